This is an optimization exercise on Yosys and OpenROAD, whose aim is small area, not a production implementation. At most, simulation tests tie the RTL to the original design; equivalence was not proved. The runs stand in the order in which they began. Some may have run side by side, so a run need not build on the results above it, and the first need not be the original design. Not every run is shown, and edits may drop behaviour that the tests do not exercise. Only the layout flow was run in runs 13, 15 to 21, 32 to 35, 37 and 38; the RTL was not checked for function there.

### flow/constraint.sdc
create_clock -name core_clock -period 3.2 [get_ports {clk}]
set_input_delay 0.6400 -clock core_clock [delete_from_list [all_inputs] [get_ports {clk}]]
set_output_delay 0.6400 -clock core_clock [all_outputs]
set_load 0.01 [all_outputs]
### flow/config.mk
export PLATFORM = sky130hd
export DESIGN_NAME = Cordic
export DESIGN_NICKNAME = Cordic
export VERILOG_FILES = /design/flow/design.v
export SDC_FILE = /design/flow/constraint.sdc
export NUM_CORES = 4
export LEC_CHECK = 0
export CAP_MARGIN = 20
export CORE_MARGIN = 2
export CORE_UTILIZATION = 40
export SLEW_MARGIN = 20
### flow/run.sh
#!/bin/bash
# synth_recipe.tcl (not shown) runs the flow's synth.tcl, then flattens the netlist and writes it again
# the make line also repeats each setting of config.mk as NAME=value (left out here)
make -C /OpenROAD-flow-scripts/flow DESIGN_CONFIG=/design/flow/config.mk WORK_HOME=/design/flow/orfs CLKGATE_MAP_FILE= SYNTH_SCRIPT=/design/flow/synth_recipe.tcl finish
### flow/design.v
`timescale 1ns / 1ps
module CordicMachine(
	input clk,
	input [12:0] x_0,
	input [12:0] y_0,
	input [12:0] z_0,
	input [31:0] stage,
	output reg [12:0] x_N,
	output reg [12:0] y_N,
	output reg [12:0] z_N
);
	reg [12:0] arctan [12:0];
	initial begin
	arctan[0] = 13'b0101101000000;
	arctan[1] = 13'b0011010100100;
	arctan[2] = 13'b0001110000010;
	arctan[3] = 13'b0000111001000;
	arctan[4] = 13'b0000011100100;
	arctan[5] = 13'b0000001110010;
	arctan[6] = 13'b0000000111001;
	arctan[7] = 13'b0000000011100;
	arctan[8] = 13'b0000000001110;
	arctan[9] = 13'b0000000000111;
	arctan[10] = 13'b0000000000011;
	arctan[11] = 13'b0000000000001;
	arctan[12] = 13'b0000000000000;
	end
	wire signed [12:0] x_s = x_0;
	wire signed [12:0] y_s = y_0;
	wire [12:0] x_sh = x_s >>> stage;
	wire [12:0] y_sh = y_s >>> stage;
	always @(posedge clk) begin
		if (stage != 10) begin
			x_N <= z_0[12] ? x_0 + y_sh : x_0 - y_sh;
			y_N <= z_0[12] ? y_0 - x_sh : y_0 + x_sh;
			z_N <= z_0[12] ? z_0 + arctan[stage] : z_0 - arctan[stage];
		end
	end
endmodule
`timescale 1ns / 1ps
module Cordic(
	input clk, 
	input [12:0] x_0,
	input [12:0] y_0,
	input [12:0] z_0,
	output [12:0] x_N,
	output [12:0] y_N,
	output [12:0] z_N
);
	wire [12:0] x0, y0, z0;
	wire [12:0] x1, y1, z1;
	wire [12:0] x2, y2, z2;
	wire [12:0] x3, y3, z3;
	wire [12:0] x4, y4, z4;
	wire [12:0] x5, y5, z5;
	wire [12:0] x6, y6, z6;
	wire [12:0] x7, y7, z7;
	wire [12:0] x8, y8, z8;
	wire [12:0] x9, y9, z9;
	CordicMachine C1 (.clk(clk), .x_0(x_0), .y_0(y_0), .z_0(z_0), .stage(0), .x_N(x0), .y_N(y0), .z_N(z0));
	CordicMachine C2 (.clk(clk), .x_0(x0), .y_0(y0), .z_0(z0), .stage(1), .x_N(x1), .y_N(y1), .z_N(z1));
	CordicMachine C3 (.clk(clk), .x_0(x1), .y_0(y1), .z_0(z1), .stage(2), .x_N(x2), .y_N(y2), .z_N(z2));
	CordicMachine C4 (.clk(clk), .x_0(x2), .y_0(y2), .z_0(z2), .stage(3), .x_N(x3), .y_N(y3), .z_N(z3));
	CordicMachine C5 (.clk(clk), .x_0(x3), .y_0(y3), .z_0(z3), .stage(4), .x_N(x4), .y_N(y4), .z_N(z4));
	CordicMachine C6 (.clk(clk), .x_0(x4), .y_0(y4), .z_0(z4), .stage(5), .x_N(x5), .y_N(y5), .z_N(z5));
	CordicMachine C7 (.clk(clk), .x_0(x5), .y_0(y5), .z_0(z5), .stage(6), .x_N(x6), .y_N(y6), .z_N(z6));
	CordicMachine C8 (.clk(clk), .x_0(x6), .y_0(y6), .z_0(z6), .stage(7), .x_N(x7), .y_N(y7), .z_N(z7));
	CordicMachine C9 (.clk(clk), .x_0(x7), .y_0(y7), .z_0(z7), .stage(8), .x_N(x8), .y_N(y8), .z_N(z8));
	CordicMachine C10 (.clk(clk), .x_0(x8), .y_0(y8), .z_0(z8), .stage(9), .x_N(x9), .y_N(y9), .z_N(z9));
	assign x_N = x9;
	assign y_N = y9;
	assign z_N = z9;
endmodule
==> impl_metrics.py, run 1 <==
metrics = {
    "status": {
        "run_status": "no timing/DRC/antenna violations",
    },
    "floorplan": {
        "fp-row-count": 93,
        "core-area_sq_um": 64200,
        "io_pins": 79,
        "start_util_pct": 40.3,
        "dieHeight_microns": 258,
        "dieWidth_microns": 258,
        "die_area_sq_um": 66700,
    },
    "timing": {
        "period_needed_ps": 3100,
        "timing.final.ws_setup_ps": 100,
        "tightestPinTransition_ps": 597,
        "slew_headroom_pct": 60.2,
        "slew_violations": 0,
        "setup_viol": 0,
        "finalHoldViolations": 0,
        "fin_skew_ps": 16.6,
        "rsz0062_at_grt": "no",
        "hold_slack_ps": 326,
        "max_clock_freq_ghz": 0.323,
        "post-route-period-util_pct": 96.9,
    },
    "layout": {
        "num-nets-final": 3467,
        "diodes": 0,
        "synthToLayoutAreaGrowth_pct": 14.4,
        "stdcell_count": 3911,
        "drive_gt1_share_pct": 7.17,
        "nFillCells": 6132,
        "utilization_pct": 46.1,
    },
    "detailed_routing": {
        "drt-met1-wl_microns": 24100,
        "wl_per_cell_microns": 14.6,
        "drc": 0,
        "drt_iter0_markers": 875,
        "drtAntennaViolNets": 0,
        "top_signal_layer_used": "met4",
        "wl_met2_microns": 29400,
        "wirelength_microns": 56900,
        "met3_length_microns": 1780,
        "vias": 20300,
        "via_per_inst": 5.20,
        "drt_pre_antenna_iters": 5,
    },
    "yosys": {
        "yosys_warnings": 1,
        "yosys.area.top_type": "dfxtp_1",
        "synth_top_area_share_pct": 30.1,
        "syn_avg_cell_area_sq_um": 9.00,
        "syn_area_sq_um": 25900,
        "synth-edff-count": 0,
        "synthesis.nets": 3322,
        "yosys-top-cells-area": "dfxtp_1 30%, ha_1 18%, xnor2_1 9.3%",
        "synth_most_common_cell": "dfxtp_1",
        "synthDistinctLibCells": 79,
        "synth_top_flop_cell": "dfxtp_1",
        "synth-async-reset-ratio_pct": 0,
        "yosys-top-cells-count": "389 x dfxtp_1, 376 x ha_1, 274 x xnor2_1",
        "netlist_instances": 2875,
        "seq_area_frac_synth_pct": 30.1,
        "synth-seq-cells": 389,
    },
    "worst_setup_path": {
        "required_ps": 3680,
        "critPathMaxFanout": 11,
        "arrival_ps": 3580,
        "crit_end": "C6.x_N[11]$_DFF_P_",
        "r2r_end": "C6.x_N[11]$_DFF_P_",
        "rrSetupSlack_ps": 100,
        "crit_path_start_kind": "register",
        "critical_path_class": "register to register",
        "crit_path_end_kind": "register",
        "startpoint": "C5.z_N[12]$_DFF_P_",
        "r2r_start": "C5.z_N[12]$_DFF_P_",
        "ff2ff_path_depth": 9,
    },
    "global_route": {
        "grt_pass1_vias": 20500,
        "grt-ovfl-total": 0,
        "antenna_found_initial": 0,
        "grt_usage_pct": 16.9,
        "grt_start_max_net_pins": 33,
        "grt_pass1_wl_microns": 95300,
    },
    "place": {
        "hpwlAfterDp_microns": 45800,
        "preCtsSetupSlack_ps": -63.4,
        "dp_cells": 3827,
        "finalWeightedCongestion": 0.865,
        "io_buffers": 78,
    },
    "cts": {
        "clk_pin_slew_worst_paths_ps": 60,
        "htreeDepth": 2,
        "numCtsBuffers": 46,
        "cts_setup_buffers": 0,
        "worstSkewPairLatency_ps": 600,
        "cts_root_buffer": "clkbuf_16",
        "clock_tree.buffer_depth": 3,
        "cts_hold_buf": 0,
        "cts_sinks": 389,
        "tritoncts": "built",
    },
    "min_path": {
        "hold_class": "register to register",
    },
    "run": {
        "maxCapViolations": 0,
    },
}
## layout by cell type, fill, tap and decap left out, types with 13 or more instances in the layout
cell             instances
a21o_1                  64
a21oi_1                267
a21oi_2                 19
a31oi_1                 19
and3_1                  18
buf_4                   60
clkbuf_16               46
clkdlybuf4s50_1         78
dfxtp_1                387
fa_1                    31
ha_1                   375
inv_1                  219
mux2_2                  15
mux2i_1                 24
nand2_1                134
nand2b_1                25
nand3_1                 19
nor2_1                 233
nor2b_1                 36
nor3_1                 106
nor4_1                  23
o211ai_1                24
o21a_1                  41
o21ai_0                 87
o21ai_1                 16
o21bai_1                37
or2_2                   13
or3_1                   25
xnor2_1                274
xor2_1                 122
## metrics by stage
step | TNS, ps | instance area (sq um)
floorplan | 0 | 25900
global placement | -151 | 28000
detailed placement | -223 | 28000
CTS | 0 | 29600
global route | 0 | 29600
finish | 0 | 29600
## layer usage
metal  track usage [%]  vias up
met4              6.29        0
met2              32.7      351
met3              2.16      115
met5                 0        -
met1              18.7     9465
li1                  -    10400
## layout make-up
cell class                 instances  area [sq um]  area share [%]
sequential                       389          7790            26.3
tap                              855          1070            3.62
timing repair buffer             138          1230            4.16
clock buffer                      65          1310            4.44
inverter                         220           826            2.79
multi-input combinational       2225         17100            57.9
clock inverter                    19           229           0.774
## how the worst min path moves through the flow
stage	slack (ps)	cells past startpoint	endpoint	startpoint
final	330	0	C4.z_N[0]$_DFF_P_	C3.z_N[0]$_DFF_P_
after global routing	330	0	C4.z_N[0]$_DFF_P_	C3.z_N[0]$_DFF_P_
after CTS	330	0	C4.z_N[0]$_DFF_P_	C3.z_N[0]$_DFF_P_
after detailed placement	310	0	C4.z_N[0]$_DFF_P_	C3.z_N[0]$_DFF_P_
after global placement	310	0	C6.z_N[0]$_DFF_P_	C5.z_N[0]$_DFF_P_
after floorplan	310	0	C2.z_N[0]$_DFF_P_	C1.z_N[0]$_DFF_P_
## repair_timing
action                     in CTS  in global routing
pin swaps                       0                  0
gates resized for setup         2                  7
setup endpoints to repair       2                  6
## logic make-up after synthesis
logic type / Yosys count / synth area share [%]
mux: 40 / 1.62
buf+inv: 261 / 3.86
flops: 389 / 30.1
fa+ha+maj: 407 / 20.6
compound gates: 706 / 17.9
simple gates: 676 / 12.5
xor+xnor: 396 / 13.4
## critical path, cell delays in order (launching register included)
cell      delay [ps]
dfxtp_1          700
mux2_2           440
ha_1             280
a21oi_1          240
o211ai_1         150
a41oi_2          340
nor2b_1          110
o21a_1           210
o41a_1           350
xor2_1           150
Power of run 1 is left out: the tool's default activity adds up to more than one toggle a clock period on the data nets, which glitch-free logic cannot reach.
==> run 2: changes to the inputs <==
==> flow/design.v (replaced) <==
module CordicMachine #(parameter SH = 0) (
	input [12:0] a,
	input [12:0] b,
	input inv,
	output [12:0] s
);
	wire signed [12:0] bs = b;
	wire [12:0] bsh = bs >>> SH;
	wire [12:0] bx = bsh ^ {13{inv}};
	assign s = a + bx + inv;
endmodule
module Cordic(
	input clk,
	input [12:0] x_0,
	input [12:0] y_0,
	input [12:0] z_0,
	output [12:0] x_N,
	output [12:0] y_N,
	output [12:0] z_N
);
	wire [12:0] xs0 = x_0, ys0 = y_0;
	wire [12:0] zs0 = z_0;
	wire d0 = zs0[12];   
	wire [12:0] xn0, yn0;
	wire [12:0] zf0;
	CordicMachine #(.SH(0)) ax0 (.a(xs0), .b(ys0), .inv(~d0), .s(xn0));
	CordicMachine #(.SH(0)) ay0 (.a(ys0), .b(xs0), .inv(d0), .s(yn0));
	assign zf0 = d0 ? zs0 + 13'd2880 : zs0 - 13'd2880;
	reg [12:0] xr1; reg [12:1] yr1; reg [12:0] zr1;
	always @(posedge clk) begin xr1 <= xn0; yr1 <= yn0[12:1]; zr1 <= zf0[12:0]; end
	wire [12:0] xs1 = xr1, ys1 = {yr1, xr1[0]};   
	wire [12:0] zs1 = zr1;
	wire d1 = zs1[12];   
	wire [12:0] xn1, yn1;
	wire [12:0] zf1;
	CordicMachine #(.SH(1)) ax1 (.a(xs1), .b(ys1), .inv(~d1), .s(xn1));
	CordicMachine #(.SH(1)) ay1 (.a(ys1), .b(xs1), .inv(d1), .s(yn1));
	assign zf1 = d1 ? zs1 + 13'd1700 : zs1 - 13'd1700;
	reg [12:0] xr2, yr2; reg [11:0] zr2;
	always @(posedge clk) begin xr2 <= xn1; yr2 <= yn1; zr2 <= zf1[11:0]; end
	wire [12:0] xs2 = xr2, ys2 = yr2;
	wire [11:0] zs2 = zr2;
	wire d2 = zs2[11];   
	wire [12:0] xn2, yn2;
	wire [11:0] zf2;
	CordicMachine #(.SH(2)) ax2 (.a(xs2), .b(ys2), .inv(~d2), .s(xn2));
	CordicMachine #(.SH(2)) ay2 (.a(ys2), .b(xs2), .inv(d2), .s(yn2));
	assign zf2 = d2 ? zs2 + 12'd898 : zs2 - 12'd898;
	reg [12:0] xr3, yr3; reg [10:0] zr3;
	always @(posedge clk) begin xr3 <= xn2; yr3 <= yn2; zr3 <= zf2[10:0]; end
	wire [12:0] xs3 = xr3, ys3 = yr3;
	wire [10:0] zs3 = zr3;
	wire d3 = zs3[10];   
	wire [12:0] xn3, yn3;
	wire [10:0] zf3;
	CordicMachine #(.SH(3)) ax3 (.a(xs3), .b(ys3), .inv(~d3), .s(xn3));
	CordicMachine #(.SH(3)) ay3 (.a(ys3), .b(xs3), .inv(d3), .s(yn3));
	assign zf3 = d3 ? zs3 + 11'd456 : zs3 - 11'd456;
	reg [12:0] xr4, yr4; reg [9:0] zr4;
	always @(posedge clk) begin xr4 <= xn3; yr4 <= yn3; zr4 <= zf3[9:0]; end
	wire [12:0] xs4 = xr4, ys4 = yr4;
	wire [9:0] zs4 = zr4;
	wire d4 = zs4[9];   
	wire [12:0] xn4, yn4;
	wire [9:0] zf4;
	CordicMachine #(.SH(4)) ax4 (.a(xs4), .b(ys4), .inv(~d4), .s(xn4));
	CordicMachine #(.SH(4)) ay4 (.a(ys4), .b(xs4), .inv(d4), .s(yn4));
	assign zf4 = d4 ? zs4 + 10'd228 : zs4 - 10'd228;
	reg [12:0] xr5, yr5; reg [8:0] zr5;
	always @(posedge clk) begin xr5 <= xn4; yr5 <= yn4; zr5 <= zf4[8:0]; end
	wire [12:0] xs5 = xr5, ys5 = yr5;
	wire [8:0] zs5 = zr5;
	wire d5 = zs5[8];   
	wire [12:0] xn5, yn5;
	wire [8:0] zf5;
	CordicMachine #(.SH(5)) ax5 (.a(xs5), .b(ys5), .inv(~d5), .s(xn5));
	CordicMachine #(.SH(5)) ay5 (.a(ys5), .b(xs5), .inv(d5), .s(yn5));
	assign zf5 = d5 ? zs5 + 9'd114 : zs5 - 9'd114;
	reg [12:0] xr6, yr6; reg [7:0] zr6;
	always @(posedge clk) begin xr6 <= xn5; yr6 <= yn5; zr6 <= zf5[7:0]; end
	wire [12:0] xs6 = xr6, ys6 = yr6;
	wire [7:0] zs6 = zr6;
	wire d6 = zs6[7];   
	wire [12:0] xn6, yn6;
	wire [7:0] zf6;
	CordicMachine #(.SH(6)) ax6 (.a(xs6), .b(ys6), .inv(~d6), .s(xn6));
	CordicMachine #(.SH(6)) ay6 (.a(ys6), .b(xs6), .inv(d6), .s(yn6));
	assign zf6 = d6 ? zs6 + 8'd57 : zs6 - 8'd57;
	reg [12:0] xr7, yr7; reg [6:0] zr7;
	always @(posedge clk) begin xr7 <= xn6; yr7 <= yn6; zr7 <= zf6[6:0]; end
	wire [12:0] xs7 = xr7, ys7 = yr7;
	wire [6:0] zs7 = zr7;
	wire d7 = zs7[6];   
	wire [12:0] xn7, yn7;
	wire [6:0] zf7;
	CordicMachine #(.SH(7)) ax7 (.a(xs7), .b(ys7), .inv(~d7), .s(xn7));
	CordicMachine #(.SH(7)) ay7 (.a(ys7), .b(xs7), .inv(d7), .s(yn7));
	assign zf7 = d7 ? zs7 + 7'd28 : zs7 - 7'd28;
	reg [12:0] xr8, yr8; reg [5:0] zr8;
	always @(posedge clk) begin xr8 <= xn7; yr8 <= yn7; zr8 <= zf7[5:0]; end
	wire [12:0] xs8 = xr8, ys8 = yr8;
	wire [5:0] zs8 = zr8;
	wire d8 = zs8[5];   
	wire [12:0] xn8, yn8;
	wire [5:0] zf8;
	CordicMachine #(.SH(8)) ax8 (.a(xs8), .b(ys8), .inv(~d8), .s(xn8));
	CordicMachine #(.SH(8)) ay8 (.a(ys8), .b(xs8), .inv(d8), .s(yn8));
	assign zf8 = d8 ? zs8 + 6'd14 : zs8 - 6'd14;
	reg [12:0] xr9, yr9; reg [4:0] zr9;
	always @(posedge clk) begin xr9 <= xn8; yr9 <= yn8; zr9 <= zf8[4:0]; end
	wire [12:0] xs9 = xr9, ys9 = yr9;
	wire [4:0] zs9 = zr9;
	wire d9 = zs9[4];   
	wire [12:0] xn9, yn9;
	wire [4:0] zf9;
	CordicMachine #(.SH(9)) ax9 (.a(xs9), .b(ys9), .inv(~d9), .s(xn9));
	CordicMachine #(.SH(9)) ay9 (.a(ys9), .b(xs9), .inv(d9), .s(yn9));
	assign zf9 = d9 ? zs9 + 5'd7 : zs9 - 5'd7;
	reg [12:0] xr10, yr10; reg [3:0] zr10;
	always @(posedge clk) begin xr10 <= xn9; yr10 <= yn9; zr10 <= zf9[3:0]; end
	wire [12:0] xs10 = xr10, ys10 = yr10;
	wire [3:0] zs10 = zr10;
	assign x_N = xs10;
	assign y_N = ys10;
	assign z_N = {{9{zs10[3]}}, zs10};
endmodule
==> run 2 against run 1 <==
Net effect:
- clock-buffer cell count is 12 lower
- global-route usage fell by 1.4 points
- cell count shrank 24%
- still clean on timing, DRC and antenna
==> impl_metrics.py, run 2 <==
metrics = {
    "status": {
        "run_status": "no timing/DRC/antenna violations",
    },
    "detailed_routing": {
        "drt_pre_antenna_iters": 5,
        "vias": 14800,
        "drt_iter0_markers": 551,
        "drtAntennaViolNets": 0,
        "wl_per_cell_microns": 13.6,
        "wirelength_microns": 40400,
        "via_per_inst": 4.97,
        "drc": 0,
    },
    "floorplan": {
        "io_pins": 79,
        "die_area_sq_um": 53500,
        "start_util_pct": 40.4,
        "dieHeight_microns": 231,
        "dieWidth_microns": 231,
        "core-area_sq_um": 51200,
        "fp-row-count": 83,
    },
    "yosys": {
        "synth-async-reset-ratio_pct": 0,
        "yosys.area.top_type": "dfxtp_1",
        "synthDistinctLibCells": 55,
        "netlist_instances": 2139,
        "yosys_warnings": 1,
        "synth_top_area_share_pct": 33.3,
        "yosys-top-cells-count": "344 x dfxtp_1, 274 x xnor2_1, 267 x ha_1",
        "yosys-top-cells-area": "dfxtp_1 33%, ha_1 16%, xnor2_1 12%",
        "synth_most_common_cell": "dfxtp_1",
        "synth-edff-count": 0,
        "synth_top_flop_cell": "dfxtp_1",
        "seq_area_frac_synth_pct": 33.3,
        "synth-seq-cells": 344,
        "syn_avg_cell_area_sq_um": 9.66,
        "syn_area_sq_um": 20700,
        "synthesis.nets": 2476,
    },
    "worst_setup_path": {
        "path_buf_inv": 0,
        "arrival_ps": 3170,
        "crit_path_frequent_cell": "a21oi_1",
        "crit_path_start_kind": "register",
        "crit_slowest_cell": "dfxtp_1",
        "crit_path_end_kind": "register",
        "cp_cell_sequence": "nor2b_1, or2_2, fa_1, nand2b_1, a21oi_1, nor4_1, o31ai_1, a21oi_1, xnor2_1",
        "critPathMaxFanout": 14,
        "rrSetupSlack_ps": 460,
        "required_ps": 3630,
        "critical_path_class": "register to register",
        "path_delay_family": "simple AND/OR/NAND/NOR gates",
        "crit_path_max_incr_delay_ps": 540,
    },
    "layout": {
        "synthToLayoutAreaGrowth_pct": 14.7,
        "nFillCells": 4850,
        "num-nets-final": 2599,
        "diodes": 0,
        "drive_gt1_share_pct": 5.29,
        "final_common_cell": "dfxtp_1",
        "final_cell_area_sq_um": 23700,
        "layout_common_cells": "344 x dfxtp_1, 274 x xnor2_1, 267 x ha_1",
        "seq_area_sq_um": 6890,
        "multi_input_area_sq_um": 13000,
    },
    "cts": {
        "worstSkewPairLatency_ps": 560,
        "post_cts_resized": 0,
        "numCtsBuffers": 40,
        "tritoncts": "built",
        "clk_pin_slew_worst_paths_ps": 60,
        "htreeDepth": 2,
        "cts_root_buffer": "clkbuf_16",
        "cts_sinks": 344,
        "cts_hold_buf": 0,
        "cts_setup_buffers": 0,
        "clock_tree.buffer_depth": 3,
    },
    "timing": {
        "tightestPinTransition_ps": 727,
        "slew_violations": 0,
        "finalHoldViolations": 0,
        "period_needed_ps": 2740,
        "slew_headroom_pct": 51.4,
        "fin_skew_ps": 16.7,
        "setup_viol": 0,
        "rsz0062_at_grt": "no",
        "max_clock_freq_ghz": 0.365,
        "fin_tns_setup_ps": 0,
        "post-route-period-util_pct": 85.5,
    },
    "global_route": {
        "grt_start_max_net_pins": 15,
        "antenna_found_initial": 0,
        "grt_usage_pct": 15.5,
        "grt_pass1_vias": 15000,
        "grt_pass1_wl_microns": 69100,
        "grt-ovfl-total": 0,
    },
    "place": {
        "io_buffers": 78,
        "hpwlAfterDp_microns": 32700,
        "placed_area_sq_um": 22300,
        "finalWeightedCongestion": 0.836,
    },
    "run": {
        "maxCapViolations": 0,
    },
    "min_path": {
        "hold_class": "register to register",
    },
}
run 2: final cells by class:
cell class,instances,area share [%]
Clock buffer,53,4.64
Clock inverter,16,1.12
Inverter,149,2.36
Multi-Input combinational cell,1616,54.9
Sequential cell,344,29.0
Tap cell,680,3.59
Timing Repair Buffer,111,4.34
run 2: path summary, 6_finish.rpt:
kind                                startpoint               to  cells past startpoint
worst min register to register  zr7[1]$_DFF_P_   zr8[1]$_DFF_P_                      0
worst max register to register  zr4[9]$_DFF_P_  xr5[12]$_DFF_P_                      9
worst min-delay path            zr7[1]$_DFF_P_   zr8[1]$_DFF_P_                      0
worst max-delay path            zr4[9]$_DFF_P_  xr5[12]$_DFF_P_                      9
run 2: routing by layer:
metal	global-route usage, %	vias up	routed length [microns]
met3	2.39	87	1060
met4	6.35	0	1550
met2	30.7	199	21800
met5	0	-	0
met1	16.0	6790	16000
li1	-	7683	-
run 2: kinds of logic after synthesis:
group	after synthesis	share of synthesized area (%)
buf+inv	179	3.67
fa+ha+maj	297	19.1
compound gates	546	17.3
simple gates	314	7.03
xor+xnor	449	19.0
flops	344	33.3
mux	10	0.612
run 2: metrics by stage:
| stage | hold slack (ps) | utilization [%] | worst slack (ps) | instances |
|---|---|---|---|---|
| 3_3_place_gp | 310 | 43.6 | 101 | 2900 |
| 2_1_floorplan | 310 | - | 540 | 2139 |
| 3_5_place_dp | 313 | 43.6 | 34.6 | 2900 |
| 4_1_cts | 327 | 46.3 | 452 | 2969 |
| 5_1_grt | 329 | 46.3 | 212 | 2969 |
| 6_report | 324 | 46.3 | 462 | 2969 |
Power of run 2 is left out for the same reason.
==> run 3: changes to the inputs <==
==> flow/design.v (replaced) <==
module CordicMachine #(parameter N = 4, parameter FIRST = 0) (
	input [N-1:0] a,
	input [N-1:0] b,
	input ci,
	output [N-1:0] s,
	output co
);
	wire [N:0] c;
	wire [N-1:0] ls;
	assign c[0] = FIRST ? ci : 1'b0;
	genvar j;
	generate for (j = 0; j < N; j = j + 1) begin : bit_
		assign ls[j] = a[j] ^ b[j] ^ c[j];
		assign c[j+1] = (a[j] & b[j]) | (c[j] & (a[j] ^ b[j]));
	end endgenerate
	generate if (FIRST) begin : rip
		assign s = ls;
		assign co = c[N];
	end else begin : inc
		wire [N:0] p;   
		assign p[0] = 1'b1;
		for (j = 0; j < N; j = j + 1) begin : pre
			assign p[j+1] = p[j] & ls[j];
			assign s[j] = ls[j] ^ (ci & p[j]);
		end
		assign co = c[N] | (ci & p[N]);
	end endgenerate
endmodule
module Cordic(
	input clk,
	input [12:0] x_0,
	input [12:0] y_0,
	input [12:0] z_0,
	output [12:0] x_N,
	output [12:0] y_N,
	output [12:0] z_N
);
	wire [12:0] xs0 = x_0, ys0 = y_0;
	wire [12:0] zs0 = z_0;
	wire d0 = zs0[12];   
	wire signed [12:0] xss0 = xs0, yss0 = ys0;
	wire [12:0] xsh0 = xss0 >>> 0, ysh0 = yss0 >>> 0;
	wire [12:0] bx0 = ysh0 ^ {13{~d0}}, by0 = xsh0 ^ {13{d0}};
	wire [12:0] xn0, yn0;
	wire cx0_3;
	CordicMachine #(.N(3), .FIRST(1)) ax0_0 (.a(xs0[2:0]), .b(bx0[2:0]), .ci(~d0), .s(xn0[2:0]), .co(cx0_3));
	wire cx0_6;
	CordicMachine #(.N(3), .FIRST(0)) ax0_1 (.a(xs0[5:3]), .b(bx0[5:3]), .ci(cx0_3), .s(xn0[5:3]), .co(cx0_6));
	wire cx0_9;
	CordicMachine #(.N(3), .FIRST(0)) ax0_2 (.a(xs0[8:6]), .b(bx0[8:6]), .ci(cx0_6), .s(xn0[8:6]), .co(cx0_9));
	wire cx0_13;
	CordicMachine #(.N(4), .FIRST(0)) ax0_3 (.a(xs0[12:9]), .b(bx0[12:9]), .ci(cx0_9), .s(xn0[12:9]), .co(cx0_13));
	wire cy0_3;
	CordicMachine #(.N(3), .FIRST(1)) ay0_0 (.a(ys0[2:0]), .b(by0[2:0]), .ci(d0), .s(yn0[2:0]), .co(cy0_3));
	wire cy0_6;
	CordicMachine #(.N(3), .FIRST(0)) ay0_1 (.a(ys0[5:3]), .b(by0[5:3]), .ci(cy0_3), .s(yn0[5:3]), .co(cy0_6));
	wire cy0_9;
	CordicMachine #(.N(3), .FIRST(0)) ay0_2 (.a(ys0[8:6]), .b(by0[8:6]), .ci(cy0_6), .s(yn0[8:6]), .co(cy0_9));
	wire cy0_13;
	CordicMachine #(.N(4), .FIRST(0)) ay0_3 (.a(ys0[12:9]), .b(by0[12:9]), .ci(cy0_9), .s(yn0[12:9]), .co(cy0_13));
	wire [12:0] zf0 = d0 ? zs0 + 13'd2880 : zs0 - 13'd2880;
	reg [12:0] xr1; reg [12:1] yr1; reg [12:0] zr1;
	always @(posedge clk) begin xr1 <= xn0; yr1 <= yn0[12:1]; zr1 <= zf0[12:0]; end
	wire [12:0] xs1 = xr1, ys1 = {yr1, xr1[0]};   
	wire [12:0] zs1 = zr1;
	wire d1 = zs1[12];   
	wire signed [12:0] xss1 = xs1, yss1 = ys1;
	wire [12:0] xsh1 = xss1 >>> 1, ysh1 = yss1 >>> 1;
	wire [12:0] bx1 = ysh1 ^ {13{~d1}}, by1 = xsh1 ^ {13{d1}};
	wire [12:0] xn1, yn1;
	wire cx1_3;
	CordicMachine #(.N(3), .FIRST(1)) ax1_0 (.a(xs1[2:0]), .b(bx1[2:0]), .ci(~d1), .s(xn1[2:0]), .co(cx1_3));
	wire cx1_6;
	CordicMachine #(.N(3), .FIRST(0)) ax1_1 (.a(xs1[5:3]), .b(bx1[5:3]), .ci(cx1_3), .s(xn1[5:3]), .co(cx1_6));
	wire cx1_9;
	CordicMachine #(.N(3), .FIRST(0)) ax1_2 (.a(xs1[8:6]), .b(bx1[8:6]), .ci(cx1_6), .s(xn1[8:6]), .co(cx1_9));
	wire cx1_13;
	CordicMachine #(.N(4), .FIRST(0)) ax1_3 (.a(xs1[12:9]), .b(bx1[12:9]), .ci(cx1_9), .s(xn1[12:9]), .co(cx1_13));
	wire cy1_3;
	CordicMachine #(.N(3), .FIRST(1)) ay1_0 (.a(ys1[2:0]), .b(by1[2:0]), .ci(d1), .s(yn1[2:0]), .co(cy1_3));
	wire cy1_6;
	CordicMachine #(.N(3), .FIRST(0)) ay1_1 (.a(ys1[5:3]), .b(by1[5:3]), .ci(cy1_3), .s(yn1[5:3]), .co(cy1_6));
	wire cy1_9;
	CordicMachine #(.N(3), .FIRST(0)) ay1_2 (.a(ys1[8:6]), .b(by1[8:6]), .ci(cy1_6), .s(yn1[8:6]), .co(cy1_9));
	wire cy1_13;
	CordicMachine #(.N(4), .FIRST(0)) ay1_3 (.a(ys1[12:9]), .b(by1[12:9]), .ci(cy1_9), .s(yn1[12:9]), .co(cy1_13));
	wire [12:0] zf1 = d1 ? zs1 + 13'd1700 : zs1 - 13'd1700;
	reg [12:0] xr2, yr2; reg [11:0] zr2;
	always @(posedge clk) begin xr2 <= xn1; yr2 <= yn1; zr2 <= zf1[11:0]; end
	wire [12:0] xs2 = xr2, ys2 = yr2;
	wire [11:0] zs2 = zr2;
	wire d2 = zs2[11];   
	wire signed [12:0] xss2 = xs2, yss2 = ys2;
	wire [12:0] xsh2 = xss2 >>> 2, ysh2 = yss2 >>> 2;
	wire [12:0] bx2 = ysh2 ^ {13{~d2}}, by2 = xsh2 ^ {13{d2}};
	wire [12:0] xn2, yn2;
	wire cx2_3;
	CordicMachine #(.N(3), .FIRST(1)) ax2_0 (.a(xs2[2:0]), .b(bx2[2:0]), .ci(~d2), .s(xn2[2:0]), .co(cx2_3));
	wire cx2_6;
	CordicMachine #(.N(3), .FIRST(0)) ax2_1 (.a(xs2[5:3]), .b(bx2[5:3]), .ci(cx2_3), .s(xn2[5:3]), .co(cx2_6));
	wire cx2_9;
	CordicMachine #(.N(3), .FIRST(0)) ax2_2 (.a(xs2[8:6]), .b(bx2[8:6]), .ci(cx2_6), .s(xn2[8:6]), .co(cx2_9));
	wire cx2_13;
	CordicMachine #(.N(4), .FIRST(0)) ax2_3 (.a(xs2[12:9]), .b(bx2[12:9]), .ci(cx2_9), .s(xn2[12:9]), .co(cx2_13));
	wire cy2_3;
	CordicMachine #(.N(3), .FIRST(1)) ay2_0 (.a(ys2[2:0]), .b(by2[2:0]), .ci(d2), .s(yn2[2:0]), .co(cy2_3));
	wire cy2_6;
	CordicMachine #(.N(3), .FIRST(0)) ay2_1 (.a(ys2[5:3]), .b(by2[5:3]), .ci(cy2_3), .s(yn2[5:3]), .co(cy2_6));
	wire cy2_9;
	CordicMachine #(.N(3), .FIRST(0)) ay2_2 (.a(ys2[8:6]), .b(by2[8:6]), .ci(cy2_6), .s(yn2[8:6]), .co(cy2_9));
	wire cy2_13;
	CordicMachine #(.N(4), .FIRST(0)) ay2_3 (.a(ys2[12:9]), .b(by2[12:9]), .ci(cy2_9), .s(yn2[12:9]), .co(cy2_13));
	wire [11:0] zf2 = d2 ? zs2 + 12'd898 : zs2 - 12'd898;
	reg [12:0] xr3, yr3; reg [10:0] zr3;
	always @(posedge clk) begin xr3 <= xn2; yr3 <= yn2; zr3 <= zf2[10:0]; end
	wire [12:0] xs3 = xr3, ys3 = yr3;
	wire [10:0] zs3 = zr3;
	wire d3 = zs3[10];   
	wire signed [12:0] xss3 = xs3, yss3 = ys3;
	wire [12:0] xsh3 = xss3 >>> 3, ysh3 = yss3 >>> 3;
	wire [12:0] bx3 = ysh3 ^ {13{~d3}}, by3 = xsh3 ^ {13{d3}};
	wire [12:0] xn3, yn3;
	wire cx3_3;
	CordicMachine #(.N(3), .FIRST(1)) ax3_0 (.a(xs3[2:0]), .b(bx3[2:0]), .ci(~d3), .s(xn3[2:0]), .co(cx3_3));
	wire cx3_6;
	CordicMachine #(.N(3), .FIRST(0)) ax3_1 (.a(xs3[5:3]), .b(bx3[5:3]), .ci(cx3_3), .s(xn3[5:3]), .co(cx3_6));
	wire cx3_9;
	CordicMachine #(.N(3), .FIRST(0)) ax3_2 (.a(xs3[8:6]), .b(bx3[8:6]), .ci(cx3_6), .s(xn3[8:6]), .co(cx3_9));
	wire cx3_13;
	CordicMachine #(.N(4), .FIRST(0)) ax3_3 (.a(xs3[12:9]), .b(bx3[12:9]), .ci(cx3_9), .s(xn3[12:9]), .co(cx3_13));
	wire cy3_3;
	CordicMachine #(.N(3), .FIRST(1)) ay3_0 (.a(ys3[2:0]), .b(by3[2:0]), .ci(d3), .s(yn3[2:0]), .co(cy3_3));
	wire cy3_6;
	CordicMachine #(.N(3), .FIRST(0)) ay3_1 (.a(ys3[5:3]), .b(by3[5:3]), .ci(cy3_3), .s(yn3[5:3]), .co(cy3_6));
	wire cy3_9;
	CordicMachine #(.N(3), .FIRST(0)) ay3_2 (.a(ys3[8:6]), .b(by3[8:6]), .ci(cy3_6), .s(yn3[8:6]), .co(cy3_9));
	wire cy3_13;
	CordicMachine #(.N(4), .FIRST(0)) ay3_3 (.a(ys3[12:9]), .b(by3[12:9]), .ci(cy3_9), .s(yn3[12:9]), .co(cy3_13));
	wire [10:0] zf3 = d3 ? zs3 + 11'd456 : zs3 - 11'd456;
	reg [12:0] xr4, yr4; reg [9:0] zr4;
	always @(posedge clk) begin xr4 <= xn3; yr4 <= yn3; zr4 <= zf3[9:0]; end
	wire [12:0] xs4 = xr4, ys4 = yr4;
	wire [9:0] zs4 = zr4;
	wire d4 = zs4[9];   
	wire signed [12:0] xss4 = xs4, yss4 = ys4;
	wire [12:0] xsh4 = xss4 >>> 4, ysh4 = yss4 >>> 4;
	wire [12:0] bx4 = ysh4 ^ {13{~d4}}, by4 = xsh4 ^ {13{d4}};
	wire [12:0] xn4, yn4;
	wire cx4_3;
	CordicMachine #(.N(3), .FIRST(1)) ax4_0 (.a(xs4[2:0]), .b(bx4[2:0]), .ci(~d4), .s(xn4[2:0]), .co(cx4_3));
	wire cx4_6;
	CordicMachine #(.N(3), .FIRST(0)) ax4_1 (.a(xs4[5:3]), .b(bx4[5:3]), .ci(cx4_3), .s(xn4[5:3]), .co(cx4_6));
	wire cx4_9;
	CordicMachine #(.N(3), .FIRST(0)) ax4_2 (.a(xs4[8:6]), .b(bx4[8:6]), .ci(cx4_6), .s(xn4[8:6]), .co(cx4_9));
	wire cx4_13;
	CordicMachine #(.N(4), .FIRST(0)) ax4_3 (.a(xs4[12:9]), .b(bx4[12:9]), .ci(cx4_9), .s(xn4[12:9]), .co(cx4_13));
	wire cy4_3;
	CordicMachine #(.N(3), .FIRST(1)) ay4_0 (.a(ys4[2:0]), .b(by4[2:0]), .ci(d4), .s(yn4[2:0]), .co(cy4_3));
	wire cy4_6;
	CordicMachine #(.N(3), .FIRST(0)) ay4_1 (.a(ys4[5:3]), .b(by4[5:3]), .ci(cy4_3), .s(yn4[5:3]), .co(cy4_6));
	wire cy4_9;
	CordicMachine #(.N(3), .FIRST(0)) ay4_2 (.a(ys4[8:6]), .b(by4[8:6]), .ci(cy4_6), .s(yn4[8:6]), .co(cy4_9));
	wire cy4_13;
	CordicMachine #(.N(4), .FIRST(0)) ay4_3 (.a(ys4[12:9]), .b(by4[12:9]), .ci(cy4_9), .s(yn4[12:9]), .co(cy4_13));
	wire [9:0] zf4 = d4 ? zs4 + 10'd228 : zs4 - 10'd228;
	reg [12:0] xr5, yr5; reg [8:0] zr5;
	always @(posedge clk) begin xr5 <= xn4; yr5 <= yn4; zr5 <= zf4[8:0]; end
	wire [12:0] xs5 = xr5, ys5 = yr5;
	wire [8:0] zs5 = zr5;
	wire d5 = zs5[8];   
	wire signed [12:0] xss5 = xs5, yss5 = ys5;
	wire [12:0] xsh5 = xss5 >>> 5, ysh5 = yss5 >>> 5;
	wire [12:0] bx5 = ysh5 ^ {13{~d5}}, by5 = xsh5 ^ {13{d5}};
	wire [12:0] xn5, yn5;
	wire cx5_3;
	CordicMachine #(.N(3), .FIRST(1)) ax5_0 (.a(xs5[2:0]), .b(bx5[2:0]), .ci(~d5), .s(xn5[2:0]), .co(cx5_3));
	wire cx5_6;
	CordicMachine #(.N(3), .FIRST(0)) ax5_1 (.a(xs5[5:3]), .b(bx5[5:3]), .ci(cx5_3), .s(xn5[5:3]), .co(cx5_6));
	wire cx5_9;
	CordicMachine #(.N(3), .FIRST(0)) ax5_2 (.a(xs5[8:6]), .b(bx5[8:6]), .ci(cx5_6), .s(xn5[8:6]), .co(cx5_9));
	wire cx5_13;
	CordicMachine #(.N(4), .FIRST(0)) ax5_3 (.a(xs5[12:9]), .b(bx5[12:9]), .ci(cx5_9), .s(xn5[12:9]), .co(cx5_13));
	wire cy5_3;
	CordicMachine #(.N(3), .FIRST(1)) ay5_0 (.a(ys5[2:0]), .b(by5[2:0]), .ci(d5), .s(yn5[2:0]), .co(cy5_3));
	wire cy5_6;
	CordicMachine #(.N(3), .FIRST(0)) ay5_1 (.a(ys5[5:3]), .b(by5[5:3]), .ci(cy5_3), .s(yn5[5:3]), .co(cy5_6));
	wire cy5_9;
	CordicMachine #(.N(3), .FIRST(0)) ay5_2 (.a(ys5[8:6]), .b(by5[8:6]), .ci(cy5_6), .s(yn5[8:6]), .co(cy5_9));
	wire cy5_13;
	CordicMachine #(.N(4), .FIRST(0)) ay5_3 (.a(ys5[12:9]), .b(by5[12:9]), .ci(cy5_9), .s(yn5[12:9]), .co(cy5_13));
	wire [8:0] zf5 = d5 ? zs5 + 9'd114 : zs5 - 9'd114;
	reg [12:0] xr6, yr6; reg [7:0] zr6;
	always @(posedge clk) begin xr6 <= xn5; yr6 <= yn5; zr6 <= zf5[7:0]; end
	wire [12:0] xs6 = xr6, ys6 = yr6;
	wire [7:0] zs6 = zr6;
	wire d6 = zs6[7];   
	wire signed [12:0] xss6 = xs6, yss6 = ys6;
	wire [12:0] xsh6 = xss6 >>> 6, ysh6 = yss6 >>> 6;
	wire [12:0] bx6 = ysh6 ^ {13{~d6}}, by6 = xsh6 ^ {13{d6}};
	wire [12:0] xn6, yn6;
	wire cx6_3;
	CordicMachine #(.N(3), .FIRST(1)) ax6_0 (.a(xs6[2:0]), .b(bx6[2:0]), .ci(~d6), .s(xn6[2:0]), .co(cx6_3));
	wire cx6_6;
	CordicMachine #(.N(3), .FIRST(0)) ax6_1 (.a(xs6[5:3]), .b(bx6[5:3]), .ci(cx6_3), .s(xn6[5:3]), .co(cx6_6));
	wire cx6_9;
	CordicMachine #(.N(3), .FIRST(0)) ax6_2 (.a(xs6[8:6]), .b(bx6[8:6]), .ci(cx6_6), .s(xn6[8:6]), .co(cx6_9));
	wire cx6_13;
	CordicMachine #(.N(4), .FIRST(0)) ax6_3 (.a(xs6[12:9]), .b(bx6[12:9]), .ci(cx6_9), .s(xn6[12:9]), .co(cx6_13));
	wire cy6_3;
	CordicMachine #(.N(3), .FIRST(1)) ay6_0 (.a(ys6[2:0]), .b(by6[2:0]), .ci(d6), .s(yn6[2:0]), .co(cy6_3));
	wire cy6_6;
	CordicMachine #(.N(3), .FIRST(0)) ay6_1 (.a(ys6[5:3]), .b(by6[5:3]), .ci(cy6_3), .s(yn6[5:3]), .co(cy6_6));
	wire cy6_9;
	CordicMachine #(.N(3), .FIRST(0)) ay6_2 (.a(ys6[8:6]), .b(by6[8:6]), .ci(cy6_6), .s(yn6[8:6]), .co(cy6_9));
	wire cy6_13;
	CordicMachine #(.N(4), .FIRST(0)) ay6_3 (.a(ys6[12:9]), .b(by6[12:9]), .ci(cy6_9), .s(yn6[12:9]), .co(cy6_13));
	wire [7:0] zf6 = d6 ? zs6 + 8'd57 : zs6 - 8'd57;
	reg [12:0] xr7, yr7; reg [6:0] zr7;
	always @(posedge clk) begin xr7 <= xn6; yr7 <= yn6; zr7 <= zf6[6:0]; end
	wire [12:0] xs7 = xr7, ys7 = yr7;
	wire [6:0] zs7 = zr7;
	wire d7 = zs7[6];   
	wire signed [12:0] xss7 = xs7, yss7 = ys7;
	wire [12:0] xsh7 = xss7 >>> 7, ysh7 = yss7 >>> 7;
	wire [12:0] bx7 = ysh7 ^ {13{~d7}}, by7 = xsh7 ^ {13{d7}};
	wire [12:0] xn7, yn7;
	wire cx7_3;
	CordicMachine #(.N(3), .FIRST(1)) ax7_0 (.a(xs7[2:0]), .b(bx7[2:0]), .ci(~d7), .s(xn7[2:0]), .co(cx7_3));
	wire cx7_6;
	CordicMachine #(.N(3), .FIRST(0)) ax7_1 (.a(xs7[5:3]), .b(bx7[5:3]), .ci(cx7_3), .s(xn7[5:3]), .co(cx7_6));
	wire cx7_9;
	CordicMachine #(.N(3), .FIRST(0)) ax7_2 (.a(xs7[8:6]), .b(bx7[8:6]), .ci(cx7_6), .s(xn7[8:6]), .co(cx7_9));
	wire cx7_13;
	CordicMachine #(.N(4), .FIRST(0)) ax7_3 (.a(xs7[12:9]), .b(bx7[12:9]), .ci(cx7_9), .s(xn7[12:9]), .co(cx7_13));
	wire cy7_3;
	CordicMachine #(.N(3), .FIRST(1)) ay7_0 (.a(ys7[2:0]), .b(by7[2:0]), .ci(d7), .s(yn7[2:0]), .co(cy7_3));
	wire cy7_6;
	CordicMachine #(.N(3), .FIRST(0)) ay7_1 (.a(ys7[5:3]), .b(by7[5:3]), .ci(cy7_3), .s(yn7[5:3]), .co(cy7_6));
	wire cy7_9;
	CordicMachine #(.N(3), .FIRST(0)) ay7_2 (.a(ys7[8:6]), .b(by7[8:6]), .ci(cy7_6), .s(yn7[8:6]), .co(cy7_9));
	wire cy7_13;
	CordicMachine #(.N(4), .FIRST(0)) ay7_3 (.a(ys7[12:9]), .b(by7[12:9]), .ci(cy7_9), .s(yn7[12:9]), .co(cy7_13));
	wire [6:0] zf7 = d7 ? zs7 + 7'd28 : zs7 - 7'd28;
	reg [12:0] xr8, yr8; reg [5:0] zr8;
	always @(posedge clk) begin xr8 <= xn7; yr8 <= yn7; zr8 <= zf7[5:0]; end
	wire [12:0] xs8 = xr8, ys8 = yr8;
	wire [5:0] zs8 = zr8;
	wire d8 = zs8[5];   
	wire signed [12:0] xss8 = xs8, yss8 = ys8;
	wire [12:0] xsh8 = xss8 >>> 8, ysh8 = yss8 >>> 8;
	wire [12:0] bx8 = ysh8 ^ {13{~d8}}, by8 = xsh8 ^ {13{d8}};
	wire [12:0] xn8, yn8;
	wire cx8_3;
	CordicMachine #(.N(3), .FIRST(1)) ax8_0 (.a(xs8[2:0]), .b(bx8[2:0]), .ci(~d8), .s(xn8[2:0]), .co(cx8_3));
	wire cx8_6;
	CordicMachine #(.N(3), .FIRST(0)) ax8_1 (.a(xs8[5:3]), .b(bx8[5:3]), .ci(cx8_3), .s(xn8[5:3]), .co(cx8_6));
	wire cx8_9;
	CordicMachine #(.N(3), .FIRST(0)) ax8_2 (.a(xs8[8:6]), .b(bx8[8:6]), .ci(cx8_6), .s(xn8[8:6]), .co(cx8_9));
	wire cx8_13;
	CordicMachine #(.N(4), .FIRST(0)) ax8_3 (.a(xs8[12:9]), .b(bx8[12:9]), .ci(cx8_9), .s(xn8[12:9]), .co(cx8_13));
	wire cy8_3;
	CordicMachine #(.N(3), .FIRST(1)) ay8_0 (.a(ys8[2:0]), .b(by8[2:0]), .ci(d8), .s(yn8[2:0]), .co(cy8_3));
	wire cy8_6;
	CordicMachine #(.N(3), .FIRST(0)) ay8_1 (.a(ys8[5:3]), .b(by8[5:3]), .ci(cy8_3), .s(yn8[5:3]), .co(cy8_6));
	wire cy8_9;
	CordicMachine #(.N(3), .FIRST(0)) ay8_2 (.a(ys8[8:6]), .b(by8[8:6]), .ci(cy8_6), .s(yn8[8:6]), .co(cy8_9));
	wire cy8_13;
	CordicMachine #(.N(4), .FIRST(0)) ay8_3 (.a(ys8[12:9]), .b(by8[12:9]), .ci(cy8_9), .s(yn8[12:9]), .co(cy8_13));
	wire [5:0] zf8 = d8 ? zs8 + 6'd14 : zs8 - 6'd14;
	reg [12:0] xr9, yr9; reg [4:0] zr9;
	always @(posedge clk) begin xr9 <= xn8; yr9 <= yn8; zr9 <= zf8[4:0]; end
	wire [12:0] xs9 = xr9, ys9 = yr9;
	wire [4:0] zs9 = zr9;
	wire d9 = zs9[4];   
	wire signed [12:0] xss9 = xs9, yss9 = ys9;
	wire [12:0] xsh9 = xss9 >>> 9, ysh9 = yss9 >>> 9;
	wire [12:0] bx9 = ysh9 ^ {13{~d9}}, by9 = xsh9 ^ {13{d9}};
	wire [12:0] xn9, yn9;
	wire cx9_3;
	CordicMachine #(.N(3), .FIRST(1)) ax9_0 (.a(xs9[2:0]), .b(bx9[2:0]), .ci(~d9), .s(xn9[2:0]), .co(cx9_3));
	wire cx9_6;
	CordicMachine #(.N(3), .FIRST(0)) ax9_1 (.a(xs9[5:3]), .b(bx9[5:3]), .ci(cx9_3), .s(xn9[5:3]), .co(cx9_6));
	wire cx9_9;
	CordicMachine #(.N(3), .FIRST(0)) ax9_2 (.a(xs9[8:6]), .b(bx9[8:6]), .ci(cx9_6), .s(xn9[8:6]), .co(cx9_9));
	wire cx9_13;
	CordicMachine #(.N(4), .FIRST(0)) ax9_3 (.a(xs9[12:9]), .b(bx9[12:9]), .ci(cx9_9), .s(xn9[12:9]), .co(cx9_13));
	wire cy9_3;
	CordicMachine #(.N(3), .FIRST(1)) ay9_0 (.a(ys9[2:0]), .b(by9[2:0]), .ci(d9), .s(yn9[2:0]), .co(cy9_3));
	wire cy9_6;
	CordicMachine #(.N(3), .FIRST(0)) ay9_1 (.a(ys9[5:3]), .b(by9[5:3]), .ci(cy9_3), .s(yn9[5:3]), .co(cy9_6));
	wire cy9_9;
	CordicMachine #(.N(3), .FIRST(0)) ay9_2 (.a(ys9[8:6]), .b(by9[8:6]), .ci(cy9_6), .s(yn9[8:6]), .co(cy9_9));
	wire cy9_13;
	CordicMachine #(.N(4), .FIRST(0)) ay9_3 (.a(ys9[12:9]), .b(by9[12:9]), .ci(cy9_9), .s(yn9[12:9]), .co(cy9_13));
	wire [4:0] zf9 = d9 ? zs9 + 5'd7 : zs9 - 5'd7;
	reg [12:0] xr10, yr10; reg [3:0] zr10;
	always @(posedge clk) begin xr10 <= xn9; yr10 <= yn9; zr10 <= zf9[3:0]; end
	wire [12:0] xs10 = xr10, ys10 = yr10;
	wire [3:0] zs10 = zr10;
	assign x_N = xs10;
	assign y_N = ys10;
	assign z_N = {{9{zs10[3]}}, zs10};
endmodule
--- a/flow/config.mk
+++ b/flow/config.mk
@@ -9,3 +9,4 @@
 export CORE_MARGIN = 2
 export CORE_UTILIZATION = 40
+export CTS_BUF_LIST = sky130_fd_sc_hd__clkbuf_4
 export SLEW_MARGIN = 20
==> run 3 against run 2 <==
Net effect:
- clock skew up 74 ps
- via count down 24%
- routed wire length down 25%
- register-to-register slack worse by 290 ps
- synthesized area down 8.6%
- setup slack worse by 290 ps
- global-route usage down 2.6 points
- non-clock buffer count up 32
- critical path type unchanged
- critical endpoint is now xr9[10]$_DFF_P_
==> impl_metrics.py, run 3 <==
metrics = {
    "floorplan": {
        "die_area_sq_um": 49000,
        "io_pins": 79,
        "core-area_sq_um": 46600,
        "fp-row-count": 79,
        "start_util_pct": 40.6,
        "dieHeight_microns": 221,
        "dieWidth_microns": 221,
    },
    "detailed_routing": {
        "vias": 11300,
        "wl_met2_microns": 17500,
        "wl_per_cell_microns": 12.2,
        "met3_length_microns": 1170,
        "wirelength_microns": 30300,
        "drc": 0,
        "drtAntennaViolNets": 0,
        "top_signal_layer_used": "met4",
        "drt-met1-wl_microns": 10600,
        "drt_pre_antenna_iters": 4,
        "via_per_inst": 4.56,
        "drt_iter0_markers": 241,
    },
    "yosys": {
        "syn_avg_cell_area_sq_um": 11.9,
        "yosys_warnings": 1,
        "netlist_instances": 1582,
        "synth-async-reset-ratio_pct": 0,
        "yosys.area.top_type": "dfxtp_1",
        "synth_most_common_cell": "dfxtp_1",
        "synth-edff-count": 0,
        "synth_top_flop_cell": "dfxtp_1",
        "synth-seq-cells": 344,
        "syn_area_sq_um": 18900,
        "synth_top_area_share_pct": 36.5,
        "seq_area_frac_synth_pct": 36.5,
        "synthesis.nets": 1959,
        "yosys-top-cells-count": "344 x dfxtp_1, 189 x xnor2_1, 175 x xor2_1",
        "synthDistinctLibCells": 43,
        "yosys-top-cells-area": "dfxtp_1 36%, fa_1 18%, ha_1 11%",
    },
    "global_route": {
        "antenna_found_initial": 1,
        "grt_usage_pct": 12.9,
        "grt_start_max_net_pins": 18,
        "grt-ovfl-total": 0,
        "grt_pass1_vias": 12100,
        "grt_pass1_wl_microns": 52300,
    },
    "layout": {
        "synthToLayoutAreaGrowth_pct": 16.2,
        "layout_common_cells": "343 x dfxtp_1, 189 x xnor2_1, 174 x xor2_1",
        "nFillCells": 4325,
        "drive_gt1_share_pct": 12.9,
        "final_common_cell": "dfxtp_1",
        "num-nets-final": 2167,
    },
    "worst_setup_path": {
        "crit_path_start_kind": "register",
        "crit_path_end_kind": "register",
        "arrival_ps": 3730,
        "required_ps": 3900,
        "critical_path_class": "register to register",
        "critPathMaxFanout": 10,
    },
    "cts": {
        "cts_sinks": 344,
        "cts_root_buffer": "clkbuf_4",
        "post_cts_resized": 0,
        "tritoncts": "built",
        "cts_hold_buf": 0,
        "clock_tree.buffer_depth": 3,
        "worstSkewPairLatency_ps": 830,
        "htreeDepth": 3,
        "numCtsBuffers": 94,
        "cts_setup_buffers": 0,
        "clk_pin_slew_worst_paths_ps": 60,
    },
    "place": {
        "io_buffers": 78,
        "hpwlAfterDp_microns": 24600,
        "finalWeightedCongestion": 0.783,
    },
    "timing": {
        "finalHoldViolations": 0,
        "slew_violations": 0,
        "setup_viol": 0,
        "fin_skew_ps": 90.6,
        "hold_slack_ps": 281,
        "tightestPinTransition_ps": 579,
        "max_clock_freq_ghz": 0.330,
        "period_needed_ps": 3030,
        "rsz0062_at_grt": "no",
        "post-route-period-util_pct": 94.6,
        "slew_headroom_pct": 61.4,
    },
    "min_path": {
        "hold_class": "input pin to register",
    },
    "status": {
        "run_status": "no timing/DRC/antenna violations",
    },
    "run": {
        "maxCapViolations": 0,
    },
}
## run 3: worst paths after layout
| kind | from | to | slack, ps | cells past startpoint |
|---|---|---|---|---|
| worst min-delay path | z_0[5] | zr1[5]$_DFF_P_ | 280 | 1 |
| worst max-delay path | zr8[5]$_DFF_P_ | xr9[10]$_DFF_P_ | 170 | 9 |
| worst min register to register | zr3[0]$_DFF_P_ | zr4[0]$_DFF_P_ | 300 | 0 |
| worst max register to register | zr8[5]$_DFF_P_ | xr9[10]$_DFF_P_ | 170 | 9 |
## run 3: critical path, cell delays in order (launching register included)
cell and delay (ps):
dfxtp_1 690, xnor2_2 180, ha_1 240, fa_1 430, fa_1 520, a41oi_1 230, o21ai_0 140, buf_4 160
ha_1 190, xor2_1 130
## run 3: stage by stage
| step | std cells | cell area [sq um] | util, % | setup slack [ps] | setup TNS [ps] |
|---|---|---|---|---|---|
| after floorplan | 1582 | 18900 | - | 38.2 | 0 |
| after global placement | 2301 | 20700 | 44.5 | -374 | -3520 |
| after detailed placement | 2301 | 20700 | 44.5 | -380 | -3980 |
| after CTS | 2475 | 22000 | 47.1 | 68.2 | 0 |
| after global routing | 2476 | 22000 | 47.2 | 1.66 | 0 |
| final | 2476 | 22000 | 47.2 | 173 | 0 |
## run 3: cells by family (layout without fill, tap and decap cells)
family | Yosys count | after routing | synth area share (%)
xor gates and xnor gates | 383 | 383 | 18.9
DFF | 344 | 344 | 36.5
adders and majority gates | 337 | 337 | 29.1
and+or+nand+nor | 189 | 189 | 5.56
buffers and inverters | 177 | 463 | 4.10
AOI/OAI and AO/OA | 142 | 142 | 5.34
muxes | 10 | 10 | 0.530
other | 0 | 1 | 0
## run 3: per-layer routing
layer | vias up | global-route usage, %
li1 | 5758 | -
met5 | - | 0
met1 | 5282 | 11.6
met2 | 174 | 26.0
met3 | 76 | 3.15
met4 | 0 | 6.73
## run 3: layout make-up
| cell class | instances | area [sq um] | area share (%) |
|---|---|---|---|
| multi-input combinational | 1061 | 11200 | 51.2 |
| sequential | 344 | 6890 | 31.4 |
| timing repair buffer | 143 | 1280 | 5.84 |
| tap | 607 | 759 | 3.46 |
| clock buffer | 143 | 1070 | 4.89 |
| clock inverter | 31 | 168 | 0.764 |
| inverter | 146 | 548 | 2.50 |
| antenna | 1 | 2.50 | 0.0114 |
Power of run 3 is left out for the same reason.
==> run 4: changes to the inputs <==
--- a/flow/config.mk
+++ b/flow/config.mk
@@ -9,4 +9,3 @@
 export CORE_MARGIN = 2
 export CORE_UTILIZATION = 40
-export CTS_BUF_LIST = sky130_fd_sc_hd__clkbuf_4
 export SLEW_MARGIN = 20
==> run 4 against run 3 <==
Net effect:
- non-clock buffer count unchanged
- setup slack worse by 8.6 ps
- first-iteration DRC count fell by 3.7%
- synthesized cell count unchanged
- synthesized area is the same
==> impl_metrics.py, run 4 <==
metrics = {
    "cts": {
        "cts_root_buffer": "clkbuf_16",
        "clock_tree.buffer_depth": 3,
        "tritoncts": "built",
        "cts_setup_buffers": 0,
        "cts_hold_buf": 0,
        "post_cts_resized": 0,
        "worstSkewPairLatency_ps": 560,
        "cts_sinks": 344,
        "clk_pin_slew_worst_paths_ps": 60,
        "htreeDepth": 2,
        "numCtsBuffers": 40,
    },
    "run": {
        "maxCapViolations": 0,
    },
    "worst_setup_path": {
        "r2r_end": "xr9[10]$_DFF_P_",
        "rrSetupSlack_ps": 160,
        "startpoint": "zr8[5]$_DFF_P_",
        "r2r_start": "zr8[5]$_DFF_P_",
        "crit_path_max_incr_delay_ps": 670,
        "crit_slowest_cell": "dfxtp_1",
        "critPathMaxFanout": 10,
        "crit_path_end_kind": "register",
        "required_ps": 3630,
        "critical_path_class": "register to register",
        "arrival_ps": 3470,
        "cp_cell_sequence": "xnor2_2, ha_1, fa_1, fa_1, a41oi_1, o21ai_0, buf_4, ha_1, xor2_1",
        "crit_path_start_kind": "register",
        "ff2ff_path_depth": 9,
    },
    "status": {
        "run_status": "no timing/DRC/antenna violations",
    },
    "place": {
        "hpwlAfterDp_microns": 24600,
        "finalWeightedCongestion": 0.783,
        "io_buffers": 78,
    },
    "layout": {
        "num-nets-final": 2113,
        "synthToLayoutAreaGrowth_pct": 17.2,
        "final_common_cell": "dfxtp_1",
        "drive_gt1_share_pct": 8.71,
        "utilization_pct": 47.5,
        "nFillCells": 4215,
        "diodes": 0,
        "layout_common_cells": "343 x dfxtp_1, 189 x xnor2_1, 174 x xor2_1",
    },
    "yosys": {
        "seq_area_frac_synth_pct": 36.5,
        "yosys.area.top_type": "dfxtp_1",
        "syn_area_sq_um": 18900,
        "synth_top_flop_cell": "dfxtp_1",
        "synthesis.nets": 1959,
        "synth-seq-cells": 344,
        "synthDistinctLibCells": 43,
        "yosys_warnings": 1,
        "syn_avg_cell_area_sq_um": 11.9,
        "yosys-top-cells-area": "dfxtp_1 36%, fa_1 18%, ha_1 11%",
        "synth_top_area_share_pct": 36.5,
        "yosys-top-cells-count": "344 x dfxtp_1, 189 x xnor2_1, 175 x xor2_1",
        "synth_most_common_cell": "dfxtp_1",
        "netlist_instances": 1582,
        "synth-edff-count": 0,
        "synth-async-reset-ratio_pct": 0,
    },
    "timing": {
        "post-route-period-util_pct": 94.9,
        "fin_skew_ps": 19.9,
        "setup_viol": 0,
        "slew_headroom_pct": 62.3,
        "tightestPinTransition_ps": 564,
        "max_clock_freq_ghz": 0.329,
        "rsz0062_at_grt": "no",
        "period_needed_ps": 3040,
        "finalHoldViolations": 0,
        "slew_violations": 0,
    },
    "detailed_routing": {
        "wirelength_microns": 30000,
        "drt_pre_antenna_iters": 4,
        "wl_per_cell_microns": 12.6,
        "vias": 10900,
        "drt_iter0_markers": 232,
        "via_per_inst": 4.59,
        "drtAntennaViolNets": 0,
        "drc": 0,
    },
    "floorplan": {
        "start_util_pct": 40.6,
        "fp-row-count": 79,
        "dieWidth_microns": 221,
        "core-area_sq_um": 46600,
        "die_area_sq_um": 49000,
        "dieHeight_microns": 221,
        "io_pins": 79,
    },
    "min_path": {
        "hold_class": "register to register",
        "holdCritStartpoint": "zr3[0]$_DFF_P_",
        "hold_depth": 0,
        "hold_end": "zr4[0]$_DFF_P_",
    },
    "global_route": {
        "antenna_found_initial": 0,
        "grt_start_max_net_pins": 18,
        "grt_usage_pct": 12.7,
        "grt-ovfl-total": 0,
        "grt_pass1_vias": 11600,
        "grt_pass1_wl_microns": 51700,
    },
}
==> run 4: final cells by class <==
cell class              instances  area (sq um)  share of cell area [%]
multi-input cells            1061         11200                    50.8
flip-flops and latches        344          6890                    31.1
repair buffers                143          1280                    5.79
clock buffers                  58          1180                    5.33
well taps                     607           759                    3.43
inverters                     146           548                    2.48
clock inverters                16           243                    1.10
==> run 4: how the worst max path moves through the flow <==
stage	endpoint	slack (ps)	cells past startpoint
after floorplan	yr8[10]$_DFF_P_	40	10
after global placement	yr1[12]$_DFF_P_	-370	12
after global routing	yr9[10]$_DFF_P_	50	9
after detailed placement	yr1[12]$_DFF_P_	-380	12
after CTS	yr8[10]$_DFF_P_	80	10
final	xr9[10]$_DFF_P_	160	9
==> run 4: critical path: cells and delay by family (launching register included) <==
kind	cells	cell delay (ps)
XOR/XNOR	2	310
buffers and inverters	1	160
flip-flops	1	670
AO/OA/AOI/OAI	2	370
adder cells (fa/ha/maj)	4	1390
==> run 4: stage by stage <==
stage	instance area, sq um	TNS [ps]	hold slack [ps]	instances	setup WS, ps
3_5_place_dp	20700	-3980	312	2301	-380
2_1_floorplan	18900	0	310	1582	38.2
6_report	22100	0	306	2375	164
3_3_place_gp	20700	-3520	311	2301	-374
4_1_cts	22100	0	307	2375	81.7
5_1_grt	22100	0	314	2375	47.0
==> run 4: cell families after synthesis <==
family	synth area share [%]
multiplexers	0.530
XOR/XNOR	18.9
AO/OA/AOI/OAI	5.34
adder cells (fa/ha/maj)	29.1
buffers and inverters	4.10
flip-flops	36.5
AND/OR/NAND/NOR	5.56
==> run 4: layer usage <==
metal | global-route usage (%) | up-vias | part of all wire (%) | wire length (microns)
li1 | - | 5578 | - | -
met1 | 12.0 | 5157 | 36 | 10800
met2 | 26.2 | 120 | 58 | 17500
met3 | 2.85 | 55 | 3.7 | 1120
met4 | 4.24 | 0 | 2.3 | 688
met5 | 0 | - | 0 | 0
Power of run 4 is left out for the same reason.
==> run 5: changes to the inputs <==
--- a/flow/config.mk
+++ b/flow/config.mk
@@ -9,3 +9,6 @@
 export CORE_MARGIN = 2
 export CORE_UTILIZATION = 40
+export CTS_BUF_LIST = sky130_fd_sc_hd__clkbuf_8
+export CTS_CLUSTER_DIAMETER = 60
+export CTS_CLUSTER_SIZE = 16
 export SLEW_MARGIN = 20
==> run 5 against run 4 <==
Net effect:
- clock-buffer cell count down 25
- synthesized area did not move
- via count decreased by 0.84%
- core utilization shrank 1.8 points
==> impl_metrics.py, run 5 <==
metrics = {
    "yosys": {
        "yosys-top-cells-count": "344 x dfxtp_1, 189 x xnor2_1, 175 x xor2_1",
        "synth-edff-count": 0,
        "yosys-top-cells-area": "dfxtp_1 36%, fa_1 18%, ha_1 11%",
        "yosys.area.top_type": "dfxtp_1",
        "synthDistinctLibCells": 43,
        "synth_top_area_share_pct": 36.5,
        "syn_area_sq_um": 18900,
        "synthesis.nets": 1959,
        "netlist_instances": 1582,
        "synth-async-reset-ratio_pct": 0,
        "synth-seq-cells": 344,
        "seq_area_frac_synth_pct": 36.5,
        "synth_most_common_cell": "dfxtp_1",
        "synth_top_flop_cell": "dfxtp_1",
        "yosys_warnings": 1,
        "syn_avg_cell_area_sq_um": 11.9,
    },
    "place": {
        "preCtsSetupSlack_ps": -380,
        "dp_cells": 2301,
        "hpwlAfterDp_microns": 24600,
        "io_buffers": 78,
        "finalWeightedCongestion": 0.783,
    },
    "cts": {
        "cts_sinks": 344,
        "htreeDepth": 1,
        "cts_setup_buffers": 0,
        "clock_tree.buffer_depth": 3,
        "cts_hold_buf": 0,
        "cts_root_buffer": "clkbuf_8",
        "worstSkewPairLatency_ps": 620,
        "tritoncts": "built",
        "numCtsBuffers": 30,
        "clk_pin_slew_worst_paths_ps": 90,
    },
    "timing": {
        "setup_viol": 0,
        "fin_tns_setup_ps": 0,
        "rsz0062_at_grt": "no",
        "fin_skew_ps": 38.6,
        "timing.final.ws_setup_ps": 178,
        "max_clock_freq_ghz": 0.331,
        "finalHoldViolations": 0,
        "post-route-period-util_pct": 94.4,
        "slew_headroom_pct": 62.6,
        "tightestPinTransition_ps": 560,
        "period_needed_ps": 3020,
        "slew_violations": 0,
    },
    "status": {
        "run_status": "no timing/DRC/antenna violations",
    },
    "detailed_routing": {
        "via_per_inst": 4.60,
        "wirelength_microns": 29300,
        "drc": 0,
        "wl_per_cell_microns": 12.5,
        "drt_pre_antenna_iters": 4,
        "drt_iter0_markers": 248,
        "vias": 10800,
        "drtAntennaViolNets": 0,
    },
    "layout": {
        "diodes": 0,
        "drive_gt1_share_pct": 7.63,
        "seq_area_sq_um": 6890,
        "num-nets-final": 2103,
        "final_common_cell": "dfxtp_1",
        "nFillCells": 4305,
        "utilization_pct": 45.7,
        "layout_common_cells": "343 x dfxtp_1, 189 x xnor2_1, 174 x xor2_1",
        "multi_input_area_sq_um": 11200,
        "synthToLayoutAreaGrowth_pct": 12.7,
        "stdcell_count": 2351,
    },
    "floorplan": {
        "start_util_pct": 40.6,
        "fp-row-count": 79,
        "core-area_sq_um": 46600,
        "dieHeight_microns": 221,
        "dieWidth_microns": 221,
        "die_area_sq_um": 49000,
        "io_pins": 79,
    },
    "worst_setup_path": {
        "critical_path_class": "register to register",
        "required_ps": 3700,
        "rrSetupSlack_ps": 180,
        "crit_path_end_kind": "register",
        "arrival_ps": 3520,
        "crit_path_start_kind": "register",
        "critPathMaxFanout": 10,
    },
    "global_route": {
        "grt_pass1_vias": 11400,
        "grt-ovfl-total": 0,
        "antenna_found_initial": 0,
        "grt_start_max_net_pins": 18,
        "grt_pass1_wl_microns": 50400,
        "grt_usage_pct": 12.2,
    },
    "run": {
        "maxCapViolations": 0,
    },
    "min_path": {
        "hold_class": "register to register",
    },
}
-- run 5: path summary, 6_finish.rpt --
check,from,to,depth (start not counted)
worst max-delay path,zr8[5]$_DFF_P_,xr9[10]$_DFF_P_,9
worst min-delay path,zr4[1]$_DFF_P_,zr5[1]$_DFF_P_,0
worst max register to register,zr8[5]$_DFF_P_,xr9[10]$_DFF_P_,9
worst min register to register,zr4[1]$_DFF_P_,zr5[1]$_DFF_P_,0
-- run 5: final cells by class --
type	instances	area share [%]
sequential	344	32.3
timing repair buffer	143	6.02
clock buffer	33	2.13
inverter	146	2.57
tap	607	3.57
clock inverter	17	0.594
multi-input combinational	1061	52.8
-- run 5: layer usage --
| metal | GRT usage [%] | vias to the layer above | share of wire [%] |
|---|---|---|---|
| met5 | 0 | - | 0 |
| met4 | 3.66 | 0 | 2.5 |
| met3 | 1.69 | 51 | 2.8 |
| met2 | 25.7 | 104 | 58 |
| met1 | 11.9 | 5125 | 36 |
| li1 | - | 5538 | - |
-- run 5: metrics by stage --
stage                     hold slack, ps  cell area, sq um
after floorplan                      310             18900
after global placement               311             20700
after detailed placement             312             20700
after CTS                            333             21300
after global routing                 344             21300
final                                332             21300
-- run 5: cells by family (layout without fill, tap and decap cells) --
kind of cell,count (synthesis),after routing,synth area share (%)
adder cells (fa/ha/maj),337,337,29.1
multiplexers,10,10,0.530
flip-flops,344,344,36.5
AO/OA/AOI/OAI,142,142,5.34
XOR/XNOR,383,383,18.9
buffers and inverters,177,339,4.10
AND/OR/NAND/NOR,189,189,5.56
-- run 5: worst max-delay path, cell delays in order, from the launching register on --
cell,delay [ps]
dfxtp_1,680
xnor2_2,170
ha_1,230
fa_1,430
fa_1,520
a41oi_1,230
o21ai_0,130
buf_4,160
ha_1,190
xor2_1,130
-- run 5: repair_timing --
action | in CTS | in global routing
setup endpoints to repair | 0 | 5
gates resized for setup | 0 | 1
endpoints found under the hold margin | 0 | 0
Power of run 5 is left out for the same reason.
==> run 6: changes to the inputs <==
--- a/flow/config.mk
+++ b/flow/config.mk
@@ -9,6 +9,6 @@
 export CORE_MARGIN = 2
 export CORE_UTILIZATION = 40
-export CTS_BUF_LIST = sky130_fd_sc_hd__clkbuf_8
-export CTS_CLUSTER_DIAMETER = 60
-export CTS_CLUSTER_SIZE = 16
+export CTS_BUF_LIST = sky130_fd_sc_hd__clkbuf_16
+export CTS_CLUSTER_DIAMETER = 100
+export CTS_CLUSTER_SIZE = 24
 export SLEW_MARGIN = 20
==> run 6 against run 5 <==
Net effect:
- first-iteration DRC count is 7.3% higher
- flip-flop and latch count stayed put
- design area is 0.24% lower
==> impl_metrics.py, run 6 <==
metrics = {
    "detailed_routing": {
        "drt_iter0_markers": 266,
        "via_per_inst": 4.62,
        "drc": 0,
        "drt_pre_antenna_iters": 5,
        "wirelength_microns": 29400,
        "vias": 10700,
        "wl_per_cell_microns": 12.7,
        "drtAntennaViolNets": 0,
    },
    "yosys": {
        "netlist_instances": 1582,
        "synth_top_flop_cell": "dfxtp_1",
        "synthesis.nets": 1959,
        "synth-edff-count": 0,
        "yosys_warnings": 1,
        "yosys-top-cells-count": "344 x dfxtp_1, 189 x xnor2_1, 175 x xor2_1",
        "synth_top_area_share_pct": 36.5,
        "syn_area_sq_um": 18900,
        "synthDistinctLibCells": 43,
        "synth_most_common_cell": "dfxtp_1",
        "synth-seq-cells": 344,
        "yosys-top-cells-area": "dfxtp_1 36%, fa_1 18%, ha_1 11%",
        "seq_area_frac_synth_pct": 36.5,
        "yosys.area.top_type": "dfxtp_1",
        "synth-async-reset-ratio_pct": 0,
        "syn_avg_cell_area_sq_um": 11.9,
    },
    "worst_setup_path": {
        "arrival_ps": 3430,
        "crit_path_end_kind": "register",
        "critical_path_class": "register to register",
        "cp_cell_sequence": "xnor2_2, ha_1, fa_1, fa_1, a41oi_1, o21ai_0, buf_4, ha_1, xor2_1",
        "critPathMaxFanout": 10,
        "crit_slowest_cell": "dfxtp_1",
        "crit_path_max_incr_delay_ps": 680,
        "crit_path_start_kind": "register",
        "required_ps": 3620,
    },
    "run": {
        "maxCapViolations": 0,
    },
    "cts": {
        "clk_pin_slew_worst_paths_ps": 90,
        "tritoncts": "built",
        "numCtsBuffers": 19,
        "cts_setup_buffers": 0,
        "cts_hold_buf": 0,
        "clock_tree.buffer_depth": 3,
        "htreeDepth": 1,
        "post_cts_resized": 0,
        "cts_sinks": 344,
        "worstSkewPairLatency_ps": 530,
        "cts_root_buffer": "clkbuf_16",
    },
    "timing": {
        "tightestPinTransition_ps": 557,
        "period_needed_ps": 3010,
        "fin_skew_ps": 24.9,
        "slew_headroom_pct": 62.8,
        "max_clock_freq_ghz": 0.332,
        "post-route-period-util_pct": 94.0,
        "rsz0062_at_grt": "no",
        "setup_viol": 0,
        "finalHoldViolations": 0,
        "slew_violations": 0,
    },
    "global_route": {
        "antenna_found_initial": 0,
        "grt_pass1_wl_microns": 50500,
        "grt_start_max_net_pins": 25,
        "grt_usage_pct": 12.2,
        "grt_pass1_vias": 11300,
        "met2_usage_pct": 25.8,
        "busiest_layer": "met2",
        "grtUsageMet1_pct": 11.9,
        "use_met3_pct": 1.65,
        "grt-ovfl-total": 0,
    },
    "layout": {
        "num-nets-final": 2092,
        "diodes": 0,
        "layout_common_cells": "343 x dfxtp_1, 189 x xnor2_1, 174 x xor2_1",
        "drive_gt1_share_pct": 6.29,
        "synthToLayoutAreaGrowth_pct": 12.5,
        "stdcell_count": 2323,
        "final_common_cell": "dfxtp_1",
    },
    "floorplan": {
        "start_util_pct": 40.6,
        "fp-row-count": 79,
        "io_pins": 79,
        "core-area_sq_um": 46600,
        "die_area_sq_um": 49000,
        "dieHeight_microns": 221,
        "dieWidth_microns": 221,
    },
    "place": {
        "dp_cells": 2301,
        "finalWeightedCongestion": 0.783,
        "hpwlAfterDp_microns": 24600,
        "io_buffers": 78,
    },
    "min_path": {
        "hold_class": "register to register",
    },
    "status": {
        "run_status": "no timing/DRC/antenna violations",
    },
}
-- run 6: cell counts after synthesis --
No cell type changed its count.
-- run 6: path summary, 6_finish.rpt --
kind / endpoint / depth (start not counted) / from / slack (ps)
min reg2reg: zr5[1]$_DFF_P_ / 0 / zr4[1]$_DFF_P_ / 320
max reg2reg: xr9[10]$_DFF_P_ / 9 / zr8[5]$_DFF_P_ / 190
max: xr9[10]$_DFF_P_ / 9 / zr8[5]$_DFF_P_ / 190
min: zr5[1]$_DFF_P_ / 0 / zr4[1]$_DFF_P_ / 320
-- run 6: area by class of cell --
class / instances / area, sq um
Clock buffer: 19 / 475
Clock inverter: 3 / 53.8
Fill cell: 4302 / 25300
Inverter: 146 / 548
Multi-Input combinational cell: 1061 / 11200
Sequential cell: 344 / 6890
Tap cell: 607 / 759
Timing Repair Buffer: 143 / 1280
-- run 6: metrics by stage --
step           utilization (%)  area, sq um  TNS (ps)  setup slack, ps  hold slack [ps]
6_report                  45.6        21200         0              192              318
5_1_grt                   45.6        21200         0             21.3              328
4_1_cts                   45.6        21200         0             71.3              319
3_5_place_dp              44.5        20700     -3980             -380              312
3_3_place_gp              44.5        20700     -3520             -374              311
2_1_floorplan                -        18900         0             38.2              310
-- run 6: critical path: cells and delay by family, from the launching register on --
kind	cells	cell delay, ps
adders and majority gates	4	1380
AOI/OAI and AO/OA	2	370
xor gates and xnor gates	2	300
DFF	1	680
buffers and inverters	1	160
-- run 6: per-layer routing --
layer	share of wire (%)	routed length, microns
met1	37	10700
met2	58	17100
met3	2.8	824
met4	2.4	713
met5	0	0
-- run 6: kinds of logic after synthesis --
group	synth area share, %
compound gates	5.34
xor+xnor	18.9
fa+ha+maj	29.1
buf+inv	4.10
flops	36.5
mux	0.530
simple gates	5.56
Power of run 6 is left out for the same reason.
==> run 7: changes to the inputs <==
--- a/flow/config.mk
+++ b/flow/config.mk
@@ -11,4 +11,4 @@
 export CTS_BUF_LIST = sky130_fd_sc_hd__clkbuf_16
 export CTS_CLUSTER_DIAMETER = 100
-export CTS_CLUSTER_SIZE = 24
+export CTS_CLUSTER_SIZE = 32
 export SLEW_MARGIN = 20
==> run 7 against run 6 <==
Net effect:
- still clean
- hold slack got worse by 17 ps
- flip-flop and latch count is the same
- routed wire length shrank 0.74%
- design area about the same
- global-route usage fell by 0.060 points
==> impl_metrics.py, run 7 <==
metrics = {
    "cts": {
        "htreeDepth": 1,
        "clk_pin_slew_worst_paths_ps": 110,
        "cts_hold_buf": 0,
        "cts_root_buffer": "clkbuf_16",
        "numCtsBuffers": 16,
        "post_cts_resized": 0,
        "clock_tree.buffer_depth": 3,
        "tritoncts": "built",
        "cts_setup_buffers": 0,
        "worstSkewPairLatency_ps": 540,
        "cts_sinks": 344,
    },
    "detailed_routing": {
        "drc": 0,
        "wl_per_cell_microns": 12.6,
        "vias": 10700,
        "drt_iter0_markers": 259,
        "drtAntennaViolNets": 0,
        "wirelength_microns": 29200,
        "via_per_inst": 4.61,
        "drt_pre_antenna_iters": 4,
    },
    "yosys": {
        "synth_xor_area_share_pct": 18.9,
        "seq_area_frac_synth_pct": 36.5,
        "synth_top_area_share_pct": 36.5,
        "synth_adder_area_share_pct": 29.1,
        "synth_most_common_cell": "dfxtp_1",
        "synth_compound_area_share_pct": 5.34,
        "synthSimpleGateAreaFrac_pct": 5.56,
        "yosys-top-cells-count": "344 x dfxtp_1, 189 x xnor2_1, 175 x xor2_1",
        "synth-seq-cells": 344,
        "yosys_warnings": 1,
        "synth_top_family_by_area": "adder cells",
        "synthDistinctLibCells": 43,
        "yosys-top-cells-area": "dfxtp_1 36%, fa_1 18%, ha_1 11%",
        "yosys.area.top_type": "dfxtp_1",
        "synth-edff-count": 0,
        "syn_area_sq_um": 18900,
        "synthesis.nets": 1959,
        "synthMuxAreaShare_pct": 0.530,
        "syn_avg_cell_area_sq_um": 11.9,
        "synth_top_flop_cell": "dfxtp_1",
        "synth-async-reset-ratio_pct": 0,
        "netlist_instances": 1582,
    },
    "worst_setup_path": {
        "crit_path_end_kind": "register",
        "crit_path_max_incr_delay_ps": 690,
        "critical_path_class": "register to register",
        "crit_end": "xr9[10]$_DFF_P_",
        "rrSetupSlack_ps": 170,
        "arrival_ps": 3460,
        "critPathMaxFanout": 10,
        "crit_path_start_kind": "register",
        "ff2ff_path_depth": 9,
        "path_depth": 9,
        "required_ps": 3630,
        "r2r_start": "zr8[5]$_DFF_P_",
        "r2r_end": "xr9[10]$_DFF_P_",
        "path_buf_inv": 1,
        "crit_slowest_cell": "dfxtp_1",
        "cp_cell_sequence": "xnor2_2, ha_1, fa_1, fa_1, a41oi_1, o21ai_0, buf_4, ha_1, xor2_1",
        "path_delay_family": "adder cells",
        "startpoint": "zr8[5]$_DFF_P_",
    },
    "timing": {
        "rsz0062_at_grt": "no",
        "timing.final.ws_setup_ps": 172,
        "slew_headroom_pct": 62.7,
        "post-route-period-util_pct": 94.6,
        "max_clock_freq_ghz": 0.330,
        "period_needed_ps": 3030,
        "finalHoldViolations": 0,
        "tightestPinTransition_ps": 559,
        "fin_skew_ps": 28.0,
        "setup_viol": 0,
        "slew_violations": 0,
    },
    "layout": {
        "synthToLayoutAreaGrowth_pct": 12.4,
        "drive_gt1_share_pct": 6.34,
        "layout_common_cells": "343 x dfxtp_1, 189 x xnor2_1, 174 x xor2_1",
        "utilization_pct": 45.6,
        "nFillCells": 4303,
        "num-nets-final": 2089,
        "diodes": 0,
        "final_common_cell": "dfxtp_1",
    },
    "floorplan": {
        "core-area_sq_um": 46600,
        "io_pins": 79,
        "dieHeight_microns": 221,
        "dieWidth_microns": 221,
        "start_util_pct": 40.6,
        "die_area_sq_um": 49000,
        "fp-row-count": 79,
    },
    "global_route": {
        "grt_pass1_wl_microns": 50300,
        "grt_pass1_vias": 11200,
        "grt_start_max_net_pins": 33,
        "antenna_found_initial": 0,
        "grt-ovfl-total": 0,
        "grt_usage_pct": 12.2,
    },
    "place": {
        "preCtsSetupSlack_ps": -380,
        "hpwlAfterDp_microns": 24600,
        "io_buffers": 78,
        "finalWeightedCongestion": 0.783,
    },
    "status": {
        "run_status": "no timing/DRC/antenna violations",
    },
    "run": {
        "maxCapViolations": 0,
    },
    "min_path": {
        "hold_class": "register to register",
    },
}
run 7: cell counts after synthesis:
No cell type changed its count.
run 7: cell families (layout without fill, tap and decap cells):
| group | Yosys count | after routing |
|---|---|---|
| xor gates and xnor gates | 383 | 383 |
| DFF | 344 | 344 |
| adders and majority gates | 337 | 337 |
| and+or+nand+nor | 189 | 189 |
| buffers and inverters | 177 | 313 |
| AOI/OAI and AO/OA | 142 | 142 |
| muxes | 10 | 10 |
run 7: layer usage:
metal  vias to the layer above  routed length, microns  share of wire (%)  track usage (%)
met5                         -                       0                  0                0
met4                         0                     580                2.0             3.29
met3                        37                     756                2.6             1.58
met2                        91                   17200                 59             26.0
met1                      5089                   10600                 36             11.8
li1                       5491                       -                  -                -
run 7: how the worst min path moves through the flow:
stage                        start  slack, ps  cells past startpoint             end
floorplan           zr1[0]$_DFF_P_        310                      0  zr2[0]$_DFF_P_
global placement    zr1[0]$_DFF_P_        310                      0  zr2[0]$_DFF_P_
detailed placement  zr4[1]$_DFF_P_        310                      0  zr5[1]$_DFF_P_
CTS                 zr4[1]$_DFF_P_        300                      0  zr5[1]$_DFF_P_
global route        zr4[1]$_DFF_P_        310                      0  zr5[1]$_DFF_P_
finish              zr4[1]$_DFF_P_        300                      0  zr5[1]$_DFF_P_
run 7: area by class of cell:
type	instances	area (sq um)	share of cell area (%)
Clock buffer	17	425	2.00
Timing Repair Buffer	143	1280	6.03
Sequential cell	344	6890	32.4
Tap cell	607	759	3.58
Clock inverter	7	93.8	0.442
Inverter	146	548	2.58
Multi-Input combinational cell	1061	11200	52.9
run 7: through the flow:
| stage | setup TNS [ps] | cells | area, sq um | hold slack, ps |
|---|---|---|---|---|
| 3_3_place_gp | -3520 | 2301 | 20700 | 311 |
| 4_1_cts | 0 | 2325 | 21200 | 303 |
| 3_5_place_dp | -3980 | 2301 | 20700 | 312 |
| 2_1_floorplan | 0 | 1582 | 18900 | 310 |
| 6_report | 0 | 2325 | 21200 | 301 |
| 5_1_grt | 0 | 2325 | 21200 | 309 |
Power of run 7 is left out for the same reason.
==> run 8: changes to the inputs <==
--- a/flow/config.mk
+++ b/flow/config.mk
@@ -9,6 +9,6 @@
 export CORE_MARGIN = 2
 export CORE_UTILIZATION = 40
-export CTS_BUF_LIST = sky130_fd_sc_hd__clkbuf_16
+export CTS_BUF_LIST = sky130_fd_sc_hd__clkbuf_8
 export CTS_CLUSTER_DIAMETER = 100
-export CTS_CLUSTER_SIZE = 32
+export CTS_CLUSTER_SIZE = 18
 export SLEW_MARGIN = 20
==> run 8 against run 7 <==
Net effect:
- design area is 0.81% lower
- critical path depth stayed put
- still clean on timing, DRC and antenna
- clock skew hardly changed
- via count is 0.40% higher
- register-to-register slack hardly changed
- highest routed layer unchanged
- synthesized area stayed put
==> impl_metrics.py, run 8 <==
metrics = {
    "yosys": {
        "synth-seq-cells": 344,
        "synth_top_flop_cell": "dfxtp_1",
        "yosys-top-cells-count": "344 x dfxtp_1, 189 x xnor2_1, 175 x xor2_1",
        "syn_area_sq_um": 18900,
        "netlist_instances": 1582,
        "synth_compound_area_share_pct": 5.34,
        "yosys.area.top_type": "dfxtp_1",
        "yosys-top-cells-area": "dfxtp_1 36%, fa_1 18%, ha_1 11%",
        "synth_most_common_cell": "dfxtp_1",
        "synth_top_family_by_area": "adder cells",
        "seq_area_frac_synth_pct": 36.5,
        "synthesis.nets": 1959,
        "synth_adder_area_share_pct": 29.1,
        "yosys_warnings": 1,
        "synth-async-reset-ratio_pct": 0,
        "synth_xor_area_share_pct": 18.9,
        "synth-edff-count": 0,
        "synthSimpleGateAreaFrac_pct": 5.56,
        "synthMuxAreaShare_pct": 0.530,
        "syn_avg_cell_area_sq_um": 11.9,
        "synth_top_area_share_pct": 36.5,
        "synthDistinctLibCells": 43,
    },
    "layout": {
        "synthToLayoutAreaGrowth_pct": 11.5,
        "utilization_pct": 45.2,
        "num-nets-final": 2096,
        "layout_common_cells": "343 x dfxtp_1, 189 x xnor2_1, 174 x xor2_1",
        "nFillCells": 4325,
        "drive_gt1_share_pct": 6.57,
        "final_common_cell": "dfxtp_1",
    },
    "cts": {
        "worstSkewPairLatency_ps": 600,
        "clock_tree.buffer_depth": 3,
        "tritoncts": "built",
        "cts_sinks": 344,
        "htreeDepth": 1,
        "cts_root_buffer": "clkbuf_8",
        "cts_setup_buffers": 0,
        "numCtsBuffers": 23,
        "clk_pin_slew_worst_paths_ps": 110,
    },
    "floorplan": {
        "dieWidth_microns": 221,
        "die_area_sq_um": 49000,
        "fp-row-count": 79,
        "io_pins": 79,
        "start_util_pct": 40.6,
        "dieHeight_microns": 221,
        "core-area_sq_um": 46600,
    },
    "status": {
        "run_status": "no timing/DRC/antenna violations",
    },
    "run": {
        "maxCapViolations": 0,
    },
    "detailed_routing": {
        "drt_pre_antenna_iters": 5,
        "drc": 0,
        "drtAntennaViolNets": 0,
        "wirelength_microns": 29400,
        "wl_per_cell_microns": 12.6,
        "vias": 10800,
        "drt_iter0_markers": 210,
        "via_per_inst": 4.62,
    },
    "global_route": {
        "antenna_found_initial": 1,
        "grt_start_max_net_pins": 19,
        "grt_pass1_wl_microns": 50700,
        "grt_usage_pct": 12.3,
        "grt_pass1_vias": 11300,
        "grt-ovfl-total": 0,
    },
    "worst_setup_path": {
        "r2r_end": "xr9[10]$_DFF_P_",
        "r2r_start": "zr8[5]$_DFF_P_",
        "crit_path_start_kind": "register",
        "critPathMaxFanout": 10,
        "arrival_ps": 3510,
        "rrSetupSlack_ps": 180,
        "crit_path_end_kind": "register",
        "ff2ff_path_depth": 9,
        "critical_path_class": "register to register",
        "required_ps": 3690,
    },
    "timing": {
        "hold_slack_ps": 332,
        "rsz0062_at_grt": "no",
        "period_needed_ps": 3020,
        "finalHoldViolations": 0,
        "fin_tns_setup_ps": 0,
        "slew_headroom_pct": 62.6,
        "setup_viol": 0,
        "tightestPinTransition_ps": 560,
        "timing.final.ws_setup_ps": 176,
        "fin_skew_ps": 28.0,
        "slew_violations": 0,
        "post-route-period-util_pct": 94.5,
        "max_clock_freq_ghz": 0.331,
    },
    "min_path": {
        "hold_end": "zr8[0]$_DFF_P_",
        "hold_depth": 0,
        "holdCritStartpoint": "zr7[0]$_DFF_P_",
        "hold_class": "register to register",
    },
    "place": {
        "preCtsSetupSlack_ps": -380,
        "finalWeightedCongestion": 0.783,
        "io_buffers": 78,
        "hpwlAfterDp_microns": 24600,
    },
}
-- run 8: kinds of logic (layout without fill, tap and decap cells) --
kind of cell	count (synthesis)	count (layout)
AOI/OAI and AO/OA	142	142
xor gates and xnor gates	383	383
adders and majority gates	337	337
buffers and inverters	177	316
DFF	344	344
muxes	10	10
other	0	1
and+or+nand+nor	189	189
-- run 8: cell type report --
class,count,area (sq um),area share (%)
antenna,1,2.50,0.0119
clock buffer,23,317,1.50
clock inverter,4,28.8,0.137
inverter,146,548,2.60
multi-input combinational,1061,11200,53.3
sequential,344,6890,32.7
tap,607,759,3.61
timing repair buffer,143,1280,6.08
-- run 8: how the worst max path moves through the flow --
stage / startpoint / to / cells past startpoint / slack (ps)
CTS: zr7[6]$_DFF_P_ / yr8[10]$_DFF_P_ / 10 / 60
detailed placement: z_0[12] / yr1[12]$_DFF_P_ / 12 / -380
global route: zr4[9]$_DFF_P_ / yr5[10]$_DFF_P_ / 8 / 30
floorplan: zr7[6]$_DFF_P_ / yr8[10]$_DFF_P_ / 10 / 40
global placement: z_0[12] / yr1[12]$_DFF_P_ / 12 / -370
finish: zr8[5]$_DFF_P_ / xr9[10]$_DFF_P_ / 9 / 180
-- run 8: worst max-delay path, stage by stage (launching register included) --
cell     delay, ps
dfxtp_1        690
xnor2_2        180
ha_1           230
fa_1           430
fa_1           520
a41oi_1        230
o21ai_0        140
buf_4          160
ha_1           190
xor2_1         130
-- run 8: timing repair --
| item | in CTS | in global routing |
|---|---|---|
| gates resized for setup | 0 | 1 |
| hold buffers | 0 | 0 |
| setup endpoints to repair | 0 | 5 |
-- run 8: through the flow --
step / cell area, sq um / cells
after floorplan: 18900 / 1582
after global placement: 20700 / 2301
after detailed placement: 20700 / 2301
after CTS: 21100 / 2328
after global routing: 21100 / 2329
final: 21100 / 2329
-- run 8: layer usage --
| metal | global-route usage, % | vias to the layer above | part of all wire, % |
|---|---|---|---|
| met2 | 25.9 | 110 | 58 |
| met3 | 1.73 | 44 | 2.9 |
| li1 | - | 5502 | - |
| met4 | 3.62 | 0 | 2.2 |
| met5 | 0 | - | 0 |
| met1 | 12.1 | 5095 | 37 |
Power of run 8 is left out for the same reason.
==> run 9: changes to the inputs <==
--- a/flow/config.mk
+++ b/flow/config.mk
@@ -9,6 +9,6 @@
 export CORE_MARGIN = 2
 export CORE_UTILIZATION = 40
-export CTS_BUF_LIST = sky130_fd_sc_hd__clkbuf_8
+export CTS_BUF_LIST = sky130_fd_sc_hd__clkbuf_8 sky130_fd_sc_hd__clkbuf_16
 export CTS_CLUSTER_DIAMETER = 100
-export CTS_CLUSTER_SIZE = 18
+export CTS_CLUSTER_SIZE = 24
 export SLEW_MARGIN = 20
==> run 9 against run 8 <==
Net effect:
- still clean on timing, DRC and antenna
- setup slack improved by 16 ps
- synthesized area did not move
- routed wire length barely moved
- first-iteration DRC count is 27% higher
- cell count is 0.26% lower
- clock-buffer cell count down 4
- largest cell class unchanged
==> impl_metrics.py, run 9 <==
metrics = {
    "status": {
        "run_status": "no timing/DRC/antenna violations",
    },
    "yosys": {
        "synth_top_flop_cell": "dfxtp_1",
        "seq_area_frac_synth_pct": 36.5,
        "synth-edff-count": 0,
        "yosys.area.top_type": "dfxtp_1",
        "synth-seq-cells": 344,
        "synth_top_area_share_pct": 36.5,
        "synthDistinctLibCells": 43,
        "synthesis.nets": 1959,
        "synth-async-reset-ratio_pct": 0,
        "yosys_warnings": 1,
        "syn_area_sq_um": 18900,
        "synth_most_common_cell": "dfxtp_1",
        "yosys-top-cells-area": "dfxtp_1 36%, fa_1 18%, ha_1 11%",
        "syn_avg_cell_area_sq_um": 11.9,
        "yosys-top-cells-count": "344 x dfxtp_1, 189 x xnor2_1, 175 x xor2_1",
        "netlist_instances": 1582,
    },
    "detailed_routing": {
        "vias": 10700,
        "drt_pre_antenna_iters": 5,
        "drtAntennaViolNets": 0,
        "wirelength_microns": 29400,
        "drt_iter0_markers": 266,
        "drc": 0,
        "via_per_inst": 4.62,
        "wl_per_cell_microns": 12.7,
    },
    "global_route": {
        "antenna_found_initial": 0,
        "grt_pass1_vias": 11300,
        "grt_pass1_wl_microns": 50500,
        "grt_start_max_net_pins": 25,
        "grt-ovfl-total": 0,
        "grt_usage_pct": 12.2,
    },
    "floorplan": {
        "dieHeight_microns": 221,
        "core-area_sq_um": 46600,
        "fp-row-count": 79,
        "start_util_pct": 40.6,
        "dieWidth_microns": 221,
        "die_area_sq_um": 49000,
        "io_pins": 79,
    },
    "cts": {
        "cts_root_buffer": "clkbuf_16",
        "clk_pin_slew_worst_paths_ps": 90,
        "htreeDepth": 1,
        "numCtsBuffers": 19,
        "tritoncts": "built",
        "cts_sinks": 344,
        "clock_tree.buffer_depth": 3,
        "worstSkewPairLatency_ps": 530,
    },
    "timing": {
        "rsz0062_at_grt": "no",
        "tightestPinTransition_ps": 557,
        "post-route-period-util_pct": 94.0,
        "max_clock_freq_ghz": 0.332,
        "hold_slack_ps": 318,
        "setup_viol": 0,
        "slew_violations": 0,
        "finalHoldViolations": 0,
        "fin_tns_setup_ps": 0,
        "period_needed_ps": 3010,
        "slew_headroom_pct": 62.8,
        "fin_skew_ps": 24.9,
    },
    "layout": {
        "diodes": 0,
        "nFillCells": 4302,
        "final_common_cell": "dfxtp_1",
        "seq_area_sq_um": 6890,
        "synthToLayoutAreaGrowth_pct": 12.5,
        "multi_input_area_sq_um": 11200,
        "drive_gt1_share_pct": 6.29,
        "layout_common_cells": "343 x dfxtp_1, 189 x xnor2_1, 174 x xor2_1",
        "utilization_pct": 45.6,
        "num-nets-final": 2092,
    },
    "worst_setup_path": {
        "crit_path_end_kind": "register",
        "r2r_start": "zr8[5]$_DFF_P_",
        "critPathMaxFanout": 10,
        "arrival_ps": 3430,
        "crit_path_start_kind": "register",
        "required_ps": 3620,
        "critical_path_class": "register to register",
        "startpoint": "zr8[5]$_DFF_P_",
    },
    "run": {
        "maxCapViolations": 0,
    },
    "min_path": {
        "holdCritStartpoint": "zr4[1]$_DFF_P_",
        "hold_class": "register to register",
    },
    "place": {
        "finalWeightedCongestion": 0.783,
        "io_buffers": 78,
        "hpwlAfterDp_microns": 24600,
    },
}
## run 9: area by class of cell
| cell class | instances | share of cell area, % |
|---|---|---|
| multi-input cells | 1061 | 52.9 |
| flip-flops and latches | 344 | 32.4 |
| repair buffers | 143 | 6.03 |
| well taps | 607 | 3.58 |
| inverters | 146 | 2.58 |
| clock buffers | 19 | 2.24 |
| clock inverters | 3 | 0.253 |
## run 9: path summary, 6_finish.rpt
check	to	slack [ps]	cells past startpoint
worst max-delay path	xr9[10]$_DFF_P_	190	9
worst max register to register	xr9[10]$_DFF_P_	190	9
worst min register to register	zr5[1]$_DFF_P_	320	0
worst min-delay path	zr5[1]$_DFF_P_	320	0
## run 9: cell families (layout without fill, tap and decap cells)
logic type               Yosys count  count (layout)  share of synthesized area, %
AO/OA/AOI/OAI                    142             142                          5.34
adder cells (fa/ha/maj)          337             337                          29.1
multiplexers                      10              10                         0.530
XOR/XNOR                         383             383                          18.9
buffers and inverters            177             311                          4.10
flip-flops                       344             344                          36.5
AND/OR/NAND/NOR                  189             189                          5.56
## run 9: metrics by stage
step / worst slack, ps / instance area (sq um) / cells
final: 192 / 21200 / 2323
after global routing: 21.3 / 21200 / 2323
after CTS: 71.3 / 21200 / 2323
after detailed placement: -380 / 20700 / 2301
after global placement: -374 / 20700 / 2301
after floorplan: 38.2 / 18900 / 1582
## run 9: layer usage
layer	routed length, microns	global-route usage (%)
met4	713	3.62
met1	10700	11.9
met2	17100	25.8
met3	824	1.65
met5	0	0
## run 9: worst max-delay path, cell delays in order (launching register included)
cell     delay (ps)
dfxtp_1         680
xnor2_2         170
ha_1            230
fa_1            430
fa_1            530
a41oi_1         230
o21ai_0         140
buf_4           160
ha_1            190
xor2_1          130
## run 9: timing repair
action / 4_1_cts / 5_1_grt
buffers inserted: 0 / 0
resized for setup: 0 / 1
setup endpoints to repair: 0 / 5
hold buffers: 0 / 0
Power of run 9 is left out for the same reason.
==> run 10: changes to the inputs <==
--- a/flow/config.mk
+++ b/flow/config.mk
@@ -9,6 +9,7 @@
 export CORE_MARGIN = 2
 export CORE_UTILIZATION = 40
-export CTS_BUF_LIST = sky130_fd_sc_hd__clkbuf_8 sky130_fd_sc_hd__clkbuf_16
+export CTS_BUF_LIST = sky130_fd_sc_hd__clkbuf_16
 export CTS_CLUSTER_DIAMETER = 100
 export CTS_CLUSTER_SIZE = 24
+export GPL_TIMING_DRIVEN = 0
 export SLEW_MARGIN = 20
==> run 10 against run 9 <==
Net effect:
- via count down 1.3%
- critical path depth up 1
- first-iteration DRC count up 1.1%
- flip-flop and latch count unchanged
- highest routed layer unchanged
==> impl_metrics.py, run 10 <==
metrics = {
    "status": {
        "run_status": "no timing/DRC/antenna violations",
    },
    "detailed_routing": {
        "drt_pre_antenna_iters": 5,
        "wl_per_cell_microns": 12.6,
        "wirelength_microns": 28900,
        "drt_iter0_markers": 269,
        "via_per_inst": 4.64,
        "drc": 0,
        "drtAntennaViolNets": 0,
        "vias": 10600,
    },
    "cts": {
        "numCtsBuffers": 18,
        "htreeDepth": 1,
        "clk_pin_slew_worst_paths_ps": 90,
        "cts_sinks": 344,
        "cts_root_buffer": "clkbuf_16",
        "clock_tree.buffer_depth": 3,
        "worstSkewPairLatency_ps": 520,
        "tritoncts": "built",
    },
    "layout": {
        "num-nets-final": 2054,
        "layout_common_cells": "342 x dfxtp_1, 189 x xnor2_1, 171 x xor2_1",
        "final_common_cell": "dfxtp_1",
        "synthToLayoutAreaGrowth_pct": 11.4,
        "nFillCells": 4355,
        "diodes": 0,
        "drive_gt1_share_pct": 5.07,
    },
    "yosys": {
        "syn_avg_cell_area_sq_um": 11.9,
        "synth_top_flop_cell": "dfxtp_1",
        "synth_most_common_cell": "dfxtp_1",
        "synthesis.nets": 1959,
        "synth-edff-count": 0,
        "synth-async-reset-ratio_pct": 0,
        "netlist_instances": 1582,
        "seq_area_frac_synth_pct": 36.5,
        "synthDistinctLibCells": 43,
        "yosys_warnings": 1,
        "syn_area_sq_um": 18900,
        "yosys.area.top_type": "dfxtp_1",
        "synth_top_area_share_pct": 36.5,
        "yosys-top-cells-count": "344 x dfxtp_1, 189 x xnor2_1, 175 x xor2_1",
        "synth-seq-cells": 344,
        "yosys-top-cells-area": "dfxtp_1 36%, fa_1 18%, ha_1 11%",
    },
    "run": {
        "maxCapViolations": 0,
    },
    "place": {
        "finalWeightedCongestion": 0.802,
        "preCtsSetupSlack_ps": -857,
        "hpwlAfterDp_microns": 24300,
        "io_buffers": 78,
    },
    "worst_setup_path": {
        "crit_path_end_kind": "register",
        "arrival_ps": 3430,
        "critPathMaxFanout": 10,
        "r2r_start": "zr1[12]$_DFF_P_",
        "crit_path_start_kind": "register",
        "rrSetupSlack_ps": 190,
        "critical_path_class": "register to register",
        "r2r_end": "xr2[10]$_DFF_P_",
        "required_ps": 3620,
        "startpoint": "zr1[12]$_DFF_P_",
        "crit_end": "xr2[10]$_DFF_P_",
        "ff2ff_path_depth": 10,
    },
    "min_path": {
        "hold_class": "register to register",
    },
    "floorplan": {
        "dieWidth_microns": 221,
        "dieHeight_microns": 221,
        "core-area_sq_um": 46600,
        "start_util_pct": 40.6,
        "fp-row-count": 79,
        "io_pins": 79,
        "die_area_sq_um": 49000,
    },
    "timing": {
        "post-route-period-util_pct": 93.9,
        "max_clock_freq_ghz": 0.333,
        "finalHoldViolations": 0,
        "slew_violations": 0,
        "slew_headroom_pct": 48.9,
        "tightestPinTransition_ps": 763,
        "fin_skew_ps": 17.1,
        "timing.final.ws_setup_ps": 194,
        "setup_viol": 0,
        "period_needed_ps": 3010,
        "rsz0062_at_grt": "no",
        "fin_tns_setup_ps": 0,
    },
    "global_route": {
        "grt_pass1_wl_microns": 49500,
        "grt_pass1_vias": 11200,
        "grt_start_max_net_pins": 25,
        "antenna_found_initial": 0,
        "grt-ovfl-total": 0,
        "grt_usage_pct": 12.0,
    },
}
run 10: final cells by class:
| cell class | instances | area (sq um) | share of cell area, % |
|---|---|---|---|
| Multi-Input combinational cell | 1061 | 11300 | 53.8 |
| Sequential cell | 344 | 6890 | 32.7 |
| Timing Repair Buffer | 78 | 783 | 3.72 |
| Tap cell | 607 | 759 | 3.61 |
| Inverter | 146 | 548 | 2.61 |
| Clock buffer | 19 | 475 | 2.26 |
| Buffer | 28 | 241 | 1.15 |
| Clock inverter | 2 | 20.0 | 0.0952 |
run 10: cells by family after synthesis:
logic type                 Yosys count  synth area share, %
muxes                               10                0.530
adders and majority gates          337                 29.1
AOI/OAI and AO/OA                  142                 5.34
and+or+nand+nor                    189                 5.56
DFF                                344                 36.5
xor gates and xnor gates           383                 18.9
buffers and inverters              177                 4.10
run 10: through the flow:
stage	cell area, sq um	utilization [%]	instances	hold WS [ps]
final	21000	45.2	2285	330
after global placement	20400	43.9	2267	312
after detailed placement	20400	43.9	2267	312
after CTS	21000	45.1	2286	336
after global routing	21000	45.2	2285	336
after floorplan	18900	-	1582	310
run 10: how the worst min path moves through the flow:
stage                     endpoint  depth (start not counted)  slack (ps)            from
floorplan           zr2[0]$_DFF_P_                          0         310  zr1[0]$_DFF_P_
global placement    zr3[0]$_DFF_P_                          0         310  zr2[0]$_DFF_P_
CTS                 zr2[1]$_DFF_P_                          0         340  zr1[1]$_DFF_P_
finish              zr2[1]$_DFF_P_                          0         330  zr1[1]$_DFF_P_
detailed placement  zr8[1]$_DFF_P_                          0         310  zr7[1]$_DFF_P_
global route        zr8[1]$_DFF_P_                          0         340  zr7[1]$_DFF_P_
run 10: repair_timing:
| action | in CTS | in global routing |
|---|---|---|
| hold buffers | 0 | 0 |
| pin swaps | 0 | 1 |
| resized for setup | 23 | 21 |
| setup buffers | 0 | 0 |
| endpoints found under the setup margin | 55 | 61 |
run 10: metal layers:
layer | vias up | wire length, microns | GRT usage (%)
met5 | - | 0 | 0
met4 | 0 | 753 | 3.49
met3 | 43 | 644 | 1.61
met2 | 110 | 17100 | 26.3
met1 | 5028 | 10400 | 11.0
li1 | 5424 | - | -
run 10: worst max-delay path: stages (launching register included):
cell and delay, ps:
dfxtp_2 420, buf_6 180, clkbuf_4 250, xnor2_1 100, ha_1 200, fa_1 430
fa_1 540, a41oi_1 280, o21ai_2 140, ha_1 220, xor2_1 130
Power of run 10 is left out for the same reason.
==> run 11: changes to the inputs <==
--- a/flow/config.mk
+++ b/flow/config.mk
@@ -9,7 +9,7 @@
 export CORE_MARGIN = 2
 export CORE_UTILIZATION = 40
-export CTS_BUF_LIST = sky130_fd_sc_hd__clkbuf_16
+export CTS_BUF_LIST = sky130_fd_sc_hd__clkbuf_8
 export CTS_CLUSTER_DIAMETER = 100
-export CTS_CLUSTER_SIZE = 24
+export CTS_CLUSTER_SIZE = 18
 export GPL_TIMING_DRIVEN = 0
 export SLEW_MARGIN = 20
==> run 11 against run 10 <==
Net effect:
- highest routed layer unchanged
- core utilization fell by 0.33 points
- non-clock buffer count rose by 1
- cell count rose by 0.31%
- global-route usage barely moved
- design area fell by 0.74%
- sequential share of layout area rose by 0.24 points
- synthesized cell count did not move
- routed wire length rose by 0.40%
- hold slack got worse by 7.7 ps
- largest cell class unchanged
- critical path depth rose by 1
- register-to-register slack barely moved
- setup slack got worse by 92 ps
==> impl_metrics.py, run 11 <==
metrics = {
    "worst_setup_path": {
        "r2r_end": "xr2[10]$_DFF_P_",
        "cp_cell_sequence": "clkdlybuf4s50_1, buf_4, buf_4, xnor2_1, ha_1, fa_1, fa_1, nand4_1, o21ai_2, ha_1, xor2_1",
        "crit_path_end_kind": "register",
        "critPathMaxFanout": 10,
        "rrSetupSlack_ps": 190,
        "crit_path_max_incr_delay_ps": 600,
        "path_buf_inv": 3,
        "required_ps": 3730,
        "ff2ff_path_depth": 10,
        "r2r_start": "zr1[12]$_DFF_P_",
        "critical_path_class": "input pin to register",
        "crit_path_start_kind": "input pin",
        "arrival_ps": 3630,
        "crit_slowest_cell": "fa_1",
        "path_delay_family": "adder cells",
    },
    "floorplan": {
        "fp-row-count": 79,
        "dieHeight_microns": 221,
        "die_area_sq_um": 49000,
        "start_util_pct": 40.6,
        "core-area_sq_um": 46600,
        "io_pins": 79,
        "dieWidth_microns": 221,
    },
    "cts": {
        "cts_sinks": 344,
        "clk_pin_slew_worst_paths_ps": 110,
        "numCtsBuffers": 23,
        "tritoncts": "built",
        "htreeDepth": 1,
        "worstSkewPairLatency_ps": 600,
        "clock_tree.buffer_depth": 3,
        "cts_root_buffer": "clkbuf_8",
    },
    "timing": {
        "finalHoldViolations": 0,
        "post-route-period-util_pct": 96.8,
        "period_needed_ps": 3100,
        "setup_viol": 0,
        "rsz0062_at_grt": "yes",
        "slew_headroom_pct": 48.3,
        "tightestPinTransition_ps": 772,
        "fin_skew_ps": 17.8,
        "max_clock_freq_ghz": 0.323,
        "slew_violations": 0,
    },
    "min_path": {
        "hold_class": "register to register",
        "hold_depth": 0,
        "hold_end": "zr5[1]$_DFF_P_",
        "holdCritStartpoint": "zr4[1]$_DFF_P_",
    },
    "yosys": {
        "synth-async-reset-ratio_pct": 0,
        "synth_top_family_by_area": "adder cells",
        "yosys.area.top_type": "dfxtp_1",
        "netlist_instances": 1582,
        "synth_xor_area_share_pct": 18.9,
        "yosys-top-cells-count": "344 x dfxtp_1, 189 x xnor2_1, 175 x xor2_1",
        "synthesis.nets": 1959,
        "synth_adder_area_share_pct": 29.1,
        "synthSimpleGateAreaFrac_pct": 5.56,
        "synth_top_flop_cell": "dfxtp_1",
        "synth-seq-cells": 344,
        "synthMuxAreaShare_pct": 0.530,
        "seq_area_frac_synth_pct": 36.5,
        "syn_avg_cell_area_sq_um": 11.9,
        "synth_compound_area_share_pct": 5.34,
        "yosys_warnings": 1,
        "synth_top_area_share_pct": 36.5,
        "synth-edff-count": 0,
        "synthDistinctLibCells": 43,
        "syn_area_sq_um": 18900,
        "synth_most_common_cell": "dfxtp_1",
        "yosys-top-cells-area": "dfxtp_1 36%, fa_1 18%, ha_1 11%",
    },
    "global_route": {
        "grt-ovfl-total": 0,
        "grt_pass1_wl_microns": 49700,
        "grt_pass1_vias": 11200,
        "grt_usage_pct": 12.1,
        "grt_start_max_net_pins": 20,
        "antenna_found_initial": 0,
    },
    "layout": {
        "synthToLayoutAreaGrowth_pct": 10.6,
        "nFillCells": 4391,
        "diodes": 0,
        "utilization_pct": 44.9,
        "final_common_cell": "dfxtp_1",
        "num-nets-final": 2060,
        "layout_common_cells": "342 x dfxtp_1, 189 x xnor2_1, 171 x xor2_1",
        "drive_gt1_share_pct": 5.40,
    },
    "detailed_routing": {
        "drt_iter0_markers": 265,
        "vias": 10600,
        "wl_per_cell_microns": 12.7,
        "via_per_inst": 4.64,
        "drc": 0,
        "drt_pre_antenna_iters": 6,
        "wirelength_microns": 29000,
        "drtAntennaViolNets": 0,
    },
    "place": {
        "hpwlAfterDp_microns": 24300,
        "io_buffers": 78,
        "finalWeightedCongestion": 0.802,
    },
    "run": {
        "maxCapViolations": 0,
    },
    "status": {
        "run_status": "no timing/DRC/antenna violations",
    },
}
run 11: final cells by class:
cell class                 count  area [sq um]  area share [%]
multi-input combinational   1061         11300            54.1
sequential                   344          6890            33.0
timing repair buffer          78           781            3.74
tap                          607           759            3.64
inverter                     146           548            2.62
clock buffer                  24           330            1.58
buffer                        29           241            1.16
clock inverter                 3          26.3           0.126
run 11: layer usage:
layer	global-route usage, %	wire, microns	up-vias
met5	0	0	-
met4	3.81	803	0
met3	1.69	725	52
met2	26.4	17200	106
met1	10.9	10300	5048
li1	-	-	5434
run 11: worst max-delay path by stage:
stage	from	endpoint	depth (start not counted)
global placement	z_0[12]	xr1[12]$_DFF_P_	11
detailed placement	z_0[12]	xr1[12]$_DFF_P_	11
finish	z_0[12]	xr1[10]$_DFF_P_	11
global route	z_0[12]	xr1[10]$_DFF_P_	11
CTS	z_0[12]	xr1[10]$_DFF_P_	11
floorplan	zr7[6]$_DFF_P_	yr8[10]$_DFF_P_	10
run 11: timing repair:
action / CTS / global route
hold endpoints to repair: 0 / 0
hold buffers: 0 / 0
setup endpoints to repair: 52 / 53
buffers inserted: 0 / 0
resized for setup: 21 / 21
run 11: metrics by stage:
stage                     hold slack, ps  TNS, ps  area [sq um]  worst slack, ps  std cells
after floorplan                      310        0         18900             38.2       1582
after global placement               312   -13620         20400             -831       2267
after detailed placement             312   -15290         20400             -857       2267
after CTS                            324        0         20800             7.37       2292
after global routing                 324    -36.0         20900            -26.0       2292
final                                322        0         20900              102       2292
run 11: worst reg2reg max path, cell delays in order (launching register included):
cell	delay, ps
dfxtp_2	420
buf_6	180
clkbuf_4	260
xnor2_1	100
ha_1	200
fa_1	440
fa_1	540
a41oi_1	280
o21ai_2	130
ha_1	220
xor2_1	140
run 11: cells by family after synthesis:
group                      after synthesis
AOI/OAI and AO/OA                      142
muxes                                   10
DFF                                    344
and+or+nand+nor                        189
xor gates and xnor gates               383
adders and majority gates              337
buffers and inverters                  177
Power of run 11 is left out for the same reason.
==> run 12: changes to the inputs <==
--- a/flow/config.mk
+++ b/flow/config.mk
@@ -8,8 +8,9 @@
 export CAP_MARGIN = 20
 export CORE_MARGIN = 2
-export CORE_UTILIZATION = 40
+export CORE_UTILIZATION = 60
 export CTS_BUF_LIST = sky130_fd_sc_hd__clkbuf_8
 export CTS_CLUSTER_DIAMETER = 100
 export CTS_CLUSTER_SIZE = 18
 export GPL_TIMING_DRIVEN = 0
+export PLACE_DENSITY = 0.75
 export SLEW_MARGIN = 20
==> run 12 against run 11 <==
Net effect:
- critical path type is now register to register
- synthesized cell count stayed put
- critical path depth is 1 lower
- hold slack better by 13 ps
- flip-flop and latch count stayed put
- setup slack better by 66 ps
- via count is 1.4% higher
- sequential share of layout area is 0.46 points higher
- largest cell class unchanged
- core utilization is 22 points higher
- register-to-register slack worse by 20 ps
==> impl_metrics.py, run 12 <==
metrics = {
    "worst_setup_path": {
        "r2r_start": "zr1[12]$_DFF_P_",
        "ff2ff_path_depth": 10,
        "critical_path_class": "register to register",
        "arrival_ps": 3540,
        "rrSetupSlack_ps": 170,
        "crit_path_start_kind": "register",
        "critPathMaxFanout": 10,
        "crit_path_end_kind": "register",
        "r2r_end": "yr2[12]$_DFF_P_",
        "required_ps": 3710,
    },
    "cts": {
        "cts_root_buffer": "clkbuf_8",
        "htreeDepth": 1,
        "clock_tree.buffer_depth": 3,
        "tritoncts": "built",
        "cts_sinks": 344,
        "cts_setup_buffers": 0,
        "worstSkewPairLatency_ps": 590,
        "clk_pin_slew_worst_paths_ps": 100,
        "cts_hold_buf": 0,
        "numCtsBuffers": 23,
    },
    "detailed_routing": {
        "drt_pre_antenna_iters": 7,
        "vias": 10800,
        "via_per_inst": 5.20,
        "drc": 0,
        "wl_per_cell_microns": 13.8,
        "drt_iter0_markers": 261,
        "wirelength_microns": 28700,
        "drtAntennaViolNets": 0,
    },
    "layout": {
        "final_cell_area_sq_um": 20600,
        "final_common_cell": "dfxtp_1",
        "num-nets-final": 2058,
        "drive_gt1_share_pct": 5.06,
        "synthToLayoutAreaGrowth_pct": 9.04,
        "diodes": 0,
        "layout_common_cells": "342 x dfxtp_1, 189 x xnor2_1, 171 x xor2_1",
    },
    "yosys": {
        "synthDistinctLibCells": 43,
        "yosys_warnings": 1,
        "synth_top_family_by_area": "adder cells",
        "synth_compound_area_share_pct": 5.34,
        "yosys-top-cells-count": "344 x dfxtp_1, 189 x xnor2_1, 175 x xor2_1",
        "synth_top_area_share_pct": 36.5,
        "synth-edff-count": 0,
        "netlist_instances": 1582,
        "seq_area_frac_synth_pct": 36.5,
        "yosys.area.top_type": "dfxtp_1",
        "synth-async-reset-ratio_pct": 0,
        "synthesis.nets": 1959,
        "synthSimpleGateAreaFrac_pct": 5.56,
        "syn_avg_cell_area_sq_um": 11.9,
        "synth_top_flop_cell": "dfxtp_1",
        "synth_adder_area_share_pct": 29.1,
        "syn_area_sq_um": 18900,
        "synthMuxAreaShare_pct": 0.530,
        "synth_most_common_cell": "dfxtp_1",
        "synth-seq-cells": 344,
        "yosys-top-cells-area": "dfxtp_1 36%, fa_1 18%, ha_1 11%",
        "synth_xor_area_share_pct": 18.9,
    },
    "timing": {
        "max_clock_freq_ghz": 0.330,
        "tightestPinTransition_ps": 745,
        "rsz0062_at_grt": "no",
        "finalHoldViolations": 0,
        "setup_viol": 0,
        "period_needed_ps": 3030,
        "post-route-period-util_pct": 94.8,
        "fin_skew_ps": 27.8,
        "slew_violations": 0,
        "slew_headroom_pct": 50.2,
    },
    "status": {
        "run_status": "no timing/DRC/antenna violations",
    },
    "run": {
        "maxCapViolations": 0,
    },
    "floorplan": {
        "io_pins": 79,
        "start_util_pct": 61.3,
        "core-area_sq_um": 30800,
        "dieHeight_microns": 181,
        "die_area_sq_um": 32900,
        "fp-row-count": 64,
        "dieWidth_microns": 181,
    },
    "global_route": {
        "grt_start_max_net_pins": 20,
        "grt-ovfl-total": 0,
        "grt_pass1_vias": 11500,
        "grt_usage_pct": 18.3,
        "grt_pass1_wl_microns": 49800,
        "antenna_found_initial": 0,
    },
    "place": {
        "placed_area_sq_um": 20200,
        "hpwlAfterDp_microns": 24100,
        "io_buffers": 78,
        "finalWeightedCongestion": 0.808,
    },
    "min_path": {
        "holdCritStartpoint": "zr3[0]$_DFF_P_",
        "hold_end": "zr4[0]$_DFF_P_",
        "hold_depth": 0,
        "hold_class": "register to register",
    },
}
[run 12: changes by cell type in the layout (fill, tap and decap cells not counted), sizes merged]
cell,before,now
dlymetal6s2s,0,1
clkinvlp,2,0
clkbuf,28,25
clkdlybuf4s50,78,77
[run 12: worst max path at each step]
stage | from | to | slack, ps | cells after the start
global placement | z_0[12] | yr1[12]$_DFF_P_ | -930 | 11
finish | zr1[12]$_DFF_P_ | yr2[12]$_DFF_P_ | 170 | 10
floorplan | zr7[6]$_DFF_P_ | yr8[10]$_DFF_P_ | 40 | 10
CTS | z_0[12] | xr1[10]$_DFF_P_ | 1 | 11
global route | zr7[6]$_DFF_P_ | yr8[10]$_DFF_P_ | 10 | 9
detailed placement | z_0[12] | yr1[12]$_DFF_P_ | -950 | 11
[run 12: repair_timing]
action	in CTS	in global routing
pin swaps	0	1
gates resized for setup	21	22
setup endpoints to repair	43	51
[run 12: cell type report]
type / count / area [sq um]
sequential: 344 / 6890
timing repair buffer: 78 / 783
multi-input combinational: 1061 / 11300
fill: 2345 / 10200
inverter: 146 / 548
buffer: 27 / 231
clock buffer: 23 / 317
clock inverter: 1 / 16.3
tap: 396 / 495
[run 12: per-layer routing]
| metal | vias up | track usage (%) | wire length [microns] |
|---|---|---|---|
| met5 | - | 0 | 0 |
| met4 | 0 | 6.76 | 1110 |
| met3 | 68 | 2.21 | 694 |
| met2 | 142 | 40.5 | 17400 |
| met1 | 5143 | 16.2 | 9550 |
| li1 | 5437 | - | - |
[run 12: cells by family (layout without fill, tap and decap cells)]
group | count (synthesis) | count (layout)
AOI/OAI and AO/OA | 142 | 142
buffers and inverters | 177 | 275
adders and majority gates | 337 | 337
and+or+nand+nor | 189 | 189
xor gates and xnor gates | 383 | 383
DFF | 344 | 344
muxes | 10 | 10
[run 12: critical path, stage by stage, from the launching register on]
cell     delay [ps]
dfxtp_2         430
buf_6           180
buf_4           220
xor2_1          110
ha_1            220
fa_1            420
fa_1            590
nand4_1         130
o21ai_1         300
nand4_1         160
xnor2_1         200
[run 12: per-stage QoR]
| step | setup TNS [ps] | cells | hold WS, ps | util (%) | setup WS (ps) |
|---|---|---|---|---|---|
| 6_report | 0 | 2076 | 336 | 66.8 | 168 |
| 5_1_grt | 0 | 2076 | 345 | 66.8 | 13.1 |
| 4_1_cts | 0 | 2078 | 337 | 66.6 | 1.37 |
| 3_5_place_dp | -16210 | 2056 | 312 | 65.5 | -949 |
| 3_3_place_gp | -14380 | 2056 | 310 | 65.4 | -927 |
| 2_1_floorplan | 0 | 1582 | 310 | - | 38.2 |
Power of run 12 is left out for the same reason.
==> run 13: changes to the inputs <==
==> flow/design.v (replaced) <==
module CordicMachine #(parameter N = 4, parameter FIRST = 0) (
	input [N-1:0] a,
	input [N-1:0] b,
	input ci,
	output [N-1:0] s,
	output co
);
	wire [N:0] c;
	wire [N-1:0] ls;
	assign c[0] = FIRST ? ci : 1'b0;
	genvar j;
	generate for (j = 0; j < N; j = j + 1) begin : bit_
		assign ls[j] = a[j] ^ b[j] ^ c[j];
		assign c[j+1] = (a[j] & b[j]) | (c[j] & (a[j] ^ b[j]));
	end endgenerate
	generate if (FIRST) begin : rip
		assign s = ls;
		assign co = c[N];
	end else begin : inc
		wire [N:0] p;   
		assign p[0] = 1'b1;
		for (j = 0; j < N; j = j + 1) begin : pre
			assign p[j+1] = p[j] & ls[j];
			assign s[j] = ls[j] ^ (ci & p[j]);
		end
		assign co = c[N] | (ci & p[N]);
	end endgenerate
endmodule
module Cordic(
	input clk,
	input [12:0] x_0,
	input [12:0] y_0,
	input [12:0] z_0,
	output [12:0] x_N,
	output [12:0] y_N,
	output [12:0] z_N
);
	wire [12:0] xs0 = x_0, ys0 = y_0;
	wire [12:0] zs0 = z_0;
	wire d0 = zs0[12];   
	wire signed [12:0] xss0 = xs0, yss0 = ys0;
	wire [12:0] xsh0 = xss0 >>> 0, ysh0 = yss0 >>> 0;
	wire [12:0] bx0 = ysh0 ^ {13{~d0}}, by0 = xsh0 ^ {13{d0}};
	wire [12:0] xn0, yn0;
	wire cx0_3;
	CordicMachine #(.N(3), .FIRST(1)) ax0_0 (.a(xs0[2:0]), .b(bx0[2:0]), .ci(~d0), .s(xn0[2:0]), .co(cx0_3));
	wire cx0_6;
	CordicMachine #(.N(3), .FIRST(0)) ax0_1 (.a(xs0[5:3]), .b(bx0[5:3]), .ci(cx0_3), .s(xn0[5:3]), .co(cx0_6));
	wire cx0_9;
	CordicMachine #(.N(3), .FIRST(0)) ax0_2 (.a(xs0[8:6]), .b(bx0[8:6]), .ci(cx0_6), .s(xn0[8:6]), .co(cx0_9));
	wire cx0_13;
	CordicMachine #(.N(4), .FIRST(0)) ax0_3 (.a(xs0[12:9]), .b(bx0[12:9]), .ci(cx0_9), .s(xn0[12:9]), .co(cx0_13));
	wire cy0_3;
	CordicMachine #(.N(3), .FIRST(1)) ay0_0 (.a(ys0[2:0]), .b(by0[2:0]), .ci(d0), .s(yn0[2:0]), .co(cy0_3));
	wire cy0_6;
	CordicMachine #(.N(3), .FIRST(0)) ay0_1 (.a(ys0[5:3]), .b(by0[5:3]), .ci(cy0_3), .s(yn0[5:3]), .co(cy0_6));
	wire cy0_9;
	CordicMachine #(.N(3), .FIRST(0)) ay0_2 (.a(ys0[8:6]), .b(by0[8:6]), .ci(cy0_6), .s(yn0[8:6]), .co(cy0_9));
	wire cy0_13;
	CordicMachine #(.N(4), .FIRST(0)) ay0_3 (.a(ys0[12:9]), .b(by0[12:9]), .ci(cy0_9), .s(yn0[12:9]), .co(cy0_13));
	wire [12:0] zf0 = d0 ? zs0 + 13'd2880 : zs0 - 13'd2880;
	reg [12:0] xr1; reg [12:1] yr1; reg [12:0] zr1;
	always @(posedge clk) begin xr1 <= xn0; yr1 <= yn0[12:1]; zr1 <= zf0[12:0]; end
	wire [12:0] xs1 = xr1, ys1 = {yr1, xr1[0]};   
	wire [12:0] zs1 = zr1;
	wire d1 = zs1[12];   
	wire signed [12:0] xss1 = xs1, yss1 = ys1;
	wire [12:0] xsh1 = xss1 >>> 1, ysh1 = yss1 >>> 1;
	wire [12:0] bx1 = ysh1 ^ {13{~d1}}, by1 = xsh1 ^ {13{d1}};
	wire [12:0] xn1, yn1;
	wire cx1_4;
	CordicMachine #(.N(4), .FIRST(1)) ax1_0 (.a(xs1[3:0]), .b(bx1[3:0]), .ci(~d1), .s(xn1[3:0]), .co(cx1_4));
	wire cx1_8;
	CordicMachine #(.N(4), .FIRST(0)) ax1_1 (.a(xs1[7:4]), .b(bx1[7:4]), .ci(cx1_4), .s(xn1[7:4]), .co(cx1_8));
	wire cx1_13;
	CordicMachine #(.N(5), .FIRST(0)) ax1_2 (.a(xs1[12:8]), .b(bx1[12:8]), .ci(cx1_8), .s(xn1[12:8]), .co(cx1_13));
	wire cy1_4;
	CordicMachine #(.N(4), .FIRST(1)) ay1_0 (.a(ys1[3:0]), .b(by1[3:0]), .ci(d1), .s(yn1[3:0]), .co(cy1_4));
	wire cy1_8;
	CordicMachine #(.N(4), .FIRST(0)) ay1_1 (.a(ys1[7:4]), .b(by1[7:4]), .ci(cy1_4), .s(yn1[7:4]), .co(cy1_8));
	wire cy1_13;
	CordicMachine #(.N(5), .FIRST(0)) ay1_2 (.a(ys1[12:8]), .b(by1[12:8]), .ci(cy1_8), .s(yn1[12:8]), .co(cy1_13));
	wire [12:0] zf1 = d1 ? zs1 + 13'd1700 : zs1 - 13'd1700;
	reg [12:0] xr2, yr2; reg [11:0] zr2;
	always @(posedge clk) begin xr2 <= xn1; yr2 <= yn1; zr2 <= zf1[11:0]; end
	wire [12:0] xs2 = xr2, ys2 = yr2;
	wire [11:0] zs2 = zr2;
	wire d2 = zs2[11];   
	wire signed [12:0] xss2 = xs2, yss2 = ys2;
	wire [12:0] xsh2 = xss2 >>> 2, ysh2 = yss2 >>> 2;
	wire [12:0] bx2 = ysh2 ^ {13{~d2}}, by2 = xsh2 ^ {13{d2}};
	wire [12:0] xn2, yn2;
	wire cx2_4;
	CordicMachine #(.N(4), .FIRST(1)) ax2_0 (.a(xs2[3:0]), .b(bx2[3:0]), .ci(~d2), .s(xn2[3:0]), .co(cx2_4));
	wire cx2_8;
	CordicMachine #(.N(4), .FIRST(0)) ax2_1 (.a(xs2[7:4]), .b(bx2[7:4]), .ci(cx2_4), .s(xn2[7:4]), .co(cx2_8));
	wire cx2_13;
	CordicMachine #(.N(5), .FIRST(0)) ax2_2 (.a(xs2[12:8]), .b(bx2[12:8]), .ci(cx2_8), .s(xn2[12:8]), .co(cx2_13));
	wire cy2_4;
	CordicMachine #(.N(4), .FIRST(1)) ay2_0 (.a(ys2[3:0]), .b(by2[3:0]), .ci(d2), .s(yn2[3:0]), .co(cy2_4));
	wire cy2_8;
	CordicMachine #(.N(4), .FIRST(0)) ay2_1 (.a(ys2[7:4]), .b(by2[7:4]), .ci(cy2_4), .s(yn2[7:4]), .co(cy2_8));
	wire cy2_13;
	CordicMachine #(.N(5), .FIRST(0)) ay2_2 (.a(ys2[12:8]), .b(by2[12:8]), .ci(cy2_8), .s(yn2[12:8]), .co(cy2_13));
	wire [11:0] zf2 = d2 ? zs2 + 12'd898 : zs2 - 12'd898;
	reg [12:0] xr3, yr3; reg [10:0] zr3;
	always @(posedge clk) begin xr3 <= xn2; yr3 <= yn2; zr3 <= zf2[10:0]; end
	wire [12:0] xs3 = xr3, ys3 = yr3;
	wire [10:0] zs3 = zr3;
	wire d3 = zs3[10];   
	wire signed [12:0] xss3 = xs3, yss3 = ys3;
	wire [12:0] xsh3 = xss3 >>> 3, ysh3 = yss3 >>> 3;
	wire [12:0] bx3 = ysh3 ^ {13{~d3}}, by3 = xsh3 ^ {13{d3}};
	wire [12:0] xn3, yn3;
	wire cx3_4;
	CordicMachine #(.N(4), .FIRST(1)) ax3_0 (.a(xs3[3:0]), .b(bx3[3:0]), .ci(~d3), .s(xn3[3:0]), .co(cx3_4));
	wire cx3_8;
	CordicMachine #(.N(4), .FIRST(0)) ax3_1 (.a(xs3[7:4]), .b(bx3[7:4]), .ci(cx3_4), .s(xn3[7:4]), .co(cx3_8));
	wire cx3_13;
	CordicMachine #(.N(5), .FIRST(0)) ax3_2 (.a(xs3[12:8]), .b(bx3[12:8]), .ci(cx3_8), .s(xn3[12:8]), .co(cx3_13));
	wire cy3_4;
	CordicMachine #(.N(4), .FIRST(1)) ay3_0 (.a(ys3[3:0]), .b(by3[3:0]), .ci(d3), .s(yn3[3:0]), .co(cy3_4));
	wire cy3_8;
	CordicMachine #(.N(4), .FIRST(0)) ay3_1 (.a(ys3[7:4]), .b(by3[7:4]), .ci(cy3_4), .s(yn3[7:4]), .co(cy3_8));
	wire cy3_13;
	CordicMachine #(.N(5), .FIRST(0)) ay3_2 (.a(ys3[12:8]), .b(by3[12:8]), .ci(cy3_8), .s(yn3[12:8]), .co(cy3_13));
	wire [10:0] zf3 = d3 ? zs3 + 11'd456 : zs3 - 11'd456;
	reg [12:0] xr4, yr4; reg [9:0] zr4;
	always @(posedge clk) begin xr4 <= xn3; yr4 <= yn3; zr4 <= zf3[9:0]; end
	wire [12:0] xs4 = xr4, ys4 = yr4;
	wire [9:0] zs4 = zr4;
	wire d4 = zs4[9];   
	wire signed [12:0] xss4 = xs4, yss4 = ys4;
	wire [12:0] xsh4 = xss4 >>> 4, ysh4 = yss4 >>> 4;
	wire [12:0] bx4 = ysh4 ^ {13{~d4}}, by4 = xsh4 ^ {13{d4}};
	wire [12:0] xn4, yn4;
	wire cx4_4;
	CordicMachine #(.N(4), .FIRST(1)) ax4_0 (.a(xs4[3:0]), .b(bx4[3:0]), .ci(~d4), .s(xn4[3:0]), .co(cx4_4));
	wire cx4_8;
	CordicMachine #(.N(4), .FIRST(0)) ax4_1 (.a(xs4[7:4]), .b(bx4[7:4]), .ci(cx4_4), .s(xn4[7:4]), .co(cx4_8));
	wire cx4_13;
	CordicMachine #(.N(5), .FIRST(0)) ax4_2 (.a(xs4[12:8]), .b(bx4[12:8]), .ci(cx4_8), .s(xn4[12:8]), .co(cx4_13));
	wire cy4_4;
	CordicMachine #(.N(4), .FIRST(1)) ay4_0 (.a(ys4[3:0]), .b(by4[3:0]), .ci(d4), .s(yn4[3:0]), .co(cy4_4));
	wire cy4_8;
	CordicMachine #(.N(4), .FIRST(0)) ay4_1 (.a(ys4[7:4]), .b(by4[7:4]), .ci(cy4_4), .s(yn4[7:4]), .co(cy4_8));
	wire cy4_13;
	CordicMachine #(.N(5), .FIRST(0)) ay4_2 (.a(ys4[12:8]), .b(by4[12:8]), .ci(cy4_8), .s(yn4[12:8]), .co(cy4_13));
	wire [9:0] zf4 = d4 ? zs4 + 10'd228 : zs4 - 10'd228;
	reg [12:0] xr5, yr5; reg [8:0] zr5;
	always @(posedge clk) begin xr5 <= xn4; yr5 <= yn4; zr5 <= zf4[8:0]; end
	wire [12:0] xs5 = xr5, ys5 = yr5;
	wire [8:0] zs5 = zr5;
	wire d5 = zs5[8];   
	wire signed [12:0] xss5 = xs5, yss5 = ys5;
	wire [12:0] xsh5 = xss5 >>> 5, ysh5 = yss5 >>> 5;
	wire [12:0] bx5 = ysh5 ^ {13{~d5}}, by5 = xsh5 ^ {13{d5}};
	wire [12:0] xn5, yn5;
	wire cx5_4;
	CordicMachine #(.N(4), .FIRST(1)) ax5_0 (.a(xs5[3:0]), .b(bx5[3:0]), .ci(~d5), .s(xn5[3:0]), .co(cx5_4));
	wire cx5_8;
	CordicMachine #(.N(4), .FIRST(0)) ax5_1 (.a(xs5[7:4]), .b(bx5[7:4]), .ci(cx5_4), .s(xn5[7:4]), .co(cx5_8));
	wire cx5_13;
	CordicMachine #(.N(5), .FIRST(0)) ax5_2 (.a(xs5[12:8]), .b(bx5[12:8]), .ci(cx5_8), .s(xn5[12:8]), .co(cx5_13));
	wire cy5_4;
	CordicMachine #(.N(4), .FIRST(1)) ay5_0 (.a(ys5[3:0]), .b(by5[3:0]), .ci(d5), .s(yn5[3:0]), .co(cy5_4));
	wire cy5_8;
	CordicMachine #(.N(4), .FIRST(0)) ay5_1 (.a(ys5[7:4]), .b(by5[7:4]), .ci(cy5_4), .s(yn5[7:4]), .co(cy5_8));
	wire cy5_13;
	CordicMachine #(.N(5), .FIRST(0)) ay5_2 (.a(ys5[12:8]), .b(by5[12:8]), .ci(cy5_8), .s(yn5[12:8]), .co(cy5_13));
	wire [8:0] zf5 = d5 ? zs5 + 9'd114 : zs5 - 9'd114;
	reg [12:0] xr6, yr6; reg [7:0] zr6;
	always @(posedge clk) begin xr6 <= xn5; yr6 <= yn5; zr6 <= zf5[7:0]; end
	wire [12:0] xs6 = xr6, ys6 = yr6;
	wire [7:0] zs6 = zr6;
	wire d6 = zs6[7];   
	wire signed [12:0] xss6 = xs6, yss6 = ys6;
	wire [12:0] xsh6 = xss6 >>> 6, ysh6 = yss6 >>> 6;
	wire [12:0] bx6 = ysh6 ^ {13{~d6}}, by6 = xsh6 ^ {13{d6}};
	wire [12:0] xn6, yn6;
	wire cx6_4;
	CordicMachine #(.N(4), .FIRST(1)) ax6_0 (.a(xs6[3:0]), .b(bx6[3:0]), .ci(~d6), .s(xn6[3:0]), .co(cx6_4));
	wire cx6_8;
	CordicMachine #(.N(4), .FIRST(0)) ax6_1 (.a(xs6[7:4]), .b(bx6[7:4]), .ci(cx6_4), .s(xn6[7:4]), .co(cx6_8));
	wire cx6_13;
	CordicMachine #(.N(5), .FIRST(0)) ax6_2 (.a(xs6[12:8]), .b(bx6[12:8]), .ci(cx6_8), .s(xn6[12:8]), .co(cx6_13));
	wire cy6_4;
	CordicMachine #(.N(4), .FIRST(1)) ay6_0 (.a(ys6[3:0]), .b(by6[3:0]), .ci(d6), .s(yn6[3:0]), .co(cy6_4));
	wire cy6_8;
	CordicMachine #(.N(4), .FIRST(0)) ay6_1 (.a(ys6[7:4]), .b(by6[7:4]), .ci(cy6_4), .s(yn6[7:4]), .co(cy6_8));
	wire cy6_13;
	CordicMachine #(.N(5), .FIRST(0)) ay6_2 (.a(ys6[12:8]), .b(by6[12:8]), .ci(cy6_8), .s(yn6[12:8]), .co(cy6_13));
	wire [7:0] zf6 = d6 ? zs6 + 8'd57 : zs6 - 8'd57;
	reg [12:0] xr7, yr7; reg [6:0] zr7;
	always @(posedge clk) begin xr7 <= xn6; yr7 <= yn6; zr7 <= zf6[6:0]; end
	wire [12:0] xs7 = xr7, ys7 = yr7;
	wire [6:0] zs7 = zr7;
	wire d7 = zs7[6];   
	wire signed [12:0] xss7 = xs7, yss7 = ys7;
	wire [12:0] xsh7 = xss7 >>> 7, ysh7 = yss7 >>> 7;
	wire [12:0] bx7 = ysh7 ^ {13{~d7}}, by7 = xsh7 ^ {13{d7}};
	wire [12:0] xn7, yn7;
	wire cx7_4;
	CordicMachine #(.N(4), .FIRST(1)) ax7_0 (.a(xs7[3:0]), .b(bx7[3:0]), .ci(~d7), .s(xn7[3:0]), .co(cx7_4));
	wire cx7_8;
	CordicMachine #(.N(4), .FIRST(0)) ax7_1 (.a(xs7[7:4]), .b(bx7[7:4]), .ci(cx7_4), .s(xn7[7:4]), .co(cx7_8));
	wire cx7_13;
	CordicMachine #(.N(5), .FIRST(0)) ax7_2 (.a(xs7[12:8]), .b(bx7[12:8]), .ci(cx7_8), .s(xn7[12:8]), .co(cx7_13));
	wire cy7_4;
	CordicMachine #(.N(4), .FIRST(1)) ay7_0 (.a(ys7[3:0]), .b(by7[3:0]), .ci(d7), .s(yn7[3:0]), .co(cy7_4));
	wire cy7_8;
	CordicMachine #(.N(4), .FIRST(0)) ay7_1 (.a(ys7[7:4]), .b(by7[7:4]), .ci(cy7_4), .s(yn7[7:4]), .co(cy7_8));
	wire cy7_13;
	CordicMachine #(.N(5), .FIRST(0)) ay7_2 (.a(ys7[12:8]), .b(by7[12:8]), .ci(cy7_8), .s(yn7[12:8]), .co(cy7_13));
	wire [6:0] zf7 = d7 ? zs7 + 7'd28 : zs7 - 7'd28;
	reg [12:0] xr8, yr8; reg [5:0] zr8;
	always @(posedge clk) begin xr8 <= xn7; yr8 <= yn7; zr8 <= zf7[5:0]; end
	wire [12:0] xs8 = xr8, ys8 = yr8;
	wire [5:0] zs8 = zr8;
	wire d8 = zs8[5];   
	wire signed [12:0] xss8 = xs8, yss8 = ys8;
	wire [12:0] xsh8 = xss8 >>> 8, ysh8 = yss8 >>> 8;
	wire [12:0] bx8 = ysh8 ^ {13{~d8}}, by8 = xsh8 ^ {13{d8}};
	wire [12:0] xn8, yn8;
	wire cx8_4;
	CordicMachine #(.N(4), .FIRST(1)) ax8_0 (.a(xs8[3:0]), .b(bx8[3:0]), .ci(~d8), .s(xn8[3:0]), .co(cx8_4));
	wire cx8_8;
	CordicMachine #(.N(4), .FIRST(0)) ax8_1 (.a(xs8[7:4]), .b(bx8[7:4]), .ci(cx8_4), .s(xn8[7:4]), .co(cx8_8));
	wire cx8_13;
	CordicMachine #(.N(5), .FIRST(0)) ax8_2 (.a(xs8[12:8]), .b(bx8[12:8]), .ci(cx8_8), .s(xn8[12:8]), .co(cx8_13));
	wire cy8_4;
	CordicMachine #(.N(4), .FIRST(1)) ay8_0 (.a(ys8[3:0]), .b(by8[3:0]), .ci(d8), .s(yn8[3:0]), .co(cy8_4));
	wire cy8_8;
	CordicMachine #(.N(4), .FIRST(0)) ay8_1 (.a(ys8[7:4]), .b(by8[7:4]), .ci(cy8_4), .s(yn8[7:4]), .co(cy8_8));
	wire cy8_13;
	CordicMachine #(.N(5), .FIRST(0)) ay8_2 (.a(ys8[12:8]), .b(by8[12:8]), .ci(cy8_8), .s(yn8[12:8]), .co(cy8_13));
	wire [5:0] zf8 = d8 ? zs8 + 6'd14 : zs8 - 6'd14;
	reg [12:0] xr9, yr9; reg [4:0] zr9;
	always @(posedge clk) begin xr9 <= xn8; yr9 <= yn8; zr9 <= zf8[4:0]; end
	wire [12:0] xs9 = xr9, ys9 = yr9;
	wire [4:0] zs9 = zr9;
	wire d9 = zs9[4];   
	wire signed [12:0] xss9 = xs9, yss9 = ys9;
	wire [12:0] xsh9 = xss9 >>> 9, ysh9 = yss9 >>> 9;
	wire [12:0] bx9 = ysh9 ^ {13{~d9}}, by9 = xsh9 ^ {13{d9}};
	wire [12:0] xn9, yn9;
	wire cx9_4;
	CordicMachine #(.N(4), .FIRST(1)) ax9_0 (.a(xs9[3:0]), .b(bx9[3:0]), .ci(~d9), .s(xn9[3:0]), .co(cx9_4));
	wire cx9_8;
	CordicMachine #(.N(4), .FIRST(0)) ax9_1 (.a(xs9[7:4]), .b(bx9[7:4]), .ci(cx9_4), .s(xn9[7:4]), .co(cx9_8));
	wire cx9_13;
	CordicMachine #(.N(5), .FIRST(0)) ax9_2 (.a(xs9[12:8]), .b(bx9[12:8]), .ci(cx9_8), .s(xn9[12:8]), .co(cx9_13));
	wire cy9_4;
	CordicMachine #(.N(4), .FIRST(1)) ay9_0 (.a(ys9[3:0]), .b(by9[3:0]), .ci(d9), .s(yn9[3:0]), .co(cy9_4));
	wire cy9_8;
	CordicMachine #(.N(4), .FIRST(0)) ay9_1 (.a(ys9[7:4]), .b(by9[7:4]), .ci(cy9_4), .s(yn9[7:4]), .co(cy9_8));
	wire cy9_13;
	CordicMachine #(.N(5), .FIRST(0)) ay9_2 (.a(ys9[12:8]), .b(by9[12:8]), .ci(cy9_8), .s(yn9[12:8]), .co(cy9_13));
	wire [4:0] zf9 = d9 ? zs9 + 5'd7 : zs9 - 5'd7;
	reg [12:0] xr10, yr10; reg [3:0] zr10;
	always @(posedge clk) begin xr10 <= xn9; yr10 <= yn9; zr10 <= zf9[3:0]; end
	wire [12:0] xs10 = xr10, ys10 = yr10;
	wire [3:0] zs10 = zr10;
	assign x_N = xs10;
	assign y_N = ys10;
	assign z_N = {{9{zs10[3]}}, zs10};
endmodule
==> run 13 against run 12 <==
Net effect:
- non-clock buffer count grew 106
- setup slack lost 93 ps
- clock-buffer cell count is the same
- die area shrank 2.1%
- critical path type unchanged
- hold slack lost 0.84 ps
- sequential share of layout area shrank 1.4 points
- fmax shrank 3.0%
- critical endpoint is now xr6[12]$_DFF_P_
- routed wire length shrank 0.75%
- design area grew 4.7%
- synthesized cell count shrank 0.44%
- via count shrank 1.9%
==> impl_metrics.py, run 13 <==
metrics = {
    "yosys": {
        "yosys_warnings": 1,
        "syn_avg_cell_area_sq_um": 11.7,
        "seq_area_frac_synth_pct": 37.3,
        "yosys.area.top_type": "dfxtp_1",
        "synth_most_common_cell": "dfxtp_1",
        "yosys-top-cells-count": "344 x dfxtp_1, 242 x inv_1, 207 x xnor2_1",
        "netlist_instances": 1575,
        "synthDistinctLibCells": 40,
        "yosys-top-cells-area": "dfxtp_1 37%, fa_1 20%, xnor2_1 9.8%",
        "synth-async-reset-ratio_pct": 0,
        "syn_area_sq_um": 18500,
        "synth_top_flop_cell": "dfxtp_1",
        "synth-edff-count": 0,
        "synth_top_area_share_pct": 37.3,
        "synth-seq-cells": 344,
        "synthesis.nets": 1934,
    },
    "timing": {
        "finalHoldViolations": 0,
        "setup_viol": 0,
        "fin_tns_setup_ps": 0,
        "post-route-period-util_pct": 97.6,
        "max_clock_freq_ghz": 0.320,
        "rsz0062_at_grt": "yes",
        "tightestPinTransition_ps": 667,
        "fin_skew_ps": 25.1,
        "slew_headroom_pct": 55.4,
        "period_needed_ps": 3120,
        "slew_violations": 0,
    },
    "status": {
        "run_status": "no timing/DRC/antenna violations",
    },
    "worst_setup_path": {
        "path_buf_inv": 3,
        "r2r_start": "zr5[8]$_DFF_P_",
        "arrival_ps": 3600,
        "crit_path_max_incr_delay_ps": 450,
        "crit_path_frequent_cell": "fa_1",
        "path_delay_family": "adder cells",
        "required_ps": 3670,
        "crit_slowest_cell": "fa_1",
        "cp_cell_sequence": "buf_8, buf_12, xnor2_1, ha_2, fa_2, fa_1, inv_1, fa_1, o21ai_2, nand4_1, or2_4, xnor2_2",
        "critical_path_class": "register to register",
        "startpoint": "zr5[8]$_DFF_P_",
        "crit_path_start_kind": "register",
        "critPathMaxFanout": 10,
        "crit_path_end_kind": "register",
    },
    "cts": {
        "clk_pin_slew_worst_paths_ps": 100,
        "cts_sinks": 344,
        "cts_hold_buf": 0,
        "cts_root_buffer": "clkbuf_8",
        "worstSkewPairLatency_ps": 570,
        "htreeDepth": 1,
        "tritoncts": "built",
        "clock_tree.buffer_depth": 3,
        "numCtsBuffers": 23,
    },
    "detailed_routing": {
        "wl_per_cell_microns": 13.1,
        "vias": 10600,
        "drt_pre_antenna_iters": 4,
        "drt_iter0_markers": 205,
        "drtAntennaViolNets": 0,
        "wirelength_microns": 28500,
        "drc": 0,
        "via_per_inst": 4.86,
    },
    "floorplan": {
        "io_pins": 79,
        "start_util_pct": 60.7,
        "dieHeight_microns": 180,
        "core-area_sq_um": 30400,
        "fp-row-count": 64,
        "dieWidth_microns": 180,
        "die_area_sq_um": 32200,
    },
    "place": {
        "io_buffers": 78,
        "finalWeightedCongestion": 0.811,
        "hpwlAfterDp_microns": 22100,
    },
    "global_route": {
        "grt-ovfl-total": 0,
        "grt_usage_pct": 17.6,
        "grt_pass1_wl_microns": 46900,
        "grt_start_max_net_pins": 19,
        "grt_pass1_vias": 11100,
        "antenna_found_initial": 0,
    },
    "min_path": {
        "holdCritStartpoint": "zr3[1]$_DFF_P_",
        "hold_class": "register to register",
    },
    "layout": {
        "layout_common_cells": "334 x dfxtp_1, 232 x inv_1, 201 x xnor2_1",
        "diodes": 0,
        "drive_gt1_share_pct": 18.2,
        "final_common_cell": "dfxtp_1",
        "synthToLayoutAreaGrowth_pct": 16.7,
        "num-nets-final": 2139,
        "utilization_pct": 70.9,
    },
    "run": {
        "maxCapViolations": 0,
    },
}
[run 13: cell types whose count changed after synthesis, sizes merged, moves of 15 or more]
cell    change
a41o       -16
nand3b     -23
a41oi      -18
nand4      -20
inv        +96
fa         +18
nor3       -15
ha         -36
nand3      -15
or2        +18
[run 13: worst reg2reg max path, cell delays in order (launching register included)]
cell and delay, ps:
dfxtp_4 360, buf_8 150, buf_12 150, xnor2_1 140, ha_2 190, fa_2 380
fa_1 390, inv_1 90, fa_1 450, o21ai_2 210, nand4_1 140, or2_4 260
xnor2_2 120
[run 13: final timing paths]
path | to | cells after the start | slack [ps]
max | xr6[12]$_DFF_P_ | 12 | 80
min | zr4[1]$_DFF_P_ | 0 | 330
max reg2reg | xr6[12]$_DFF_P_ | 12 | 80
min reg2reg | zr4[1]$_DFF_P_ | 0 | 330
[run 13: cell families (layout without fill, tap and decap cells)]
logic type	Yosys count	in the layout	share of synthesized area [%]
adder cells (fa/ha/maj)	319	319	29.2
multiplexers	10	10	0.542
AND/OR/NAND/NOR	130	130	4.11
XOR/XNOR	393	393	18.8
flip-flops	344	344	37.3
AO/OA/AOI/OAI	106	106	4.12
buffers and inverters	273	478	5.94
[run 13: routing by layer]
| layer | GRT usage, % | wire [microns] |
|---|---|---|
| met1 | 14.7 | 8990 |
| met2 | 39.9 | 17900 |
| met3 | 2.27 | 752 |
| met4 | 5.53 | 856 |
| met5 | 0 | 0 |
[run 13: per-stage QoR]
step	instances	area [sq um]	setup WS, ps	hold WS [ps]
detailed placement	2049	19900	-948	312
global placement	2049	19900	-898	310
CTS	2130	21000	3.51	339
global route	2176	21600	-56.0	347
finish	2176	21600	75.2	335
floorplan	1575	18600	-20.6	310
[run 13: timing repair]
action                                  in CTS  in global routing
pin swaps                                   59                 63
gates cloned                                 0                  1
gates resized for setup                    110                 76
endpoints found under the setup margin      67                 27
buffers inserted                            56                 48
[run 13: layout make-up]
class                   count  area (sq um)
well taps                 396           495
repair buffers            183          1600
clock buffers              23           317
fillers                  2110          8860
inverters                 242           913
multi-input cells         958         10900
flip-flops and latches    344          6920
plain buffers              28           375
clock inverters             2          23.8
Power of run 13 is left out for the same reason.
==> run 14: changes to the inputs <==
==> flow/design.v: back to that of run 3 <==
==> flow/flow/run.sh (new file) <==
#!/bin/bash
# Standard layout, but the port buffers that placement inserts use the smallest buffer cell.
set -euo pipefail
export BUFFER_PORTS_ARGS="-buffer_cell sky130_fd_sc_hd__buf_1"
bash standard.sh > standard.log 2>&1
==> flow/standard.sh (new file) <==
#!/bin/bash
# synth_recipe.tcl (not shown) runs the flow's synth.tcl, then flattens the netlist and writes it again
# the make line also repeats each setting of config.mk as NAME=value (left out here)
make -C /OpenROAD-flow-scripts/flow DESIGN_CONFIG=/design/flow/config.mk WORK_HOME=/design/flow/orfs CLKGATE_MAP_FILE= SYNTH_SCRIPT=/design/flow/synth_recipe.tcl "${@:-finish}"
--- a/flow/config.mk
+++ b/flow/config.mk
@@ -8,9 +8,8 @@
 export CAP_MARGIN = 20
 export CORE_MARGIN = 2
-export CORE_UTILIZATION = 60
+export CORE_UTILIZATION = 40
 export CTS_BUF_LIST = sky130_fd_sc_hd__clkbuf_8
 export CTS_CLUSTER_DIAMETER = 100
 export CTS_CLUSTER_SIZE = 18
 export GPL_TIMING_DRIVEN = 0
-export PLACE_DENSITY = 0.75
 export SLEW_MARGIN = 20
removed: flow/run.sh
==> run 14 against run 13 <==
Net effect:
- non-clock buffer count fell by 105
- fmax is 4.1% higher
- still clean on timing, DRC and antenna
- design area decreased by 5.6%
==> impl_metrics.py, run 14 <==
metrics = {
    "global_route": {
        "grtUsageMet1_pct": 11.5,
        "use_met3_pct": 1.66,
        "grt_pass1_wl_microns": 50100,
        "antenna_found_initial": 0,
        "grt_start_max_net_pins": 20,
        "busiest_layer": "met2",
        "grt-ovfl-total": 0,
        "met2_usage_pct": 25.3,
        "grt_pass1_vias": 11300,
        "grt_usage_pct": 12.1,
    },
    "timing": {
        "tightestPinTransition_ps": 750,
        "slew_violations": 0,
        "post-route-period-util_pct": 93.8,
        "setup_viol": 0,
        "finalHoldViolations": 0,
        "period_needed_ps": 3000,
        "max_clock_freq_ghz": 0.333,
        "rsz0062_at_grt": "no",
        "fin_skew_ps": 16.0,
        "slew_headroom_pct": 49.8,
        "hold_slack_ps": 134,
    },
    "layout": {
        "layout_common_cells": "342 x dfxtp_1, 189 x xnor2_1, 171 x xor2_1",
        "diodes": 0,
        "synthToLayoutAreaGrowth_pct": 7.82,
        "num-nets-final": 2059,
        "drive_gt1_share_pct": 4.93,
        "final_common_cell": "dfxtp_1",
        "nFillCells": 4403,
    },
    "run": {
        "maxCapViolations": 0,
    },
    "worst_setup_path": {
        "arrival_ps": 3500,
        "crit_path_end_kind": "register",
        "critPathMaxFanout": 10,
        "critical_path_class": "register to register",
        "crit_path_start_kind": "register",
        "required_ps": 3700,
    },
    "yosys": {
        "synth-async-reset-ratio_pct": 0,
        "yosys_warnings": 1,
        "syn_avg_cell_area_sq_um": 11.9,
        "synthesis.nets": 1959,
        "syn_area_sq_um": 18900,
        "yosys-top-cells-area": "dfxtp_1 36%, fa_1 18%, ha_1 11%",
        "yosys-top-cells-count": "344 x dfxtp_1, 189 x xnor2_1, 175 x xor2_1",
        "synth-seq-cells": 344,
        "synth_top_flop_cell": "dfxtp_1",
        "synth_top_area_share_pct": 36.5,
        "netlist_instances": 1582,
        "synth-edff-count": 0,
        "seq_area_frac_synth_pct": 36.5,
        "yosys.area.top_type": "dfxtp_1",
        "synth_most_common_cell": "dfxtp_1",
        "synthDistinctLibCells": 43,
    },
    "detailed_routing": {
        "drc": 0,
        "wirelength_microns": 28600,
        "via_per_inst": 4.65,
        "vias": 10600,
        "drt_iter0_markers": 301,
        "drtAntennaViolNets": 0,
        "drt_pre_antenna_iters": 4,
        "wl_per_cell_microns": 12.5,
    },
    "cts": {
        "cts_hold_buf": 0,
        "cts_root_buffer": "clkbuf_8",
        "cts_sinks": 344,
        "clock_tree.buffer_depth": 3,
        "tritoncts": "built",
        "numCtsBuffers": 23,
        "worstSkewPairLatency_ps": 600,
        "htreeDepth": 1,
        "clk_pin_slew_worst_paths_ps": 110,
    },
    "min_path": {
        "hold_class": "input pin to register",
    },
    "floorplan": {
        "start_util_pct": 40.6,
        "die_area_sq_um": 49000,
        "fp-row-count": 79,
        "dieWidth_microns": 221,
        "io_pins": 79,
        "core-area_sq_um": 46600,
        "dieHeight_microns": 221,
    },
    "status": {
        "run_status": "no timing/DRC/antenna violations",
    },
    "place": {
        "finalWeightedCongestion": 0.782,
        "hpwlAfterDp_microns": 24100,
        "io_buffers": 78,
    },
}
-- run 14: cell types whose count changed in the layout (fill, tap and decap cells not counted), sizes merged, moves of 20 or more --
cell           delta
inv              -96
clkdlybuf4s50    -77
ha               +36
buf              -29
nand3b           +23
nand4            +20
-- run 14: final cells by class --
class                   instances  area, sq um  area share [%]
repair buffers                 78          293            1.44
well taps                     607          759            3.73
inverters                     146          548            2.69
flip-flops and latches        344         6890            33.8
clock buffers                  23          317            1.55
clock inverters                 2         20.0          0.0983
plain buffers                  28          234            1.15
multi-input cells            1061        11300            55.5
-- run 14: path summary, 6_finish.rpt --
path	cells past startpoint	endpoint	slack, ps	startpoint
worst min register to register	0	zr5[1]$_DFF_P_	330	zr4[1]$_DFF_P_
worst max register to register	10	yr4[10]$_DFF_P_	200	zr3[10]$_DFF_P_
worst min-delay path	1	zr1[0]$_DFF_P_	130	z_0[0]
worst max-delay path	10	yr4[10]$_DFF_P_	200	zr3[10]$_DFF_P_
-- run 14: through the flow --
step | setup slack (ps) | util [%] | instance area [sq um] | std cells | TNS, ps
after global routing | 31.0 | 43.7 | 20400 | 2289 | 0
after detailed placement | -516 | 42.9 | 20000 | 2267 | -9870
after CTS | 17.5 | 43.6 | 20300 | 2290 | 0
final | 200 | 43.7 | 20400 | 2289 | 0
after floorplan | 38.2 | - | 18900 | 1582 | 0
after global placement | -473 | 42.8 | 19900 | 2267 | -8140
-- run 14: logic make-up after synthesis --
family	count (synthesis)	share of synthesized area, %
adders and majority gates	337	29.1
and+or+nand+nor	189	5.56
muxes	10	0.530
xor gates and xnor gates	383	18.9
buffers and inverters	177	4.10
DFF	344	36.5
AOI/OAI and AO/OA	142	5.34
-- run 14: timing repair --
item,4_1_cts,5_1_grt
endpoints found under the setup margin,43,56
buffers inserted,0,0
resized for setup,16,21
-- run 14: routing by layer --
layer / wire length, microns / part of all wire [%]
met4: 1280 / 4.5
met2: 16500 / 58
met3: 657 / 2.3
met1: 10200 / 36
met5: 0 / 0
-- run 14: worst max-delay path, cell delays in order (launching register included) --
cell and delay [ps]:
dfxtp_1 410, buf_6 150, buf_2 280, xor2_1 140, ha_1 230, fa_1 420
fa_1 520, a41oi_1 240, o21ai_1 140, ha_1 210, xor2_1 150
Power of run 14 is left out for the same reason.
==> run 15: changes to the inputs <==
--- a/flow/design.v
+++ b/flow/design.v
@@ -59,5 +59,11 @@
 	wire cy0_13;
 	CordicMachine #(.N(4), .FIRST(0)) ay0_3 (.a(ys0[12:9]), .b(by0[12:9]), .ci(cy0_9), .s(yn0[12:9]), .co(cy0_13));
-	wire [12:0] zf0 = d0 ? zs0 + 13'd2880 : zs0 - 13'd2880;
+	wire [12:0] zf0;
+	wire [12:0] za0 = {~d0, d0, ~d0, d0, d0, ~d0, 1'b1, 1'b0, 1'b0, 1'b0, 1'b0, 1'b0, 1'b0};   
+	assign zf0[5:0] = zs0[5:0];
+	wire cz0_9;
+	CordicMachine #(.N(3), .FIRST(1)) az0_0 (.a(zs0[8:6]), .b(za0[8:6]), .ci(1'b0), .s(zf0[8:6]), .co(cz0_9));
+	wire cz0_13;
+	CordicMachine #(.N(4), .FIRST(0)) az0_1 (.a(zs0[12:9]), .b(za0[12:9]), .ci(cz0_9), .s(zf0[12:9]), .co(cz0_13));
 	reg [12:0] xr1; reg [12:1] yr1; reg [12:0] zr1;
 	always @(posedge clk) begin xr1 <= xn0; yr1 <= yn0[12:1]; zr1 <= zf0[12:0]; end
@@ -85,5 +91,13 @@
 	wire cy1_13;
 	CordicMachine #(.N(4), .FIRST(0)) ay1_3 (.a(ys1[12:9]), .b(by1[12:9]), .ci(cy1_9), .s(yn1[12:9]), .co(cy1_13));
-	wire [12:0] zf1 = d1 ? zs1 + 13'd1700 : zs1 - 13'd1700;
+	wire [11:0] zf1;
+	wire [11:0] za1 = {~d1, d1, d1, ~d1, d1, ~d1, d1, ~d1, ~d1, 1'b1, 1'b0, 1'b0};   
+	assign zf1[1:0] = zs1[1:0];
+	wire cz1_5;
+	CordicMachine #(.N(3), .FIRST(1)) az1_0 (.a(zs1[4:2]), .b(za1[4:2]), .ci(1'b0), .s(zf1[4:2]), .co(cz1_5));
+	wire cz1_8;
+	CordicMachine #(.N(3), .FIRST(0)) az1_1 (.a(zs1[7:5]), .b(za1[7:5]), .ci(cz1_5), .s(zf1[7:5]), .co(cz1_8));
+	wire cz1_12;
+	CordicMachine #(.N(4), .FIRST(0)) az1_2 (.a(zs1[11:8]), .b(za1[11:8]), .ci(cz1_8), .s(zf1[11:8]), .co(cz1_12));
 	reg [12:0] xr2, yr2; reg [11:0] zr2;
 	always @(posedge clk) begin xr2 <= xn1; yr2 <= yn1; zr2 <= zf1[11:0]; end
@@ -111,5 +125,13 @@
 	wire cy2_13;
 	CordicMachine #(.N(4), .FIRST(0)) ay2_3 (.a(ys2[12:9]), .b(by2[12:9]), .ci(cy2_9), .s(yn2[12:9]), .co(cy2_13));
-	wire [11:0] zf2 = d2 ? zs2 + 12'd898 : zs2 - 12'd898;
+	wire [10:0] zf2;
+	wire [10:0] za2 = {~d2, d2, d2, d2, ~d2, ~d2, ~d2, ~d2, ~d2, 1'b1, 1'b0};   
+	assign zf2[0:0] = zs2[0:0];
+	wire cz2_4;
+	CordicMachine #(.N(3), .FIRST(1)) az2_0 (.a(zs2[3:1]), .b(za2[3:1]), .ci(1'b0), .s(zf2[3:1]), .co(cz2_4));
+	wire cz2_7;
+	CordicMachine #(.N(3), .FIRST(0)) az2_1 (.a(zs2[6:4]), .b(za2[6:4]), .ci(cz2_4), .s(zf2[6:4]), .co(cz2_7));
+	wire cz2_11;
+	CordicMachine #(.N(4), .FIRST(0)) az2_2 (.a(zs2[10:7]), .b(za2[10:7]), .ci(cz2_7), .s(zf2[10:7]), .co(cz2_11));
 	reg [12:0] xr3, yr3; reg [10:0] zr3;
 	always @(posedge clk) begin xr3 <= xn2; yr3 <= yn2; zr3 <= zf2[10:0]; end
@@ -137,5 +159,11 @@
 	wire cy3_13;
 	CordicMachine #(.N(4), .FIRST(0)) ay3_3 (.a(ys3[12:9]), .b(by3[12:9]), .ci(cy3_9), .s(yn3[12:9]), .co(cy3_13));
-	wire [10:0] zf3 = d3 ? zs3 + 11'd456 : zs3 - 11'd456;
+	wire [9:0] zf3;
+	wire [9:0] za3 = {~d3, d3, d3, d3, ~d3, ~d3, 1'b1, 1'b0, 1'b0, 1'b0};   
+	assign zf3[2:0] = zs3[2:0];
+	wire cz3_6;
+	CordicMachine #(.N(3), .FIRST(1)) az3_0 (.a(zs3[5:3]), .b(za3[5:3]), .ci(1'b0), .s(zf3[5:3]), .co(cz3_6));
+	wire cz3_10;
+	CordicMachine #(.N(4), .FIRST(0)) az3_1 (.a(zs3[9:6]), .b(za3[9:6]), .ci(cz3_6), .s(zf3[9:6]), .co(cz3_10));
 	reg [12:0] xr4, yr4; reg [9:0] zr4;
 	always @(posedge clk) begin xr4 <= xn3; yr4 <= yn3; zr4 <= zf3[9:0]; end
@@ -163,5 +191,11 @@
 	wire cy4_13;
 	CordicMachine #(.N(4), .FIRST(0)) ay4_3 (.a(ys4[12:9]), .b(by4[12:9]), .ci(cy4_9), .s(yn4[12:9]), .co(cy4_13));
-	wire [9:0] zf4 = d4 ? zs4 + 10'd228 : zs4 - 10'd228;
+	wire [8:0] zf4;
+	wire [8:0] za4 = {~d4, d4, d4, d4, ~d4, ~d4, 1'b1, 1'b0, 1'b0};   
+	assign zf4[1:0] = zs4[1:0];
+	wire cz4_5;
+	CordicMachine #(.N(3), .FIRST(1)) az4_0 (.a(zs4[4:2]), .b(za4[4:2]), .ci(1'b0), .s(zf4[4:2]), .co(cz4_5));
+	wire cz4_9;
+	CordicMachine #(.N(4), .FIRST(0)) az4_1 (.a(zs4[8:5]), .b(za4[8:5]), .ci(cz4_5), .s(zf4[8:5]), .co(cz4_9));
 	reg [12:0] xr5, yr5; reg [8:0] zr5;
 	always @(posedge clk) begin xr5 <= xn4; yr5 <= yn4; zr5 <= zf4[8:0]; end
@@ -189,5 +223,11 @@
 	wire cy5_13;
 	CordicMachine #(.N(4), .FIRST(0)) ay5_3 (.a(ys5[12:9]), .b(by5[12:9]), .ci(cy5_9), .s(yn5[12:9]), .co(cy5_13));
-	wire [8:0] zf5 = d5 ? zs5 + 9'd114 : zs5 - 9'd114;
+	wire [7:0] zf5;
+	wire [7:0] za5 = {~d5, d5, d5, d5, ~d5, ~d5, 1'b1, 1'b0};   
+	assign zf5[0:0] = zs5[0:0];
+	wire cz5_4;
+	CordicMachine #(.N(3), .FIRST(1)) az5_0 (.a(zs5[3:1]), .b(za5[3:1]), .ci(1'b0), .s(zf5[3:1]), .co(cz5_4));
+	wire cz5_8;
+	CordicMachine #(.N(4), .FIRST(0)) az5_1 (.a(zs5[7:4]), .b(za5[7:4]), .ci(cz5_4), .s(zf5[7:4]), .co(cz5_8));
 	reg [12:0] xr6, yr6; reg [7:0] zr6;
 	always @(posedge clk) begin xr6 <= xn5; yr6 <= yn5; zr6 <= zf5[7:0]; end
@@ -215,5 +255,10 @@
 	wire cy6_13;
 	CordicMachine #(.N(4), .FIRST(0)) ay6_3 (.a(ys6[12:9]), .b(by6[12:9]), .ci(cy6_9), .s(yn6[12:9]), .co(cy6_13));
-	wire [7:0] zf6 = d6 ? zs6 + 8'd57 : zs6 - 8'd57;
+	wire [6:0] zf6;
+	wire [6:0] za6 = {~d6, d6, d6, d6, ~d6, ~d6, 1'b1};   
+	wire cz6_3;
+	CordicMachine #(.N(3), .FIRST(1)) az6_0 (.a(zs6[2:0]), .b(za6[2:0]), .ci(1'b0), .s(zf6[2:0]), .co(cz6_3));
+	wire cz6_7;
+	CordicMachine #(.N(4), .FIRST(0)) az6_1 (.a(zs6[6:3]), .b(za6[6:3]), .ci(cz6_3), .s(zf6[6:3]), .co(cz6_7));
 	reg [12:0] xr7, yr7; reg [6:0] zr7;
 	always @(posedge clk) begin xr7 <= xn6; yr7 <= yn6; zr7 <= zf6[6:0]; end
@@ -241,5 +286,9 @@
 	wire cy7_13;
 	CordicMachine #(.N(4), .FIRST(0)) ay7_3 (.a(ys7[12:9]), .b(by7[12:9]), .ci(cy7_9), .s(yn7[12:9]), .co(cy7_13));
-	wire [6:0] zf7 = d7 ? zs7 + 7'd28 : zs7 - 7'd28;
+	wire [5:0] zf7;
+	wire [5:0] za7 = {~d7, d7, d7, 1'b1, 1'b0, 1'b0};   
+	assign zf7[1:0] = zs7[1:0];
+	wire cz7_6;
+	CordicMachine #(.N(4), .FIRST(1)) az7_0 (.a(zs7[5:2]), .b(za7[5:2]), .ci(1'b0), .s(zf7[5:2]), .co(cz7_6));
 	reg [12:0] xr8, yr8; reg [5:0] zr8;
 	always @(posedge clk) begin xr8 <= xn7; yr8 <= yn7; zr8 <= zf7[5:0]; end
@@ -267,5 +316,9 @@
 	wire cy8_13;
 	CordicMachine #(.N(4), .FIRST(0)) ay8_3 (.a(ys8[12:9]), .b(by8[12:9]), .ci(cy8_9), .s(yn8[12:9]), .co(cy8_13));
-	wire [5:0] zf8 = d8 ? zs8 + 6'd14 : zs8 - 6'd14;
+	wire [4:0] zf8;
+	wire [4:0] za8 = {~d8, d8, d8, 1'b1, 1'b0};   
+	assign zf8[0:0] = zs8[0:0];
+	wire cz8_5;
+	CordicMachine #(.N(4), .FIRST(1)) az8_0 (.a(zs8[4:1]), .b(za8[4:1]), .ci(1'b0), .s(zf8[4:1]), .co(cz8_5));
 	reg [12:0] xr9, yr9; reg [4:0] zr9;
 	always @(posedge clk) begin xr9 <= xn8; yr9 <= yn8; zr9 <= zf8[4:0]; end
@@ -293,5 +346,8 @@
 	wire cy9_13;
 	CordicMachine #(.N(4), .FIRST(0)) ay9_3 (.a(ys9[12:9]), .b(by9[12:9]), .ci(cy9_9), .s(yn9[12:9]), .co(cy9_13));
-	wire [4:0] zf9 = d9 ? zs9 + 5'd7 : zs9 - 5'd7;
+	wire [3:0] zf9;
+	wire [3:0] za9 = {~d9, d9, d9, 1'b1};   
+	wire cz9_4;
+	CordicMachine #(.N(4), .FIRST(1)) az9_0 (.a(zs9[3:0]), .b(za9[3:0]), .ci(1'b0), .s(zf9[3:0]), .co(cz9_4));
 	reg [12:0] xr10, yr10; reg [3:0] zr10;
 	always @(posedge clk) begin xr10 <= xn9; yr10 <= yn9; zr10 <= zf9[3:0]; end
==> run 15 against run 14 <==
Net effect:
- largest cell class unchanged
- die area is 3.3% lower
- setup slack got worse by 70 ps
- core utilization about the same
- routed wire length down 1.9%
- clock-buffer cell count stayed put
- global-route usage rose by 0.31 points
- cell count decreased by 5.6%
- register-to-register slack lost 70 ps
- highest routed layer unchanged
- synthesized area down 3.3%
==> impl_metrics.py, run 15 <==
metrics = {
    "global_route": {
        "grt_pass1_wl_microns": 47600,
        "grt-ovfl-total": 0,
        "grt_usage_pct": 12.4,
        "use_met3_pct": 1.81,
        "grt_start_max_net_pins": 19,
        "met2_usage_pct": 27.3,
        "busiest_layer": "met2",
        "grt_pass1_vias": 10600,
        "antenna_found_initial": 0,
        "grtUsageMet1_pct": 10.7,
    },
    "place": {
        "io_buffers": 78,
        "finalWeightedCongestion": 0.821,
        "preCtsSetupSlack_ps": -485,
        "hpwlAfterDp_microns": 23900,
    },
    "worst_setup_path": {
        "rrSetupSlack_ps": 130,
        "critPathMaxFanout": 10,
        "required_ps": 3720,
        "startpoint": "zr7[6]$_DFF_P_",
        "cp_cell_sequence": "buf_4, xor2_4, ha_1, fa_1, fa_1, nand4_1, o21ai_2, nand4_1, xnor2_2",
        "path_depth": 9,
        "path_delay_family": "adder cells",
        "ff2ff_path_depth": 9,
        "crit_end": "yr8[12]$_DFF_P_",
        "critical_path_class": "register to register",
        "crit_path_max_incr_delay_ps": 580,
        "arrival_ps": 3590,
        "crit_slowest_cell": "fa_1",
        "crit_path_end_kind": "register",
        "r2r_start": "zr7[6]$_DFF_P_",
        "crit_path_start_kind": "register",
        "r2r_end": "yr8[12]$_DFF_P_",
        "path_buf_inv": 1,
    },
    "yosys": {
        "yosys-top-cells-area": "dfxtp_1 38%, fa_1 22%, ha_1 9.5%",
        "synthDistinctLibCells": 26,
        "synth-seq-cells": 344,
        "netlist_instances": 1461,
        "synth_top_area_share_pct": 37.7,
        "yosys_warnings": 1,
        "synth-async-reset-ratio_pct": 0,
        "seq_area_frac_synth_pct": 37.7,
        "syn_area_sq_um": 18300,
        "syn_avg_cell_area_sq_um": 12.5,
        "yosys.area.top_type": "dfxtp_1",
        "yosys-top-cells-count": "344 x dfxtp_1, 198 x fa_1, 183 x xnor2_1",
        "synth_most_common_cell": "dfxtp_1",
        "synthesis.nets": 1837,
        "synth-edff-count": 0,
        "synth_top_flop_cell": "dfxtp_1",
    },
    "layout": {
        "seq_area_sq_um": 6890,
        "layout_common_cells": "341 x dfxtp_1, 198 x fa_1, 182 x xnor2_1",
        "synthToLayoutAreaGrowth_pct": 8.14,
        "diodes": 0,
        "final_common_cell": "dfxtp_1",
        "multi_input_area_sq_um": 10700,
        "drive_gt1_share_pct": 5.71,
        "num-nets-final": 1936,
        "nFillCells": 4220,
    },
    "cts": {
        "cts_sinks": 344,
        "htreeDepth": 1,
        "numCtsBuffers": 23,
        "clk_pin_slew_worst_paths_ps": 110,
        "worstSkewPairLatency_ps": 610,
        "clock_tree.buffer_depth": 3,
        "cts_hold_buf": 0,
        "tritoncts": "built",
        "cts_setup_buffers": 0,
        "cts_root_buffer": "clkbuf_8",
    },
    "detailed_routing": {
        "wirelength_microns": 28100,
        "drt_pre_antenna_iters": 4,
        "drtAntennaViolNets": 0,
        "drc": 0,
        "via_per_inst": 4.47,
        "wl_per_cell_microns": 13.0,
        "vias": 9665,
        "drt_iter0_markers": 183,
    },
    "min_path": {
        "hold_class": "input pin to register",
    },
    "timing": {
        "fin_skew_ps": 35.9,
        "setup_viol": 0,
        "slew_violations": 0,
        "rsz0062_at_grt": "no",
        "post-route-period-util_pct": 96.0,
        "max_clock_freq_ghz": 0.326,
        "timing.final.ws_setup_ps": 129,
        "tightestPinTransition_ps": 734,
        "finalHoldViolations": 0,
        "period_needed_ps": 3070,
        "slew_headroom_pct": 50.9,
    },
    "floorplan": {
        "core-area_sq_um": 45200,
        "dieHeight_microns": 218,
        "dieWidth_microns": 218,
        "die_area_sq_um": 47400,
        "io_pins": 79,
        "start_util_pct": 40.4,
        "fp-row-count": 78,
    },
    "run": {
        "maxCapViolations": 0,
    },
    "status": {
        "run_status": "no timing/DRC/antenna violations",
    },
}
## run 15: cell count changes in the layout (fill, tap and decap cells not counted), moves of 9 or more
| cell | before | now |
|---|---|---|
| fa_1 | 170 | 198 |
| nand3_1 | 58 | 48 |
| nor3_1 | 17 | 1 |
| a21o_1 | 16 | 0 |
| nor2_1 | 26 | 16 |
| inv_2 | 0 | 9 |
| a21oi_1 | 31 | 10 |
| o21ai_0 | 13 | 0 |
| ha_1 | 167 | 138 |
## run 15: worst reg2reg max path: stages, from the launching register on
cell and delay [ps]:
dfxtp_2 450, buf_4 270, xor2_4 180, ha_1 280
fa_1 440, fa_1 580, nand4_1 120, o21ai_2 190
nand4_1 180, xnor2_2 280
## run 15: logic make-up after synthesis
family,Yosys count,synth area share (%)
xor+xnor,380,19.3
simple gates,127,3.93
compound gates,73,3.00
mux,10,0.548
buf+inv,191,4.39
flops,344,37.7
fa+ha+maj,336,31.2
## run 15: cell type report
| cell class | count | area share, % |
|---|---|---|
| flip-flops and latches | 344 | 34.9 |
| inverters | 162 | 3.08 |
| clock buffers | 23 | 1.60 |
| multi-input cells | 926 | 54.0 |
| well taps | 600 | 3.80 |
| clock inverters | 2 | 0.120 |
| repair buffers | 78 | 1.48 |
| plain buffers | 25 | 0.988 |
## run 15: worst min path at each step
stage,cells after the start,end,from,slack (ps)
detailed placement,0,zr4[0]$_DFF_P_,zr3[0]$_DFF_P_,310
global route,1,zr1[5]$_DFF_P_,z_0[5],100
finish,1,zr1[5]$_DFF_P_,z_0[5],140
CTS,1,zr1[5]$_DFF_P_,z_0[5],90
floorplan,0,zr2[0]$_DFF_P_,zr1[0]$_DFF_P_,310
global placement,0,zr9[0]$_DFF_P_,zr8[0]$_DFF_P_,310
## run 15: metal layers
| metal | vias to the layer above | wire length, microns | share of wire [%] |
|---|---|---|---|
| met3 | 69 | 668 | 2.4 |
| met5 | - | 0 | 0 |
| met4 | 0 | 1200 | 4.3 |
| li1 | 4853 | - | - |
| met2 | 118 | 16900 | 60 |
| met1 | 4625 | 9330 | 33 |
## run 15: through the flow
step	setup TNS, ps	hold WS [ps]	cells	area [sq um]	util (%)
3_3_place_gp	-7720	311	2139	19300	42.7
4_1_cts	0	92.1	2162	19700	43.6
2_1_floorplan	0	310	1461	18300	-
5_1_grt	0	101	2160	19700	43.7
3_5_place_dp	-8970	312	2139	19300	42.7
6_report	0	143	2160	19700	43.7
## run 15: what timing repair did
action	CTS	global route
gates resized for setup	10	16
endpoints found under the setup margin	24	39
hold endpoints to repair	0	0
Power of run 15 is left out for the same reason.
==> run 16: changes to the inputs <==
--- a/flow/design.v
+++ b/flow/design.v
@@ -62,8 +62,8 @@
 	wire [12:0] za0 = {~d0, d0, ~d0, d0, d0, ~d0, 1'b1, 1'b0, 1'b0, 1'b0, 1'b0, 1'b0, 1'b0};   
 	assign zf0[5:0] = zs0[5:0];
-	wire cz0_9;
-	CordicMachine #(.N(3), .FIRST(1)) az0_0 (.a(zs0[8:6]), .b(za0[8:6]), .ci(1'b0), .s(zf0[8:6]), .co(cz0_9));
+	wire cz0_10;
+	CordicMachine #(.N(4), .FIRST(1)) az0_0 (.a(zs0[9:6]), .b(za0[9:6]), .ci(1'b0), .s(zf0[9:6]), .co(cz0_10));
 	wire cz0_13;
-	CordicMachine #(.N(4), .FIRST(0)) az0_1 (.a(zs0[12:9]), .b(za0[12:9]), .ci(cz0_9), .s(zf0[12:9]), .co(cz0_13));
+	CordicMachine #(.N(3), .FIRST(0)) az0_1 (.a(zs0[12:10]), .b(za0[12:10]), .ci(cz0_10), .s(zf0[12:10]), .co(cz0_13));
 	reg [12:0] xr1; reg [12:1] yr1; reg [12:0] zr1;
 	always @(posedge clk) begin xr1 <= xn0; yr1 <= yn0[12:1]; zr1 <= zf0[12:0]; end
@@ -94,10 +94,10 @@
 	wire [11:0] za1 = {~d1, d1, d1, ~d1, d1, ~d1, d1, ~d1, ~d1, 1'b1, 1'b0, 1'b0};   
 	assign zf1[1:0] = zs1[1:0];
-	wire cz1_5;
-	CordicMachine #(.N(3), .FIRST(1)) az1_0 (.a(zs1[4:2]), .b(za1[4:2]), .ci(1'b0), .s(zf1[4:2]), .co(cz1_5));
-	wire cz1_8;
-	CordicMachine #(.N(3), .FIRST(0)) az1_1 (.a(zs1[7:5]), .b(za1[7:5]), .ci(cz1_5), .s(zf1[7:5]), .co(cz1_8));
+	wire cz1_6;
+	CordicMachine #(.N(4), .FIRST(1)) az1_0 (.a(zs1[5:2]), .b(za1[5:2]), .ci(1'b0), .s(zf1[5:2]), .co(cz1_6));
+	wire cz1_10;
+	CordicMachine #(.N(4), .FIRST(0)) az1_1 (.a(zs1[9:6]), .b(za1[9:6]), .ci(cz1_6), .s(zf1[9:6]), .co(cz1_10));
 	wire cz1_12;
-	CordicMachine #(.N(4), .FIRST(0)) az1_2 (.a(zs1[11:8]), .b(za1[11:8]), .ci(cz1_8), .s(zf1[11:8]), .co(cz1_12));
+	CordicMachine #(.N(2), .FIRST(0)) az1_2 (.a(zs1[11:10]), .b(za1[11:10]), .ci(cz1_10), .s(zf1[11:10]), .co(cz1_12));
 	reg [12:0] xr2, yr2; reg [11:0] zr2;
 	always @(posedge clk) begin xr2 <= xn1; yr2 <= yn1; zr2 <= zf1[11:0]; end
@@ -128,10 +128,10 @@
 	wire [10:0] za2 = {~d2, d2, d2, d2, ~d2, ~d2, ~d2, ~d2, ~d2, 1'b1, 1'b0};   
 	assign zf2[0:0] = zs2[0:0];
-	wire cz2_4;
-	CordicMachine #(.N(3), .FIRST(1)) az2_0 (.a(zs2[3:1]), .b(za2[3:1]), .ci(1'b0), .s(zf2[3:1]), .co(cz2_4));
-	wire cz2_7;
-	CordicMachine #(.N(3), .FIRST(0)) az2_1 (.a(zs2[6:4]), .b(za2[6:4]), .ci(cz2_4), .s(zf2[6:4]), .co(cz2_7));
+	wire cz2_5;
+	CordicMachine #(.N(4), .FIRST(1)) az2_0 (.a(zs2[4:1]), .b(za2[4:1]), .ci(1'b0), .s(zf2[4:1]), .co(cz2_5));
+	wire cz2_9;
+	CordicMachine #(.N(4), .FIRST(0)) az2_1 (.a(zs2[8:5]), .b(za2[8:5]), .ci(cz2_5), .s(zf2[8:5]), .co(cz2_9));
 	wire cz2_11;
-	CordicMachine #(.N(4), .FIRST(0)) az2_2 (.a(zs2[10:7]), .b(za2[10:7]), .ci(cz2_7), .s(zf2[10:7]), .co(cz2_11));
+	CordicMachine #(.N(2), .FIRST(0)) az2_2 (.a(zs2[10:9]), .b(za2[10:9]), .ci(cz2_9), .s(zf2[10:9]), .co(cz2_11));
 	reg [12:0] xr3, yr3; reg [10:0] zr3;
 	always @(posedge clk) begin xr3 <= xn2; yr3 <= yn2; zr3 <= zf2[10:0]; end
@@ -162,8 +162,8 @@
 	wire [9:0] za3 = {~d3, d3, d3, d3, ~d3, ~d3, 1'b1, 1'b0, 1'b0, 1'b0};   
 	assign zf3[2:0] = zs3[2:0];
-	wire cz3_6;
-	CordicMachine #(.N(3), .FIRST(1)) az3_0 (.a(zs3[5:3]), .b(za3[5:3]), .ci(1'b0), .s(zf3[5:3]), .co(cz3_6));
+	wire cz3_7;
+	CordicMachine #(.N(4), .FIRST(1)) az3_0 (.a(zs3[6:3]), .b(za3[6:3]), .ci(1'b0), .s(zf3[6:3]), .co(cz3_7));
 	wire cz3_10;
-	CordicMachine #(.N(4), .FIRST(0)) az3_1 (.a(zs3[9:6]), .b(za3[9:6]), .ci(cz3_6), .s(zf3[9:6]), .co(cz3_10));
+	CordicMachine #(.N(3), .FIRST(0)) az3_1 (.a(zs3[9:7]), .b(za3[9:7]), .ci(cz3_7), .s(zf3[9:7]), .co(cz3_10));
 	reg [12:0] xr4, yr4; reg [9:0] zr4;
 	always @(posedge clk) begin xr4 <= xn3; yr4 <= yn3; zr4 <= zf3[9:0]; end
@@ -194,8 +194,8 @@
 	wire [8:0] za4 = {~d4, d4, d4, d4, ~d4, ~d4, 1'b1, 1'b0, 1'b0};   
 	assign zf4[1:0] = zs4[1:0];
-	wire cz4_5;
-	CordicMachine #(.N(3), .FIRST(1)) az4_0 (.a(zs4[4:2]), .b(za4[4:2]), .ci(1'b0), .s(zf4[4:2]), .co(cz4_5));
+	wire cz4_6;
+	CordicMachine #(.N(4), .FIRST(1)) az4_0 (.a(zs4[5:2]), .b(za4[5:2]), .ci(1'b0), .s(zf4[5:2]), .co(cz4_6));
 	wire cz4_9;
-	CordicMachine #(.N(4), .FIRST(0)) az4_1 (.a(zs4[8:5]), .b(za4[8:5]), .ci(cz4_5), .s(zf4[8:5]), .co(cz4_9));
+	CordicMachine #(.N(3), .FIRST(0)) az4_1 (.a(zs4[8:6]), .b(za4[8:6]), .ci(cz4_6), .s(zf4[8:6]), .co(cz4_9));
 	reg [12:0] xr5, yr5; reg [8:0] zr5;
 	always @(posedge clk) begin xr5 <= xn4; yr5 <= yn4; zr5 <= zf4[8:0]; end
@@ -226,8 +226,8 @@
 	wire [7:0] za5 = {~d5, d5, d5, d5, ~d5, ~d5, 1'b1, 1'b0};   
 	assign zf5[0:0] = zs5[0:0];
-	wire cz5_4;
-	CordicMachine #(.N(3), .FIRST(1)) az5_0 (.a(zs5[3:1]), .b(za5[3:1]), .ci(1'b0), .s(zf5[3:1]), .co(cz5_4));
+	wire cz5_5;
+	CordicMachine #(.N(4), .FIRST(1)) az5_0 (.a(zs5[4:1]), .b(za5[4:1]), .ci(1'b0), .s(zf5[4:1]), .co(cz5_5));
 	wire cz5_8;
-	CordicMachine #(.N(4), .FIRST(0)) az5_1 (.a(zs5[7:4]), .b(za5[7:4]), .ci(cz5_4), .s(zf5[7:4]), .co(cz5_8));
+	CordicMachine #(.N(3), .FIRST(0)) az5_1 (.a(zs5[7:5]), .b(za5[7:5]), .ci(cz5_5), .s(zf5[7:5]), .co(cz5_8));
 	reg [12:0] xr6, yr6; reg [7:0] zr6;
 	always @(posedge clk) begin xr6 <= xn5; yr6 <= yn5; zr6 <= zf5[7:0]; end
@@ -257,8 +257,8 @@
 	wire [6:0] zf6;
 	wire [6:0] za6 = {~d6, d6, d6, d6, ~d6, ~d6, 1'b1};   
-	wire cz6_3;
-	CordicMachine #(.N(3), .FIRST(1)) az6_0 (.a(zs6[2:0]), .b(za6[2:0]), .ci(1'b0), .s(zf6[2:0]), .co(cz6_3));
+	wire cz6_4;
+	CordicMachine #(.N(4), .FIRST(1)) az6_0 (.a(zs6[3:0]), .b(za6[3:0]), .ci(1'b0), .s(zf6[3:0]), .co(cz6_4));
 	wire cz6_7;
-	CordicMachine #(.N(4), .FIRST(0)) az6_1 (.a(zs6[6:3]), .b(za6[6:3]), .ci(cz6_3), .s(zf6[6:3]), .co(cz6_7));
+	CordicMachine #(.N(3), .FIRST(0)) az6_1 (.a(zs6[6:4]), .b(za6[6:4]), .ci(cz6_4), .s(zf6[6:4]), .co(cz6_7));
 	reg [12:0] xr7, yr7; reg [6:0] zr7;
 	always @(posedge clk) begin xr7 <= xn6; yr7 <= yn6; zr7 <= zf6[6:0]; end
==> run 16 against run 15 <==
Net effect:
- still clean on timing, DRC and antenna
- synthesized cell count down 0.55%
- synthesized area decreased by 0.47%
- via count up 0.66%
- global-route usage rose by 0.29 points
- hold slack worse by 1.5 ps
- clock-buffer cell count grew 1
==> impl_metrics.py, run 16 <==
metrics = {
    "yosys": {
        "syn_avg_cell_area_sq_um": 12.5,
        "seq_area_frac_synth_pct": 37.9,
        "syn_area_sq_um": 18200,
        "synth-seq-cells": 344,
        "yosys-top-cells-area": "dfxtp_1 38%, fa_1 22%, ha_1 9.5%",
        "yosys-top-cells-count": "344 x dfxtp_1, 198 x fa_1, 181 x xor2_1",
        "synth-async-reset-ratio_pct": 0,
        "synth_top_flop_cell": "dfxtp_1",
        "synth_most_common_cell": "dfxtp_1",
        "synth_top_area_share_pct": 37.9,
        "synthesis.nets": 1829,
        "yosys.area.top_type": "dfxtp_1",
        "yosys_warnings": 1,
        "synthDistinctLibCells": 30,
        "synth-edff-count": 0,
        "netlist_instances": 1453,
    },
    "timing": {
        "setup_viol": 0,
        "slew_headroom_pct": 51.3,
        "post-route-period-util_pct": 94.2,
        "fin_skew_ps": 14.0,
        "tightestPinTransition_ps": 728,
        "hold_slack_ps": 141,
        "timing.final.ws_setup_ps": 185,
        "max_clock_freq_ghz": 0.332,
        "slew_violations": 0,
        "period_needed_ps": 3020,
        "rsz0062_at_grt": "no",
        "finalHoldViolations": 0,
    },
    "global_route": {
        "grt_usage_pct": 12.7,
        "grt_start_max_net_pins": 20,
        "grt-ovfl-total": 0,
        "grt_pass1_vias": 10700,
        "grt_pass1_wl_microns": 49400,
        "antenna_found_initial": 1,
    },
    "worst_setup_path": {
        "crit_path_frequent_cell": "fa_1",
        "crit_path_start_kind": "register",
        "crit_slowest_cell": "fa_1",
        "critical_path_class": "register to register",
        "crit_path_max_incr_delay_ps": 450,
        "critPathMaxFanout": 10,
        "cp_cell_sequence": "buf_4, buf_6, clkinvlp_4, ha_1, fa_1, inv_1, fa_1, fa_1, o31ai_1, ha_1, xnor2_1, xnor2_1",
        "required_ps": 3710,
        "crit_path_end_kind": "register",
        "arrival_ps": 3530,
    },
    "place": {
        "preCtsSetupSlack_ps": -445,
        "dp_cells": 2131,
        "io_buffers": 78,
        "placed_area_sq_um": 19200,
        "hpwlAfterDp_microns": 23100,
        "finalWeightedCongestion": 0.788,
    },
    "layout": {
        "final_cell_area_sq_um": 19800,
        "synthToLayoutAreaGrowth_pct": 9.11,
        "layout_common_cells": "336 x dfxtp_1, 198 x fa_1, 177 x xnor2_1, 177 x xor2_1, 160 x inv_1",
        "final_common_cell": "dfxtp_1",
        "num-nets-final": 1940,
        "drive_gt1_share_pct": 6.77,
        "nFillCells": 4258,
        "stdcell_count": 2165,
        "diodes": 0,
    },
    "floorplan": {
        "fp-row-count": 78,
        "start_util_pct": 40.3,
        "core-area_sq_um": 45100,
        "dieWidth_microns": 217,
        "die_area_sq_um": 47200,
        "io_pins": 79,
        "dieHeight_microns": 217,
    },
    "cts": {
        "worstSkewPairLatency_ps": 580,
        "tritoncts": "built",
        "cts_sinks": 344,
        "numCtsBuffers": 23,
        "cts_root_buffer": "clkbuf_8",
        "htreeDepth": 1,
        "clk_pin_slew_worst_paths_ps": 110,
        "clock_tree.buffer_depth": 3,
        "cts_hold_buf": 0,
    },
    "detailed_routing": {
        "drt_iter0_markers": 199,
        "wirelength_microns": 27700,
        "via_per_inst": 4.49,
        "drtAntennaViolNets": 0,
        "drc": 0,
        "wl_per_cell_microns": 12.8,
        "drt_pre_antenna_iters": 4,
        "vias": 9729,
    },
    "status": {
        "run_status": "no timing/DRC/antenna violations",
    },
    "min_path": {
        "hold_class": "input pin to register",
    },
    "run": {
        "maxCapViolations": 0,
    },
}
## run 16: cell type report
cell class	instances	area [sq um]	area share [%]
sequential	344	6900	34.8
timing repair buffer	87	360	1.82
multi-input combinational	914	10600	53.5
tap	600	751	3.79
clock buffer	24	330	1.67
buffer	28	235	1.19
inverter	166	631	3.18
clock inverter	2	17.5	0.0883
## run 16: repair_timing
item | CTS | global route
buffers inserted | 2 | 7
endpoints found under the hold margin | 0 | 0
setup endpoints to repair | 60 | 42
resized for setup | 21 | 26
## run 16: metal layers
metal  GRT usage [%]  wire, microns  up-vias
li1                -              -     4866
met1            15.2          12100     4739
met2            23.8          14300       91
met3            1.94            863       33
met4            2.97            504        0
met5               0              0        -
## run 16: final timing paths
path | startpoint | to | slack [ps] | depth (start not counted)
worst max-delay path | zr2[11]$_DFF_P_ | zr3[10]$_DFF_P_ | 180 | 12
worst min-delay path | z_0[5] | zr1[5]$_DFF_P_ | 140 | 1
worst max register to register | zr2[11]$_DFF_P_ | zr3[10]$_DFF_P_ | 180 | 12
worst min register to register | zr3[2]$_DFF_P_ | zr4[2]$_DFF_P_ | 330 | 0
## run 16: cells by family (layout without fill, tap and decap cells)
family | Yosys count | count (layout) | share of synthesized area (%)
AO/OA/AOI/OAI | 72 | 72 | 2.96
XOR/XNOR | 374 | 374 | 19.0
adder cells (fa/ha/maj) | 336 | 336 | 31.3
buffers and inverters | 195 | 307 | 4.49
flip-flops | 344 | 344 | 37.9
multiplexers | 10 | 10 | 0.551
AND/OR/NAND/NOR | 122 | 122 | 3.85
## run 16: through the flow
step	setup TNS [ps]	utilization, %
3_5_place_dp	-11790	42.7
6_report	0	44.0
4_1_cts	-2.45	43.6
2_1_floorplan	0	-
5_1_grt	0	44.0
3_3_place_gp	-10030	42.7
## run 16: worst max-delay path: cells and delay by family, from the launching register on
| family | cells | cell delay, ps |
|---|---|---|
| xor+xnor | 2 | 260 |
| buf+inv | 4 | 620 |
| flops | 1 | 410 |
| fa+ha+maj | 5 | 1400 |
| compound gates | 1 | 250 |
Power of run 16 is left out for the same reason.
==> run 17: changes to the inputs <==
--- a/flow/design.v
+++ b/flow/design.v
@@ -62,8 +62,8 @@
 	wire [12:0] za0 = {~d0, d0, ~d0, d0, d0, ~d0, 1'b1, 1'b0, 1'b0, 1'b0, 1'b0, 1'b0, 1'b0};   
 	assign zf0[5:0] = zs0[5:0];
-	wire cz0_10;
-	CordicMachine #(.N(4), .FIRST(1)) az0_0 (.a(zs0[9:6]), .b(za0[9:6]), .ci(1'b0), .s(zf0[9:6]), .co(cz0_10));
+	wire cz0_11;
+	CordicMachine #(.N(5), .FIRST(1)) az0_0 (.a(zs0[10:6]), .b(za0[10:6]), .ci(1'b0), .s(zf0[10:6]), .co(cz0_11));
 	wire cz0_13;
-	CordicMachine #(.N(3), .FIRST(0)) az0_1 (.a(zs0[12:10]), .b(za0[12:10]), .ci(cz0_10), .s(zf0[12:10]), .co(cz0_13));
+	CordicMachine #(.N(2), .FIRST(0)) az0_1 (.a(zs0[12:11]), .b(za0[12:11]), .ci(cz0_11), .s(zf0[12:11]), .co(cz0_13));
 	reg [12:0] xr1; reg [12:1] yr1; reg [12:0] zr1;
 	always @(posedge clk) begin xr1 <= xn0; yr1 <= yn0[12:1]; zr1 <= zf0[12:0]; end
@@ -94,10 +94,8 @@
 	wire [11:0] za1 = {~d1, d1, d1, ~d1, d1, ~d1, d1, ~d1, ~d1, 1'b1, 1'b0, 1'b0};   
 	assign zf1[1:0] = zs1[1:0];
-	wire cz1_6;
-	CordicMachine #(.N(4), .FIRST(1)) az1_0 (.a(zs1[5:2]), .b(za1[5:2]), .ci(1'b0), .s(zf1[5:2]), .co(cz1_6));
-	wire cz1_10;
-	CordicMachine #(.N(4), .FIRST(0)) az1_1 (.a(zs1[9:6]), .b(za1[9:6]), .ci(cz1_6), .s(zf1[9:6]), .co(cz1_10));
+	wire cz1_7;
+	CordicMachine #(.N(5), .FIRST(1)) az1_0 (.a(zs1[6:2]), .b(za1[6:2]), .ci(1'b0), .s(zf1[6:2]), .co(cz1_7));
 	wire cz1_12;
-	CordicMachine #(.N(2), .FIRST(0)) az1_2 (.a(zs1[11:10]), .b(za1[11:10]), .ci(cz1_10), .s(zf1[11:10]), .co(cz1_12));
+	CordicMachine #(.N(5), .FIRST(0)) az1_1 (.a(zs1[11:7]), .b(za1[11:7]), .ci(cz1_7), .s(zf1[11:7]), .co(cz1_12));
 	reg [12:0] xr2, yr2; reg [11:0] zr2;
 	always @(posedge clk) begin xr2 <= xn1; yr2 <= yn1; zr2 <= zf1[11:0]; end
@@ -128,10 +126,8 @@
 	wire [10:0] za2 = {~d2, d2, d2, d2, ~d2, ~d2, ~d2, ~d2, ~d2, 1'b1, 1'b0};   
 	assign zf2[0:0] = zs2[0:0];
-	wire cz2_5;
-	CordicMachine #(.N(4), .FIRST(1)) az2_0 (.a(zs2[4:1]), .b(za2[4:1]), .ci(1'b0), .s(zf2[4:1]), .co(cz2_5));
-	wire cz2_9;
-	CordicMachine #(.N(4), .FIRST(0)) az2_1 (.a(zs2[8:5]), .b(za2[8:5]), .ci(cz2_5), .s(zf2[8:5]), .co(cz2_9));
+	wire cz2_6;
+	CordicMachine #(.N(5), .FIRST(1)) az2_0 (.a(zs2[5:1]), .b(za2[5:1]), .ci(1'b0), .s(zf2[5:1]), .co(cz2_6));
 	wire cz2_11;
-	CordicMachine #(.N(2), .FIRST(0)) az2_2 (.a(zs2[10:9]), .b(za2[10:9]), .ci(cz2_9), .s(zf2[10:9]), .co(cz2_11));
+	CordicMachine #(.N(5), .FIRST(0)) az2_1 (.a(zs2[10:6]), .b(za2[10:6]), .ci(cz2_6), .s(zf2[10:6]), .co(cz2_11));
 	reg [12:0] xr3, yr3; reg [10:0] zr3;
 	always @(posedge clk) begin xr3 <= xn2; yr3 <= yn2; zr3 <= zf2[10:0]; end
@@ -162,8 +158,8 @@
 	wire [9:0] za3 = {~d3, d3, d3, d3, ~d3, ~d3, 1'b1, 1'b0, 1'b0, 1'b0};   
 	assign zf3[2:0] = zs3[2:0];
-	wire cz3_7;
-	CordicMachine #(.N(4), .FIRST(1)) az3_0 (.a(zs3[6:3]), .b(za3[6:3]), .ci(1'b0), .s(zf3[6:3]), .co(cz3_7));
+	wire cz3_8;
+	CordicMachine #(.N(5), .FIRST(1)) az3_0 (.a(zs3[7:3]), .b(za3[7:3]), .ci(1'b0), .s(zf3[7:3]), .co(cz3_8));
 	wire cz3_10;
-	CordicMachine #(.N(3), .FIRST(0)) az3_1 (.a(zs3[9:7]), .b(za3[9:7]), .ci(cz3_7), .s(zf3[9:7]), .co(cz3_10));
+	CordicMachine #(.N(2), .FIRST(0)) az3_1 (.a(zs3[9:8]), .b(za3[9:8]), .ci(cz3_8), .s(zf3[9:8]), .co(cz3_10));
 	reg [12:0] xr4, yr4; reg [9:0] zr4;
 	always @(posedge clk) begin xr4 <= xn3; yr4 <= yn3; zr4 <= zf3[9:0]; end
@@ -194,8 +190,8 @@
 	wire [8:0] za4 = {~d4, d4, d4, d4, ~d4, ~d4, 1'b1, 1'b0, 1'b0};   
 	assign zf4[1:0] = zs4[1:0];
-	wire cz4_6;
-	CordicMachine #(.N(4), .FIRST(1)) az4_0 (.a(zs4[5:2]), .b(za4[5:2]), .ci(1'b0), .s(zf4[5:2]), .co(cz4_6));
+	wire cz4_7;
+	CordicMachine #(.N(5), .FIRST(1)) az4_0 (.a(zs4[6:2]), .b(za4[6:2]), .ci(1'b0), .s(zf4[6:2]), .co(cz4_7));
 	wire cz4_9;
-	CordicMachine #(.N(3), .FIRST(0)) az4_1 (.a(zs4[8:6]), .b(za4[8:6]), .ci(cz4_6), .s(zf4[8:6]), .co(cz4_9));
+	CordicMachine #(.N(2), .FIRST(0)) az4_1 (.a(zs4[8:7]), .b(za4[8:7]), .ci(cz4_7), .s(zf4[8:7]), .co(cz4_9));
 	reg [12:0] xr5, yr5; reg [8:0] zr5;
 	always @(posedge clk) begin xr5 <= xn4; yr5 <= yn4; zr5 <= zf4[8:0]; end
@@ -226,8 +222,8 @@
 	wire [7:0] za5 = {~d5, d5, d5, d5, ~d5, ~d5, 1'b1, 1'b0};   
 	assign zf5[0:0] = zs5[0:0];
-	wire cz5_5;
-	CordicMachine #(.N(4), .FIRST(1)) az5_0 (.a(zs5[4:1]), .b(za5[4:1]), .ci(1'b0), .s(zf5[4:1]), .co(cz5_5));
+	wire cz5_6;
+	CordicMachine #(.N(5), .FIRST(1)) az5_0 (.a(zs5[5:1]), .b(za5[5:1]), .ci(1'b0), .s(zf5[5:1]), .co(cz5_6));
 	wire cz5_8;
-	CordicMachine #(.N(3), .FIRST(0)) az5_1 (.a(zs5[7:5]), .b(za5[7:5]), .ci(cz5_5), .s(zf5[7:5]), .co(cz5_8));
+	CordicMachine #(.N(2), .FIRST(0)) az5_1 (.a(zs5[7:6]), .b(za5[7:6]), .ci(cz5_6), .s(zf5[7:6]), .co(cz5_8));
 	reg [12:0] xr6, yr6; reg [7:0] zr6;
 	always @(posedge clk) begin xr6 <= xn5; yr6 <= yn5; zr6 <= zf5[7:0]; end
@@ -257,8 +253,8 @@
 	wire [6:0] zf6;
 	wire [6:0] za6 = {~d6, d6, d6, d6, ~d6, ~d6, 1'b1};   
-	wire cz6_4;
-	CordicMachine #(.N(4), .FIRST(1)) az6_0 (.a(zs6[3:0]), .b(za6[3:0]), .ci(1'b0), .s(zf6[3:0]), .co(cz6_4));
+	wire cz6_5;
+	CordicMachine #(.N(5), .FIRST(1)) az6_0 (.a(zs6[4:0]), .b(za6[4:0]), .ci(1'b0), .s(zf6[4:0]), .co(cz6_5));
 	wire cz6_7;
-	CordicMachine #(.N(3), .FIRST(0)) az6_1 (.a(zs6[6:4]), .b(za6[6:4]), .ci(cz6_4), .s(zf6[6:4]), .co(cz6_7));
+	CordicMachine #(.N(2), .FIRST(0)) az6_1 (.a(zs6[6:5]), .b(za6[6:5]), .ci(cz6_5), .s(zf6[6:5]), .co(cz6_7));
 	reg [12:0] xr7, yr7; reg [6:0] zr7;
 	always @(posedge clk) begin xr7 <= xn6; yr7 <= yn6; zr7 <= zf6[6:0]; end
==> run 17 against run 16 <==
Net effect:
- still clean on timing, DRC and antenna
- global-route usage fell by 0.52 points
- synthesized area fell by 0.33%
- cell count fell by 1.1%
- synthesized cell count fell by 0.41%
- critical path depth fell by 1
- core utilization rose by 0.30 points
- critical path type is now input pin to register
- largest cell class unchanged
==> impl_metrics.py, run 17 <==
metrics = {
    "detailed_routing": {
        "via_per_inst": 4.46,
        "drt_iter0_markers": 220,
        "vias": 9562,
        "wirelength_microns": 26800,
        "wl_per_cell_microns": 12.5,
        "drc": 0,
        "drtAntennaViolNets": 0,
        "drt_pre_antenna_iters": 4,
    },
    "min_path": {
        "hold_end": "zr1[3]$_DFF_P_",
        "hold_class": "input pin to register",
        "holdCritStartpoint": "z_0[3]",
        "hold_depth": 1,
    },
    "worst_setup_path": {
        "ff2ff_path_depth": 10,
        "critPathMaxFanout": 10,
        "rrSetupSlack_ps": 210,
        "required_ps": 3690,
        "crit_path_start_kind": "input pin",
        "crit_path_max_incr_delay_ps": 580,
        "cp_cell_sequence": "buf_1, buf_6, buf_2, xnor2_1, ha_1, fa_1, fa_1, nand4_1, o21ai_1, nand4_1, xnor2_1",
        "arrival_ps": 3520,
        "path_delay_family": "adder cells",
        "r2r_end": "yr4[10]$_DFF_P_",
        "critical_path_class": "input pin to register",
        "crit_path_end_kind": "register",
        "r2r_start": "zr3[10]$_DFF_P_",
        "path_buf_inv": 3,
        "crit_slowest_cell": "fa_1",
    },
    "global_route": {
        "grt_pass1_vias": 10400,
        "grt_start_max_net_pins": 20,
        "grt_usage_pct": 12.2,
        "grt_pass1_wl_microns": 47100,
        "antenna_found_initial": 0,
        "grt-ovfl-total": 0,
    },
    "yosys": {
        "synthesis.nets": 1820,
        "synthDistinctLibCells": 32,
        "seq_area_frac_synth_pct": 38.0,
        "yosys-top-cells-count": "344 x dfxtp_1, 201 x fa_1, 184 x xnor2_1",
        "synth-seq-cells": 344,
        "yosys-top-cells-area": "dfxtp_1 38%, fa_1 22%, ha_1 9.1%",
        "synth-async-reset-ratio_pct": 0,
        "synth_top_area_share_pct": 38.0,
        "synth-edff-count": 0,
        "netlist_instances": 1447,
        "yosys_warnings": 1,
        "syn_avg_cell_area_sq_um": 12.5,
        "syn_area_sq_um": 18100,
        "synth_most_common_cell": "dfxtp_1",
        "yosys.area.top_type": "dfxtp_1",
        "synth_top_flop_cell": "dfxtp_1",
    },
    "timing": {
        "finalHoldViolations": 0,
        "period_needed_ps": 3030,
        "setup_viol": 0,
        "tightestPinTransition_ps": 724,
        "max_clock_freq_ghz": 0.330,
        "post-route-period-util_pct": 94.7,
        "slew_violations": 0,
        "rsz0062_at_grt": "no",
        "fin_skew_ps": 22.7,
        "slew_headroom_pct": 51.5,
        "timing.final.ws_setup_ps": 168,
    },
    "floorplan": {
        "io_pins": 79,
        "dieHeight_microns": 217,
        "core-area_sq_um": 44400,
        "dieWidth_microns": 217,
        "die_area_sq_um": 47000,
        "fp-row-count": 77,
        "start_util_pct": 40.8,
    },
    "place": {
        "io_buffers": 78,
        "finalWeightedCongestion": 0.786,
        "preCtsSetupSlack_ps": -623,
        "hpwlAfterDp_microns": 22700,
    },
    "layout": {
        "multi_input_area_sq_um": 10500,
        "layout_common_cells": "337 x dfxtp_1, 200 x fa_1, 184 x xnor2_1",
        "drive_gt1_share_pct": 6.00,
        "synthToLayoutAreaGrowth_pct": 8.57,
        "num-nets-final": 1923,
        "nFillCells": 4160,
        "diodes": 0,
        "seq_area_sq_um": 6900,
        "final_common_cell": "dfxtp_1",
    },
    "cts": {
        "cts_sinks": 344,
        "htreeDepth": 1,
        "clock_tree.buffer_depth": 3,
        "numCtsBuffers": 23,
        "clk_pin_slew_worst_paths_ps": 100,
        "tritoncts": "built",
        "worstSkewPairLatency_ps": 580,
        "cts_root_buffer": "clkbuf_8",
        "cts_hold_buf": 0,
    },
    "run": {
        "maxCapViolations": 0,
    },
    "status": {
        "run_status": "no timing/DRC/antenna violations",
    },
}
## run 17: kinds of logic after synthesis
logic type / synth area share (%)
xor+xnor: 18.7
buf+inv: 4.74
simple gates: 3.76
flops: 38.0
compound gates: 2.95
fa+ha+maj: 31.3
mux: 0.553
## run 17: worst max path at each step
stage | cells after the start | to | startpoint
2_1_floorplan | 9 | yr9[10]$_DFF_P_ | zr8[5]$_DFF_P_
3_3_place_gp | 11 | xr1[12]$_DFF_P_ | z_0[12]
3_5_place_dp | 11 | xr1[12]$_DFF_P_ | z_0[12]
4_1_cts | 9 | yr9[10]$_DFF_P_ | zr8[5]$_DFF_P_
5_1_grt | 11 | xr1[12]$_DFF_P_ | z_0[12]
6_report | 11 | xr1[12]$_DFF_P_ | z_0[12]
## run 17: layer usage
| layer | wire (microns) | track usage, % | vias to the layer above |
|---|---|---|---|
| met4 | 707 | 3.58 | 0 |
| li1 | - | - | 4810 |
| met5 | 0 | 0 | - |
| met1 | 10200 | 12.4 | 4611 |
| met3 | 824 | 1.90 | 35 |
| met2 | 15100 | 25.1 | 106 |
## run 17: repair_timing
item	in CTS	in global routing
setup endpoints to repair	65	55
pin swaps	0	1
gates resized for setup	29	26
setup buffers	1	2
## run 17: cell type report
class | instances | area share, %
Buffer | 27 | 1.08
Clock buffer | 24 | 1.68
Clock inverter | 1 | 0.0827
Inverter | 174 | 3.34
Multi-Input combinational cell | 899 | 53.4
Sequential cell | 344 | 35.1
Tap cell | 592 | 3.77
Timing Repair Buffer | 81 | 1.60
## run 17: stage by stage
stage	TNS (ps)	cells	hold WS (ps)	utilization, %	instance area [sq um]
final	0	2142	140	44.3	19700
after CTS	0	2140	79.0	44.0	19600
after global placement	-17600	2117	311	43.1	19100
after floorplan	0	1447	310	-	18100
after detailed placement	-19450	2117	312	43.1	19200
after global routing	0	2142	82.6	44.3	19700
Power of run 17 is left out for the same reason.
--- run 18: outline of the changes from run 17 ---
flow/design.v: 355 -> 319 lines; modules unchanged: 1
  Cordic: edited, 327 -> 291 lines, not shown
==> run 18 against run 17 <==
Net effect:
- largest cell class unchanged
- non-clock buffer count grew 11
- register-to-register slack got worse by 70 ps
- clock skew is 6.7 ps higher
- hold slack improved by 19 ps
- core utilization increased by 0.33 points
- critical path type is now register to register
- sequential share of layout area about the same
==> impl_metrics.py, run 18 <==
metrics = {
    "yosys": {
        "synthMuxAreaShare_pct": 0.559,
        "synth_most_common_cell": "dfxtp_1",
        "synth_top_family_by_area": "adder cells",
        "netlist_instances": 1495,
        "yosys_warnings": 1,
        "synth_adder_area_share_pct": 31.2,
        "synth_top_flop_cell": "dfxtp_1",
        "yosys-top-cells-count": "344 x dfxtp_1, 256 x inv_1, 219 x fa_1",
        "synth_compound_area_share_pct": 1.14,
        "syn_area_sq_um": 17900,
        "synth-async-reset-ratio_pct": 0,
        "syn_avg_cell_area_sq_um": 12.0,
        "synth_xor_area_share_pct": 18.1,
        "yosys-top-cells-area": "dfxtp_1 38%, fa_1 24%, xnor2_1 9.3%",
        "synth_top_area_share_pct": 38.4,
        "synthDistinctLibCells": 31,
        "synth-seq-cells": 344,
        "seq_area_frac_synth_pct": 38.4,
        "synthSimpleGateAreaFrac_pct": 4.17,
        "synth-edff-count": 0,
        "yosys.area.top_type": "dfxtp_1",
        "synthesis.nets": 1850,
    },
    "floorplan": {
        "io_pins": 79,
        "dieHeight_microns": 216,
        "start_util_pct": 40.5,
        "dieWidth_microns": 216,
        "core-area_sq_um": 44200,
        "fp-row-count": 77,
        "die_area_sq_um": 46500,
    },
    "worst_setup_path": {
        "ff2ff_path_depth": 10,
        "arrival_ps": 3530,
        "crit_path_start_kind": "register",
        "critical_path_class": "register to register",
        "crit_path_end_kind": "register",
        "required_ps": 3670,
        "critPathMaxFanout": 10,
        "rrSetupSlack_ps": 140,
    },
    "cts": {
        "worstSkewPairLatency_ps": 590,
        "numCtsBuffers": 23,
        "cts_sinks": 344,
        "clock_tree.buffer_depth": 3,
        "tritoncts": "built",
        "cts_hold_buf": 0,
        "cts_root_buffer": "clkbuf_8",
        "clk_pin_slew_worst_paths_ps": 100,
        "htreeDepth": 1,
    },
    "run": {
        "maxCapViolations": 0,
    },
    "layout": {
        "synthToLayoutAreaGrowth_pct": 10.1,
        "nFillCells": 4102,
        "utilization_pct": 44.6,
        "layout_common_cells": "335 x dfxtp_1, 254 x inv_1, 213 x fa_1",
        "drive_gt1_share_pct": 7.14,
        "num-nets-final": 1964,
        "final_common_cell": "dfxtp_1",
    },
    "detailed_routing": {
        "drt_pre_antenna_iters": 4,
        "vias": 9278,
        "wl_per_cell_microns": 11.4,
        "wirelength_microns": 25200,
        "drt_iter0_markers": 192,
        "via_per_inst": 4.21,
        "drc": 0,
        "drtAntennaViolNets": 0,
    },
    "place": {
        "hpwlAfterDp_microns": 21200,
        "preCtsSetupSlack_ps": -775,
        "finalWeightedCongestion": 0.787,
        "io_buffers": 78,
    },
    "global_route": {
        "grt-ovfl-total": 0,
        "grt_start_max_net_pins": 20,
        "grt_pass1_vias": 10100,
        "grt_pass1_wl_microns": 44200,
        "grt_usage_pct": 11.6,
        "antenna_found_initial": 1,
    },
    "timing": {
        "period_needed_ps": 3060,
        "fin_skew_ps": 29.4,
        "slew_headroom_pct": 47.0,
        "timing.final.ws_setup_ps": 139,
        "finalHoldViolations": 0,
        "setup_viol": 0,
        "tightestPinTransition_ps": 792,
        "max_clock_freq_ghz": 0.327,
        "post-route-period-util_pct": 95.7,
        "slew_violations": 0,
    },
    "min_path": {
        "hold_class": "input pin to register",
        "hold_depth": 1,
    },
    "status": {
        "run_status": "no timing/DRC/antenna violations",
    },
}
## run 18: cell count changes after synthesis, sizes merged, moves of 19 or more
cell,previous run,this run
nand2,2,21
ha,132,96
inv,174,256
and3,1,21
nand4,38,2
## run 18: final cells by class
class	instances	area, sq um	share of cell area, %
Multi-Input combinational cell	865	10100	51.0
Sequential cell	344	6920	35.1
Inverter	256	963	4.88
Tap cell	592	741	3.75
Timing Repair Buffer	92	399	2.02
Clock buffer	24	330	1.67
Buffer	27	290	1.47
Clock inverter	3	28.8	0.146
Antenna cell	1	2.50	0.0127
## run 18: final timing paths
kind | startpoint | endpoint
max reg2reg | zr1[12]$_DFF_P_ | xr2[8]$_DFF_P_
min reg2reg | zr4[0]$_DFF_P_ | zr5[0]$_DFF_P_
min | z_0[3] | zr1[3]$_DFF_P_
max | zr1[12]$_DFF_P_ | xr2[8]$_DFF_P_
## run 18: critical path, cell delays in order, from the launching register on
cell and delay [ps]:
dfxtp_4 370, buf_6 140, buf_4 190, nor2_1 110, a21oi_1 60, fa_1 420
fa_1 430, fa_2 390, nand4b_1 220, o21ai_2 280, ha_2 330
## run 18: kinds of logic after synthesis
family / Yosys count
flops: 344
compound gates: 36
buf+inv: 286
xor+xnor: 367
fa+ha+maj: 315
simple gates: 137
mux: 10
## run 18: stage by stage
step	hold WS, ps	setup TNS, ps	instance area [sq um]	instances
after floorplan	310	0	17900	1495
after detailed placement	312	-39850	19000	2165
after global routing	87.6	-9.78	19700	2204
final	158	0	19700	2204
after CTS	95.2	0	19500	2195
after global placement	312	-35340	19000	2165
## run 18: timing repair
action	in CTS	in global routing
gates resized for setup	58	40
setup endpoints to repair	97	84
pin swaps	6	15
buffers inserted	5	8
## run 18: metal layers
layer	routed length (microns)	global-route usage (%)
met5	0	0
met3	673	1.76
met2	15100	25.2
met1	8690	10.5
met4	774	3.75
Power of run 18 is left out for the same reason.
==> run 19: changes to the inputs <==
--- a/flow/design.v
+++ b/flow/design.v
@@ -43,20 +43,16 @@
 	wire [12:0] bx0 = ysh0 ^ {13{~d0}}, by0 = xsh0 ^ {13{d0}};
 	wire [12:0] xn0, yn0;
-	wire cx0_3;
-	CordicMachine #(.N(3), .FIRST(1)) ax0_0 (.a(xs0[2:0]), .b(bx0[2:0]), .ci(~d0), .s(xn0[2:0]), .co(cx0_3));
-	wire cx0_6;
-	CordicMachine #(.N(3), .FIRST(0)) ax0_1 (.a(xs0[5:3]), .b(bx0[5:3]), .ci(cx0_3), .s(xn0[5:3]), .co(cx0_6));
-	wire cx0_9;
-	CordicMachine #(.N(3), .FIRST(0)) ax0_2 (.a(xs0[8:6]), .b(bx0[8:6]), .ci(cx0_6), .s(xn0[8:6]), .co(cx0_9));
+	wire cx0_4;
+	CordicMachine #(.N(4), .FIRST(1)) ax0_0 (.a(xs0[3:0]), .b(bx0[3:0]), .ci(~d0), .s(xn0[3:0]), .co(cx0_4));
+	wire cx0_8;
+	CordicMachine #(.N(4), .FIRST(0)) ax0_1 (.a(xs0[7:4]), .b(bx0[7:4]), .ci(cx0_4), .s(xn0[7:4]), .co(cx0_8));
 	wire cx0_13;
-	CordicMachine #(.N(4), .FIRST(0)) ax0_3 (.a(xs0[12:9]), .b(bx0[12:9]), .ci(cx0_9), .s(xn0[12:9]), .co(cx0_13));
-	wire cy0_3;
-	CordicMachine #(.N(3), .FIRST(1)) ay0_0 (.a(ys0[2:0]), .b(by0[2:0]), .ci(d0), .s(yn0[2:0]), .co(cy0_3));
-	wire cy0_6;
-	CordicMachine #(.N(3), .FIRST(0)) ay0_1 (.a(ys0[5:3]), .b(by0[5:3]), .ci(cy0_3), .s(yn0[5:3]), .co(cy0_6));
-	wire cy0_9;
-	CordicMachine #(.N(3), .FIRST(0)) ay0_2 (.a(ys0[8:6]), .b(by0[8:6]), .ci(cy0_6), .s(yn0[8:6]), .co(cy0_9));
+	CordicMachine #(.N(5), .FIRST(0)) ax0_2 (.a(xs0[12:8]), .b(bx0[12:8]), .ci(cx0_8), .s(xn0[12:8]), .co(cx0_13));
+	wire cy0_4;
+	CordicMachine #(.N(4), .FIRST(1)) ay0_0 (.a(ys0[3:0]), .b(by0[3:0]), .ci(d0), .s(yn0[3:0]), .co(cy0_4));
+	wire cy0_8;
+	CordicMachine #(.N(4), .FIRST(0)) ay0_1 (.a(ys0[7:4]), .b(by0[7:4]), .ci(cy0_4), .s(yn0[7:4]), .co(cy0_8));
 	wire cy0_13;
-	CordicMachine #(.N(4), .FIRST(0)) ay0_3 (.a(ys0[12:9]), .b(by0[12:9]), .ci(cy0_9), .s(yn0[12:9]), .co(cy0_13));
+	CordicMachine #(.N(5), .FIRST(0)) ay0_2 (.a(ys0[12:8]), .b(by0[12:8]), .ci(cy0_8), .s(yn0[12:8]), .co(cy0_13));
 	wire [12:0] zf0;
 	wire [12:0] za0 = {~d0, d0, ~d0, d0, d0, ~d0, 1'b1, 1'b0, 1'b0, 1'b0, 1'b0, 1'b0, 1'b0};   
==> run 19 against run 18 <==
Net effect:
- still clean
- hold slack worse by 31 ps
- critical path depth up 1
- register-to-register slack about the same
- clock-buffer cell count down 1
- cell count about the same
- die area down 0.17%
- setup slack worse by 2.7 ps
- fmax about the same
- via count up 0.63%
- clock skew up 12 ps
- critical endpoint is now xr5[9]$_DFF_P_
==> impl_metrics.py, run 19 <==
metrics = {
    "worst_setup_path": {
        "crit_path_end_kind": "register",
        "critPathMaxFanout": 10,
        "required_ps": 3730,
        "critical_path_class": "register to register",
        "arrival_ps": 3600,
        "crit_path_start_kind": "register",
    },
    "timing": {
        "period_needed_ps": 3060,
        "max_clock_freq_ghz": 0.326,
        "slew_headroom_pct": 47.4,
        "rsz0062_at_grt": "yes",
        "post-route-period-util_pct": 95.7,
        "fin_skew_ps": 40.9,
        "timing.final.ws_setup_ps": 136,
        "tightestPinTransition_ps": 786,
        "setup_viol": 0,
        "fin_tns_setup_ps": 0,
        "finalHoldViolations": 0,
        "slew_violations": 0,
    },
    "global_route": {
        "antenna_found_initial": 0,
        "grt_pass1_vias": 10100,
        "grt_start_max_net_pins": 19,
        "grt_usage_pct": 11.6,
        "grt_pass1_wl_microns": 44300,
        "grt-ovfl-total": 0,
    },
    "layout": {
        "diodes": 0,
        "num-nets-final": 1967,
        "layout_common_cells": "335 x dfxtp_1, 260 x inv_1, 216 x fa_1",
        "synthToLayoutAreaGrowth_pct": 10.5,
        "final_common_cell": "dfxtp_1",
        "drive_gt1_share_pct": 7.25,
        "nFillCells": 4143,
    },
    "yosys": {
        "yosys-top-cells-area": "dfxtp_1 38%, fa_1 25%, xnor2_1 9.6%",
        "yosys-top-cells-count": "344 x dfxtp_1, 263 x inv_1, 221 x fa_1",
        "syn_avg_cell_area_sq_um": 11.9,
        "netlist_instances": 1498,
        "synth-async-reset-ratio_pct": 0,
        "synth_most_common_cell": "dfxtp_1",
        "synth_top_flop_cell": "dfxtp_1",
        "synth-seq-cells": 344,
        "synthesis.nets": 1851,
        "synth-edff-count": 0,
        "synth_top_area_share_pct": 38.5,
        "yosys_warnings": 1,
        "synthDistinctLibCells": 22,
        "seq_area_frac_synth_pct": 38.5,
        "yosys.area.top_type": "dfxtp_1",
        "syn_area_sq_um": 17900,
    },
    "cts": {
        "tritoncts": "built",
        "htreeDepth": 1,
        "cts_hold_buf": 0,
        "numCtsBuffers": 23,
        "cts_root_buffer": "clkbuf_8",
        "clk_pin_slew_worst_paths_ps": 110,
        "cts_sinks": 344,
        "clock_tree.buffer_depth": 3,
        "worstSkewPairLatency_ps": 600,
    },
    "floorplan": {
        "io_pins": 79,
        "core-area_sq_um": 44200,
        "fp-row-count": 77,
        "die_area_sq_um": 46400,
        "dieHeight_microns": 215,
        "start_util_pct": 40.5,
        "dieWidth_microns": 215,
    },
    "detailed_routing": {
        "wl_per_cell_microns": 11.4,
        "drtAntennaViolNets": 0,
        "drt_pre_antenna_iters": 4,
        "drc": 0,
        "drt-met1-wl_microns": 8610,
        "via_per_inst": 4.23,
        "vias": 9336,
        "wirelength_microns": 25200,
        "wl_met2_microns": 15100,
        "met3_length_microns": 809,
        "drt_iter0_markers": 202,
        "top_signal_layer_used": "met4",
    },
    "place": {
        "finalWeightedCongestion": 0.771,
        "io_buffers": 78,
        "preCtsSetupSlack_ps": -826,
        "hpwlAfterDp_microns": 21000,
    },
    "status": {
        "run_status": "no timing/DRC/antenna violations",
    },
    "run": {
        "maxCapViolations": 0,
    },
    "min_path": {
        "hold_class": "input pin to register",
    },
}
run 19: metrics by stage:
step / util [%] / area (sq um) / hold slack [ps] / cells
6_report: 44.7 / 19800 / 128 / 2206
5_1_grt: 44.7 / 19800 / 65.6 / 2206
4_1_cts: 44.2 / 19500 / 63.3 / 2196
2_1_floorplan: - / 17900 / 310 / 1498
3_3_place_gp: 42.9 / 19000 / 312 / 2168
3_5_place_dp: 42.9 / 19000 / 312 / 2168
run 19: layout make-up:
cell class	count	area, sq um	area share (%)
buffer	28	322	1.63
clock buffer	23	317	1.60
clock inverter	2	23.8	0.120
inverter	263	992	5.02
multi-input combinational	861	10000	50.8
sequential	344	6920	35.0
tap	592	741	3.75
timing repair buffer	93	407	2.06
run 19: final timing paths:
| check | start | to | slack [ps] | cells after the start |
|---|---|---|---|---|
| max | zr4[9]$_DFF_P_ | xr5[9]$_DFF_P_ | 140 | 11 |
| min reg2reg | zr5[0]$_DFF_P_ | zr6[0]$_DFF_P_ | 330 | 0 |
| min | z_0[4] | zr1[4]$_DFF_P_ | 130 | 1 |
| max reg2reg | zr4[9]$_DFF_P_ | xr5[9]$_DFF_P_ | 140 | 11 |
run 19: timing repair:
item                                   in CTS  in global routing
gates resized for setup                    72                 36
setup endpoints to repair                 100                 79
endpoints found under the hold margin       0                  0
buffers inserted                            3                 12
pin swaps                                   8                 18
cloned                                      0                  0
run 19: critical path: stages, from the launching register on:
cell and delay [ps]:
dfxtp_4 370, buf_8 150, buf_8 150, nor2_1 120, a21oi_1 70, fa_1 440
fa_1 430, fa_1 440, nand4b_1 250, o21ai_2 240, ha_1 190, xor2_1 130
run 19: cell families (layout without fill, tap and decap cells):
group / Yosys count / after routing / synth area share [%]
xor+xnor: 368 / 368 / 18.1
flops: 344 / 344 / 38.5
mux: 10 / 10 / 0.560
buf+inv: 293 / 409 / 6.52
compound gates: 32 / 32 / 0.930
fa+ha+maj: 313 / 313 / 31.2
simple gates: 138 / 138 / 4.19
run 19: per-layer routing:
| layer | global-route usage [%] | vias up |
|---|---|---|
| li1 | - | 4719 |
| met1 | 10.4 | 4462 |
| met2 | 25.2 | 109 |
| met3 | 1.66 | 46 |
| met4 | 4.02 | 0 |
| met5 | 0 | - |
Power of run 19 is left out for the same reason.
==> run 20: changes to the inputs <==
--- a/flow/design.v
+++ b/flow/design.v
@@ -43,16 +43,20 @@
 	wire [12:0] bx0 = ysh0 ^ {13{~d0}}, by0 = xsh0 ^ {13{d0}};
 	wire [12:0] xn0, yn0;
-	wire cx0_4;
-	CordicMachine #(.N(4), .FIRST(1)) ax0_0 (.a(xs0[3:0]), .b(bx0[3:0]), .ci(~d0), .s(xn0[3:0]), .co(cx0_4));
-	wire cx0_8;
-	CordicMachine #(.N(4), .FIRST(0)) ax0_1 (.a(xs0[7:4]), .b(bx0[7:4]), .ci(cx0_4), .s(xn0[7:4]), .co(cx0_8));
+	wire cx0_3;
+	CordicMachine #(.N(3), .FIRST(1)) ax0_0 (.a(xs0[2:0]), .b(bx0[2:0]), .ci(~d0), .s(xn0[2:0]), .co(cx0_3));
+	wire cx0_6;
+	CordicMachine #(.N(3), .FIRST(0)) ax0_1 (.a(xs0[5:3]), .b(bx0[5:3]), .ci(cx0_3), .s(xn0[5:3]), .co(cx0_6));
+	wire cx0_9;
+	CordicMachine #(.N(3), .FIRST(0)) ax0_2 (.a(xs0[8:6]), .b(bx0[8:6]), .ci(cx0_6), .s(xn0[8:6]), .co(cx0_9));
 	wire cx0_13;
-	CordicMachine #(.N(5), .FIRST(0)) ax0_2 (.a(xs0[12:8]), .b(bx0[12:8]), .ci(cx0_8), .s(xn0[12:8]), .co(cx0_13));
-	wire cy0_4;
-	CordicMachine #(.N(4), .FIRST(1)) ay0_0 (.a(ys0[3:0]), .b(by0[3:0]), .ci(d0), .s(yn0[3:0]), .co(cy0_4));
-	wire cy0_8;
-	CordicMachine #(.N(4), .FIRST(0)) ay0_1 (.a(ys0[7:4]), .b(by0[7:4]), .ci(cy0_4), .s(yn0[7:4]), .co(cy0_8));
+	CordicMachine #(.N(4), .FIRST(0)) ax0_3 (.a(xs0[12:9]), .b(bx0[12:9]), .ci(cx0_9), .s(xn0[12:9]), .co(cx0_13));
+	wire cy0_3;
+	CordicMachine #(.N(3), .FIRST(1)) ay0_0 (.a(ys0[2:0]), .b(by0[2:0]), .ci(d0), .s(yn0[2:0]), .co(cy0_3));
+	wire cy0_6;
+	CordicMachine #(.N(3), .FIRST(0)) ay0_1 (.a(ys0[5:3]), .b(by0[5:3]), .ci(cy0_3), .s(yn0[5:3]), .co(cy0_6));
+	wire cy0_9;
+	CordicMachine #(.N(3), .FIRST(0)) ay0_2 (.a(ys0[8:6]), .b(by0[8:6]), .ci(cy0_6), .s(yn0[8:6]), .co(cy0_9));
 	wire cy0_13;
-	CordicMachine #(.N(5), .FIRST(0)) ay0_2 (.a(ys0[12:8]), .b(by0[12:8]), .ci(cy0_8), .s(yn0[12:8]), .co(cy0_13));
+	CordicMachine #(.N(4), .FIRST(0)) ay0_3 (.a(ys0[12:9]), .b(by0[12:9]), .ci(cy0_9), .s(yn0[12:9]), .co(cy0_13));
 	wire [12:0] zf0;
 	wire [12:0] za0 = {~d0, d0, ~d0, d0, d0, ~d0, 1'b1, 1'b0, 1'b0, 1'b0, 1'b0, 1'b0, 1'b0};   
@@ -71,16 +75,20 @@
 	wire [12:0] bx1 = ysh1 ^ {13{~d1}}, by1 = xsh1 ^ {13{d1}};
 	wire [12:0] xn1, yn1;
-	wire cx1_4;
-	CordicMachine #(.N(4), .FIRST(1)) ax1_0 (.a(xs1[3:0]), .b(bx1[3:0]), .ci(~d1), .s(xn1[3:0]), .co(cx1_4));
-	wire cx1_8;
-	CordicMachine #(.N(4), .FIRST(0)) ax1_1 (.a(xs1[7:4]), .b(bx1[7:4]), .ci(cx1_4), .s(xn1[7:4]), .co(cx1_8));
+	wire cx1_3;
+	CordicMachine #(.N(3), .FIRST(1)) ax1_0 (.a(xs1[2:0]), .b(bx1[2:0]), .ci(~d1), .s(xn1[2:0]), .co(cx1_3));
+	wire cx1_6;
+	CordicMachine #(.N(3), .FIRST(0)) ax1_1 (.a(xs1[5:3]), .b(bx1[5:3]), .ci(cx1_3), .s(xn1[5:3]), .co(cx1_6));
+	wire cx1_9;
+	CordicMachine #(.N(3), .FIRST(0)) ax1_2 (.a(xs1[8:6]), .b(bx1[8:6]), .ci(cx1_6), .s(xn1[8:6]), .co(cx1_9));
 	wire cx1_13;
-	CordicMachine #(.N(5), .FIRST(0)) ax1_2 (.a(xs1[12:8]), .b(bx1[12:8]), .ci(cx1_8), .s(xn1[12:8]), .co(cx1_13));
-	wire cy1_4;
-	CordicMachine #(.N(4), .FIRST(1)) ay1_0 (.a(ys1[3:0]), .b(by1[3:0]), .ci(d1), .s(yn1[3:0]), .co(cy1_4));
-	wire cy1_8;
-	CordicMachine #(.N(4), .FIRST(0)) ay1_1 (.a(ys1[7:4]), .b(by1[7:4]), .ci(cy1_4), .s(yn1[7:4]), .co(cy1_8));
+	CordicMachine #(.N(4), .FIRST(0)) ax1_3 (.a(xs1[12:9]), .b(bx1[12:9]), .ci(cx1_9), .s(xn1[12:9]), .co(cx1_13));
+	wire cy1_3;
+	CordicMachine #(.N(3), .FIRST(1)) ay1_0 (.a(ys1[2:0]), .b(by1[2:0]), .ci(d1), .s(yn1[2:0]), .co(cy1_3));
+	wire cy1_6;
+	CordicMachine #(.N(3), .FIRST(0)) ay1_1 (.a(ys1[5:3]), .b(by1[5:3]), .ci(cy1_3), .s(yn1[5:3]), .co(cy1_6));
+	wire cy1_9;
+	CordicMachine #(.N(3), .FIRST(0)) ay1_2 (.a(ys1[8:6]), .b(by1[8:6]), .ci(cy1_6), .s(yn1[8:6]), .co(cy1_9));
 	wire cy1_13;
-	CordicMachine #(.N(5), .FIRST(0)) ay1_2 (.a(ys1[12:8]), .b(by1[12:8]), .ci(cy1_8), .s(yn1[12:8]), .co(cy1_13));
+	CordicMachine #(.N(4), .FIRST(0)) ay1_3 (.a(ys1[12:9]), .b(by1[12:9]), .ci(cy1_9), .s(yn1[12:9]), .co(cy1_13));
 	wire [11:0] zf1;
 	wire [11:0] za1 = {~d1, d1, d1, ~d1, d1, ~d1, d1, ~d1, ~d1, 1'b1, 1'b0, 1'b0};   
@@ -99,16 +107,20 @@
 	wire [12:0] bx2 = ysh2 ^ {13{~d2}}, by2 = xsh2 ^ {13{d2}};
 	wire [12:0] xn2, yn2;
-	wire cx2_4;
-	CordicMachine #(.N(4), .FIRST(1)) ax2_0 (.a(xs2[3:0]), .b(bx2[3:0]), .ci(~d2), .s(xn2[3:0]), .co(cx2_4));
-	wire cx2_8;
-	CordicMachine #(.N(4), .FIRST(0)) ax2_1 (.a(xs2[7:4]), .b(bx2[7:4]), .ci(cx2_4), .s(xn2[7:4]), .co(cx2_8));
+	wire cx2_3;
+	CordicMachine #(.N(3), .FIRST(1)) ax2_0 (.a(xs2[2:0]), .b(bx2[2:0]), .ci(~d2), .s(xn2[2:0]), .co(cx2_3));
+	wire cx2_6;
+	CordicMachine #(.N(3), .FIRST(0)) ax2_1 (.a(xs2[5:3]), .b(bx2[5:3]), .ci(cx2_3), .s(xn2[5:3]), .co(cx2_6));
+	wire cx2_9;
+	CordicMachine #(.N(3), .FIRST(0)) ax2_2 (.a(xs2[8:6]), .b(bx2[8:6]), .ci(cx2_6), .s(xn2[8:6]), .co(cx2_9));
 	wire cx2_13;
-	CordicMachine #(.N(5), .FIRST(0)) ax2_2 (.a(xs2[12:8]), .b(bx2[12:8]), .ci(cx2_8), .s(xn2[12:8]), .co(cx2_13));
-	wire cy2_4;
-	CordicMachine #(.N(4), .FIRST(1)) ay2_0 (.a(ys2[3:0]), .b(by2[3:0]), .ci(d2), .s(yn2[3:0]), .co(cy2_4));
-	wire cy2_8;
-	CordicMachine #(.N(4), .FIRST(0)) ay2_1 (.a(ys2[7:4]), .b(by2[7:4]), .ci(cy2_4), .s(yn2[7:4]), .co(cy2_8));
+	CordicMachine #(.N(4), .FIRST(0)) ax2_3 (.a(xs2[12:9]), .b(bx2[12:9]), .ci(cx2_9), .s(xn2[12:9]), .co(cx2_13));
+	wire cy2_3;
+	CordicMachine #(.N(3), .FIRST(1)) ay2_0 (.a(ys2[2:0]), .b(by2[2:0]), .ci(d2), .s(yn2[2:0]), .co(cy2_3));
+	wire cy2_6;
+	CordicMachine #(.N(3), .FIRST(0)) ay2_1 (.a(ys2[5:3]), .b(by2[5:3]), .ci(cy2_3), .s(yn2[5:3]), .co(cy2_6));
+	wire cy2_9;
+	CordicMachine #(.N(3), .FIRST(0)) ay2_2 (.a(ys2[8:6]), .b(by2[8:6]), .ci(cy2_6), .s(yn2[8:6]), .co(cy2_9));
 	wire cy2_13;
-	CordicMachine #(.N(5), .FIRST(0)) ay2_2 (.a(ys2[12:8]), .b(by2[12:8]), .ci(cy2_8), .s(yn2[12:8]), .co(cy2_13));
+	CordicMachine #(.N(4), .FIRST(0)) ay2_3 (.a(ys2[12:9]), .b(by2[12:9]), .ci(cy2_9), .s(yn2[12:9]), .co(cy2_13));
 	wire [10:0] zf2;
 	wire [10:0] za2 = {~d2, d2, d2, d2, ~d2, ~d2, ~d2, ~d2, ~d2, 1'b1, 1'b0};   
@@ -127,16 +139,20 @@
 	wire [12:0] bx3 = ysh3 ^ {13{~d3}}, by3 = xsh3 ^ {13{d3}};
 	wire [12:0] xn3, yn3;
-	wire cx3_4;
-	CordicMachine #(.N(4), .FIRST(1)) ax3_0 (.a(xs3[3:0]), .b(bx3[3:0]), .ci(~d3), .s(xn3[3:0]), .co(cx3_4));
-	wire cx3_8;
-	CordicMachine #(.N(4), .FIRST(0)) ax3_1 (.a(xs3[7:4]), .b(bx3[7:4]), .ci(cx3_4), .s(xn3[7:4]), .co(cx3_8));
+	wire cx3_3;
+	CordicMachine #(.N(3), .FIRST(1)) ax3_0 (.a(xs3[2:0]), .b(bx3[2:0]), .ci(~d3), .s(xn3[2:0]), .co(cx3_3));
+	wire cx3_6;
+	CordicMachine #(.N(3), .FIRST(0)) ax3_1 (.a(xs3[5:3]), .b(bx3[5:3]), .ci(cx3_3), .s(xn3[5:3]), .co(cx3_6));
+	wire cx3_9;
+	CordicMachine #(.N(3), .FIRST(0)) ax3_2 (.a(xs3[8:6]), .b(bx3[8:6]), .ci(cx3_6), .s(xn3[8:6]), .co(cx3_9));
 	wire cx3_13;
-	CordicMachine #(.N(5), .FIRST(0)) ax3_2 (.a(xs3[12:8]), .b(bx3[12:8]), .ci(cx3_8), .s(xn3[12:8]), .co(cx3_13));
-	wire cy3_4;
-	CordicMachine #(.N(4), .FIRST(1)) ay3_0 (.a(ys3[3:0]), .b(by3[3:0]), .ci(d3), .s(yn3[3:0]), .co(cy3_4));
-	wire cy3_8;
-	CordicMachine #(.N(4), .FIRST(0)) ay3_1 (.a(ys3[7:4]), .b(by3[7:4]), .ci(cy3_4), .s(yn3[7:4]), .co(cy3_8));
+	CordicMachine #(.N(4), .FIRST(0)) ax3_3 (.a(xs3[12:9]), .b(bx3[12:9]), .ci(cx3_9), .s(xn3[12:9]), .co(cx3_13));
+	wire cy3_3;
+	CordicMachine #(.N(3), .FIRST(1)) ay3_0 (.a(ys3[2:0]), .b(by3[2:0]), .ci(d3), .s(yn3[2:0]), .co(cy3_3));
+	wire cy3_6;
+	CordicMachine #(.N(3), .FIRST(0)) ay3_1 (.a(ys3[5:3]), .b(by3[5:3]), .ci(cy3_3), .s(yn3[5:3]), .co(cy3_6));
+	wire cy3_9;
+	CordicMachine #(.N(3), .FIRST(0)) ay3_2 (.a(ys3[8:6]), .b(by3[8:6]), .ci(cy3_6), .s(yn3[8:6]), .co(cy3_9));
 	wire cy3_13;
-	CordicMachine #(.N(5), .FIRST(0)) ay3_2 (.a(ys3[12:8]), .b(by3[12:8]), .ci(cy3_8), .s(yn3[12:8]), .co(cy3_13));
+	CordicMachine #(.N(4), .FIRST(0)) ay3_3 (.a(ys3[12:9]), .b(by3[12:9]), .ci(cy3_9), .s(yn3[12:9]), .co(cy3_13));
 	wire [9:0] zf3;
 	wire [9:0] za3 = {~d3, d3, d3, d3, ~d3, ~d3, 1'b1, 1'b0, 1'b0, 1'b0};   
@@ -155,16 +171,20 @@
 	wire [12:0] bx4 = ysh4 ^ {13{~d4}}, by4 = xsh4 ^ {13{d4}};
 	wire [12:0] xn4, yn4;
-	wire cx4_4;
-	CordicMachine #(.N(4), .FIRST(1)) ax4_0 (.a(xs4[3:0]), .b(bx4[3:0]), .ci(~d4), .s(xn4[3:0]), .co(cx4_4));
-	wire cx4_8;
-	CordicMachine #(.N(4), .FIRST(0)) ax4_1 (.a(xs4[7:4]), .b(bx4[7:4]), .ci(cx4_4), .s(xn4[7:4]), .co(cx4_8));
+	wire cx4_3;
+	CordicMachine #(.N(3), .FIRST(1)) ax4_0 (.a(xs4[2:0]), .b(bx4[2:0]), .ci(~d4), .s(xn4[2:0]), .co(cx4_3));
+	wire cx4_6;
+	CordicMachine #(.N(3), .FIRST(0)) ax4_1 (.a(xs4[5:3]), .b(bx4[5:3]), .ci(cx4_3), .s(xn4[5:3]), .co(cx4_6));
+	wire cx4_9;
+	CordicMachine #(.N(3), .FIRST(0)) ax4_2 (.a(xs4[8:6]), .b(bx4[8:6]), .ci(cx4_6), .s(xn4[8:6]), .co(cx4_9));
 	wire cx4_13;
-	CordicMachine #(.N(5), .FIRST(0)) ax4_2 (.a(xs4[12:8]), .b(bx4[12:8]), .ci(cx4_8), .s(xn4[12:8]), .co(cx4_13));
-	wire cy4_4;
-	CordicMachine #(.N(4), .FIRST(1)) ay4_0 (.a(ys4[3:0]), .b(by4[3:0]), .ci(d4), .s(yn4[3:0]), .co(cy4_4));
-	wire cy4_8;
-	CordicMachine #(.N(4), .FIRST(0)) ay4_1 (.a(ys4[7:4]), .b(by4[7:4]), .ci(cy4_4), .s(yn4[7:4]), .co(cy4_8));
+	CordicMachine #(.N(4), .FIRST(0)) ax4_3 (.a(xs4[12:9]), .b(bx4[12:9]), .ci(cx4_9), .s(xn4[12:9]), .co(cx4_13));
+	wire cy4_3;
+	CordicMachine #(.N(3), .FIRST(1)) ay4_0 (.a(ys4[2:0]), .b(by4[2:0]), .ci(d4), .s(yn4[2:0]), .co(cy4_3));
+	wire cy4_6;
+	CordicMachine #(.N(3), .FIRST(0)) ay4_1 (.a(ys4[5:3]), .b(by4[5:3]), .ci(cy4_3), .s(yn4[5:3]), .co(cy4_6));
+	wire cy4_9;
+	CordicMachine #(.N(3), .FIRST(0)) ay4_2 (.a(ys4[8:6]), .b(by4[8:6]), .ci(cy4_6), .s(yn4[8:6]), .co(cy4_9));
 	wire cy4_13;
-	CordicMachine #(.N(5), .FIRST(0)) ay4_2 (.a(ys4[12:8]), .b(by4[12:8]), .ci(cy4_8), .s(yn4[12:8]), .co(cy4_13));
+	CordicMachine #(.N(4), .FIRST(0)) ay4_3 (.a(ys4[12:9]), .b(by4[12:9]), .ci(cy4_9), .s(yn4[12:9]), .co(cy4_13));
 	wire [8:0] zf4;
 	wire [8:0] za4 = {~d4, d4, d4, d4, ~d4, ~d4, 1'b1, 1'b0, 1'b0};   
==> run 20 against run 19 <==
Net effect:
- core utilization barely moved
- die area increased by 1.2%
- design area up 0.41%
- setup slack got worse by 28 ps
- flip-flop and latch count stayed put
- clock-buffer cell count did not move
- fmax decreased by 0.91%
- clock skew increased by 13 ps
- routed wire length grew 7.8%
- non-clock buffer count rose by 2
- still clean
- hold slack lost 3.7 ps
==> impl_metrics.py, run 20 <==
metrics = {
    "worst_setup_path": {
        "r2r_end": "yr6[12]$_DFF_P_",
        "required_ps": 3720,
        "crit_path_end_kind": "register",
        "r2r_start": "zr5[8]$_DFF_P_",
        "crit_path_start_kind": "register",
        "arrival_ps": 3610,
        "critPathMaxFanout": 10,
        "ff2ff_path_depth": 10,
        "critical_path_class": "register to register",
        "rrSetupSlack_ps": 110,
    },
    "cts": {
        "worstSkewPairLatency_ps": 610,
        "tritoncts": "built",
        "cts_sinks": 344,
        "clk_pin_slew_worst_paths_ps": 110,
        "htreeDepth": 1,
        "clock_tree.buffer_depth": 3,
        "cts_root_buffer": "clkbuf_8",
        "cts_hold_buf": 0,
        "numCtsBuffers": 23,
    },
    "floorplan": {
        "io_pins": 79,
        "fp-row-count": 77,
        "core-area_sq_um": 44400,
        "dieHeight_microns": 217,
        "start_util_pct": 40.8,
        "die_area_sq_um": 47000,
        "dieWidth_microns": 217,
    },
    "timing": {
        "hold_slack_ps": 124,
        "period_needed_ps": 3090,
        "timing.final.ws_setup_ps": 108,
        "post-route-period-util_pct": 96.6,
        "fin_skew_ps": 53.5,
        "setup_viol": 0,
        "max_clock_freq_ghz": 0.323,
        "finalHoldViolations": 0,
        "slew_violations": 0,
        "slew_headroom_pct": 51.7,
        "tightestPinTransition_ps": 722,
    },
    "yosys": {
        "yosys-top-cells-area": "dfxtp_1 38%, fa_1 23%, xnor2_1 9.2%",
        "synth-async-reset-ratio_pct": 0,
        "synth_most_common_cell": "dfxtp_1",
        "synth-seq-cells": 344,
        "yosys-top-cells-count": "344 x dfxtp_1, 223 x inv_1, 211 x fa_1",
        "yosys.area.top_type": "dfxtp_1",
        "yosys_warnings": 1,
        "synthesis.nets": 1841,
        "synth_top_flop_cell": "dfxtp_1",
        "synthDistinctLibCells": 33,
        "seq_area_frac_synth_pct": 38.0,
        "netlist_instances": 1478,
        "syn_area_sq_um": 18100,
        "synth-edff-count": 0,
        "synth_top_area_share_pct": 38.0,
        "syn_avg_cell_area_sq_um": 12.3,
    },
    "layout": {
        "nFillCells": 4149,
        "num-nets-final": 1958,
        "stdcell_count": 2188,
        "synthToLayoutAreaGrowth_pct": 9.58,
        "layout_common_cells": "335 x dfxtp_1, 220 x inv_1, 207 x fa_1",
        "final_cell_area_sq_um": 19800,
        "drive_gt1_share_pct": 7.65,
        "final_common_cell": "dfxtp_1",
    },
    "place": {
        "finalWeightedCongestion": 0.774,
        "dp_cells": 2148,
        "io_buffers": 78,
        "hpwlAfterDp_microns": 22900,
        "preCtsSetupSlack_ps": -598,
        "placed_area_sq_um": 19200,
    },
    "global_route": {
        "grt-ovfl-total": 0,
        "grt_start_max_net_pins": 20,
        "antenna_found_initial": 1,
        "grt_pass1_vias": 10600,
        "grt_usage_pct": 12.5,
        "grt_pass1_wl_microns": 48200,
    },
    "min_path": {
        "hold_depth": 1,
        "holdCritStartpoint": "z_0[0]",
        "hold_end": "zr1[0]$_DFF_P_",
        "hold_class": "input pin to register",
    },
    "detailed_routing": {
        "vias": 9610,
        "drtAntennaViolNets": 0,
        "wl_per_cell_microns": 12.4,
        "via_per_inst": 4.39,
        "wirelength_microns": 27200,
        "drt_pre_antenna_iters": 4,
        "drt_iter0_markers": 175,
        "drc": 0,
    },
    "run": {
        "maxCapViolations": 0,
    },
    "status": {
        "run_status": "no timing/DRC/antenna violations",
    },
}
run 20: changes by cell type after synthesis, moves of 5 or more:
cell      before  now
inv_1        263  223
ha_1          92  112
nand4_1        0   19
and3_1        22   11
nand2_1       22   11
a41o_1         0   10
fa_1         221  211
nand4b_1      20   10
a41oi_1        0    9
nand3b_1       0    9
nand3_1       58   50
xnor2_1      196  191
run 20: what timing repair did:
item,CTS,global route
endpoints found under the hold margin,0,0
pin swaps,3,11
buffers inserted,3,13
setup endpoints to repair,94,85
gates resized for setup,43,33
run 20: per-stage QoR:
| step | setup TNS (ps) | util [%] |
|---|---|---|
| detailed placement | -29200 | 43.1 |
| finish | 0 | 44.7 |
| CTS | -52.8 | 44.2 |
| global placement | -26940 | 43.1 |
| global route | -36.1 | 44.7 |
| floorplan | 0 | - |
run 20: cell type report:
type | count | area [sq um] | area share (%)
diodes | 1 | 2.50 | 0.0126
plain buffers | 29 | 269 | 1.36
clock buffers | 23 | 317 | 1.60
clock inverters | 2 | 27.5 | 0.139
inverters | 223 | 848 | 4.28
multi-input cells | 880 | 10300 | 52.0
flip-flops and latches | 344 | 6910 | 34.8
well taps | 592 | 741 | 3.73
repair buffers | 94 | 414 | 2.09
run 20: worst max-delay path: stages, from the launching register on:
cell	delay (ps)
dfxtp_4	360
buf_8	150
buf_8	160
xnor2_1	150
fa_1	460
fa_1	440
fa_1	440
nand4b_1	250
o21ai_2	200
nand3_1	140
xnor2_2	240
run 20: logic make-up after synthesis:
group                      after synthesis  synth area share [%]
and+or+nand+nor                        127                  3.95
AOI/OAI and AO/OA                       51                  1.93
adders and majority gates              323                  31.1
buffers and inverters                  254                  5.78
muxes                                   10                 0.553
xor gates and xnor gates               369                  18.7
DFF                                    344                  38.0
run 20: metal layers:
metal / vias to the layer above / share of wire [%] / GRT usage, %
met5: - / 0 / 0
met4: 0 / 2.1 / 3.38
met3: 40 / 3.0 / 1.54
met2: 102 / 52 / 23.5
met1: 4678 / 43 / 14.9
li1: 4790 / - / -
run 20: worst max path at each step:
stage                          from         endpoint  cells past startpoint
finish               zr5[8]$_DFF_P_  yr6[12]$_DFF_P_                     10
global route         zr7[6]$_DFF_P_   xr8[9]$_DFF_P_                     11
CTS                  zr5[8]$_DFF_P_  yr6[12]$_DFF_P_                     10
detailed placement          z_0[12]  xr1[12]$_DFF_P_                     11
global placement     zr5[8]$_DFF_P_  yr6[12]$_DFF_P_                     10
floorplan           zr2[11]$_DFF_P_  zr3[10]$_DFF_P_                     12
Power of run 20 is left out for the same reason.
==> run 21: changes to the inputs <==
==> flow/design.v: back to that of run 17 <==
--- a/flow/flow/run.sh
+++ b/flow/flow/run.sh
@@ -3,3 +3,4 @@
 set -euo pipefail
 export BUFFER_PORTS_ARGS="-buffer_cell sky130_fd_sc_hd__buf_1"
+export RECOVER_POWER=100
 bash standard.sh > standard.log 2>&1
==> run 21 against run 20 <==
Net effect:
- setup slack improved by 60 ps
- register-to-register slack gained 100 ps
- critical path depth is 1 higher
- clock-buffer cell count is 1 higher
- critical endpoint is now xr1[12]$_DFF_P_
- fmax up 2.0%
- sequential share of layout area is 0.25 points higher
- synthesized area is essentially flat
- still clean
- synthesized cell count shrank 2.1%
- cell count decreased by 2.1%
- routed wire length shrank 1.7%
- first-iteration DRC count up 26%
- via count down 0.52%
==> impl_metrics.py, run 21 <==
metrics = {
    "detailed_routing": {
        "wl_per_cell_microns": 12.5,
        "via_per_inst": 4.46,
        "drc": 0,
        "vias": 9560,
        "drt_pre_antenna_iters": 4,
        "drt_iter0_markers": 220,
        "wirelength_microns": 26800,
        "drtAntennaViolNets": 0,
    },
    "yosys": {
        "synth_most_common_cell": "dfxtp_1",
        "synth_top_area_share_pct": 38.0,
        "synth-seq-cells": 344,
        "synth_top_flop_cell": "dfxtp_1",
        "synthDistinctLibCells": 32,
        "syn_avg_cell_area_sq_um": 12.5,
        "synth-async-reset-ratio_pct": 0,
        "syn_area_sq_um": 18100,
        "yosys-top-cells-count": "344 x dfxtp_1, 201 x fa_1, 184 x xnor2_1",
        "seq_area_frac_synth_pct": 38.0,
        "netlist_instances": 1447,
        "yosys.area.top_type": "dfxtp_1",
        "yosys_warnings": 1,
        "synth-edff-count": 0,
        "yosys-top-cells-area": "dfxtp_1 38%, fa_1 22%, ha_1 9.1%",
        "synthesis.nets": 1820,
    },
    "worst_setup_path": {
        "crit_path_end_kind": "register",
        "path_delay_family": "adder cells",
        "crit_path_start_kind": "input pin",
        "arrival_ps": 3520,
        "critPathMaxFanout": 10,
        "crit_slowest_cell": "fa_1",
        "required_ps": 3690,
        "crit_path_max_incr_delay_ps": 580,
        "path_buf_inv": 3,
        "critical_path_class": "input pin to register",
        "cp_cell_sequence": "clkbuf_1, buf_6, buf_2, xnor2_1, ha_1, fa_1, fa_1, nand4_1, o21ai_1, nand4_1, xnor2_1",
    },
    "status": {
        "run_status": "no timing/DRC/antenna violations",
    },
    "place": {
        "dp_cells": 2117,
        "io_buffers": 78,
        "hpwlAfterDp_microns": 22700,
        "placed_area_sq_um": 19200,
        "finalWeightedCongestion": 0.786,
    },
    "layout": {
        "drive_gt1_share_pct": 6.00,
        "nFillCells": 4160,
        "diodes": 0,
        "layout_common_cells": "337 x dfxtp_1, 200 x fa_1, 184 x xnor2_1",
        "num-nets-final": 1923,
        "final_common_cell": "dfxtp_1",
        "final_cell_area_sq_um": 19700,
        "stdcell_count": 2142,
        "synthToLayoutAreaGrowth_pct": 8.57,
    },
    "cts": {
        "cts_hold_buf": 0,
        "tritoncts": "built",
        "clk_pin_slew_worst_paths_ps": 100,
        "htreeDepth": 1,
        "cts_sinks": 344,
        "numCtsBuffers": 23,
        "clock_tree.buffer_depth": 3,
        "cts_root_buffer": "clkbuf_8",
        "worstSkewPairLatency_ps": 580,
    },
    "timing": {
        "fin_skew_ps": 22.7,
        "max_clock_freq_ghz": 0.330,
        "slew_headroom_pct": 51.5,
        "slew_violations": 0,
        "post-route-period-util_pct": 94.8,
        "setup_viol": 0,
        "tightestPinTransition_ps": 724,
        "fin_tns_setup_ps": 0,
        "finalHoldViolations": 0,
        "rsz0062_at_grt": "no",
        "period_needed_ps": 3030,
    },
    "global_route": {
        "grt_start_max_net_pins": 20,
        "grt_pass1_wl_microns": 47100,
        "antenna_found_initial": 0,
        "grt_usage_pct": 12.2,
        "grt-ovfl-total": 0,
        "grt_pass1_vias": 10400,
    },
    "floorplan": {
        "start_util_pct": 40.8,
        "core-area_sq_um": 44400,
        "die_area_sq_um": 47000,
        "dieHeight_microns": 217,
        "dieWidth_microns": 217,
        "io_pins": 79,
        "fp-row-count": 77,
    },
    "run": {
        "maxCapViolations": 0,
    },
    "min_path": {
        "hold_class": "input pin to register",
    },
}
[run 21: cell count changes after synthesis, moves of 11 or more]
cell and change:
ha_1 +20, inv_1 -49, nand4_1 +19, nand3_1 -11
[run 21: logic make-up (layout without fill, tap and decap cells)]
family,count (synthesis),count (layout),share of synthesized area (%)
simple gates,118,118,3.76
xor+xnor,367,367,18.7
fa+ha+maj,333,333,31.3
compound gates,71,71,2.95
mux,10,10,0.553
buf+inv,204,307,4.74
flops,344,344,38.0
[run 21: final timing paths]
path,startpoint,slack (ps),depth (start not counted),endpoint
max,z_0[12],170,11,xr1[12]$_DFF_P_
min,z_0[3],140,1,zr1[3]$_DFF_P_
max reg2reg,zr3[10]$_DFF_P_,210,10,yr4[10]$_DFF_P_
min reg2reg,zr3[2]$_DFF_P_,340,0,zr4[2]$_DFF_P_
[run 21: stage by stage]
stage,hold slack [ps],utilization [%],setup slack (ps)
3_3_place_gp,311,43.1,-603
3_5_place_dp,312,43.1,-623
2_1_floorplan,310,-,3.75
6_report,140,44.3,168
4_1_cts,79.0,44.0,19.0
5_1_grt,82.6,44.3,4.41
[run 21: worst reg2reg max path, delay by kind of cell (launching register included)]
family / cells / cell delay [ps]
DFF: 1 / 380
adders and majority gates: 4 / 1360
AOI/OAI and AO/OA: 2 / 390
buffers and inverters: 2 / 390
xor gates and xnor gates: 2 / 360
[run 21: area by class of cell]
class / count / area (sq um) / area share [%]
plain buffers: 27 / 213 / 1.08
clock buffers: 24 / 330 / 1.68
clock inverters: 1 / 16.3 / 0.0827
inverters: 174 / 657 / 3.34
multi-input cells: 899 / 10500 / 53.4
flip-flops and latches: 344 / 6900 / 35.1
well taps: 592 / 741 / 3.77
repair buffers: 81 / 315 / 1.60
[run 21: repair_timing]
item,CTS,global route
buffers inserted,1,2
pin swaps,0,1
setup endpoints to repair,65,55
cloned,0,0
resized for setup,29,26
[run 21: routing by layer]
layer	global-route usage (%)	vias to the layer above	part of all wire, %
li1	-	4810	-
met3	1.90	35	3.1
met2	25.1	106	56
met1	12.4	4609	38
met4	3.58	0	2.6
met5	0	-	0
Power of run 21 is left out for the same reason.
==> run 22: changes to the inputs <==
--- a/flow/design.v
+++ b/flow/design.v
@@ -66,8 +66,10 @@
 	wire cz0_13;
 	CordicMachine #(.N(2), .FIRST(0)) az0_1 (.a(zs0[12:11]), .b(za0[12:11]), .ci(cz0_11), .s(zf0[12:11]), .co(cz0_13));
+	localparam [12:0] IM1 = 13'd6, JM1 = 13'd6;   
+	localparam [12:0] KM1 = 13'd576;
 	reg [12:0] xr1; reg [12:1] yr1; reg [12:0] zr1;
-	always @(posedge clk) begin xr1 <= xn0; yr1 <= yn0[12:1]; zr1 <= zf0[12:0]; end
-	wire [12:0] xs1 = xr1, ys1 = {yr1, xr1[0]};   
-	wire [12:0] zs1 = zr1;
+	always @(posedge clk) begin xr1 <= xn0 ^ IM1; yr1 <= yn0[12:1] ^ JM1[12:1]; zr1 <= zf0[12:0] ^ KM1; end
+	wire [12:0] xs1 = xr1 ^ IM1, ys1 = {yr1 ^ JM1[12:1], xs1[0]};   
+	wire [12:0] zs1 = zr1 ^ KM1;
 	wire d1 = zs1[12];   
 	wire signed [12:0] xss1 = xs1, yss1 = ys1;
@@ -98,8 +100,10 @@
 	wire cz1_12;
 	CordicMachine #(.N(5), .FIRST(0)) az1_1 (.a(zs1[11:7]), .b(za1[11:7]), .ci(cz1_7), .s(zf1[11:7]), .co(cz1_12));
+	localparam [12:0] IM2 = 13'd6, JM2 = 13'd6;   
+	localparam [11:0] KM2 = 12'd20;
 	reg [12:0] xr2, yr2; reg [11:0] zr2;
-	always @(posedge clk) begin xr2 <= xn1; yr2 <= yn1; zr2 <= zf1[11:0]; end
-	wire [12:0] xs2 = xr2, ys2 = yr2;
-	wire [11:0] zs2 = zr2;
+	always @(posedge clk) begin xr2 <= xn1 ^ IM2; yr2 <= yn1 ^ JM2; zr2 <= zf1[11:0] ^ KM2; end
+	wire [12:0] xs2 = xr2 ^ IM2, ys2 = yr2 ^ JM2;
+	wire [11:0] zs2 = zr2 ^ KM2;
 	wire d2 = zs2[11];   
 	wire signed [12:0] xss2 = xs2, yss2 = ys2;
@@ -130,8 +134,10 @@
 	wire cz2_11;
 	CordicMachine #(.N(5), .FIRST(0)) az2_1 (.a(zs2[10:6]), .b(za2[10:6]), .ci(cz2_6), .s(zf2[10:6]), .co(cz2_11));
+	localparam [12:0] IM3 = 13'd6, JM3 = 13'd6;   
+	localparam [10:0] KM3 = 11'd24;
 	reg [12:0] xr3, yr3; reg [10:0] zr3;
-	always @(posedge clk) begin xr3 <= xn2; yr3 <= yn2; zr3 <= zf2[10:0]; end
-	wire [12:0] xs3 = xr3, ys3 = yr3;
-	wire [10:0] zs3 = zr3;
+	always @(posedge clk) begin xr3 <= xn2 ^ IM3; yr3 <= yn2 ^ JM3; zr3 <= zf2[10:0] ^ KM3; end
+	wire [12:0] xs3 = xr3 ^ IM3, ys3 = yr3 ^ JM3;
+	wire [10:0] zs3 = zr3 ^ KM3;
 	wire d3 = zs3[10];   
 	wire signed [12:0] xss3 = xs3, yss3 = ys3;
@@ -162,8 +168,10 @@
 	wire cz3_10;
 	CordicMachine #(.N(2), .FIRST(0)) az3_1 (.a(zs3[9:8]), .b(za3[9:8]), .ci(cz3_8), .s(zf3[9:8]), .co(cz3_10));
+	localparam [12:0] IM4 = 13'd6, JM4 = 13'd6;   
+	localparam [9:0] KM4 = 10'd16;
 	reg [12:0] xr4, yr4; reg [9:0] zr4;
-	always @(posedge clk) begin xr4 <= xn3; yr4 <= yn3; zr4 <= zf3[9:0]; end
-	wire [12:0] xs4 = xr4, ys4 = yr4;
-	wire [9:0] zs4 = zr4;
+	always @(posedge clk) begin xr4 <= xn3 ^ IM4; yr4 <= yn3 ^ JM4; zr4 <= zf3[9:0] ^ KM4; end
+	wire [12:0] xs4 = xr4 ^ IM4, ys4 = yr4 ^ JM4;
+	wire [9:0] zs4 = zr4 ^ KM4;
 	wire d4 = zs4[9];   
 	wire signed [12:0] xss4 = xs4, yss4 = ys4;
@@ -194,8 +202,10 @@
 	wire cz4_9;
 	CordicMachine #(.N(2), .FIRST(0)) az4_1 (.a(zs4[8:7]), .b(za4[8:7]), .ci(cz4_7), .s(zf4[8:7]), .co(cz4_9));
+	localparam [12:0] IM5 = 13'd6, JM5 = 13'd6;   
+	localparam [8:0] KM5 = 9'd0;
 	reg [12:0] xr5, yr5; reg [8:0] zr5;
-	always @(posedge clk) begin xr5 <= xn4; yr5 <= yn4; zr5 <= zf4[8:0]; end
-	wire [12:0] xs5 = xr5, ys5 = yr5;
-	wire [8:0] zs5 = zr5;
+	always @(posedge clk) begin xr5 <= xn4 ^ IM5; yr5 <= yn4 ^ JM5; zr5 <= zf4[8:0] ^ KM5; end
+	wire [12:0] xs5 = xr5 ^ IM5, ys5 = yr5 ^ JM5;
+	wire [8:0] zs5 = zr5 ^ KM5;
 	wire d5 = zs5[8];   
 	wire signed [12:0] xss5 = xs5, yss5 = ys5;
@@ -226,8 +236,10 @@
 	wire cz5_8;
 	CordicMachine #(.N(2), .FIRST(0)) az5_1 (.a(zs5[7:6]), .b(za5[7:6]), .ci(cz5_6), .s(zf5[7:6]), .co(cz5_8));
+	localparam [12:0] IM6 = 13'd6, JM6 = 13'd6;   
+	localparam [7:0] KM6 = 8'd0;
 	reg [12:0] xr6, yr6; reg [7:0] zr6;
-	always @(posedge clk) begin xr6 <= xn5; yr6 <= yn5; zr6 <= zf5[7:0]; end
-	wire [12:0] xs6 = xr6, ys6 = yr6;
-	wire [7:0] zs6 = zr6;
+	always @(posedge clk) begin xr6 <= xn5 ^ IM6; yr6 <= yn5 ^ JM6; zr6 <= zf5[7:0] ^ KM6; end
+	wire [12:0] xs6 = xr6 ^ IM6, ys6 = yr6 ^ JM6;
+	wire [7:0] zs6 = zr6 ^ KM6;
 	wire d6 = zs6[7];   
 	wire signed [12:0] xss6 = xs6, yss6 = ys6;
@@ -257,8 +269,10 @@
 	wire cz6_7;
 	CordicMachine #(.N(2), .FIRST(0)) az6_1 (.a(zs6[6:5]), .b(za6[6:5]), .ci(cz6_5), .s(zf6[6:5]), .co(cz6_7));
+	localparam [12:0] IM7 = 13'd6, JM7 = 13'd6;   
+	localparam [6:0] KM7 = 7'd0;
 	reg [12:0] xr7, yr7; reg [6:0] zr7;
-	always @(posedge clk) begin xr7 <= xn6; yr7 <= yn6; zr7 <= zf6[6:0]; end
-	wire [12:0] xs7 = xr7, ys7 = yr7;
-	wire [6:0] zs7 = zr7;
+	always @(posedge clk) begin xr7 <= xn6 ^ IM7; yr7 <= yn6 ^ JM7; zr7 <= zf6[6:0] ^ KM7; end
+	wire [12:0] xs7 = xr7 ^ IM7, ys7 = yr7 ^ JM7;
+	wire [6:0] zs7 = zr7 ^ KM7;
 	wire d7 = zs7[6];   
 	wire signed [12:0] xss7 = xs7, yss7 = ys7;
@@ -287,8 +301,10 @@
 	wire cz7_6;
 	CordicMachine #(.N(4), .FIRST(1)) az7_0 (.a(zs7[5:2]), .b(za7[5:2]), .ci(1'b0), .s(zf7[5:2]), .co(cz7_6));
+	localparam [12:0] IM8 = 13'd6, JM8 = 13'd6;   
+	localparam [5:0] KM8 = 6'd0;
 	reg [12:0] xr8, yr8; reg [5:0] zr8;
-	always @(posedge clk) begin xr8 <= xn7; yr8 <= yn7; zr8 <= zf7[5:0]; end
-	wire [12:0] xs8 = xr8, ys8 = yr8;
-	wire [5:0] zs8 = zr8;
+	always @(posedge clk) begin xr8 <= xn7 ^ IM8; yr8 <= yn7 ^ JM8; zr8 <= zf7[5:0] ^ KM8; end
+	wire [12:0] xs8 = xr8 ^ IM8, ys8 = yr8 ^ JM8;
+	wire [5:0] zs8 = zr8 ^ KM8;
 	wire d8 = zs8[5];   
 	wire signed [12:0] xss8 = xs8, yss8 = ys8;
@@ -317,8 +333,10 @@
 	wire cz8_5;
 	CordicMachine #(.N(4), .FIRST(1)) az8_0 (.a(zs8[4:1]), .b(za8[4:1]), .ci(1'b0), .s(zf8[4:1]), .co(cz8_5));
+	localparam [12:0] IM9 = 13'd6, JM9 = 13'd6;   
+	localparam [4:0] KM9 = 5'd2;
 	reg [12:0] xr9, yr9; reg [4:0] zr9;
-	always @(posedge clk) begin xr9 <= xn8; yr9 <= yn8; zr9 <= zf8[4:0]; end
-	wire [12:0] xs9 = xr9, ys9 = yr9;
-	wire [4:0] zs9 = zr9;
+	always @(posedge clk) begin xr9 <= xn8 ^ IM9; yr9 <= yn8 ^ JM9; zr9 <= zf8[4:0] ^ KM9; end
+	wire [12:0] xs9 = xr9 ^ IM9, ys9 = yr9 ^ JM9;
+	wire [4:0] zs9 = zr9 ^ KM9;
 	wire d9 = zs9[4];   
 	wire signed [12:0] xss9 = xs9, yss9 = ys9;
@@ -346,8 +364,10 @@
 	wire cz9_4;
 	CordicMachine #(.N(4), .FIRST(1)) az9_0 (.a(zs9[3:0]), .b(za9[3:0]), .ci(1'b0), .s(zf9[3:0]), .co(cz9_4));
+	localparam [12:0] IM10 = 13'd0, JM10 = 13'd0;   
+	localparam [3:0] KM10 = 4'd0;
 	reg [12:0] xr10, yr10; reg [3:0] zr10;
-	always @(posedge clk) begin xr10 <= xn9; yr10 <= yn9; zr10 <= zf9[3:0]; end
-	wire [12:0] xs10 = xr10, ys10 = yr10;
-	wire [3:0] zs10 = zr10;
+	always @(posedge clk) begin xr10 <= xn9 ^ IM10; yr10 <= yn9 ^ JM10; zr10 <= zf9[3:0] ^ KM10; end
+	wire [12:0] xs10 = xr10 ^ IM10, ys10 = yr10 ^ JM10;
+	wire [3:0] zs10 = zr10 ^ KM10;
 	assign x_N = xs10;
 	assign y_N = ys10;
--- a/flow/flow/run.sh
+++ b/flow/flow/run.sh
@@ -3,4 +3,3 @@
 set -euo pipefail
 export BUFFER_PORTS_ARGS="-buffer_cell sky130_fd_sc_hd__buf_1"
-export RECOVER_POWER=100
 bash standard.sh > standard.log 2>&1
==> run 22 against run 21 <==
Net effect:
- flip-flop and latch count is the same
- critical path depth shrank 1
- still clean on timing, DRC and antenna
- largest cell class unchanged
- cell count shrank 4.1%
==> impl_metrics.py, run 22 <==
metrics = {
    "layout": {
        "final_common_cell": "dfxtp_1",
        "diodes": 0,
        "num-nets-final": 1835,
        "utilization_pct": 43.9,
        "layout_common_cells": "336 x dfxtp_1, 201 x fa_1, 186 x xnor2_1",
        "synthToLayoutAreaGrowth_pct": 9.01,
        "final_cell_area_sq_um": 19300,
        "drive_gt1_share_pct": 6.77,
    },
    "yosys": {
        "netlist_instances": 1357,
        "synth-async-reset-ratio_pct": 0,
        "synth_top_area_share_pct": 38.9,
        "yosys.area.top_type": "dfxtp_1",
        "yosys-top-cells-count": "344 x dfxtp_1, 201 x fa_1, 187 x xnor2_1",
        "syn_area_sq_um": 17700,
        "yosys-top-cells-area": "dfxtp_1 39%, fa_1 23%, ha_1 9.3%",
        "synth_top_flop_cell": "dfxtp_1",
        "synth-seq-cells": 344,
        "yosys_warnings": 1,
        "syn_avg_cell_area_sq_um": 13.1,
        "synth-edff-count": 0,
        "synthesis.nets": 1730,
        "synth_most_common_cell": "dfxtp_1",
        "synthDistinctLibCells": 30,
        "seq_area_frac_synth_pct": 38.9,
    },
    "cts": {
        "htreeDepth": 1,
        "cts_hold_buf": 0,
        "numCtsBuffers": 23,
        "cts_sinks": 344,
        "worstSkewPairLatency_ps": 590,
        "clk_pin_slew_worst_paths_ps": 110,
        "clock_tree.buffer_depth": 3,
        "tritoncts": "built",
        "cts_root_buffer": "clkbuf_8",
    },
    "min_path": {
        "hold_class": "input pin to register",
        "holdCritStartpoint": "z_0[2]",
    },
    "timing": {
        "tightestPinTransition_ps": 789,
        "setup_viol": 0,
        "fin_skew_ps": 27.2,
        "post-route-period-util_pct": 95.2,
        "slew_violations": 0,
        "max_clock_freq_ghz": 0.328,
        "fin_tns_setup_ps": 0,
        "hold_slack_ps": 152,
        "slew_headroom_pct": 47.2,
        "period_needed_ps": 3050,
        "finalHoldViolations": 0,
    },
    "worst_setup_path": {
        "arrival_ps": 3540,
        "r2r_start": "zr6[7]$_DFF_P_",
        "critical_path_class": "register to register",
        "crit_path_start_kind": "register",
        "crit_path_end_kind": "register",
        "startpoint": "zr6[7]$_DFF_P_",
        "required_ps": 3700,
        "critPathMaxFanout": 10,
    },
    "global_route": {
        "grt_usage_pct": 12.3,
        "grt_start_max_net_pins": 20,
        "grt-ovfl-total": 0,
        "antenna_found_initial": 0,
        "grt_pass1_vias": 9961,
        "grt_pass1_wl_microns": 46500,
    },
    "place": {
        "placed_area_sq_um": 18800,
        "finalWeightedCongestion": 0.820,
        "io_buffers": 78,
        "hpwlAfterDp_microns": 23100,
    },
    "detailed_routing": {
        "wirelength_microns": 27400,
        "vias": 9304,
        "drtAntennaViolNets": 0,
        "drc": 0,
        "drt_iter0_markers": 215,
        "wl_per_cell_microns": 13.3,
        "drt_pre_antenna_iters": 4,
        "via_per_inst": 4.53,
    },
    "floorplan": {
        "core-area_sq_um": 43900,
        "start_util_pct": 40.3,
        "die_area_sq_um": 46000,
        "io_pins": 79,
        "dieHeight_microns": 214,
        "dieWidth_microns": 214,
        "fp-row-count": 77,
    },
    "run": {
        "maxCapViolations": 0,
    },
    "status": {
        "run_status": "no timing/DRC/antenna violations",
    },
}
run 22: cell types whose count changed after synthesis, moves of 3 or more:
cell	previous run	this run
nand3b_1	19	15
nand2b_1	1	4
o21ai_0	19	0
xnor2_1	184	187
inv_2	0	4
o21ai_1	0	22
buf_2	14	17
inv_1	174	80
nand3_1	39	49
a21oi_1	10	6
nor2_1	13	9
a41o_1	20	16
buf_6	4	0
run 22: stage by stage:
step	std cells	setup WS, ps
6_report	2055	154
3_5_place_dp	2027	-552
4_1_cts	2052	2.27
5_1_grt	2055	-6.04
2_1_floorplan	1357	0.226
3_3_place_gp	2027	-512
run 22: path summary, 6_finish.rpt:
path	endpoint	slack (ps)	depth (start not counted)
worst max-delay path	yr7[10]$_DFF_P_	150	10
worst min-delay path	zr1[2]$_DFF_P_	150	1
worst min register to register	zr3[0]$_DFF_P_	320	0
worst max register to register	yr7[10]$_DFF_P_	150	10
run 22: metal layers:
metal  up-vias  wire (microns)  part of all wire, %  global-route usage (%)
li1       4627               -                    -                       -
met1      4536            9510                   35                    11.8
met2        90           16300                   59                    26.0
met3        51             684                  2.5                    1.83
met4         0             906                  3.3                    3.96
met5         -               0                    0                       0
run 22: cell type report:
class                      instances  area (sq um)
clock inverter                     2          23.8
clock buffer                      24           330
sequential                       344          6900
fill                            4143         24600
inverter                          84           315
timing repair buffer              82           323
buffer                            27           216
multi-input combinational        900         10500
tap                              592           741
run 22: critical path: stages (launching register included):
cell and delay [ps]:
dfxtp_2 420, buf_4 240, buf_6 210, xor2_4 150, ha_1 250, fa_1 420, fa_1 530, a41oi_1 280
o21ai_2 130, ha_1 210, xor2_1 130
run 22: what timing repair did:
action                     CTS  global route
pin swaps                    0             1
cloned                       0             0
setup endpoints to repair   63            50
buffers inserted             0             4
resized for setup           25            21
run 22: cell families (layout without fill, tap and decap cells):
| kind of cell | count (synthesis) | in the layout | synth area share [%] |
|---|---|---|---|
| muxes | 11 | 11 | 0.629 |
| AOI/OAI and AO/OA | 66 | 66 | 2.77 |
| DFF | 344 | 344 | 38.9 |
| buffers and inverters | 113 | 219 | 2.77 |
| adders and majority gates | 333 | 333 | 32.0 |
| and+or+nand+nor | 123 | 123 | 3.94 |
| xor gates and xnor gates | 367 | 367 | 19.0 |
Power of run 22 is left out for the same reason.
==> run 23: changes to the inputs <==
--- a/flow/config.mk
+++ b/flow/config.mk
@@ -10,6 +10,6 @@
 export CORE_UTILIZATION = 40
 export CTS_BUF_LIST = sky130_fd_sc_hd__clkbuf_8
-export CTS_CLUSTER_DIAMETER = 100
-export CTS_CLUSTER_SIZE = 18
+export CTS_CLUSTER_DIAMETER = 60
+export CTS_CLUSTER_SIZE = 22
 export GPL_TIMING_DRIVEN = 0
 export SLEW_MARGIN = 20
==> run 23 against run 22 <==
Net effect:
- clock skew grew 8.0 ps
- cell count grew 1.2%
- core utilization grew 0.73 points
- first-iteration DRC count grew 0.93%
- global-route usage grew 0.17 points
- critical path depth is the same
- largest cell class unchanged
- fmax shrank 0.17%
- highest routed layer unchanged
- sequential share of layout area shrank 0.57 points
- non-clock buffer count shrank 4
- synthesized cell count is the same
==> impl_metrics.py, run 23 <==
metrics = {
    "status": {
        "run_status": "no timing/DRC/antenna violations",
    },
    "yosys": {
        "synth-async-reset-ratio_pct": 0,
        "synth_most_common_cell": "dfxtp_1",
        "synth-seq-cells": 344,
        "syn_avg_cell_area_sq_um": 13.1,
        "synth_top_flop_cell": "dfxtp_1",
        "synth_xor_area_share_pct": 19.0,
        "synth_compound_area_share_pct": 2.77,
        "yosys_warnings": 1,
        "synthesis.nets": 1730,
        "yosys-top-cells-count": "344 x dfxtp_1, 201 x fa_1, 187 x xnor2_1",
        "synthDistinctLibCells": 30,
        "synth_top_family_by_area": "adder cells",
        "synth_adder_area_share_pct": 32.0,
        "synthMuxAreaShare_pct": 0.629,
        "seq_area_frac_synth_pct": 38.9,
        "yosys.area.top_type": "dfxtp_1",
        "synthSimpleGateAreaFrac_pct": 3.94,
        "syn_area_sq_um": 17700,
        "netlist_instances": 1357,
        "yosys-top-cells-area": "dfxtp_1 39%, fa_1 23%, ha_1 9.3%",
        "synth_top_area_share_pct": 38.9,
        "synth-edff-count": 0,
    },
    "global_route": {
        "grt-ovfl-total": 0,
        "grt_pass1_vias": 10100,
        "grt_start_max_net_pins": 23,
        "grt_usage_pct": 12.5,
        "antenna_found_initial": 0,
        "grt_pass1_wl_microns": 47000,
    },
    "timing": {
        "rsz0062_at_grt": "no",
        "max_clock_freq_ghz": 0.328,
        "fin_tns_setup_ps": 0,
        "period_needed_ps": 3050,
        "slew_violations": 0,
        "post-route-period-util_pct": 95.4,
        "tightestPinTransition_ps": 789,
        "finalHoldViolations": 0,
        "setup_viol": 0,
        "fin_skew_ps": 35.3,
        "slew_headroom_pct": 47.2,
    },
    "worst_setup_path": {
        "arrival_ps": 3590,
        "cp_cell_sequence": "buf_6, buf_6, xor2_4, ha_1, fa_1, fa_1, a41oi_1, o21ai_2, ha_1, xor2_1",
        "crit_path_max_incr_delay_ps": 520,
        "critPathMaxFanout": 10,
        "required_ps": 3740,
        "crit_path_end_kind": "register",
        "crit_path_start_kind": "register",
        "crit_slowest_cell": "fa_1",
        "critical_path_class": "register to register",
    },
    "cts": {
        "clk_pin_slew_worst_paths_ps": 120,
        "worstSkewPairLatency_ps": 640,
        "cts_sinks": 344,
        "cts_root_buffer": "clkbuf_8",
        "cts_hold_buf": 0,
        "clock_tree.buffer_depth": 3,
        "tritoncts": "built",
        "htreeDepth": 1,
        "numCtsBuffers": 29,
    },
    "min_path": {
        "hold_class": "input pin to register",
    },
    "place": {
        "finalWeightedCongestion": 0.820,
        "io_buffers": 78,
        "hpwlAfterDp_microns": 23100,
    },
    "layout": {
        "drive_gt1_share_pct": 8.20,
        "final_common_cell": "dfxtp_1",
        "nFillCells": 4088,
        "synthToLayoutAreaGrowth_pct": 10.8,
        "num-nets-final": 1837,
        "multi_input_area_sq_um": 10500,
        "diodes": 0,
        "seq_area_sq_um": 6900,
        "layout_common_cells": "336 x dfxtp_1, 201 x fa_1, 186 x xnor2_1",
    },
    "floorplan": {
        "die_area_sq_um": 46000,
        "fp-row-count": 77,
        "core-area_sq_um": 43900,
        "dieHeight_microns": 214,
        "io_pins": 79,
        "start_util_pct": 40.3,
        "dieWidth_microns": 214,
    },
    "detailed_routing": {
        "wl_per_cell_microns": 13.3,
        "drtAntennaViolNets": 0,
        "drt_iter0_markers": 217,
        "via_per_inst": 4.51,
        "drt_pre_antenna_iters": 4,
        "wirelength_microns": 27600,
        "vias": 9379,
        "drc": 0,
    },
    "run": {
        "maxCapViolations": 0,
    },
}
run 23: cell types whose count changed in the layout (fill, tap and decap cells not counted), sizes merged:
cell and change:
buf -4, bufinv +1, clkbuf +6, clkinv +10
clkinvlp +1, inv +10
run 23: cell type report:
cell class              count  share of cell area (%)
inverters                  84                    1.61
clock inverters            24                    1.47
clock buffers              30                    2.10
well taps                 592                    3.77
flip-flops and latches    344                    35.2
multi-input cells         900                    53.3
plain buffers              27                    1.12
repair buffers             78                    1.49
run 23: path summary, 6_finish.rpt:
path	start	end	slack (ps)	cells after the start
setup / recovery	zr6[7]$_DFF_P_	yr7[10]$_DFF_P_	150	10
hold / removal	z_0[2]	zr1[2]$_DFF_P_	90	1
setup reg to reg	zr6[7]$_DFF_P_	yr7[10]$_DFF_P_	150	10
hold reg to reg	zr7[1]$_DFF_P_	zr8[1]$_DFF_P_	330	0
run 23: critical path: cells and delay by family (launching register included):
family	cells	cell delay [ps]
buffers and inverters	2	400
adder cells (fa/ha/maj)	4	1400
flip-flops	1	430
AO/OA/AOI/OAI	2	420
XOR/XNOR	2	280
run 23: routing by layer:
metal	vias up	GRT usage, %	routed length [microns]
met4	0	4.70	1050
li1	4656	-	-
met2	103	26.2	16300
met5	-	0	0
met1	4561	11.8	9500
met3	59	1.91	735
run 23: per-stage QoR:
stage	instance area [sq um]	worst slack [ps]	utilization, %	std cells	hold WS (ps)
2_1_floorplan	17700	0.226	-	1357	310
3_3_place_gp	18700	-512	42.7	2027	312
3_5_place_dp	18800	-552	42.7	2027	312
4_1_cts	19600	39.0	44.5	2079	37.3
5_1_grt	19600	12.0	44.7	2079	30.3
6_report	19600	149	44.7	2079	89.6
run 23: logic make-up (layout without fill, tap and decap cells):
group                      after synthesis  count (layout)
AOI/OAI and AO/OA                       66              66
xor gates and xnor gates               367             367
adders and majority gates              333             333
buffers and inverters                  113             243
DFF                                    344             344
muxes                                   11              11
and+or+nand+nor                        123             123
run 23: timing repair:
item                                    in CTS  in global routing
endpoints found under the setup margin      67                 37
resized for setup                           28                 18
buffers inserted                             0                  0
Power of run 23 is left out for the same reason.
==> run 24: changes to the inputs <==
--- a/flow/config.mk
+++ b/flow/config.mk
@@ -9,7 +9,7 @@
 export CORE_MARGIN = 2
 export CORE_UTILIZATION = 40
-export CTS_BUF_LIST = sky130_fd_sc_hd__clkbuf_8
-export CTS_CLUSTER_DIAMETER = 60
-export CTS_CLUSTER_SIZE = 22
+export CTS_BUF_LIST = sky130_fd_sc_hd__clkbuf_4 sky130_fd_sc_hd__clkbuf_8
+export CTS_CLUSTER_DIAMETER = 100
+export CTS_CLUSTER_SIZE = 18
 export GPL_TIMING_DRIVEN = 0
 export SLEW_MARGIN = 20
==> run 24 against run 23 <==
Net effect:
- still clean on timing, DRC and antenna
- non-clock buffer count rose by 4
- via count decreased by 0.80%
- hold slack gained 63 ps
- critical endpoint unchanged
==> impl_metrics.py, run 24 <==
metrics = {
    "timing": {
        "fin_tns_setup_ps": 0,
        "setup_viol": 0,
        "fin_skew_ps": 27.2,
        "period_needed_ps": 3050,
        "slew_headroom_pct": 47.2,
        "finalHoldViolations": 0,
        "slew_violations": 0,
        "max_clock_freq_ghz": 0.328,
        "post-route-period-util_pct": 95.2,
        "tightestPinTransition_ps": 789,
    },
    "yosys": {
        "synth-edff-count": 0,
        "synth-seq-cells": 344,
        "yosys.area.top_type": "dfxtp_1",
        "synth_most_common_cell": "dfxtp_1",
        "synth_top_flop_cell": "dfxtp_1",
        "netlist_instances": 1357,
        "syn_area_sq_um": 17700,
        "yosys-top-cells-count": "344 x dfxtp_1, 201 x fa_1, 187 x xnor2_1",
        "synthesis.nets": 1730,
        "yosys-top-cells-area": "dfxtp_1 39%, fa_1 23%, ha_1 9.3%",
        "seq_area_frac_synth_pct": 38.9,
        "synth_top_area_share_pct": 38.9,
        "synth-async-reset-ratio_pct": 0,
        "synthDistinctLibCells": 30,
        "syn_avg_cell_area_sq_um": 13.1,
        "yosys_warnings": 1,
    },
    "floorplan": {
        "dieWidth_microns": 214,
        "start_util_pct": 40.3,
        "dieHeight_microns": 214,
        "die_area_sq_um": 46000,
        "io_pins": 79,
        "core-area_sq_um": 43900,
        "fp-row-count": 77,
    },
    "layout": {
        "synthToLayoutAreaGrowth_pct": 9.01,
        "stdcell_count": 2055,
        "nFillCells": 4143,
        "final_common_cell": "dfxtp_1",
        "layout_common_cells": "336 x dfxtp_1, 201 x fa_1, 186 x xnor2_1",
        "drive_gt1_share_pct": 6.77,
        "num-nets-final": 1835,
        "final_cell_area_sq_um": 19300,
        "multi_input_area_sq_um": 10500,
        "seq_area_sq_um": 6900,
        "utilization_pct": 43.9,
        "diodes": 0,
    },
    "cts": {
        "cts_root_buffer": "clkbuf_8",
        "numCtsBuffers": 23,
        "cts_sinks": 344,
        "worstSkewPairLatency_ps": 590,
        "clock_tree.buffer_depth": 3,
        "htreeDepth": 1,
        "tritoncts": "built",
        "clk_pin_slew_worst_paths_ps": 110,
    },
    "worst_setup_path": {
        "required_ps": 3700,
        "crit_path_end_kind": "register",
        "critPathMaxFanout": 10,
        "critical_path_class": "register to register",
        "crit_path_start_kind": "register",
        "arrival_ps": 3540,
    },
    "run": {
        "maxCapViolations": 0,
    },
    "place": {
        "hpwlAfterDp_microns": 23100,
        "dp_cells": 2027,
        "placed_area_sq_um": 18800,
        "finalWeightedCongestion": 0.820,
        "io_buffers": 78,
    },
    "detailed_routing": {
        "drt_iter0_markers": 215,
        "drc": 0,
        "vias": 9304,
        "wirelength_microns": 27400,
        "via_per_inst": 4.53,
        "drt_pre_antenna_iters": 4,
        "wl_per_cell_microns": 13.3,
        "drtAntennaViolNets": 0,
    },
    "global_route": {
        "antenna_found_initial": 0,
        "grt-ovfl-total": 0,
        "grt_pass1_vias": 9961,
        "grt_pass1_wl_microns": 46500,
        "grt_start_max_net_pins": 20,
        "grt_usage_pct": 12.3,
    },
    "min_path": {
        "hold_class": "input pin to register",
    },
    "status": {
        "run_status": "no timing/DRC/antenna violations",
    },
}
run 24: cell counts after synthesis:
Identical to the previous run, type by type.
run 24: stage by stage:
step           hold WS [ps]  setup WS (ps)
2_1_floorplan           310          0.226
5_1_grt                96.3          -6.04
4_1_cts                 100           2.27
3_5_place_dp            312           -552
6_report                152            154
3_3_place_gp            312           -512
run 24: layout make-up:
| type | instances | share of cell area, % |
|---|---|---|
| tap | 592 | 3.84 |
| multi-input combinational | 900 | 54.2 |
| timing repair buffer | 82 | 1.67 |
| clock inverter | 2 | 0.123 |
| sequential | 344 | 35.7 |
| inverter | 84 | 1.63 |
| buffer | 27 | 1.12 |
| clock buffer | 24 | 1.71 |
run 24: worst paths after layout:
path | endpoint | slack (ps) | depth (start not counted) | from
setup / recovery | yr7[10]$_DFF_P_ | 150 | 10 | zr6[7]$_DFF_P_
hold / removal | zr1[2]$_DFF_P_ | 150 | 1 | z_0[2]
hold reg to reg | zr3[0]$_DFF_P_ | 320 | 0 | zr2[0]$_DFF_P_
setup reg to reg | yr7[10]$_DFF_P_ | 150 | 10 | zr6[7]$_DFF_P_
run 24: kinds of logic (layout without fill, tap and decap cells):
family | count (synthesis) | count (layout) | share of synthesized area, %
DFF | 344 | 344 | 38.9
AOI/OAI and AO/OA | 66 | 66 | 2.77
muxes | 11 | 11 | 0.629
xor gates and xnor gates | 367 | 367 | 19.0
buffers and inverters | 113 | 219 | 2.77
adders and majority gates | 333 | 333 | 32.0
and+or+nand+nor | 123 | 123 | 3.94
run 24: worst max-delay path, stage by stage (launching register included):
cell     delay [ps]
dfxtp_2         420
buf_4           240
buf_6           210
xor2_4          150
ha_1            250
fa_1            420
fa_1            530
a41oi_1         280
o21ai_2         130
ha_1            210
xor2_1          130
run 24: per-layer routing:
metal	global-route usage (%)	vias to the layer above	routed length [microns]
li1	-	4627	-
met1	11.8	4536	9510
met2	26.0	90	16300
met3	1.83	51	684
met4	3.96	0	906
met5	0	-	0
run 24: repair_timing:
| item | 4_1_cts | 5_1_grt |
|---|---|---|
| cloned | 0 | 0 |
| setup endpoints to repair | 63 | 50 |
| buffers inserted | 0 | 4 |
| pin swaps | 0 | 1 |
| hold buffers | 0 | 0 |
| resized for setup | 25 | 21 |
| hold endpoints to repair | 0 | 0 |
Power of run 24 is left out for the same reason.
## Run 25: large edit since run 24, in outline
flow/design.v: 375 -> 339 lines; modules unchanged: 1
  Cordic: edited, 347 -> 311 lines, not shown
--- a/flow/config.mk
+++ b/flow/config.mk
@@ -9,5 +9,5 @@
 export CORE_MARGIN = 2
 export CORE_UTILIZATION = 40
-export CTS_BUF_LIST = sky130_fd_sc_hd__clkbuf_4 sky130_fd_sc_hd__clkbuf_8
+export CTS_BUF_LIST = sky130_fd_sc_hd__clkbuf_8
 export CTS_CLUSTER_DIAMETER = 100
 export CTS_CLUSTER_SIZE = 18
==> run 25 against run 24 <==
Net effect:
- still clean on timing, DRC and antenna
- fmax up 0.22%
- hold slack lost 4.3 ps
- register-to-register slack hardly changed
- via count decreased by 3.8%
- die area fell by 1.1%
- non-clock buffer count is the same
- clock skew rose by 2.1 ps
- sequential share of layout area rose by 0.28 points
- routed wire length shrank 6.3%
- highest routed layer unchanged
==> impl_metrics.py, run 25 <==
metrics = {
    "global_route": {
        "antenna_found_initial": 1,
        "grt-ovfl-total": 0,
        "grt_pass1_wl_microns": 45800,
        "grt_usage_pct": 12.6,
        "grt_start_max_net_pins": 19,
        "grt_pass1_vias": 9977,
    },
    "detailed_routing": {
        "wl_met2_microns": 14300,
        "drtAntennaViolNets": 0,
        "drt_iter0_markers": 210,
        "drc": 0,
        "top_signal_layer_used": "met4",
        "drt-met1-wl_microns": 10100,
        "drt_pre_antenna_iters": 4,
        "vias": 8950,
        "met3_length_microns": 746,
        "via_per_inst": 4.33,
        "wirelength_microns": 25700,
        "wl_per_cell_microns": 12.4,
    },
    "cts": {
        "cts_sinks": 344,
        "tritoncts": "built",
        "cts_root_buffer": "clkbuf_8",
        "clock_tree.buffer_depth": 3,
        "htreeDepth": 1,
        "numCtsBuffers": 23,
        "worstSkewPairLatency_ps": 590,
        "cts_hold_buf": 0,
        "clk_pin_slew_worst_paths_ps": 100,
    },
    "yosys": {
        "synthesis.nets": 1731,
        "yosys_warnings": 1,
        "syn_area_sq_um": 17500,
        "netlist_instances": 1376,
        "yosys.area.top_type": "dfxtp_1",
        "synth_top_area_share_pct": 39.3,
        "synth-seq-cells": 344,
        "synth_top_flop_cell": "dfxtp_1",
        "synth-edff-count": 0,
        "synth-async-reset-ratio_pct": 0,
        "yosys-top-cells-area": "dfxtp_1 39%, fa_1 25%, xnor2_1 9.6%",
        "synth_most_common_cell": "dfxtp_1",
        "synthDistinctLibCells": 27,
        "seq_area_frac_synth_pct": 39.3,
        "yosys-top-cells-count": "344 x dfxtp_1, 219 x fa_1, 191 x xnor2_1",
        "syn_avg_cell_area_sq_um": 12.7,
    },
    "worst_setup_path": {
        "crit_path_end_kind": "register",
        "critical_path_class": "register to register",
        "critPathMaxFanout": 9,
        "crit_path_start_kind": "register",
        "required_ps": 3720,
        "arrival_ps": 3560,
    },
    "timing": {
        "tightestPinTransition_ps": 933,
        "fin_skew_ps": 29.3,
        "setup_viol": 0,
        "post-route-period-util_pct": 95.0,
        "slew_violations": 0,
        "finalHoldViolations": 0,
        "max_clock_freq_ghz": 0.329,
        "slew_headroom_pct": 37.6,
        "period_needed_ps": 3040,
        "fin_tns_setup_ps": 0,
    },
    "floorplan": {
        "start_util_pct": 40.6,
        "fp-row-count": 76,
        "die_area_sq_um": 45500,
        "io_pins": 79,
        "dieHeight_microns": 213,
        "core-area_sq_um": 43200,
        "dieWidth_microns": 213,
    },
    "place": {
        "dp_cells": 2039,
        "finalWeightedCongestion": 0.763,
        "hpwlAfterDp_microns": 21700,
        "io_buffers": 78,
    },
    "layout": {
        "layout_common_cells": "335 x dfxtp_1, 217 x fa_1, 191 x xnor2_1",
        "drive_gt1_share_pct": 8.10,
        "final_common_cell": "dfxtp_1",
        "stdcell_count": 2067,
        "num-nets-final": 1836,
        "synthToLayoutAreaGrowth_pct": 9.71,
    },
    "run": {
        "maxCapViolations": 0,
    },
    "min_path": {
        "hold_class": "input pin to register",
    },
    "status": {
        "run_status": "no timing/DRC/antenna violations",
    },
}
run 25: cell count changes after synthesis, moves of 6 or more:
cell | previous run | this run
ha_1 | 132 | 96
nand2_1 | 3 | 29
and3_1 | 1 | 18
o21ai_1 | 22 | 31
nand4_1 | 40 | 9
a41o_1 | 16 | 0
inv_1 | 80 | 128
mux2i_1 | 10 | 1
nand4b_1 | 0 | 14
nand3_1 | 49 | 63
nand3b_1 | 15 | 0
inv_2 | 4 | 10
a41oi_1 | 19 | 2
fa_1 | 201 | 219
run 25: cell families after synthesis:
kind of cell | synth area share (%)
buffers and inverters | 3.97
DFF | 39.3
adders and majority gates | 31.9
AOI/OAI and AO/OA | 1.06
muxes | 0.507
and+or+nand+nor | 4.28
xor gates and xnor gates | 19.0
run 25: layer usage:
layer / up-vias / global-route usage (%)
li1: 4479 / -
met1: 4367 / 13.3
met2: 72 / 25.4
met3: 32 / 1.82
met4: 0 / 3.42
met5: - / 0
run 25: final cells by class:
class	instances	area [sq um]
Multi-Input combinational cell	865	10100
Antenna cell	1	2.50
Fill cell	4047	24000
Clock inverter	2	20.0
Inverter	138	523
Timing Repair Buffer	81	315
Clock buffer	23	317
Buffer	28	283
Sequential cell	344	6920
Tap cell	585	732
run 25: worst paths after layout:
check	start	to	slack, ps	cells after the start
worst min register to register	zr3[1]$_DFF_P_	zr4[1]$_DFF_P_	340	0
worst max register to register	zr9[4]$_DFF_P_	xr10[9]$_DFF_P_	160	11
worst min-delay path	z_0[4]	zr1[4]$_DFF_P_	150	1
worst max-delay path	zr9[4]$_DFF_P_	xr10[9]$_DFF_P_	160	11
run 25: through the flow:
stage                     hold WS (ps)  setup WS (ps)  util (%)  instance area, sq um
after detailed placement           312           -475      43.0                 18600
final                              148            161      44.5                 19200
after CTS                         90.7           1.37      44.2                 19100
after global routing               102          -15.1      44.5                 19200
after floorplan                    310           6.54         -                 17500
after global placement             313           -429      43.0                 18600
run 25: critical path, cell delays in order, from the launching register on:
cell and delay (ps):
dfxtp_4 400, buf_12 160, xor2_4 200, inv_4 100, ha_1 230, fa_1 420, fa_1 410, inv_1 80
fa_1 450, o21ai_2 210, ha_1 190, xor2_1 130
run 25: what timing repair did:
action / 4_1_cts / 5_1_grt
setup endpoints to repair: 91 / 80
resized for setup: 52 / 35
setup buffers: 1 / 2
pin swaps: 2 / 14
hold endpoints to repair: 0 / 0
Power of run 25 is left out for the same reason.
==> run 26: changes to the inputs <==
==> flow/flow/run.sh (replaced) <==
#!/bin/bash
# Standard layout, except: the port buffers that placement inserts use the smallest
# buffer cell, and the buffers synthesis left in the netlist are removed before global
# placement (placement's repair then buffers only where it needs to).
set -euo pipefail
export BUFFER_PORTS_ARGS="-buffer_cell sky130_fd_sc_hd__buf_1"
export PRE_GLOBAL_PLACE_TCL="$PWD/flow/rmbuf.tcl"
bash standard.sh > standard.log 2>&1
==> flow/flow/rmbuf.tcl (new file) <==
remove_buffers
==> run 26 against run 25 <==
Net effect:
- die area stayed put
- non-clock buffer count shrank 9
- cell count shrank 0.48%
- setup slack got worse by 7.5 ps
- critical path type unchanged
- synthesized cell count is the same
- highest routed layer unchanged
- critical path depth fell by 1
- global-route usage down 0.60 points
- fmax fell by 0.25%
- core utilization fell by 0.41 points
- design area down 0.92%
- hold slack lost 2.8 ps
==> impl_metrics.py, run 26 <==
metrics = {
    "detailed_routing": {
        "drt-met1-wl_microns": 9910,
        "via_per_inst": 4.31,
        "wl_met2_microns": 13900,
        "wl_per_cell_microns": 12.2,
        "drc": 0,
        "top_signal_layer_used": "met4",
        "met3_length_microns": 730,
        "drt_pre_antenna_iters": 4,
        "drt_iter0_markers": 256,
        "wirelength_microns": 25000,
        "drtAntennaViolNets": 0,
        "vias": 8873,
    },
    "global_route": {
        "grt_usage_pct": 12.0,
        "grt-ovfl-total": 0,
        "grt_pass1_vias": 9709,
        "grt_start_max_net_pins": 27,
        "antenna_found_initial": 0,
        "grt_pass1_wl_microns": 43900,
    },
    "worst_setup_path": {
        "crit_path_end_kind": "register",
        "required_ps": 3710,
        "critical_path_class": "register to register",
        "startpoint": "zr7[6]$_DFF_P_",
        "r2r_start": "zr7[6]$_DFF_P_",
        "critPathMaxFanout": 10,
        "crit_path_start_kind": "register",
        "arrival_ps": 3550,
    },
    "yosys": {
        "synth_top_area_share_pct": 39.3,
        "synth_most_common_cell": "dfxtp_1",
        "yosys-top-cells-area": "dfxtp_1 39%, fa_1 25%, xnor2_1 9.6%",
        "netlist_instances": 1376,
        "yosys.area.top_type": "dfxtp_1",
        "synthesis.nets": 1731,
        "seq_area_frac_synth_pct": 39.3,
        "synthDistinctLibCells": 27,
        "synth-edff-count": 0,
        "synth-seq-cells": 344,
        "synth-async-reset-ratio_pct": 0,
        "yosys_warnings": 1,
        "yosys-top-cells-count": "344 x dfxtp_1, 219 x fa_1, 191 x xnor2_1",
        "synth_top_flop_cell": "dfxtp_1",
        "syn_area_sq_um": 17500,
        "syn_avg_cell_area_sq_um": 12.7,
    },
    "cts": {
        "cts_hold_buf": 0,
        "numCtsBuffers": 23,
        "clk_pin_slew_worst_paths_ps": 110,
        "htreeDepth": 1,
        "tritoncts": "built",
        "worstSkewPairLatency_ps": 590,
        "cts_root_buffer": "clkbuf_8",
        "clock_tree.buffer_depth": 3,
        "cts_sinks": 344,
    },
    "floorplan": {
        "dieHeight_microns": 213,
        "start_util_pct": 40.6,
        "io_pins": 79,
        "die_area_sq_um": 45500,
        "fp-row-count": 76,
        "dieWidth_microns": 213,
        "core-area_sq_um": 43200,
    },
    "layout": {
        "final_common_cell": "dfxtp_1",
        "num-nets-final": 1827,
        "utilization_pct": 44.1,
        "layout_common_cells": "333 x dfxtp_1, 219 x fa_1, 191 x xnor2_1",
        "diodes": 0,
        "drive_gt1_share_pct": 6.59,
        "synthToLayoutAreaGrowth_pct": 8.69,
    },
    "place": {
        "preCtsSetupSlack_ps": -815,
        "io_buffers": 78,
        "hpwlAfterDp_microns": 20400,
        "finalWeightedCongestion": 0.739,
    },
    "timing": {
        "slew_headroom_pct": 37.9,
        "period_needed_ps": 3050,
        "rsz0062_at_grt": "no",
        "finalHoldViolations": 0,
        "fin_skew_ps": 29.4,
        "setup_viol": 0,
        "post-route-period-util_pct": 95.2,
        "timing.final.ws_setup_ps": 153,
        "slew_violations": 0,
        "tightestPinTransition_ps": 928,
        "max_clock_freq_ghz": 0.328,
        "hold_slack_ps": 145,
        "fin_tns_setup_ps": 0,
    },
    "min_path": {
        "holdCritStartpoint": "z_0[1]",
        "hold_class": "input pin to register",
    },
    "run": {
        "maxCapViolations": 0,
    },
    "status": {
        "run_status": "no timing/DRC/antenna violations",
    },
}
-- run 26: cell counts after synthesis --
Identical to the previous run, type by type.
-- run 26: cell type report --
type                            instances  area (sq um)
Clock buffer                           23           317
Clock inverter                          2          20.0
Timing Repair Buffer                  100           510
Inverter                              138           520
Sequential cell                       344          6920
Tap cell                              585           732
Fill cell                            4000         24100
Multi-Input combinational cell        865         10000
-- run 26: kinds of logic after synthesis --
group | Yosys count | synth area share, %
XOR/XNOR | 367 | 19.0
flip-flops | 344 | 39.3
adder cells (fa/ha/maj) | 315 | 31.9
buffers and inverters | 167 | 3.97
AND/OR/NAND/NOR | 140 | 4.28
AO/OA/AOI/OAI | 35 | 1.06
multiplexers | 8 | 0.507
-- run 26: through the flow --
step | instances | cell area, sq um
6_report | 2057 | 19000
3_3_place_gp | 2010 | 18400
3_5_place_dp | 2012 | 18400
2_1_floorplan | 1376 | 17500
4_1_cts | 2041 | 18800
5_1_grt | 2057 | 19000
-- run 26: path summary, 6_finish.rpt --
kind	endpoint	slack, ps	cells after the start
max	yr8[9]$_DFF_P_	150	10
min	zr1[1]$_DFF_P_	150	1
max reg2reg	yr8[9]$_DFF_P_	150	10
min reg2reg	zr5[1]$_DFF_P_	340	0
-- run 26: layer usage --
layer,global-route usage (%),vias up
li1,-,4457
met1,12.7,4309
met2,24.1,74
met3,1.99,33
met4,3.07,0
met5,0,-
-- run 26: critical path, stage by stage, from the launching register on --
cell and delay, ps:
dfxtp_4 420, buf_4 170, xor2_1 190, ha_1 230
fa_1 420, fa_1 390, inv_1 80, fa_1 440
o21ai_1 300, ha_1 220, xor2_1 120
-- run 26: what timing repair did --
action,CTS,global route
buffers inserted,4,16
setup endpoints to repair,92,68
hold endpoints to repair,0,0
pin swaps,0,3
resized for setup,19,12
Power of run 26 is left out for the same reason.
==> run 27: changes to the inputs <==
--- a/flow/config.mk
+++ b/flow/config.mk
@@ -8,8 +8,9 @@
 export CAP_MARGIN = 20
 export CORE_MARGIN = 2
-export CORE_UTILIZATION = 40
+export CORE_UTILIZATION = 60
 export CTS_BUF_LIST = sky130_fd_sc_hd__clkbuf_8
 export CTS_CLUSTER_DIAMETER = 100
 export CTS_CLUSTER_SIZE = 18
 export GPL_TIMING_DRIVEN = 0
+export PLACE_DENSITY = 0.75
 export SLEW_MARGIN = 20
==> run 27 against run 26 <==
Net effect:
- still clean
- die area down 33%
- setup slack worse by 15 ps
- register-to-register slack worse by 20 ps
- fmax down 0.50%
- global-route usage up 5.7 points
- clock skew up 6.3 ps
- routed wire length down 0.35%
- non-clock buffer count down 1
- synthesized cell count unchanged
- largest cell class unchanged
==> impl_metrics.py, run 27 <==
metrics = {
    "status": {
        "run_status": "no timing/DRC/antenna violations",
    },
    "timing": {
        "finalHoldViolations": 0,
        "setup_viol": 0,
        "slew_violations": 0,
        "post-route-period-util_pct": 95.7,
        "slew_headroom_pct": 49.5,
        "rsz0062_at_grt": "yes",
        "max_clock_freq_ghz": 0.327,
        "period_needed_ps": 3060,
        "tightestPinTransition_ps": 755,
        "fin_skew_ps": 35.7,
    },
    "worst_setup_path": {
        "ff2ff_path_depth": 10,
        "crit_path_start_kind": "register",
        "critical_path_class": "register to register",
        "rrSetupSlack_ps": 140,
        "r2r_end": "yr8[12]$_DFF_P_",
        "crit_path_end_kind": "register",
        "arrival_ps": 3520,
        "startpoint": "zr7[6]$_DFF_P_",
        "required_ps": 3660,
        "r2r_start": "zr7[6]$_DFF_P_",
        "critPathMaxFanout": 9,
        "crit_end": "yr8[12]$_DFF_P_",
    },
    "layout": {
        "num-nets-final": 1826,
        "final_common_cell": "dfxtp_1",
        "diodes": 0,
        "nFillCells": 2151,
        "synthToLayoutAreaGrowth_pct": 7.52,
        "drive_gt1_share_pct": 6.73,
        "utilization_pct": 65.6,
        "layout_common_cells": "335 x dfxtp_1, 218 x fa_1, 191 x xnor2_1",
    },
    "floorplan": {
        "start_util_pct": 61.0,
        "dieHeight_microns": 175,
        "io_pins": 79,
        "core-area_sq_um": 28700,
        "dieWidth_microns": 175,
        "fp-row-count": 62,
        "die_area_sq_um": 30600,
    },
    "detailed_routing": {
        "vias": 9025,
        "via_per_inst": 4.87,
        "drtAntennaViolNets": 0,
        "wl_per_cell_microns": 13.4,
        "wirelength_microns": 24900,
        "drc": 0,
        "drt_iter0_markers": 248,
        "drt_pre_antenna_iters": 4,
    },
    "yosys": {
        "synth-edff-count": 0,
        "synth_top_flop_cell": "dfxtp_1",
        "yosys_warnings": 1,
        "syn_area_sq_um": 17500,
        "netlist_instances": 1376,
        "yosys.area.top_type": "dfxtp_1",
        "yosys-top-cells-count": "344 x dfxtp_1, 219 x fa_1, 191 x xnor2_1",
        "syn_avg_cell_area_sq_um": 12.7,
        "synth-seq-cells": 344,
        "synth_most_common_cell": "dfxtp_1",
        "seq_area_frac_synth_pct": 39.3,
        "synth_top_area_share_pct": 39.3,
        "synth-async-reset-ratio_pct": 0,
        "synthesis.nets": 1731,
        "synthDistinctLibCells": 27,
        "yosys-top-cells-area": "dfxtp_1 39%, fa_1 25%, xnor2_1 9.6%",
    },
    "cts": {
        "clk_pin_slew_worst_paths_ps": 100,
        "worstSkewPairLatency_ps": 590,
        "htreeDepth": 1,
        "cts_root_buffer": "clkbuf_8",
        "cts_sinks": 344,
        "tritoncts": "built",
        "numCtsBuffers": 23,
        "cts_hold_buf": 0,
        "clock_tree.buffer_depth": 3,
    },
    "global_route": {
        "grt_start_max_net_pins": 27,
        "grt_pass1_wl_microns": 44200,
        "grt_usage_pct": 17.7,
        "grt-ovfl-total": 0,
        "grt_pass1_vias": 10000,
        "antenna_found_initial": 0,
    },
    "place": {
        "finalWeightedCongestion": 0.802,
        "io_buffers": 78,
        "hpwlAfterDp_microns": 20300,
    },
    "min_path": {
        "hold_class": "input pin to register",
    },
    "run": {
        "maxCapViolations": 0,
    },
}
-- run 27: cell counts after synthesis --
No cell type changed its count.
-- run 27: area by class of cell --
type                    instances  area [sq um]  area share [%]
clock buffers                  23           317            1.68
clock inverters                 2          27.5           0.146
inverters                     138           526            2.79
multi-input cells             865         10000            53.3
flip-flops and latches        344          6920            36.7
well taps                     384           480            2.55
repair buffers                 99           519            2.76
-- run 27: stage by stage --
step	cells	TNS [ps]	hold slack [ps]	cell area, sq um	setup slack, ps
after floorplan	1376	0	310	17500	6.54
after global placement	1809	-70110	310	18100	-894
after detailed placement	1810	-27950	312	18100	-853
after CTS	1840	0	104	18600	5.38
after global routing	1855	-8.30	98.5	18800	-8.30
final	1855	0	146	18800	138
-- run 27: worst min path at each step --
stage | from | to | cells after the start
after CTS | z_0[3] | zr1[3]$_DFF_P_ | 1
after global placement | zr1[0]$_DFF_P_ | zr2[0]$_DFF_P_ | 0
final | z_0[3] | zr1[3]$_DFF_P_ | 1
after detailed placement | zr7[0]$_DFF_P_ | zr8[0]$_DFF_P_ | 0
after floorplan | zr1[0]$_DFF_P_ | zr2[0]$_DFF_P_ | 0
after global routing | z_0[3] | zr1[3]$_DFF_P_ | 1
-- run 27: metal layers --
metal | global-route usage [%] | vias up | routed length (microns)
li1 | - | 4464 | -
met1 | 17.6 | 4407 | 8760
met2 | 36.8 | 102 | 14500
met3 | 2.18 | 52 | 654
met4 | 6.22 | 0 | 976
met5 | 0 | - | 0
-- run 27: logic make-up after synthesis --
group / Yosys count / share of synthesized area [%]
XOR/XNOR: 367 / 19.0
flip-flops: 344 / 39.3
adder cells (fa/ha/maj): 315 / 31.9
buffers and inverters: 167 / 3.97
AND/OR/NAND/NOR: 140 / 4.28
AO/OA/AOI/OAI: 35 / 1.06
multiplexers: 8 / 0.507
-- run 27: worst max-delay path: stages, from the launching register on --
cell and delay, ps:
dfxtp_4 420, buf_4 180, xor2_1 210, ha_1 260, fa_1 410, fa_1 410
inv_1 90, fa_1 460, o21ai_2 250, nand3_1 130, xnor2_1 130
-- run 27: what timing repair did --
item	CTS	global route
hold endpoints to repair	0	0
resized for setup	21	16
endpoints found under the setup margin	94	79
buffers inserted	5	15
pin swaps	0	7
Power of run 27 is left out for the same reason.
==> run 28: changes to the inputs <==
--- a/flow/config.mk
+++ b/flow/config.mk
@@ -8,9 +8,9 @@
 export CAP_MARGIN = 20
 export CORE_MARGIN = 2
-export CORE_UTILIZATION = 60
+export CORE_UTILIZATION = 50
 export CTS_BUF_LIST = sky130_fd_sc_hd__clkbuf_8
 export CTS_CLUSTER_DIAMETER = 100
 export CTS_CLUSTER_SIZE = 18
 export GPL_TIMING_DRIVEN = 0
-export PLACE_DENSITY = 0.75
+export PLACE_DENSITY = 0.65
 export SLEW_MARGIN = 20
==> run 28 against run 27 <==
Net effect:
- setup slack improved by 39 ps
- die area up 20%
- flip-flop and latch count is the same
- non-clock buffer count increased by 2
- design area grew 0.41%
- synthesized area unchanged
- register-to-register slack improved by 40 ps
- largest cell class unchanged
==> impl_metrics.py, run 28 <==
metrics = {
    "timing": {
        "slew_headroom_pct": 48.1,
        "period_needed_ps": 3020,
        "finalHoldViolations": 0,
        "fin_skew_ps": 29.5,
        "timing.final.ws_setup_ps": 177,
        "tightestPinTransition_ps": 777,
        "rsz0062_at_grt": "yes",
        "hold_slack_ps": 136,
        "setup_viol": 0,
        "post-route-period-util_pct": 94.5,
        "slew_violations": 0,
        "max_clock_freq_ghz": 0.331,
    },
    "run": {
        "maxCapViolations": 0,
    },
    "yosys": {
        "synth-edff-count": 0,
        "synth-seq-cells": 344,
        "synth_top_area_share_pct": 39.3,
        "synth-async-reset-ratio_pct": 0,
        "syn_avg_cell_area_sq_um": 12.7,
        "synth_most_common_cell": "dfxtp_1",
        "yosys.area.top_type": "dfxtp_1",
        "yosys-top-cells-count": "344 x dfxtp_1, 219 x fa_1, 191 x xnor2_1",
        "synthDistinctLibCells": 27,
        "seq_area_frac_synth_pct": 39.3,
        "yosys_warnings": 1,
        "netlist_instances": 1376,
        "synth_top_flop_cell": "dfxtp_1",
        "yosys-top-cells-area": "dfxtp_1 39%, fa_1 25%, xnor2_1 9.6%",
        "synthesis.nets": 1731,
        "syn_area_sq_um": 17500,
    },
    "cts": {
        "cts_root_buffer": "clkbuf_8",
        "tritoncts": "built",
        "cts_hold_buf": 0,
        "htreeDepth": 1,
        "numCtsBuffers": 23,
        "clk_pin_slew_worst_paths_ps": 110,
        "clock_tree.buffer_depth": 3,
        "worstSkewPairLatency_ps": 590,
        "cts_sinks": 344,
    },
    "detailed_routing": {
        "vias": 8969,
        "via_per_inst": 4.65,
        "drt_iter0_markers": 206,
        "drc": 0,
        "drt_pre_antenna_iters": 6,
        "drtAntennaViolNets": 0,
        "wl_per_cell_microns": 13.1,
        "wirelength_microns": 25200,
    },
    "min_path": {
        "hold_class": "input pin to register",
        "holdCritStartpoint": "z_0[5]",
    },
    "worst_setup_path": {
        "cp_cell_sequence": "buf_12, xor2_4, inv_2, ha_1, fa_1, fa_1, fa_1, nand3_1, xnor2_1",
        "arrival_ps": 3500,
        "path_delay_family": "adder cells",
        "critPathMaxFanout": 15,
        "crit_path_end_kind": "register",
        "crit_slowest_cell": "fa_1",
        "crit_path_frequent_cell": "fa_1",
        "startpoint": "zr6[7]$_DFF_P_",
        "required_ps": 3670,
        "path_buf_inv": 2,
        "crit_path_start_kind": "register",
        "r2r_start": "zr6[7]$_DFF_P_",
        "crit_path_max_incr_delay_ps": 550,
        "critical_path_class": "register to register",
    },
    "place": {
        "io_buffers": 78,
        "finalWeightedCongestion": 0.788,
        "hpwlAfterDp_microns": 20400,
        "preCtsSetupSlack_ps": -881,
    },
    "floorplan": {
        "fp-row-count": 68,
        "start_util_pct": 50.7,
        "io_pins": 79,
        "die_area_sq_um": 36500,
        "dieWidth_microns": 191,
        "core-area_sq_um": 34500,
        "dieHeight_microns": 191,
    },
    "global_route": {
        "grt-ovfl-total": 0,
        "antenna_found_initial": 0,
        "grt_pass1_wl_microns": 44100,
        "grt_start_max_net_pins": 27,
        "grt_usage_pct": 14.9,
        "grt_pass1_vias": 9836,
    },
    "layout": {
        "final_common_cell": "dfxtp_1",
        "synthToLayoutAreaGrowth_pct": 7.96,
        "layout_common_cells": "334 x dfxtp_1, 219 x fa_1, 191 x xnor2_1",
        "num-nets-final": 1828,
        "diodes": 0,
        "drive_gt1_share_pct": 6.92,
    },
    "status": {
        "run_status": "no timing/DRC/antenna violations",
    },
}
## run 28: stage by stage
step           cells  cell area [sq um]  util, %  TNS [ps]
3_3_place_gp    1880              18200     52.7    -73990
2_1_floorplan   1376              17500        -         0
6_report        1928              18900     54.7         0
4_1_cts         1911              18700     54.1         0
3_5_place_dp    1881              18200     52.8    -24010
5_1_grt         1928              18900     54.7     -70.7
## run 28: kinds of logic after synthesis
group | count (synthesis) | share of synthesized area, %
compound gates | 35 | 1.06
xor+xnor | 367 | 19.0
fa+ha+maj | 315 | 31.9
buf+inv | 167 | 3.97
flops | 344 | 39.3
mux | 8 | 0.507
simple gates | 140 | 4.28
## run 28: final timing paths
check	to	slack, ps	depth (start not counted)
hold reg to reg	zr5[0]$_DFF_P_	340	0
setup reg to reg	xr7[12]$_DFF_P_	180	9
hold / removal	zr1[5]$_DFF_P_	140	1
setup / recovery	xr7[12]$_DFF_P_	180	9
## run 28: cell type report
type / count / area, sq um
Timing Repair Buffer: 101 / 528
Inverter: 138 / 520
Clock inverter: 2 / 27.5
Fill cell: 3028 / 15600
Clock buffer: 23 / 317
Sequential cell: 344 / 6920
Multi-Input combinational cell: 865 / 10000
Tap cell: 455 / 569
## run 28: repair_timing
item	in CTS	in global routing
buffers inserted	5	17
gates resized for setup	21	11
pin swaps	0	3
endpoints found under the setup margin	86	57
gates cloned	0	0
## run 28: worst reg2reg max path, stage by stage (launching register included)
cell and delay [ps]:
dfxtp_4 520, buf_12 160, xor2_4 220, inv_2 140
ha_1 240, fa_1 420, fa_1 420, fa_1 550
nand3_1 90, xnor2_1 140
## run 28: metal layers
layer,up-vias,part of all wire [%],global-route usage (%)
li1,4468,-,-
met1,4348,36,14.7
met2,95,57,30.8
met3,58,2.6,1.98
met4,0,4.0,5.77
met5,-,0,0
Power of run 28 is left out for the same reason.
==> run 29: changes to the inputs <==
--- a/flow/config.mk
+++ b/flow/config.mk
@@ -8,9 +8,8 @@
 export CAP_MARGIN = 20
 export CORE_MARGIN = 2
-export CORE_UTILIZATION = 50
+export CORE_UTILIZATION = 40
 export CTS_BUF_LIST = sky130_fd_sc_hd__clkbuf_8
-export CTS_CLUSTER_DIAMETER = 100
+export CTS_CLUSTER_DIAMETER = 150
 export CTS_CLUSTER_SIZE = 18
 export GPL_TIMING_DRIVEN = 0
-export PLACE_DENSITY = 0.65
 export SLEW_MARGIN = 20
==> run 29 against run 28 <==
Net effect:
- still clean
- setup slack worse by 27 ps
- clock skew hardly changed
- register-to-register slack got worse by 30 ps
- routed wire length shrank 0.21%
- first-iteration DRC count grew 11%
- synthesized cell count unchanged
- global-route usage decreased by 2.9 points
- clock-buffer cell count unchanged
- core utilization down 11 points
==> impl_metrics.py, run 29 <==
metrics = {
    "layout": {
        "synthToLayoutAreaGrowth_pct": 8.65,
        "num-nets-final": 1827,
        "diodes": 0,
        "drive_gt1_share_pct": 6.53,
        "layout_common_cells": "333 x dfxtp_1, 219 x fa_1, 191 x xnor2_1",
        "nFillCells": 3997,
        "final_common_cell": "dfxtp_1",
    },
    "global_route": {
        "grt_pass1_vias": 9740,
        "grt_pass1_wl_microns": 44000,
        "grt-ovfl-total": 0,
        "grt_usage_pct": 12.0,
        "grt_start_max_net_pins": 27,
        "antenna_found_initial": 0,
    },
    "floorplan": {
        "dieHeight_microns": 213,
        "fp-row-count": 76,
        "dieWidth_microns": 213,
        "start_util_pct": 40.6,
        "die_area_sq_um": 45500,
        "core-area_sq_um": 43200,
        "io_pins": 79,
    },
    "yosys": {
        "synthDistinctLibCells": 27,
        "synth_most_common_cell": "dfxtp_1",
        "synth-async-reset-ratio_pct": 0,
        "yosys-top-cells-area": "dfxtp_1 39%, fa_1 25%, xnor2_1 9.6%",
        "synth_top_flop_cell": "dfxtp_1",
        "yosys_warnings": 1,
        "syn_area_sq_um": 17500,
        "seq_area_frac_synth_pct": 39.3,
        "synth-seq-cells": 344,
        "yosys-top-cells-count": "344 x dfxtp_1, 219 x fa_1, 191 x xnor2_1",
        "netlist_instances": 1376,
        "yosys.area.top_type": "dfxtp_1",
        "synth_top_area_share_pct": 39.3,
        "synthesis.nets": 1731,
        "syn_avg_cell_area_sq_um": 12.7,
        "synth-edff-count": 0,
    },
    "place": {
        "io_buffers": 78,
        "finalWeightedCongestion": 0.739,
        "hpwlAfterDp_microns": 20400,
    },
    "worst_setup_path": {
        "critical_path_class": "register to register",
        "startpoint": "zr7[6]$_DFF_P_",
        "critPathMaxFanout": 10,
        "crit_path_end_kind": "register",
        "r2r_start": "zr7[6]$_DFF_P_",
        "arrival_ps": 3560,
        "crit_path_start_kind": "register",
        "required_ps": 3710,
    },
    "min_path": {
        "hold_class": "input pin to register",
        "holdCritStartpoint": "z_0[0]",
    },
    "cts": {
        "cts_root_buffer": "clkbuf_8",
        "tritoncts": "built",
        "cts_hold_buf": 0,
        "worstSkewPairLatency_ps": 570,
        "htreeDepth": 1,
        "clock_tree.buffer_depth": 3,
        "clk_pin_slew_worst_paths_ps": 100,
        "cts_sinks": 344,
        "numCtsBuffers": 23,
    },
    "timing": {
        "slew_violations": 0,
        "tightestPinTransition_ps": 926,
        "hold_slack_ps": 157,
        "rsz0062_at_grt": "no",
        "fin_skew_ps": 29.4,
        "slew_headroom_pct": 38.1,
        "post-route-period-util_pct": 95.3,
        "max_clock_freq_ghz": 0.328,
        "setup_viol": 0,
        "period_needed_ps": 3050,
        "finalHoldViolations": 0,
    },
    "detailed_routing": {
        "vias": 8870,
        "drc": 0,
        "via_per_inst": 4.31,
        "drt_iter0_markers": 229,
        "wl_per_cell_microns": 12.2,
        "wirelength_microns": 25200,
        "drt_pre_antenna_iters": 4,
        "drtAntennaViolNets": 0,
    },
    "status": {
        "run_status": "no timing/DRC/antenna violations",
    },
    "run": {
        "maxCapViolations": 0,
    },
}
[run 29: logic make-up (layout without fill, tap and decap cells)]
group / count (synthesis) / in the layout / share of synthesized area [%]
DFF: 344 / 344 / 39.3
and+or+nand+nor: 140 / 140 / 4.28
muxes: 8 / 8 / 0.507
xor gates and xnor gates: 367 / 367 / 19.0
buffers and inverters: 167 / 262 / 3.97
AOI/OAI and AO/OA: 35 / 35 / 1.06
adders and majority gates: 315 / 315 / 31.9
[run 29: critical path: stages (launching register included)]
cell and delay (ps):
dfxtp_4 420, buf_4 170, xor2_1 190, ha_1 230
fa_1 420, fa_1 390, inv_1 80, fa_1 440
o21ai_1 300, ha_1 220, xor2_1 120
[run 29: layout make-up]
class	count	area [sq um]	area share [%]
Clock inverter	1	16.3	0.0855
Multi-Input combinational cell	865	10000	52.6
Sequential cell	344	6920	36.4
Clock buffer	23	317	1.66
Inverter	138	520	2.74
Timing Repair Buffer	100	510	2.68
Tap cell	585	732	3.85
[run 29: worst paths after layout]
path / endpoint / slack [ps] / cells past startpoint
max: yr8[9]$_DFF_P_ / 150 / 10
min: zr1[0]$_DFF_P_ / 160 / 1
max reg2reg: yr8[9]$_DFF_P_ / 150 / 10
min reg2reg: zr4[1]$_DFF_P_ / 320 / 0
[run 29: per-layer routing]
| metal | global-route usage [%] | wire length, microns | vias up |
|---|---|---|---|
| met5 | 0 | 0 | - |
| met4 | 3.16 | 510 | 0 |
| met3 | 1.97 | 703 | 30 |
| met2 | 24.2 | 14000 | 76 |
| met1 | 12.7 | 9970 | 4306 |
| li1 | - | - | 4458 |
[run 29: timing repair]
item,in CTS,in global routing
pin swaps,0,3
resized for setup,19,11
setup endpoints to repair,90,66
buffers inserted,4,16
[run 29: metrics by stage]
| step | setup slack [ps] | setup TNS, ps | cell area, sq um | std cells | util [%] |
|---|---|---|---|---|---|
| after floorplan | 6.54 | 0 | 17500 | 1376 | - |
| after global placement | -954 | -71280 | 18400 | 2010 | 42.6 |
| after detailed placement | -815 | -26780 | 18400 | 2012 | 42.6 |
| after CTS | 29.0 | 0 | 18800 | 2040 | 43.6 |
| after global routing | 9.78 | 0 | 19000 | 2056 | 44.1 |
| final | 150 | 0 | 19000 | 2056 | 44.1 |
Power of run 29 is left out for the same reason.
==> run 30: changes to the inputs <==
--- a/flow/config.mk
+++ b/flow/config.mk
@@ -9,7 +9,7 @@
 export CORE_MARGIN = 2
 export CORE_UTILIZATION = 40
-export CTS_BUF_LIST = sky130_fd_sc_hd__clkbuf_8
-export CTS_CLUSTER_DIAMETER = 150
-export CTS_CLUSTER_SIZE = 18
+export CTS_BUF_LIST = sky130_fd_sc_hd__clkbuf_16
+export CTS_CLUSTER_DIAMETER = 80
+export CTS_CLUSTER_SIZE = 28
 export GPL_TIMING_DRIVEN = 0
 export SLEW_MARGIN = 20
==> run 30 against run 29 <==
Net effect:
- cell count rose by 0.44%
- non-clock buffer count did not move
- via count barely moved
- synthesized cell count did not move
- clock skew fell by 17 ps
- critical path depth did not move
- largest cell class unchanged
- core utilization rose by 0.69 points
- synthesized area did not move
- setup slack got worse by 34 ps
- clock-buffer cell count fell by 4
- first-iteration DRC count rose by 16%
==> impl_metrics.py, run 30 <==
metrics = {
    "yosys": {
        "syn_avg_cell_area_sq_um": 12.7,
        "synthMuxAreaShare_pct": 0.507,
        "synth_most_common_cell": "dfxtp_1",
        "synthesis.nets": 1731,
        "synth-edff-count": 0,
        "synthDistinctLibCells": 27,
        "synthSimpleGateAreaFrac_pct": 4.28,
        "syn_area_sq_um": 17500,
        "synth_compound_area_share_pct": 1.06,
        "synth_top_flop_cell": "dfxtp_1",
        "yosys.area.top_type": "dfxtp_1",
        "synth_top_family_by_area": "adder cells",
        "synth_xor_area_share_pct": 19.0,
        "synth_top_area_share_pct": 39.3,
        "synth-async-reset-ratio_pct": 0,
        "netlist_instances": 1376,
        "yosys-top-cells-area": "dfxtp_1 39%, fa_1 25%, xnor2_1 9.6%",
        "seq_area_frac_synth_pct": 39.3,
        "synth_adder_area_share_pct": 31.9,
        "yosys-top-cells-count": "344 x dfxtp_1, 219 x fa_1, 191 x xnor2_1",
        "yosys_warnings": 1,
        "synth-seq-cells": 344,
    },
    "worst_setup_path": {
        "r2r_start": "zr7[6]$_DFF_P_",
        "crit_end": "yr8[9]$_DFF_P_",
        "crit_path_end_kind": "register",
        "cp_cell_sequence": "buf_4, xor2_1, ha_1, fa_1, fa_1, inv_1, fa_1, o21ai_1, ha_1, xor2_1",
        "crit_path_frequent_cell": "fa_1",
        "required_ps": 3650,
        "crit_path_max_incr_delay_ps": 440,
        "path_buf_inv": 2,
        "rrSetupSlack_ps": 120,
        "crit_slowest_cell": "fa_1",
        "critPathMaxFanout": 10,
        "critical_path_class": "register to register",
        "arrival_ps": 3540,
        "ff2ff_path_depth": 10,
        "crit_path_start_kind": "register",
        "startpoint": "zr7[6]$_DFF_P_",
        "r2r_end": "yr8[9]$_DFF_P_",
        "path_delay_family": "adder cells",
        "path_depth": 10,
    },
    "detailed_routing": {
        "vias": 8877,
        "drt_pre_antenna_iters": 6,
        "via_per_inst": 4.30,
        "wl_per_cell_microns": 12.1,
        "wirelength_microns": 25000,
        "drt_iter0_markers": 266,
        "drtAntennaViolNets": 0,
        "drc": 0,
    },
    "place": {
        "io_buffers": 78,
        "hpwlAfterDp_microns": 20400,
        "placed_area_sq_um": 18400,
        "finalWeightedCongestion": 0.739,
    },
    "cts": {
        "cts_sinks": 344,
        "worstSkewPairLatency_ps": 520,
        "cts_root_buffer": "clkbuf_16",
        "clk_pin_slew_worst_paths_ps": 100,
        "cts_hold_buf": 0,
        "numCtsBuffers": 19,
        "tritoncts": "built",
        "clock_tree.buffer_depth": 3,
        "htreeDepth": 1,
    },
    "layout": {
        "num-nets-final": 1823,
        "nFillCells": 3981,
        "drive_gt1_share_pct": 6.96,
        "layout_common_cells": "334 x dfxtp_1, 219 x fa_1, 191 x xnor2_1",
        "final_common_cell": "dfxtp_1",
        "synthToLayoutAreaGrowth_pct": 10.4,
        "final_cell_area_sq_um": 19300,
        "diodes": 0,
        "utilization_pct": 44.8,
    },
    "timing": {
        "max_clock_freq_ghz": 0.324,
        "fin_skew_ps": 12.2,
        "finalHoldViolations": 0,
        "hold_slack_ps": 201,
        "post-route-period-util_pct": 96.4,
        "fin_tns_setup_ps": 0,
        "setup_viol": 0,
        "period_needed_ps": 3080,
        "slew_violations": 0,
        "slew_headroom_pct": 47.9,
        "tightestPinTransition_ps": 778,
    },
    "floorplan": {
        "start_util_pct": 40.6,
        "dieHeight_microns": 213,
        "fp-row-count": 76,
        "core-area_sq_um": 43200,
        "io_pins": 79,
        "die_area_sq_um": 45500,
        "dieWidth_microns": 213,
    },
    "global_route": {
        "grt_pass1_vias": 9711,
        "grt_start_max_net_pins": 29,
        "antenna_found_initial": 0,
        "grt_usage_pct": 11.8,
        "grt_pass1_wl_microns": 43700,
        "grt-ovfl-total": 0,
    },
    "run": {
        "maxCapViolations": 0,
    },
    "status": {
        "run_status": "no timing/DRC/antenna violations",
    },
    "min_path": {
        "hold_class": "input pin to register",
        "holdCritStartpoint": "z_0[1]",
    },
}
[run 30: cell counts after synthesis]
No cell type changed its count.
[run 30: per-stage QoR]
step / setup WS (ps) / std cells
2_1_floorplan: 6.54 / 1376
3_3_place_gp: -954 / 2010
3_5_place_dp: -815 / 2012
4_1_cts: 24.0 / 2049
5_1_grt: -2.52 / 2065
6_report: 116 / 2065
[run 30: cells by family after synthesis]
| family | after synthesis |
|---|---|
| buf+inv | 167 |
| flops | 344 |
| compound gates | 35 |
| xor+xnor | 367 |
| simple gates | 140 |
| fa+ha+maj | 315 |
| mux | 8 |
[run 30: layout make-up]
| cell class | instances | area, sq um | share of cell area (%) |
|---|---|---|---|
| clock buffers | 19 | 475 | 2.46 |
| well taps | 585 | 732 | 3.79 |
| clock inverters | 14 | 154 | 0.796 |
| multi-input cells | 865 | 10000 | 51.8 |
| inverters | 138 | 520 | 2.69 |
| flip-flops and latches | 344 | 6920 | 35.8 |
| repair buffers | 100 | 513 | 2.65 |
[run 30: how the worst min path moves through the flow]
stage / depth (start not counted) / slack (ps) / endpoint
2_1_floorplan: 0 / 310 / zr2[0]$_DFF_P_
3_3_place_gp: 0 / 310 / zr8[0]$_DFF_P_
3_5_place_dp: 0 / 310 / zr6[0]$_DFF_P_
4_1_cts: 1 / 170 / zr1[1]$_DFF_P_
5_1_grt: 1 / 170 / zr1[2]$_DFF_P_
6_report: 1 / 200 / zr1[1]$_DFF_P_
[run 30: worst register-to-register path, cell delays in order (launching register included)]
cell and delay, ps:
dfxtp_4 420, buf_4 180, xor2_1 200, ha_1 240, fa_1 420, fa_1 390, inv_1 80, fa_1 440
o21ai_1 300, ha_1 220, xor2_1 120
[run 30: what timing repair did]
item                                    in CTS  in global routing
pin swaps                                    0                  3
setup buffers                                4                 16
resized for setup                           19                 11
endpoints found under the setup margin      91                 69
endpoints found under the hold margin        0                  0
[run 30: metal layers]
metal,routed length [microns],global-route usage [%]
met1,9950,12.6
met2,14000,24.1
met3,578,1.66
met4,511,2.78
met5,0,0
Power of run 30 is left out for the same reason.
==> run 31: changes to the inputs <==
--- a/flow/config.mk
+++ b/flow/config.mk
@@ -9,7 +9,7 @@
 export CORE_MARGIN = 2
 export CORE_UTILIZATION = 40
-export CTS_BUF_LIST = sky130_fd_sc_hd__clkbuf_16
-export CTS_CLUSTER_DIAMETER = 80
-export CTS_CLUSTER_SIZE = 28
-export GPL_TIMING_DRIVEN = 0
+export CTS_BUF_LIST = sky130_fd_sc_hd__clkbuf_8
+export CTS_CLUSTER_DIAMETER = 100
+export CTS_CLUSTER_SIZE = 18
+export GPL_TIMING_DRIVEN = 1
 export SLEW_MARGIN = 20
==> run 31 against run 30 <==
Net effect:
- first-iteration DRC count is 29% lower
- design area is 0.61% lower
- global-route usage is 0.77 points higher
- routed wire length is 4.0% higher
- non-clock buffer count is 37 higher
- critical path type unchanged
- largest cell class unchanged
- highest routed layer unchanged
==> impl_metrics.py, run 31 <==
metrics = {
    "yosys": {
        "seq_area_frac_synth_pct": 39.3,
        "synth_xor_area_share_pct": 19.0,
        "yosys-top-cells-area": "dfxtp_1 39%, fa_1 25%, xnor2_1 9.6%",
        "synthDistinctLibCells": 27,
        "synthSimpleGateAreaFrac_pct": 4.28,
        "synth_most_common_cell": "dfxtp_1",
        "yosys.area.top_type": "dfxtp_1",
        "synth_compound_area_share_pct": 1.06,
        "synth-async-reset-ratio_pct": 0,
        "netlist_instances": 1376,
        "yosys-top-cells-count": "344 x dfxtp_1, 219 x fa_1, 191 x xnor2_1",
        "synth-seq-cells": 344,
        "synth_top_family_by_area": "adder cells",
        "synthMuxAreaShare_pct": 0.507,
        "synth_top_flop_cell": "dfxtp_1",
        "syn_area_sq_um": 17500,
        "synth_top_area_share_pct": 39.3,
        "synth-edff-count": 0,
        "yosys_warnings": 1,
        "synthesis.nets": 1731,
        "syn_avg_cell_area_sq_um": 12.7,
        "synth_adder_area_share_pct": 31.9,
    },
    "worst_setup_path": {
        "cp_cell_sequence": "buf_4, xor2_2, buf_4, fa_1, fa_1, inv_1, fa_1, o21ai_1, ha_1, xor2_1",
        "rrSetupSlack_ps": 180,
        "critical_path_class": "register to register",
        "crit_path_start_kind": "register",
        "r2r_start": "zr8[5]$_DFF_P_",
        "crit_slowest_cell": "fa_1",
        "arrival_ps": 3520,
        "path_delay_family": "adder cells",
        "critPathMaxFanout": 9,
        "crit_path_end_kind": "register",
        "ff2ff_path_depth": 10,
        "path_buf_inv": 3,
        "crit_path_max_incr_delay_ps": 450,
        "r2r_end": "yr9[9]$_DFF_P_",
        "crit_path_frequent_cell": "fa_1",
        "required_ps": 3710,
    },
    "detailed_routing": {
        "drtAntennaViolNets": 0,
        "via_per_inst": 4.31,
        "drt_pre_antenna_iters": 4,
        "top_signal_layer_used": "met4",
        "vias": 9029,
        "wirelength_microns": 26000,
        "wl_met2_microns": 14300,
        "drt_iter0_markers": 189,
        "met3_length_microns": 639,
        "wl_per_cell_microns": 12.4,
        "drt-met1-wl_microns": 10500,
        "drc": 0,
    },
    "timing": {
        "setup_viol": 0,
        "rsz0062_at_grt": "no",
        "finalHoldViolations": 0,
        "fin_tns_setup_ps": 0,
        "max_clock_freq_ghz": 0.332,
        "slew_headroom_pct": 58.2,
        "fin_skew_ps": 13.8,
        "tightestPinTransition_ps": 623,
        "post-route-period-util_pct": 94.2,
        "slew_violations": 0,
        "period_needed_ps": 3020,
    },
    "place": {
        "io_buffers": 78,
        "finalWeightedCongestion": 0.767,
        "hpwlAfterDp_microns": 22100,
        "dp_cells": 2069,
    },
    "layout": {
        "layout_common_cells": "337 x dfxtp_1, 219 x fa_1, 190 x xnor2_1",
        "diodes": 0,
        "synthToLayoutAreaGrowth_pct": 9.67,
        "utilization_pct": 44.5,
        "num-nets-final": 1864,
        "stdcell_count": 2095,
        "seq_area_sq_um": 6900,
        "drive_gt1_share_pct": 8.28,
        "multi_input_area_sq_um": 9970,
        "nFillCells": 4031,
        "final_common_cell": "dfxtp_1",
    },
    "global_route": {
        "grt_pass1_vias": 9959,
        "grt_pass1_wl_microns": 45900,
        "grt_usage_pct": 12.6,
        "grt-ovfl-total": 0,
        "antenna_found_initial": 0,
        "grt_start_max_net_pins": 19,
    },
    "cts": {
        "numCtsBuffers": 23,
        "cts_hold_buf": 0,
        "htreeDepth": 1,
        "clk_pin_slew_worst_paths_ps": 100,
        "worstSkewPairLatency_ps": 580,
        "tritoncts": "built",
        "clock_tree.buffer_depth": 3,
        "cts_root_buffer": "clkbuf_8",
        "cts_sinks": 344,
    },
    "floorplan": {
        "start_util_pct": 40.6,
        "dieHeight_microns": 213,
        "fp-row-count": 76,
        "core-area_sq_um": 43200,
        "io_pins": 79,
        "die_area_sq_um": 45500,
        "dieWidth_microns": 213,
    },
    "status": {
        "run_status": "no timing/DRC/antenna violations",
    },
    "run": {
        "maxCapViolations": 0,
    },
    "min_path": {
        "hold_depth": 1,
        "hold_class": "input pin to register",
        "hold_end": "zr1[5]$_DFF_P_",
        "holdCritStartpoint": "z_0[5]",
    },
}
==> run 31: cell counts after synthesis <==
Identical to the previous run, type by type.
==> run 31: cell families after synthesis <==
kind of cell               count (synthesis)
DFF                                      344
AOI/OAI and AO/OA                         35
muxes                                      8
adders and majority gates                315
buffers and inverters                    167
xor gates and xnor gates                 367
and+or+nand+nor                          140
==> run 31: layout make-up <==
class                      count  share of cell area, %
sequential                   344                   35.9
clock buffer                  23                   1.65
inverter                     138                   2.70
timing repair buffer         137                   3.90
tap                          585                   3.81
multi-input combinational    865                   51.9
clock inverter                 3                  0.124
==> run 31: layer usage <==
metal	vias to the layer above	global-route usage, %
li1	4534	-
met1	4393	13.7
met2	73	25.2
met3	29	1.84
met4	0	3.16
met5	-	0
==> run 31: stage by stage <==
stage | setup slack [ps] | hold WS, ps | cell area (sq um)
after floorplan | 6.54 | 310 | 17500
after global placement | 93.3 | 312 | 18800
after detailed placement | 61.6 | 312 | 18800
after CTS | 24.9 | 86.4 | 19200
after global routing | 13.3 | 92.4 | 19200
final | 184 | 141 | 19200
==> run 31: how the worst max path moves through the flow <==
stage / slack, ps / to / start / depth (start not counted)
after CTS: 20 / xr6[9]$_DFF_P_ / zr5[8]$_DFF_P_ / 9
after floorplan: 7 / yr10[9]$_DFF_P_ / zr9[4]$_DFF_P_ / 10
after global placement: 90 / xr1[12]$_DFF_P_ / z_0[12] / 9
after global routing: 10 / yr2[9]$_DFF_P_ / zr1[12]$_DFF_P_ / 9
after detailed placement: 60 / xr6[9]$_DFF_P_ / zr5[8]$_DFF_P_ / 9
final: 180 / yr9[9]$_DFF_P_ / zr8[5]$_DFF_P_ / 10
==> run 31: what timing repair did <==
| item | 4_1_cts | 5_1_grt |
|---|---|---|
| setup buffers | 0 | 0 |
| endpoints found under the setup margin | 0 | 63 |
| gates resized for setup | 0 | 13 |
Power of run 31 is left out for the same reason.
==> run 32: changes to the inputs <==
--- a/flow/design.v
+++ b/flow/design.v
@@ -201,12 +201,36 @@
 	wire cx5_8;
 	CordicMachine #(.N(4), .FIRST(0)) ax5_1 (.a(xs5[7:4]), .b(bx5[7:4]), .ci(cx5_4), .s(xn5[7:4]), .co(cx5_8));
-	wire cx5_13;
-	CordicMachine #(.N(5), .FIRST(0)) ax5_2 (.a(xs5[12:8]), .b(bx5[12:8]), .ci(cx5_8), .s(xn5[12:8]), .co(cx5_13));
+	wire [12:8] qx5 = xs5[12:8] ^ {5{bx5[12]}};
+	wire kx5 = cx5_8 ^ bx5[12];   
+	wire [13:8] px5;
+	assign px5[8] = 1'b1;
+	assign px5[9] = px5[8] & qx5[8];
+	assign xn5[8] = xs5[8] ^ (kx5 & px5[8]);
+	assign px5[10] = px5[9] & qx5[9];
+	assign xn5[9] = xs5[9] ^ (kx5 & px5[9]);
+	assign px5[11] = px5[10] & qx5[10];
+	assign xn5[10] = xs5[10] ^ (kx5 & px5[10]);
+	assign px5[12] = px5[11] & qx5[11];
+	assign xn5[11] = xs5[11] ^ (kx5 & px5[11]);
+	assign px5[13] = px5[12] & qx5[12];
+	assign xn5[12] = xs5[12] ^ (kx5 & px5[12]);
 	wire cy5_4;
 	CordicMachine #(.N(4), .FIRST(1)) ay5_0 (.a(ys5[3:0]), .b(by5[3:0]), .ci(d5), .s(yn5[3:0]), .co(cy5_4));
 	wire cy5_8;
 	CordicMachine #(.N(4), .FIRST(0)) ay5_1 (.a(ys5[7:4]), .b(by5[7:4]), .ci(cy5_4), .s(yn5[7:4]), .co(cy5_8));
-	wire cy5_13;
-	CordicMachine #(.N(5), .FIRST(0)) ay5_2 (.a(ys5[12:8]), .b(by5[12:8]), .ci(cy5_8), .s(yn5[12:8]), .co(cy5_13));
+	wire [12:8] qy5 = ys5[12:8] ^ {5{by5[12]}};
+	wire ky5 = cy5_8 ^ by5[12];   
+	wire [13:8] py5;
+	assign py5[8] = 1'b1;
+	assign py5[9] = py5[8] & qy5[8];
+	assign yn5[8] = ys5[8] ^ (ky5 & py5[8]);
+	assign py5[10] = py5[9] & qy5[9];
+	assign yn5[9] = ys5[9] ^ (ky5 & py5[9]);
+	assign py5[11] = py5[10] & qy5[10];
+	assign yn5[10] = ys5[10] ^ (ky5 & py5[10]);
+	assign py5[12] = py5[11] & qy5[11];
+	assign yn5[11] = ys5[11] ^ (ky5 & py5[11]);
+	assign py5[13] = py5[12] & qy5[12];
+	assign yn5[12] = ys5[12] ^ (ky5 & py5[12]);
 	wire [7:0] zf5;
 	wire [7:0] za5 = {~d5, d5, d5, d5, ~d5, ~d5, 1'b1, 1'b0};   
@@ -227,16 +251,44 @@
 	wire [12:0] bx6 = ysh6 ^ {13{~d6}}, by6 = xsh6 ^ {13{d6}};
 	wire [12:0] xn6, yn6;
-	wire cx6_4;
-	CordicMachine #(.N(4), .FIRST(1)) ax6_0 (.a(xs6[3:0]), .b(bx6[3:0]), .ci(~d6), .s(xn6[3:0]), .co(cx6_4));
-	wire cx6_8;
-	CordicMachine #(.N(4), .FIRST(0)) ax6_1 (.a(xs6[7:4]), .b(bx6[7:4]), .ci(cx6_4), .s(xn6[7:4]), .co(cx6_8));
-	wire cx6_13;
-	CordicMachine #(.N(5), .FIRST(0)) ax6_2 (.a(xs6[12:8]), .b(bx6[12:8]), .ci(cx6_8), .s(xn6[12:8]), .co(cx6_13));
-	wire cy6_4;
-	CordicMachine #(.N(4), .FIRST(1)) ay6_0 (.a(ys6[3:0]), .b(by6[3:0]), .ci(d6), .s(yn6[3:0]), .co(cy6_4));
-	wire cy6_8;
-	CordicMachine #(.N(4), .FIRST(0)) ay6_1 (.a(ys6[7:4]), .b(by6[7:4]), .ci(cy6_4), .s(yn6[7:4]), .co(cy6_8));
-	wire cy6_13;
-	CordicMachine #(.N(5), .FIRST(0)) ay6_2 (.a(ys6[12:8]), .b(by6[12:8]), .ci(cy6_8), .s(yn6[12:8]), .co(cy6_13));
+	wire cx6_3;
+	CordicMachine #(.N(3), .FIRST(1)) ax6_0 (.a(xs6[2:0]), .b(bx6[2:0]), .ci(~d6), .s(xn6[2:0]), .co(cx6_3));
+	wire cx6_7;
+	CordicMachine #(.N(4), .FIRST(0)) ax6_1 (.a(xs6[6:3]), .b(bx6[6:3]), .ci(cx6_3), .s(xn6[6:3]), .co(cx6_7));
+	wire [12:7] qx6 = xs6[12:7] ^ {6{bx6[12]}};
+	wire kx6 = cx6_7 ^ bx6[12];   
+	wire [13:7] px6;
+	assign px6[7] = 1'b1;
+	assign px6[8] = px6[7] & qx6[7];
+	assign xn6[7] = xs6[7] ^ (kx6 & px6[7]);
+	assign px6[9] = px6[8] & qx6[8];
+	assign xn6[8] = xs6[8] ^ (kx6 & px6[8]);
+	assign px6[10] = px6[9] & qx6[9];
+	assign xn6[9] = xs6[9] ^ (kx6 & px6[9]);
+	assign px6[11] = px6[10] & qx6[10];
+	assign xn6[10] = xs6[10] ^ (kx6 & px6[10]);
+	assign px6[12] = px6[11] & qx6[11];
+	assign xn6[11] = xs6[11] ^ (kx6 & px6[11]);
+	assign px6[13] = px6[12] & qx6[12];
+	assign xn6[12] = xs6[12] ^ (kx6 & px6[12]);
+	wire cy6_3;
+	CordicMachine #(.N(3), .FIRST(1)) ay6_0 (.a(ys6[2:0]), .b(by6[2:0]), .ci(d6), .s(yn6[2:0]), .co(cy6_3));
+	wire cy6_7;
+	CordicMachine #(.N(4), .FIRST(0)) ay6_1 (.a(ys6[6:3]), .b(by6[6:3]), .ci(cy6_3), .s(yn6[6:3]), .co(cy6_7));
+	wire [12:7] qy6 = ys6[12:7] ^ {6{by6[12]}};
+	wire ky6 = cy6_7 ^ by6[12];   
+	wire [13:7] py6;
+	assign py6[7] = 1'b1;
+	assign py6[8] = py6[7] & qy6[7];
+	assign yn6[7] = ys6[7] ^ (ky6 & py6[7]);
+	assign py6[9] = py6[8] & qy6[8];
+	assign yn6[8] = ys6[8] ^ (ky6 & py6[8]);
+	assign py6[10] = py6[9] & qy6[9];
+	assign yn6[9] = ys6[9] ^ (ky6 & py6[9]);
+	assign py6[11] = py6[10] & qy6[10];
+	assign yn6[10] = ys6[10] ^ (ky6 & py6[10]);
+	assign py6[12] = py6[11] & qy6[11];
+	assign yn6[11] = ys6[11] ^ (ky6 & py6[11]);
+	assign py6[13] = py6[12] & qy6[12];
+	assign yn6[12] = ys6[12] ^ (ky6 & py6[12]);
 	wire [6:0] zf6;
 	wire [6:0] za6 = {~d6, d6, d6, d6, ~d6, ~d6, 1'b1};   
@@ -256,16 +308,48 @@
 	wire [12:0] bx7 = ysh7 ^ {13{~d7}}, by7 = xsh7 ^ {13{d7}};
 	wire [12:0] xn7, yn7;
-	wire cx7_4;
-	CordicMachine #(.N(4), .FIRST(1)) ax7_0 (.a(xs7[3:0]), .b(bx7[3:0]), .ci(~d7), .s(xn7[3:0]), .co(cx7_4));
-	wire cx7_8;
-	CordicMachine #(.N(4), .FIRST(0)) ax7_1 (.a(xs7[7:4]), .b(bx7[7:4]), .ci(cx7_4), .s(xn7[7:4]), .co(cx7_8));
-	wire cx7_13;
-	CordicMachine #(.N(5), .FIRST(0)) ax7_2 (.a(xs7[12:8]), .b(bx7[12:8]), .ci(cx7_8), .s(xn7[12:8]), .co(cx7_13));
-	wire cy7_4;
-	CordicMachine #(.N(4), .FIRST(1)) ay7_0 (.a(ys7[3:0]), .b(by7[3:0]), .ci(d7), .s(yn7[3:0]), .co(cy7_4));
-	wire cy7_8;
-	CordicMachine #(.N(4), .FIRST(0)) ay7_1 (.a(ys7[7:4]), .b(by7[7:4]), .ci(cy7_4), .s(yn7[7:4]), .co(cy7_8));
-	wire cy7_13;
-	CordicMachine #(.N(5), .FIRST(0)) ay7_2 (.a(ys7[12:8]), .b(by7[12:8]), .ci(cy7_8), .s(yn7[12:8]), .co(cy7_13));
+	wire cx7_3;
+	CordicMachine #(.N(3), .FIRST(1)) ax7_0 (.a(xs7[2:0]), .b(bx7[2:0]), .ci(~d7), .s(xn7[2:0]), .co(cx7_3));
+	wire cx7_6;
+	CordicMachine #(.N(3), .FIRST(0)) ax7_1 (.a(xs7[5:3]), .b(bx7[5:3]), .ci(cx7_3), .s(xn7[5:3]), .co(cx7_6));
+	wire [12:6] qx7 = xs7[12:6] ^ {7{bx7[12]}};
+	wire kx7 = cx7_6 ^ bx7[12];   
+	wire [13:6] px7;
+	assign px7[6] = 1'b1;
+	assign px7[7] = px7[6] & qx7[6];
+	assign xn7[6] = xs7[6] ^ (kx7 & px7[6]);
+	assign px7[8] = px7[7] & qx7[7];
+	assign xn7[7] = xs7[7] ^ (kx7 & px7[7]);
+	assign px7[9] = px7[8] & qx7[8];
+	assign xn7[8] = xs7[8] ^ (kx7 & px7[8]);
+	assign px7[10] = px7[9] & qx7[9];
+	assign xn7[9] = xs7[9] ^ (kx7 & px7[9]);
+	assign px7[11] = px7[10] & qx7[10];
+	assign xn7[10] = xs7[10] ^ (kx7 & px7[10]);
+	assign px7[12] = px7[11] & qx7[11];
+	assign xn7[11] = xs7[11] ^ (kx7 & px7[11]);
+	assign px7[13] = px7[12] & qx7[12];
+	assign xn7[12] = xs7[12] ^ (kx7 & px7[12]);
+	wire cy7_3;
+	CordicMachine #(.N(3), .FIRST(1)) ay7_0 (.a(ys7[2:0]), .b(by7[2:0]), .ci(d7), .s(yn7[2:0]), .co(cy7_3));
+	wire cy7_6;
+	CordicMachine #(.N(3), .FIRST(0)) ay7_1 (.a(ys7[5:3]), .b(by7[5:3]), .ci(cy7_3), .s(yn7[5:3]), .co(cy7_6));
+	wire [12:6] qy7 = ys7[12:6] ^ {7{by7[12]}};
+	wire ky7 = cy7_6 ^ by7[12];   
+	wire [13:6] py7;
+	assign py7[6] = 1'b1;
+	assign py7[7] = py7[6] & qy7[6];
+	assign yn7[6] = ys7[6] ^ (ky7 & py7[6]);
+	assign py7[8] = py7[7] & qy7[7];
+	assign yn7[7] = ys7[7] ^ (ky7 & py7[7]);
+	assign py7[9] = py7[8] & qy7[8];
+	assign yn7[8] = ys7[8] ^ (ky7 & py7[8]);
+	assign py7[10] = py7[9] & qy7[9];
+	assign yn7[9] = ys7[9] ^ (ky7 & py7[9]);
+	assign py7[11] = py7[10] & qy7[10];
+	assign yn7[10] = ys7[10] ^ (ky7 & py7[10]);
+	assign py7[12] = py7[11] & qy7[11];
+	assign yn7[11] = ys7[11] ^ (ky7 & py7[11]);
+	assign py7[13] = py7[12] & qy7[12];
+	assign yn7[12] = ys7[12] ^ (ky7 & py7[12]);
 	wire [5:0] zf7;
 	wire [5:0] za7 = {~d7, d7, d7, 1'b1, 1'b0, 1'b0};   
@@ -284,16 +368,48 @@
 	wire [12:0] bx8 = ysh8 ^ {13{~d8}}, by8 = xsh8 ^ {13{d8}};
 	wire [12:0] xn8, yn8;
-	wire cx8_4;
-	CordicMachine #(.N(4), .FIRST(1)) ax8_0 (.a(xs8[3:0]), .b(bx8[3:0]), .ci(~d8), .s(xn8[3:0]), .co(cx8_4));
-	wire cx8_8;
-	CordicMachine #(.N(4), .FIRST(0)) ax8_1 (.a(xs8[7:4]), .b(bx8[7:4]), .ci(cx8_4), .s(xn8[7:4]), .co(cx8_8));
-	wire cx8_13;
-	CordicMachine #(.N(5), .FIRST(0)) ax8_2 (.a(xs8[12:8]), .b(bx8[12:8]), .ci(cx8_8), .s(xn8[12:8]), .co(cx8_13));
-	wire cy8_4;
-	CordicMachine #(.N(4), .FIRST(1)) ay8_0 (.a(ys8[3:0]), .b(by8[3:0]), .ci(d8), .s(yn8[3:0]), .co(cy8_4));
-	wire cy8_8;
-	CordicMachine #(.N(4), .FIRST(0)) ay8_1 (.a(ys8[7:4]), .b(by8[7:4]), .ci(cy8_4), .s(yn8[7:4]), .co(cy8_8));
-	wire cy8_13;
-	CordicMachine #(.N(5), .FIRST(0)) ay8_2 (.a(ys8[12:8]), .b(by8[12:8]), .ci(cy8_8), .s(yn8[12:8]), .co(cy8_13));
+	wire cx8_5;
+	CordicMachine #(.N(5), .FIRST(1)) ax8_0 (.a(xs8[4:0]), .b(bx8[4:0]), .ci(~d8), .s(xn8[4:0]), .co(cx8_5));
+	wire [12:5] qx8 = xs8[12:5] ^ {8{bx8[12]}};
+	wire kx8 = cx8_5 ^ bx8[12];   
+	wire [13:5] px8;
+	assign px8[5] = 1'b1;
+	assign px8[6] = px8[5] & qx8[5];
+	assign xn8[5] = xs8[5] ^ (kx8 & px8[5]);
+	assign px8[7] = px8[6] & qx8[6];
+	assign xn8[6] = xs8[6] ^ (kx8 & px8[6]);
+	assign px8[8] = px8[7] & qx8[7];
+	assign xn8[7] = xs8[7] ^ (kx8 & px8[7]);
+	assign px8[9] = px8[8] & qx8[8];
+	assign xn8[8] = xs8[8] ^ (kx8 & px8[8]);
+	assign px8[10] = px8[9] & qx8[9];
+	assign xn8[9] = xs8[9] ^ (kx8 & px8[9]);
+	assign px8[11] = px8[10] & qx8[10];
+	assign xn8[10] = xs8[10] ^ (kx8 & px8[10]);
+	assign px8[12] = px8[11] & qx8[11];
+	assign xn8[11] = xs8[11] ^ (kx8 & px8[11]);
+	assign px8[13] = px8[12] & qx8[12];
+	assign xn8[12] = xs8[12] ^ (kx8 & px8[12]);
+	wire cy8_5;
+	CordicMachine #(.N(5), .FIRST(1)) ay8_0 (.a(ys8[4:0]), .b(by8[4:0]), .ci(d8), .s(yn8[4:0]), .co(cy8_5));
+	wire [12:5] qy8 = ys8[12:5] ^ {8{by8[12]}};
+	wire ky8 = cy8_5 ^ by8[12];   
+	wire [13:5] py8;
+	assign py8[5] = 1'b1;
+	assign py8[6] = py8[5] & qy8[5];
+	assign yn8[5] = ys8[5] ^ (ky8 & py8[5]);
+	assign py8[7] = py8[6] & qy8[6];
+	assign yn8[6] = ys8[6] ^ (ky8 & py8[6]);
+	assign py8[8] = py8[7] & qy8[7];
+	assign yn8[7] = ys8[7] ^ (ky8 & py8[7]);
+	assign py8[9] = py8[8] & qy8[8];
+	assign yn8[8] = ys8[8] ^ (ky8 & py8[8]);
+	assign py8[10] = py8[9] & qy8[9];
+	assign yn8[9] = ys8[9] ^ (ky8 & py8[9]);
+	assign py8[11] = py8[10] & qy8[10];
+	assign yn8[10] = ys8[10] ^ (ky8 & py8[10]);
+	assign py8[12] = py8[11] & qy8[11];
+	assign yn8[11] = ys8[11] ^ (ky8 & py8[11]);
+	assign py8[13] = py8[12] & qy8[12];
+	assign yn8[12] = ys8[12] ^ (ky8 & py8[12]);
 	wire [4:0] zf8;
 	wire [4:0] za8 = {~d8, d8, d8, 1'b1, 1'b0};   
@@ -314,14 +430,50 @@
 	wire cx9_4;
 	CordicMachine #(.N(4), .FIRST(1)) ax9_0 (.a(xs9[3:0]), .b(bx9[3:0]), .ci(~d9), .s(xn9[3:0]), .co(cx9_4));
-	wire cx9_8;
-	CordicMachine #(.N(4), .FIRST(0)) ax9_1 (.a(xs9[7:4]), .b(bx9[7:4]), .ci(cx9_4), .s(xn9[7:4]), .co(cx9_8));
-	wire cx9_13;
-	CordicMachine #(.N(5), .FIRST(0)) ax9_2 (.a(xs9[12:8]), .b(bx9[12:8]), .ci(cx9_8), .s(xn9[12:8]), .co(cx9_13));
+	wire [12:4] qx9 = xs9[12:4] ^ {9{bx9[12]}};
+	wire kx9 = cx9_4 ^ bx9[12];   
+	wire [13:4] px9;
+	assign px9[4] = 1'b1;
+	assign px9[5] = px9[4] & qx9[4];
+	assign xn9[4] = xs9[4] ^ (kx9 & px9[4]);
+	assign px9[6] = px9[5] & qx9[5];
+	assign xn9[5] = xs9[5] ^ (kx9 & px9[5]);
+	assign px9[7] = px9[6] & qx9[6];
+	assign xn9[6] = xs9[6] ^ (kx9 & px9[6]);
+	assign px9[8] = px9[7] & qx9[7];
+	assign xn9[7] = xs9[7] ^ (kx9 & px9[7]);
+	assign px9[9] = px9[8] & qx9[8];
+	assign xn9[8] = xs9[8] ^ (kx9 & px9[8]);
+	assign px9[10] = px9[9] & qx9[9];
+	assign xn9[9] = xs9[9] ^ (kx9 & px9[9]);
+	assign px9[11] = px9[10] & qx9[10];
+	assign xn9[10] = xs9[10] ^ (kx9 & px9[10]);
+	assign px9[12] = px9[11] & qx9[11];
+	assign xn9[11] = xs9[11] ^ (kx9 & px9[11]);
+	assign px9[13] = px9[12] & qx9[12];
+	assign xn9[12] = xs9[12] ^ (kx9 & px9[12]);
 	wire cy9_4;
 	CordicMachine #(.N(4), .FIRST(1)) ay9_0 (.a(ys9[3:0]), .b(by9[3:0]), .ci(d9), .s(yn9[3:0]), .co(cy9_4));
-	wire cy9_8;
-	CordicMachine #(.N(4), .FIRST(0)) ay9_1 (.a(ys9[7:4]), .b(by9[7:4]), .ci(cy9_4), .s(yn9[7:4]), .co(cy9_8));
-	wire cy9_13;
-	CordicMachine #(.N(5), .FIRST(0)) ay9_2 (.a(ys9[12:8]), .b(by9[12:8]), .ci(cy9_8), .s(yn9[12:8]), .co(cy9_13));
+	wire [12:4] qy9 = ys9[12:4] ^ {9{by9[12]}};
+	wire ky9 = cy9_4 ^ by9[12];   
+	wire [13:4] py9;
+	assign py9[4] = 1'b1;
+	assign py9[5] = py9[4] & qy9[4];
+	assign yn9[4] = ys9[4] ^ (ky9 & py9[4]);
+	assign py9[6] = py9[5] & qy9[5];
+	assign yn9[5] = ys9[5] ^ (ky9 & py9[5]);
+	assign py9[7] = py9[6] & qy9[6];
+	assign yn9[6] = ys9[6] ^ (ky9 & py9[6]);
+	assign py9[8] = py9[7] & qy9[7];
+	assign yn9[7] = ys9[7] ^ (ky9 & py9[7]);
+	assign py9[9] = py9[8] & qy9[8];
+	assign yn9[8] = ys9[8] ^ (ky9 & py9[8]);
+	assign py9[10] = py9[9] & qy9[9];
+	assign yn9[9] = ys9[9] ^ (ky9 & py9[9]);
+	assign py9[11] = py9[10] & qy9[10];
+	assign yn9[10] = ys9[10] ^ (ky9 & py9[10]);
+	assign py9[12] = py9[11] & qy9[11];
+	assign yn9[11] = ys9[11] ^ (ky9 & py9[11]);
+	assign py9[13] = py9[12] & qy9[12];
+	assign yn9[12] = ys9[12] ^ (ky9 & py9[12]);
 	wire [3:0] zf9;
 	wire [3:0] za9 = {~d9, d9, d9, 1'b1};   
--- a/flow/config.mk
+++ b/flow/config.mk
@@ -12,4 +12,4 @@
 export CTS_CLUSTER_DIAMETER = 100
 export CTS_CLUSTER_SIZE = 18
-export GPL_TIMING_DRIVEN = 1
+export GPL_TIMING_DRIVEN = 0
 export SLEW_MARGIN = 20
==> run 32 against run 31 <==
Net effect:
- design area shrank 1.2%
- still clean on timing, DRC and antenna
- core utilization grew 0.54 points
- routed wire length grew 2.3%
- highest routed layer unchanged
- critical path type unchanged
- synthesized cell count grew 5.7%
- fmax shrank 2.3%
- first-iteration DRC count grew 95%
==> impl_metrics.py, run 32 <==
metrics = {
    "worst_setup_path": {
        "cp_cell_sequence": "buf_4, xnor2_1, ha_1, fa_1, fa_1, inv_1, fa_1, o21ai_2, nand4_1, or2_2, xnor2_2",
        "path_delay_family": "adder cells",
        "path_buf_inv": 2,
        "crit_slowest_cell": "fa_1",
        "crit_path_end_kind": "register",
        "arrival_ps": 3560,
        "critical_path_class": "register to register",
        "critPathMaxFanout": 5,
        "crit_path_frequent_cell": "fa_1",
        "crit_path_max_incr_delay_ps": 430,
        "required_ps": 3670,
        "rrSetupSlack_ps": 110,
        "crit_path_start_kind": "register",
    },
    "yosys": {
        "synth_compound_area_share_pct": 2.66,
        "synth_top_area_share_pct": 40.1,
        "synthMuxAreaShare_pct": 1.35,
        "synth_most_common_cell": "dfxtp_1",
        "synth_top_family_by_area": "adder cells",
        "yosys-top-cells-area": "dfxtp_1 40%, fa_1 20%, xnor2_1 11%",
        "syn_area_sq_um": 17200,
        "synth_adder_area_share_pct": 25.1,
        "synth_xor_area_share_pct": 19.5,
        "synthDistinctLibCells": 54,
        "yosys_warnings": 1,
        "synth-edff-count": 0,
        "syn_avg_cell_area_sq_um": 11.8,
        "seq_area_frac_synth_pct": 40.1,
        "synthesis.nets": 1735,
        "yosys-top-cells-count": "344 x dfxtp_1, 220 x xnor2_1, 173 x fa_1",
        "synthSimpleGateAreaFrac_pct": 6.58,
        "yosys.area.top_type": "dfxtp_1",
        "synth-seq-cells": 344,
        "synth-async-reset-ratio_pct": 0,
        "synth_top_flop_cell": "dfxtp_1",
        "netlist_instances": 1454,
    },
    "timing": {
        "tightestPinTransition_ps": 990,
        "max_clock_freq_ghz": 0.324,
        "slew_headroom_pct": 33.5,
        "setup_viol": 0,
        "slew_violations": 0,
        "finalHoldViolations": 0,
        "fin_skew_ps": 33.7,
        "rsz0062_at_grt": "yes",
        "period_needed_ps": 3090,
        "post-route-period-util_pct": 96.4,
        "hold_slack_ps": 152,
    },
    "status": {
        "run_status": "no timing/DRC/antenna violations",
    },
    "layout": {
        "num-nets-final": 1855,
        "seq_area_sq_um": 6930,
        "diodes": 0,
        "synthToLayoutAreaGrowth_pct": 10.6,
        "drive_gt1_share_pct": 10.9,
        "final_common_cell": "dfxtp_1",
        "nFillCells": 3961,
        "final_cell_area_sq_um": 19000,
        "layout_common_cells": "331 x dfxtp_1, 216 x xnor2_1, 160 x fa_1",
        "multi_input_area_sq_um": 9670,
    },
    "place": {
        "io_buffers": 78,
        "finalWeightedCongestion": 0.784,
        "hpwlAfterDp_microns": 20500,
        "placed_area_sq_um": 17900,
    },
    "cts": {
        "cts_root_buffer": "clkbuf_8",
        "cts_sinks": 344,
        "cts_hold_buf": 0,
        "worstSkewPairLatency_ps": 580,
        "clock_tree.buffer_depth": 3,
        "clk_pin_slew_worst_paths_ps": 110,
        "tritoncts": "built",
        "numCtsBuffers": 23,
        "htreeDepth": 1,
    },
    "global_route": {
        "grt_pass1_wl_microns": 46600,
        "busiest_layer": "met2",
        "grt_pass1_vias": 10200,
        "grt_usage_pct": 12.7,
        "use_met3_pct": 2.08,
        "met2_usage_pct": 24.6,
        "grt-ovfl-total": 0,
        "grt_start_max_net_pins": 27,
        "antenna_found_initial": 0,
        "grtUsageMet1_pct": 14.0,
    },
    "floorplan": {
        "core-area_sq_um": 42100,
        "fp-row-count": 75,
        "start_util_pct": 40.7,
        "dieHeight_microns": 211,
        "io_pins": 79,
        "die_area_sq_um": 44600,
        "dieWidth_microns": 211,
    },
    "run": {
        "maxCapViolations": 0,
    },
    "detailed_routing": {
        "via_per_inst": 4.50,
        "wirelength_microns": 26600,
        "wl_per_cell_microns": 12.6,
        "drtAntennaViolNets": 0,
        "vias": 9511,
        "drt_pre_antenna_iters": 4,
        "drt_iter0_markers": 369,
        "drc": 0,
    },
    "min_path": {
        "hold_class": "input pin to register",
    },
}
==> run 32: cell types whose count changed after synthesis, moves of 10 or more <==
| cell | delta |
|---|---|
| o21ai_1 | -28 |
| mux2i_1 | +12 |
| nor2_1 | +27 |
| nor3_1 | +15 |
| nand3_1 | -28 |
| xnor2_1 | +29 |
| and3_1 | -10 |
| inv_1 | +17 |
| ha_1 | -28 |
| fa_1 | -46 |
| o21ai_0 | +26 |
| clkbuf_1 | +16 |
| nand4_1 | +12 |
==> run 32: layer usage <==
metal	up-vias	part of all wire (%)
met5	-	0
met4	0	2.6
met3	43	2.9
met2	106	54
met1	4558	41
li1	4804	-
==> run 32: cell families after synthesis <==
logic type	Yosys count
XOR/XNOR	381
flip-flops	344
adder cells (fa/ha/maj)	241
AND/OR/NAND/NOR	205
buffers and inverters	193
AO/OA/AOI/OAI	68
multiplexers	22
==> run 32: repair_timing <==
action / CTS / global route
buffers inserted: 20 / 44
pin swaps: 2 / 21
resized for setup: 20 / 37
hold endpoints to repair: 0 / 0
endpoints found under the setup margin: 89 / 38
==> run 32: cell type report <==
| class | count | share of cell area [%] |
|---|---|---|
| clock buffers | 23 | 1.67 |
| clock inverters | 1 | 0.0857 |
| inverters | 146 | 2.91 |
| multi-input cells | 917 | 51.0 |
| flip-flops and latches | 344 | 36.5 |
| well taps | 539 | 3.55 |
| repair buffers | 142 | 4.31 |
==> run 32: final timing paths <==
check                                     from         endpoint  depth (start not counted)
worst max-delay path            zr4[9]$_DFF_P_  xr5[12]$_DFF_P_                         11
worst min-delay path                    z_0[2]   zr1[2]$_DFF_P_                          1
worst max register to register  zr4[9]$_DFF_P_  xr5[12]$_DFF_P_                         11
worst min register to register  zr7[1]$_DFF_P_   zr8[1]$_DFF_P_                          0
==> run 32: stage by stage <==
| step | setup TNS (ps) | util [%] | cells | worst slack (ps) |
|---|---|---|---|---|
| 6_report | 0 | 45.0 | 2112 | 114 |
| 4_1_cts | -6.59 | 43.9 | 2068 | -6.59 |
| 2_1_floorplan | -2.30 | - | 1454 | -2.30 |
| 3_3_place_gp | -39850 | 42.6 | 2024 | -1020 |
| 5_1_grt | -95.8 | 45.0 | 2112 | -20.7 |
| 3_5_place_dp | -19770 | 42.6 | 2024 | -685 |
Power of run 32 is left out for the same reason.
==> run 33: changes to the inputs <==
==> flow/flow/run.sh (replaced) <==
#!/bin/bash
# Standard layout, but the port buffers that placement inserts use the smallest buffer cell.
set -euo pipefail
export BUFFER_PORTS_ARGS="-buffer_cell sky130_fd_sc_hd__buf_1"
bash standard.sh > standard.log 2>&1
removed: flow/flow/rmbuf.tcl
==> run 33 against run 32 <==
Net effect:
- critical path depth down 1
- fmax up 0.62%
- setup slack better by 19 ps
- register-to-register slack better by 20 ps
- first-iteration DRC count down 21%
- design area up 2.8%
- hold slack worse by 12 ps
- clock-buffer cell count up 1
- sequential share of layout area down 1.0 points
- critical path type unchanged
- largest cell class unchanged
- highest routed layer unchanged
==> impl_metrics.py, run 33 <==
metrics = {
    "timing": {
        "slew_violations": 0,
        "tightestPinTransition_ps": 698,
        "finalHoldViolations": 0,
        "fin_skew_ps": 25.6,
        "max_clock_freq_ghz": 0.326,
        "slew_headroom_pct": 53.1,
        "setup_viol": 0,
        "post-route-period-util_pct": 95.8,
        "period_needed_ps": 3070,
    },
    "layout": {
        "utilization_pct": 46.3,
        "diodes": 0,
        "num-nets-final": 1899,
        "drive_gt1_share_pct": 14.3,
        "final_common_cell": "dfxtp_1",
        "synthToLayoutAreaGrowth_pct": 13.6,
        "layout_common_cells": "336 x dfxtp_1, 213 x xnor2_1, 156 x xor2_1",
    },
    "run": {
        "maxCapViolations": 0,
    },
    "cts": {
        "clock_tree.buffer_depth": 3,
        "htreeDepth": 1,
        "numCtsBuffers": 23,
        "cts_sinks": 344,
        "clk_pin_slew_worst_paths_ps": 110,
        "worstSkewPairLatency_ps": 590,
        "tritoncts": "built",
        "cts_root_buffer": "clkbuf_8",
    },
    "yosys": {
        "synthesis.nets": 1735,
        "synth_most_common_cell": "dfxtp_1",
        "synth_adder_area_share_pct": 25.1,
        "yosys-top-cells-count": "344 x dfxtp_1, 220 x xnor2_1, 173 x fa_1",
        "syn_avg_cell_area_sq_um": 11.8,
        "synth-edff-count": 0,
        "synth-seq-cells": 344,
        "synthSimpleGateAreaFrac_pct": 6.58,
        "synth_top_area_share_pct": 40.1,
        "yosys-top-cells-area": "dfxtp_1 40%, fa_1 20%, xnor2_1 11%",
        "synth_compound_area_share_pct": 2.66,
        "synth_top_family_by_area": "adder cells",
        "synth_xor_area_share_pct": 19.5,
        "netlist_instances": 1454,
        "synthDistinctLibCells": 54,
        "synth-async-reset-ratio_pct": 0,
        "synth_top_flop_cell": "dfxtp_1",
        "seq_area_frac_synth_pct": 40.1,
        "yosys.area.top_type": "dfxtp_1",
        "synthMuxAreaShare_pct": 1.35,
        "syn_area_sq_um": 17200,
        "yosys_warnings": 1,
    },
    "worst_setup_path": {
        "arrival_ps": 3590,
        "crit_path_frequent_cell": "fa_1",
        "ff2ff_path_depth": 10,
        "path_buf_inv": 3,
        "critical_path_class": "register to register",
        "cp_cell_sequence": "buf_8, clkinvlp_4, buf_4, fa_1, fa_2, fa_1, fa_1, ha_1, xnor2_1, xnor2_1",
        "path_depth": 10,
        "crit_path_end_kind": "register",
        "crit_slowest_cell": "fa_1",
        "rrSetupSlack_ps": 130,
        "critPathMaxFanout": 10,
        "crit_path_start_kind": "register",
        "crit_end": "zr5[8]$_DFF_P_",
        "r2r_end": "zr5[8]$_DFF_P_",
        "path_delay_family": "adder cells",
        "crit_path_max_incr_delay_ps": 450,
        "startpoint": "zr4[9]$_DFF_P_",
        "required_ps": 3720,
        "r2r_start": "zr4[9]$_DFF_P_",
    },
    "floorplan": {
        "fp-row-count": 75,
        "dieWidth_microns": 211,
        "die_area_sq_um": 44600,
        "dieHeight_microns": 211,
        "io_pins": 79,
        "core-area_sq_um": 42100,
        "start_util_pct": 40.7,
    },
    "detailed_routing": {
        "drc": 0,
        "drtAntennaViolNets": 0,
        "vias": 9753,
        "wirelength_microns": 27500,
        "drt_iter0_markers": 291,
        "via_per_inst": 4.52,
        "drt_pre_antenna_iters": 4,
        "wl_per_cell_microns": 12.7,
    },
    "global_route": {
        "grt-ovfl-total": 0,
        "grt_pass1_wl_microns": 47900,
        "antenna_found_initial": 0,
        "grt_start_max_net_pins": 19,
        "grt_usage_pct": 13.1,
        "grt_pass1_vias": 10400,
    },
    "min_path": {
        "hold_class": "input pin to register",
        "hold_depth": 1,
    },
    "place": {
        "finalWeightedCongestion": 0.812,
        "io_buffers": 78,
        "hpwlAfterDp_microns": 22000,
    },
    "status": {
        "run_status": "no timing/DRC/antenna violations",
    },
}
run 33: cell count changes in the layout (fill, tap and decap cells not counted), sizes merged:
| cell | delta |
|---|---|
| inv | -2 |
| clkinvlp | +3 |
| clkbuf | +12 |
| buf | +33 |
run 33: stage by stage:
step	TNS, ps	setup slack (ps)	area [sq um]	std cells	hold slack [ps]
2_1_floorplan	-2.30	-2.30	17300	1454	310
3_3_place_gp	-10160	-433	18300	2071	313
3_5_place_dp	-12460	-472	18300	2071	312
4_1_cts	0	0.766	19000	2121	84.3
5_1_grt	-37.4	-33.0	19500	2158	78.5
6_report	0	133	19500	2158	140
run 33: cells by family (layout without fill, tap and decap cells):
| kind of cell | after synthesis | in the layout |
|---|---|---|
| compound gates | 68 | 68 |
| xor+xnor | 381 | 381 |
| fa+ha+maj | 241 | 241 |
| buf+inv | 193 | 358 |
| flops | 344 | 344 |
| mux | 22 | 22 |
| simple gates | 205 | 205 |
run 33: layout make-up:
cell class                 count  area [sq um]
clock buffer                  24           330
timing repair buffer         147           811
inverter                     146           559
clock inverter                 2          23.8
multi-input combinational    917          9810
fill                        3890         22600
buffer                        39           374
tap                          539           674
sequential                   344          6920
run 33: worst min path at each step:
| stage | start | to | slack (ps) |
|---|---|---|---|
| 2_1_floorplan | zr1[0]$_DFF_P_ | zr2[0]$_DFF_P_ | 310 |
| 3_3_place_gp | zr7[0]$_DFF_P_ | zr8[0]$_DFF_P_ | 310 |
| 3_5_place_dp | zr5[0]$_DFF_P_ | zr6[0]$_DFF_P_ | 310 |
| 4_1_cts | z_0[1] | zr1[1]$_DFF_P_ | 80 |
| 5_1_grt | z_0[1] | zr1[1]$_DFF_P_ | 80 |
| 6_report | z_0[1] | zr1[1]$_DFF_P_ | 140 |
run 33: layer usage:
metal  track usage, %  share of wire, %  wire, microns  up-vias
met2             26.0                54          14800      114
li1                 -                 -              -     4907
met3             1.93               2.6            701       69
met1             13.8                39          10700     4663
met4             5.15               4.3           1190        0
met5                0                 0              0        -
run 33: what timing repair did:
action / 4_1_cts / 5_1_grt
endpoints found under the setup margin: 63 / 44
hold buffers: 0 / 0
setup buffers: 27 / 42
gates resized for setup: 59 / 55
pin swaps: 32 / 49
run 33: worst register-to-register path: cells and delay by family (launching register included):
kind	cells	cell delay, ps
flip-flops	1	370
adder cells (fa/ha/maj)	5	1920
buffers and inverters	3	430
XOR/XNOR	2	290
Power of run 33 is left out for the same reason.
==> run 34: changes to the inputs <==
--- a/flow/design.v
+++ b/flow/design.v
@@ -297,5 +297,5 @@
 	wire cz6_7;
 	CordicMachine #(.N(2), .FIRST(0)) az6_1 (.a(zs6[6:5]), .b(za6[6:5]), .ci(cz6_5), .s(zf6[6:5]), .co(cz6_7));
-	localparam [12:0] IM7 = 13'd12, JM7 = 13'd12;   
+	localparam [12:0] IM7 = 13'd4, JM7 = 13'd4;   
 	localparam [6:0] KM7 = 7'd4;
 	reg [12:0] xr7, yr7; reg [6:0] zr7;
==> flow/flow/run.sh (replaced) <==
#!/bin/bash
# Standard layout, except: the port buffers that placement inserts use the smallest
# buffer cell, and the buffers synthesis left in the netlist are removed before global
# placement (placement's repair then buffers only where it needs to).
set -euo pipefail
export BUFFER_PORTS_ARGS="-buffer_cell sky130_fd_sc_hd__buf_1"
export PRE_GLOBAL_PLACE_TCL="$PWD/flow/rmbuf.tcl"
bash standard.sh > standard.log 2>&1
==> flow/flow/rmbuf.tcl (new file) <==
remove_buffers
==> run 34 against run 33 <==
Net effect:
- critical path depth did not move
- synthesized cell count about the same
- still clean on timing, DRC and antenna
- critical endpoint is now xr7[11]$_DFF_P_
- fmax is 0.75% lower
- design area down 3.5%
- largest cell class unchanged
- via count decreased by 2.6%
- register-to-register slack got worse by 20 ps
- flip-flop and latch count unchanged
- die area is essentially flat
==> impl_metrics.py, run 34 <==
metrics = {
    "worst_setup_path": {
        "crit_path_start_kind": "register",
        "r2r_start": "zr6[7]$_DFF_P_",
        "crit_path_end_kind": "register",
        "crit_slowest_cell": "fa_2",
        "required_ps": 3680,
        "crit_path_max_incr_delay_ps": 620,
        "critPathMaxFanout": 9,
        "cp_cell_sequence": "xnor2_1, ha_1, fa_1, fa_2, fa_2, a31oi_4, buf_4, nor4bb_1, a21oi_1, xnor2_1",
        "path_buf_inv": 1,
        "critical_path_class": "register to register",
        "rrSetupSlack_ps": 110,
        "arrival_ps": 3570,
        "startpoint": "zr6[7]$_DFF_P_",
        "path_delay_family": "adder cells",
    },
    "min_path": {
        "hold_class": "input pin to register",
        "holdCritStartpoint": "z_0[5]",
    },
    "global_route": {
        "grt_pass1_vias": 10100,
        "grt_start_max_net_pins": 27,
        "grt_usage_pct": 12.5,
        "grt_pass1_wl_microns": 45700,
        "grt-ovfl-total": 0,
        "antenna_found_initial": 0,
    },
    "layout": {
        "multi_input_area_sq_um": 9640,
        "nFillCells": 3939,
        "seq_area_sq_um": 6930,
        "synthToLayoutAreaGrowth_pct": 9.59,
        "diodes": 0,
        "layout_common_cells": "329 x dfxtp_1, 218 x xnor2_1, 166 x fa_1",
        "final_common_cell": "dfxtp_1",
        "drive_gt1_share_pct": 9.38,
        "num-nets-final": 1837,
    },
    "detailed_routing": {
        "vias": 9502,
        "via_per_inst": 4.54,
        "drt_pre_antenna_iters": 4,
        "drtAntennaViolNets": 0,
        "drt_iter0_markers": 288,
        "wl_per_cell_microns": 12.5,
        "drc": 0,
        "wirelength_microns": 26300,
    },
    "cts": {
        "tritoncts": "built",
        "worstSkewPairLatency_ps": 590,
        "cts_sinks": 344,
        "numCtsBuffers": 23,
        "cts_hold_buf": 0,
        "clock_tree.buffer_depth": 3,
        "htreeDepth": 1,
        "cts_root_buffer": "clkbuf_8",
        "clk_pin_slew_worst_paths_ps": 110,
    },
    "timing": {
        "setup_viol": 0,
        "rsz0062_at_grt": "yes",
        "fin_skew_ps": 30.7,
        "finalHoldViolations": 0,
        "max_clock_freq_ghz": 0.324,
        "post-route-period-util_pct": 96.6,
        "slew_headroom_pct": 37.4,
        "timing.final.ws_setup_ps": 110,
        "period_needed_ps": 3090,
        "tightestPinTransition_ps": 937,
        "hold_slack_ps": 155,
        "slew_violations": 0,
    },
    "yosys": {
        "yosys-top-cells-count": "344 x dfxtp_1, 220 x xnor2_1, 173 x fa_1",
        "yosys-top-cells-area": "dfxtp_1 40%, fa_1 20%, xnor2_1 11%",
        "synth-edff-count": 0,
        "syn_avg_cell_area_sq_um": 11.8,
        "seq_area_frac_synth_pct": 40.1,
        "synth_top_flop_cell": "dfxtp_1",
        "syn_area_sq_um": 17200,
        "yosys.area.top_type": "dfxtp_1",
        "synth_most_common_cell": "dfxtp_1",
        "synth-async-reset-ratio_pct": 0,
        "yosys_warnings": 1,
        "synthesis.nets": 1736,
        "netlist_instances": 1455,
        "synth_top_area_share_pct": 40.1,
        "synth-seq-cells": 344,
        "synthDistinctLibCells": 60,
    },
    "status": {
        "run_status": "no timing/DRC/antenna violations",
    },
    "floorplan": {
        "die_area_sq_um": 44600,
        "core-area_sq_um": 42100,
        "fp-row-count": 75,
        "start_util_pct": 40.8,
        "io_pins": 79,
        "dieHeight_microns": 211,
        "dieWidth_microns": 211,
    },
    "place": {
        "finalWeightedCongestion": 0.792,
        "io_buffers": 78,
        "hpwlAfterDp_microns": 20300,
        "preCtsSetupSlack_ps": -520,
    },
    "run": {
        "maxCapViolations": 0,
    },
}
run 34: final cells by class:
cell class / instances / area share [%]
Clock buffer: 23 / 1.68
Clock inverter: 2 / 0.106
Inverter: 141 / 2.83
Multi-Input combinational cell: 917 / 51.2
Sequential cell: 344 / 36.8
Tap cell: 539 / 3.58
Timing Repair Buffer: 129 / 3.79
run 34: layer usage:
layer | wire, microns | global-route usage [%] | vias to the layer above
met4 | 694 | 3.89 | 0
met2 | 14400 | 25.0 | 101
li1 | - | - | 4766
met5 | 0 | 0 | -
met3 | 694 | 1.77 | 49
met1 | 10400 | 13.3 | 4586
run 34: final timing paths:
kind	endpoint	cells past startpoint
worst max register to register	xr7[11]$_DFF_P_	10
worst min-delay path	zr1[5]$_DFF_P_	1
worst max-delay path	xr7[11]$_DFF_P_	10
worst min register to register	zr5[1]$_DFF_P_	0
run 34: kinds of logic after synthesis:
logic type / Yosys count / synth area share [%]
AO/OA/AOI/OAI: 67 / 2.64
XOR/XNOR: 381 / 19.5
adder cells (fa/ha/maj): 241 / 25.1
buffers and inverters: 194 / 4.66
flip-flops: 344 / 40.1
multiplexers: 20 / 1.22
AND/OR/NAND/NOR: 208 / 6.79
run 34: worst register-to-register path, delay by kind of cell, from the launching register on:
kind,cells,cell delay [ps]
adders and majority gates,4,1650
DFF,1,410
xor gates and xnor gates,2,310
and+or+nand+nor,1,280
AOI/OAI and AO/OA,2,190
buffers and inverters,1,170
run 34: timing repair:
action	CTS	global route
buffers inserted	19	32
gates cloned	0	0
pin swaps	2	16
resized for setup	17	32
setup endpoints to repair	92	39
run 34: through the flow:
stage               setup TNS, ps  util (%)  area [sq um]  instances
detailed placement         -18630      42.5         17900       2019
finish                          0      44.7         18800       2095
global route                -9.40      44.7         18800       2095
global placement           -44800      42.5         17900       2019
CTS                             0      43.9         18500       2063
floorplan                       0         -         17300       1455
Power of run 34 is left out for the same reason.
==> run 35: changes to the inputs <==
--- a/flow/design.v
+++ b/flow/design.v
@@ -67,5 +67,5 @@
 	CordicMachine #(.N(2), .FIRST(0)) az0_1 (.a(zs0[12:11]), .b(za0[12:11]), .ci(cz0_11), .s(zf0[12:11]), .co(cz0_13));
 	localparam [12:0] IM1 = 13'd4, JM1 = 13'd4;   
-	localparam [12:0] KM1 = 13'd1600;
+	localparam [12:0] KM1 = 13'd1856;
 	reg [12:0] xr1; reg [12:1] yr1; reg [12:0] zr1;
 	always @(posedge clk) begin xr1 <= xn0 ^ IM1; yr1 <= yn0[12:1] ^ JM1[12:1]; zr1 <= zf0[12:0] ^ KM1; end
@@ -126,5 +126,5 @@
 	wire cz2_11;
 	CordicMachine #(.N(5), .FIRST(0)) az2_1 (.a(zs2[10:6]), .b(za2[10:6]), .ci(cz2_6), .s(zf2[10:6]), .co(cz2_11));
-	localparam [12:0] IM3 = 13'd12, JM3 = 13'd12;   
+	localparam [12:0] IM3 = 13'd4, JM3 = 13'd4;   
 	localparam [10:0] KM3 = 11'd56;
 	reg [12:0] xr3, yr3; reg [10:0] zr3;
@@ -137,16 +137,36 @@
 	wire [12:0] bx3 = ysh3 ^ {13{~d3}}, by3 = xsh3 ^ {13{d3}};
 	wire [12:0] xn3, yn3;
-	wire cx3_4;
-	CordicMachine #(.N(4), .FIRST(1)) ax3_0 (.a(xs3[3:0]), .b(bx3[3:0]), .ci(~d3), .s(xn3[3:0]), .co(cx3_4));
-	wire cx3_8;
-	CordicMachine #(.N(4), .FIRST(0)) ax3_1 (.a(xs3[7:4]), .b(bx3[7:4]), .ci(cx3_4), .s(xn3[7:4]), .co(cx3_8));
-	wire cx3_13;
-	CordicMachine #(.N(5), .FIRST(0)) ax3_2 (.a(xs3[12:8]), .b(bx3[12:8]), .ci(cx3_8), .s(xn3[12:8]), .co(cx3_13));
-	wire cy3_4;
-	CordicMachine #(.N(4), .FIRST(1)) ay3_0 (.a(ys3[3:0]), .b(by3[3:0]), .ci(d3), .s(yn3[3:0]), .co(cy3_4));
-	wire cy3_8;
-	CordicMachine #(.N(4), .FIRST(0)) ay3_1 (.a(ys3[7:4]), .b(by3[7:4]), .ci(cy3_4), .s(yn3[7:4]), .co(cy3_8));
-	wire cy3_13;
-	CordicMachine #(.N(5), .FIRST(0)) ay3_2 (.a(ys3[12:8]), .b(by3[12:8]), .ci(cy3_8), .s(yn3[12:8]), .co(cy3_13));
+	wire cx3_3;
+	CordicMachine #(.N(3), .FIRST(1)) ax3_0 (.a(xs3[2:0]), .b(bx3[2:0]), .ci(~d3), .s(xn3[2:0]), .co(cx3_3));
+	wire cx3_6;
+	CordicMachine #(.N(3), .FIRST(0)) ax3_1 (.a(xs3[5:3]), .b(bx3[5:3]), .ci(cx3_3), .s(xn3[5:3]), .co(cx3_6));
+	wire cx3_10;
+	CordicMachine #(.N(4), .FIRST(0)) ax3_2 (.a(xs3[9:6]), .b(bx3[9:6]), .ci(cx3_6), .s(xn3[9:6]), .co(cx3_10));
+	wire [12:10] qx3 = xs3[12:10] ^ {3{bx3[12]}};
+	wire kx3 = cx3_10 ^ bx3[12];   
+	wire [13:10] px3;
+	assign px3[10] = 1'b1;
+	assign px3[11] = px3[10] & qx3[10];
+	assign xn3[10] = xs3[10] ^ (kx3 & px3[10]);
+	assign px3[12] = px3[11] & qx3[11];
+	assign xn3[11] = xs3[11] ^ (kx3 & px3[11]);
+	assign px3[13] = px3[12] & qx3[12];
+	assign xn3[12] = xs3[12] ^ (kx3 & px3[12]);
+	wire cy3_3;
+	CordicMachine #(.N(3), .FIRST(1)) ay3_0 (.a(ys3[2:0]), .b(by3[2:0]), .ci(d3), .s(yn3[2:0]), .co(cy3_3));
+	wire cy3_6;
+	CordicMachine #(.N(3), .FIRST(0)) ay3_1 (.a(ys3[5:3]), .b(by3[5:3]), .ci(cy3_3), .s(yn3[5:3]), .co(cy3_6));
+	wire cy3_10;
+	CordicMachine #(.N(4), .FIRST(0)) ay3_2 (.a(ys3[9:6]), .b(by3[9:6]), .ci(cy3_6), .s(yn3[9:6]), .co(cy3_10));
+	wire [12:10] qy3 = ys3[12:10] ^ {3{by3[12]}};
+	wire ky3 = cy3_10 ^ by3[12];   
+	wire [13:10] py3;
+	assign py3[10] = 1'b1;
+	assign py3[11] = py3[10] & qy3[10];
+	assign yn3[10] = ys3[10] ^ (ky3 & py3[10]);
+	assign py3[12] = py3[11] & qy3[11];
+	assign yn3[11] = ys3[11] ^ (ky3 & py3[11]);
+	assign py3[13] = py3[12] & qy3[12];
+	assign yn3[12] = ys3[12] ^ (ky3 & py3[12]);
 	wire [9:0] zf3;
 	wire [9:0] za3 = {~d3, d3, d3, d3, ~d3, ~d3, 1'b1, 1'b0, 1'b0, 1'b0};   
@@ -156,5 +176,5 @@
 	wire cz3_10;
 	CordicMachine #(.N(2), .FIRST(0)) az3_1 (.a(zs3[9:8]), .b(za3[9:8]), .ci(cz3_8), .s(zf3[9:8]), .co(cz3_10));
-	localparam [12:0] IM4 = 13'd12, JM4 = 13'd12;   
+	localparam [12:0] IM4 = 13'd4, JM4 = 13'd4;   
 	localparam [9:0] KM4 = 10'd16;
 	reg [12:0] xr4, yr4; reg [9:0] zr4;
@@ -169,14 +189,34 @@
 	wire cx4_4;
 	CordicMachine #(.N(4), .FIRST(1)) ax4_0 (.a(xs4[3:0]), .b(bx4[3:0]), .ci(~d4), .s(xn4[3:0]), .co(cx4_4));
-	wire cx4_8;
-	CordicMachine #(.N(4), .FIRST(0)) ax4_1 (.a(xs4[7:4]), .b(bx4[7:4]), .ci(cx4_4), .s(xn4[7:4]), .co(cx4_8));
-	wire cx4_13;
-	CordicMachine #(.N(5), .FIRST(0)) ax4_2 (.a(xs4[12:8]), .b(bx4[12:8]), .ci(cx4_8), .s(xn4[12:8]), .co(cx4_13));
+	wire cx4_9;
+	CordicMachine #(.N(5), .FIRST(0)) ax4_1 (.a(xs4[8:4]), .b(bx4[8:4]), .ci(cx4_4), .s(xn4[8:4]), .co(cx4_9));
+	wire [12:9] qx4 = xs4[12:9] ^ {4{bx4[12]}};
+	wire kx4 = cx4_9 ^ bx4[12];   
+	wire [13:9] px4;
+	assign px4[9] = 1'b1;
+	assign px4[10] = px4[9] & qx4[9];
+	assign xn4[9] = xs4[9] ^ (kx4 & px4[9]);
+	assign px4[11] = px4[10] & qx4[10];
+	assign xn4[10] = xs4[10] ^ (kx4 & px4[10]);
+	assign px4[12] = px4[11] & qx4[11];
+	assign xn4[11] = xs4[11] ^ (kx4 & px4[11]);
+	assign px4[13] = px4[12] & qx4[12];
+	assign xn4[12] = xs4[12] ^ (kx4 & px4[12]);
 	wire cy4_4;
 	CordicMachine #(.N(4), .FIRST(1)) ay4_0 (.a(ys4[3:0]), .b(by4[3:0]), .ci(d4), .s(yn4[3:0]), .co(cy4_4));
-	wire cy4_8;
-	CordicMachine #(.N(4), .FIRST(0)) ay4_1 (.a(ys4[7:4]), .b(by4[7:4]), .ci(cy4_4), .s(yn4[7:4]), .co(cy4_8));
-	wire cy4_13;
-	CordicMachine #(.N(5), .FIRST(0)) ay4_2 (.a(ys4[12:8]), .b(by4[12:8]), .ci(cy4_8), .s(yn4[12:8]), .co(cy4_13));
+	wire cy4_9;
+	CordicMachine #(.N(5), .FIRST(0)) ay4_1 (.a(ys4[8:4]), .b(by4[8:4]), .ci(cy4_4), .s(yn4[8:4]), .co(cy4_9));
+	wire [12:9] qy4 = ys4[12:9] ^ {4{by4[12]}};
+	wire ky4 = cy4_9 ^ by4[12];   
+	wire [13:9] py4;
+	assign py4[9] = 1'b1;
+	assign py4[10] = py4[9] & qy4[9];
+	assign yn4[9] = ys4[9] ^ (ky4 & py4[9]);
+	assign py4[11] = py4[10] & qy4[10];
+	assign yn4[10] = ys4[10] ^ (ky4 & py4[10]);
+	assign py4[12] = py4[11] & qy4[11];
+	assign yn4[11] = ys4[11] ^ (ky4 & py4[11]);
+	assign py4[13] = py4[12] & qy4[12];
+	assign yn4[12] = ys4[12] ^ (ky4 & py4[12]);
 	wire [8:0] zf4;
 	wire [8:0] za4 = {~d4, d4, d4, d4, ~d4, ~d4, 1'b1, 1'b0, 1'b0};   
@@ -186,5 +226,5 @@
 	wire cz4_9;
 	CordicMachine #(.N(2), .FIRST(0)) az4_1 (.a(zs4[8:7]), .b(za4[8:7]), .ci(cz4_7), .s(zf4[8:7]), .co(cz4_9));
-	localparam [12:0] IM5 = 13'd12, JM5 = 13'd12;   
+	localparam [12:0] IM5 = 13'd4, JM5 = 13'd4;   
 	localparam [8:0] KM5 = 9'd0;
 	reg [12:0] xr5, yr5; reg [8:0] zr5;
@@ -240,5 +280,5 @@
 	wire cz5_8;
 	CordicMachine #(.N(2), .FIRST(0)) az5_1 (.a(zs5[7:6]), .b(za5[7:6]), .ci(cz5_6), .s(zf5[7:6]), .co(cz5_8));
-	localparam [12:0] IM6 = 13'd12, JM6 = 13'd12;   
+	localparam [12:0] IM6 = 13'd4, JM6 = 13'd4;   
 	localparam [7:0] KM6 = 8'd0;
 	reg [12:0] xr6, yr6; reg [7:0] zr6;
==> run 35 against run 34 <==
Net effect:
- critical endpoint is now yr5[10]$_DFF_P_
- clock-buffer cell count grew 1
- cell count is 2.6% higher
- flip-flop and latch count is the same
- register-to-register slack lost 40 ps
- synthesized cell count up 3.1%
==> impl_metrics.py, run 35 <==
metrics = {
    "global_route": {
        "grt_pass1_wl_microns": 46700,
        "grt-ovfl-total": 0,
        "grt_pass1_vias": 10200,
        "grt_start_max_net_pins": 28,
        "antenna_found_initial": 0,
        "grt_usage_pct": 12.7,
    },
    "cts": {
        "htreeDepth": 1,
        "clk_pin_slew_worst_paths_ps": 110,
        "numCtsBuffers": 23,
        "worstSkewPairLatency_ps": 610,
        "clock_tree.buffer_depth": 3,
        "cts_root_buffer": "clkbuf_8",
        "cts_sinks": 344,
        "tritoncts": "built",
        "cts_hold_buf": 0,
    },
    "worst_setup_path": {
        "required_ps": 3730,
        "critPathMaxFanout": 8,
        "arrival_ps": 3660,
        "critical_path_class": "register to register",
        "crit_path_end_kind": "register",
        "crit_path_start_kind": "register",
    },
    "place": {
        "hpwlAfterDp_microns": 20700,
        "finalWeightedCongestion": 0.816,
        "io_buffers": 78,
        "dp_cells": 2068,
    },
    "timing": {
        "tightestPinTransition_ps": 998,
        "slew_violations": 0,
        "fin_skew_ps": 25.4,
        "rsz0062_at_grt": "yes",
        "period_needed_ps": 3130,
        "post-route-period-util_pct": 97.8,
        "slew_headroom_pct": 33.2,
        "setup_viol": 0,
        "finalHoldViolations": 0,
        "max_clock_freq_ghz": 0.320,
    },
    "yosys": {
        "synthesis.nets": 1769,
        "synth-edff-count": 0,
        "yosys.area.top_type": "dfxtp_1",
        "synth_top_flop_cell": "dfxtp_1",
        "synth-seq-cells": 344,
        "yosys-top-cells-area": "dfxtp_1 40%, fa_1 19%, xnor2_1 11%",
        "synth_most_common_cell": "dfxtp_1",
        "syn_area_sq_um": 17200,
        "yosys-top-cells-count": "344 x dfxtp_1, 211 x xnor2_1, 167 x xor2_1",
        "netlist_instances": 1500,
        "syn_avg_cell_area_sq_um": 11.5,
        "seq_area_frac_synth_pct": 40.1,
        "synth_top_area_share_pct": 40.1,
        "yosys_warnings": 1,
        "synthDistinctLibCells": 54,
        "synth-async-reset-ratio_pct": 0,
    },
    "min_path": {
        "hold_class": "input pin to register",
    },
    "detailed_routing": {
        "wirelength_microns": 26600,
        "via_per_inst": 4.50,
        "drc": 0,
        "drt_pre_antenna_iters": 5,
        "drtAntennaViolNets": 0,
        "wl_per_cell_microns": 12.4,
        "drt_iter0_markers": 264,
        "vias": 9660,
    },
    "layout": {
        "stdcell_count": 2149,
        "diodes": 0,
        "num-nets-final": 1875,
        "synthToLayoutAreaGrowth_pct": 10.9,
        "final_common_cell": "dfxtp_1",
        "nFillCells": 3903,
        "layout_common_cells": "330 x dfxtp_1, 208 x xnor2_1, 165 x xor2_1",
        "drive_gt1_share_pct": 10.6,
    },
    "run": {
        "maxCapViolations": 0,
    },
    "status": {
        "run_status": "no timing/DRC/antenna violations",
    },
    "floorplan": {
        "io_pins": 79,
        "dieHeight_microns": 211,
        "die_area_sq_um": 44600,
        "fp-row-count": 75,
        "dieWidth_microns": 211,
        "start_util_pct": 40.8,
        "core-area_sq_um": 42100,
    },
}
[run 35: cell type report]
class	instances	area, sq um	share of cell area, %
sequential	344	6920	36.3
clock buffer	24	330	1.73
timing repair buffer	130	718	3.77
clock inverter	5	31.3	0.164
inverter	159	604	3.17
multi-input combinational	948	9770	51.3
tap	539	674	3.54
[run 35: logic make-up after synthesis]
| logic type | synth area share [%] |
|---|---|
| muxes | 1.44 |
| AOI/OAI and AO/OA | 3.08 |
| DFF | 40.1 |
| xor gates and xnor gates | 19.6 |
| adders and majority gates | 23.9 |
| buffers and inverters | 4.84 |
| and+or+nand+nor | 7.10 |
[run 35: worst paths after layout]
path | from | end | slack [ps] | depth (start not counted)
max | zr4[9]$_DFF_P_ | yr5[10]$_DFF_P_ | 70 | 10
min | z_0[1] | zr1[1]$_DFF_P_ | 120 | 1
max reg2reg | zr4[9]$_DFF_P_ | yr5[10]$_DFF_P_ | 70 | 10
min reg2reg | zr3[0]$_DFF_P_ | zr4[0]$_DFF_P_ | 330 | 0
[run 35: through the flow]
stage	area (sq um)	hold WS [ps]	TNS (ps)	util, %	setup WS (ps)
after floorplan	17400	310	-11.2	-	-11.2
after global placement	18000	314	-57780	42.8	-1370
after detailed placement	18000	314	-24670	42.8	-678
after CTS	18600	62.4	0	44.2	9.36
after global routing	19100	61.7	-191	45.2	-89.1
final	19100	118	0	45.2	70.7
[run 35: routing by layer]
metal | global-route usage (%) | routed length, microns
met1 | 14.1 | 10900
met2 | 24.9 | 14400
met3 | 1.77 | 709
met4 | 3.74 | 663
met5 | 0 | 0
[run 35: repair_timing]
item / in CTS / in global routing
hold endpoints to repair: 0 / 0
buffers inserted: 19 / 33
pin swaps: 2 / 13
setup endpoints to repair: 89 / 61
resized for setup: 17 / 50
[run 35: critical path, stage by stage (launching register included)]
cell	delay, ps
dfxtp_4	410
buf_4	160
xor2_1	170
fa_2	410
fa_2	370
fa_2	370
fa_2	580
a31oi_4	130
buf_6	150
o22ai_2	160
xor2_1	150
Power of run 35 is left out for the same reason.
==> run 36: changes to the inputs <==
--- a/flow/design.v
+++ b/flow/design.v
@@ -67,5 +67,5 @@
 	CordicMachine #(.N(2), .FIRST(0)) az0_1 (.a(zs0[12:11]), .b(za0[12:11]), .ci(cz0_11), .s(zf0[12:11]), .co(cz0_13));
 	localparam [12:0] IM1 = 13'd4, JM1 = 13'd4;   
-	localparam [12:0] KM1 = 13'd1856;
+	localparam [12:0] KM1 = 13'd1600;
 	reg [12:0] xr1; reg [12:1] yr1; reg [12:0] zr1;
 	always @(posedge clk) begin xr1 <= xn0 ^ IM1; yr1 <= yn0[12:1] ^ JM1[12:1]; zr1 <= zf0[12:0] ^ KM1; end
@@ -126,5 +126,5 @@
 	wire cz2_11;
 	CordicMachine #(.N(5), .FIRST(0)) az2_1 (.a(zs2[10:6]), .b(za2[10:6]), .ci(cz2_6), .s(zf2[10:6]), .co(cz2_11));
-	localparam [12:0] IM3 = 13'd4, JM3 = 13'd4;   
+	localparam [12:0] IM3 = 13'd12, JM3 = 13'd12;   
 	localparam [10:0] KM3 = 11'd56;
 	reg [12:0] xr3, yr3; reg [10:0] zr3;
@@ -137,36 +137,16 @@
 	wire [12:0] bx3 = ysh3 ^ {13{~d3}}, by3 = xsh3 ^ {13{d3}};
 	wire [12:0] xn3, yn3;
-	wire cx3_3;
-	CordicMachine #(.N(3), .FIRST(1)) ax3_0 (.a(xs3[2:0]), .b(bx3[2:0]), .ci(~d3), .s(xn3[2:0]), .co(cx3_3));
-	wire cx3_6;
-	CordicMachine #(.N(3), .FIRST(0)) ax3_1 (.a(xs3[5:3]), .b(bx3[5:3]), .ci(cx3_3), .s(xn3[5:3]), .co(cx3_6));
-	wire cx3_10;
-	CordicMachine #(.N(4), .FIRST(0)) ax3_2 (.a(xs3[9:6]), .b(bx3[9:6]), .ci(cx3_6), .s(xn3[9:6]), .co(cx3_10));
-	wire [12:10] qx3 = xs3[12:10] ^ {3{bx3[12]}};
-	wire kx3 = cx3_10 ^ bx3[12];   
-	wire [13:10] px3;
-	assign px3[10] = 1'b1;
-	assign px3[11] = px3[10] & qx3[10];
-	assign xn3[10] = xs3[10] ^ (kx3 & px3[10]);
-	assign px3[12] = px3[11] & qx3[11];
-	assign xn3[11] = xs3[11] ^ (kx3 & px3[11]);
-	assign px3[13] = px3[12] & qx3[12];
-	assign xn3[12] = xs3[12] ^ (kx3 & px3[12]);
-	wire cy3_3;
-	CordicMachine #(.N(3), .FIRST(1)) ay3_0 (.a(ys3[2:0]), .b(by3[2:0]), .ci(d3), .s(yn3[2:0]), .co(cy3_3));
-	wire cy3_6;
-	CordicMachine #(.N(3), .FIRST(0)) ay3_1 (.a(ys3[5:3]), .b(by3[5:3]), .ci(cy3_3), .s(yn3[5:3]), .co(cy3_6));
-	wire cy3_10;
-	CordicMachine #(.N(4), .FIRST(0)) ay3_2 (.a(ys3[9:6]), .b(by3[9:6]), .ci(cy3_6), .s(yn3[9:6]), .co(cy3_10));
-	wire [12:10] qy3 = ys3[12:10] ^ {3{by3[12]}};
-	wire ky3 = cy3_10 ^ by3[12];   
-	wire [13:10] py3;
-	assign py3[10] = 1'b1;
-	assign py3[11] = py3[10] & qy3[10];
-	assign yn3[10] = ys3[10] ^ (ky3 & py3[10]);
-	assign py3[12] = py3[11] & qy3[11];
-	assign yn3[11] = ys3[11] ^ (ky3 & py3[11]);
-	assign py3[13] = py3[12] & qy3[12];
-	assign yn3[12] = ys3[12] ^ (ky3 & py3[12]);
+	wire cx3_4;
+	CordicMachine #(.N(4), .FIRST(1)) ax3_0 (.a(xs3[3:0]), .b(bx3[3:0]), .ci(~d3), .s(xn3[3:0]), .co(cx3_4));
+	wire cx3_8;
+	CordicMachine #(.N(4), .FIRST(0)) ax3_1 (.a(xs3[7:4]), .b(bx3[7:4]), .ci(cx3_4), .s(xn3[7:4]), .co(cx3_8));
+	wire cx3_13;
+	CordicMachine #(.N(5), .FIRST(0)) ax3_2 (.a(xs3[12:8]), .b(bx3[12:8]), .ci(cx3_8), .s(xn3[12:8]), .co(cx3_13));
+	wire cy3_4;
+	CordicMachine #(.N(4), .FIRST(1)) ay3_0 (.a(ys3[3:0]), .b(by3[3:0]), .ci(d3), .s(yn3[3:0]), .co(cy3_4));
+	wire cy3_8;
+	CordicMachine #(.N(4), .FIRST(0)) ay3_1 (.a(ys3[7:4]), .b(by3[7:4]), .ci(cy3_4), .s(yn3[7:4]), .co(cy3_8));
+	wire cy3_13;
+	CordicMachine #(.N(5), .FIRST(0)) ay3_2 (.a(ys3[12:8]), .b(by3[12:8]), .ci(cy3_8), .s(yn3[12:8]), .co(cy3_13));
 	wire [9:0] zf3;
 	wire [9:0] za3 = {~d3, d3, d3, d3, ~d3, ~d3, 1'b1, 1'b0, 1'b0, 1'b0};   
@@ -176,5 +156,5 @@
 	wire cz3_10;
 	CordicMachine #(.N(2), .FIRST(0)) az3_1 (.a(zs3[9:8]), .b(za3[9:8]), .ci(cz3_8), .s(zf3[9:8]), .co(cz3_10));
-	localparam [12:0] IM4 = 13'd4, JM4 = 13'd4;   
+	localparam [12:0] IM4 = 13'd12, JM4 = 13'd12;   
 	localparam [9:0] KM4 = 10'd16;
 	reg [12:0] xr4, yr4; reg [9:0] zr4;
@@ -189,34 +169,14 @@
 	wire cx4_4;
 	CordicMachine #(.N(4), .FIRST(1)) ax4_0 (.a(xs4[3:0]), .b(bx4[3:0]), .ci(~d4), .s(xn4[3:0]), .co(cx4_4));
-	wire cx4_9;
-	CordicMachine #(.N(5), .FIRST(0)) ax4_1 (.a(xs4[8:4]), .b(bx4[8:4]), .ci(cx4_4), .s(xn4[8:4]), .co(cx4_9));
-	wire [12:9] qx4 = xs4[12:9] ^ {4{bx4[12]}};
-	wire kx4 = cx4_9 ^ bx4[12];   
-	wire [13:9] px4;
-	assign px4[9] = 1'b1;
-	assign px4[10] = px4[9] & qx4[9];
-	assign xn4[9] = xs4[9] ^ (kx4 & px4[9]);
-	assign px4[11] = px4[10] & qx4[10];
-	assign xn4[10] = xs4[10] ^ (kx4 & px4[10]);
-	assign px4[12] = px4[11] & qx4[11];
-	assign xn4[11] = xs4[11] ^ (kx4 & px4[11]);
-	assign px4[13] = px4[12] & qx4[12];
-	assign xn4[12] = xs4[12] ^ (kx4 & px4[12]);
+	wire cx4_8;
+	CordicMachine #(.N(4), .FIRST(0)) ax4_1 (.a(xs4[7:4]), .b(bx4[7:4]), .ci(cx4_4), .s(xn4[7:4]), .co(cx4_8));
+	wire cx4_13;
+	CordicMachine #(.N(5), .FIRST(0)) ax4_2 (.a(xs4[12:8]), .b(bx4[12:8]), .ci(cx4_8), .s(xn4[12:8]), .co(cx4_13));
 	wire cy4_4;
 	CordicMachine #(.N(4), .FIRST(1)) ay4_0 (.a(ys4[3:0]), .b(by4[3:0]), .ci(d4), .s(yn4[3:0]), .co(cy4_4));
-	wire cy4_9;
-	CordicMachine #(.N(5), .FIRST(0)) ay4_1 (.a(ys4[8:4]), .b(by4[8:4]), .ci(cy4_4), .s(yn4[8:4]), .co(cy4_9));
-	wire [12:9] qy4 = ys4[12:9] ^ {4{by4[12]}};
-	wire ky4 = cy4_9 ^ by4[12];   
-	wire [13:9] py4;
-	assign py4[9] = 1'b1;
-	assign py4[10] = py4[9] & qy4[9];
-	assign yn4[9] = ys4[9] ^ (ky4 & py4[9]);
-	assign py4[11] = py4[10] & qy4[10];
-	assign yn4[10] = ys4[10] ^ (ky4 & py4[10]);
-	assign py4[12] = py4[11] & qy4[11];
-	assign yn4[11] = ys4[11] ^ (ky4 & py4[11]);
-	assign py4[13] = py4[12] & qy4[12];
-	assign yn4[12] = ys4[12] ^ (ky4 & py4[12]);
+	wire cy4_8;
+	CordicMachine #(.N(4), .FIRST(0)) ay4_1 (.a(ys4[7:4]), .b(by4[7:4]), .ci(cy4_4), .s(yn4[7:4]), .co(cy4_8));
+	wire cy4_13;
+	CordicMachine #(.N(5), .FIRST(0)) ay4_2 (.a(ys4[12:8]), .b(by4[12:8]), .ci(cy4_8), .s(yn4[12:8]), .co(cy4_13));
 	wire [8:0] zf4;
 	wire [8:0] za4 = {~d4, d4, d4, d4, ~d4, ~d4, 1'b1, 1'b0, 1'b0};   
@@ -226,5 +186,5 @@
 	wire cz4_9;
 	CordicMachine #(.N(2), .FIRST(0)) az4_1 (.a(zs4[8:7]), .b(za4[8:7]), .ci(cz4_7), .s(zf4[8:7]), .co(cz4_9));
-	localparam [12:0] IM5 = 13'd4, JM5 = 13'd4;   
+	localparam [12:0] IM5 = 13'd12, JM5 = 13'd12;   
 	localparam [8:0] KM5 = 9'd0;
 	reg [12:0] xr5, yr5; reg [8:0] zr5;
@@ -241,36 +201,12 @@
 	wire cx5_8;
 	CordicMachine #(.N(4), .FIRST(0)) ax5_1 (.a(xs5[7:4]), .b(bx5[7:4]), .ci(cx5_4), .s(xn5[7:4]), .co(cx5_8));
-	wire [12:8] qx5 = xs5[12:8] ^ {5{bx5[12]}};
-	wire kx5 = cx5_8 ^ bx5[12];   
-	wire [13:8] px5;
-	assign px5[8] = 1'b1;
-	assign px5[9] = px5[8] & qx5[8];
-	assign xn5[8] = xs5[8] ^ (kx5 & px5[8]);
-	assign px5[10] = px5[9] & qx5[9];
-	assign xn5[9] = xs5[9] ^ (kx5 & px5[9]);
-	assign px5[11] = px5[10] & qx5[10];
-	assign xn5[10] = xs5[10] ^ (kx5 & px5[10]);
-	assign px5[12] = px5[11] & qx5[11];
-	assign xn5[11] = xs5[11] ^ (kx5 & px5[11]);
-	assign px5[13] = px5[12] & qx5[12];
-	assign xn5[12] = xs5[12] ^ (kx5 & px5[12]);
+	wire cx5_13;
+	CordicMachine #(.N(5), .FIRST(0)) ax5_2 (.a(xs5[12:8]), .b(bx5[12:8]), .ci(cx5_8), .s(xn5[12:8]), .co(cx5_13));
 	wire cy5_4;
 	CordicMachine #(.N(4), .FIRST(1)) ay5_0 (.a(ys5[3:0]), .b(by5[3:0]), .ci(d5), .s(yn5[3:0]), .co(cy5_4));
 	wire cy5_8;
 	CordicMachine #(.N(4), .FIRST(0)) ay5_1 (.a(ys5[7:4]), .b(by5[7:4]), .ci(cy5_4), .s(yn5[7:4]), .co(cy5_8));
-	wire [12:8] qy5 = ys5[12:8] ^ {5{by5[12]}};
-	wire ky5 = cy5_8 ^ by5[12];   
-	wire [13:8] py5;
-	assign py5[8] = 1'b1;
-	assign py5[9] = py5[8] & qy5[8];
-	assign yn5[8] = ys5[8] ^ (ky5 & py5[8]);
-	assign py5[10] = py5[9] & qy5[9];
-	assign yn5[9] = ys5[9] ^ (ky5 & py5[9]);
-	assign py5[11] = py5[10] & qy5[10];
-	assign yn5[10] = ys5[10] ^ (ky5 & py5[10]);
-	assign py5[12] = py5[11] & qy5[11];
-	assign yn5[11] = ys5[11] ^ (ky5 & py5[11]);
-	assign py5[13] = py5[12] & qy5[12];
-	assign yn5[12] = ys5[12] ^ (ky5 & py5[12]);
+	wire cy5_13;
+	CordicMachine #(.N(5), .FIRST(0)) ay5_2 (.a(ys5[12:8]), .b(by5[12:8]), .ci(cy5_8), .s(yn5[12:8]), .co(cy5_13));
 	wire [7:0] zf5;
 	wire [7:0] za5 = {~d5, d5, d5, d5, ~d5, ~d5, 1'b1, 1'b0};   
@@ -280,5 +216,5 @@
 	wire cz5_8;
 	CordicMachine #(.N(2), .FIRST(0)) az5_1 (.a(zs5[7:6]), .b(za5[7:6]), .ci(cz5_6), .s(zf5[7:6]), .co(cz5_8));
-	localparam [12:0] IM6 = 13'd4, JM6 = 13'd4;   
+	localparam [12:0] IM6 = 13'd12, JM6 = 13'd12;   
 	localparam [7:0] KM6 = 8'd0;
 	reg [12:0] xr6, yr6; reg [7:0] zr6;
@@ -291,44 +227,16 @@
 	wire [12:0] bx6 = ysh6 ^ {13{~d6}}, by6 = xsh6 ^ {13{d6}};
 	wire [12:0] xn6, yn6;
-	wire cx6_3;
-	CordicMachine #(.N(3), .FIRST(1)) ax6_0 (.a(xs6[2:0]), .b(bx6[2:0]), .ci(~d6), .s(xn6[2:0]), .co(cx6_3));
-	wire cx6_7;
-	CordicMachine #(.N(4), .FIRST(0)) ax6_1 (.a(xs6[6:3]), .b(bx6[6:3]), .ci(cx6_3), .s(xn6[6:3]), .co(cx6_7));
-	wire [12:7] qx6 = xs6[12:7] ^ {6{bx6[12]}};
-	wire kx6 = cx6_7 ^ bx6[12];   
-	wire [13:7] px6;
-	assign px6[7] = 1'b1;
-	assign px6[8] = px6[7] & qx6[7];
-	assign xn6[7] = xs6[7] ^ (kx6 & px6[7]);
-	assign px6[9] = px6[8] & qx6[8];
-	assign xn6[8] = xs6[8] ^ (kx6 & px6[8]);
-	assign px6[10] = px6[9] & qx6[9];
-	assign xn6[9] = xs6[9] ^ (kx6 & px6[9]);
-	assign px6[11] = px6[10] & qx6[10];
-	assign xn6[10] = xs6[10] ^ (kx6 & px6[10]);
-	assign px6[12] = px6[11] & qx6[11];
-	assign xn6[11] = xs6[11] ^ (kx6 & px6[11]);
-	assign px6[13] = px6[12] & qx6[12];
-	assign xn6[12] = xs6[12] ^ (kx6 & px6[12]);
-	wire cy6_3;
-	CordicMachine #(.N(3), .FIRST(1)) ay6_0 (.a(ys6[2:0]), .b(by6[2:0]), .ci(d6), .s(yn6[2:0]), .co(cy6_3));
-	wire cy6_7;
-	CordicMachine #(.N(4), .FIRST(0)) ay6_1 (.a(ys6[6:3]), .b(by6[6:3]), .ci(cy6_3), .s(yn6[6:3]), .co(cy6_7));
-	wire [12:7] qy6 = ys6[12:7] ^ {6{by6[12]}};
-	wire ky6 = cy6_7 ^ by6[12];   
-	wire [13:7] py6;
-	assign py6[7] = 1'b1;
-	assign py6[8] = py6[7] & qy6[7];
-	assign yn6[7] = ys6[7] ^ (ky6 & py6[7]);
-	assign py6[9] = py6[8] & qy6[8];
-	assign yn6[8] = ys6[8] ^ (ky6 & py6[8]);
-	assign py6[10] = py6[9] & qy6[9];
-	assign yn6[9] = ys6[9] ^ (ky6 & py6[9]);
-	assign py6[11] = py6[10] & qy6[10];
-	assign yn6[10] = ys6[10] ^ (ky6 & py6[10]);
-	assign py6[12] = py6[11] & qy6[11];
-	assign yn6[11] = ys6[11] ^ (ky6 & py6[11]);
-	assign py6[13] = py6[12] & qy6[12];
-	assign yn6[12] = ys6[12] ^ (ky6 & py6[12]);
+	wire cx6_4;
+	CordicMachine #(.N(4), .FIRST(1)) ax6_0 (.a(xs6[3:0]), .b(bx6[3:0]), .ci(~d6), .s(xn6[3:0]), .co(cx6_4));
+	wire cx6_8;
+	CordicMachine #(.N(4), .FIRST(0)) ax6_1 (.a(xs6[7:4]), .b(bx6[7:4]), .ci(cx6_4), .s(xn6[7:4]), .co(cx6_8));
+	wire cx6_13;
+	CordicMachine #(.N(5), .FIRST(0)) ax6_2 (.a(xs6[12:8]), .b(bx6[12:8]), .ci(cx6_8), .s(xn6[12:8]), .co(cx6_13));
+	wire cy6_4;
+	CordicMachine #(.N(4), .FIRST(1)) ay6_0 (.a(ys6[3:0]), .b(by6[3:0]), .ci(d6), .s(yn6[3:0]), .co(cy6_4));
+	wire cy6_8;
+	CordicMachine #(.N(4), .FIRST(0)) ay6_1 (.a(ys6[7:4]), .b(by6[7:4]), .ci(cy6_4), .s(yn6[7:4]), .co(cy6_8));
+	wire cy6_13;
+	CordicMachine #(.N(5), .FIRST(0)) ay6_2 (.a(ys6[12:8]), .b(by6[12:8]), .ci(cy6_8), .s(yn6[12:8]), .co(cy6_13));
 	wire [6:0] zf6;
 	wire [6:0] za6 = {~d6, d6, d6, d6, ~d6, ~d6, 1'b1};   
@@ -337,5 +245,5 @@
 	wire cz6_7;
 	CordicMachine #(.N(2), .FIRST(0)) az6_1 (.a(zs6[6:5]), .b(za6[6:5]), .ci(cz6_5), .s(zf6[6:5]), .co(cz6_7));
-	localparam [12:0] IM7 = 13'd4, JM7 = 13'd4;   
+	localparam [12:0] IM7 = 13'd12, JM7 = 13'd12;   
 	localparam [6:0] KM7 = 7'd4;
 	reg [12:0] xr7, yr7; reg [6:0] zr7;
==> run 36 against run 35 <==
Net effect:
- synthesized cell count is 2.9% lower
- hold slack better by 40 ps
- non-clock buffer count is 37 lower
- first-iteration DRC count is 11% lower
- global-route usage is 0.42 points lower
- flip-flop and latch count stayed put
- largest cell class unchanged
- register-to-register slack better by 50 ps
- critical endpoint is now yr9[10]$_DFF_P_
- via count is 2.3% lower
- critical path type unchanged
- still clean
==> impl_metrics.py, run 36 <==
metrics = {
    "yosys": {
        "synth-async-reset-ratio_pct": 0,
        "yosys-top-cells-count": "344 x dfxtp_1, 224 x xnor2_1, 187 x fa_1",
        "synth-seq-cells": 344,
        "synth_most_common_cell": "dfxtp_1",
        "synthDistinctLibCells": 46,
        "yosys-top-cells-area": "dfxtp_1 40%, fa_1 22%, xnor2_1 11%",
        "synth-edff-count": 0,
        "yosys_warnings": 1,
        "syn_avg_cell_area_sq_um": 11.9,
        "seq_area_frac_synth_pct": 39.8,
        "synth_top_area_share_pct": 39.8,
        "syn_area_sq_um": 17300,
        "yosys.area.top_type": "dfxtp_1",
        "synthesis.nets": 1760,
        "synth_top_flop_cell": "dfxtp_1",
        "netlist_instances": 1457,
    },
    "worst_setup_path": {
        "crit_path_max_incr_delay_ps": 640,
        "crit_path_frequent_cell": "fa_1",
        "crit_path_end_kind": "register",
        "crit_slowest_cell": "or4b_2",
        "arrival_ps": 3540,
        "required_ps": 3660,
        "critPathMaxFanout": 7,
        "crit_path_start_kind": "register",
        "path_delay_family": "adder cells",
        "critical_path_class": "register to register",
        "cp_cell_sequence": "mux2_2, fa_1, inv_1, fa_1, fa_1, fa_2, or4b_2, nor3_2, o21ai_0, xnor2_1",
        "path_buf_inv": 1,
    },
    "timing": {
        "period_needed_ps": 3080,
        "hold_slack_ps": 157,
        "tightestPinTransition_ps": 738,
        "slew_headroom_pct": 50.7,
        "setup_viol": 0,
        "slew_violations": 0,
        "fin_skew_ps": 26.0,
        "max_clock_freq_ghz": 0.325,
        "post-route-period-util_pct": 96.1,
        "finalHoldViolations": 0,
    },
    "cts": {
        "numCtsBuffers": 23,
        "worstSkewPairLatency_ps": 570,
        "clk_pin_slew_worst_paths_ps": 100,
        "cts_hold_buf": 0,
        "clock_tree.buffer_depth": 3,
        "cts_root_buffer": "clkbuf_8",
        "cts_sinks": 344,
        "htreeDepth": 1,
        "tritoncts": "built",
    },
    "global_route": {
        "busiest_layer": "met2",
        "grtUsageMet1_pct": 12.5,
        "antenna_found_initial": 0,
        "grt_usage_pct": 12.3,
        "grt_pass1_vias": 10100,
        "grt_start_max_net_pins": 27,
        "met2_usage_pct": 25.2,
        "grt-ovfl-total": 0,
        "grt_pass1_wl_microns": 45300,
        "use_met3_pct": 1.74,
    },
    "floorplan": {
        "dieHeight_microns": 212,
        "core-area_sq_um": 42900,
        "start_util_pct": 40.4,
        "die_area_sq_um": 44900,
        "io_pins": 79,
        "dieWidth_microns": 212,
        "fp-row-count": 76,
    },
    "layout": {
        "stdcell_count": 2117,
        "synthToLayoutAreaGrowth_pct": 8.44,
        "final_common_cell": "dfxtp_1",
        "layout_common_cells": "332 x dfxtp_1, 222 x xnor2_1, 185 x fa_1",
        "num-nets-final": 1835,
        "diodes": 0,
        "final_cell_area_sq_um": 18800,
        "drive_gt1_share_pct": 5.55,
    },
    "min_path": {
        "hold_class": "input pin to register",
    },
    "detailed_routing": {
        "wl_per_cell_microns": 12.1,
        "drtAntennaViolNets": 0,
        "vias": 9434,
        "wirelength_microns": 25700,
        "drt_iter0_markers": 236,
        "drc": 0,
        "via_per_inst": 4.46,
        "drt_pre_antenna_iters": 4,
    },
    "place": {
        "hpwlAfterDp_microns": 20600,
        "finalWeightedCongestion": 0.783,
        "placed_area_sq_um": 18200,
        "dp_cells": 2078,
        "io_buffers": 78,
    },
    "run": {
        "maxCapViolations": 0,
    },
    "status": {
        "run_status": "no timing/DRC/antenna violations",
    },
}
## run 36: cell count changes after synthesis, moves of 16 or more
cell	previous run	this run
fa_1	165	187
nand2_1	57	31
nand3_1	33	49
nor2_1	36	20
## run 36: worst register-to-register path, delay by kind of cell (launching register included)
| family | cells | cell delay, ps |
|---|---|---|
| AND/OR/NAND/NOR | 2 | 790 |
| buffers and inverters | 1 | 100 |
| AO/OA/AOI/OAI | 1 | 120 |
| flip-flops | 1 | 390 |
| adder cells (fa/ha/maj) | 4 | 1080 |
| multiplexers | 1 | 350 |
| XOR/XNOR | 1 | 140 |
## run 36: final timing paths
check | startpoint | endpoint | slack [ps] | depth (start not counted)
setup / recovery | xr8[8]$_DFF_P_ | yr9[10]$_DFF_P_ | 120 | 10
hold / removal | z_0[3] | zr1[3]$_DFF_P_ | 160 | 1
setup reg to reg | xr8[8]$_DFF_P_ | yr9[10]$_DFF_P_ | 120 | 10
hold reg to reg | zr7[1]$_DFF_P_ | zr8[1]$_DFF_P_ | 320 | 0
## run 36: metal layers
| layer | vias to the layer above | wire [microns] |
|---|---|---|
| met5 | - | 0 |
| met4 | 0 | 739 |
| met3 | 43 | 748 |
| met2 | 106 | 14400 |
| met1 | 4532 | 9820 |
| li1 | 4753 | - |
## run 36: repair_timing
| item | 4_1_cts | 5_1_grt |
|---|---|---|
| buffers inserted | 8 | 6 |
| setup endpoints to repair | 102 | 64 |
| pin swaps | 0 | 2 |
| gates resized for setup | 24 | 24 |
## run 36: final cells by class
class	instances	area (sq um)
sequential	344	6930
clock inverter	2	20.0
fill	4034	24100
timing repair buffer	93	444
inverter	146	552
multi-input combinational	924	9780
tap	585	732
clock buffer	23	317
## run 36: kinds of logic after synthesis
| group | count (synthesis) | share of synthesized area [%] |
|---|---|---|
| flops | 344 | 39.8 |
| compound gates | 67 | 2.39 |
| mux | 10 | 0.622 |
| fa+ha+maj | 263 | 27.1 |
| buf+inv | 189 | 4.34 |
| xor+xnor | 378 | 19.2 |
| simple gates | 206 | 6.55 |
## run 36: stage by stage
step	utilization (%)	worst slack [ps]	TNS [ps]
6_report	43.8	124	0
5_1_grt	43.8	-46.7	-51.9
2_1_floorplan	-	5.48	0
3_5_place_dp	42.3	-961	-33900
4_1_cts	43.4	1.46	0
3_3_place_gp	42.3	-1240	-80080
Power of run 36 is left out for the same reason.
==> run 37: changes to the inputs <==
--- a/flow/design.v
+++ b/flow/design.v
@@ -256,48 +256,16 @@
 	wire [12:0] bx7 = ysh7 ^ {13{~d7}}, by7 = xsh7 ^ {13{d7}};
 	wire [12:0] xn7, yn7;
-	wire cx7_3;
-	CordicMachine #(.N(3), .FIRST(1)) ax7_0 (.a(xs7[2:0]), .b(bx7[2:0]), .ci(~d7), .s(xn7[2:0]), .co(cx7_3));
-	wire cx7_6;
-	CordicMachine #(.N(3), .FIRST(0)) ax7_1 (.a(xs7[5:3]), .b(bx7[5:3]), .ci(cx7_3), .s(xn7[5:3]), .co(cx7_6));
-	wire [12:6] qx7 = xs7[12:6] ^ {7{bx7[12]}};
-	wire kx7 = cx7_6 ^ bx7[12];   
-	wire [13:6] px7;
-	assign px7[6] = 1'b1;
-	assign px7[7] = px7[6] & qx7[6];
-	assign xn7[6] = xs7[6] ^ (kx7 & px7[6]);
-	assign px7[8] = px7[7] & qx7[7];
-	assign xn7[7] = xs7[7] ^ (kx7 & px7[7]);
-	assign px7[9] = px7[8] & qx7[8];
-	assign xn7[8] = xs7[8] ^ (kx7 & px7[8]);
-	assign px7[10] = px7[9] & qx7[9];
-	assign xn7[9] = xs7[9] ^ (kx7 & px7[9]);
-	assign px7[11] = px7[10] & qx7[10];
-	assign xn7[10] = xs7[10] ^ (kx7 & px7[10]);
-	assign px7[12] = px7[11] & qx7[11];
-	assign xn7[11] = xs7[11] ^ (kx7 & px7[11]);
-	assign px7[13] = px7[12] & qx7[12];
-	assign xn7[12] = xs7[12] ^ (kx7 & px7[12]);
-	wire cy7_3;
-	CordicMachine #(.N(3), .FIRST(1)) ay7_0 (.a(ys7[2:0]), .b(by7[2:0]), .ci(d7), .s(yn7[2:0]), .co(cy7_3));
-	wire cy7_6;
-	CordicMachine #(.N(3), .FIRST(0)) ay7_1 (.a(ys7[5:3]), .b(by7[5:3]), .ci(cy7_3), .s(yn7[5:3]), .co(cy7_6));
-	wire [12:6] qy7 = ys7[12:6] ^ {7{by7[12]}};
-	wire ky7 = cy7_6 ^ by7[12];   
-	wire [13:6] py7;
-	assign py7[6] = 1'b1;
-	assign py7[7] = py7[6] & qy7[6];
-	assign yn7[6] = ys7[6] ^ (ky7 & py7[6]);
-	assign py7[8] = py7[7] & qy7[7];
-	assign yn7[7] = ys7[7] ^ (ky7 & py7[7]);
-	assign py7[9] = py7[8] & qy7[8];
-	assign yn7[8] = ys7[8] ^ (ky7 & py7[8]);
-	assign py7[10] = py7[9] & qy7[9];
-	assign yn7[9] = ys7[9] ^ (ky7 & py7[9]);
-	assign py7[11] = py7[10] & qy7[10];
-	assign yn7[10] = ys7[10] ^ (ky7 & py7[10]);
-	assign py7[12] = py7[11] & qy7[11];
-	assign yn7[11] = ys7[11] ^ (ky7 & py7[11]);
-	assign py7[13] = py7[12] & qy7[12];
-	assign yn7[12] = ys7[12] ^ (ky7 & py7[12]);
+	wire cx7_4;
+	CordicMachine #(.N(4), .FIRST(1)) ax7_0 (.a(xs7[3:0]), .b(bx7[3:0]), .ci(~d7), .s(xn7[3:0]), .co(cx7_4));
+	wire cx7_8;
+	CordicMachine #(.N(4), .FIRST(0)) ax7_1 (.a(xs7[7:4]), .b(bx7[7:4]), .ci(cx7_4), .s(xn7[7:4]), .co(cx7_8));
+	wire cx7_13;
+	CordicMachine #(.N(5), .FIRST(0)) ax7_2 (.a(xs7[12:8]), .b(bx7[12:8]), .ci(cx7_8), .s(xn7[12:8]), .co(cx7_13));
+	wire cy7_4;
+	CordicMachine #(.N(4), .FIRST(1)) ay7_0 (.a(ys7[3:0]), .b(by7[3:0]), .ci(d7), .s(yn7[3:0]), .co(cy7_4));
+	wire cy7_8;
+	CordicMachine #(.N(4), .FIRST(0)) ay7_1 (.a(ys7[7:4]), .b(by7[7:4]), .ci(cy7_4), .s(yn7[7:4]), .co(cy7_8));
+	wire cy7_13;
+	CordicMachine #(.N(5), .FIRST(0)) ay7_2 (.a(ys7[12:8]), .b(by7[12:8]), .ci(cy7_8), .s(yn7[12:8]), .co(cy7_13));
 	wire [5:0] zf7;
 	wire [5:0] za7 = {~d7, d7, d7, 1'b1, 1'b0, 1'b0};   
==> run 37 against run 36 <==
Net effect:
- still clean on timing, DRC and antenna
- hold slack worse by 16 ps
- setup slack better by 26 ps
- critical path depth is 1 lower
==> impl_metrics.py, run 37 <==
metrics = {
    "worst_setup_path": {
        "cp_cell_sequence": "mux2i_1, fa_1, inv_1, fa_1, fa_1, or4_4, nor3_1, o22ai_1, xnor2_1",
        "path_buf_inv": 1,
        "crit_slowest_cell": "or4_4",
        "critPathMaxFanout": 8,
        "arrival_ps": 3520,
        "crit_path_max_incr_delay_ps": 620,
        "crit_path_frequent_cell": "fa_1",
        "crit_path_start_kind": "register",
        "required_ps": 3670,
        "critical_path_class": "register to register",
        "path_delay_family": "adder cells",
        "crit_path_end_kind": "register",
    },
    "place": {
        "io_buffers": 78,
        "finalWeightedCongestion": 0.796,
        "hpwlAfterDp_microns": 20900,
        "placed_area_sq_um": 18300,
    },
    "floorplan": {
        "start_util_pct": 40.6,
        "dieWidth_microns": 213,
        "dieHeight_microns": 213,
        "fp-row-count": 76,
        "die_area_sq_um": 45400,
        "io_pins": 79,
        "core-area_sq_um": 43100,
    },
    "yosys": {
        "yosys-top-cells-count": "344 x dfxtp_1, 207 x xnor2_1, 197 x fa_1",
        "synth_most_common_cell": "dfxtp_1",
        "synth-edff-count": 0,
        "syn_avg_cell_area_sq_um": 12.2,
        "synth-async-reset-ratio_pct": 0,
        "synth_top_flop_cell": "dfxtp_1",
        "netlist_instances": 1432,
        "synthDistinctLibCells": 55,
        "yosys_warnings": 1,
        "synth-seq-cells": 344,
        "seq_area_frac_synth_pct": 39.4,
        "synth_top_area_share_pct": 39.4,
        "yosys-top-cells-area": "dfxtp_1 39%, fa_1 23%, xnor2_1 10%",
        "syn_area_sq_um": 17500,
        "synthesis.nets": 1749,
        "yosys.area.top_type": "dfxtp_1",
    },
    "global_route": {
        "grt-ovfl-total": 0,
        "grt_usage_pct": 12.4,
        "grt_pass1_wl_microns": 45700,
        "grt_start_max_net_pins": 27,
        "grt_pass1_vias": 9898,
        "antenna_found_initial": 1,
    },
    "timing": {
        "finalHoldViolations": 0,
        "post-route-period-util_pct": 95.3,
        "tightestPinTransition_ps": 802,
        "fin_tns_setup_ps": 0,
        "slew_violations": 0,
        "period_needed_ps": 3050,
        "rsz0062_at_grt": "yes",
        "setup_viol": 0,
        "hold_slack_ps": 141,
        "slew_headroom_pct": 46.4,
        "fin_skew_ps": 28.3,
        "max_clock_freq_ghz": 0.328,
    },
    "cts": {
        "htreeDepth": 1,
        "worstSkewPairLatency_ps": 590,
        "cts_root_buffer": "clkbuf_8",
        "clk_pin_slew_worst_paths_ps": 110,
        "tritoncts": "built",
        "numCtsBuffers": 23,
        "cts_sinks": 344,
        "clock_tree.buffer_depth": 3,
    },
    "layout": {
        "layout_common_cells": "330 x dfxtp_1, 207 x xnor2_1, 195 x fa_1",
        "drive_gt1_share_pct": 6.10,
        "multi_input_area_sq_um": 9880,
        "final_cell_area_sq_um": 18900,
        "seq_area_sq_um": 6930,
        "final_common_cell": "dfxtp_1",
        "num-nets-final": 1825,
        "nFillCells": 4029,
        "synthToLayoutAreaGrowth_pct": 7.89,
    },
    "detailed_routing": {
        "wirelength_microns": 25900,
        "drc": 0,
        "via_per_inst": 4.42,
        "met3_length_microns": 780,
        "wl_per_cell_microns": 12.4,
        "drt-met1-wl_microns": 10500,
        "drtAntennaViolNets": 0,
        "drt_iter0_markers": 349,
        "vias": 9264,
        "top_signal_layer_used": "met4",
        "wl_met2_microns": 14100,
        "drt_pre_antenna_iters": 5,
    },
    "run": {
        "maxCapViolations": 0,
    },
    "min_path": {
        "hold_class": "input pin to register",
    },
    "status": {
        "run_status": "no timing/DRC/antenna violations",
    },
}
-- run 37: worst register-to-register path: stages (launching register included) --
cell and delay [ps]:
dfxtp_2 430, mux2i_1 260, fa_1 200, inv_1 50
fa_1 380, fa_1 530, or4_4 620, nor3_1 200
o22ai_1 140, xnor2_1 140
-- run 37: metal layers --
metal / up-vias / GRT usage (%)
met3: 33 / 1.82
met1: 4484 / 13.6
li1: 4647 / -
met5: - / 0
met2: 100 / 24.5
met4: 0 / 3.33
-- run 37: stage by stage --
stage,util [%],setup slack (ps),instances
floorplan,-,1.79,1432
global placement,42.4,-1280,2055
detailed placement,42.4,-808,2056
CTS,43.5,9.85,2089
global route,43.8,1.32,2094
finish,43.8,151,2094
-- run 37: what timing repair did --
action,4_1_cts,5_1_grt
resized for setup,25,25
hold buffers,0,0
setup endpoints to repair,102,64
pin swaps,0,0
setup buffers,8,4
-- run 37: final cells by class --
cell class / instances / area share [%]
multi-input combinational: 905 / 52.4
clock inverter: 2 / 0.126
sequential: 344 / 36.7
tap: 585 / 3.88
inverter: 143 / 2.87
timing repair buffer: 91 / 2.28
clock buffer: 23 / 1.68
antenna: 1 / 0.0133
-- run 37: cells by family after synthesis --
logic type	after synthesis	synth area share, %
buffers and inverters	183	4.47
xor gates and xnor gates	371	18.9
muxes	9	0.558
and+or+nand+nor	189	6.34
adders and majority gates	277	28.3
DFF	344	39.4
AOI/OAI and AO/OA	59	2.05
-- run 37: final timing paths --
kind,from,endpoint,slack [ps],cells past startpoint
hold reg to reg,zr4[1]$_DFF_P_,zr5[1]$_DFF_P_,340,0
setup reg to reg,xr9[9]$_DFF_P_,yr10[12]$_DFF_P_,150,9
setup / recovery,xr9[9]$_DFF_P_,yr10[12]$_DFF_P_,150,9
hold / removal,z_0[0],zr1[0]$_DFF_P_,140,1
Power of run 37 is left out for the same reason.
==> run 38: changes to the inputs <==
--- a/flow/design.v
+++ b/flow/design.v
@@ -227,16 +227,44 @@
 	wire [12:0] bx6 = ysh6 ^ {13{~d6}}, by6 = xsh6 ^ {13{d6}};
 	wire [12:0] xn6, yn6;
-	wire cx6_4;
-	CordicMachine #(.N(4), .FIRST(1)) ax6_0 (.a(xs6[3:0]), .b(bx6[3:0]), .ci(~d6), .s(xn6[3:0]), .co(cx6_4));
-	wire cx6_8;
-	CordicMachine #(.N(4), .FIRST(0)) ax6_1 (.a(xs6[7:4]), .b(bx6[7:4]), .ci(cx6_4), .s(xn6[7:4]), .co(cx6_8));
-	wire cx6_13;
-	CordicMachine #(.N(5), .FIRST(0)) ax6_2 (.a(xs6[12:8]), .b(bx6[12:8]), .ci(cx6_8), .s(xn6[12:8]), .co(cx6_13));
-	wire cy6_4;
-	CordicMachine #(.N(4), .FIRST(1)) ay6_0 (.a(ys6[3:0]), .b(by6[3:0]), .ci(d6), .s(yn6[3:0]), .co(cy6_4));
-	wire cy6_8;
-	CordicMachine #(.N(4), .FIRST(0)) ay6_1 (.a(ys6[7:4]), .b(by6[7:4]), .ci(cy6_4), .s(yn6[7:4]), .co(cy6_8));
-	wire cy6_13;
-	CordicMachine #(.N(5), .FIRST(0)) ay6_2 (.a(ys6[12:8]), .b(by6[12:8]), .ci(cy6_8), .s(yn6[12:8]), .co(cy6_13));
+	wire cx6_3;
+	CordicMachine #(.N(3), .FIRST(1)) ax6_0 (.a(xs6[2:0]), .b(bx6[2:0]), .ci(~d6), .s(xn6[2:0]), .co(cx6_3));
+	wire cx6_7;
+	CordicMachine #(.N(4), .FIRST(0)) ax6_1 (.a(xs6[6:3]), .b(bx6[6:3]), .ci(cx6_3), .s(xn6[6:3]), .co(cx6_7));
+	wire [12:7] qx6 = xs6[12:7] ^ {6{bx6[12]}};
+	wire kx6 = cx6_7 ^ bx6[12];   
+	wire [13:7] px6;
+	assign px6[7] = 1'b1;
+	assign px6[8] = px6[7] & qx6[7];
+	assign xn6[7] = xs6[7] ^ (kx6 & px6[7]);
+	assign px6[9] = px6[8] & qx6[8];
+	assign xn6[8] = xs6[8] ^ (kx6 & px6[8]);
+	assign px6[10] = px6[9] & qx6[9];
+	assign xn6[9] = xs6[9] ^ (kx6 & px6[9]);
+	assign px6[11] = px6[10] & qx6[10];
+	assign xn6[10] = xs6[10] ^ (kx6 & px6[10]);
+	assign px6[12] = px6[11] & qx6[11];
+	assign xn6[11] = xs6[11] ^ (kx6 & px6[11]);
+	assign px6[13] = px6[12] & qx6[12];
+	assign xn6[12] = xs6[12] ^ (kx6 & px6[12]);
+	wire cy6_3;
+	CordicMachine #(.N(3), .FIRST(1)) ay6_0 (.a(ys6[2:0]), .b(by6[2:0]), .ci(d6), .s(yn6[2:0]), .co(cy6_3));
+	wire cy6_7;
+	CordicMachine #(.N(4), .FIRST(0)) ay6_1 (.a(ys6[6:3]), .b(by6[6:3]), .ci(cy6_3), .s(yn6[6:3]), .co(cy6_7));
+	wire [12:7] qy6 = ys6[12:7] ^ {6{by6[12]}};
+	wire ky6 = cy6_7 ^ by6[12];   
+	wire [13:7] py6;
+	assign py6[7] = 1'b1;
+	assign py6[8] = py6[7] & qy6[7];
+	assign yn6[7] = ys6[7] ^ (ky6 & py6[7]);
+	assign py6[9] = py6[8] & qy6[8];
+	assign yn6[8] = ys6[8] ^ (ky6 & py6[8]);
+	assign py6[10] = py6[9] & qy6[9];
+	assign yn6[9] = ys6[9] ^ (ky6 & py6[9]);
+	assign py6[11] = py6[10] & qy6[10];
+	assign yn6[10] = ys6[10] ^ (ky6 & py6[10]);
+	assign py6[12] = py6[11] & qy6[11];
+	assign yn6[11] = ys6[11] ^ (ky6 & py6[11]);
+	assign py6[13] = py6[12] & qy6[12];
+	assign yn6[12] = ys6[12] ^ (ky6 & py6[12]);
 	wire [6:0] zf6;
 	wire [6:0] za6 = {~d6, d6, d6, d6, ~d6, ~d6, 1'b1};   
@@ -256,16 +284,48 @@
 	wire [12:0] bx7 = ysh7 ^ {13{~d7}}, by7 = xsh7 ^ {13{d7}};
 	wire [12:0] xn7, yn7;
-	wire cx7_4;
-	CordicMachine #(.N(4), .FIRST(1)) ax7_0 (.a(xs7[3:0]), .b(bx7[3:0]), .ci(~d7), .s(xn7[3:0]), .co(cx7_4));
-	wire cx7_8;
-	CordicMachine #(.N(4), .FIRST(0)) ax7_1 (.a(xs7[7:4]), .b(bx7[7:4]), .ci(cx7_4), .s(xn7[7:4]), .co(cx7_8));
-	wire cx7_13;
-	CordicMachine #(.N(5), .FIRST(0)) ax7_2 (.a(xs7[12:8]), .b(bx7[12:8]), .ci(cx7_8), .s(xn7[12:8]), .co(cx7_13));
-	wire cy7_4;
-	CordicMachine #(.N(4), .FIRST(1)) ay7_0 (.a(ys7[3:0]), .b(by7[3:0]), .ci(d7), .s(yn7[3:0]), .co(cy7_4));
-	wire cy7_8;
-	CordicMachine #(.N(4), .FIRST(0)) ay7_1 (.a(ys7[7:4]), .b(by7[7:4]), .ci(cy7_4), .s(yn7[7:4]), .co(cy7_8));
-	wire cy7_13;
-	CordicMachine #(.N(5), .FIRST(0)) ay7_2 (.a(ys7[12:8]), .b(by7[12:8]), .ci(cy7_8), .s(yn7[12:8]), .co(cy7_13));
+	wire cx7_3;
+	CordicMachine #(.N(3), .FIRST(1)) ax7_0 (.a(xs7[2:0]), .b(bx7[2:0]), .ci(~d7), .s(xn7[2:0]), .co(cx7_3));
+	wire cx7_6;
+	CordicMachine #(.N(3), .FIRST(0)) ax7_1 (.a(xs7[5:3]), .b(bx7[5:3]), .ci(cx7_3), .s(xn7[5:3]), .co(cx7_6));
+	wire [12:6] qx7 = xs7[12:6] ^ {7{bx7[12]}};
+	wire kx7 = cx7_6 ^ bx7[12];   
+	wire [13:6] px7;
+	assign px7[6] = 1'b1;
+	assign px7[7] = px7[6] & qx7[6];
+	assign xn7[6] = xs7[6] ^ (kx7 & px7[6]);
+	assign px7[8] = px7[7] & qx7[7];
+	assign xn7[7] = xs7[7] ^ (kx7 & px7[7]);
+	assign px7[9] = px7[8] & qx7[8];
+	assign xn7[8] = xs7[8] ^ (kx7 & px7[8]);
+	assign px7[10] = px7[9] & qx7[9];
+	assign xn7[9] = xs7[9] ^ (kx7 & px7[9]);
+	assign px7[11] = px7[10] & qx7[10];
+	assign xn7[10] = xs7[10] ^ (kx7 & px7[10]);
+	assign px7[12] = px7[11] & qx7[11];
+	assign xn7[11] = xs7[11] ^ (kx7 & px7[11]);
+	assign px7[13] = px7[12] & qx7[12];
+	assign xn7[12] = xs7[12] ^ (kx7 & px7[12]);
+	wire cy7_3;
+	CordicMachine #(.N(3), .FIRST(1)) ay7_0 (.a(ys7[2:0]), .b(by7[2:0]), .ci(d7), .s(yn7[2:0]), .co(cy7_3));
+	wire cy7_6;
+	CordicMachine #(.N(3), .FIRST(0)) ay7_1 (.a(ys7[5:3]), .b(by7[5:3]), .ci(cy7_3), .s(yn7[5:3]), .co(cy7_6));
+	wire [12:6] qy7 = ys7[12:6] ^ {7{by7[12]}};
+	wire ky7 = cy7_6 ^ by7[12];   
+	wire [13:6] py7;
+	assign py7[6] = 1'b1;
+	assign py7[7] = py7[6] & qy7[6];
+	assign yn7[6] = ys7[6] ^ (ky7 & py7[6]);
+	assign py7[8] = py7[7] & qy7[7];
+	assign yn7[7] = ys7[7] ^ (ky7 & py7[7]);
+	assign py7[9] = py7[8] & qy7[8];
+	assign yn7[8] = ys7[8] ^ (ky7 & py7[8]);
+	assign py7[10] = py7[9] & qy7[9];
+	assign yn7[9] = ys7[9] ^ (ky7 & py7[9]);
+	assign py7[11] = py7[10] & qy7[10];
+	assign yn7[10] = ys7[10] ^ (ky7 & py7[10]);
+	assign py7[12] = py7[11] & qy7[11];
+	assign yn7[11] = ys7[11] ^ (ky7 & py7[11]);
+	assign py7[13] = py7[12] & qy7[12];
+	assign yn7[12] = ys7[12] ^ (ky7 & py7[12]);
 	wire [5:0] zf7;
 	wire [5:0] za7 = {~d7, d7, d7, 1'b1, 1'b0, 1'b0};   
==> run 38 against run 37 <==
Net effect:
- cell count is 1.4% higher
- setup slack worse by 43 ps
- sequential share of layout area is 0.58 points lower
- clock skew is 9.9 ps lower
- critical path depth stayed put
- synthesized cell count is 2.1% higher
- non-clock buffer count is 54 higher
- via count is 2.8% higher
- fmax is 1.4% lower
- routed wire length is 2.1% higher
- critical path type unchanged
- critical endpoint is now yr7[9]$_DFF_P_
==> impl_metrics.py, run 38 <==
metrics = {
    "status": {
        "run_status": "no timing/DRC/antenna violations",
    },
    "place": {
        "dp_cells": 2029,
        "hpwlAfterDp_microns": 20600,
        "io_buffers": 78,
        "finalWeightedCongestion": 0.796,
        "placed_area_sq_um": 18000,
    },
    "cts": {
        "clk_pin_slew_worst_paths_ps": 100,
        "htreeDepth": 1,
        "cts_root_buffer": "clkbuf_8",
        "clock_tree.buffer_depth": 3,
        "cts_hold_buf": 0,
        "numCtsBuffers": 23,
        "cts_sinks": 344,
        "tritoncts": "built",
        "worstSkewPairLatency_ps": 580,
    },
    "layout": {
        "num-nets-final": 1873,
        "stdcell_count": 2123,
        "multi_input_area_sq_um": 9780,
        "drive_gt1_share_pct": 11.7,
        "layout_common_cells": "330 x dfxtp_1, 203 x xnor2_1, 169 x fa_1",
        "diodes": 0,
        "nFillCells": 3949,
        "final_common_cell": "dfxtp_1",
        "final_cell_area_sq_um": 19200,
        "seq_area_sq_um": 6930,
        "synthToLayoutAreaGrowth_pct": 11.4,
    },
    "yosys": {
        "synth_adder_area_share_pct": 26.1,
        "synth_top_area_share_pct": 40.1,
        "netlist_instances": 1462,
        "yosys.area.top_type": "dfxtp_1",
        "yosys-top-cells-area": "dfxtp_1 40%, fa_1 21%, xnor2_1 11%",
        "synth_top_family_by_area": "adder cells",
        "synthesis.nets": 1753,
        "synth_compound_area_share_pct": 2.55,
        "syn_area_sq_um": 17200,
        "synth-edff-count": 0,
        "synth_xor_area_share_pct": 19.5,
        "yosys_warnings": 1,
        "syn_avg_cell_area_sq_um": 11.8,
        "synth_most_common_cell": "dfxtp_1",
        "synthDistinctLibCells": 49,
        "synthMuxAreaShare_pct": 0.924,
        "synthSimpleGateAreaFrac_pct": 6.24,
        "seq_area_frac_synth_pct": 40.1,
        "synth-seq-cells": 344,
        "synth_top_flop_cell": "dfxtp_1",
        "yosys-top-cells-count": "344 x dfxtp_1, 211 x xnor2_1, 179 x fa_1",
        "synth-async-reset-ratio_pct": 0,
    },
    "floorplan": {
        "dieHeight_microns": 211,
        "dieWidth_microns": 211,
        "io_pins": 79,
        "fp-row-count": 75,
        "start_util_pct": 40.7,
        "core-area_sq_um": 42200,
        "die_area_sq_um": 44600,
    },
    "global_route": {
        "grt_start_max_net_pins": 27,
        "grt_pass1_wl_microns": 46600,
        "grt-ovfl-total": 0,
        "grt_pass1_vias": 10100,
        "grt_usage_pct": 12.7,
        "antenna_found_initial": 0,
    },
    "worst_setup_path": {
        "arrival_ps": 3570,
        "ff2ff_path_depth": 9,
        "critical_path_class": "register to register",
        "crit_path_start_kind": "register",
        "crit_path_end_kind": "register",
        "critPathMaxFanout": 8,
        "required_ps": 3680,
    },
    "timing": {
        "fin_skew_ps": 18.4,
        "setup_viol": 0,
        "finalHoldViolations": 0,
        "slew_violations": 0,
        "slew_headroom_pct": 33.7,
        "rsz0062_at_grt": "yes",
        "max_clock_freq_ghz": 0.323,
        "post-route-period-util_pct": 96.6,
        "period_needed_ps": 3090,
        "tightestPinTransition_ps": 991,
    },
    "min_path": {
        "hold_depth": 1,
        "hold_class": "input pin to register",
    },
    "detailed_routing": {
        "drc": 0,
        "vias": 9519,
        "drtAntennaViolNets": 0,
        "wirelength_microns": 26400,
        "drt_iter0_markers": 238,
        "wl_per_cell_microns": 12.5,
        "via_per_inst": 4.48,
        "drt_pre_antenna_iters": 4,
    },
    "run": {
        "maxCapViolations": 0,
    },
}
-- run 38: changes by cell type after synthesis, sizes merged, moves of 5 or more --
cell	delta
or2	+10
xor2	+8
mux2i	+5
and3	-17
nand4b	-5
clkbuf	+13
nor2	+9
inv	+8
nand3	-13
nand4	+13
nand2	+16
fa	-18
ha	-8
-- run 38: worst paths after layout --
check	slack, ps	to	startpoint
min	140	zr1[1]$_DFF_P_	z_0[1]
min reg2reg	340	zr2[0]$_DFF_P_	zr1[0]$_DFF_P_
max reg2reg	110	yr7[9]$_DFF_P_	zr6[7]$_DFF_P_
max	110	yr7[9]$_DFF_P_	zr6[7]$_DFF_P_
-- run 38: layout make-up --
class | count | share of cell area [%]
tap | 539 | 3.52
multi-input combinational | 917 | 51.0
clock inverter | 2 | 0.124
clock buffer | 25 | 1.80
timing repair buffer | 145 | 4.34
inverter | 151 | 3.02
sequential | 344 | 36.2
-- run 38: metrics by stage --
step                      hold WS, ps  setup WS, ps  setup TNS (ps)  util (%)
final                             145           108               0      45.4
after global routing             95.6         -13.4           -27.9      45.4
after CTS                        89.0         -38.4           -38.4      44.1
after detailed placement          313          -649          -27760      42.6
after global placement            314         -1030          -45860      42.6
after floorplan                   310         -86.0           -86.0         -
-- run 38: critical path: stages (launching register included) --
cell and delay [ps]:
dfxtp_4 410, buf_4 160, xor2_1 180, fa_2 410, fa_2 380, fa_1 560
a31oi_4 320, nand2_1 120, o32a_1 310, xnor2_1 130
-- run 38: per-layer routing --
metal	vias up	GRT usage [%]	share of wire, %
met1	4592	14.0	41
met3	37	1.71	2.2
met4	0	3.72	2.5
li1	4807	-	-
met5	-	0	0
met2	83	25.1	54
-- run 38: cells by family (layout without fill, tap and decap cells) --
family	after synthesis	count (layout)
buffers and inverters	201	323
flip-flops	344	344
AND/OR/NAND/NOR	201	201
AO/OA/AOI/OAI	69	69
adder cells (fa/ha/maj)	251	251
XOR/XNOR	381	381
multiplexers	15	15
-- run 38: timing repair --
item | CTS | global route
gates resized for setup | 30 | 50
endpoints found under the setup margin | 97 | 26
setup buffers | 20 | 47
endpoints found under the hold margin | 0 | 0
pin swaps | 1 | 24
Power of run 38 is left out for the same reason.

re-timing with driven ports:
No port has a modelled driver above. Below, the same layouts with a new extraction and two added sets of constraints. Step 1 (the two cells are an assumption about what drives the block):
set clk [get_ports {clk}]
set_driving_cell -lib_cell sky130_fd_sc_hd__clkbuf_16 $clk
set_driving_cell -lib_cell sky130_fd_sc_hd__buf_2 [delete_from_list [all_inputs] $clk]
Step 2 adds t to the input delays and takes it off the output delays; t is the mean of the earliest and latest rising clock arrival at the registers after step 1. Input paths then give back, and output paths get back, about the clock's delay inside the block. a / b / c = ideal ports / drivers / drivers and shift; a / b = the first two.
| run | t (ns) | slack for setup (ns) | clock arrival spread, ns | worst slew at a driven data input, ns |
|---|---|---|---|---|
| run 1 | 0.648 | 0.100 / 0.100 / -0.097 | 0.018 / 0.018 | 0.05 |
| run 2 | 0.611 | 0.462 / 0.462 / -0.001 | 0.018 / 0.019 | 0.03 |
| run 3 | 0.833 | 0.173 / 0.173 / -0.385 | 0.091 / 0.090 | 0.04 |
| run 4 | 0.601 | 0.164 / 0.164 / -0.353 | 0.022 / 0.023 | 0.04 |
| run 5 | 0.650 | 0.178 / 0.178 / -0.356 | 0.045 / 0.046 | 0.04 |
| run 6 | 0.567 | 0.192 / 0.192 / -0.344 | 0.028 / 0.028 | 0.04 |
| run 7 | 0.575 | 0.172 / 0.172 / -0.369 | 0.030 / 0.030 | 0.04 |
| run 8 | 0.643 | 0.176 / 0.176 / -0.381 | 0.029 / 0.029 | 0.04 |
| run 9 | 0.567 | 0.192 / 0.192 / -0.344 | 0.028 / 0.028 | 0.04 |
| run 10 | 0.570 | 0.194 / 0.194 / -0.113 | 0.019 / 0.019 | 0.04 |
| run 11 | 0.645 | 0.102 / 0.128 / -0.517 | 0.023 / 0.023 | 0.04 |
| run 12 | 0.619 | 0.168 / 0.168 / -0.179 | 0.032 / 0.031 | 0.03 |
| run 13 | 0.613 | 0.075 / 0.075 / -0.153 | 0.028 / 0.029 | 0.03 |
| run 14 | 0.639 | 0.200 / 0.200 / -0.310 | 0.017 / 0.017 | 0.03 |
| run 15 | 0.625 | 0.129 / 0.129 / -0.430 | 0.063 / 0.063 | 0.07 |
| run 16 | 0.625 | 0.185 / 0.185 / -0.381 | 0.017 / 0.017 | 0.03 |
| run 17 | 0.625 | 0.168 / 0.195 / -0.430 | 0.032 / 0.033 | 0.04 |
| run 18 | 0.627 | 0.139 / 0.139 / -0.359 | 0.032 / 0.033 | 0.03 |
| run 19 | 0.625 | 0.136 / 0.136 / -0.440 | 0.041 / 0.041 | 0.04 |
| run 20 | 0.639 | 0.108 / 0.108 / -0.366 | 0.054 / 0.053 | 0.03 |
| run 21 | 0.625 | 0.168 / 0.193 / -0.432 | 0.032 / 0.033 | 0.04 |
| run 22 | 0.613 | 0.154 / 0.154 / -0.418 | 0.041 / 0.042 | 0.05 |
| run 23 | 0.674 | 0.149 / 0.149 / -0.445 | 0.042 / 0.042 | 0.05 |
| run 24 | 0.613 | 0.154 / 0.154 / -0.418 | 0.041 / 0.042 | 0.05 |
| run 25 | 0.625 | 0.161 / 0.161 / -0.370 | 0.030 / 0.030 | 0.04 |
| run 26 | 0.620 | 0.153 / 0.153 / -0.317 | 0.032 / 0.032 | 0.04 |
| run 27 | 0.610 | 0.138 / 0.138 / -0.240 | 0.036 / 0.036 | 0.04 |
| run 28 | 0.617 | 0.177 / 0.177 / -0.251 | 0.031 / 0.031 | 0.03 |
| run 29 | 0.607 | 0.150 / 0.150 / -0.330 | 0.040 / 0.041 | 0.04 |
| run 30 | 0.566 | 0.116 / 0.116 / -0.135 | 0.014 / 0.014 | 0.04 |
| run 31 | 0.623 | 0.184 / 0.184 / 0.149 | 0.019 / 0.019 | 0.03 |
| run 32 | 0.607 | 0.114 / 0.114 / -0.334 | 0.034 / 0.034 | 0.04 |
| run 33 | 0.621 | 0.133 / 0.133 / -0.442 | 0.027 / 0.028 | 0.03 |
| run 34 | 0.621 | 0.110 / 0.110 / -0.263 | 0.031 / 0.031 | 0.03 |
| run 35 | 0.641 | 0.071 / 0.071 / -0.279 | 0.027 / 0.027 | 0.03 |
| run 36 | 0.607 | 0.124 / 0.124 / -0.197 | 0.026 / 0.026 | 0.03 |
| run 37 | 0.625 | 0.151 / 0.151 / -0.232 | 0.028 / 0.029 | 0.03 |
| run 38 | 0.625 | 0.108 / 0.108 / -0.264 | 0.025 / 0.025 | 0.03 |
Met with ideal ports but missed after step 2: setup timing in 37 of these runs. For run 11, which loses most, drivers alone change the setup slack by +0.026 ns; drivers and shift together by -0.619 ns.
